This design comes from an exercise in tuning for small area, a short achievable clock period and few clock cycles per item on the open sky130 flow, not from production work.
RTL that was checked went through simulation tests only; none was proved equivalent to the original.
Runs are listed by start time; runs that overlapped did not see each other's results, and the first one shown may already differ from the original design.
The series may have gaps, and a smaller design here may also do less where the tests do not look.
No functional check of the RTL was part of runs 2 to 9, 12, 14 to 16, 20 to 24, 41, 42, 45, 46, 49 to 52, 55 and 56.
Power and IR drop assume default switching activity.

--- design/flow/config.mk ---
export PLATFORM = sky130hd
export DESIGN_NAME = alu
export DESIGN_NICKNAME = alu
export VERILOG_FILES = /design/flow/design.v
export SDC_FILE = /design/flow/constraint.sdc
export NUM_CORES = 4
export LEC_CHECK = 0
export CAP_MARGIN = 20
export CELL_PAD_IN_SITES_DETAIL_PLACEMENT = 1
export CELL_PAD_IN_SITES_GLOBAL_PLACEMENT = 2
export CORE_MARGIN = 2
export CORE_UTILIZATION = 25
export PLACE_DENSITY = 0.5
export SLEW_MARGIN = 20
--- design/flow/run.sh ---
#!/bin/bash
# synth_recipe.tcl (not shown) runs the flow's synth.tcl, then flattens the netlist and writes it again
# the make line also repeats each setting of config.mk as NAME=value (left out here)
make -C /OpenROAD-flow-scripts/flow DESIGN_CONFIG=/design/flow/config.mk WORK_HOME=/design/flow/orfs CLKGATE_MAP_FILE= SYNTH_SCRIPT=/design/flow/synth_recipe.tcl finish
--- design/flow/constraint.sdc ---
create_clock -name core_clock -period 5.0 [get_ports {clk}]
set_input_delay 1.0000 -clock core_clock [delete_from_list [all_inputs] [get_ports {clk}]]
set_output_delay 1.0000 -clock core_clock [all_outputs]
set_load 0.01 [all_outputs]
--- design/flow/design.v ---
module alu(
        input clk,
        input rst,
        input [2:0] operation,
        input [15:0] srcA_i,
        input [15:0] srcB_i,
        input [15:0] sortNum0_i,
        input [15:0] sortNum1_i,
        input [15:0] sortNum2_i,
        input [15:0] sortNum3_i,
        input [15:0] sortNum4_i,
        input [15:0] sortNum5_i,
        input [15:0] sortNum6_i,
        input [15:0] sortNum7_i,
        input [15:0] sortNum8_i,
        output reg [15:0] data_o,
        output reg [15:0] sortNum0_o,
        output reg [15:0] sortNum1_o,
        output reg [15:0] sortNum2_o,
        output reg [15:0] sortNum3_o,
        output reg [15:0] sortNum4_o,
        output reg [15:0] sortNum5_o,
        output reg [15:0] sortNum6_o,
        output reg [15:0] sortNum7_o,
        output reg [15:0] sortNum8_o,
        output reg           done
);
localparam [2:0] OP_ADD  = 3'b000;
localparam [2:0] OP_SUB  = 3'b001;
localparam [2:0] OP_MUL  = 3'b010;
localparam [2:0] OP_DIV  = 3'b011;
localparam [2:0] OP_SORT = 3'b100;
localparam OP = 0;
localparam IDLE = 30;
localparam ADD_1 = 1;
localparam SUB_1 = 2;
localparam MUL_1 = 3;
localparam MUL_2 = 4;
localparam MUL_3 = 5;
localparam DIV_1 = 6;
localparam DIV_2 = 7;
localparam DIV_3 = 8;
localparam DIV_4 = 9;
localparam SORT_1 = 10;
localparam SORT_2 = 11;
localparam SORT_3 = 12;
localparam SORT_4 = 13;
localparam SORT_5 = 14;
localparam SORT_6 = 15;
localparam SORT_7 = 16;
localparam SORT_8 = 17;
localparam SORT_9 = 18;
localparam SORT_10 = 19;
localparam OUT = 31; 
reg signed [15:0] result;
reg OV, UN;
reg signed [32:0] P;
wire signed [15:0] P_result = P[26:11] + (P[10]&(^P[9:1]) | P[11]&P[10]&(~^P[9:1]));
wire round_bit = P[27:11] + (P[10]&(^P[9:1]) | P[11]&P[10]&(~^P[9:1]));
reg [3:0] cycle_cnt;
reg [15:0] srcA_i_tmp;
reg [15:0] divisor;
reg [31:0] remainder;
reg contrary_sign_flag;
reg [4:0]cycle_cnt2;
wire [15:0] srcA_i_n = ~srcA_i + 1;
reg [15:0] sortNum[0:15];
assign sortNum0_o = sortNum[0];
assign sortNum1_o = sortNum[1];
assign sortNum2_o = sortNum[2];
assign sortNum3_o = sortNum[3];
assign sortNum4_o = sortNum[4];
assign sortNum5_o = sortNum[5];
assign sortNum6_o = sortNum[6];
assign sortNum7_o = sortNum[7];
assign sortNum8_o = sortNum[8];
reg [4:0] cstate, nstate;
always@(posedge clk or posedge rst)begin
        if(rst)begin
                done <= 0;
                P <= 0;
                cycle_cnt <= 0; 
                cycle_cnt2 <= 0;
                cstate <= IDLE;
                divisor <= 0;
                remainder <= 0;
                result <= 0;
                OV <= 0; 
                UN <= 0;
        end
        else begin
                cstate <= nstate;
                case(cstate)
                        IDLE:begin
                        end
                        OP:begin
                                done <= 0;
                                case(operation)
                                        OP_ADD:begin
                                                result <= $signed(srcA_i) + $signed(srcB_i);
                                                OV <= ~srcA_i[15]&~srcB_i[15];
                                                UN <= srcA_i[15]&srcB_i[15];
                                        end
                                        OP_SUB:begin
                                                result <= $signed(srcA_i) - $signed(srcB_i);
                                                OV <= ~srcA_i[15]&srcB_i[15];
                                                UN <= srcA_i[15]&~srcB_i[15];
                                        end
                                        OP_MUL:begin
                                                P <= {16'b0, srcB_i[15:0], 1'b0};
                                                srcA_i_tmp <= srcA_i;
                                                OV <= ~srcA_i[15]&~srcB_i[15] | srcA_i[15]&srcB_i[15];
                                                UN <= srcA_i[15] ^ srcB_i[15];
                                        end
                                        OP_DIV:begin
                                                contrary_sign_flag <= srcA_i[15] ^ srcB_i[15];
                                                remainder <= srcA_i[15] ? {15'b0, srcA_i_n, 1'b0} : {15'b0, srcA_i, 1'b0};
                                                divisor <= srcB_i[15] ? ~srcB_i+1 : srcB_i;
                                        end
                                        OP_SORT:begin
                                                sortNum[0] <= sortNum0_i;
                                                sortNum[1] <= sortNum1_i;
                                                sortNum[2] <= sortNum2_i;
                                                sortNum[3] <= sortNum3_i;
                                                sortNum[4] <= sortNum4_i;
                                                sortNum[5] <= sortNum5_i;
                                                sortNum[6] <= sortNum6_i;
                                                sortNum[7] <= sortNum7_i;
                                                sortNum[8] <= sortNum8_i;
                                                sortNum[9] <= 16'hFFFF;
                                                sortNum[10] <= 16'hFFFF;
                                                sortNum[11] <= 16'hFFFF;
                                                sortNum[12] <= 16'hFFFF;
                                                sortNum[13] <= 16'hFFFF;
                                                sortNum[14] <= 16'hFFFF;
                                                sortNum[15] <= 16'hFFFF;
                                        end
                                endcase
                        end
                        ADD_1:begin
                                data_o <= OV&result[15] ? 16'h7FFF : UN&(~result[15]) ? 16'h8000 : result[15:0];
                        end
                        SUB_1:begin
                                data_o <= OV&result[15] ? 16'h7FFF : UN&(~result[15]) ? 16'h8000 : result[15:0];
                        end
                        MUL_1:begin
                                case(P[1:0])
                                        2'b00:begin
                                        end
                                        2'b01:begin
                                                P[32:17] <= $signed(P[32:17]) + $signed(srcA_i_tmp);
                                        end
                                        2'b10:begin
                                                P[32:17] <= $signed(P[32:17]) - $signed(srcA_i_tmp);
                                        end
                                        2'b11:begin
                                        end
                                endcase
                        end
                        MUL_2:begin
                                P <= P >>> 1;
                                cycle_cnt <= cycle_cnt + 1;
                        end
                        MUL_3:begin
                                data_o <= OV&P_result[15] ? 16'h7FFF : UN&(~P_result[15]) ? 16'h8000 : P_result;
                        end
                        DIV_1:begin
                                remainder[31:16] <= remainder[31:16] > divisor ? remainder[31:16] - divisor : remainder[31:16];
                        end
                        DIV_2:begin  
                                remainder <= {remainder[30:0], 1'b1};
                                cycle_cnt2 <= cycle_cnt2 + 1;
                        end
                        DIV_3:begin  
                                remainder <= remainder << 1;
                                cycle_cnt2 <= cycle_cnt2 + 1;
                        end
                        DIV_4:begin
                                data_o <= contrary_sign_flag ? ~remainder[15:0]+1 : remainder[15:0];
                        end
                        SORT_1:begin
                                sortNum[0] <= sortNum[0] > sortNum[1] ? sortNum[1] : sortNum[0];
                                sortNum[1] <= sortNum[0] > sortNum[1] ? sortNum[0] : sortNum[1];
                                sortNum[2] <= sortNum[2] < sortNum[3] ? sortNum[3] : sortNum[2];
                                sortNum[3] <= sortNum[2] < sortNum[3] ? sortNum[2] : sortNum[3];
                                sortNum[4] <= sortNum[4] > sortNum[5] ? sortNum[5] : sortNum[4];
                                sortNum[5] <= sortNum[4] > sortNum[5] ? sortNum[4] : sortNum[5];
                                sortNum[6] <= sortNum[6] < sortNum[7] ? sortNum[7] : sortNum[6];
                                sortNum[7] <= sortNum[6] < sortNum[7] ? sortNum[6] : sortNum[7];
                                sortNum[8] <= sortNum[8] > sortNum[9] ? sortNum[9] : sortNum[8];
                                sortNum[9] <= sortNum[8] > sortNum[9] ? sortNum[8] : sortNum[9];
                                sortNum[10] <= sortNum[10] < sortNum[11] ? sortNum[11] : sortNum[10];
                                sortNum[11] <= sortNum[10] < sortNum[11] ? sortNum[10] : sortNum[11];
                                sortNum[12] <= sortNum[12] > sortNum[13] ? sortNum[13] : sortNum[12];
                                sortNum[13] <= sortNum[12] > sortNum[13] ? sortNum[12] : sortNum[13];
                                sortNum[14] <= sortNum[14] < sortNum[15] ? sortNum[15] : sortNum[14];
                                sortNum[15] <= sortNum[14] < sortNum[15] ? sortNum[14] : sortNum[15];
                        end
                        SORT_2:begin
                                sortNum[0] <= sortNum[0] > sortNum[2] ? sortNum[2] : sortNum[0];
                                sortNum[2] <= sortNum[0] > sortNum[2] ? sortNum[0] : sortNum[2];
                                sortNum[1] <= sortNum[1] > sortNum[3] ? sortNum[3] : sortNum[1];
                                sortNum[3] <= sortNum[1] > sortNum[3] ? sortNum[1] : sortNum[3];
                                sortNum[4] <= sortNum[4] < sortNum[6] ? sortNum[6] : sortNum[4];
                                sortNum[6] <= sortNum[4] < sortNum[6] ? sortNum[4] : sortNum[6];
                                sortNum[5] <= sortNum[5] < sortNum[7] ? sortNum[7] : sortNum[5];
                                sortNum[7] <= sortNum[5] < sortNum[7] ? sortNum[5] : sortNum[7];
                                sortNum[8] <= sortNum[8] > sortNum[10] ? sortNum[10] : sortNum[8];
                                sortNum[10] <= sortNum[8] > sortNum[10] ? sortNum[8] : sortNum[10];
                                sortNum[9] <= sortNum[9] > sortNum[11] ? sortNum[11] : sortNum[9];
                                sortNum[11] <= sortNum[9] > sortNum[11] ? sortNum[9] : sortNum[11];
                                sortNum[12] <= sortNum[12] < sortNum[14] ? sortNum[14] : sortNum[12];
                                sortNum[14] <= sortNum[12] < sortNum[14] ? sortNum[12] : sortNum[14];
                                sortNum[13] <= sortNum[13] < sortNum[15] ? sortNum[15] : sortNum[13];
                                sortNum[15] <= sortNum[13] < sortNum[15] ? sortNum[13] : sortNum[15];
                        end
                        SORT_3:begin
                                sortNum[0] <= sortNum[0] > sortNum[1] ? sortNum[1] : sortNum[0]; 
                                sortNum[1] <= sortNum[0] > sortNum[1] ? sortNum[0] : sortNum[1];
                                sortNum[2] <= sortNum[2] > sortNum[3] ? sortNum[3] : sortNum[2];
                                sortNum[3] <= sortNum[2] > sortNum[3] ? sortNum[2] : sortNum[3];
                                sortNum[4] <= sortNum[4] < sortNum[5] ? sortNum[5] : sortNum[4];
                                sortNum[5] <= sortNum[4] < sortNum[5] ? sortNum[4] : sortNum[5];
                                sortNum[6] <= sortNum[6] < sortNum[7] ? sortNum[7] : sortNum[6];
                                sortNum[7] <= sortNum[6] < sortNum[7] ? sortNum[6] : sortNum[7];
                                sortNum[8] <= sortNum[8] > sortNum[9] ? sortNum[9] : sortNum[8];
                                sortNum[9] <= sortNum[8] > sortNum[9] ? sortNum[8] : sortNum[9];
                                sortNum[10] <= sortNum[10] > sortNum[11] ? sortNum[11] : sortNum[10];
                                sortNum[11] <= sortNum[10] > sortNum[11] ? sortNum[10] : sortNum[11];
                                sortNum[12] <= sortNum[12] < sortNum[13] ? sortNum[13] : sortNum[12];
                                sortNum[13] <= sortNum[12] < sortNum[13] ? sortNum[12] : sortNum[13];
                                sortNum[14] <= sortNum[14] < sortNum[15] ? sortNum[15] : sortNum[14];
                                sortNum[15] <= sortNum[14] < sortNum[15] ? sortNum[14] : sortNum[15];
                        end
                        SORT_4:begin
                                sortNum[0] <= sortNum[0] > sortNum[4] ? sortNum[4] : sortNum[0]; 
                                sortNum[4] <= sortNum[0] > sortNum[4] ? sortNum[0] : sortNum[4];
                                sortNum[1] <= sortNum[1] > sortNum[5] ? sortNum[5] : sortNum[1];
                                sortNum[5] <= sortNum[1] > sortNum[5] ? sortNum[1] : sortNum[5];
                                sortNum[2] <= sortNum[2] > sortNum[6] ? sortNum[6] : sortNum[2];
                                sortNum[6] <= sortNum[2] > sortNum[6] ? sortNum[2] : sortNum[6];
                                sortNum[3] <= sortNum[3] > sortNum[7] ? sortNum[7] : sortNum[3];
                                sortNum[7] <= sortNum[3] > sortNum[7] ? sortNum[3] : sortNum[7];
                                sortNum[8] <= sortNum[8] < sortNum[12] ? sortNum[12] : sortNum[8];
                                sortNum[12] <= sortNum[8] < sortNum[12] ? sortNum[8] : sortNum[12];
                                sortNum[9] <= sortNum[9] < sortNum[13] ? sortNum[13] : sortNum[9];
                                sortNum[13] <= sortNum[9] < sortNum[13] ? sortNum[9] : sortNum[13];
                                sortNum[10] <= sortNum[10] < sortNum[14] ? sortNum[14] : sortNum[10];
                                sortNum[14] <= sortNum[10] < sortNum[14] ? sortNum[10] : sortNum[14];
                                sortNum[11] <= sortNum[11] < sortNum[15] ? sortNum[15] : sortNum[11];
                                sortNum[15] <= sortNum[11] < sortNum[15] ? sortNum[11] : sortNum[15];
                        end
                        SORT_5:begin
                                sortNum[0] <= sortNum[0] > sortNum[2] ? sortNum[2] : sortNum[0];
                                sortNum[2] <= sortNum[0] > sortNum[2] ? sortNum[0] : sortNum[2];
                                sortNum[1] <= sortNum[1] > sortNum[3] ? sortNum[3] : sortNum[1];
                                sortNum[3] <= sortNum[1] > sortNum[3] ? sortNum[1] : sortNum[3];
                                sortNum[4] <= sortNum[4] > sortNum[6] ? sortNum[6] : sortNum[4];
                                sortNum[6] <= sortNum[4] > sortNum[6] ? sortNum[4] : sortNum[6];
                                sortNum[5] <= sortNum[5] > sortNum[7] ? sortNum[7] : sortNum[5];
                                sortNum[7] <= sortNum[5] > sortNum[7] ? sortNum[5] : sortNum[7];
                                sortNum[8] <= sortNum[8] < sortNum[10] ? sortNum[10] : sortNum[8];
                                sortNum[10] <= sortNum[8] < sortNum[10] ? sortNum[8] : sortNum[10];
                                sortNum[9] <= sortNum[9] < sortNum[11] ? sortNum[11] : sortNum[9];
                                sortNum[11] <= sortNum[9] < sortNum[11] ? sortNum[9] : sortNum[11];
                                sortNum[12] <= sortNum[12] < sortNum[14] ? sortNum[14] : sortNum[12];
                                sortNum[14] <= sortNum[12] < sortNum[14] ? sortNum[12] : sortNum[14];
                                sortNum[13] <= sortNum[13] < sortNum[15] ? sortNum[15] : sortNum[13];
                                sortNum[15] <= sortNum[13] < sortNum[15] ? sortNum[13] : sortNum[15];
                        end
                        SORT_6:begin
                                sortNum[0] <= sortNum[0] > sortNum[1] ? sortNum[1] : sortNum[0]; 
                                sortNum[1] <= sortNum[0] > sortNum[1] ? sortNum[0] : sortNum[1];
                                sortNum[2] <= sortNum[2] > sortNum[3] ? sortNum[3] : sortNum[2];
                                sortNum[3] <= sortNum[2] > sortNum[3] ? sortNum[2] : sortNum[3];
                                sortNum[4] <= sortNum[4] > sortNum[5] ? sortNum[5] : sortNum[4];
                                sortNum[5] <= sortNum[4] > sortNum[5] ? sortNum[4] : sortNum[5];
                                sortNum[6] <= sortNum[6] > sortNum[7] ? sortNum[7] : sortNum[6];
                                sortNum[7] <= sortNum[6] > sortNum[7] ? sortNum[6] : sortNum[7];
                                sortNum[8] <= sortNum[8] < sortNum[9] ? sortNum[9] : sortNum[8];
                                sortNum[9] <= sortNum[8] < sortNum[9] ? sortNum[8] : sortNum[9];
                                sortNum[10] <= sortNum[10] < sortNum[11] ? sortNum[11] : sortNum[10];
                                sortNum[11] <= sortNum[10] < sortNum[11] ? sortNum[10] : sortNum[11];
                                sortNum[12] <= sortNum[12] < sortNum[13] ? sortNum[13] : sortNum[12];
                                sortNum[13] <= sortNum[12] < sortNum[13] ? sortNum[12] : sortNum[13];
                                sortNum[14] <= sortNum[14] < sortNum[15] ? sortNum[15] : sortNum[14];
                                sortNum[15] <= sortNum[14] < sortNum[15] ? sortNum[14] : sortNum[15];
                        end
                        SORT_7:begin
                                sortNum[0] <= sortNum[0] > sortNum[8] ? sortNum[8] : sortNum[0]; 
                                sortNum[8] <= sortNum[0] > sortNum[8] ? sortNum[0] : sortNum[8];
                                sortNum[1] <= sortNum[1] > sortNum[9] ? sortNum[9] : sortNum[1];
                                sortNum[9] <= sortNum[1] > sortNum[9] ? sortNum[1] : sortNum[9];
                                sortNum[2] <= sortNum[2] > sortNum[10] ? sortNum[10] : sortNum[2];
                                sortNum[10] <= sortNum[2] > sortNum[10] ? sortNum[2] : sortNum[10];
                                sortNum[3] <= sortNum[3] > sortNum[11] ? sortNum[11] : sortNum[3];
                                sortNum[11] <= sortNum[3] > sortNum[11] ? sortNum[3] : sortNum[11];
                                sortNum[4] <= sortNum[4] > sortNum[12] ? sortNum[12] : sortNum[4];
                                sortNum[12] <= sortNum[4] > sortNum[12] ? sortNum[4] : sortNum[12];
                                sortNum[5] <= sortNum[5] > sortNum[13] ? sortNum[13] : sortNum[5];
                                sortNum[13] <= sortNum[5] > sortNum[13] ? sortNum[5] : sortNum[13];
                                sortNum[6] <= sortNum[6] > sortNum[14] ? sortNum[14] : sortNum[6];
                                sortNum[14] <= sortNum[6] > sortNum[14] ? sortNum[6] : sortNum[14];
                                sortNum[7] <= sortNum[7] > sortNum[15] ? sortNum[15] : sortNum[7];
                                sortNum[15] <= sortNum[7] > sortNum[15] ? sortNum[7] : sortNum[15];
                        end
                        SORT_8:begin
                                sortNum[0] <= sortNum[0] > sortNum[4] ? sortNum[4] : sortNum[0]; 
                                sortNum[4] <= sortNum[0] > sortNum[4] ? sortNum[0] : sortNum[4];
                                sortNum[1] <= sortNum[1] > sortNum[5] ? sortNum[5] : sortNum[1];
                                sortNum[5] <= sortNum[1] > sortNum[5] ? sortNum[1] : sortNum[5];
                                sortNum[2] <= sortNum[2] > sortNum[6] ? sortNum[6] : sortNum[2];
                                sortNum[6] <= sortNum[2] > sortNum[6] ? sortNum[2] : sortNum[6];
                                sortNum[3] <= sortNum[3] > sortNum[7] ? sortNum[7] : sortNum[3];
                                sortNum[7] <= sortNum[3] > sortNum[7] ? sortNum[3] : sortNum[7];
                                sortNum[8] <= sortNum[8] > sortNum[12] ? sortNum[12] : sortNum[8];
                                sortNum[12] <= sortNum[8] > sortNum[12] ? sortNum[8] : sortNum[12];
                                sortNum[9] <= sortNum[9] > sortNum[13] ? sortNum[13] : sortNum[9];
                                sortNum[13] <= sortNum[9] > sortNum[13] ? sortNum[9] : sortNum[13];
                                sortNum[10] <= sortNum[10] > sortNum[14] ? sortNum[14] : sortNum[10];
                                sortNum[14] <= sortNum[10] > sortNum[14] ? sortNum[10] : sortNum[14];
                                sortNum[11] <= sortNum[11] > sortNum[15] ? sortNum[15] : sortNum[11];
                                sortNum[15] <= sortNum[11] > sortNum[15] ? sortNum[11] : sortNum[15];
                        end
                        SORT_9:begin
                                sortNum[0] <= sortNum[0] > sortNum[2] ? sortNum[2] : sortNum[0];
                                sortNum[2] <= sortNum[0] > sortNum[2] ? sortNum[0] : sortNum[2];
                                sortNum[1] <= sortNum[1] > sortNum[3] ? sortNum[3] : sortNum[1];
                                sortNum[3] <= sortNum[1] > sortNum[3] ? sortNum[1] : sortNum[3];
                                sortNum[4] <= sortNum[4] > sortNum[6] ? sortNum[6] : sortNum[4];
                                sortNum[6] <= sortNum[4] > sortNum[6] ? sortNum[4] : sortNum[6];
                                sortNum[5] <= sortNum[5] > sortNum[7] ? sortNum[7] : sortNum[5];
                                sortNum[7] <= sortNum[5] > sortNum[7] ? sortNum[5] : sortNum[7];
                                sortNum[8] <= sortNum[8] > sortNum[10] ? sortNum[10] : sortNum[8];
                                sortNum[10] <= sortNum[8] > sortNum[10] ? sortNum[8] : sortNum[10];
                                sortNum[9] <= sortNum[9] > sortNum[11] ? sortNum[11] : sortNum[9];
                                sortNum[11] <= sortNum[9] > sortNum[11] ? sortNum[9] : sortNum[11];
                                sortNum[12] <= sortNum[12] > sortNum[14] ? sortNum[14] : sortNum[12];
                                sortNum[14] <= sortNum[12] > sortNum[14] ? sortNum[12] : sortNum[14];
                                sortNum[13] <= sortNum[13] > sortNum[15] ? sortNum[15] : sortNum[13];
                                sortNum[15] <= sortNum[13] > sortNum[15] ? sortNum[13] : sortNum[15];
                        end
                        SORT_10:begin
                                sortNum[0] <= sortNum[0] > sortNum[1] ? sortNum[1] : sortNum[0]; 
                                sortNum[1] <= sortNum[0] > sortNum[1] ? sortNum[0] : sortNum[1];
                                sortNum[2] <= sortNum[2] > sortNum[3] ? sortNum[3] : sortNum[2];
                                sortNum[3] <= sortNum[2] > sortNum[3] ? sortNum[2] : sortNum[3];
                                sortNum[4] <= sortNum[4] > sortNum[5] ? sortNum[5] : sortNum[4];
                                sortNum[5] <= sortNum[4] > sortNum[5] ? sortNum[4] : sortNum[5];
                                sortNum[6] <= sortNum[6] > sortNum[7] ? sortNum[7] : sortNum[6];
                                sortNum[7] <= sortNum[6] > sortNum[7] ? sortNum[6] : sortNum[7];
                                sortNum[8] <= sortNum[8] > sortNum[9] ? sortNum[9] : sortNum[8];
                                sortNum[9] <= sortNum[8] > sortNum[9] ? sortNum[8] : sortNum[9];
                                sortNum[10] <= sortNum[10] > sortNum[11] ? sortNum[11] : sortNum[10];
                                sortNum[11] <= sortNum[10] > sortNum[11] ? sortNum[10] : sortNum[11];
                                sortNum[12] <= sortNum[12] > sortNum[13] ? sortNum[13] : sortNum[12];
                                sortNum[13] <= sortNum[12] > sortNum[13] ? sortNum[12] : sortNum[13];
                                sortNum[14] <= sortNum[14] > sortNum[15] ? sortNum[15] : sortNum[14];
                                sortNum[15] <= sortNum[14] > sortNum[15] ? sortNum[14] : sortNum[15];
                        end
                        OUT:begin
                                done <= 1;
                                contrary_sign_flag <= 0;
                                P <= 0;
                                remainder <= 0;
                                cycle_cnt <= 0;
                                cycle_cnt2 <= 0;
                        end
                endcase
        end
end
always@*begin
        if(rst)begin
                nstate = OP;
        end
        else begin
                nstate = 'bx;
                case(cstate)
                        IDLE:begin
                                nstate = OP;
                        end
                        OP:begin
                                case(operation)
                                        OP_ADD:begin
                                                nstate = ADD_1;
                                        end
                                        OP_SUB:begin
                                                nstate = SUB_1;
                                        end
                                        OP_MUL:begin
                                                nstate = MUL_1;
                                        end
                                        OP_DIV:begin
                                                nstate = DIV_1;
                                        end
                                        OP_SORT:begin
                                                nstate = SORT_1;
                                        end                
                                endcase
                        end
                        ADD_1:begin
                                nstate = OUT;
                        end
                        SUB_1:begin
                                nstate = OUT;
                        end
                        MUL_1:begin
                                nstate = MUL_2;
                        end
                        MUL_2:begin
                                nstate = cycle_cnt == 15 ? MUL_3 : MUL_1;
                        end
                        MUL_3:begin
                                nstate = OUT;
                        end
                        DIV_1:begin
                                nstate = remainder[31:16] > divisor ? DIV_2 : DIV_3;
                        end
                        DIV_2:begin
                                nstate = cycle_cnt2 == 25 ? DIV_4 : DIV_1;
                        end
                        DIV_3:begin
                                nstate = cycle_cnt2 == 25 ? DIV_4 : DIV_1;
                        end
                        DIV_4:begin
                                nstate = OUT;
                        end
                        SORT_1:begin
                                nstate = SORT_2;
                        end
                        SORT_2:begin
                                nstate = SORT_3;
                        end
                        SORT_3:begin
                                nstate = SORT_4;
                        end
                        SORT_4:begin
                                nstate = SORT_5;
                        end
                        SORT_5:begin
                                nstate = SORT_6;
                        end
                        SORT_6:begin
                                nstate = SORT_7;
                        end
                        SORT_7:begin
                                nstate = SORT_8;
                        end
                        SORT_8:begin
                                nstate = SORT_9;
                        end
                        SORT_9:begin
                                nstate = SORT_10;
                        end
                        SORT_10:begin
                                nstate = OUT;
                        end
                        OUT:begin
                                nstate = OP;
                        end
                endcase
        end
end
endmodule
==> flow_summary.yaml, run 1 <==
outcome:
  status: "finished clean"
flow_run:
  maxCapViolations: 0
power_and_ir_drop:
  vdd_drop_max_mv: 0.3145
  intPower_mw: 17.10
  clockPowerShare_pct: 12.6
  seq_power_share_pct: 23.7
  swShare_pct: 53.95
  switchingPower_mw: 20.03
  combPwrFrac_pct: 63.7
  powerDensity_nw_per_um2: 806.6
  p_leak_nw: 18.85
place:
  hpwl_um: 179700
  dp.cells: 6391
  place.gp.congestion: 0.9331
  dp_slack_ns: 0.3447
  numPortBuffers: 341
clock_tree:
  cts_buffer_depth: 3
  ctsHoldBuffers: 0
  postCtsSetupBuffers: 0
  clock-root-buffer: "clkbuf_16"
  clk_latency_ns: 0.72
  clock_sinks: 403
  ctsResizeCount: 0
  tritoncts: "built"
  htree_levels: 2
  cts_buffers: 58
  clk_pin_slew_ns: 0.06
synthesis:
  yosysSeqAreaShare_pct: 31.15
  syn_area_per_cell_sq_um: 8.989
  synth_seq_cells: 403
  synth_edf_count: 289
  synth_nets: 4876
  synth_flop_cell: "edfxtp_1"
  synth_warnings: 11
  synthArstFlopShare_pct: 28.29
  ys_types: 89
  synth.cell_area_sq_um: 37040
  syn_inst: 4120
sta:
  rsz0062_at_grt: "false"
  fmax_mhz: 241.5
  hold_violations: 0
  slew_viol_final: 0
  layout_setup_ws_ns: 0.8589
  min_period_ns: 4.141
  timing.final.crit_share_pct: 82.82
  worst_pin_slew_ns: 1.247
  fin_skew_ns: 0.07457
  finalSetupTns_ns: 0
  setup_violations: 0
  relSlewSlack_pct: 15.81
final_layout:
  final_cell_mix: "572 x ha_1, 379 x nand2_1, 341 x clkdlybuf4s50_1, 335 x nor2_1, 292 x inv_1"
  fillers: 16980
  layout-drive-gt1-share_pct: 8.207
  syn_to_final_growth_pct: 24.29
  nNetsFinal: 5277
  stdcell_count: 6501
  layout_commonest_cell: "ha_1"
worst_setup_path:
  crit_slowest_cell: "dfstp_2"
  critPathCaptureType: "register"
  criticalPathCategory: "reg -> reg"
  required_ns: 5.39
  reg2reg_to: "sortNum[13][4]"
  path_cells: "inv_2 > nand2_1 > nor2_1 > a21o_1 > a21oi_1 > o311ai_0 > nor4_2 > buf_4"
  r2r_start: "cstate[4]"
  reg2reg_slack_ns: 0.86
  start_kind: "register"
  reg2reg_depth: 8
  worst-path-max-fanout: 23
  slowest_delay_ns: 0.96
  cp.arrival_ns: 4.53
min_path:
  hold_end: "divisor[1]"
  whs_path_depth: 2
  min_path_type: "reg -> reg"
  min_from: "divisor[1]"
detailed_routing:
  drt_iter0_drc: 4101
  first_pass_iters: 13
  route.detailed.drc: 0
  route.antenna.remaining_nets: 0
  vias: 38260
  wirelength_um: 229500
  viasPerCell: 5.884
  wl_per_cell_um: 35.30
global_route:
  grt_first_pass_wirelength_um: 315200
  grt-ovfl-total: 0
  grt_pass1_vias: 38710
  grt_usage_pct: 29.35
  antenna_found_initial: 8
  grt_max_degree: 139
floorplan:
  coreArea_sq_um: 147500
  die_width_um: 388.9
  rows: 141
  start_util_pct: 25.11
  die_area_sq_um: 151200
  ios: 342
  die_y_um: 388.9
worst max path at each step:
stage,start,endpoint,depth (start not counted)
after floorplan,rst,srcA_i_tmp[0],3
after global placement,srcB_i[0],result[14],15
after detailed placement,srcB_i[0],result[14],15
after CTS,P[8],data_o[0],14
after global routing,cstate[4],sortNum[13][4],8
final,cstate[4],sortNum[13][4],8
metal layers:
layer | wire (um) | vias up | global-route usage (%)
met3 | 15430 | 231 | 4.011
met5 | 13 | - | 0
met1 | 100300 | 19660 | 39.74
met2 | 106100 | 1545 | 48.26
met4 | 7643 | 2 | 8.999
li1 | - | 16820 | -
worst max-delay path, delay by kind of cell, from the launching register on:
kind                   cells  cell delay (ns)
buffers and inverters      2             0.62
AND/OR/NAND/NOR            3             0.85
AO/OA/AOI/OAI              3             1.41
flip-flops                 1             0.96
power by group through the flow:
stage / clock (mW) / sequential [mW] / combinational [mW]
3_5_place_dp: 0 / 8.73 / 23.5
5_1_grt: 4.89 / 8.83 / 25.6
6_report: 4.69 / 8.79 / 23.6
3_3_place_gp: 0 / 8.74 / 23.3
4_1_cts: 4.79 / 8.68 / 23.6
2_1_floorplan: 0 / 7.69 / 12.4
cell families after synthesis:
family | Yosys count | synth area share [%]
and+or+nand+nor | 1151 | 14.47
xor gates and xnor gates | 133 | 3.145
muxes | 12 | 0.3311
DFF | 403 | 31.15
buffers and inverters | 517 | 5.547
adders and majority gates | 576 | 19.51
AOI/OAI and AO/OA | 1328 | 25.85
per-stage QoR:
stage / hold slack [ns] / cell area [sq um] / power (mW) / util [%]
floorplan: 0.4432 / 37040 / 20.09 / -
global placement: 0.4700 / 43950 / 32.08 / 29.80
detailed placement: 0.4728 / 43950 / 32.18 / 29.80
CTS: 0.4869 / 46020 / 37.05 / 31.20
global route: 0.5281 / 46030 / 39.29 / 31.21
finish: 0.4800 / 46030 / 37.13 / 31.21
cell usage after synthesis (all sizes together) (29+ instances only):
| cell | count | area share, % |
|---|---|---|
| o221ai | 113 | 2.7 |
| a21oi | 230 | 3.1 |
| a211oi | 34 | 0.69 |
| o21ai | 203 | 2.7 |
| dfrtp | 110 | 7.4 |
| xnor2 | 66 | 1.6 |
| clkbuf | 128 | 1.3 |
| nor2 | 340 | 3.5 |
| a222oi | 144 | 3.9 |
| a31oi | 165 | 2.8 |
| xor2 | 67 | 1.6 |
| a22oi | 29 | 0.60 |
| ha | 572 | 19 |
| edfxtp | 289 | 23 |
| nand3 | 77 | 1.0 |
| nand2 | 382 | 3.9 |
| nand4 | 93 | 1.6 |
| o21a | 32 | 0.65 |
| inv | 295 | 3.0 |
| a21o | 99 | 2.0 |
| nor3 | 60 | 0.89 |
| a221o | 114 | 3.1 |
| nor2b | 65 | 1.1 |
| buf | 94 | 1.3 |
| nand2b | 30 | 0.51 |
state kept, by name (all words and copies together) (netlist names):
name / cells
cycle_cnt: 4
OV: 1
sortNum: 256
data_o: 16
result: 16
UN: 1
contrary_sign_flag: 1
cstate: 5
cycle_cnt2: 5
P: 33
srcA_i_tmp: 16
remainder: 32
divisor: 16
done: 1
layout make-up:
class                   count  area [sq um]  share of cell area (%)
well taps                1930          2415                   5.246
multi-input cells        3200         23630                   51.33
flip-flops and latches    403         11540                   25.06
diodes                      2         5.005                 0.01087
clock buffers              77          1627                   3.534
repair buffers            563          5268                   11.44
clock inverters            31         442.9                  0.9622
inverters                 295          1110                   2.411
Testbench counts, summed over its fixed seeds: cycles 34,171, items 1,600.
==> run 2: changes to the inputs <==
==> design/flow/design.v (replaced) <==
module alu(
        input clk,
        input rst,
        input [2:0] operation,
        input [15:0] srcA_i,
        input [15:0] srcB_i,
        input [15:0] sortNum0_i,
        input [15:0] sortNum1_i,
        input [15:0] sortNum2_i,
        input [15:0] sortNum3_i,
        input [15:0] sortNum4_i,
        input [15:0] sortNum5_i,
        input [15:0] sortNum6_i,
        input [15:0] sortNum7_i,
        input [15:0] sortNum8_i,
        output reg [15:0] data_o,
        output [15:0] sortNum0_o,
        output [15:0] sortNum1_o,
        output [15:0] sortNum2_o,
        output [15:0] sortNum3_o,
        output [15:0] sortNum4_o,
        output [15:0] sortNum5_o,
        output [15:0] sortNum6_o,
        output [15:0] sortNum7_o,
        output [15:0] sortNum8_o,
        output reg        done
);
localparam [2:0] OP_ADD  = 3'd0;
localparam [2:0] OP_SUB  = 3'd1;
localparam [2:0] OP_MUL  = 3'd2;
localparam [2:0] OP_DIV  = 3'd3;
localparam [2:0] OP_SORT = 3'd4;
wire [15:0] a = srcA_i;
wire [15:0] b = srcB_i;
reg  [3:0]  cnt;
reg  [15:0] H, L, D;
reg         prev;       
reg         neg;        
reg  [8:0]  cmp;        
reg  [15:0] S [0:8];
assign sortNum0_o = S[0];
assign sortNum1_o = S[1];
assign sortNum2_o = S[2];
assign sortNum3_o = S[3];
assign sortNum4_o = S[4];
assign sortNum5_o = S[5];
assign sortNum6_o = S[6];
assign sortNum7_o = S[7];
assign sortNum8_o = S[8];
wire        is_sub = operation[0];
wire [15:0] as_r   = is_sub ? a - b : a + b;
wire        as_ov  = ~a[15] & (b[15] ^ ~is_sub);
wire        as_un  =  a[15] & (b[15] ^  is_sub);
wire [15:0] as_res = (as_ov & as_r[15]) ? 16'h7fff :
                     (as_un & ~as_r[15]) ? 16'h8000 : as_r;
function [32:0] booth;
        input [15:0] h;
        input [15:0] l;
        input        p;
        input [15:0] m;
        reg   [15:0] s;
        begin
                case ({l[0], p})
                        2'b01:   s = h + m;
                        2'b10:   s = h - m;
                        default: s = h;
                endcase
                booth = {s[15], s[15:1], s[0], l[15:1], l[0]};
        end
endfunction
wire [15:0] m1_s  = b[0] ? -a : 16'd0;
wire [32:0] m_st1 = booth(H, L, prev, D);
wire [32:0] m_st2 = booth(m_st1[32:17], m_st1[16:1], m_st1[0], D);
wire [15:0] pf_h  = m_st1[32:17];
wire [15:0] pf_l  = m_st1[16:1];
wire        rnd   = (pf_l[9] & ^pf_l[8:0]) | (pf_l[10] & pf_l[9] & ~^pf_l[8:0]);
wire [15:0] mq    = {pf_h[9:0], pf_l[15:10]} + {15'd0, rnd};
wire [15:0] m_res = (~(a[15] ^ b[15]) & mq[15]) ? 16'h7fff :
                    ((a[15] ^ b[15]) & ~mq[15]) ? 16'h8000 : mq;
wire [15:0] am = a[15] ? -a : a;
wire [15:0] bm = b[15] ? -b : b;
wire        dv_g1 = am[15] & (bm == 16'd0);
wire [1:0]  dv_t1 = {am[15], am[14]};
wire        dv_g2 = {14'd0, dv_t1} > bm;
wire [1:0]  dv_t2 = dv_g2 ? dv_t1 - bm[1:0] : dv_t1;
function [32:0] dstep;
        input [15:0] top;
        input [15:0] low;
        input [15:0] d;
        reg          g;
        reg   [15:0] t;
        begin
                g = top > d;
                t = g ? top - d : top;
                dstep = {t[14:0], low[15], low[14:0], g, g};
        end
endfunction
wire [32:0] d_st1 = dstep(H, L, D);
wire [32:0] d_st2 = dstep(d_st1[32:17], d_st1[16:1], D);
wire [15:0] dq    = d_st2[16:1];
wire [15:0] d_res = neg ? -dq : dq;
reg  [15:0] sel;
always @* begin
        case (cnt)
                4'd0: sel = sortNum0_i;
                4'd1: sel = sortNum1_i;
                4'd2: sel = sortNum2_i;
                4'd3: sel = sortNum3_i;
                4'd4: sel = sortNum4_i;
                4'd5: sel = sortNum5_i;
                4'd6: sel = sortNum6_i;
                4'd7: sel = sortNum7_i;
                default: sel = sortNum8_i;
        endcase
end
wire [15:0] xin [0:8];
assign xin[0] = sortNum0_i;
assign xin[1] = sortNum1_i;
assign xin[2] = sortNum2_i;
assign xin[3] = sortNum3_i;
assign xin[4] = sortNum4_i;
assign xin[5] = sortNum5_i;
assign xin[6] = sortNum6_i;
assign xin[7] = sortNum7_i;
assign xin[8] = sortNum8_i;
reg [8:0] cmp_n;
integer j;
always @* begin
        for (j = 0; j < 9; j = j + 1)
                cmp_n[j] = (j < cnt) ? (xin[j] <= sel) : (xin[j] < sel);
end
reg [3:0] rank;
integer k;
always @* begin
        rank = 4'd0;
        for (k = 0; k < 9; k = k + 1)
                rank = rank + {3'd0, cmp[k]};
end
wire last = (operation == OP_MUL)  ? (cnt == 4'd8)  :
            (operation == OP_DIV)  ? (cnt == 4'd12) :
            (operation == OP_SORT) ? (cnt == 4'd9)  : 1'b1;
always @(posedge clk or posedge rst) begin
        if (rst) begin
                cnt  <= 4'd0;
                done <= 1'b0;
        end else begin
                cnt  <= last ? 4'd0 : cnt + 4'd1;
                done <= last;
        end
end
integer p;
always @(posedge clk) begin
        case (operation)
        OP_ADD, OP_SUB: begin
                data_o <= as_res;
        end
        OP_MUL: begin
                if (cnt == 4'd0) begin
                        H    <= {m1_s[15], m1_s[15:1]};
                        L    <= {m1_s[0], b[15:1]};
                        prev <= b[0];
                        D    <= a;
                end else begin
                        H    <= m_st2[32:17];
                        L    <= m_st2[16:1];
                        prev <= m_st2[0];
                end
                data_o <= m_res;
        end
        OP_DIV: begin
                if (cnt == 4'd0) begin
                        H   <= {13'd0, dv_t2, am[13]};
                        L   <= {am[12:0], 1'b0, dv_g1, dv_g2};
                        D   <= bm;
                        neg <= a[15] ^ b[15];
                end else begin
                        H   <= d_st2[32:17];
                        L   <= d_st2[16:1];
                end
                data_o <= d_res;
        end
        OP_SORT: begin
                D   <= sel;
                cmp <= cmp_n;
                if (cnt != 4'd0)
                        for (p = 0; p < 9; p = p + 1)
                                if (rank == p) S[p] <= D;
        end
        default: begin
                data_o <= as_res;
        end
        endcase
end
endmodule
==> run 2 against run 1 <==
The layout now fails its checks (setup timing). Wire length fell by 57%. Clock skew fell by 0.047 ns. Sequential share of layout area fell by 1.7 points. Highest routed layer is now met4.
==> flow_summary.yaml, run 2 <==
power_and_ir_drop:
  p_seq_mw: 2.26
  seq_power_share_pct: 25.5
  fin_total_pwr_mw: 8.868
  powerComb_mw: 4.49
  intPower_mw: 5.546
  p_leak_nw: 11.70
  swShare_pct: 37.45
  vdd_drop_max_mv: 0.2667
  power_clock_mw: 2.11
  clockPowerShare_pct: 23.8
  switchingPower_mw: 3.321
  powerDensity_nw_per_um2: 308.5
  maxPowerGroup: "combinational cells"
  combPwrFrac_pct: 50.7
worst_setup_path:
  worst-path-max-fanout: 5
  required_ns: 5.30
  crit_slowest_cell: "fa_2"
  crit_family: "compound AO/OA/AOI/OAI gates"
  slowest_delay_ns: 0.41
  cp_num_buf_inv: 5
  critPathCaptureType: "register"
  cp.arrival_ns: 6.63
  start_kind: "register"
  criticalPathCategory: "reg -> reg"
  crit_path_frequent_cell: "or3_4"
synthesis:
  yosysSeqAreaShare_pct: 34.73
  syn_inst: 1974
  synth_most_common_cell: "ha_1"
  synth_warnings: 2
  synth_flop_cell: "edfxtp_1"
  yosysTopAreaCellShare_pct: 34.08
  synth_nets: 2412
  synth_edf_count: 219
  syn_area_per_cell_sq_um: 9.776
  ys_types: 84
  synth_seq_cells: 224
  yosys-top-cells-area: "edfxtp_1 34%, ha_1 16%, xnor2_1 5.3%"
  synth.cell_area_sq_um: 19300
  synthArstFlopShare_pct: 2.232
  synth_area_leader_cell: "edfxtp_1"
  synth_top_cells_by_count: "246 x ha_1, 219 x edfxtp_1, 159 x nand2_1"
detailed_routing:
  viasPerCell: 5.032
  route.detailed.drc: 0
  wl_per_cell_um: 26.12
  first_pass_iters: 5
  drt_iter0_drc: 960
  vias: 19140
  wirelength_um: 99340
  route.antenna.remaining_nets: 0
sta:
  worst_pin_slew_ns: 0.9207
  whs_ns: 0.5353
  slew_viol_final: 0
  rsz0062_at_grt: "true"
  hold_violations: 0
  setup_violations: 28
  layout_setup_ws_ns: -1.328
  relSlewSlack_pct: 37.95
  min_period_ns: 6.328
  fmax_mhz: 158.0
  fin_skew_ns: 0.02733
  finalSetupTns_ns: -10.66
  timing.final.crit_share_pct: 126.6
outcome:
  status: "finished with violations"
  so_faults: "setup timing"
global_route:
  antenna_found_initial: 11
  grt_first_pass_wirelength_um: 143000
  grt_usage_pct: 24.81
  grt-ovfl-total: 0
  grt_pass1_vias: 20590
  grt_max_degree: 36
final_layout:
  finish.utilization_pct: 37.72
  syn_to_final_growth_pct: 48.94
  fillers: 8684
  layout-drive-gt1-share_pct: 23.04
  nNetsFinal: 3178
  top_register: "S"
  stdcell_count: 3803
  final_cell_mix: "459 x buf_4, 339 x clkdlybuf4s50_1, 238 x ha_1, 219 x edfxtp_1, 156 x nand2_1"
  fin_area_sq_um: 28740
  layout_commonest_cell: "buf_4"
  largest_register_ffs: 144
floorplan:
  rows: 101
  ios: 342
  die_y_um: 281.8
  die_width_um: 281.8
  coreArea_sq_um: 76200
  start_util_pct: 25.33
  die_area_sq_um: 79430
clock_tree:
  clk_pin_slew_ns: 0.07
  clk_latency_ns: 0.58
  tritoncts: "built"
  clock_sinks: 224
  htree_levels: 1
  cts_buffers: 27
  cts_buffer_depth: 3
  clock-root-buffer: "clkbuf_16"
place:
  hpwl_um: 83050
  post_dp_cell_area_sq_um: 27330
  dp_slack_ns: -1.522
  place.gp.congestion: 0.8821
  dp.cells: 3723
  numPortBuffers: 341
min_path:
  min_path_type: "reg -> reg"
flow_run:
  maxCapViolations: 0
==> run 2: cell types whose count changed in the layout (fill, tap and decap cells not counted), sizes merged, moves of 108 or more <==
cell / change
buf: +250
inv: -200
a222oi: -144
nand2: -223
ha: -326
a221o: -108
nor2: -216
a31oi: -142
a21oi: -124
o21ai: -123
==> run 2: repair_timing <==
item | in CTS | in global routing
gates resized for setup | 51 | 18
pin swaps | 12 | 8
cloned | 2 | 0
buffers inserted | 15 | 1
hold buffers | 0 | 0
setup endpoints to repair | 31 | 32
==> run 2: path summary, 6_finish.rpt <==
| kind | startpoint | to | slack (ns) | depth (start not counted) |
|---|---|---|---|---|
| worst max-delay path | H[0] | data_o[14] | -1.33 | 29 |
| worst min-delay path | cnt[0] | cnt[0] | 0.54 | 1 |
| worst max register to register | H[0] | data_o[14] | -1.33 | 29 |
| worst min register to register | cnt[0] | cnt[0] | 0.54 | 1 |
| max in group asynchronous | rst | cnt[2] | 4.11 | 2 |
| min in group asynchronous | rst | done | 0.67 | 2 |
==> run 2: area by class of cell <==
cell class | instances | area, sq um | area share, %
Antenna cell | 12 | 30.03 | 0.1045
Clock inverter | 20 | 247.7 | 0.8619
Tap cell | 1030 | 1289 | 4.484
Inverter | 95 | 356.6 | 1.241
Multi-Input combinational cell | 1579 | 12390 | 43.10
Timing Repair Buffer | 813 | 7042 | 24.50
Sequential cell | 224 | 6701 | 23.32
Clock buffer | 30 | 686.9 | 2.390
==> run 2: metal layers <==
layer | global-route usage [%] | up-vias | wire [um]
li1 | - | 9028 | -
met1 | 33.93 | 9582 | 45840
met2 | 41.65 | 430 | 47280
met3 | 2.196 | 98 | 3624
met4 | 6.942 | 0 | 2592
met5 | 0 | - | 0
==> run 2: cell families (layout without fill, tap and decap cells) <==
kind of cell / after synthesis / in the layout / share of synthesized area [%]
DFF: 224 / 224 / 34.73
xor gates and xnor gates: 152 / 152 / 6.937
other: 0 / 12 / 0
adders and majority gates: 257 / 257 / 17.09
and+or+nand+nor: 580 / 580 / 15.07
buffers and inverters: 173 / 958 / 3.443
AOI/OAI and AO/OA: 534 / 536 / 19.13
muxes: 54 / 54 / 3.598
==> run 3: changes to the inputs <==
==> design/flow/design.v (replaced) <==
module alu(
        input clk,
        input rst,
        input [2:0] operation,
        input [15:0] srcA_i,
        input [15:0] srcB_i,
        input [15:0] sortNum0_i,
        input [15:0] sortNum1_i,
        input [15:0] sortNum2_i,
        input [15:0] sortNum3_i,
        input [15:0] sortNum4_i,
        input [15:0] sortNum5_i,
        input [15:0] sortNum6_i,
        input [15:0] sortNum7_i,
        input [15:0] sortNum8_i,
        output reg [15:0] data_o,
        output [15:0] sortNum0_o,
        output [15:0] sortNum1_o,
        output [15:0] sortNum2_o,
        output [15:0] sortNum3_o,
        output [15:0] sortNum4_o,
        output [15:0] sortNum5_o,
        output [15:0] sortNum6_o,
        output [15:0] sortNum7_o,
        output [15:0] sortNum8_o,
        output reg        done
);
localparam [2:0] OP_ADD  = 3'd0;
localparam [2:0] OP_SUB  = 3'd1;
localparam [2:0] OP_MUL  = 3'd2;
localparam [2:0] OP_DIV  = 3'd3;
localparam [2:0] OP_SORT = 3'd4;
wire [15:0] a = srcA_i;
wire [15:0] b = srcB_i;
reg  [4:0]  cnt;
reg  [15:0] H, L, D;
reg         prev;       
reg         neg;        
reg  [8:0]  cmp;        
reg  [15:0] S [0:8];
assign sortNum0_o = S[0];
assign sortNum1_o = S[1];
assign sortNum2_o = S[2];
assign sortNum3_o = S[3];
assign sortNum4_o = S[4];
assign sortNum5_o = S[5];
assign sortNum6_o = S[6];
assign sortNum7_o = S[7];
assign sortNum8_o = S[8];
wire first = (cnt == 5'd0);
wire        is_sub = operation[0];
wire [15:0] as_r   = is_sub ? a - b : a + b;
wire        as_ov  = ~a[15] & (b[15] ^ ~is_sub);
wire        as_un  =  a[15] & (b[15] ^  is_sub);
wire [15:0] as_res = (as_ov & as_r[15]) ? 16'h7fff :
                     (as_un & ~as_r[15]) ? 16'h8000 : as_r;
wire [15:0] m1_s = b[0] ? -a : 16'd0;
reg  [15:0] m_s;
always @* begin
        case ({L[0], prev})
                2'b01:   m_s = H + D;
                2'b10:   m_s = H - D;
                default: m_s = H;
        endcase
end
wire        rnd   = (L[9] & ^L[8:0]) | (L[10] & L[9] & ~^L[8:0]);
wire [15:0] mq    = {H[9:0], L[15:10]} + {15'd0, rnd};
wire [15:0] m_res = (~(a[15] ^ b[15]) & mq[15]) ? 16'h7fff :
                    ((a[15] ^ b[15]) & ~mq[15]) ? 16'h8000 : mq;
wire [15:0] am = a[15] ? -a : a;
wire [15:0] bm = b[15] ? -b : b;
wire        dv_g1 = am[15] & (bm == 16'd0);
wire [1:0]  dv_t1 = {am[15], am[14]};
wire        dv_g2 = {14'd0, dv_t1} > bm;
wire [1:0]  dv_t2 = dv_g2 ? dv_t1 - bm[1:0] : dv_t1;
wire        d_g = H > D;
wire [15:0] d_t = d_g ? H - D : H;
wire [15:0] dq = {L[14:0], d_g};
reg  [15:0] orl;
integer q;
always @* begin
        orl[0] = 1'b0;
        for (q = 1; q < 16; q = q + 1)
                orl[q] = orl[q-1] | L[q-1];
end
wire [15:0] d_res = neg ? {dq[15:1] ^ (orl[14:0] | {15{d_g}}), d_g} : dq;
reg  [15:0] sel;
always @* begin
        case (cnt[3:0])
                4'd0: sel = sortNum0_i;
                4'd1: sel = sortNum1_i;
                4'd2: sel = sortNum2_i;
                4'd3: sel = sortNum3_i;
                4'd4: sel = sortNum4_i;
                4'd5: sel = sortNum5_i;
                4'd6: sel = sortNum6_i;
                4'd7: sel = sortNum7_i;
                default: sel = sortNum8_i;
        endcase
end
wire [15:0] xin [0:8];
assign xin[0] = sortNum0_i;
assign xin[1] = sortNum1_i;
assign xin[2] = sortNum2_i;
assign xin[3] = sortNum3_i;
assign xin[4] = sortNum4_i;
assign xin[5] = sortNum5_i;
assign xin[6] = sortNum6_i;
assign xin[7] = sortNum7_i;
assign xin[8] = sortNum8_i;
reg [8:0] cmp_n;
integer j;
always @* begin
        for (j = 0; j < 9; j = j + 1)
                cmp_n[j] = (j < cnt[3:0]) ? (xin[j] <= sel) : (xin[j] < sel);
end
reg [3:0] rank;
integer k;
always @* begin
        rank = 4'd0;
        for (k = 0; k < 9; k = k + 1)
                rank = rank + {3'd0, cmp[k]};
end
wire last = (operation == OP_MUL)  ? (cnt == 5'd16) :
            (operation == OP_DIV)  ? (cnt == 5'd24) :
            (operation == OP_SORT) ? (cnt == 5'd9)  : 1'b1;
always @(posedge clk or posedge rst) begin
        if (rst) begin
                cnt  <= 5'd0;
                done <= 1'b0;
        end else begin
                cnt  <= last ? 5'd0 : cnt + 5'd1;
                done <= last;
        end
end
always @(posedge clk) begin
        cmp <= cmp_n;
        neg <= a[15] ^ b[15];
        case (operation)
        OP_MUL: begin
                if (first) begin
                        H    <= {m1_s[15], m1_s[15:1]};
                        L    <= {m1_s[0], b[15:1]};
                        prev <= b[0];
                end else begin
                        H    <= {m_s[15], m_s[15:1]};
                        L    <= {m_s[0], L[15:1]};
                        prev <= L[0];
                end
                D      <= a;
                data_o <= m_res;
        end
        OP_DIV: begin
                if (first) begin
                        H <= {13'd0, dv_t2, am[13]};
                        L <= {am[12:0], 1'b0, dv_g1, dv_g2};
                end else begin
                        H <= {d_t[14:0], L[15]};
                        L <= {L[14:0], d_g};
                end
                prev   <= 1'b0;
                D      <= bm;
                data_o <= d_res;
        end
        OP_SORT: begin
                H      <= {m_s[15], m_s[15:1]};
                L      <= {m_s[0], L[15:1]};
                prev   <= L[0];
                D      <= sel;
                data_o <= as_res;
        end
        default: begin
                H      <= {m_s[15], m_s[15:1]};
                L      <= {m_s[0], L[15:1]};
                prev   <= L[0];
                D      <= a;
                data_o <= as_res;
        end
        endcase
end
integer p;
always @(posedge clk)
        if (operation == OP_SORT && !first)
                for (p = 0; p < 9; p = p + 1)
                        if (rank == p) S[p] <= D;
endmodule
==> run 3 against run 2 <==
The run now finishes clean. Highest routed layer is now met5. First-iteration DRC count decreased by 2.3%. Register-to-register slack improved by 2.0 ns. Clock power is 2% lower. Cell count shrank 18%. Via count fell by 16%. Worst setup slack better by 1.8 ns. Count of clock-buffer cells in the layout is 1 higher. Wire length decreased by 18%. Non-clock buffer count fell by 344. Sequential share of layout area is 2.6 points higher. Critical path depth decreased by 13. Fmax rose by 40%.
==> flow_summary.yaml, run 3 <==
outcome:
  status: "finished clean"
sta:
  timing.final.crit_share_pct: 90.40
  relSlewSlack_pct: 31.83
  fmax_mhz: 221.3
  slew_viol_final: 0
  hold_violations: 0
  setup_violations: 0
  rsz0062_at_grt: "false"
  worst_pin_slew_ns: 0.9942
  fin_skew_ns: 0.03868
  finalSetupTns_ns: 0
  min_period_ns: 4.520
  layout_setup_ws_ns: 0.4802
synthesis:
  yosysSeqAreaShare_pct: 35.20
  synth_flop_cell: "edfxtp_1"
  synth.cell_area_sq_um: 16980
  yosys-top-cells-area: "edfxtp_1 25%, ha_1 15%, dfxtp_1 8.8%"
  syn_area_per_cell_sq_um: 9.410
  synth_area_leader_cell: "edfxtp_1"
  yosysTopAreaCellShare_pct: 25.47
  synth_warnings: 2
  synth_edf_count: 144
  synth_seq_cells: 225
  synth_most_common_cell: "ha_1"
  syn_inst: 1804
  synthArstFlopShare_pct: 2.667
  synth_nets: 2204
  ys_types: 86
  synth_top_cells_by_count: "210 x ha_1, 144 x edfxtp_1, 117 x nand2_1"
final_layout:
  layout-drive-gt1-share_pct: 9.438
  top_register: "S"
  stdcell_count: 3100
  syn_to_final_growth_pct: 35.75
  final_cell_mix: "340 x clkdlybuf4s50_1, 210 x ha_1, 144 x edfxtp_1, 128 x buf_4, 116 x nand2_1"
  regArea_sq_um: 5976
  multiInputGateArea_sq_um: 10360
  layout_commonest_cell: "clkdlybuf4s50_1"
  fillers: 7621
  largest_register_ffs: 144
  nNetsFinal: 2604
  fin_area_sq_um: 23050
place:
  hpwl_um: 67070
  place.gp.congestion: 0.8712
  dp.cells: 3047
  post_dp_cell_area_sq_um: 22110
  dp_slack_ns: -0.4243
  numPortBuffers: 341
detailed_routing:
  viasPerCell: 5.185
  wl_per_cell_um: 26.19
  vias: 16080
  first_pass_iters: 5
  route.antenna.remaining_nets: 0
  wirelength_um: 81200
  drt_iter0_drc: 938
  route.detailed.drc: 0
clock_tree:
  clock_sinks: 225
  clk_latency_ns: 0.59
  postCtsSetupBuffers: 0
  htree_levels: 1
  tritoncts: "built"
  cts_buffers: 28
  clk_pin_slew_ns: 0.06
  clock-root-buffer: "clkbuf_16"
  ctsHoldBuffers: 0
  ctsResizeCount: 0
  cts_buffer_depth: 3
power_and_ir_drop:
  fin_total_pwr_mw: 9.133
  vdd_drop_max_mv: 0.2523
  powerDensity_nw_per_um2: 396.3
  p_leak_nw: 8.965
global_route:
  grt_max_degree: 35
  grt_pass1_vias: 16790
  grt_first_pass_wirelength_um: 118000
  grt-ovfl-total: 0
  antenna_found_initial: 2
  grt_usage_pct: 22.71
floorplan:
  start_util_pct: 25.28
  ios: 342
  die_area_sq_um: 70010
  rows: 95
  coreArea_sq_um: 67160
  die_y_um: 264.6
  die_width_um: 264.6
worst_setup_path:
  criticalPathCategory: "in -> reg"
  reg2reg_slack_ns: 0.64
  worst-path-max-fanout: 3
  crit_end: "data_o[14]"
  cp.arrival_ns: 4.99
  critPathCaptureType: "register"
  start_kind: "input pin"
  required_ns: 5.47
  reg2reg_depth: 16
  reg2reg_to: "cmp[5]"
  r2r_start: "cnt[3]"
  cp-startpoint: "srcB_i[0]"
flow_run:
  maxCapViolations: 0
min_path:
  min_path_type: "reg -> reg"
run 3: worst min path at each step:
stage          depth (start not counted)     end  slack, ns    from
2_1_floorplan                          2   L[10]       0.49   L[11]
3_3_place_gp                           2    L[1]       0.57    L[0]
3_5_place_dp                           2    L[1]       0.56    L[0]
4_1_cts                                2    L[1]       0.57    L[0]
5_1_grt                                1  cnt[0]       0.62  cnt[0]
6_report                               2    L[1]       0.57    L[0]
run 3: cell families (layout without fill, tap and decap cells):
logic type               count (synthesis)  count (layout)  synth area share [%]
AO/OA/AOI/OAI                          537             537                 21.37
AND/OR/NAND/NOR                        495             495                 15.02
flip-flops                             225             225                 35.20
adder cells (fa/ha/maj)                220             220                 16.60
buffers and inverters                  186             607                 4.201
XOR/XNOR                               105             105                 5.417
multiplexers                            36              36                 2.196
other                                    0               2                     0
run 3: stage by stage:
stage | hold WS [ns] | util [%]
after floorplan | 0.4898 | -
after global placement | 0.5664 | 32.93
after detailed placement | 0.5594 | 32.93
after CTS | 0.5682 | 34.30
after global routing | 0.6200 | 34.31
final | 0.5699 | 34.32
run 3: routing by layer:
metal	track usage [%]	up-vias	part of all wire (%)	wire (um)
li1	-	7639	-	-
met1	30.90	7983	47	38070
met2	38.73	375	47	38460
met3	2.517	76	3.8	3055
met4	4.791	2	2.0	1606
met5	0	-	0.012	10
run 3: layout make-up:
class | instances | share of cell area [%]
multi-input combinational | 1393 | 44.94
sequential | 225 | 25.93
tap | 873 | 4.740
clock inverter | 20 | 0.9067
timing repair buffer | 469 | 18.96
clock buffer | 31 | 3.089
antenna | 2 | 0.02172
inverter | 87 | 1.417
run 3: critical path, stage by stage:
cell and delay, ns:
clkdlybuf4s50_1 0.43, inv_1 0.10, ha_1 0.17, or3b_2 0.46, nor3_1 0.22, nor2_1 0.08, xnor2_1 0.14, ha_1 0.30
a211o_1 0.28, or2_1 0.23, o2111ai_2 0.22, nand4_2 0.14, and4_4 0.17, or3_4 0.37, or3b_1 0.41, a311oi_1 0.27
run 3: power breakdown:
part	switching, mW	leakage (nW)	internal [mW]
clock network	0.871	0.445	1.19
registers	0.296	2.01	2.25
logic	2.65	6.51	1.87
total	3.82	8.96	5.31
==> run 4: changes to the inputs <==
--- a/design/flow/design.v
+++ b/design/flow/design.v
@@ -110,2 +110,15 @@
 assign xin[8] = sortNum8_i;
+function gtc;
+        input [15:0] x;
+        input [15:0] y;
+        input        ci;
+        integer i;
+        reg c;
+        begin
+                c = ci;
+                for (i = 0; i < 16; i = i + 1)
+                        c = (x[i] & ~y[i]) | ((x[i] | ~y[i]) & c);
+                gtc = c;
+        end
+endfunction
 reg [8:0] cmp_n;
@@ -114,3 +127,3 @@
         for (j = 0; j < 9; j = j + 1)
-                cmp_n[j] = (j < cnt[3:0]) ? (xin[j] <= sel) : (xin[j] < sel);
+                cmp_n[j] = gtc(sel, xin[j], j < cnt[3:0]);
 end
--- a/design/flow/config.mk
+++ b/design/flow/config.mk
@@ -13,2 +13,3 @@
 export PLACE_DENSITY = 0.5
+export SETUP_SLACK_MARGIN = 2.5
 export SLEW_MARGIN = 20
==> run 4 against run 3 <==
Worst setup slack better by 0.35 ns. Clock power down 8%. Register-to-register slack improved by 0.48 ns. Via count is 3.7% higher. First-iteration DRC count fell by 3.6%. Sequential cell count unchanged. Critical path type unchanged.
==> flow_summary.yaml, run 4 <==
outcome:
  status: "finished clean"
place:
  hpwl_um: 63410
  dp.cells: 2960
  place.gp.congestion: 0.8657
  numPortBuffers: 341
  dp_slack_ns: -0.3591
sta:
  whs_ns: 0.5841
  min_period_ns: 4.169
  finalSetupTns_ns: 0
  setup_violations: 0
  slew_viol_final: 0
  hold_violations: 0
  fmax_mhz: 239.9
  rsz0062_at_grt: "true"
  worst_pin_slew_ns: 0.8379
  timing.final.crit_share_pct: 83.38
  fin_skew_ns: 0.01911
  layout_setup_ws_ns: 0.8310
  relSlewSlack_pct: 44.10
synthesis:
  yosysSeqAreaShare_pct: 37.65
  synth_warnings: 2
  syn_inst: 1742
  syn_area_per_cell_sq_um: 9.112
  yosysTopAreaCellShare_pct: 27.24
  synth_top_cells_by_count: "144 x edfxtp_1, 139 x nand2_1, 133 x a21oi_1"
  synth_seq_cells: 225
  synthArstFlopShare_pct: 2.667
  yosys-top-cells-area: "edfxtp_1 27%, dfxtp_1 9.5%, ha_1 5.1%"
  synth_nets: 1997
  synth_edf_count: 144
  synth.cell_area_sq_um: 15870
  synth_flop_cell: "edfxtp_1"
  synth_area_leader_cell: "edfxtp_1"
  synth_most_common_cell: "edfxtp_1"
  ys_types: 93
final_layout:
  syn_to_final_growth_pct: 64.13
  top_register: "S"
  layout-drive-gt1-share_pct: 30.81
  final_cell_mix: "280 x clkdlybuf4s50_1, 210 x buf_4, 144 x edfxtp_1, 117 x nand2_1, 105 x buf_6"
  layout_commonest_cell: "clkdlybuf4s50_1"
  largest_register_ffs: 144
  stdcell_count: 3211
  nNetsFinal: 2597
worst_setup_path:
  cp.arrival_ns: 4.60
  reg2reg_depth: 11
  start_kind: "input pin"
  worst-path-max-fanout: 3
  r2r_start: "cmp[0]"
  reg2reg_to: "S[7][5]"
  crit_end: "H[2]"
  critPathCaptureType: "register"
  cp-startpoint: "srcA_i[1]"
  criticalPathCategory: "in -> reg"
  reg2reg_slack_ns: 1.12
  required_ns: 5.43
detailed_routing:
  highest_layer: "met4"
  route.detailed.drc: 0
  wl_met3_um: 3372
  m1WireLength_um: 38500
  wirelength_um: 82840
  route.antenna.remaining_nets: 0
  viasPerCell: 5.191
  wl_met2_um: 39160
  vias: 16670
  drt_iter0_drc: 904
  first_pass_iters: 5
  wl_per_cell_um: 25.80
power_and_ir_drop:
  p_leak_nw: 9.995
  powerDensity_nw_per_um2: 390.7
  vdd_drop_max_mv: 0.3065
  fin_total_pwr_mw: 10.18
global_route:
  grt_pass1_vias: 17300
  grt-ovfl-total: 0
  antenna_found_initial: 3
  grt_first_pass_wirelength_um: 119200
  grt_max_degree: 29
  grt_usage_pct: 24.18
clock_tree:
  clock_sinks: 225
  clock-root-buffer: "clkbuf_16"
  clk_latency_ns: 0.58
  tritoncts: "built"
  cts_buffer_depth: 3
  clk_pin_slew_ns: 0.06
  ctsHoldBuffers: 0
  cts_buffers: 27
  htree_levels: 1
flow_run:
  maxCapViolations: 0
floorplan:
  ios: 342
  coreArea_sq_um: 62970
  rows: 92
  die_area_sq_um: 65520
  die_y_um: 256.0
  die_width_um: 256.0
  start_util_pct: 25.21
min_path:
  min_from: "D[2]"
  min_path_type: "reg -> reg"
  hold_end: "S[1][2]"
  whs_path_depth: 0
-- run 4: changes by cell type after synthesis, moves of 12 or more --
cell	before	now
a21o_1	31	10
a21oi_1	100	133
a221o_1	4	16
a221oi_1	16	39
a22oi_1	70	35
buf_2	9	25
ha_1	210	65
maj3_1	1	22
nand2_1	117	139
nand4_1	58	13
o21a_1	49	6
o21bai_1	3	19
o22ai_1	17	36
xor2_1	33	51
-- run 4: routing by layer --
layer	vias to the layer above	track usage, %
met5	-	0
met4	0	6.027
met3	83	2.535
met2	452	40.33
met1	8352	33.37
li1	7781	-
-- run 4: timing repair --
action	in CTS	in global routing
gates resized for setup	355	199
endpoints found under the setup margin	235	232
setup buffers	147	43
gates cloned	7	2
hold endpoints to repair	0	0
pin swaps	127	129
-- run 4: where the power goes --
group / internal [mW] / switching [mW]
clock network: 1.06 / 0.846
registers: 2.27 / 0.341
logic: 2.60 / 3.07
total: 5.92 / 4.26
-- run 4: worst max-delay path: stages --
cell,delay (ns)
buf_8,0.09
or3_4,0.37
or3_4,0.37
or2_4,0.25
or4_4,0.43
or3_4,0.36
or3_4,0.36
nor3_4,0.15
ha_4,0.19
fa_2,0.43
mux2_4,0.27
o211ai_1,0.18
o221ai_1,0.14
-- run 4: cell type report --
class / instances / area (sq um)
Inverter: 84 / 337.8
Clock inverter: 17 / 137.6
Multi-Input combinational cell: 1318 / 11060
Timing Repair Buffer: 686 / 6751
Antenna cell: 2 / 5.005
Fill cell: 7019 / 36910
Clock buffer: 33 / 698.2
Sequential cell: 225 / 6007
Tap cell: 846 / 1059
-- run 4: cell families (layout without fill, tap and decap cells) --
logic type      after synthesis  after routing  synth area share (%)
fa+ha+maj                   102            102                 8.072
other cells                   0              2                     0
flops                       225            225                 37.65
mux                          32             32                 2.105
xor+xnor                    122            122                 6.779
compound gates              589            590                 25.56
simple gates                472            472                 14.67
buf+inv                     200            820                 5.163
-- run 4: through the flow --
stage                     area (sq um)  util [%]
after floorplan                  16560         -
after global placement           21530     34.19
after detailed placement         21530     34.19
after CTS                        24850     39.47
after global routing             26050     41.37
final                            26050     41.37
==> run 5: changes to the inputs <==
--- a/design/flow/config.mk
+++ b/design/flow/config.mk
@@ -13,3 +13,3 @@
 export PLACE_DENSITY = 0.5
-export SETUP_SLACK_MARGIN = 2.5
+export SETUP_SLACK_MARGIN = 2.0
 export SLEW_MARGIN = 20
==> run 5 against run 4 <==
Sequential power is essentially flat. Critical endpoint is now data_o[4]. Largest power group unchanged. Sequential cell count unchanged. Cell count decreased by 0.44%.
==> flow_summary.yaml, run 5 <==
worst_setup_path:
  criticalPathCategory: "in -> reg"
  worst-path-max-fanout: 5
  start_kind: "input pin"
  critPathCaptureType: "register"
  required_ns: 5.42
  cp.arrival_ns: 4.56
sta:
  timing.final.crit_share_pct: 82.79
  layout_setup_ws_ns: 0.8605
  rsz0062_at_grt: "true"
  finalSetupTns_ns: 0
  fmax_mhz: 241.6
  whs_ns: 0.5474
  min_period_ns: 4.139
  setup_violations: 0
  hold_violations: 0
  slew_viol_final: 0
  fin_skew_ns: 0.02160
  relSlewSlack_pct: 47.94
  worst_pin_slew_ns: 0.7810
floorplan:
  coreArea_sq_um: 62970
  start_util_pct: 25.21
  die_y_um: 256.0
  die_width_um: 256.0
  rows: 92
  die_area_sq_um: 65520
  ios: 342
detailed_routing:
  first_pass_iters: 5
  wl_met3_um: 3536
  wl_per_cell_um: 26.18
  highest_layer: "met5"
  vias: 16680
  route.detailed.drc: 0
  wirelength_um: 83700
  route.antenna.remaining_nets: 0
  wl_met2_um: 38810
  viasPerCell: 5.218
  drt_iter0_drc: 930
  m1WireLength_um: 39880
final_layout:
  final_cell_mix: "305 x clkdlybuf4s50_1, 225 x buf_4, 144 x edfxtp_1, 132 x nand2_1, 101 x nor2_1"
  layout_commonest_cell: "clkdlybuf4s50_1"
  fin_area_sq_um: 25600
  stdcell_count: 3197
  top_register: "S"
  layout-drive-gt1-share_pct: 28.44
  syn_to_final_growth_pct: 61.27
  largest_register_ffs: 144
  finish.utilization_pct: 40.65
  nNetsFinal: 2582
synthesis:
  yosysSeqAreaShare_pct: 37.65
  yosys-top-cells-area: "edfxtp_1 27%, dfxtp_1 9.5%, ha_1 5.1%"
  synth_warnings: 2
  synth_flop_cell: "edfxtp_1"
  syn_inst: 1742
  synth_seq_cells: 225
  synth_most_common_cell: "edfxtp_1"
  synth.cell_area_sq_um: 15870
  synth_top_cells_by_count: "144 x edfxtp_1, 139 x nand2_1, 133 x a21oi_1"
  synthArstFlopShare_pct: 2.667
  yosysTopAreaCellShare_pct: 27.24
  syn_area_per_cell_sq_um: 9.112
  ys_types: 93
  synth_edf_count: 144
  synth_nets: 1997
  synth_area_leader_cell: "edfxtp_1"
clock_tree:
  clk_latency_ns: 0.58
  clock_sinks: 225
  htree_levels: 1
  tritoncts: "built"
  ctsHoldBuffers: 0
  clk_pin_slew_ns: 0.06
  cts_buffers: 28
  cts_buffer_depth: 3
  clock-root-buffer: "clkbuf_16"
global_route:
  grt_usage_pct: 24.64
  use_met3_pct: 2.674
  grt_max_degree: 43
  grt-ovfl-total: 0
  use_met1_pct: 34.72
  antenna_found_initial: 3
  gr-usage-met2_pct: 41.04
  grt_first_pass_wirelength_um: 121400
  grt_pass1_vias: 17140
  grt-busiest-layer: "met2"
power_and_ir_drop:
  intPower_mw: 6.013
  combPwrFrac_pct: 54.8
  p_leak_nw: 9.775
  powerDensity_nw_per_um2: 399.5
  clockPowerShare_pct: 19.8
  seq_power_share_pct: 25.4
  switchingPower_mw: 4.214
  swShare_pct: 41.20
  fin_total_pwr_mw: 10.23
  vdd_drop_max_mv: 0.3634
place:
  dp_slack_ns: -0.3739
  numPortBuffers: 341
  hpwl_um: 63630
  place.gp.congestion: 0.8828
  post_dp_cell_area_sq_um: 21490
  dp.cells: 2960
flow_run:
  maxCapViolations: 0
outcome:
  status: "finished clean"
min_path:
  min_path_type: "reg -> reg"
run 5: cell counts after synthesis:
No cell type changed its count.
run 5: critical path, cell delays in order:
cell and delay (ns):
buf_6 0.09, or3_4 0.37, or3_4 0.35, nor4b_4 0.26
buf_4 0.19, buf_6 0.11, nor2_4 0.03, xnor2_2 0.13
ha_1 0.31, or3_4 0.34, o21ai_4 0.07, a21oi_4 0.07
a31o_4 0.27, a311oi_4 0.35, nor4_2 0.07, a221oi_2 0.36
o2111ai_1 0.17
run 5: path summary, 6_finish.rpt:
kind | start | slack [ns] | to | cells past startpoint
max | srcB_i[0] | 0.86 | data_o[4] | 17
min | cnt[0] | 0.55 | cnt[0] | 1
max reg2reg | cmp[0] | 1.13 | S[0][10] | 12
min reg2reg | cnt[0] | 0.55 | cnt[0] | 1
max in group asynchronous | rst | 4.14 | cnt[3] | 2
min in group asynchronous | rst | 0.64 | cnt[4] | 2
run 5: power by group through the flow:
| stage | combinational (mW) | clock [mW] | sequential [mW] |
|---|---|---|---|
| floorplan | 2.99 | 0 | 2.50 |
| global placement | 4.42 | 0 | 2.65 |
| detailed placement | 4.46 | 0 | 2.65 |
| CTS | 5.26 | 2.08 | 2.61 |
| global route | 6.05 | 2.15 | 2.64 |
| finish | 5.61 | 2.02 | 2.60 |
run 5: what timing repair did:
item,4_1_cts,5_1_grt
setup endpoints to repair,201,191
resized for setup,290,148
pin swaps,100,110
setup buffers,138,37
cloned,8,0
run 5: cell families (layout without fill, tap and decap cells):
family	count (synthesis)	after routing	synth area share, %
xor gates and xnor gates	122	122	6.779
buffers and inverters	200	806	5.163
other	0	2	0
AOI/OAI and AO/OA	589	590	25.56
muxes	32	32	2.105
DFF	225	225	37.65
and+or+nand+nor	472	472	14.67
adders and majority gates	102	102	8.072
run 5: final cells by class:
type	count	area, sq um
Clock buffer	33	739.5
Tap cell	846	1059
Antenna cell	2	5.005
Multi-Input combinational cell	1318	10690
Timing Repair Buffer	670	6584
Inverter	84	340.3
Fill cell	7047	37370
Clock inverter	19	182.7
Sequential cell	225	6000
==> run 6: changes to the inputs <==
--- a/design/flow/design.v
+++ b/design/flow/design.v
@@ -34,6 +34,6 @@
 wire [15:0] b = srcB_i;
-reg  [4:0]  cnt;
+reg  [3:0]  cnt;
 reg  [15:0] H, L, D;
+reg  [16:0] D3;
 reg         prev;       
-reg         neg;        
 reg  [8:0]  cmp;        
@@ -49,3 +49,16 @@
 assign sortNum8_o = S[8];
-wire first = (cnt == 5'd0);
+wire first = (cnt == 4'd0);
+function gtc;
+        input [16:0] x;
+        input [16:0] y;
+        input        ci;
+        integer i;
+        reg c;
+        begin
+                c = ci;
+                for (i = 0; i < 17; i = i + 1)
+                        c = (x[i] & ~y[i]) | ((x[i] | ~y[i]) & c);
+                gtc = c;
+        end
+endfunction
 wire        is_sub = operation[0];
@@ -57,16 +70,37 @@
 wire [15:0] m1_s = b[0] ? -a : 16'd0;
-reg  [15:0] m_s;
-always @* begin
-        case ({L[0], prev})
-                2'b01:   m_s = H + D;
-                2'b10:   m_s = H - D;
-                default: m_s = H;
-        endcase
-end
-wire        rnd   = (L[9] & ^L[8:0]) | (L[10] & L[9] & ~^L[8:0]);
-wire [15:0] mq    = {H[9:0], L[15:10]} + {15'd0, rnd};
+wire        e1p = ~L[0] & prev, e1n = L[0] & ~prev;    
+wire        e2p = ~L[1] & L[0], e2n = L[1] & ~L[0];    
+wire [15:0] y1  = e1p ? D : e1n ? ~D : 16'd0;
+wire [15:0] y2  = e2p ? D : e2n ? ~D : 16'd0;
+wire        c1  = e1p ? 1'b0 : e1n;                    
+wire [15:0] ms  = H ^ y1;
+wire [15:0] mk  = H & y1;
+wire        mt0 = ms[0] & c1;
+wire        mo1 = ms[0] ^ c1;                          
+wire [15:0] ua  = {1'b0, ms[15:1]};
+wire [15:0] ub  = {1'b0, mk[14:0]};
+wire [14:0] u14 = {1'b0, ua[13:0]} + {1'b0, ub[13:0]} + {14'd0, mt0};
+wire        uc  = u14[14];                             
+wire        mf  = (ua[14] | ub[14] | uc) & ~(ua[14] & ub[14] & uc);   
+wire [15:0] cs_s = ua ^ ub ^ y2;
+wire [15:0] cs_c = (ua & ub) | (ua & y2) | (ub & y2);
+wire [15:0] s2r  = cs_s + {cs_c[14:0], mt0} + {15'd0, e2n};
+wire [15:0] s2   = {s2r[15] ^ mf, s2r[14:0]};
+wire        rnd  = (L[10] & ^L[9:1]) | (L[11] & L[10] & ~^L[9:1]);
+wire [4:0]  ql   = L[15:11] + {4'd0, rnd};
+wire        c5   = rnd & (&L[15:11]);
+wire [10:0] fa_  = H[10:0];
+wire [10:0] fb_  = y1[10:0];
+wire [10:0] fc_  = {9'd0, c1 & c5, c1 ^ c5};
+wire [10:0] qh   = (fa_ ^ fb_ ^ fc_) + {((fa_ & fb_) | (fa_ & fc_) | (fb_ & fc_)), 1'b0};
+wire [15:0] mq   = {qh, ql};
 wire [15:0] m_res = (~(a[15] ^ b[15]) & mq[15]) ? 16'h7fff :
                     ((a[15] ^ b[15]) & ~mq[15]) ? 16'h8000 : mq;
+wire [15:0] nb = b ^ {16{b[15]}};
 wire [15:0] am = a[15] ? -a : a;
-wire [15:0] bm = b[15] ? -b : b;
+wire [15:0] bm = nb + {15'd0, b[15]};
+wire [16:0] t3a = {1'b0, nb};
+wire [16:0] t3b = {nb, 1'b0};
+wire [16:0] t3c = {15'd0, b[15], b[15]};
+wire [16:0] bm3 = (t3a ^ t3b ^ t3c) + {((t3a & t3b) | (t3a & t3c) | (t3b & t3c)), 1'b0};
 wire        dv_g1 = am[15] & (bm == 16'd0);
@@ -75,6 +109,19 @@
 wire [1:0]  dv_t2 = dv_g2 ? dv_t1 - bm[1:0] : dv_t1;
-wire        d_g = H > D;
-wire [15:0] d_t = d_g ? H - D : H;
-wire [15:0] dq = {L[14:0], d_g};
-reg  [15:0] orl;
+wire [16:0] X    = {H, L[15]};
+wire        d_g1 = gtc({1'b0, H}, {1'b0, D}, 1'b0);
+wire        d_ms = H[15] & gtc({2'b0, H[14:0]}, {1'b0, D}, 1'b1);
+wire        d_ca = gtc({1'b0, X[15:0]}, {1'b0, D}, 1'b0);
+wire        d_c3 = gtc(X, D3, 1'b0);
+wire        d_ch = X[16] & ~D3[16] & gtc({1'b0, X[15:0]}, {1'b0, D3[15:0]}, 1'b0);
+wire        d_g2 = d_g1 ? (d_ms ? d_ch : d_c3) : d_ca;
+wire [14:0] r0   = X[14:0];
+wire [14:0] r1   = X[14:0] - D[14:0];
+wire [14:0] r2   = X[14:0] - {D[13:0], 1'b0};
+wire [14:0] r3   = X[14:0] - D3[14:0];
+wire [14:0] rA   = d_g1 ? r2 : r0;
+wire [14:0] rB   = d_g1 ? r3 : r1;
+wire [14:0] rr   = d_g2 ? rB : rA;
+wire        neg = a[15] ^ b[15];
+wire [15:0] dq  = {L[13:0], d_g1, d_g2};
+reg  [13:0] orl;
 integer q;
@@ -82,9 +129,10 @@
         orl[0] = 1'b0;
-        for (q = 1; q < 16; q = q + 1)
+        for (q = 1; q < 14; q = q + 1)
                 orl[q] = orl[q-1] | L[q-1];
 end
-wire [15:0] d_res = neg ? {dq[15:1] ^ (orl[14:0] | {15{d_g}}), d_g} : dq;
+wire        glo   = d_g1 | d_g2;
+wire [15:0] d_res = neg ? {L[13:0] ^ (orl | {14{glo}}), d_g1 ^ d_g2, d_g2} : dq;
 reg  [15:0] sel;
 always @* begin
-        case (cnt[3:0])
+        case (cnt)
                 4'd0: sel = sortNum0_i;
@@ -110,15 +158,2 @@
 assign xin[8] = sortNum8_i;
-function gtc;
-        input [15:0] x;
-        input [15:0] y;
-        input        ci;
-        integer i;
-        reg c;
-        begin
-                c = ci;
-                for (i = 0; i < 16; i = i + 1)
-                        c = (x[i] & ~y[i]) | ((x[i] | ~y[i]) & c);
-                gtc = c;
-        end
-endfunction
 reg [8:0] cmp_n;
@@ -127,3 +162,3 @@
         for (j = 0; j < 9; j = j + 1)
-                cmp_n[j] = gtc(sel, xin[j], j < cnt[3:0]);
+                cmp_n[j] = gtc({1'b0, sel}, {1'b0, xin[j]}, j < cnt);
 end
@@ -136,11 +171,11 @@
 end
-wire last = (operation == OP_MUL)  ? (cnt == 5'd16) :
-            (operation == OP_DIV)  ? (cnt == 5'd24) :
-            (operation == OP_SORT) ? (cnt == 5'd9)  : 1'b1;
+wire last = (operation == OP_MUL)  ? (cnt == 4'd8)  :
+            (operation == OP_DIV)  ? (cnt == 4'd12) :
+            (operation == OP_SORT) ? (cnt == 4'd9)  : 1'b1;
 always @(posedge clk or posedge rst) begin
         if (rst) begin
-                cnt  <= 5'd0;
+                cnt  <= 4'd0;
                 done <= 1'b0;
         end else begin
-                cnt  <= last ? 5'd0 : cnt + 5'd1;
+                cnt  <= last ? 4'd0 : cnt + 4'd1;
                 done <= last;
@@ -150,3 +185,3 @@
         cmp <= cmp_n;
-        neg <= a[15] ^ b[15];
+        D3  <= bm3;
         case (operation)
@@ -158,5 +193,5 @@
                 end else begin
-                        H    <= {m_s[15], m_s[15:1]};
-                        L    <= {m_s[0], L[15:1]};
-                        prev <= L[0];
+                        H    <= {s2[15], s2[15:1]};
+                        L    <= {s2[0], mo1, L[15:2]};
+                        prev <= L[1];
                 end
@@ -170,6 +205,6 @@
                 end else begin
-                        H <= {d_t[14:0], L[15]};
-                        L <= {L[14:0], d_g};
+                        H <= {rr, L[14]};
+                        L <= {L[13:0], d_g1, d_g2};
                 end
-                prev   <= 1'b0;
+                prev   <= L[1];
                 D      <= bm;
@@ -178,5 +213,5 @@
         OP_SORT: begin
-                H      <= {m_s[15], m_s[15:1]};
-                L      <= {m_s[0], L[15:1]};
-                prev   <= L[0];
+                H      <= {s2[15], s2[15:1]};
+                L      <= {s2[0], mo1, L[15:2]};
+                prev   <= L[1];
                 D      <= sel;
@@ -185,5 +220,5 @@
         default: begin
-                H      <= {m_s[15], m_s[15:1]};
-                L      <= {m_s[0], L[15:1]};
-                prev   <= L[0];
+                H      <= {s2[15], s2[15:1]};
+                L      <= {s2[0], mo1, L[15:2]};
+                prev   <= L[1];
                 D      <= a;
--- a/design/flow/config.mk
+++ b/design/flow/config.mk
@@ -13,3 +13,3 @@
 export PLACE_DENSITY = 0.5
-export SETUP_SLACK_MARGIN = 2.0
+export SETUP_SLACK_MARGIN = 0.0
 export SLEW_MARGIN = 20
==> run 6 against run 5 <==
Core utilization is 5.3 points lower. Critical path type is now reg -> reg. Sequential cell count is 15 higher. Sequential share of layout area is 0.90 points lower. Cell count is 23% higher. Design area is 8.8% higher. Synthesized cell count is 31% higher. Largest power group unchanged. Area after synthesis is 25% higher. Critical path depth is 1 lower. Count of clock-buffer cells in the layout stayed put. Global-route usage is 1.3 points lower.
==> flow_summary.yaml, run 6 <==
worst_setup_path:
  required_ns: 5.51
  cp.arrival_ns: 5.32
  criticalPathCategory: "reg -> reg"
  critPathCaptureType: "register"
  crit_path_frequent_cell: "maj3_2"
  worst-path-max-fanout: 16
  reg2reg_slack_ns: 0.19
  reg2reg_to: "cmp[1]"
  reg2reg_depth: 16
  cp_num_buf_inv: 2
  start_kind: "register"
  path_cells: "inv_1 > ha_1 > buf_4 > a22o_1 > a22oi_1 > o211ai_1 > o32ai_1 > a221oi_1 > o21ai_0 > a31o_1 > maj3_2 > maj3_2 > maj3_2 > maj3_2 > maj3_2 > a2bb2oi_2"
  slowest_delay_ns: 0.52
  r2r_start: "cnt[0]"
  crit_family: "adder cells"
  crit_slowest_cell: "ha_1"
sta:
  setup_violations: 0
  slew_viol_final: 0
  timing.final.crit_share_pct: 96.29
  worst_pin_slew_ns: 1.033
  hold_violations: 0
  fin_skew_ns: 0.04801
  min_period_ns: 4.815
  finalSetupTns_ns: 0
  whs_ns: 0.5817
  fmax_mhz: 207.7
  relSlewSlack_pct: 30.70
clock_tree:
  tritoncts: "built"
  clock-root-buffer: "clkbuf_16"
  clk_pin_slew_ns: 0.06
  htree_levels: 1
  cts_buffer_depth: 3
  clk_latency_ns: 0.61
  cts_buffers: 29
  clock_sinks: 240
place:
  numPortBuffers: 341
  post_dp_cell_area_sq_um: 26680
  place.gp.congestion: 0.8536
  hpwl_um: 81260
flow_run:
  maxCapViolations: 0
synthesis:
  synth-xor-area-share_pct: 6.873
  ys_types: 92
  synth_area_leader_cell: "edfxtp_1"
  synth_edf_count: 144
  synth_top_cells_by_count: "202 x inv_1, 187 x nand2_1, 168 x a21oi_1"
  synth_compound_area_share_pct: 24.36
  synthArstFlopShare_pct: 2.083
  synth_flop_cell: "edfxtp_1"
  yosysSeqAreaShare_pct: 31.54
  synth_warnings: 2
  synth.cell_area_sq_um: 19880
  yosys-top-cells-area: "edfxtp_1 22%, ha_1 9.5%, dfxtp_1 9.2%"
  synth_nets: 2639
  syn_area_per_cell_sq_um: 8.731
  synth_adder_area_share_pct: 15.43
  synth_top_family_by_area: "compound AO/OA/AOI/OAI gates"
  yosysTopAreaCellShare_pct: 21.75
  syn_inst: 2277
  synth_seq_cells: 240
  muxShareOfSynthArea_pct: 1.769
  synth_most_common_cell: "inv_1"
  synthSimpleGateAreaFrac_pct: 13.94
floorplan:
  ios: 342
  rows: 103
  die_y_um: 286.0
  coreArea_sq_um: 78870
  start_util_pct: 25.21
  die_width_um: 286.0
  die_area_sq_um: 81790
min_path:
  min_path_type: "reg -> reg"
  hold_end: "cnt[3]"
  whs_path_depth: 2
  min_from: "cnt[1]"
detailed_routing:
  viasPerCell: 5.072
  drt_iter0_drc: 1104
  wl_per_cell_um: 24.87
  route.antenna.remaining_nets: 0
  wirelength_um: 97900
  first_pass_iters: 6
  vias: 19970
  route.detailed.drc: 0
final_layout:
  multiInputGateArea_sq_um: 12580
  largest_register_ffs: 144
  finish.utilization_pct: 35.32
  fillers: 9230
  layout-drive-gt1-share_pct: 16.60
  syn_to_final_growth_pct: 40.13
  top_register: "S"
  regArea_sq_um: 6279
  reg_top3: "S: 144 flops, D3: 17 flops"
  layout_commonest_cell: "clkdlybuf4s50_1"
  insertedDiodeCount: 0
  nNetsFinal: 3225
  final_cell_mix: "341 x clkdlybuf4s50_1, 314 x buf_4, 201 x inv_1, 186 x nand2_1, 161 x a21oi_1"
  fin_area_sq_um: 27860
global_route:
  grt_max_degree: 39
  antenna_found_initial: 3
  grt_usage_pct: 23.36
  grt-ovfl-total: 0
  grt_first_pass_wirelength_um: 142600
  grt_pass1_vias: 21000
power_and_ir_drop:
  fin_total_pwr_mw: 14.99
  vdd_drop_max_mv: 0.2673
  p_leak_nw: 11.30
  powerDensity_nw_per_um2: 538.1
outcome:
  status: "finished clean"
-- run 6: cells by family after synthesis --
group / count (synthesis)
and+or+nand+nor: 586
xor gates and xnor gates: 156
adders and majority gates: 237
AOI/OAI and AO/OA: 715
DFF: 240
muxes: 34
buffers and inverters: 309
-- run 6: worst max-delay path by stage --
stage / from / endpoint / slack [ns] / cells past startpoint
after global placement: srcA_i[0] / H[1] / -0.33 / 17
after detailed placement: srcA_i[0] / H[1] / -0.46 / 17
after CTS: L[0] / H[14] / 0.02 / 21
after global routing: srcA_i[1] / H[1] / -0.03 / 17
after floorplan: D[8] / H[14] / 0.05 / 25
final: cnt[0] / cmp[1] / 0.19 / 16
-- run 6: routing by layer --
metal | global-route usage [%] | wire (um) | vias to the layer above
met4 | 4.908 | 1914 | 0
met5 | 0 | 0 | -
li1 | - | - | 9517
met2 | 41.26 | 48070 | 424
met1 | 30.97 | 44850 | 9932
met3 | 1.914 | 3069 | 92
-- run 6: per-stage QoR --
step                instances  setup slack (ns)
floorplan                2277           0.04686
global placement         3878           -0.3319
detailed placement       3878           -0.4561
CTS                      3932           0.02410
global route             3936          -0.03106
finish                   3936            0.1854
-- run 6: layout make-up --
cell class	instances	share of cell area, %
inverters	203	2.735
clock inverters	21	1.042
multi-input cells	1728	45.16
well taps	1050	4.716
clock buffers	33	2.695
repair buffers	661	21.11
flip-flops and latches	240	22.54
-- run 6: timing repair --
action,CTS,global route
pin swaps,0,9
gates cloned,0,0
buffers inserted,0,4
gates resized for setup,1,40
endpoints found under the setup margin,1,21
hold buffers,0,0
-- run 6: where the power goes --
group,internal [mW],leakage [nW],switching (mW)
Sequential,2.50,2.13,0.321
Clock,1.40,0.517,0.950
Combinational,4.30,8.65,5.52
Total,8.20,11.3,6.79
-- run 6: worst register-to-register path, delay by kind of cell (launching register included) --
family / cells / cell delay (ns)
compound gates: 8 / 1.67
buf+inv: 2 / 0.51
flops: 1 / 0.38
fa+ha+maj: 6 / 2.16
==> run 7: changes to the inputs <==
--- a/design/flow/config.mk
+++ b/design/flow/config.mk
@@ -13,3 +13,3 @@
 export PLACE_DENSITY = 0.5
-export SETUP_SLACK_MARGIN = 0.0
+export SETUP_SLACK_MARGIN = 1.5
 export SLEW_MARGIN = 20
==> run 7 against run 6 <==
Still clean. Highest routed layer unchanged. Count of clock-buffer cells in the layout rose by 11. Synthesized cell count unchanged. Global-route usage increased by 0.78 points. Largest cell class unchanged. Power up 15%. Register-to-register slack better by 0.34 ns. Sequential share of layout area fell by 2.0 points. Clock power is 3% lower.
==> flow_summary.yaml, run 7 <==
outcome:
  status: "finished clean"
detailed_routing:
  wl_met3_um: 3004
  wirelength_um: 101000
  highest_layer: "met4"
  m1WireLength_um: 45520
  route.antenna.remaining_nets: 0
  drt_iter0_drc: 1068
  wl_per_cell_um: 25.26
  vias: 20480
  wl_met2_um: 50220
  first_pass_iters: 6
  viasPerCell: 5.121
  route.detailed.drc: 0
clock_tree:
  clock-root-buffer: "clkbuf_16"
  clk_latency_ns: 0.62
  clk_pin_slew_ns: 0.06
  cts_buffers: 30
  htree_levels: 1
  tritoncts: "built"
  cts_buffer_depth: 3
  clock_sinks: 240
  ctsHoldBuffers: 0
floorplan:
  die_area_sq_um: 81790
  die_width_um: 286.0
  coreArea_sq_um: 78870
  die_y_um: 286.0
  ios: 342
  start_util_pct: 25.21
  rows: 103
synthesis:
  yosysSeqAreaShare_pct: 31.54
  synth_top_cells_by_count: "202 x inv_1, 187 x nand2_1, 168 x a21oi_1"
  synth_flop_cell: "edfxtp_1"
  synth_nets: 2639
  syn_area_per_cell_sq_um: 8.731
  synth_most_common_cell: "inv_1"
  synth_warnings: 2
  yosysTopAreaCellShare_pct: 21.75
  ys_types: 92
  synth_area_leader_cell: "edfxtp_1"
  synth_edf_count: 144
  yosys-top-cells-area: "edfxtp_1 22%, ha_1 9.5%, dfxtp_1 9.2%"
  synth_seq_cells: 240
  synth.cell_area_sq_um: 19880
  syn_inst: 2277
  synthArstFlopShare_pct: 2.083
worst_setup_path:
  cp.arrival_ns: 5.02
  worst-path-max-fanout: 16
  criticalPathCategory: "reg -> reg"
  required_ns: 5.54
  critPathCaptureType: "register"
  start_kind: "register"
sta:
  hold_violations: 0
  setup_violations: 0
  finalSetupTns_ns: 0
  relSlewSlack_pct: 28.90
  layout_setup_ws_ns: 0.5240
  slew_viol_final: 0
  fin_skew_ns: 0.03557
  fmax_mhz: 223.4
  timing.final.crit_share_pct: 89.52
  rsz0062_at_grt: "true"
  min_period_ns: 4.476
  worst_pin_slew_ns: 1.059
global_route:
  grt-busiest-layer: "met2"
  gr-usage-met2_pct: 42.94
  grt_first_pass_wirelength_um: 147900
  antenna_found_initial: 7
  grt_pass1_vias: 21820
  grt-ovfl-total: 0
  use_met3_pct: 2.129
  grt_usage_pct: 24.14
  use_met1_pct: 31.52
  grt_max_degree: 31
final_layout:
  fin_area_sq_um: 30800
  reg_top3: "S: 144 flops, D3: 17 flops"
  layout-drive-gt1-share_pct: 27.95
  largest_register_ffs: 144
  final_cell_mix: "318 x clkdlybuf4s50_1, 285 x buf_4, 182 x nand2_1, 180 x inv_1, 144 x edfxtp_1"
  layout_commonest_cell: "clkdlybuf4s50_1"
  syn_to_final_growth_pct: 54.92
  fillers: 8978
  top_register: "S"
  finish.utilization_pct: 39.05
  nNetsFinal: 3286
place:
  dp_slack_ns: -0.2171
  hpwl_um: 79650
  place.gp.congestion: 0.8293
  numPortBuffers: 341
  post_dp_cell_area_sq_um: 26230
power_and_ir_drop:
  fin_total_pwr_mw: 17.26
  p_leak_nw: 12.25
  powerDensity_nw_per_um2: 560.3
  vdd_drop_max_mv: 0.3265
flow_run:
  maxCapViolations: 0
min_path:
  min_path_type: "reg -> reg"
==> run 7: cell counts after synthesis <==
No cell type changed its count.
==> run 7: kinds of logic after synthesis <==
logic type,Yosys count,share of synthesized area (%)
AO/OA/AOI/OAI,715,24.36
AND/OR/NAND/NOR,586,13.94
buffers and inverters,309,6.086
flip-flops,240,31.54
adder cells (fa/ha/maj),237,15.43
XOR/XNOR,156,6.873
multiplexers,34,1.769
==> run 7: timing repair <==
item / 4_1_cts / 5_1_grt
endpoints found under the setup margin: 198 / 195
gates resized for setup: 364 / 93
buffers inserted: 160 / 27
endpoints found under the hold margin: 0 / 0
cloned: 11 / 0
pin swaps: 186 / 82
==> run 7: critical path: stages, from the launching register on <==
cell and delay [ns]:
dfxtp_4 0.36, buf_4 0.22, maj3_1 0.38, maj3_1 0.37, a21oi_1 0.20, o221ai_1 0.13
nor2_1 0.16, nor3_1 0.08, o21bai_2 0.78, clkinvlp_4 0.56, or2_2 0.56, a21oi_1 0.40
or2_4 0.19
==> run 7: worst paths after layout <==
check | startpoint | endpoint | slack (ns) | cells after the start
worst max-delay path | D[8] | data_o[0] | 0.52 | 12
worst min-delay path | cnt[0] | cnt[0] | 0.52 | 1
worst max register to register | D[8] | data_o[0] | 0.52 | 12
worst min register to register | cnt[0] | cnt[0] | 0.52 | 1
max in group asynchronous | rst | cnt[2] | 4.12 | 2
min in group asynchronous | rst | done | 0.66 | 2
==> run 7: layout make-up <==
type,instances,area [sq um],share of cell area (%)
timing repair buffer,719,6913,22.44
antenna,1,2.502,0.008125
inverter,203,813.3,2.641
clock buffer,44,853.3,2.771
sequential,240,6319,20.52
multi-input combinational,1730,14400,46.76
tap,1050,1314,4.266
clock inverter,12,183.9,0.5972
==> run 7: through the flow <==
step | cells | hold WS (ns)
2_1_floorplan | 2277 | 0.4807
3_3_place_gp | 3744 | 0.5665
3_5_place_dp | 3744 | 0.5723
4_1_cts | 3971 | 0.5003
5_1_grt | 3999 | 0.5387
6_report | 3999 | 0.5157
==> run 7: power by group <==
group          switching, mW  internal, mW
clock network          0.941          1.35
logic                   6.42          5.68
registers              0.353          2.51
total                   7.72          9.54
==> run 8: changes to the inputs <==
--- a/design/flow/design.v
+++ b/design/flow/design.v
@@ -15,3 +15,3 @@
         input [15:0] sortNum8_i,
-        output reg [15:0] data_o,
+        output [15:0] data_o,
         output [15:0] sortNum0_o,
@@ -39,3 +39,6 @@
 reg  [8:0]  cmp;        
+reg  [15:0] R;          
+reg         fmax, fmin;
 reg  [15:0] S [0:8];
+assign data_o = {(R[15] & ~fmax) | fmin, (R[14:0] | {15{fmax}}) & ~{15{fmin}}};
 assign sortNum0_o = S[0];
@@ -50,13 +53,35 @@
 wire first = (cnt == 4'd0);
-function gtc;
-        input [16:0] x;
-        input [16:0] y;
-        input        ci;
+function gt24;
+        input [23:0] x;
+        input [23:0] y;
+        reg   [23:0] g, p;
+        reg   [11:0] g1, p1;
+        reg   [5:0]  g2, p2;
+        reg   [2:0]  g3, p3;
         integer i;
-        reg c;
         begin
-                c = ci;
-                for (i = 0; i < 17; i = i + 1)
-                        c = (x[i] & ~y[i]) | ((x[i] | ~y[i]) & c);
-                gtc = c;
+                g = x & ~y;
+                p = x | ~y;
+                for (i = 0; i < 12; i = i + 1) begin
+                        g1[i] = g[2*i+1] | (p[2*i+1] & g[2*i]);
+                        p1[i] = p[2*i+1] & p[2*i];
+                end
+                for (i = 0; i < 6; i = i + 1) begin
+                        g2[i] = g1[2*i+1] | (p1[2*i+1] & g1[2*i]);
+                        p2[i] = p1[2*i+1] & p1[2*i];
+                end
+                for (i = 0; i < 3; i = i + 1) begin
+                        g3[i] = g2[2*i+1] | (p2[2*i+1] & g2[2*i]);
+                        p3[i] = p2[2*i+1] & p2[2*i];
+                end
+                gt24 = g3[2] | (p3[2] & (g3[1] | (p3[1] & g3[0])));
+        end
+endfunction
+function [15:0] lor16;
+        input [15:0] x;
+        integer i;
+        begin
+                lor16[0] = 1'b0;
+                for (i = 1; i < 16; i = i + 1)
+                        lor16[i] = lor16[i-1] | x[i-1];
         end
@@ -64,13 +89,12 @@
 wire        is_sub = operation[0];
-wire [15:0] as_r   = is_sub ? a - b : a + b;
-wire        as_ov  = ~a[15] & (b[15] ^ ~is_sub);
-wire        as_un  =  a[15] & (b[15] ^  is_sub);
-wire [15:0] as_res = (as_ov & as_r[15]) ? 16'h7fff :
-                     (as_un & ~as_r[15]) ? 16'h8000 : as_r;
-wire [15:0] m1_s = b[0] ? -a : 16'd0;
+wire [15:0] as_r   = a + (b ^ {16{is_sub}}) + {15'd0, is_sub};
+wire        as_ov  = ~a[15] & (b[15] ^ ~is_sub) & as_r[15];
+wire        as_un  =  a[15] & (b[15] ^  is_sub) & ~as_r[15];
+wire [15:0] na   = a ^ lor16(a);              
+wire [15:0] m1_h = {16{b[0]}} & {na[15], na[15:1]};
 wire        e1p = ~L[0] & prev, e1n = L[0] & ~prev;    
 wire        e2p = ~L[1] & L[0], e2n = L[1] & ~L[0];    
-wire [15:0] y1  = e1p ? D : e1n ? ~D : 16'd0;
-wire [15:0] y2  = e2p ? D : e2n ? ~D : 16'd0;
-wire        c1  = e1p ? 1'b0 : e1n;                    
+wire [15:0] y1  = (D & {16{e1p | e1n}}) ^ {16{e1n}};
+wire [15:0] y2  = (D & {16{e2p | e2n}}) ^ {16{e2n}};
+wire        c1  = e1n;
 wire [15:0] ms  = H ^ y1;
@@ -96,7 +120,6 @@
 wire [15:0] mq   = {qh, ql};
-wire [15:0] m_res = (~(a[15] ^ b[15]) & mq[15]) ? 16'h7fff :
-                    ((a[15] ^ b[15]) & ~mq[15]) ? 16'h8000 : mq;
-wire [15:0] nb = b ^ {16{b[15]}};
-wire [15:0] am = a[15] ? -a : a;
-wire [15:0] bm = nb + {15'd0, b[15]};
+wire        sgn  = a[15] ^ b[15];
+wire [15:0] am  = a ^ ({16{a[15]}} & lor16(a));      
+wire [15:0] bm  = b ^ ({16{b[15]}} & lor16(b));      
+wire [15:0] nb  = b ^ {16{b[15]}};
 wire [16:0] t3a = {1'b0, nb};
@@ -105,12 +128,17 @@
 wire [16:0] bm3 = (t3a ^ t3b ^ t3c) + {((t3a & t3b) | (t3a & t3c) | (t3b & t3c)), 1'b0};
-wire        dv_g1 = am[15] & (bm == 16'd0);
+wire        bz    = (b == 16'd0);
+wire        b1    = (b == 16'd1) | (b == 16'hffff);
+wire        dv_g1 = am[15] & bz;
 wire [1:0]  dv_t1 = {am[15], am[14]};
-wire        dv_g2 = {14'd0, dv_t1} > bm;
-wire [1:0]  dv_t2 = dv_g2 ? dv_t1 - bm[1:0] : dv_t1;
+wire        dv_g2 = ((dv_t1 != 2'd0) & bz) | (dv_t1[1] & b1);
+wire [1:0]  dv_t2 = (dv_g2 & b1) ? dv_t1 - 2'd1 : dv_t1;
 wire [16:0] X    = {H, L[15]};
-wire        d_g1 = gtc({1'b0, H}, {1'b0, D}, 1'b0);
-wire        d_ms = H[15] & gtc({2'b0, H[14:0]}, {1'b0, D}, 1'b1);
-wire        d_ca = gtc({1'b0, X[15:0]}, {1'b0, D}, 1'b0);
-wire        d_c3 = gtc(X, D3, 1'b0);
-wire        d_ch = X[16] & ~D3[16] & gtc({1'b0, X[15:0]}, {1'b0, D3[15:0]}, 1'b0);
+wire        h_gt = gt24({9'd0, H[14:0]}, {9'd0, D[14:0]});
+wire        h_eq = (H[14:0] == D[14:0]);
+wire        d_g1 = (H[15] & ~D[15]) | (~(H[15] ^ D[15]) & h_gt);           
+wire        d_ms = H[15] & ~D[15] & (h_gt | h_eq);                         
+wire        d_ca = gt24({8'd0, X[15:0]}, {8'd0, D});                       
+wire        x_gt = gt24({8'd0, X[15:0]}, {8'd0, D3[15:0]});
+wire        d_c3 = (X[16] & ~D3[16]) | (~(X[16] ^ D3[16]) & x_gt);         
+wire        d_ch = X[16] & ~D3[16] & x_gt;                                 
 wire        d_g2 = d_g1 ? (d_ms ? d_ch : d_c3) : d_ca;
@@ -123,27 +151,6 @@
 wire [14:0] rr   = d_g2 ? rB : rA;
-wire        neg = a[15] ^ b[15];
 wire [15:0] dq  = {L[13:0], d_g1, d_g2};
-reg  [13:0] orl;
-integer q;
-always @* begin
-        orl[0] = 1'b0;
-        for (q = 1; q < 14; q = q + 1)
-                orl[q] = orl[q-1] | L[q-1];
-end
-wire        glo   = d_g1 | d_g2;
-wire [15:0] d_res = neg ? {L[13:0] ^ (orl | {14{glo}}), d_g1 ^ d_g2, d_g2} : dq;
-reg  [15:0] sel;
-always @* begin
-        case (cnt)
-                4'd0: sel = sortNum0_i;
-                4'd1: sel = sortNum1_i;
-                4'd2: sel = sortNum2_i;
-                4'd3: sel = sortNum3_i;
-                4'd4: sel = sortNum4_i;
-                4'd5: sel = sortNum5_i;
-                4'd6: sel = sortNum6_i;
-                4'd7: sel = sortNum7_i;
-                default: sel = sortNum8_i;
-        endcase
-end
+wire [15:0] orl = lor16({2'b00, L[13:0]});
+wire        glo = d_g1 | d_g2;
+wire [15:0] d_res = sgn ? {L[13:0] ^ (orl[13:0] | {14{glo}}), d_g1 ^ d_g2, d_g2} : dq;
 wire [15:0] xin [0:8];
@@ -158,2 +165,9 @@
 assign xin[8] = sortNum8_i;
+reg  [15:0] sel;
+integer u;
+always @* begin
+        sel = 16'd0;
+        for (u = 0; u < 9; u = u + 1)
+                sel = sel | (xin[u] & {16{cnt == u || (u == 8 && cnt > 8)}});
+end
 reg [8:0] cmp_n;
@@ -162,3 +176,3 @@
         for (j = 0; j < 9; j = j + 1)
-                cmp_n[j] = gtc({1'b0, sel}, {1'b0, xin[j]}, j < cnt);
+                cmp_n[j] = gt24({7'd0, sel, 1'b1}, {7'd0, xin[j], ~(j < cnt)});
 end
@@ -189,4 +203,4 @@
                 if (first) begin
-                        H    <= {m1_s[15], m1_s[15:1]};
-                        L    <= {m1_s[0], b[15:1]};
+                        H    <= m1_h;
+                        L    <= {a[0] & b[0], b[15:1]};
                         prev <= b[0];
@@ -197,4 +211,6 @@
                 end
-                D      <= a;
-                data_o <= m_res;
+                D    <= a;
+                R    <= mq;
+                fmax <= ~sgn & mq[15];
+                fmin <= sgn & ~mq[15];
         end
@@ -208,19 +224,25 @@
                 end
-                prev   <= L[1];
-                D      <= bm;
-                data_o <= d_res;
+                prev <= L[1];
+                D    <= bm;
+                R    <= d_res;
+                fmax <= 1'b0;
+                fmin <= 1'b0;
         end
         OP_SORT: begin
-                H      <= {s2[15], s2[15:1]};
-                L      <= {s2[0], mo1, L[15:2]};
-                prev   <= L[1];
-                D      <= sel;
-                data_o <= as_res;
+                H    <= {s2[15], s2[15:1]};
+                L    <= {s2[0], mo1, L[15:2]};
+                prev <= L[1];
+                D    <= sel;
+                R    <= as_r;
+                fmax <= as_ov;
+                fmin <= as_un;
         end
         default: begin
-                H      <= {s2[15], s2[15:1]};
-                L      <= {s2[0], mo1, L[15:2]};
-                prev   <= L[1];
-                D      <= a;
-                data_o <= as_res;
+                H    <= {s2[15], s2[15:1]};
+                L    <= {s2[0], mo1, L[15:2]};
+                prev <= L[1];
+                D    <= a;
+                R    <= as_r;
+                fmax <= as_ov;
+                fmin <= as_un;
         end
--- a/design/flow/config.mk
+++ b/design/flow/config.mk
@@ -13,3 +13,3 @@
 export PLACE_DENSITY = 0.5
-export SETUP_SLACK_MARGIN = 1.5
+export SETUP_SLACK_MARGIN = 1.0
 export SLEW_MARGIN = 20
==> run 8 against run 7 <==
First-iteration DRC count fell by 26%. Non-clock buffer count down 134. Clock power up 3%. Worst setup slack better by 0.20 ns. Via count down 5.8%. Core utilization fell by 2.7 points. Sequential power up 8.0%. Critical endpoint is now H[12]. Highest routed layer is now met5.
==> flow_summary.yaml, run 8 <==
detailed_routing:
  wirelength_um: 98500
  route.detailed.drc: 0
  vias: 19290
  viasPerCell: 5.166
  route.antenna.remaining_nets: 0
  drt_iter0_drc: 791
  first_pass_iters: 5
  wl_per_cell_um: 26.38
clock_tree:
  ctsResizeCount: 115
  cts_buffer_depth: 3
  cts_buffers: 34
  clock_sinks: 242
  clock-root-buffer: "clkbuf_16"
  postCtsSetupBuffers: 63
  ctsHoldBuffers: 0
  tritoncts: "built"
  clk_pin_slew_ns: 0.06
  htree_levels: 2
  clk_latency_ns: 0.58
final_layout:
  seqAreaFraction_pct: 22.73
  nNonClkBuffers: 585
  multiInputGateArea_sq_um: 13380
  stdcell_count: 3734
  final_cell_mix: "327 x clkdlybuf4s50_1, 219 x buf_4, 171 x nor2_1, 161 x nand2_1, 144 x edfxtp_1"
  inv_count: 146
  fin_area_sq_um: 28050
  largestClassByArea: "multi-input combinational cells"
  top_register: "S"
  nonClkBufAreaFrac_pct: 19.12
  insertedDiodeCount: 2
  clock_buffers: 42
  layout_commonest_cell: "clkdlybuf4s50_1"
  regArea_sq_um: 6376
  multi_input_gates: 1662
  clk_share_pct: 3.769
  largest_register_ffs: 144
  syn_to_final_growth_pct: 44.29
  fillers: 8812
  nFlopsAndLatches: 242
  layout-drive-gt1-share_pct: 20.73
  reg_top3: "S: 144 flops, D3: 17 flops"
  multi_input_area_share_pct: 47.68
  nNetsFinal: 3052
floorplan:
  die_width_um: 282.9
  coreArea_sq_um: 77210
  die_area_sq_um: 80020
  start_util_pct: 25.18
  rows: 102
  ios: 342
  tap_cells: 1040
  die_y_um: 282.9
synthesis:
  synth_area_leader_cell: "edfxtp_1"
  synth_top_cells_by_count: "175 x nor2_1, 171 x ha_1, 163 x nand2_1"
  syn_inst: 2176
  synth_most_common_cell: "nor2_1"
  synth_flop_cell: "edfxtp_1"
  yosysSeqAreaShare_pct: 32.46
  synth.cell_area_sq_um: 19440
  yosysTopAreaCellShare_pct: 22.24
  synth_warnings: 2
  syn_area_per_cell_sq_um: 8.936
  synthArstFlopShare_pct: 2.066
  synth_nets: 2557
  ys_types: 93
  synth_edf_count: 144
  synth_seq_cells: 242
  yosys-top-cells-area: "edfxtp_1 22%, ha_1 11%, dfxtp_1 9.6%"
place:
  hpwl_um: 79160
  post_dp_cell_area_sq_um: 25290
  place.gp.congestion: 0.8650
  dp.cells: 3580
  numPortBuffers: 341
worst_setup_path:
  criticalPathCategory: "reg -> reg"
  cp.arrival_ns: 4.70
  required_ns: 5.42
  worst-path-max-fanout: 6
  slowest_delay_ns: 0.57
  path_cells: "inv_2 > ha_4 > nand2b_4 > xnor2_1 > ha_1 > fa_1 > ha_1 > nor2b_1 > o21ai_1 > nand2b_1 > a21o_1 > a31o_4 > a211oi_4 > o31ai_4 > xor2_2 > a32oi_1 > nor2_1 > a21oi_2 > o21ai_1"
  start_kind: "register"
  crit_slowest_cell: "fa_1"
  critPathCaptureType: "register"
sta:
  min_period_ns: 4.280
  slew_viol_final: 0
  setup_violations: 0
  relSlewSlack_pct: 32.97
  timing.final.crit_share_pct: 85.61
  fin_skew_ns: 0.03561
  rsz0062_at_grt: "true"
  worst_pin_slew_ns: 0.9987
  hold_violations: 0
  fmax_mhz: 233.6
global_route:
  use_met3_pct: 2.882
  grt_first_pass_wirelength_um: 140000
  gr-usage-met2_pct: 44.31
  antenna_found_initial: 11
  grt_max_degree: 49
  grt-ovfl-total: 0
  use_met1_pct: 28.85
  grt_usage_pct: 24.00
  grt_pass1_vias: 20200
  grt-busiest-layer: "met2"
power_and_ir_drop:
  powerDensity_nw_per_um2: 771.2
  vdd_drop_max_mv: 0.4304
  p_leak_nw: 10.90
flow_run:
  maxCapViolations: 0
outcome:
  status: "finished clean"
min_path:
  min_path_type: "reg -> reg"
==> run 8: cell count changes in the layout (fill, tap and decap cells not counted), moves of 18 or more <==
cell and delta:
buf_4 -66, inv_1 -52, buf_6 -43, xnor2_1 +35, nor2_1 +33, a22oi_1 +25, a21oi_1 -23, nand2_1 -21
ha_1 +18
==> run 8: routing by layer <==
layer	vias up	part of all wire, %
met1	9688	41
met5	-	0.11
met2	480	52
met3	147	3.7
li1	8958	-
met4	16	3.6
==> run 8: through the flow <==
stage | utilization [%] | hold slack (ns) | TNS [ns] | power [mW] | worst slack [ns]
CTS | 35.30 | 0.5740 | 0 | 20.68 | 0.5851
global placement | 32.75 | 0.6582 | -0.05863 | 16.79 | -0.03419
floorplan | - | 0.5225 | 0 | 12.10 | 0.5581
global route | 36.33 | 0.6020 | 0 | 23.35 | 0.5530
finish | 36.33 | 0.5757 | 0 | 21.64 | 0.7197
detailed placement | 32.75 | 0.6544 | -0.1645 | 16.94 | -0.07755
==> run 8: critical path, delay by kind of cell, from the launching register on <==
kind                     cells  cell delay (ns)
XOR/XNOR                     2             0.37
flip-flops                   1             0.33
AO/OA/AOI/OAI                8             1.55
buffers and inverters        1             0.04
adder cells (fa/ha/maj)      4             1.40
AND/OR/NAND/NOR              4             0.46
==> run 8: cells by family after synthesis <==
kind of cell | Yosys count | synth area share, %
adder cells (fa/ha/maj) | 250 | 16.63
multiplexers | 39 | 2.053
XOR/XNOR | 180 | 8.108
AO/OA/AOI/OAI | 644 | 22.03
buffers and inverters | 273 | 5.585
flip-flops | 242 | 32.46
AND/OR/NAND/NOR | 548 | 13.14
==> run 8: final timing paths <==
kind | start | to | slack (ns) | cells past startpoint
worst max-delay path | prev | H[12] | 0.72 | 19
worst min-delay path | L[0] | L[2] | 0.58 | 2
worst max register to register | prev | H[12] | 0.72 | 19
worst min register to register | L[0] | L[2] | 0.58 | 2
max in group asynchronous | rst | cnt[2] | 4.10 | 2
min in group asynchronous | rst | cnt[0] | 0.68 | 2
==> run 8: report_power, final <==
part	switching [mW]	internal, mW	total, mW	leakage [nW]
combinational	8.98	7.21	16.2	8.24
clock	1.01	1.35	2.36	0.516
sequential	0.429	2.66	3.09	2.15
==> run 9: changes to the inputs <==
--- a/design/flow/config.mk
+++ b/design/flow/config.mk
@@ -13,3 +13,3 @@
 export PLACE_DENSITY = 0.5
-export SETUP_SLACK_MARGIN = 1.0
+export SETUP_SLACK_MARGIN = 0.0
 export SLEW_MARGIN = 20
==> run 9 against run 8 <==
Core utilization fell by 1.6 points. Via count hardly changed. Combinational power shrank 9%. Count of clock-buffer cells in the layout up 3. Die area is the same. Sequential share of layout area increased by 0.81 points. Sequential power fell by 4%. Fmax is 10% lower. Clock power grew 12%. Register-to-register slack worse by 0.48 ns.
==> flow_summary.yaml, run 9 <==
synthesis:
  yosysTopAreaCellShare_pct: 22.24
  ys_types: 93
  synth_warnings: 2
  synth_top_cells_by_count: "175 x nor2_1, 171 x ha_1, 163 x nand2_1"
  syn_inst: 2176
  yosys-top-cells-area: "edfxtp_1 22%, ha_1 11%, dfxtp_1 9.6%"
  synth.cell_area_sq_um: 19440
  yosysSeqAreaShare_pct: 32.46
  synth_area_leader_cell: "edfxtp_1"
  synthArstFlopShare_pct: 2.066
  syn_area_per_cell_sq_um: 8.936
  synth_most_common_cell: "nor2_1"
  synth_seq_cells: 242
  synth_edf_count: 144
  synth_flop_cell: "edfxtp_1"
  synth_nets: 2557
min_path:
  hold_end: "H[1]"
  whs_path_depth: 2
  min_path_type: "reg -> reg"
  min_from: "L[15]"
global_route:
  use_met1_pct: 33.11
  grt-ovfl-total: 0
  gr-usage-met2_pct: 41.71
  grt-busiest-layer: "met2"
  grt_usage_pct: 25.03
  grt_pass1_vias: 20390
  grt_max_degree: 51
  use_met3_pct: 3.812
  antenna_found_initial: 8
  grt_first_pass_wirelength_um: 143900
detailed_routing:
  m1WireLength_um: 45800
  route.antenna.remaining_nets: 0
  drt_iter0_drc: 1132
  route.detailed.drc: 0
  first_pass_iters: 6
  wirelength_um: 101100
  viasPerCell: 5.169
  wl_per_cell_um: 27.09
  vias: 19290
  wl_met2_um: 47730
  wl_met3_um: 4503
  highest_layer: "met4"
final_layout:
  largest_register_ffs: 144
  reg_top3: "S: 144 flops, D3: 17 flops"
  regArea_sq_um: 6315
  final_cell_mix: "338 x clkdlybuf4s50_1, 233 x buf_4, 172 x nor2_1, 163 x nand2_1, 163 x ha_1"
  nNetsFinal: 3043
  multiInputGateArea_sq_um: 12250
  layout_commonest_cell: "clkdlybuf4s50_1"
  stdcell_count: 3731
  syn_to_final_growth_pct: 38.00
  fillers: 8832
  layout-drive-gt1-share_pct: 13.92
  fin_area_sq_um: 26830
  top_register: "S"
clock_tree:
  cts_buffer_depth: 3
  ctsHoldBuffers: 0
  clock-root-buffer: "clkbuf_16"
  clk_latency_ns: 0.55
  clock_sinks: 242
  cts_buffers: 35
  htree_levels: 2
  clk_pin_slew_ns: 0.06
  tritoncts: "built"
worst_setup_path:
  criticalPathCategory: "in -> reg"
  worst-path-max-fanout: 2
  crit_family: "adder cells"
  required_ns: 5.47
  critPathCaptureType: "register"
  reg2reg_slack_ns: 0.24
  reg2reg_to: "H[10]"
  slowest_delay_ns: 0.48
  crit_slowest_cell: "clkdlybuf4s50_1"
  r2r_start: "L[0]"
  cp.arrival_ns: 5.23
  start_kind: "input pin"
  cp_num_buf_inv: 3
  path_cells: "clkdlybuf4s50_1 > inv_1 > ha_2 > ha_2 > ha_2 > ha_2 > ha_2 > ha_2 > ha_2 > ha_1 > ha_1 > ha_1 > ha_1 > ha_1 > ha_2 > ha_1 > ha_1 > inv_1 > ha_1 > nor2b_1 > nor4_2 > a221oi_2 > o21ai_1"
  reg2reg_depth: 19
floorplan:
  die_y_um: 282.9
  die_width_um: 282.9
  rows: 102
  ios: 342
  die_area_sq_um: 80020
  coreArea_sq_um: 77210
  start_util_pct: 25.18
sta:
  fmax_mhz: 209.8
  whs_ns: 0.6287
  setup_violations: 0
  hold_violations: 0
  timing.final.crit_share_pct: 95.34
  relSlewSlack_pct: 29.57
  layout_setup_ws_ns: 0.2328
  fin_skew_ns: 0.02945
  worst_pin_slew_ns: 1.045
  slew_viol_final: 0
  min_period_ns: 4.767
outcome:
  status: "finished clean"
flow_run:
  maxCapViolations: 0
power_and_ir_drop:
  p_leak_nw: 10.68
  vdd_drop_max_mv: 0.4558
  fin_total_pwr_mw: 20.46
  powerDensity_nw_per_um2: 762.5
place:
  place.gp.congestion: 0.8620
  numPortBuffers: 341
  dp.cells: 3664
  post_dp_cell_area_sq_um: 25520
  dp_slack_ns: -0.5618
  hpwl_um: 82380
==> run 9: cell count changes in the layout (fill, tap and decap cells not counted), moves of 20 or more <==
cell	change
a21oi_2	-27
ha_1	+26
a21oi_1	+27
o21ai_0	+20
dfxtp_1	+20
ha_4	-29
==> run 9: how the worst max path moves through the flow <==
stage            end  depth (start not counted)  slack (ns)       from
6_report        H[2]                         23        0.23  srcA_i[1]
5_1_grt        H[13]                         21       -0.01       prev
4_1_cts        H[10]                         19        0.02       L[0]
3_5_place_dp    H[2]                         23       -0.56  srcA_i[0]
3_3_place_gp    H[2]                         23       -0.49  srcA_i[0]
2_1_floorplan   H[9]                         25        0.04       D[9]
==> run 9: where the power goes <==
group	total (mW)	internal, mW	switching (mW)
sequential	2.98	2.63	0.355
clock	2.65	1.61	1.04
combinational	14.8	6.10	8.72
==> run 9: through the flow <==
stage / util (%) / TNS, ns
2_1_floorplan: - / 0
3_3_place_gp: 33.05 / -2.410
3_5_place_dp: 33.05 / -3.084
4_1_cts: 34.62 / 0
5_1_grt: 34.74 / -0.01228
6_report: 34.75 / 0
==> run 9: cells by family (layout without fill, tap and decap cells) <==
| kind of cell | after synthesis | count (layout) | synth area share (%) |
|---|---|---|---|
| AO/OA/AOI/OAI | 644 | 644 | 22.03 |
| AND/OR/NAND/NOR | 548 | 548 | 13.14 |
| buffers and inverters | 273 | 784 | 5.585 |
| adder cells (fa/ha/maj) | 250 | 250 | 16.63 |
| flip-flops | 242 | 242 | 32.46 |
| XOR/XNOR | 180 | 180 | 8.108 |
| multiplexers | 39 | 39 | 2.053 |
| other | 0 | 4 | 0 |
==> run 9: cell type report <==
cell class,instances,area share [%]
repair buffers,576,19.36
well taps,1040,4.850
clock buffers,45,3.665
flip-flops and latches,242,23.53
clock inverters,17,0.8440
inverters,146,2.042
multi-input cells,1661,45.67
diodes,4,0.03730
==> run 9: timing repair <==
| action | CTS | global route |
|---|---|---|
| buffers inserted | 0 | 1 |
| pin swaps | 0 | 5 |
| gates cloned | 0 | 0 |
| gates resized for setup | 2 | 30 |
| setup endpoints to repair | 1 | 11 |
==> run 10: changes to the inputs <==
--- a/design/flow/design.v
+++ b/design/flow/design.v
@@ -94,4 +94,4 @@
 wire [15:0] m1_h = {16{b[0]}} & {na[15], na[15:1]};
-wire        e1p = ~L[0] & prev, e1n = L[0] & ~prev;    
-wire        e2p = ~L[1] & L[0], e2n = L[1] & ~L[0];    
+reg         e1p, e1n, e2p, e2n;                        
+wire [2:0]  bq  = first ? b[2:0] : L[3:1];             
 wire [15:0] y1  = (D & {16{e1p | e1n}}) ^ {16{e1n}};
@@ -105,4 +105,3 @@
 wire [15:0] ub  = {1'b0, mk[14:0]};
-wire [14:0] u14 = {1'b0, ua[13:0]} + {1'b0, ub[13:0]} + {14'd0, mt0};
-wire        uc  = u14[14];                             
+wire        uc  = {ua[13:0], mt0} > {~ub[13:0], 1'b0};   
 wire        mf  = (ua[14] | ub[14] | uc) & ~(ua[14] & ub[14] & uc);   
@@ -135,3 +134,3 @@
 wire [16:0] X    = {H, L[15]};
-wire        h_gt = gt24({9'd0, H[14:0]}, {9'd0, D[14:0]});
+wire        h_gt = H[14:0] > D[14:0];
 wire        h_eq = (H[14:0] == D[14:0]);
@@ -139,4 +138,4 @@
 wire        d_ms = H[15] & ~D[15] & (h_gt | h_eq);                         
-wire        d_ca = gt24({8'd0, X[15:0]}, {8'd0, D});                       
-wire        x_gt = gt24({8'd0, X[15:0]}, {8'd0, D3[15:0]});
+wire        d_ca = X[15:0] > D;
+wire        x_gt = X[15:0] > D3[15:0];
 wire        d_c3 = (X[16] & ~D3[16]) | (~(X[16] ^ D3[16]) & x_gt);         
@@ -176,3 +175,3 @@
         for (j = 0; j < 9; j = j + 1)
-                cmp_n[j] = gt24({7'd0, sel, 1'b1}, {7'd0, xin[j], ~(j < cnt)});
+                cmp_n[j] = {sel, 1'b1} > {xin[j], ~(j < cnt)};
 end
@@ -200,2 +199,6 @@
         D3  <= bm3;
+        e1p <= ~bq[1] & bq[0];
+        e1n <= bq[1] & ~bq[0];
+        e2p <= ~bq[2] & bq[1];
+        e2n <= bq[2] & ~bq[1];
         case (operation)
--- a/design/flow/config.mk
+++ b/design/flow/config.mk
@@ -13,3 +13,3 @@
 export PLACE_DENSITY = 0.5
-export SETUP_SLACK_MARGIN = 0.0
+export SETUP_SLACK_MARGIN = 1.5
 export SLEW_MARGIN = 20
==> run 10 against run 9 <==
Die area up 6.9%. Core utilization up 2.6 points. Area after synthesis up 7.0%. Clock skew up 0.0013 ns. Fmax up 12%. Non-clock buffer count up 14. Design area up 15%. Global-route usage down 1.6 points. First-iteration DRC count down 14%. Hold slack worse by 0.0074 ns. Cell count up 4.6%. Combinational power down 16%. Critical path type is now reg -> reg.
==> flow_summary.yaml, run 10 <==
worst_setup_path:
  worst-path-max-fanout: 6
  slowest_delay_ns: 0.38
  path_cells: "inv_6 > ha_4 > nor2b_4 > o31a_1 > o221a_4 > o21ai_4 > a21boi_4 > or2_4 > buf_6 > mux2_4 > ha_4 > fa_2 > nand2b_4 > a21oi_4 > o21ai_4 > o21ai_2 > a21o_1 > a21oi_2 > xnor3_1 > nor2_1 > o31ai_1"
  criticalPathCategory: "reg -> reg"
  start_kind: "register"
  cp.arrival_ns: 4.71
  crit_family: "compound AO/OA/AOI/OAI gates"
  required_ns: 5.47
  crit_slowest_cell: "dfxtp_4"
  cp_num_buf_inv: 2
  cp-startpoint: "D[1]"
  r2r_start: "D[1]"
  critPathCaptureType: "register"
synthesis:
  synth_area_leader_cell: "edfxtp_1"
  ys_types: 74
  synth_nets: 2809
  syn_area_per_cell_sq_um: 9.157
  yosysSeqAreaShare_pct: 30.62
  synth_top_cells_by_count: "327 x ha_1, 249 x inv_1, 147 x nor2_1"
  yosys-top-cells-area: "edfxtp_1 21%, ha_1 20%, dfxtp_1 9.2%"
  synth.cell_area_sq_um: 20800
  synth_warnings: 2
  synth_most_common_cell: "ha_1"
  synthArstFlopShare_pct: 2.041
  syn_inst: 2272
  synth_edf_count: 144
  synth_flop_cell: "edfxtp_1"
  yosysTopAreaCellShare_pct: 20.78
  synth_seq_cells: 245
floorplan:
  start_util_pct: 25.30
  ios: 342
  rows: 105
  die_area_sq_um: 85540
  coreArea_sq_um: 82240
  die_y_um: 292.5
  die_width_um: 292.5
power_and_ir_drop:
  switchingPower_mw: 8.140
  maxPowerGroup: "combinational cells"
  swShare_pct: 45.27
  vdd_drop_max_mv: 0.3440
  combPwrFrac_pct: 68.8
  powerDensity_nw_per_um2: 585.1
  clockPowerShare_pct: 14.6
  intPower_mw: 9.841
  fin_total_pwr_mw: 17.98
  powerComb_mw: 12.4
  power_clock_mw: 2.63
  seq_power_share_pct: 16.5
  p_seq_mw: 2.97
  p_leak_nw: 13.01
final_layout:
  layout_commonest_cell: "clkdlybuf4s50_1"
  nNetsFinal: 3339
  fillers: 9264
  stdcell_count: 3901
  largest_register_ffs: 144
  reg_top3: "S: 144 flops, D3: 17 flops"
  multiInputGateArea_sq_um: 15050
  regArea_sq_um: 6410
  top_register: "S"
  layout-drive-gt1-share_pct: 22.77
  final_cell_mix: "316 x clkdlybuf4s50_1, 264 x ha_1, 232 x inv_1, 182 x buf_4, 144 x edfxtp_1"
  syn_to_final_growth_pct: 47.71
clock_tree:
  clk_pin_slew_ns: 0.07
  clk_latency_ns: 0.58
  clock-root-buffer: "clkbuf_16"
  clock_sinks: 245
  htree_levels: 2
  tritoncts: "built"
  cts_buffers: 34
  cts_buffer_depth: 3
detailed_routing:
  wirelength_um: 102200
  route.detailed.drc: 0
  vias: 19670
  route.antenna.remaining_nets: 0
  first_pass_iters: 5
  viasPerCell: 5.043
  drt_iter0_drc: 973
  wl_per_cell_um: 26.21
global_route:
  use_met3_pct: 3.225
  grt-busiest-layer: "met2"
  grt_usage_pct: 23.44
  grt_first_pass_wirelength_um: 146300
  grt_max_degree: 52
  use_met1_pct: 30.48
  grt_pass1_vias: 20980
  antenna_found_initial: 1
  gr-usage-met2_pct: 40.54
  grt-ovfl-total: 0
place:
  hpwl_um: 81780
  place.gp.congestion: 0.8522
  dp.cells: 3695
  numPortBuffers: 341
flow_run:
  maxCapViolations: 0
sta:
  relSlewSlack_pct: 19.41
  min_period_ns: 4.240
  fmax_mhz: 235.9
  finalSetupTns_ns: 0
  timing.final.crit_share_pct: 84.79
  slew_viol_final: 0
  fin_skew_ns: 0.03074
  setup_violations: 0
  worst_pin_slew_ns: 1.201
  rsz0062_at_grt: "true"
  hold_violations: 0
outcome:
  status: "finished clean"
min_path:
  min_from: "cnt[0]"
  min_path_type: "reg -> reg"
==> run 10: cell types whose count changed after synthesis, moves of 39 or more <==
cell / delta
nand2_1: -61
inv_1: +105
o21a_1: +46
xnor2_1: -39
ha_1: +156
maj3_1: -40
==> run 10: worst paths after layout <==
path                       endpoint  slack [ns]  cells past startpoint
min in group asynchronous      done        0.65                      2
min reg2reg                  cnt[0]        0.62                      2
max in group asynchronous    cnt[2]        4.17                      2
max reg2reg                   H[15]        0.76                     21
max                           H[15]        0.76                     21
min                          cnt[0]        0.62                      2
==> run 10: final cells by class <==
class                   instances  area share [%]
inverters                     249           3.143
well taps                    1070           4.356
clock buffers                  44           3.054
diodes                          3         0.02443
repair buffers                590           18.70
multi-input cells            1682           48.98
clock inverters                18          0.8794
flip-flops and latches        245           20.86
==> run 10: per-stage QoR <==
step | worst slack (ns) | instance area [sq um] | util, % | hold WS (ns)
after floorplan | 0.8097 | 21490 | - | 0.4880
after global placement | 0.006320 | 26590 | 32.34 | 0.5729
after detailed placement | -0.01854 | 26590 | 32.34 | 0.5779
after CTS | 0.7978 | 29940 | 36.41 | 0.6254
after global routing | 0.5809 | 30730 | 37.36 | 0.6413
final | 0.7603 | 30730 | 37.37 | 0.6213
==> run 10: cells by family (layout without fill, tap and decap cells) <==
family          after synthesis  in the layout  share of synthesized area, %
compound gates              601            601                         19.27
xor+xnor                    148            148                         6.297
fa+ha+maj                   356            356                         22.46
buf+inv                     345            901                         6.297
flops                       245            245                         30.62
mux                          41             41                         2.105
other cells                   0              3                             0
simple gates                536            536                         12.95
==> run 10: timing repair <==
| action | 4_1_cts | 5_1_grt |
|---|---|---|
| setup endpoints to repair | 203 | 194 |
| cloned | 5 | 1 |
| setup buffers | 103 | 32 |
| hold buffers | 0 | 0 |
| pin swaps | 115 | 98 |
| resized for setup | 316 | 117 |
==> run 10: per-layer routing <==
layer / vias up / share of wire, %
li1: 9332 / -
met1: 9818 / 45
met2: 407 / 49
met3: 117 / 3.7
met4: 0 / 2.6
met5: - / 0
Testbench counts for the RTL of run 10, summed over its fixed seeds: cycles 10,811, items 1,600.
==> run 11: changes to the inputs <==
--- a/design/flow/config.mk
+++ b/design/flow/config.mk
@@ -13,3 +13,3 @@
 export PLACE_DENSITY = 0.5
-export SETUP_SLACK_MARGIN = 1.5
+export SETUP_SLACK_MARGIN = 1.0
 export SLEW_MARGIN = 20
==> run 11 against run 10 <==
Clock skew up 0.0027 ns. Largest power group unchanged. Still clean. Sequential share of layout area is 1.3 points higher. Count of clock-buffer cells in the layout is the same. Synthesized cell count unchanged. Die area did not move. Critical endpoint is now H[7].
==> flow_summary.yaml, run 11 <==
outcome:
  status: "finished clean"
sta:
  rsz0062_at_grt: "true"
  setup_violations: 0
  fmax_mhz: 242.8
  min_period_ns: 4.118
  worst_pin_slew_ns: 1.089
  timing.final.crit_share_pct: 82.37
  relSlewSlack_pct: 27.40
  slew_viol_final: 0
  hold_violations: 0
  fin_skew_ns: 0.03340
  finalSetupTns_ns: 0
worst_setup_path:
  required_ns: 5.44
  crit_family: "compound AO/OA/AOI/OAI gates"
  crit_path_frequent_cell: "ha_4"
  worst-path-max-fanout: 8
  cp.arrival_ns: 4.55
  cp_num_buf_inv: 2
  slowest_delay_ns: 0.36
  start_kind: "register"
  critPathCaptureType: "register"
  criticalPathCategory: "reg -> reg"
  path_cells: "inv_6 > ha_4 > nor2b_4 > o31a_1 > o221a_4 > o21ai_4 > a21boi_4 > or2_4 > mux2_4 > ha_4 > fa_2 > nand2b_4 > a21oi_4 > buf_4 > o21ai_1 > nand2b_1 > xnor2_1 > mux2i_1 > a221o_1"
  crit_slowest_cell: "dfxtp_4"
synthesis:
  synth_area_leader_cell: "edfxtp_1"
  synth-xor-area-share_pct: 6.297
  synthSimpleGateAreaFrac_pct: 12.95
  synth_compound_area_share_pct: 19.27
  synth_top_cells_by_count: "327 x ha_1, 249 x inv_1, 147 x nor2_1"
  yosysSeqAreaShare_pct: 30.62
  syn_inst: 2272
  synth_flop_cell: "edfxtp_1"
  yosysTopAreaCellShare_pct: 20.78
  synth_edf_count: 144
  syn_area_per_cell_sq_um: 9.157
  ys_types: 74
  synth_adder_area_share_pct: 22.46
  synth.cell_area_sq_um: 20800
  muxShareOfSynthArea_pct: 2.105
  synth_warnings: 2
  synth_nets: 2809
  synth_top_family_by_area: "adder cells"
  yosys-top-cells-area: "edfxtp_1 21%, ha_1 20%, dfxtp_1 9.2%"
  synth_most_common_cell: "ha_1"
  synth_seq_cells: 245
  synthArstFlopShare_pct: 2.041
floorplan:
  coreArea_sq_um: 82240
  rows: 105
  start_util_pct: 25.30
  ios: 342
  die_area_sq_um: 85540
  die_y_um: 292.5
  die_width_um: 292.5
detailed_routing:
  wl_per_cell_um: 26.28
  route.detailed.drc: 0
  drt_iter0_drc: 1093
  viasPerCell: 5.007
  vias: 19190
  first_pass_iters: 7
  wirelength_um: 100700
  route.antenna.remaining_nets: 0
power_and_ir_drop:
  switchingPower_mw: 7.694
  powerDensity_nw_per_um2: 578.3
  combPwrFrac_pct: 67.0
  swShare_pct: 46.06
  clockPowerShare_pct: 15.2
  intPower_mw: 9.009
  seq_power_share_pct: 17.8
  p_leak_nw: 12.37
  vdd_drop_max_mv: 0.2890
place:
  dp.cells: 3708
  numPortBuffers: 341
  place.gp.congestion: 0.8727
  hpwl_um: 82560
  post_dp_cell_area_sq_um: 26580
final_layout:
  largest_register_ffs: 144
  syn_to_final_growth_pct: 38.82
  nNetsFinal: 3275
  fillers: 9306
  multiInputGateArea_sq_um: 14070
  layout_commonest_cell: "clkdlybuf4s50_1"
  fin_area_sq_um: 28880
  layout-drive-gt1-share_pct: 15.89
  finish.utilization_pct: 35.12
  final_cell_mix: "334 x clkdlybuf4s50_1, 291 x ha_1, 237 x inv_1, 163 x buf_4, 144 x edfxtp_1"
  regArea_sq_um: 6406
  reg_top3: "S: 144 flops, D3: 17 flops"
  stdcell_count: 3833
  top_register: "S"
global_route:
  grt-ovfl-total: 0
  antenna_found_initial: 4
  grt_pass1_vias: 20380
  grt_usage_pct: 23.07
  grt_max_degree: 52
  grt_first_pass_wirelength_um: 144300
clock_tree:
  clk_latency_ns: 0.57
  clock_sinks: 245
  cts_buffer_depth: 3
  clk_pin_slew_ns: 0.06
  tritoncts: "built"
  clock-root-buffer: "clkbuf_16"
  htree_levels: 2
  cts_buffers: 35
flow_run:
  maxCapViolations: 0
min_path:
  min_path_type: "reg -> reg"
run 11: cell counts after synthesis:
Identical to the previous run, type by type.
run 11: power groups by stage:
stage / clock network, mW / logic (mW) / registers (mW)
final: 2.54 / 11.2 / 2.98
after global routing: 2.70 / 12.3 / 3.03
after CTS: 2.63 / 10.8 / 2.98
after detailed placement: 0 / 10.1 / 3.02
after global placement: 0 / 9.92 / 3.02
after floorplan: 0 / 6.47 / 2.89
run 11: metal layers:
metal  GRT usage [%]  wire, um  vias to the layer above  part of all wire, %
li1                -         -                     9199                    -
met1           30.57     46160                     9510                   46
met2           40.25     49070                      387                   49
met3           2.398      3276                       97                  3.3
met4           5.178      2218                        0                  2.2
met5               0         0                        -                    0
run 11: metrics by stage:
step / hold slack [ns] / setup slack [ns] / power [mW]
floorplan: 0.4880 / 0.5344 / 9.363
global placement: 0.5631 / -0.02179 / 12.94
detailed placement: 0.5813 / -0.09106 / 13.07
CTS: 0.5265 / 0.8647 / 16.38
global route: 0.5483 / 0.7172 / 18.02
finish: 0.5231 / 0.8816 / 16.70
run 11: area by class of cell:
| type | instances | area share (%) |
|---|---|---|
| Multi-Input combinational cell | 1682 | 48.72 |
| Antenna cell | 1 | 0.008664 |
| Tap cell | 1070 | 4.635 |
| Clock buffer | 44 | 3.253 |
| Inverter | 249 | 3.327 |
| Sequential cell | 245 | 22.18 |
| Clock inverter | 17 | 0.7191 |
| Timing Repair Buffer | 525 | 17.16 |
run 11: path summary, 6_finish.rpt:
check	start	to	slack (ns)	cells after the start
hold / removal	cnt[0]	cnt[0]	0.52	1
max in group asynchronous	rst	cnt[2]	4.18	2
setup reg to reg	D[1]	H[7]	0.88	19
setup / recovery	D[1]	H[7]	0.88	19
min in group asynchronous	rst	done	0.63	2
hold reg to reg	cnt[0]	cnt[0]	0.52	1
run 11: what timing repair did:
item,4_1_cts,5_1_grt
setup endpoints to repair,61,77
setup buffers,27,33
hold buffers,0,0
gates resized for setup,102,86
pin swaps,45,45
cloned,2,1
==> run 12: too many edits to list; what changed since run 11 <==
design/flow/design.v: 259 -> 533 lines; modules unchanged: 0
  alu: edited, 259 -> 533 lines, shown in part
==> module alu, changes in run 12, first 37 of 359 lines <==
@@ -81,7 +81,10 @@
         input [15:0] x;
-        integer i;
+        reg   [15:0] o;
+        integer i, l;
         begin
-                lor16[0] = 1'b0;
-                for (i = 1; i < 16; i = i + 1)
-                        lor16[i] = lor16[i-1] | x[i-1];
+                o = x;
+                for (l = 1; l < 16; l = l * 2)
+                        for (i = 15; i >= l; i = i - 1)
+                                o[i] = o[i] | o[i-l];
+                lor16 = {o[14:0], 1'b0};
         end
@@ -89,3 +92,9 @@
 wire        is_sub = operation[0];
-wire [15:0] as_r   = a + (b ^ {16{is_sub}}) + {15'd0, is_sub};
+wire        mul0;                   
+wire [15:0] m0_a, m0_b;
+wire        m0_c;
+wire [15:0] as_x   = mul0 ? m0_a : a;
+wire [15:0] as_y   = mul0 ? m0_b : b ^ {16{is_sub}};
+wire        as_ci  = mul0 ? m0_c : is_sub;
+wire [15:0] as_r   = as_x + as_y + {15'd0, as_ci};
 wire        as_ov  = ~a[15] & (b[15] ^ ~is_sub) & as_r[15];
@@ -93,5 +102,10 @@
 wire [15:0] na   = a ^ lor16(a);              
-wire [15:0] m1_h = {16{b[0]}} & {na[15], na[15:1]};
+wire        m0p  = ~b[1] & b[0], m0n = b[1] & ~b[0];
+assign mul0 = (operation == OP_MUL) & first;
+assign m0_a = {1'b0, {15{b[0]}} & na[15:1]};
+assign m0_b = (a & {16{m0p | m0n}}) ^ {16{m0n}};
+assign m0_c = m0n;
+wire [15:0] m0_s = {as_r[15] ^ (b[0] & na[15]), as_r[14:0]};
 reg         e1p, e1n, e2p, e2n;                        
-wire [2:0]  bq  = first ? b[2:0] : L[3:1];             
==> run 12 against run 11 <==
Core utilization increased by 0.37 points. Sequential cell count unchanged. Fmax is 16% lower. Critical path depth rose by 1. Critical path type unchanged. Highest routed layer unchanged. Largest power group unchanged.
==> flow_summary.yaml, run 12 <==
synthesis:
  synth_nets: 3140
  syn_inst: 2609
  yosys-top-cells-area: "edfxtp_1 19%, ha_1 18%, dfxtp_1 8.5%"
  synth_seq_cells: 245
  synth_warnings: 2
  synth_edf_count: 144
  synth_flop_cell: "edfxtp_1"
  syn_area_per_cell_sq_um: 8.688
  synth.cell_area_sq_um: 22670
  synth_area_leader_cell: "edfxtp_1"
  synthArstFlopShare_pct: 2.041
  yosysSeqAreaShare_pct: 28.11
  synth_most_common_cell: "ha_1"
  synth_top_cells_by_count: "323 x ha_1, 238 x inv_1, 197 x nand2_1"
  yosysTopAreaCellShare_pct: 19.08
  ys_types: 90
final_layout:
  multi_input_gates: 1983
  fillers: 10400
  clock_buffers: 41
  layout_commonest_cell: "clkdlybuf4s50_1"
  layout-drive-gt1-share_pct: 18.71
  nFlopsAndLatches: 245
  nNonClkBuffers: 661
  insertedDiodeCount: 2
  top_register: "S"
  nonClkBufAreaFrac_pct: 18.87
  largestClassByArea: "multi-input combinational cells"
  stdcell_count: 4369
  clk_share_pct: 3.703
  nNetsFinal: 3696
  final_cell_mix: "325 x clkdlybuf4s50_1, 305 x ha_1, 283 x buf_4, 227 x inv_1, 189 x nand2_1"
  finish.utilization_pct: 35.49
  reg_top3: "S: 144 flops, D3: 17 flops"
  multi_input_area_share_pct: 49.84
  seqAreaFraction_pct: 20.08
  inv_count: 240
  largest_register_ffs: 144
  syn_to_final_growth_pct: 40.71
  regArea_sq_um: 6405
  multiInputGateArea_sq_um: 15900
sta:
  timing.final.crit_share_pct: 98.20
  relSlewSlack_pct: 27.42
  hold_violations: 0
  slew_viol_final: 0
  setup_violations: 0
  worst_pin_slew_ns: 1.077
  min_period_ns: 4.910
  fin_skew_ns: 0.02964
  fmax_mhz: 203.7
  rsz0062_at_grt: "true"
min_path:
  min_path_type: "reg -> reg"
clock_tree:
  htree_levels: 2
  cts_buffers: 34
  clk_latency_ns: 0.58
  cts_buffer_depth: 3
  ctsHoldBuffers: 0
  tritoncts: "built"
  clk_pin_slew_ns: 0.06
  clock_sinks: 245
  clock-root-buffer: "clkbuf_16"
global_route:
  antenna_found_initial: 3
  grt-ovfl-total: 0
  grt_pass1_vias: 23480
  grt_max_degree: 42
  grt_first_pass_wirelength_um: 166800
  grt_usage_pct: 24.30
detailed_routing:
  wl_per_cell_um: 26.49
  wirelength_um: 115700
  route.antenna.remaining_nets: 0
  viasPerCell: 5.122
  vias: 22380
  drt_iter0_drc: 1229
  first_pass_iters: 7
  route.detailed.drc: 0
floorplan:
  coreArea_sq_um: 89870
  ios: 342
  die_width_um: 305.1
  rows: 110
  die_y_um: 305.1
  die_area_sq_um: 93090
  tap_cells: 1176
  start_util_pct: 25.22
worst_setup_path:
  cp_num_buf_inv: 2
  crit_slowest_cell: "or4_4"
  worst-path-max-fanout: 7
  critPathCaptureType: "register"
  path_cells: "inv_4 > ha_4 > nand2_4 > or4_4 > o31a_1 > nor2b_4 > a311oi_4 > buf_12 > nor2_4 > a21oi_4 > ha_1 > nor2b_4 > o31a_1 > o41ai_4 > o21ai_2 > o211a_1 > o21a_1 > or3_1 > a21o_1 > a31o_1"
  crit_family: "compound AO/OA/AOI/OAI gates"
  slowest_delay_ns: 0.54
  cp.arrival_ns: 5.38
  criticalPathCategory: "reg -> reg"
  required_ns: 5.47
  start_kind: "register"
power_and_ir_drop:
  vdd_drop_max_mv: 0.2635
  p_leak_nw: 13.65
  powerDensity_nw_per_um2: 526.3
place:
  hpwl_um: 95000
  numPortBuffers: 341
  dp.cells: 4259
  place.gp.congestion: 0.8725
flow_run:
  maxCapViolations: 0
outcome:
  status: "finished clean"
-- run 12: changes by cell type after synthesis, sizes merged, moves of 22 or more --
cell / change
o22ai: -23
nand2: +95
nor3: +26
xnor2: +27
clkbuf: +40
nor2: +34
nor2b: -22
mux2i: +25
-- run 12: cell families after synthesis --
kind of cell               after synthesis  share of synthesized area (%)
AOI/OAI and AO/OA                      705                          20.89
xor gates and xnor gates               167                          6.486
adders and majority gates              350                          20.21
buffers and inverters                  381                          6.469
DFF                                    245                          28.11
muxes                                   67                          3.202
and+or+nand+nor                        694                          14.63
-- run 12: layer usage --
layer	part of all wire [%]	vias to the layer above	global-route usage (%)	routed length, um
met5	0	-	0	0
met4	1.8	0	4.927	2053
met3	3.2	94	2.239	3731
met2	49	502	42.02	56440
met1	46	11180	32.82	53500
li1	-	10610	-	-
-- run 12: per-stage QoR --
| step | setup WS, ns | hold WS [ns] | power [mW] | setup TNS, ns | cell area (sq um) |
|---|---|---|---|---|---|
| 5_1_grt | -0.09771 | 0.5382 | 18.02 | -0.1670 | 31890 |
| 3_3_place_gp | -0.3697 | 0.5372 | 12.84 | -2.856 | 29420 |
| 4_1_cts | 0.09736 | 0.5552 | 16.26 | 0 | 31190 |
| 6_report | 0.09002 | 0.5229 | 16.79 | 0 | 31890 |
| 2_1_floorplan | 0.1866 | 0.4859 | 8.823 | 0 | 23140 |
| 3_5_place_dp | -0.3691 | 0.5437 | 12.98 | -3.300 | 29420 |
-- run 12: where the power goes --
group          internal, mW  total (mW)  switching [mW]
Combinational          4.91        11.3            6.41
Sequential             2.53        2.86           0.323
Clock                  1.55        2.61            1.05
Total                  9.00        16.8            7.79
-- run 12: timing repair --
item	CTS	global route
cloned	1	2
resized for setup	122	114
setup buffers	21	21
setup endpoints to repair	123	136
pin swaps	51	55
-- run 12: path summary, 6_finish.rpt --
kind / from / end / slack (ns) / depth (start not counted)
max in group asynchronous: rst / cnt[0] / 4.10 / 2
min: cnt[0] / cnt[0] / 0.52 / 1
max reg2reg: D[2] / H[14] / 0.09 / 20
max: D[2] / H[14] / 0.09 / 20
min reg2reg: cnt[0] / cnt[0] / 0.52 / 1
min in group asynchronous: rst / done / 0.67 / 2
==> run 13: changes to the inputs <==
==> design/flow/design.v: back to that of run 10 <==
--- a/design/flow/config.mk
+++ b/design/flow/config.mk
@@ -11,4 +11,5 @@
 export CORE_MARGIN = 2
-export CORE_UTILIZATION = 25
-export PLACE_DENSITY = 0.5
+export CORE_UTILIZATION = 50
+export CTS_BUF_LIST = sky130_fd_sc_hd__clkbuf_4 sky130_fd_sc_hd__clkbuf_8
+export PLACE_DENSITY = 0.7
 export SETUP_SLACK_MARGIN = 1.0
==> run 13 against run 12 <==
Synthesized cell count down 13%. The run now fails in 3_3_place_gp. Area after synthesis fell by 8.2%.
==> flow_summary.yaml, run 13 <==
synthesis:
  synth_flop_cell: "edfxtp_1"
  synth_edf_count: 144
  synth_top_family_by_area: "adder cells"
  synth_area_leader_cell: "edfxtp_1"
  yosysTopAreaCellShare_pct: 20.78
  synth_compound_area_share_pct: 19.27
  yosysSeqAreaShare_pct: 30.62
  synth_most_common_cell: "ha_1"
  synth_warnings: 2
  synth_top_cells_by_count: "327 x ha_1, 249 x inv_1, 147 x nor2_1"
  yosys-top-cells-area: "edfxtp_1 21%, ha_1 20%, dfxtp_1 9.2%"
  synthSimpleGateAreaFrac_pct: 12.95
  synth_nets: 2809
  synthArstFlopShare_pct: 2.041
  syn_inst: 2272
  syn_area_per_cell_sq_um: 9.157
  ys_types: 74
  synth_seq_cells: 245
  synth_adder_area_share_pct: 22.46
  synth-xor-area-share_pct: 6.297
  synth.cell_area_sq_um: 20800
  muxShareOfSynthArea_pct: 2.105
floorplan:
  rows: 74
  die_width_um: 208.0
  ios: 342
  start_util_pct: 50.84
  die_y_um: 208.0
outcome:
  error: "[ERROR GPL-0301] Utilization 100.838 % exceeds 100%."
  lastStage: "3_3_place_gp"
  status: "stopped before the end"
place:
  numPortBuffers: 341
==> run 13: changes by cell type after synthesis, moves of 20 or more <==
cell      change
clkbuf_1     -40
mux2i_1      -25
a22oi_1      -20
nor2b_1      +23
xnor2_1      -27
o22ai_1      +23
nand2_1      -95
nor3_1       -25
nor2_1       -34
==> run 13: cells by family after synthesis <==
kind of cell / after synthesis
muxes: 41
buffers and inverters: 345
and+or+nand+nor: 536
xor gates and xnor gates: 148
DFF: 245
AOI/OAI and AO/OA: 601
adders and majority gates: 356
Testbench counts for the RTL of run 13, summed over its fixed seeds: cycles 10,811, items 1,600.
--- run 14: outline of the changes from run 13 ---
design/flow/design.v: 259 -> 525 lines; modules unchanged: 0
  alu: edited, 259 -> 525 lines, shown in part
==> module alu, changes in run 14, first 30 of 305 lines <==
@@ -81,7 +81,10 @@
         input [15:0] x;
-        integer i;
+        reg   [15:0] o;
+        integer i, l;
         begin
-                lor16[0] = 1'b0;
-                for (i = 1; i < 16; i = i + 1)
-                        lor16[i] = lor16[i-1] | x[i-1];
+                o = x;
+                for (l = 1; l < 16; l = l * 2)
+                        for (i = 15; i >= l; i = i - 1)
+                                o[i] = o[i] | o[i-l];
+                lor16 = {o[14:0], 1'b0};
         end
@@ -127,8 +130,271 @@
 wire [16:0] bm3 = (t3a ^ t3b ^ t3c) + {((t3a & t3b) | (t3a & t3c) | (t3b & t3c)), 1'b0};
-wire        bz    = (b == 16'd0);
-wire        b1    = (b == 16'd1) | (b == 16'hffff);
-wire        dv_g1 = am[15] & bz;
-wire [1:0]  dv_t1 = {am[15], am[14]};
-wire        dv_g2 = ((dv_t1 != 2'd0) & bz) | (dv_t1[1] & b1);
-wire [1:0]  dv_t2 = (dv_g2 & b1) ? dv_t1 - 2'd1 : dv_t1;
+wire        bsm   = (b[15:4] == 12'h000) | ((b[15:4] == 12'hfff) & (b[3:0] != 4'd0));
+wire [3:0]  b4    = bm[3:0];
+function [7:0] dv4;
+        input [7:0] idx;
+        begin
+                case (idx)
+                8'd0: dv4 = 8'b00000000;
--- a/design/flow/config.mk
+++ b/design/flow/config.mk
@@ -11,5 +11,4 @@
 export CORE_MARGIN = 2
-export CORE_UTILIZATION = 50
-export CTS_BUF_LIST = sky130_fd_sc_hd__clkbuf_4 sky130_fd_sc_hd__clkbuf_8
-export PLACE_DENSITY = 0.7
+export CORE_UTILIZATION = 25
+export PLACE_DENSITY = 0.5
 export SETUP_SLACK_MARGIN = 1.0
==> run 14 against run 13 <==
The run now finishes clean. Area after synthesis rose by 6.7%. Synthesized cell count rose by 10%.
==> flow_summary.yaml, run 14 <==
power_and_ir_drop:
  p_leak_nw: 12.75
  powerDensity_nw_per_um2: 672.1
  vdd_drop_max_mv: 0.3643
  fin_total_pwr_mw: 20.34
clock_tree:
  tritoncts: "built"
  htree_levels: 2
  clock-root-buffer: "clkbuf_16"
  clk_latency_ns: 0.57
  clk_pin_slew_ns: 0.06
  cts_buffer_depth: 3
  ctsHoldBuffers: 0
  cts_buffers: 35
  clock_sinks: 245
place:
  post_dp_cell_area_sq_um: 27930
  hpwl_um: 90550
  dp.cells: 4040
  numPortBuffers: 341
  place.gp.congestion: 0.9023
  dp_slack_ns: 0.02793
final_layout:
  seqAreaFraction_pct: 21.23
  reg_top3: "S: 144 flops, D3: 17 flops"
  layout-drive-gt1-share_pct: 14.62
  final_cell_mix: "336 x clkdlybuf4s50_1, 305 x ha_1, 226 x inv_1, 184 x nor2_1, 174 x buf_4"
  top_register: "S"
  multi_input_gates: 1905
  stdcell_count: 4162
  insertedDiodeCount: 1
  fillers: 10080
  multiInputGateArea_sq_um: 15210
  layout_commonest_cell: "clkdlybuf4s50_1"
  fin_area_sq_um: 30260
  multi_input_area_share_pct: 50.27
  syn_to_final_growth_pct: 36.35
  nNonClkBuffers: 542
  clk_share_pct: 3.630
  largestClassByArea: "multi-input combinational cells"
  finish.utilization_pct: 34.29
  inv_count: 242
  nNetsFinal: 3508
  largest_register_ffs: 144
  clock_buffers: 47
  nonClkBufAreaFrac_pct: 17.01
  regArea_sq_um: 6424
  nFlopsAndLatches: 245
synthesis:
  syn_inst: 2509
  synth.cell_area_sq_um: 22190
  synth_edf_count: 144
  synth_seq_cells: 245
  synth_flop_cell: "edfxtp_1"
  synth_most_common_cell: "ha_1"
  synth_top_cells_by_count: "327 x ha_1, 239 x inv_1, 192 x nor2_1"
  synthArstFlopShare_pct: 2.041
  syn_area_per_cell_sq_um: 8.846
  synth_nets: 3046
  synth_warnings: 2
  ys_types: 83
  yosys-top-cells-area: "edfxtp_1 19%, ha_1 18%, dfxtp_1 8.7%"
  yosysTopAreaCellShare_pct: 19.48
  yosysSeqAreaShare_pct: 28.71
  synth_area_leader_cell: "edfxtp_1"
sta:
  worst_pin_slew_ns: 0.9403
  fmax_mhz: 245.7
  hold_violations: 0
  fin_skew_ns: 0.03407
  layout_setup_ws_ns: 0.9295
  rsz0062_at_grt: "true"
  min_period_ns: 4.070
  finalSetupTns_ns: 0
  timing.final.crit_share_pct: 81.41
  relSlewSlack_pct: 36.86
  whs_ns: 0.5266
  setup_violations: 0
  slew_viol_final: 0
floorplan:
  die_area_sq_um: 91170
  die_width_um: 302.0
  start_util_pct: 25.15
  ios: 342
  coreArea_sq_um: 88240
  tap_cells: 1165
  rows: 109
  die_y_um: 302.0
worst_setup_path:
  reg2reg_slack_ns: 0.93
  start_kind: "register"
  crit_slowest_cell: "fa_2"
  reg2reg_to: "H[13]"
  crit_end: "H[13]"
  r2r_start: "D[12]"
  path_cells: "inv_4 > ha_4 > a21oi_2 > o21ai_2 > or3_4 > o21a_1 > and2_4 > mux2_4 > ha_4 > inv_2 > fa_2 > a211oi_2 > nor2_2 > o41ai_2 > buf_4 > o21ai_4 > o41ai_4 > buf_4 > xnor2_2 > mux2i_1 > o211ai_1"
  cp.arrival_ns: 4.56
  reg2reg_depth: 21
  worst-path-max-fanout: 4
  slowest_delay_ns: 0.40
  cp-startpoint: "D[12]"
  criticalPathCategory: "reg -> reg"
  required_ns: 5.49
  critPathCaptureType: "register"
detailed_routing:
  wirelength_um: 111500
  wl_per_cell_um: 26.80
  route.detailed.drc: 0
  route.antenna.remaining_nets: 0
  drt_iter0_drc: 1417
  first_pass_iters: 9
  viasPerCell: 5.222
  vias: 21730
global_route:
  antenna_found_initial: 4
  grt_max_degree: 42
  grt_first_pass_wirelength_um: 160100
  grt-ovfl-total: 0
  grt_usage_pct: 23.95
  grt_pass1_vias: 22610
flow_run:
  maxCapViolations: 0
outcome:
  status: "finished clean"
min_path:
  min_path_type: "reg -> reg"
==> run 14: changes by cell type after synthesis, moves of 10 or more <==
| cell | change |
|---|---|
| a22oi_1 | +12 |
| a31oi_1 | +14 |
| clkbuf_1 | +23 |
| inv_1 | -10 |
| nand2_1 | +32 |
| nand3_1 | +29 |
| nor2_1 | +45 |
| nor2b_1 | -22 |
| nor3_1 | +27 |
| o211ai_1 | +12 |
| o21a_1 | +14 |
| o22ai_1 | -14 |
==> run 14: critical path: cells and delay by family (launching register included) <==
family	cells	cell delay, ns
flip-flops	1	0.37
adder cells (fa/ha/maj)	3	0.75
AO/OA/AOI/OAI	8	1.35
multiplexers	2	0.32
XOR/XNOR	1	0.10
buffers and inverters	4	0.45
AND/OR/NAND/NOR	3	0.63
==> run 14: power by group <==
part / total (mW) / switching, mW / internal (mW)
clock network: 2.47 / 1.04 / 1.42
logic: 14.7 / 8.44 / 6.27
registers: 3.16 / 0.437 / 2.72
==> run 14: cell families after synthesis <==
family                     share of synthesized area [%]
muxes                                              1.641
and+or+nand+nor                                    14.47
adders and majority gates                          21.05
AOI/OAI and AO/OA                                  21.65
DFF                                                28.71
xor gates and xnor gates                           6.263
buffers and inverters                              6.213
==> run 14: timing repair <==
action	CTS	global route
pin swaps	35	32
resized for setup	83	83
endpoints found under the setup margin	78	125
gates cloned	0	2
setup buffers	31	26
==> run 14: worst min-delay path by stage <==
stage	startpoint	endpoint	slack, ns	cells past startpoint
after CTS	cnt[0]	cnt[0]	0.51	1
after detailed placement	D[11]	S[2][11]	0.56	0
after global placement	D[11]	S[2][11]	0.54	0
final	cnt[0]	cnt[0]	0.53	1
after floorplan	D[11]	S[0][11]	0.49	0
after global routing	cnt[0]	cnt[0]	0.57	1
==> run 14: metal layers <==
layer / share of wire, % / wire length (um) / up-vias / GRT usage [%]
met3: 4.2 / 4645 / 113 / 2.787
met2: 48 / 53140 / 562 / 40.45
met5: 0 / 0 / - / 0
li1: - / - / 10160 / -
met4: 2.1 / 2309 / 0 / 5.080
met1: 46 / 51450 / 10890 / 32.78
==> run 15: changes to the inputs <==
==> design/flow/design.v (replaced) <==
module alu(
        input clk,
        input rst,
        input [2:0] operation,
        input [15:0] srcA_i,
        input [15:0] srcB_i,
        input [15:0] sortNum0_i,
        input [15:0] sortNum1_i,
        input [15:0] sortNum2_i,
        input [15:0] sortNum3_i,
        input [15:0] sortNum4_i,
        input [15:0] sortNum5_i,
        input [15:0] sortNum6_i,
        input [15:0] sortNum7_i,
        input [15:0] sortNum8_i,
        output [15:0] data_o,
        output [15:0] sortNum0_o,
        output [15:0] sortNum1_o,
        output [15:0] sortNum2_o,
        output [15:0] sortNum3_o,
        output [15:0] sortNum4_o,
        output [15:0] sortNum5_o,
        output [15:0] sortNum6_o,
        output [15:0] sortNum7_o,
        output [15:0] sortNum8_o,
        output reg        done
);
localparam [2:0] OP_ADD  = 3'd0;
localparam [2:0] OP_SUB  = 3'd1;
localparam [2:0] OP_MUL  = 3'd2;
localparam [2:0] OP_DIV  = 3'd3;
localparam [2:0] OP_SORT = 3'd4;
wire [15:0] a = srcA_i;
wire [15:0] b = srcB_i;
reg  [3:0]  cnt;
reg  [15:0] H, L, D;
reg  [16:0] D3;
reg         prev;       
reg  [8:0]  cmp;        
reg  [15:0] R;          
reg         fmax, fmin;
reg  [15:0] S [0:8];
assign data_o = {(R[15] & ~fmax) | fmin, (R[14:0] | {15{fmax}}) & ~{15{fmin}}};
assign sortNum0_o = S[0];
assign sortNum1_o = S[1];
assign sortNum2_o = S[2];
assign sortNum3_o = S[3];
assign sortNum4_o = S[4];
assign sortNum5_o = S[5];
assign sortNum6_o = S[6];
assign sortNum7_o = S[7];
assign sortNum8_o = S[8];
wire first = (cnt == 4'd0);
function gt24;
        input [23:0] x;
        input [23:0] y;
        reg   [23:0] g, p;
        reg   [11:0] g1, p1;
        reg   [5:0]  g2, p2;
        reg   [2:0]  g3, p3;
        integer i;
        begin
                g = x & ~y;
                p = x | ~y;
                for (i = 0; i < 12; i = i + 1) begin
                        g1[i] = g[2*i+1] | (p[2*i+1] & g[2*i]);
                        p1[i] = p[2*i+1] & p[2*i];
                end
                for (i = 0; i < 6; i = i + 1) begin
                        g2[i] = g1[2*i+1] | (p1[2*i+1] & g1[2*i]);
                        p2[i] = p1[2*i+1] & p1[2*i];
                end
                for (i = 0; i < 3; i = i + 1) begin
                        g3[i] = g2[2*i+1] | (p2[2*i+1] & g2[2*i]);
                        p3[i] = p2[2*i+1] & p2[2*i];
                end
                gt24 = g3[2] | (p3[2] & (g3[1] | (p3[1] & g3[0])));
        end
endfunction
function [15:0] lor16;
        input [15:0] x;
        reg   [15:0] o;
        integer i, l;
        begin
                o = x;
                for (l = 1; l < 16; l = l * 2)
                        for (i = 15; i >= l; i = i - 1)
                                o[i] = o[i] | o[i-l];
                lor16 = {o[14:0], 1'b0};
        end
endfunction
wire        is_sub = operation[0];
wire        mul0;                   
wire [15:0] m0_a, m0_b;
wire        m0_c;
wire [15:0] as_x   = mul0 ? m0_a : a;
wire [15:0] as_y   = mul0 ? m0_b : b ^ {16{is_sub}};
wire        as_ci  = mul0 ? m0_c : is_sub;
wire [15:0] as_r   = as_x + as_y + {15'd0, as_ci};
wire        as_ov  = ~a[15] & (b[15] ^ ~is_sub) & as_r[15];
wire        as_un  =  a[15] & (b[15] ^  is_sub) & ~as_r[15];
wire [15:0] na   = a ^ lor16(a);              
wire        m0p  = ~b[1] & b[0], m0n = b[1] & ~b[0];
assign mul0 = (operation == OP_MUL) & first;
assign m0_a = {1'b0, {15{b[0]}} & na[15:1]};
assign m0_b = (a & {16{m0p | m0n}}) ^ {16{m0n}};
assign m0_c = m0n;
wire [15:0] m0_s = {as_r[15] ^ (b[0] & na[15]), as_r[14:0]};
reg         e1p, e1n, e2p, e2n;                        
wire [2:0]  bq  = first ? b[3:1] : L[3:1];             
wire [15:0] y1  = (D & {16{e1p | e1n}}) ^ {16{e1n}};
wire [15:0] y2  = (D & {16{e2p | e2n}}) ^ {16{e2n}};
wire        c1  = e1n;
wire [15:0] ms  = H ^ y1;
wire [15:0] mk  = H & y1;
wire        mt0 = ms[0] & c1;
wire        mo1 = ms[0] ^ c1;                          
wire [15:0] ua  = {1'b0, ms[15:1]};
wire [15:0] ub  = {1'b0, mk[14:0]};
wire        uc  = {ua[13:0], mt0} > {~ub[13:0], 1'b0};   
wire        mf  = (ua[14] | ub[14] | uc) & ~(ua[14] & ub[14] & uc);   
wire [15:0] cs_s = ua ^ ub ^ y2;
wire [15:0] cs_c = (ua & ub) | (ua & y2) | (ub & y2);
wire        rnd  = (L[11] & ^L[10:2]) | (L[12] & L[11] & ~^L[10:2]);
wire [4:0]  ql   = {mo1, L[15:12]} + {4'd0, rnd};
wire        mlast = (cnt == 4'd7);
wire        c5   = mlast & rnd & mo1 & (&L[15:12]);
wire [15:0] s2r  = cs_s + {cs_c[14:0], mt0 | c5} + {15'd0, e2n};
wire [15:0] s2   = {s2r[15] ^ mf, s2r[14:0]};
wire [15:0] mq   = {s2r[10:0], ql};
wire        sgn  = a[15] ^ b[15];
wire [15:0] am  = a ^ ({16{a[15]}} & lor16(a));      
wire [15:0] bm  = b ^ ({16{b[15]}} & lor16(b));      
wire [15:0] nb  = b ^ {16{b[15]}};
wire [16:0] t3a = {1'b0, nb};
wire [16:0] t3b = {nb, 1'b0};
wire [16:0] t3c = {15'd0, b[15], b[15]};
wire [16:0] bm3 = (t3a ^ t3b ^ t3c) + {((t3a & t3b) | (t3a & t3c) | (t3b & t3c)), 1'b0};
wire        bz    = (b == 16'd0);
wire        b1    = (b == 16'd1) | (b == 16'hffff);
wire        dv_g1 = am[15] & bz;
wire [1:0]  dv_t1 = {am[15], am[14]};
wire        dv_g2 = ((dv_t1 != 2'd0) & bz) | (dv_t1[1] & b1);
wire [1:0]  dv_t2 = (dv_g2 & b1) ? dv_t1 - 2'd1 : dv_t1;
wire [16:0] X    = {H, L[15]};
wire        h_gt = H[14:0] > D[14:0];
wire        h_eq = (H[14:0] == D[14:0]);
wire        d_g1 = (H[15] & ~D[15]) | (~(H[15] ^ D[15]) & h_gt);           
wire        d_ms = H[15] & ~D[15] & (h_gt | h_eq);                         
wire        d_ca = X[15:0] > D;
wire        x_gt = X[15:0] > D3[15:0];
wire        d_c3 = (X[16] & ~D3[16]) | (~(X[16] ^ D3[16]) & x_gt);         
wire        d_ch = X[16] & ~D3[16] & x_gt;                                 
wire        d_g2 = d_g1 ? (d_ms ? d_ch : d_c3) : d_ca;
wire [14:0] r0   = X[14:0];
wire [14:0] r1   = X[14:0] - D[14:0];
wire [14:0] r2   = X[14:0] - {D[13:0], 1'b0};
wire [14:0] r3   = X[14:0] - D3[14:0];
wire [14:0] rA   = d_g1 ? r2 : r0;
wire [14:0] rB   = d_g1 ? r3 : r1;
wire [14:0] rr   = d_g2 ? rB : rA;
wire [15:0] dq  = {L[13:0], d_g1, d_g2};
wire [15:0] orl = lor16({2'b00, L[13:0]});
wire        glo = d_g1 | d_g2;
wire [15:0] d_res = sgn ? {L[13:0] ^ (orl[13:0] | {14{glo}}), d_g1 ^ d_g2, d_g2} : dq;
wire [15:0] xin [0:8];
assign xin[0] = sortNum0_i;
assign xin[1] = sortNum1_i;
assign xin[2] = sortNum2_i;
assign xin[3] = sortNum3_i;
assign xin[4] = sortNum4_i;
assign xin[5] = sortNum5_i;
assign xin[6] = sortNum6_i;
assign xin[7] = sortNum7_i;
assign xin[8] = sortNum8_i;
reg  [15:0] sel;
integer u;
always @* begin
        sel = 16'd0;
        for (u = 0; u < 9; u = u + 1)
                sel = sel | (xin[u] & {16{cnt == u || (u == 8 && cnt > 8)}});
end
reg [8:0] cmp_n;
integer j;
always @* begin
        for (j = 0; j < 9; j = j + 1)
                cmp_n[j] = {sel, 1'b1} > {xin[j], ~(j < cnt)};
end
reg [3:0] rank;
integer k;
always @* begin
        rank = 4'd0;
        for (k = 0; k < 9; k = k + 1)
                rank = rank + {3'd0, cmp[k]};
end
wire last = (operation == OP_MUL)  ? (cnt == 4'd7)  :
            (operation == OP_DIV)  ? (cnt == 4'd12) :
            (operation == OP_SORT) ? (cnt == 4'd9)  : 1'b1;
always @(posedge clk or posedge rst) begin
        if (rst) begin
                cnt  <= 4'd0;
                done <= 1'b0;
        end else begin
                cnt  <= last ? 4'd0 : cnt + 4'd1;
                done <= last;
        end
end
always @(posedge clk) begin
        cmp <= cmp_n;
        D3  <= bm3;
        e1p <= ~bq[1] & bq[0];
        e1n <= bq[1] & ~bq[0];
        e2p <= ~bq[2] & bq[1];
        e2n <= bq[2] & ~bq[1];
        case (operation)
        OP_MUL: begin
                if (first) begin
                        H    <= {m0_s[15], m0_s[15:1]};
                        L    <= {m0_s[0], a[0] & b[0], b[15:2]};
                        prev <= b[1];
                end else begin
                        H    <= {s2[15], s2[15:1]};
                        L    <= {s2[0], mo1, L[15:2]};
                        prev <= L[1];
                end
                D    <= a;
                R    <= mq;
                fmax <= ~sgn & mq[15];
                fmin <= sgn & ~mq[15];
        end
        OP_DIV: begin
                if (first) begin
                        H <= {13'd0, dv_t2, am[13]};
                        L <= {am[12:0], 1'b0, dv_g1, dv_g2};
                end else begin
                        H <= {rr, L[14]};
                        L <= {L[13:0], d_g1, d_g2};
                end
                prev <= L[1];
                D    <= bm;
                R    <= d_res;
                fmax <= 1'b0;
                fmin <= 1'b0;
        end
        OP_SORT: begin
                H    <= {s2[15], s2[15:1]};
                L    <= {s2[0], mo1, L[15:2]};
                prev <= L[1];
                D    <= sel;
                R    <= as_r;
                fmax <= as_ov;
                fmin <= as_un;
        end
        default: begin
                H    <= {s2[15], s2[15:1]};
                L    <= {s2[0], mo1, L[15:2]};
                prev <= L[1];
                D    <= a;
                R    <= as_r;
                fmax <= as_ov;
                fmin <= as_un;
        end
        endcase
end
integer p;
always @(posedge clk)
        if (operation == OP_SORT && !first)
                for (p = 0; p < 9; p = p + 1)
                        if (rank == p) S[p] <= D;
endmodule
==> run 15 against run 14 <==
Die area fell by 3.7%. Design area up 0.72%. Cell count down 1.1%. Register-to-register slack worse by 0.52 ns. First-iteration DRC count fell by 26%. Via count decreased by 5.3%. Synthesized cell count fell by 5.6%. Global-route usage rose by 0.30 points. Largest power group unchanged.
==> flow_summary.yaml, run 15 <==
sta:
  rsz0062_at_grt: "true"
  fin_skew_ns: 0.02396
  setup_violations: 0
  worst_pin_slew_ns: 1.115
  layout_setup_ws_ns: 0.4145
  relSlewSlack_pct: 25.15
  fmax_mhz: 218.1
  timing.final.crit_share_pct: 91.71
  hold_violations: 0
  min_period_ns: 4.586
  slew_viol_final: 0
power_and_ir_drop:
  vdd_drop_max_mv: 0.2661
  p_leak_nw: 13.29
  powerDensity_nw_per_um2: 527.7
  fin_total_pwr_mw: 16.08
synthesis:
  synth_edf_count: 144
  synthSimpleGateAreaFrac_pct: 13.79
  synth_flop_cell: "edfxtp_1"
  synth_most_common_cell: "ha_1"
  syn_inst: 2368
  synth_top_family_by_area: "adder cells"
  ys_types: 86
  syn_area_per_cell_sq_um: 9.024
  synth_warnings: 2
  yosys-top-cells-area: "edfxtp_1 20%, ha_1 19%, dfxtp_1 9.0%"
  muxShareOfSynthArea_pct: 2.284
  synth_nets: 2894
  synth.cell_area_sq_um: 21370
  yosysSeqAreaShare_pct: 29.82
  synthArstFlopShare_pct: 2.041
  synth_compound_area_share_pct: 20.32
  synth_seq_cells: 245
  yosysTopAreaCellShare_pct: 20.24
  synth_adder_area_share_pct: 21.15
  synth-xor-area-share_pct: 6.306
  synth_top_cells_by_count: "318 x ha_1, 233 x inv_1, 191 x nor2_1"
  synth_area_leader_cell: "edfxtp_1"
global_route:
  antenna_found_initial: 2
  grt_pass1_vias: 21970
  grt_first_pass_wirelength_um: 154800
  grt-ovfl-total: 0
  grt_usage_pct: 24.25
  grt_max_degree: 56
detailed_routing:
  first_pass_iters: 6
  viasPerCell: 5.003
  route.antenna.remaining_nets: 0
  wirelength_um: 107300
  vias: 20590
  route.detailed.drc: 0
  wl_per_cell_um: 26.08
  drt_iter0_drc: 1051
floorplan:
  rows: 107
  die_y_um: 296.4
  die_width_um: 296.4
  ios: 342
  die_area_sq_um: 87830
  coreArea_sq_um: 84880
  start_util_pct: 25.17
worst_setup_path:
  start_kind: "register"
  crit_family: "compound AO/OA/AOI/OAI gates"
  cp.arrival_ns: 5.02
  slowest_delay_ns: 0.49
  path_cells: "inv_4 > ha_4 > and4_4 > nand2_4 > or4_4 > a31oi_4 > and2_4 > nor2_2 > a21o_1 > inv_1 > ha_1 > nor2b_4 > o31a_1 > o41ai_4 > buf_4 > o2111ai_4 > a31o_2 > a21oi_2 > xor2_1 > nand2b_1 > a31o_2"
  criticalPathCategory: "reg -> reg"
  worst-path-max-fanout: 5
  crit_slowest_cell: "or4_4"
  critPathCaptureType: "register"
  crit_path_frequent_cell: "a31o_2"
  required_ns: 5.44
  cp_num_buf_inv: 3
clock_tree:
  ctsResizeCount: 109
  cts_buffers: 34
  clk_latency_ns: 0.55
  clk_pin_slew_ns: 0.06
  postCtsSetupBuffers: 28
  clock-root-buffer: "clkbuf_16"
  cts_buffer_depth: 3
  tritoncts: "built"
  clock_sinks: 245
  htree_levels: 2
  ctsHoldBuffers: 0
final_layout:
  nNetsFinal: 3470
  final_cell_mix: "323 x clkdlybuf4s50_1, 302 x ha_1, 293 x buf_4, 219 x inv_1, 175 x nor2_1"
  layout-drive-gt1-share_pct: 20.57
  reg_top3: "S: 144 flops, D3: 17 flops"
  top_register: "S"
  largest_register_ffs: 144
  multiInputGateArea_sq_um: 14730
  fillers: 9760
  regArea_sq_um: 6396
  finish.utilization_pct: 35.91
  layout_commonest_cell: "clkdlybuf4s50_1"
  syn_to_final_growth_pct: 42.63
  stdcell_count: 4116
flow_run:
  maxCapViolations: 0
place:
  place.gp.congestion: 0.8689
  dp.cells: 3997
  hpwl_um: 88570
  numPortBuffers: 341
  dp_slack_ns: -0.3050
outcome:
  status: "finished clean"
min_path:
  min_path_type: "reg -> reg"
run 15: cell types whose count changed after synthesis, moves of 9 or more:
cell / previous run / this run
a21oi_1: 140 / 149
a31oi_1: 25 / 12
a22o_1: 6 / 24
a221o_1: 25 / 15
o21ai_0: 119 / 86
nor3_1: 56 / 46
nand3_1: 83 / 63
xnor2_1: 78 / 89
o21a_1: 64 / 50
ha_1: 327 / 318
mux2_2: 19 / 30
xor2_1: 77 / 63
run 15: cell families (layout without fill, tap and decap cells):
logic type / count (synthesis) / count (layout)
adder cells (fa/ha/maj): 345 / 345
buffers and inverters: 349 / 951
AO/OA/AOI/OAI: 625 / 625
XOR/XNOR: 153 / 153
flip-flops: 245 / 245
AND/OR/NAND/NOR: 606 / 606
other: 0 / 2
multiplexers: 45 / 45
run 15: report_power, final:
part	switching (mW)	total, mW	internal, mW
logic	6.14	10.8	4.62
registers	0.338	2.86	2.53
clock network	1.05	2.46	1.41
run 15: path summary, 6_finish.rpt:
path | start | to | slack (ns) | depth (start not counted)
hold reg to reg | L[1] | e1p | 0.59 | 2
setup reg to reg | D[8] | H[14] | 0.41 | 21
min in group asynchronous | rst | done | 0.67 | 2
setup / recovery | D[8] | H[14] | 0.41 | 21
max in group asynchronous | rst | cnt[1] | 4.12 | 2
hold / removal | L[1] | e1p | 0.59 | 2
run 15: layout make-up:
| type | instances | share of cell area [%] |
|---|---|---|
| antenna | 2 | 0.01642 |
| clock buffer | 42 | 2.956 |
| clock inverter | 20 | 0.6733 |
| inverter | 233 | 3.001 |
| multi-input combinational | 1774 | 48.33 |
| sequential | 245 | 20.99 |
| tap | 1144 | 4.696 |
| timing repair buffer | 656 | 19.34 |
run 15: through the flow:
stage               cell area (sq um)  hold WS [ns]  TNS (ns)
floorplan                       21850        0.4919         0
global placement                28120        0.5724   -0.8983
detailed placement              28120        0.5888   -0.9267
CTS                             29820        0.5914         0
global route                    30470        0.6196         0
finish                          30480        0.5911         0
run 15: routing by layer:
metal / GRT usage, % / part of all wire, % / vias up
li1: - / - / 9784
met1: 31.61 / 45 / 10340
met2: 43.82 / 50 / 384
met3: 1.980 / 2.8 / 82
met4: 4.447 / 1.6 / 0
met5: 0 / 0 / -
==> run 16: changes to the inputs <==
--- a/design/flow/design.v
+++ b/design/flow/design.v
@@ -81,10 +81,7 @@
         input [15:0] x;
-        reg   [15:0] o;
-        integer i, l;
+        integer i;
         begin
-                o = x;
-                for (l = 1; l < 16; l = l * 2)
-                        for (i = 15; i >= l; i = i - 1)
-                                o[i] = o[i] | o[i-l];
-                lor16 = {o[14:0], 1'b0};
+                lor16[0] = 1'b0;
+                for (i = 1; i < 16; i = i + 1)
+                        lor16[i] = lor16[i-1] | x[i-1];
         end
@@ -92,9 +89,3 @@
 wire        is_sub = operation[0];
-wire        mul0;                   
-wire [15:0] m0_a, m0_b;
-wire        m0_c;
-wire [15:0] as_x   = mul0 ? m0_a : a;
-wire [15:0] as_y   = mul0 ? m0_b : b ^ {16{is_sub}};
-wire        as_ci  = mul0 ? m0_c : is_sub;
-wire [15:0] as_r   = as_x + as_y + {15'd0, as_ci};
+wire [15:0] as_r   = a + (b ^ {16{is_sub}}) + {15'd0, is_sub};
 wire        as_ov  = ~a[15] & (b[15] ^ ~is_sub) & as_r[15];
@@ -102,10 +93,5 @@
 wire [15:0] na   = a ^ lor16(a);              
-wire        m0p  = ~b[1] & b[0], m0n = b[1] & ~b[0];
-assign mul0 = (operation == OP_MUL) & first;
-assign m0_a = {1'b0, {15{b[0]}} & na[15:1]};
-assign m0_b = (a & {16{m0p | m0n}}) ^ {16{m0n}};
-assign m0_c = m0n;
-wire [15:0] m0_s = {as_r[15] ^ (b[0] & na[15]), as_r[14:0]};
+wire [15:0] m1_h = {16{b[0]}} & {na[15], na[15:1]};
 reg         e1p, e1n, e2p, e2n;                        
-wire [2:0]  bq  = first ? b[3:1] : L[3:1];             
+wire [2:0]  bq  = first ? b[2:0] : L[3:1];             
 wire [15:0] y1  = (D & {16{e1p | e1n}}) ^ {16{e1n}};
@@ -123,9 +109,12 @@
 wire [15:0] cs_c = (ua & ub) | (ua & y2) | (ub & y2);
-wire        rnd  = (L[11] & ^L[10:2]) | (L[12] & L[11] & ~^L[10:2]);
-wire [4:0]  ql   = {mo1, L[15:12]} + {4'd0, rnd};
-wire        mlast = (cnt == 4'd7);
-wire        c5   = mlast & rnd & mo1 & (&L[15:12]);
-wire [15:0] s2r  = cs_s + {cs_c[14:0], mt0 | c5} + {15'd0, e2n};
+wire [15:0] s2r  = cs_s + {cs_c[14:0], mt0} + {15'd0, e2n};
 wire [15:0] s2   = {s2r[15] ^ mf, s2r[14:0]};
-wire [15:0] mq   = {s2r[10:0], ql};
+wire        rnd  = (L[10] & ^L[9:1]) | (L[11] & L[10] & ~^L[9:1]);
+wire [4:0]  ql   = L[15:11] + {4'd0, rnd};
+wire        c5   = rnd & (&L[15:11]);
+wire [10:0] fa_  = H[10:0];
+wire [10:0] fb_  = y1[10:0];
+wire [10:0] fc_  = {9'd0, c1 & c5, c1 ^ c5};
+wire [10:0] qh   = (fa_ ^ fb_ ^ fc_) + {((fa_ & fb_) | (fa_ & fc_) | (fb_ & fc_)), 1'b0};
+wire [15:0] mq   = {qh, ql};
 wire        sgn  = a[15] ^ b[15];
@@ -186,3 +175,3 @@
         for (j = 0; j < 9; j = j + 1)
-                cmp_n[j] = {sel, 1'b1} > {xin[j], ~(j < cnt)};
+                cmp_n[j] = gt24({7'd0, sel, 1'b1}, {7'd0, xin[j], ~(j < cnt)});
 end
@@ -195,3 +184,3 @@
 end
-wire last = (operation == OP_MUL)  ? (cnt == 4'd7)  :
+wire last = (operation == OP_MUL)  ? (cnt == 4'd8)  :
             (operation == OP_DIV)  ? (cnt == 4'd12) :
@@ -217,5 +206,5 @@
                 if (first) begin
-                        H    <= {m0_s[15], m0_s[15:1]};
-                        L    <= {m0_s[0], a[0] & b[0], b[15:2]};
-                        prev <= b[1];
+                        H    <= m1_h;
+                        L    <= {a[0] & b[0], b[15:1]};
+                        prev <= b[0];
                 end else begin
==> run 16 against run 15 <==
Highest routed layer unchanged. Area after synthesis down 7.7%. Fmax about the same. Wire length down 6.6%. Largest power group unchanged.
==> flow_summary.yaml, run 16 <==
place:
  hpwl_um: 80630
  dp.cells: 3635
  post_dp_cell_area_sq_um: 25750
  place.gp.congestion: 0.8879
  dp_slack_ns: -0.03842
  numPortBuffers: 341
worst_setup_path:
  reg2reg_to: "H[13]"
  worst-path-max-fanout: 4
  crit_end: "H[13]"
  cp.arrival_ns: 5.03
  reg2reg_slack_ns: 0.41
  critPathCaptureType: "register"
  reg2reg_depth: 27
  cp-startpoint: "D[1]"
  r2r_start: "D[1]"
  criticalPathCategory: "reg -> reg"
  start_kind: "register"
  required_ns: 5.44
final_layout:
  stdcell_count: 3789
  finish.utilization_pct: 36.45
  nNetsFinal: 3113
  fillers: 8866
  layout_commonest_cell: "clkdlybuf4s50_1"
  largest_register_ffs: 144
  layout-drive-gt1-share_pct: 20.95
  syn_to_final_growth_pct: 43.68
  fin_area_sq_um: 28330
  reg_top3: "S: 144 flops, D3: 17 flops"
  top_register: "S"
  final_cell_mix: "328 x clkdlybuf4s50_1, 243 x buf_4, 186 x nor2_1, 157 x nand2_1, 155 x ha_1"
synthesis:
  synth_edf_count: 144
  synth_adder_area_share_pct: 17.11
  yosysSeqAreaShare_pct: 32.32
  synth_top_cells_by_count: "197 x nor2_1, 184 x ha_1, 161 x nand2_1"
  synth_top_family_by_area: "compound AO/OA/AOI/OAI gates"
  synthArstFlopShare_pct: 2.041
  muxShareOfSynthArea_pct: 2.170
  synth_nets: 2601
  syn_area_per_cell_sq_um: 8.933
  synth_most_common_cell: "nor2_1"
  yosysTopAreaCellShare_pct: 21.93
  synth_compound_area_share_pct: 23.04
  synth_seq_cells: 245
  ys_types: 98
  synth_warnings: 2
  syn_inst: 2207
  synthSimpleGateAreaFrac_pct: 13.53
  synth-xor-area-share_pct: 6.264
  synth_flop_cell: "edfxtp_1"
  synth_area_leader_cell: "edfxtp_1"
  yosys-top-cells-area: "edfxtp_1 22%, ha_1 12%, dfxtp_1 9.7%"
  synth.cell_area_sq_um: 19720
detailed_routing:
  first_pass_iters: 5
  wirelength_um: 100300
  m1WireLength_um: 44000
  route.detailed.drc: 0
  highest_layer: "met4"
  viasPerCell: 5.149
  wl_per_cell_um: 26.46
  drt_iter0_drc: 1098
  wl_met3_um: 4352
  route.antenna.remaining_nets: 0
  wl_met2_um: 49350
  vias: 19510
global_route:
  grt_max_degree: 54
  grt-ovfl-total: 0
  use_met1_pct: 30.81
  grt_first_pass_wirelength_um: 143000
  grt_usage_pct: 23.91
  grt-busiest-layer: "met2"
  use_met3_pct: 3.240
  gr-usage-met2_pct: 41.73
  antenna_found_initial: 10
  grt_pass1_vias: 20240
floorplan:
  start_util_pct: 25.37
  ios: 342
  die_area_sq_um: 81120
  die_width_um: 284.8
  die_y_um: 284.8
  rows: 102
  coreArea_sq_um: 77720
sta:
  timing.final.crit_share_pct: 91.76
  layout_setup_ws_ns: 0.4121
  rsz0062_at_grt: "true"
  slew_viol_final: 0
  hold_violations: 0
  worst_pin_slew_ns: 0.7922
  fmax_mhz: 218.0
  setup_violations: 0
  finalSetupTns_ns: 0
  relSlewSlack_pct: 46.81
  whs_ns: 0.6499
  min_period_ns: 4.588
  fin_skew_ns: 0.02329
power_and_ir_drop:
  clockPowerShare_pct: 14.6
  swShare_pct: 46.01
  vdd_drop_max_mv: 0.3200
  combPwrFrac_pct: 68.1
  seq_power_share_pct: 17.3
  powerDensity_nw_per_um2: 598.1
  switchingPower_mw: 7.794
  fin_total_pwr_mw: 16.94
  p_leak_nw: 11.15
  intPower_mw: 9.147
clock_tree:
  cts_buffers: 34
  clock-root-buffer: "clkbuf_16"
  clock_sinks: 245
  ctsHoldBuffers: 0
  cts_buffer_depth: 3
  clk_pin_slew_ns: 0.06
  tritoncts: "built"
  htree_levels: 2
  clk_latency_ns: 0.57
outcome:
  status: "finished clean"
flow_run:
  maxCapViolations: 0
min_path:
  whs_path_depth: 2
  min_path_type: "reg -> reg"
run 16: cell count changes after synthesis, moves of 22 or more:
cell     change
ha_1       -134
inv_1       -91
maj3_1      +40
nand2_1     +29
nand3_1     -27
nor3_1      -22
o21a_1      -34
o21ai_0     +53
o22ai_1     +33
run 16: power groups by stage:
stage	Clock [mW]	Sequential, mW	Combinational (mW)
3_5_place_dp	0	2.98	10.2
3_3_place_gp	0	2.98	10.1
2_1_floorplan	0	2.89	6.33
4_1_cts	2.55	2.94	11.1
6_report	2.47	2.94	11.5
5_1_grt	2.62	2.99	12.7
run 16: worst min-delay path by stage:
stage	startpoint	to	slack, ns
6_report	L[13]	L[11]	0.65
5_1_grt	D[2]	S[1][2]	0.66
4_1_cts	L[0]	L[2]	0.65
3_5_place_dp	L[0]	L[2]	0.64
3_3_place_gp	L[0]	L[2]	0.63
2_1_floorplan	D[1]	S[0][1]	0.51
run 16: worst max-delay path, stage by stage (launching register included):
cell       delay (ns)
dfxtp_4          0.36
inv_6            0.03
ha_4             0.23
nor2b_4          0.12
o21ai_2          0.14
a21boi_2         0.09
o21a_1           0.22
o21ai_2          0.19
a21boi_2         0.10
o2111ai_4        0.29
and2_4           0.20
nand2_2          0.04
nand2_1          0.06
ha_2             0.19
inv_2            0.04
fa_2             0.35
a21o_1           0.19
a21oi_2          0.18
o21ai_2          0.08
a21oi_2          0.15
o21bai_1         0.09
a21oi_2          0.18
o21ai_2          0.09
o41ai_4          0.25
xnor2_1          0.13
nor2_1           0.13
a211oi_2         0.06
a221o_1          0.28
run 16: cell type report:
cell class              instances  area, sq um  share of cell area, %
clock inverters                19        195.2                 0.6890
multi-input cells            1685        13370                  47.20
flip-flops and latches        245         6394                  22.57
well taps                    1040         1301                  4.594
repair buffers                609         5582                  19.70
diodes                          4        10.01                0.03534
inverters                     144        551.8                  1.948
clock buffers                  43        924.6                  3.264
run 16: what timing repair did:
item / in CTS / in global routing
setup buffers: 53 / 31
resized for setup: 114 / 94
setup endpoints to repair: 50 / 79
cloned: 0 / 4
pin swaps: 60 / 64
hold endpoints to repair: 0 / 0
==> run 17: changes to the inputs <==
--- a/design/flow/design.v
+++ b/design/flow/design.v
@@ -99,8 +99,6 @@
 wire        c1  = e1n;
-wire [15:0] ms  = H ^ y1;
-wire [15:0] mk  = H & y1;
-wire        mt0 = ms[0] & c1;
-wire        mo1 = ms[0] ^ c1;                          
-wire [15:0] ua  = {1'b0, ms[15:1]};
-wire [15:0] ub  = {1'b0, mk[14:0]};
+wire        mt0 = (H[0] & y1[0]) | (H[0] & c1) | (y1[0] & c1);   
+wire        mo1 = H[0] ^ y1[0] ^ c1;                   
+wire [15:0] ua  = {1'b0, H[15:1]};
+wire [15:0] ub  = {1'b0, y1[15:1]};
 wire        uc  = {ua[13:0], mt0} > {~ub[13:0], 1'b0};   
@@ -109,3 +107,4 @@
 wire [15:0] cs_c = (ua & ub) | (ua & y2) | (ub & y2);
-wire [15:0] s2r  = cs_s + {cs_c[14:0], mt0} + {15'd0, e2n};
+wire [16:0] s2t  = {cs_s, 1'b1} + {cs_c[14:0], mt0, e2n};
+wire [15:0] s2r  = s2t[16:1];
 wire [15:0] s2   = {s2r[15] ^ mf, s2r[14:0]};
@@ -147,5 +146,4 @@
 wire [14:0] r3   = X[14:0] - D3[14:0];
-wire [14:0] rA   = d_g1 ? r2 : r0;
-wire [14:0] rB   = d_g1 ? r3 : r1;
-wire [14:0] rr   = d_g2 ? rB : rA;
+wire        ds0  = ~d_g1 & ~d_g2, ds1 = ~d_g1 & d_g2, ds2 = d_g1 & ~d_g2, ds3 = d_g1 & d_g2;
+wire [14:0] rr   = ({15{ds0}} & r0) | ({15{ds1}} & r1) | ({15{ds2}} & r2) | ({15{ds3}} & r3);
 wire [15:0] dq  = {L[13:0], d_g1, d_g2};
@@ -175,3 +173,3 @@
         for (j = 0; j < 9; j = j + 1)
-                cmp_n[j] = gt24({7'd0, sel, 1'b1}, {7'd0, xin[j], ~(j < cnt)});
+                cmp_n[j] = {sel, 1'b1} > {xin[j], ~(j < cnt)};
 end
==> run 17 against run 16 <==
Cell count down 0.29%. Still clean. Area after synthesis up 5.2%. First-iteration DRC count up 13%. Register-to-register slack better by 0.65 ns. Synthesized cell count up 2.2%. Design area down 0.87%. Clock power up 6%.
==> flow_summary.yaml, run 17 <==
outcome:
  status: "finished clean"
final_layout:
  largestClassByArea: "multi-input combinational cells"
  nNetsFinal: 3200
  layout_commonest_cell: "clkdlybuf4s50_1"
  final_cell_mix: "332 x clkdlybuf4s50_1, 284 x ha_1, 244 x inv_1, 144 x edfxtp_1, 136 x nor2_1"
  multiInputGateArea_sq_um: 13630
  multi_input_area_share_pct: 48.54
  reg_top3: "S: 144 flops, D3: 17 flops"
  nonClkBufAreaFrac_pct: 16.06
  regArea_sq_um: 6390
  finish.utilization_pct: 34.20
  clk_share_pct: 4.282
  insertedDiodeCount: 2
  fillers: 9256
  layout-drive-gt1-share_pct: 12.31
  inv_count: 257
  nFlopsAndLatches: 245
  nNonClkBuffers: 477
  largest_register_ffs: 144
  fin_area_sq_um: 28080
  seqAreaFraction_pct: 22.76
  top_register: "S"
  clock_buffers: 44
  multi_input_gates: 1664
  syn_to_final_growth_pct: 35.43
sta:
  relSlewSlack_pct: 38.53
  fmax_mhz: 252.6
  hold_violations: 0
  layout_setup_ws_ns: 1.041
  fin_skew_ns: 0.04896
  setup_violations: 0
  slew_viol_final: 0
  timing.final.crit_share_pct: 79.18
  min_period_ns: 3.959
  worst_pin_slew_ns: 0.9159
  rsz0062_at_grt: "true"
worst_setup_path:
  critPathCaptureType: "register"
  crit_path_frequent_cell: "ha_4"
  required_ns: 5.43
  start_kind: "input pin"
  criticalPathCategory: "in -> reg"
  worst-path-max-fanout: 2
  crit_slowest_cell: "ha_4"
  crit_family: "adder cells"
  cp_num_buf_inv: 3
  cp.arrival_ns: 4.38
  reg2reg_slack_ns: 1.06
  slowest_delay_ns: 0.28
  path_cells: "buf_6 > buf_6 > inv_8 > ha_4 > ha_4 > ha_4 > ha_4 > ha_4 > ha_4 > ha_4 > ha_4 > ha_4 > ha_4 > ha_4 > ha_4 > ha_4 > nor2b_4 > xnor2_4 > ha_4 > o211ai_1 > a21oi_1 > nor2_1 > o211ai_1 > nand3_1"
detailed_routing:
  wl_per_cell_um: 26.55
  vias: 19150
  route.detailed.drc: 0
  first_pass_iters: 8
  viasPerCell: 5.068
  route.antenna.remaining_nets: 0
  drt_iter0_drc: 1246
  wirelength_um: 100300
synthesis:
  synth.cell_area_sq_um: 20730
  synth_seq_cells: 245
  syn_inst: 2255
  yosysTopAreaCellShare_pct: 20.85
  synth_nets: 2774
  synth_area_leader_cell: "edfxtp_1"
  synth_flop_cell: "edfxtp_1"
  synthArstFlopShare_pct: 2.041
  yosys-top-cells-area: "edfxtp_1 21%, ha_1 18%, dfxtp_1 9.3%"
  ys_types: 86
  synth_edf_count: 144
  syn_area_per_cell_sq_um: 9.195
  synth_warnings: 2
  synth_top_cells_by_count: "305 x ha_1, 255 x inv_1, 144 x edfxtp_1"
  synth_most_common_cell: "ha_1"
  yosysSeqAreaShare_pct: 30.73
floorplan:
  die_width_um: 292.0
  die_y_um: 292.0
  ios: 342
  tap_cells: 1070
  coreArea_sq_um: 82110
  die_area_sq_um: 85260
  rows: 105
  start_util_pct: 25.25
global_route:
  grt_usage_pct: 23.07
  antenna_found_initial: 7
  grt_max_degree: 51
  grt_pass1_vias: 20300
  grt_first_pass_wirelength_um: 143900
  grt-ovfl-total: 0
clock_tree:
  clk_latency_ns: 0.59
  clock_sinks: 245
  cts_buffers: 36
  clk_pin_slew_ns: 0.06
  tritoncts: "built"
  postCtsSetupBuffers: 16
  ctsResizeCount: 54
  clock-root-buffer: "clkbuf_16"
  cts_buffer_depth: 3
  htree_levels: 2
  ctsHoldBuffers: 0
place:
  post_dp_cell_area_sq_um: 26180
  hpwl_um: 81890
  numPortBuffers: 341
  place.gp.congestion: 0.8715
  dp_slack_ns: -0.09693
power_and_ir_drop:
  vdd_drop_max_mv: 0.2399
  powerDensity_nw_per_um2: 494.8
  p_leak_nw: 11.98
min_path:
  min_path_type: "reg -> reg"
flow_run:
  maxCapViolations: 0
[run 17: cell types whose count changed in the layout (fill, tap and decap cells not counted), moves of 21 or more]
cell	previous run	this run
nand3_1	35	63
a21o_1	30	54
buf_4	243	121
ha_1	155	284
inv_1	131	244
nor2b_1	16	40
nand2_1	157	86
o21a_1	16	38
nor2_1	186	136
nand4_1	19	41
a21oi_1	105	126
maj3_1	36	0
[run 17: through the flow]
stage	std cells	TNS, ns	power (mW)	hold WS, ns
2_1_floorplan	2255	0	7.962	0.4920
3_3_place_gp	3679	-0.1020	10.80	0.5608
3_5_place_dp	3679	-0.1269	10.88	0.5668
4_1_cts	3759	0	13.80	0.5925
5_1_grt	3777	0	14.98	0.6363
6_report	3778	0	13.90	0.6082
[run 17: worst paths after layout]
check                           from  endpoint  cells after the start
setup reg to reg              cmp[0]   S[8][1]                     10
min in group asynchronous        rst    cnt[1]                      2
hold / removal                 L[15]      H[1]                      2
max in group asynchronous        rst    cnt[3]                      2
hold reg to reg                L[15]      H[1]                      2
setup / recovery           srcA_i[0]      H[2]                     24
[run 17: power by group]
group / internal, mW / switching [mW] / total, mW
sequential: 2.52 / 0.478 / 3.00
clock: 1.55 / 1.07 / 2.63
combinational: 3.51 / 4.76 / 8.27
[run 17: cell families (layout without fill, tap and decap cells)]
kind of cell    Yosys count  in the layout  share of synthesized area [%]
flops                   245            245                          30.73
other cells               0              2                              0
xor+xnor                159            159                          6.716
fa+ha+maj               338            338                          21.59
compound gates          614            614                          20.07
simple gates            520            520                          12.81
buf+inv                 346            797                          6.390
mux                      33             33                          1.696
[run 17: worst register-to-register path, delay by kind of cell, from the launching register on]
family / cells / cell delay, ns
adders and majority gates: 5 / 2.47
buffers and inverters: 3 / 0.36
DFF: 1 / 0.33
and+or+nand+nor: 2 / 0.47
[run 17: metal layers]
metal	track usage (%)	up-vias	routed length, um
met5	0	-	27
met4	6.600	4	2864
met3	2.748	134	4050
met2	38.58	481	46910
met1	31.16	9430	46440
li1	-	9098	-
Testbench counts for the RTL of run 17, summed over its fixed seeds: cycles 10,811, items 1,600.
==> run 18: changes to the inputs <==
==> design/flow/flow/run.sh (new file) <==
#!/bin/bash
# The standard layout, except that the port buffers are buf_1 cells
# (buffer_ports would otherwise pick its lowest-drive buffer, a delay cell).
export BUFFER_PORTS_ARGS="-buffer_cell sky130_fd_sc_hd__buf_1"
bash standard.sh > standard.log 2>&1
==> design/flow/standard.sh (new file) <==
#!/bin/bash
# synth_recipe.tcl (not shown) runs the flow's synth.tcl, then flattens the netlist and writes it again
# the make line also repeats each setting of config.mk as NAME=value (left out here)
make -C /OpenROAD-flow-scripts/flow DESIGN_CONFIG=/design/flow/config.mk WORK_HOME=/design/flow/orfs CLKGATE_MAP_FILE= SYNTH_SCRIPT=/design/flow/synth_recipe.tcl "${@:-finish}"
removed: design/flow/run.sh
==> run 18 against run 17 <==
Largest power group unchanged. Sequential cell count is the same. Count of clock-buffer cells in the layout down 3. Critical path type unchanged. Hold slack got worse by 0.31 ns.
==> flow_summary.yaml, run 18 <==
final_layout:
  top_register: "S"
  syn_to_final_growth_pct: 23.52
  nNetsFinal: 3170
  finish.utilization_pct: 31.19
  final_cell_mix: "337 x buf_1, 288 x ha_1, 250 x inv_1, 144 x edfxtp_1, 137 x nor2_1"
  reg_top3: "S: 144 flops, D3: 17 flops"
  stdcell_count: 3749
  layout-drive-gt1-share_pct: 10.72
  largest_register_ffs: 144
  layout_commonest_cell: "buf_1"
  fin_area_sq_um: 25610
synthesis:
  synth_flop_cell: "edfxtp_1"
  yosys-top-cells-area: "edfxtp_1 21%, ha_1 18%, dfxtp_1 9.3%"
  synth-xor-area-share_pct: 6.716
  synth_compound_area_share_pct: 20.07
  synth_top_cells_by_count: "305 x ha_1, 255 x inv_1, 144 x edfxtp_1"
  yosysSeqAreaShare_pct: 30.73
  syn_area_per_cell_sq_um: 9.195
  synthSimpleGateAreaFrac_pct: 12.81
  synth_area_leader_cell: "edfxtp_1"
  synth.cell_area_sq_um: 20730
  synth_adder_area_share_pct: 21.59
  synth_seq_cells: 245
  synth_top_family_by_area: "adder cells"
  syn_inst: 2255
  synth_nets: 2774
  yosysTopAreaCellShare_pct: 20.85
  ys_types: 86
  synth_warnings: 2
  synth_edf_count: 144
  synth_most_common_cell: "ha_1"
  synthArstFlopShare_pct: 2.041
  muxShareOfSynthArea_pct: 1.696
global_route:
  grt_pass1_vias: 20150
  antenna_found_initial: 5
  grt-ovfl-total: 0
  grt_first_pass_wirelength_um: 140300
  grt_max_degree: 51
  grt_usage_pct: 22.23
place:
  post_dp_cell_area_sq_um: 23940
  dp_slack_ns: 0.2175
  numPortBuffers: 341
  place.gp.congestion: 0.8534
  dp.cells: 3663
  hpwl_um: 78470
detailed_routing:
  first_pass_iters: 5
  wl_per_cell_um: 25.73
  route.detailed.drc: 0
  vias: 19120
  route.antenna.remaining_nets: 0
  drt_iter0_drc: 1050
  viasPerCell: 5.100
  wirelength_um: 96470
worst_setup_path:
  critPathCaptureType: "register"
  crit_slowest_cell: "ha_4"
  crit_family: "adder cells"
  cp_num_buf_inv: 2
  required_ns: 5.39
  worst-path-max-fanout: 3
  worstSetupPathDepth: 23
  reg2reg_depth: 14
  start_kind: "input pin"
  cp.arrival_ns: 4.33
  path_cells: "buf_8 > inv_8 > ha_4 > ha_4 > ha_4 > ha_4 > ha_4 > ha_4 > ha_4 > ha_4 > ha_4 > ha_4 > ha_4 > ha_4 > ha_4 > nor2b_4 > xnor2_4 > ha_4 > o211ai_1 > a21oi_1 > nor2_1 > o211ai_1 > nand3_1"
  crit_path_frequent_cell: "ha_4"
  slowest_delay_ns: 0.29
  criticalPathCategory: "in -> reg"
clock_tree:
  clock_sinks: 245
  clk_latency_ns: 0.57
  cts_buffer_depth: 3
  ctsHoldBuffers: 0
  htree_levels: 2
  cts_buffers: 34
  clk_pin_slew_ns: 0.07
  tritoncts: "built"
  clock-root-buffer: "clkbuf_16"
sta:
  timing.final.crit_share_pct: 78.74
  rsz0062_at_grt: "true"
  finalSetupTns_ns: 0
  fmax_mhz: 254.0
  setup_violations: 0
  min_period_ns: 3.937
  layout_setup_ws_ns: 1.063
  fin_skew_ns: 0.05916
  worst_pin_slew_ns: 0.9362
  relSlewSlack_pct: 37.17
  whs_ns: 0.2949
  hold_violations: 0
  slew_viol_final: 0
floorplan:
  start_util_pct: 25.25
  die_y_um: 292.0
  ios: 342
  die_area_sq_um: 85260
  die_width_um: 292.0
  rows: 105
  coreArea_sq_um: 82110
flow_run:
  maxCapViolations: 0
min_path:
  min_path_type: "in -> async"
power_and_ir_drop:
  p_leak_nw: 10.85
  powerDensity_nw_per_um2: 526.5
  vdd_drop_max_mv: 0.2035
  fin_total_pwr_mw: 13.48
outcome:
  status: "finished clean"
==> run 18: worst register-to-register path, stage by stage, from the launching register on <==
cell and delay (ns):
dfrtp_2 0.43, buf_4 0.14, ha_1 0.26, and2_2 0.30, buf_4 0.24, a22oi_1 0.21
nand3_1 0.11, a221o_2 0.46, ha_1 0.33, and3_1 0.19, a221o_1 0.38, a21oi_2 0.27
o211a_1 0.20, a211oi_1 0.05, buf_4 0.17
==> run 18: worst paths after layout <==
kind | start | to | slack [ns]
max | srcA_i[0] | H[2] | 1.06
min reg2reg | cnt[0] | cnt[0] | 0.58
max in group asynchronous | rst | cnt[2] | 4.49
min in group core_clock | cnt[0] | cnt[0] | 0.58
max reg2reg | cnt[1] | cmp[7] | 1.13
min | rst | cnt[0] | 0.29
==> run 18: logic make-up after synthesis <==
group	count (synthesis)
buffers and inverters	346
adder cells (fa/ha/maj)	338
multiplexers	33
AND/OR/NAND/NOR	520
AO/OA/AOI/OAI	614
XOR/XNOR	159
flip-flops	245
==> run 18: metal layers <==
layer	GRT usage [%]	vias to the layer above	share of wire [%]
met5	0	-	0
met1	30.28	9567	47
met2	37.82	432	48
met3	1.964	99	3.1
li1	-	9021	-
met4	5.494	0	2.4
==> run 18: area by class of cell <==
| type | count | area (sq um) |
|---|---|---|
| Clock inverter | 21 | 289.0 |
| Timing Repair Buffer | 449 | 2163 |
| Sequential cell | 245 | 6384 |
| Multi-Input combinational cell | 1664 | 13540 |
| Fill cell | 9532 | 56500 |
| Clock buffer | 41 | 897.1 |
| Antenna cell | 2 | 5.005 |
| Tap cell | 1070 | 1339 |
| Inverter | 256 | 984.7 |
| Timing Repair inverter | 1 | 7.507 |
==> run 18: power by group <==
group          internal [mW]  leakage [nW]  switching [mW]
clock                   1.56         0.561            1.05
combinational           3.19          8.13            4.72
sequential              2.52          2.17           0.446
==> run 18: repair_timing <==
item	CTS	global route
resized for setup	29	57
pin swaps	5	24
gates cloned	1	0
setup endpoints to repair	78	111
buffers inserted	5	16
==> run 19: changes to the inputs <==
--- a/design/flow/config.mk
+++ b/design/flow/config.mk
@@ -13,3 +13,3 @@
 export PLACE_DENSITY = 0.5
-export SETUP_SLACK_MARGIN = 1.0
+export SETUP_SLACK_MARGIN = 1.5
 export SLEW_MARGIN = 20
==> run 19 against run 18 <==
Fmax up 1.9%. Hold slack better by 0.032 ns. Sequential cell count unchanged. Design area up 8.0%. Die area unchanged. Worst setup slack better by 0.074 ns. Clock skew down 0.026 ns. First-iteration DRC count up 9.9%. Power up 10%. Count of clock-buffer cells in the layout down 2. Critical path depth down 13. Highest routed layer unchanged.
==> flow_summary.yaml, run 19 <==
final_layout:
  largest_register_ffs: 144
  nNetsFinal: 3249
  reg_top3: "S: 144 flops, D3: 17 flops"
  top_register: "S"
  finish.utilization_pct: 33.68
  layout_commonest_cell: "buf_1"
  syn_to_final_growth_pct: 33.36
  final_cell_mix: "331 x buf_1, 254 x ha_1, 245 x inv_1, 144 x edfxtp_1, 134 x buf_4"
  insertedDiodeCount: 0
  layout-drive-gt1-share_pct: 18.37
  stdcell_count: 3824
detailed_routing:
  route.detailed.drc: 0
  route.antenna.remaining_nets: 0
  wirelength_um: 98120
  wl_per_cell_um: 25.66
  first_pass_iters: 5
  viasPerCell: 5.078
  vias: 19420
  drt_iter0_drc: 1154
global_route:
  gr-usage-met2_pct: 37.84
  use_met1_pct: 29.87
  grt_max_degree: 51
  grt_usage_pct: 22.46
  grt-ovfl-total: 0
  antenna_found_initial: 9
  grt_first_pass_wirelength_um: 140700
  grt_pass1_vias: 20470
  grt-busiest-layer: "met2"
  use_met3_pct: 2.892
clock_tree:
  tritoncts: "built"
  cts_buffers: 34
  htree_levels: 2
  clk_pin_slew_ns: 0.06
  clock_sinks: 245
  cts_buffer_depth: 3
  clk_latency_ns: 0.58
  clock-root-buffer: "clkbuf_16"
  ctsHoldBuffers: 0
synthesis:
  syn_inst: 2255
  yosysTopAreaCellShare_pct: 20.85
  synth_area_leader_cell: "edfxtp_1"
  synth.cell_area_sq_um: 20730
  syn_area_per_cell_sq_um: 9.195
  synth_nets: 2774
  synth_warnings: 2
  synth_flop_cell: "edfxtp_1"
  synth_edf_count: 144
  yosys-top-cells-area: "edfxtp_1 21%, ha_1 18%, dfxtp_1 9.3%"
  synth_most_common_cell: "ha_1"
  yosysSeqAreaShare_pct: 30.73
  ys_types: 86
  synthArstFlopShare_pct: 2.041
  synth_seq_cells: 245
  synth_top_cells_by_count: "305 x ha_1, 255 x inv_1, 144 x edfxtp_1"
sta:
  setup_violations: 0
  min_period_ns: 3.863
  timing.final.crit_share_pct: 77.25
  worst_pin_slew_ns: 0.9199
  rsz0062_at_grt: "true"
  fmax_mhz: 258.9
  slew_viol_final: 0
  relSlewSlack_pct: 38.45
  finalSetupTns_ns: 0
  layout_setup_ws_ns: 1.137
  hold_violations: 0
  fin_skew_ns: 0.03365
worst_setup_path:
  slowest_delay_ns: 0.58
  start_kind: "register"
  cp_num_buf_inv: 3
  critPathCaptureType: "register"
  cp.arrival_ns: 4.14
  worst-path-max-fanout: 5
  criticalPathCategory: "reg -> reg"
  crit_slowest_cell: "fa_2"
  crit_path_frequent_cell: "fa_1"
  crit_family: "adder cells"
  required_ns: 5.28
  path_cells: "fa_1 > inv_1 > fa_1 > fa_1 > fa_2 > fa_2 > nand4_1 > buf_6 > nor2_4 > clkbuf_16"
flow_run:
  maxCapViolations: 0
power_and_ir_drop:
  fin_total_pwr_mw: 14.87
  powerDensity_nw_per_um2: 537.8
  vdd_drop_max_mv: 0.2731
  p_leak_nw: 11.53
floorplan:
  die_y_um: 292.0
  rows: 105
  ios: 342
  die_width_um: 292.0
  coreArea_sq_um: 82110
  die_area_sq_um: 85260
  start_util_pct: 25.25
place:
  numPortBuffers: 341
  hpwl_um: 77630
  dp.cells: 3656
  place.gp.congestion: 0.8777
  dp_slack_ns: 0.2988
min_path:
  min_path_type: "in -> async"
outcome:
  status: "finished clean"
[run 19: cell counts after synthesis]
Identical to the previous run, type by type.
[run 19: worst paths after layout]
kind                       startpoint  endpoint  slack (ns)  cells past startpoint
max reg2reg                    cmp[0]   S[4][0]        1.14                     10
max                            cmp[0]   S[4][0]        1.14                     10
max in group asynchronous         rst    cnt[0]        4.46                      2
min reg2reg                    cnt[0]    cnt[0]        0.61                      2
min in group core_clock        cnt[0]    cnt[0]        0.61                      2
min                               rst      done        0.33                      2
[run 19: cells by family after synthesis]
| kind of cell | Yosys count | synth area share [%] |
|---|---|---|
| simple gates | 520 | 12.81 |
| xor+xnor | 159 | 6.716 |
| mux | 33 | 1.696 |
| fa+ha+maj | 338 | 21.59 |
| buf+inv | 346 | 6.390 |
| compound gates | 614 | 20.07 |
| flops | 245 | 30.73 |
[run 19: power by group]
part	internal [mW]	switching, mW
sequential	2.53	0.493
clock	1.73	1.07
combinational	3.92	5.12
[run 19: final cells by class]
cell class	count	area, sq um
Clock inverter	21	379.1
Inverter	256	997.2
Timing Repair Buffer	528	3142
Multi-Input combinational cell	1665	14480
Sequential cell	245	6415
Clock buffer	39	899.6
Fill cell	9440	54460
Tap cell	1070	1339
[run 19: stage by stage]
stage | cell area, sq um | hold slack (ns)
after global placement | 24040 | 0.5309
after global routing | 27650 | 0.3253
after floorplan | 21210 | 0.4920
after CTS | 26500 | 0.3083
after detailed placement | 24050 | 0.5512
final | 27650 | 0.3268
[run 19: repair_timing]
action | in CTS | in global routing
resized for setup | 181 | 141
setup buffers | 49 | 53
endpoints found under the setup margin | 191 | 187
pin swaps | 71 | 83
cloned | 2 | 4
[run 19: routing by layer]
layer / wire, um / share of wire [%]
met5: 0 / 0
met4: 2841 / 2.9
met3: 4016 / 4.1
met2: 46290 / 47
met1: 44970 / 46
==> run 20: changes to the inputs <==
--- a/design/flow/design.v
+++ b/design/flow/design.v
@@ -81,7 +81,10 @@
         input [15:0] x;
-        integer i;
+        reg   [15:0] o;
+        integer i, l;
         begin
-                lor16[0] = 1'b0;
-                for (i = 1; i < 16; i = i + 1)
-                        lor16[i] = lor16[i-1] | x[i-1];
+                o = x;
+                for (l = 1; l < 16; l = l * 2)
+                        for (i = 15; i >= l; i = i - 1)
+                                o[i] = o[i] | o[i-l];
+                lor16 = {o[14:0], 1'b0};
         end
@@ -175,8 +178,17 @@
 end
-reg [3:0] rank;
-integer k;
+reg [3:0] ga, gb, gc;       
+reg [8:0] slot;
+integer k, i1, i2;
 always @* begin
-        rank = 4'd0;
-        for (k = 0; k < 9; k = k + 1)
-                rank = rank + {3'd0, cmp[k]};
+        for (k = 0; k < 4; k = k + 1) begin
+                ga[k] = (cmp[0] + cmp[1] + cmp[2] == k);
+                gb[k] = (cmp[3] + cmp[4] + cmp[5] == k);
+                gc[k] = (cmp[6] + cmp[7] + cmp[8] == k);
+        end
+        slot = 9'd0;
+        for (i1 = 0; i1 < 4; i1 = i1 + 1)
+                for (i2 = 0; i2 < 4; i2 = i2 + 1)
+                        for (k = 0; k < 4; k = k + 1)
+                                if (i1 + i2 + k < 9)
+                                        slot[i1 + i2 + k] = slot[i1 + i2 + k] | (ga[i1] & gb[i2] & gc[k]);
 end
@@ -255,3 +267,3 @@
                 for (p = 0; p < 9; p = p + 1)
-                        if (rank == p) S[p] <= D;
+                        if (slot[p]) S[p] <= D;
 endmodule
--- a/design/flow/config.mk
+++ b/design/flow/config.mk
@@ -13,3 +13,3 @@
 export PLACE_DENSITY = 0.5
-export SETUP_SLACK_MARGIN = 1.5
+export SETUP_SLACK_MARGIN = 1.0
 export SLEW_MARGIN = 20
==> run 20 against run 19 <==
First-iteration DRC count shrank 13%. Combinational power shrank 11%. Count of clock-buffer cells in the layout rose by 4. Via count rose by 1.4%. Area after synthesis increased by 1.3%. Critical endpoint is now H[13]. Still clean. Hold slack improved by 0.026 ns. Cell count fell by 0.13%. Largest power group unchanged. Sequential power decreased by 3%.
==> flow_summary.yaml, run 20 <==
outcome:
  status: "finished clean"
place:
  hpwl_um: 82370
  post_dp_cell_area_sq_um: 23990
  numPortBuffers: 341
  place.gp.congestion: 0.8665
  dp_slack_ns: 0.5344
power_and_ir_drop:
  vdd_drop_max_mv: 0.2545
  p_leak_nw: 11.05
  combPwrFrac_pct: 59.5
  seq_power_share_pct: 21.7
  powerDensity_nw_per_um2: 531.2
  swShare_pct: 46.99
  intPower_mw: 7.185
  switchingPower_mw: 6.368
  clockPowerShare_pct: 18.8
worst_setup_path:
  start_kind: "register"
  cp-startpoint: "e1n"
  reg2reg_to: "H[13]"
  crit_path_frequent_cell: "inv_1"
  reg2reg_slack_ns: 1.11
  cp_num_buf_inv: 3
  path_cells: "nor2b_1 > buf_6 > mux2_2 > inv_1 > fa_2 > inv_1 > ha_1 > a21o_1 > a21oi_2 > nor3_1 > nor2_1 > a31oi_1 > a31oi_2 > o21ai_0 > xor2_1 > a221o_1"
  worstSetupPathDepth: 16
  criticalPathCategory: "reg -> reg"
  critPathCaptureType: "register"
  cp.arrival_ns: 4.32
  required_ns: 5.43
  reg2reg_depth: 16
  crit_family: "compound AO/OA/AOI/OAI gates"
  crit_end: "H[13]"
  worst-path-max-fanout: 15
  r2r_start: "e1n"
  slowest_delay_ns: 0.59
  crit_slowest_cell: "fa_2"
floorplan:
  die_area_sq_um: 86340
  start_util_pct: 25.17
  rows: 106
  ios: 342
  coreArea_sq_um: 83420
  die_width_um: 293.8
  die_y_um: 293.8
global_route:
  grt-ovfl-total: 0
  antenna_found_initial: 3
  grt_first_pass_wirelength_um: 144500
  grt_max_degree: 41
  grt_pass1_vias: 20800
  grt_usage_pct: 22.66
final_layout:
  layout_commonest_cell: "buf_1"
  nNetsFinal: 3213
  top_register: "S"
  fin_area_sq_um: 25510
  final_cell_mix: "337 x buf_1, 286 x ha_1, 250 x inv_1, 144 x edfxtp_1, 137 x nor2_1"
  layout-drive-gt1-share_pct: 9.748
  insertedDiodeCount: 0
  reg_top3: "S: 144 flops, D3: 17 flops"
  syn_to_final_growth_pct: 21.50
  largest_register_ffs: 144
min_path:
  min_path_type: "in -> async"
synthesis:
  synth_nets: 2826
  synth_adder_area_share_pct: 20.05
  synth_top_cells_by_count: "287 x ha_1, 252 x inv_1, 144 x edfxtp_1"
  synth_flop_cell: "edfxtp_1"
  synth_edf_count: 144
  synth_warnings: 2
  syn_inst: 2327
  synth_compound_area_share_pct: 21.09
  synth.cell_area_sq_um: 21000
  synth_most_common_cell: "ha_1"
  ys_types: 84
  synth-xor-area-share_pct: 7.132
  syn_area_per_cell_sq_um: 9.025
  yosysSeqAreaShare_pct: 30.34
  yosysTopAreaCellShare_pct: 20.59
  synthArstFlopShare_pct: 2.041
  synth_top_family_by_area: "compound AO/OA/AOI/OAI gates"
  yosys-top-cells-area: "edfxtp_1 21%, ha_1 17%, dfxtp_1 9.2%"
  synth_area_leader_cell: "edfxtp_1"
  synth_seq_cells: 245
  muxShareOfSynthArea_pct: 2.079
  synthSimpleGateAreaFrac_pct: 12.87
detailed_routing:
  wl_per_cell_um: 26.14
  first_pass_iters: 8
  wirelength_um: 99840
  drt_iter0_drc: 1008
  viasPerCell: 5.154
  route.antenna.remaining_nets: 0
  vias: 19680
  route.detailed.drc: 0
sta:
  finalSetupTns_ns: 0
  relSlewSlack_pct: 27.88
  worst_pin_slew_ns: 1.068
  fmax_mhz: 256.8
  min_period_ns: 3.894
  hold_violations: 0
  layout_setup_ws_ns: 1.106
  timing.final.crit_share_pct: 77.89
  rsz0062_at_grt: "true"
  slew_viol_final: 0
  setup_violations: 0
  fin_skew_ns: 0.02259
clock_tree:
  clock-root-buffer: "clkbuf_16"
  clk_latency_ns: 0.56
  clk_pin_slew_ns: 0.06
  htree_levels: 2
  tritoncts: "built"
  clock_sinks: 245
  cts_buffer_depth: 3
  cts_buffers: 35
flow_run:
  maxCapViolations: 0
## run 20: cell types whose count changed in the layout (fill, tap and decap cells not counted), sizes merged, moves of 11 or more
cell | previous run | this run
a21o | 54 | 68
xnor2 | 89 | 78
buf | 522 | 449
o21a | 40 | 23
a221oi | 8 | 21
ha | 305 | 287
nand2 | 87 | 116
xor2 | 70 | 93
o21ai | 123 | 134
## run 20: metal layers
layer | wire [um] | up-vias | GRT usage, % | part of all wire, %
met4 | 2001 | 2 | 4.978 | 2.0
met2 | 48810 | 437 | 39.73 | 49
met3 | 3282 | 115 | 2.137 | 3.3
li1 | - | 9296 | - | -
met5 | 13 | - | 0 | 0.013
met1 | 45730 | 9833 | 30.00 | 46
## run 20: metrics by stage
stage	power, mW	instances	hold slack (ns)	utilization, %
2_1_floorplan	8.002	2327	0.4879	-
3_3_place_gp	10.77	3737	0.6091	28.76
3_5_place_dp	10.85	3737	0.6190	28.76
4_1_cts	13.58	3804	0.3278	30.28
5_1_grt	14.59	3819	0.3460	30.58
6_report	13.55	3819	0.3524	30.58
## run 20: cells by family after synthesis
family | Yosys count
compound gates | 652
simple gates | 544
buf+inv | 356
fa+ha+maj | 318
flops | 245
xor+xnor | 171
mux | 41
## run 20: area by class of cell
type | instances | area, sq um
clock inverters | 19 | 222.7
flip-flops and latches | 245 | 6385
inverters | 253 | 953.4
fillers | 9763 | 57910
well taps | 1080 | 1351
multi-input cells | 1726 | 13530
repair buffers | 453 | 2151
clock buffers | 43 | 925.9
## run 20: worst min-delay path by stage
stage	start	end	cells after the start
floorplan	L[1]	e1n	1
global placement	L[14]	L[12]	2
detailed placement	L[14]	L[12]	2
CTS	rst	cnt[3]	2
global route	rst	cnt[2]	2
finish	rst	done	2
## run 20: power groups by stage
stage	Combinational (mW)	Clock [mW]	Sequential [mW]
detailed placement	7.85	0	3.00
global placement	7.77	0	2.99
finish	8.07	2.55	2.94
CTS	7.98	2.64	2.96
global route	8.91	2.69	2.99
floorplan	5.25	0	2.76
## run 20: timing repair
item / CTS / global route
pin swaps: 3 / 13
buffers inserted: 5 / 15
endpoints found under the setup margin: 18 / 34
hold buffers: 0 / 0
gates resized for setup: 27 / 41
## Run 21: large edit since run 20, in outline
design/flow/design.v: 269 -> 540 lines; modules unchanged: 0
  alu: edited, 269 -> 540 lines, shown in part
==> module alu, changes in run 21, first 35 of 379 lines <==
@@ -36,3 +36,3 @@
 reg  [15:0] H, L, D;
-reg  [16:0] D3;
+reg  [16:0] E;          
 reg         prev;       
@@ -92,3 +92,10 @@
 wire        is_sub = operation[0];
-wire [15:0] as_r   = a + (b ^ {16{is_sub}}) + {15'd0, is_sub};
+wire        mul0;                   
+wire [15:0] m0_a, m0_b;
+wire        m0_c;
+wire [15:0] as_x   = mul0 ? m0_a : a;
+wire [15:0] as_y   = mul0 ? m0_b : b ^ {16{is_sub}};
+wire        as_ci  = mul0 ? m0_c : is_sub;
+wire [16:0] as_t   = {as_x, 1'b1} + {as_y, as_ci};
+wire [15:0] as_r   = as_t[16:1];
 wire        as_ov  = ~a[15] & (b[15] ^ ~is_sub) & as_r[15];
@@ -96,10 +103,14 @@
 wire [15:0] na   = a ^ lor16(a);              
-wire [15:0] m1_h = {16{b[0]}} & {na[15], na[15:1]};
+wire        m0p  = ~b[1] & b[0], m0n = b[1] & ~b[0];
+assign mul0 = (operation == OP_MUL) & first;
+assign m0_a = {1'b0, {15{b[0]}} & na[15:1]};
+assign m0_b = ({16{m0p}} & a) | ({16{m0n}} & na);
+assign m0_c = 1'b0;
+wire [15:0] m0_s = {as_r[15] ^ (b[0] & na[15]), as_r[14:0]};
 reg         e1p, e1n, e2p, e2n;                        
-wire [2:0]  bq  = first ? b[2:0] : L[3:1];             
-wire [15:0] y1  = (D & {16{e1p | e1n}}) ^ {16{e1n}};
-wire [15:0] y2  = (D & {16{e2p | e2n}}) ^ {16{e2n}};
-wire        c1  = e1n;
-wire        mt0 = (H[0] & y1[0]) | (H[0] & c1) | (y1[0] & c1);   
-wire        mo1 = H[0] ^ y1[0] ^ c1;                   
+wire [2:0]  bq  = first ? b[3:1] : L[3:1];             
+wire [15:0] y1  = ({16{e1p}} & D) | ({16{e1n}} & E[15:0]);
==> run 21 against run 20 <==
Still clean. Core utilization increased by 0.67 points. Hold slack worse by 0.088 ns. Fmax is 8.6% lower. Design area is 9.7% higher. Sequential cell count is the same. Global-route usage increased by 0.85 points. Critical path depth increased by 3.
==> flow_summary.yaml, run 21 <==
floorplan:
  rows: 110
  die_y_um: 304.0
  coreArea_sq_um: 89600
  die_area_sq_um: 92400
  die_width_um: 304.0
  start_util_pct: 25.11
  ios: 342
synthesis:
  synth.cell_area_sq_um: 22500
  yosysTopAreaCellShare_pct: 19.22
  synth_flop_cell: "edfxtp_1"
  synth_warnings: 2
  syn_inst: 2621
  synth_top_cells_by_count: "287 x ha_1, 233 x inv_1, 201 x a21oi_1"
  syn_area_per_cell_sq_um: 8.583
  synth_seq_cells: 245
  synth_nets: 3113
  synth_edf_count: 144
  yosys-top-cells-area: "edfxtp_1 19%, ha_1 16%, dfxtp_1 8.5%"
  ys_types: 82
  synth_most_common_cell: "ha_1"
  synthArstFlopShare_pct: 2.041
  yosysSeqAreaShare_pct: 28.32
  synth_area_leader_cell: "edfxtp_1"
worst_setup_path:
  reg2reg_slack_ns: 0.92
  cp_num_buf_inv: 5
  criticalPathCategory: "in -> reg"
  worst-path-max-fanout: 3
  reg2reg_to: "H[13]"
  required_ns: 5.44
  r2r_start: "cnt[1]"
  reg2reg_depth: 18
  critPathCaptureType: "register"
  path_cells: "buf_8 > inv_6 > ha_4 > or3b_4 > or2_4 > or3_4 > buf_6 > xor2_2 > buf_4 > a22o_1 > ha_4 > buf_6 > and3_4 > a31oi_4 > a211o_1 > o21ai_2 > a31oi_1 > xnor2_1 > a221o_1"
  slowest_delay_ns: 0.38
  cp-startpoint: "srcA_i[0]"
  crit_family: "compound AO/OA/AOI/OAI gates"
  start_kind: "input pin"
  crit_slowest_cell: "or3b_4"
  cp.arrival_ns: 4.70
global_route:
  grt_pass1_vias: 23390
  grt_first_pass_wirelength_um: 162900
  grt_max_degree: 35
  grt_usage_pct: 23.51
  antenna_found_initial: 8
  grt-ovfl-total: 0
sta:
  setup_violations: 0
  min_period_ns: 4.262
  rsz0062_at_grt: "true"
  timing.final.crit_share_pct: 85.23
  worst_pin_slew_ns: 1.137
  relSlewSlack_pct: 23.94
  fmax_mhz: 234.6
  finalSetupTns_ns: 0
  hold_violations: 0
  slew_viol_final: 0
  fin_skew_ns: 0.06867
power_and_ir_drop:
  fin_total_pwr_mw: 18.01
  powerDensity_nw_per_um2: 643.3
  vdd_drop_max_mv: 0.3095
  p_leak_nw: 11.63
min_path:
  min_path_type: "in -> async"
final_layout:
  reg_top3: "S: 144 flops, E: 17 flops"
  finish.utilization_pct: 31.25
  final_cell_mix: "337 x buf_1, 280 x ha_1, 230 x inv_1, 195 x buf_4, 186 x a21oi_1"
  stdcell_count: 4251
  syn_to_final_growth_pct: 24.47
  layout_commonest_cell: "buf_1"
  largest_register_ffs: 144
  layout-drive-gt1-share_pct: 13.19
  top_register: "S"
  nNetsFinal: 3540
clock_tree:
  cts_buffer_depth: 3
  clock-root-buffer: "clkbuf_16"
  htree_levels: 1
  clk_latency_ns: 0.62
  ctsHoldBuffers: 0
  cts_buffers: 30
  clock_sinks: 245
  clk_pin_slew_ns: 0.07
  tritoncts: "built"
flow_run:
  maxCapViolations: 0
detailed_routing:
  route.detailed.drc: 0
  wirelength_um: 112400
  vias: 22240
  viasPerCell: 5.231
  route.antenna.remaining_nets: 0
  first_pass_iters: 7
  drt_iter0_drc: 1273
  wl_per_cell_um: 26.44
outcome:
  status: "finished clean"
place:
  dp.cells: 4169
  numPortBuffers: 341
  place.gp.congestion: 0.8775
  hpwl_um: 91710
[run 21: how the worst max path moves through the flow]
stage,endpoint,slack [ns],depth (start not counted)
floorplan,H[14],0.45,19
global placement,H[14],-0.22,20
detailed placement,H[14],-0.26,20
CTS,H[13],0.77,19
global route,H[14],0.61,20
finish,H[13],0.74,19
[run 21: report_power, final]
group	leakage (nW)	switching, mW	total [mW]	internal [mW]
registers	2.17	0.576	3.20	2.63
clock network	0.482	0.954	2.29	1.33
logic	8.98	7.48	12.5	5.04
[run 21: cells by family (layout without fill, tap and decap cells)]
family,count (synthesis),after routing,synth area share [%]
xor+xnor,181,181,7.047
simple gates,664,664,14.44
mux,34,34,1.619
buf+inv,384,834,6.480
flops,245,245,28.32
compound gates,801,801,23.95
other cells,0,4,0
fa+ha+maj,312,312,18.14
[run 21: what timing repair did]
action | in CTS | in global routing
resized for setup | 67 | 56
pin swaps | 31 | 26
setup buffers | 12 | 10
endpoints found under the hold margin | 0 | 0
endpoints found under the setup margin | 39 | 31
[run 21: metrics by stage]
stage / area (sq um) / setup slack, ns / hold WS, ns
2_1_floorplan: 22690 / 0.4479 / 0.4677
3_3_place_gp: 26270 / -0.2178 / 0.6000
3_5_place_dp: 26270 / -0.2649 / 0.5867
4_1_cts: 27660 / 0.7713 / 0.2149
5_1_grt: 28000 / 0.6084 / 0.2441
6_report: 28000 / 0.7383 / 0.2645
[run 21: layout make-up]
cell class / instances / area, sq um
Clock inverter: 21 / 254.0
Sequential cell: 245 / 6377
Tap cell: 1176 / 1471
Fill cell: 10580 / 61600
Timing Repair Buffer: 544 / 2873
Antenna cell: 4 / 10.01
Inverter: 235 / 903.4
Multi-Input combinational cell: 1992 / 15330
Clock buffer: 34 / 775.7
[run 21: routing by layer]
layer	GRT usage, %	up-vias	part of all wire [%]
met1	31.70	11160	46
met3	1.734	113	3.1
met4	5.091	0	2.1
met2	40.97	496	49
li1	-	10470	-
met5	0	-	0
==> run 22: too many edits to list; what changed since run 21 <==
design/flow/design.v: 540 -> 284 lines; modules unchanged: 0
  alu: edited, 540 -> 284 lines, shown in part
==> module alu, changes in run 22, first 43 of 348 lines <==
@@ -53,8 +53,8 @@
 wire first = (cnt == 4'd0);
-function gt24;
-        input [23:0] x;
-        input [23:0] y;
-        reg   [23:0] g, p;
-        reg   [11:0] g1, p1;
-        reg   [5:0]  g2, p2;
+function gt17;
+        input [16:0] x;
+        input [16:0] y;
+        reg   [16:0] g, p;
+        reg   [8:0]  g1, p1;
+        reg   [4:0]  g2, p2;
         reg   [2:0]  g3, p3;
@@ -64,3 +64,3 @@
                 p = x | ~y;
-                for (i = 0; i < 12; i = i + 1) begin
+                for (i = 0; i < 8; i = i + 1) begin
                         g1[i] = g[2*i+1] | (p[2*i+1] & g[2*i]);
@@ -68,3 +68,5 @@
                 end
-                for (i = 0; i < 6; i = i + 1) begin
+                g1[8] = g[16];
+                p1[8] = p[16];
+                for (i = 0; i < 4; i = i + 1) begin
                         g2[i] = g1[2*i+1] | (p1[2*i+1] & g1[2*i]);
@@ -72,3 +74,5 @@
                 end
-                for (i = 0; i < 3; i = i + 1) begin
+                g2[4] = g1[8];
+                p2[4] = p1[8];
+                for (i = 0; i < 2; i = i + 1) begin
                         g3[i] = g2[2*i+1] | (p2[2*i+1] & g2[2*i]);
@@ -76,3 +80,5 @@
                 end
-                gt24 = g3[2] | (p3[2] & (g3[1] | (p3[1] & g3[0])));
+                g3[2] = g2[4];
+                p3[2] = p2[4];
+                gt17 = g3[2] | (p3[2] & (g3[1] | (p3[1] & g3[0])));
         end
@@ -105,6 +111,7 @@
 assign mul0 = (operation == OP_MUL) & first;
==> run 22 against run 21 <==
First-iteration DRC count shrank 9.6%. Design area is 10% lower. Sequential power down 5%. Hold slack got worse by 0.0076 ns. Non-clock buffer count is 38 lower. Synthesized cell count decreased by 11%.
==> flow_summary.yaml, run 22 <==
clock_tree:
  ctsHoldBuffers: 0
  clk_pin_slew_ns: 0.06
  cts_buffer_depth: 3
  clock_sinks: 245
  tritoncts: "built"
  cts_buffers: 30
  htree_levels: 1
  clk_latency_ns: 0.61
  clock-root-buffer: "clkbuf_16"
synthesis:
  synth_warnings: 2
  synth_edf_count: 144
  synth_seq_cells: 245
  yosys-top-cells-area: "edfxtp_1 21%, dfxtp_1 9.5%, ha_1 9.1%"
  syn_area_per_cell_sq_um: 8.704
  synth_flop_cell: "edfxtp_1"
  synth_top_cells_by_count: "236 x nand2_1, 173 x nor2_1, 147 x ha_1"
  syn_inst: 2320
  synth_area_leader_cell: "edfxtp_1"
  synth.cell_area_sq_um: 20190
  ys_types: 97
  synth_nets: 2672
  yosysSeqAreaShare_pct: 31.55
  yosysTopAreaCellShare_pct: 21.41
  synthArstFlopShare_pct: 2.041
  synth_most_common_cell: "nand2_1"
sta:
  timing.final.crit_share_pct: 81.28
  finalSetupTns_ns: 0
  whs_ns: 0.2569
  relSlewSlack_pct: 17.65
  fin_skew_ns: 0.03292
  rsz0062_at_grt: "true"
  setup_violations: 0
  min_period_ns: 4.064
  worst_pin_slew_ns: 1.227
  hold_violations: 0
  fmax_mhz: 246.1
  slew_viol_final: 0
place:
  hpwl_um: 81870
  dp.cells: 3691
  numPortBuffers: 341
  place.gp.congestion: 0.8752
global_route:
  use_met1_pct: 32.32
  grt_usage_pct: 23.48
  grt-busiest-layer: "met2"
  gr-usage-met2_pct: 39.66
  grt_first_pass_wirelength_um: 143600
  grt_max_degree: 51
  grt-ovfl-total: 0
  grt_pass1_vias: 20180
  use_met3_pct: 2.204
  antenna_found_initial: 3
worst_setup_path:
  crit_slowest_cell: "or4b_4"
  crit_family: "compound AO/OA/AOI/OAI gates"
  required_ns: 5.46
  cp.arrival_ns: 4.53
  crit_path_frequent_cell: "a21o_1"
  cp_num_buf_inv: 2
  critPathCaptureType: "register"
  path_cells: "buf_2 > clkinv_8 > ha_4 > nand2_2 > xor2_1 > o21ai_2 > ha_1 > a21o_1 > a21o_1 > a41o_1 > a31oi_4 > o311ai_4 > or4b_4 > a311o_1 > xor2_2 > o2bb2ai_1 > or3_1"
  criticalPathCategory: "in -> reg"
  slowest_delay_ns: 0.54
  start_kind: "input pin"
  worst-path-max-fanout: 4
floorplan:
  die_y_um: 288.2
  ios: 342
  die_area_sq_um: 83060
  rows: 104
  coreArea_sq_um: 80290
  start_util_pct: 25.15
  die_width_um: 288.2
detailed_routing:
  route.antenna.remaining_nets: 0
  first_pass_iters: 7
  route.detailed.drc: 0
  wl_met3_um: 3375
  m1WireLength_um: 47450
  vias: 19910
  highest_layer: "met4"
  viasPerCell: 5.263
  wl_met2_um: 48390
  drt_iter0_drc: 1151
  wirelength_um: 101600
  wl_per_cell_um: 26.85
final_layout:
  fillers: 9434
  nNetsFinal: 3052
  reg_top3: "S: 144 flops, E: 17 flops"
  largest_register_ffs: 144
  layout-drive-gt1-share_pct: 13.30
  layout_commonest_cell: "buf_1"
  stdcell_count: 3783
  syn_to_final_growth_pct: 24.26
  final_cell_mix: "336 x buf_1, 230 x nand2_1, 169 x nor2_1, 154 x buf_4, 144 x edfxtp_1"
  top_register: "S"
power_and_ir_drop:
  powerDensity_nw_per_um2: 532.5
  vdd_drop_max_mv: 0.3150
  p_leak_nw: 9.645
outcome:
  status: "finished clean"
min_path:
  min_path_type: "in -> async"
flow_run:
  maxCapViolations: 0
run 22: changes by cell type after synthesis, moves of 20 or more:
cell / delta
a21oi_1: -62
clkbuf_1: -20
ha_1: -140
inv_1: -125
maj3_1: +36
nand2_1: +68
nand4_1: -20
nor3_1: -23
o22ai_1: +20
o31ai_1: +24
run 22: power breakdown:
part / internal [mW] / switching (mW)
registers: 2.50 / 0.551
logic: 3.29 / 4.94
clock network: 1.18 / 0.905
total: 6.97 / 6.39
run 22: per-stage QoR:
step                total power [mW]  util [%]  instance area, sq um  worst slack (ns)
floorplan                      8.120         -                 20450            0.2774
global placement               10.95     29.05                 23320           0.07504
detailed placement             10.98     29.05                 23320           0.02962
CTS                            13.28     30.55                 24530            0.8585
global route                   14.39     31.25                 25090            0.7726
finish                         13.36     31.25                 25090            0.9359
run 22: timing repair:
action	in CTS	in global routing
buffers inserted	7	29
hold endpoints to repair	0	0
resized for setup	51	70
endpoints found under the setup margin	27	44
gates cloned	0	1
pin swaps	15	30
run 22: area by class of cell:
| type | instances | area, sq um | share of cell area [%] |
|---|---|---|---|
| repair buffers | 506 | 2618 | 10.43 |
| inverters | 110 | 426.7 | 1.700 |
| diodes | 2 | 5.005 | 0.01995 |
| flip-flops and latches | 245 | 6377 | 25.42 |
| clock buffers | 39 | 794.5 | 3.166 |
| clock inverters | 14 | 137.6 | 0.5485 |
| multi-input cells | 1807 | 13410 | 53.43 |
| well taps | 1060 | 1326 | 5.286 |
run 22: logic make-up after synthesis:
logic type	after synthesis	synth area share, %
AO/OA/AOI/OAI	737	25.22
AND/OR/NAND/NOR	652	15.31
buffers and inverters	268	5.186
flip-flops	245	31.55
adder cells (fa/ha/maj)	210	13.43
XOR/XNOR	179	7.832
multiplexers	29	1.468
run 22: worst paths after layout:
path / startpoint / end / slack, ns / depth (start not counted)
max: srcB_i[0] / H[13] / 0.94 / 17
min: rst / done / 0.26 / 2
max reg2reg: cnt[0] / H[13] / 0.94 / 17
min reg2reg: L[6] / L[4] / 0.59 / 2
max in group asynchronous: rst / cnt[1] / 4.57 / 2
min in group core_clock: L[6] / L[4] / 0.59 / 2
==> run 23: changes to the inputs <==
--- a/design/flow/config.mk
+++ b/design/flow/config.mk
@@ -12,2 +12,3 @@
 export CORE_UTILIZATION = 25
+export CTS_BUF_LIST = sky130_fd_sc_hd__clkbuf_4 sky130_fd_sc_hd__clkbuf_8
 export PLACE_DENSITY = 0.5
==> run 23 against run 22 <==
Via count rose by 0.82%. Fmax down 1.2%. Worst setup slack got worse by 0.050 ns. Count of clock-buffer cells in the layout rose by 22. Still clean on timing, DRC and antenna. First-iteration DRC count down 0.78%. Power about the same. Wire length grew 0.30%. Sequential share of layout area fell by 0.056 points.
==> flow_summary.yaml, run 23 <==
outcome:
  status: "finished clean"
synthesis:
  synth_most_common_cell: "nand2_1"
  synth_edf_count: 144
  yosysSeqAreaShare_pct: 31.55
  synth_area_leader_cell: "edfxtp_1"
  synth_nets: 2672
  synth_seq_cells: 245
  synth_flop_cell: "edfxtp_1"
  yosys-top-cells-area: "edfxtp_1 21%, dfxtp_1 9.5%, ha_1 9.1%"
  yosysTopAreaCellShare_pct: 21.41
  synth_warnings: 2
  syn_inst: 2320
  synth_top_cells_by_count: "236 x nand2_1, 173 x nor2_1, 147 x ha_1"
  synth.cell_area_sq_um: 20190
  syn_area_per_cell_sq_um: 8.704
  synthArstFlopShare_pct: 2.041
  ys_types: 97
final_layout:
  nNetsFinal: 3064
  largest_register_ffs: 144
  final_cell_mix: "337 x buf_1, 229 x nand2_1, 169 x nor2_1, 147 x buf_4, 144 x edfxtp_1"
  syn_to_final_growth_pct: 24.58
  reg_top3: "S: 144 flops, E: 17 flops"
  stdcell_count: 3808
  top_register: "S"
  layout_commonest_cell: "buf_1"
  finish.utilization_pct: 31.33
  layout-drive-gt1-share_pct: 14.64
clock_tree:
  htree_levels: 2
  clock_sinks: 245
  clk_latency_ns: 0.68
  cts_buffer_depth: 3
  clock-root-buffer: "clkbuf_8"
  tritoncts: "built"
  cts_buffers: 46
  clk_pin_slew_ns: 0.06
floorplan:
  die_area_sq_um: 83060
  start_util_pct: 25.15
  die_width_um: 288.2
  ios: 342
  coreArea_sq_um: 80290
  rows: 104
  die_y_um: 288.2
global_route:
  grt_usage_pct: 23.69
  use_met1_pct: 32.42
  grt_max_degree: 51
  grt_pass1_vias: 20280
  grt-ovfl-total: 0
  antenna_found_initial: 6
  gr-usage-met2_pct: 39.60
  grt-busiest-layer: "met2"
  grt_first_pass_wirelength_um: 144400
  use_met3_pct: 2.773
sta:
  relSlewSlack_pct: 22.77
  finalSetupTns_ns: 0
  setup_violations: 0
  fin_skew_ns: 0.07495
  worst_pin_slew_ns: 1.151
  slew_viol_final: 0
  timing.final.crit_share_pct: 82.28
  min_period_ns: 4.114
  fmax_mhz: 243.1
  hold_violations: 0
  rsz0062_at_grt: "true"
  whs_ns: 0.1843
power_and_ir_drop:
  powerComb_mw: 8.23
  maxPowerGroup: "combinational cells"
  p_seq_mw: 3.05
  swShare_pct: 48.03
  vdd_drop_max_mv: 0.2079
  switchingPower_mw: 6.421
  seq_power_share_pct: 22.8
  powerDensity_nw_per_um2: 531.4
  p_leak_nw: 9.696
  power_clock_mw: 2.09
  combPwrFrac_pct: 61.5
  clockPowerShare_pct: 15.6
  intPower_mw: 6.947
detailed_routing:
  drt_iter0_drc: 1142
  vias: 20070
  route.antenna.remaining_nets: 0
  wirelength_um: 101900
  wl_per_cell_um: 26.75
  first_pass_iters: 8
  route.detailed.drc: 0
  viasPerCell: 5.271
place:
  hpwl_um: 81870
  place.gp.congestion: 0.8752
  dp.cells: 3691
  numPortBuffers: 341
worst_setup_path:
  critPathCaptureType: "register"
  worst-path-max-fanout: 7
  start_kind: "register"
  cp.arrival_ns: 4.61
  required_ns: 5.49
  reg2reg_slack_ns: 0.89
  criticalPathCategory: "reg -> reg"
flow_run:
  maxCapViolations: 0
min_path:
  min_path_type: "in -> async"
run 23: what timing repair did:
action                                  in CTS  in global routing
hold buffers                                 0                  0
gates cloned                                 0                  1
endpoints found under the setup margin      29                 44
setup buffers                                8                 24
gates resized for setup                     50                 94
endpoints found under the hold margin        0                  0
pin swaps                                   16                 35
run 23: routing by layer:
layer	part of all wire [%]	vias up
met5	0.036	-
met2	47	481
met1	46	10060
li1	-	9407
met4	2.4	6
met3	3.9	120
run 23: logic make-up after synthesis:
group	count (synthesis)	share of synthesized area (%)
flip-flops	245	31.55
buffers and inverters	268	5.186
AO/OA/AOI/OAI	737	25.22
XOR/XNOR	179	7.832
adder cells (fa/ha/maj)	210	13.43
AND/OR/NAND/NOR	652	15.31
multiplexers	29	1.468
run 23: final timing paths:
kind / from / cells past startpoint / to
worst max-delay path: cnt[1] / 17 / H[13]
worst min-delay path: rst / 2 / done
worst max register to register: cnt[1] / 17 / H[13]
worst min register to register: D[2] / 0 / S[4][2]
max in group asynchronous: rst / 2 / cnt[2]
min in group core_clock: D[2] / 0 / S[4][2]
run 23: worst max-delay path: stages, from the launching register on:
cell       delay [ns]
dfrtp_2          0.40
inv_2            0.08
ha_4             0.15
nor3b_4          0.29
nand2_4          0.15
nand2_2          0.09
o21ai_2          0.06
ha_1             0.31
a21o_1           0.16
a21o_1           0.15
a41o_1           0.25
a31oi_4          0.23
o311ai_4         0.11
or4b_4           0.55
a311o_1          0.31
xor2_2           0.19
o2bb2ai_1        0.14
or3_1            0.30
run 23: layout make-up:
| cell class | count | area, sq um |
|---|---|---|
| clock inverter | 20 | 202.7 |
| sequential | 245 | 6380 |
| multi-input combinational | 1807 | 13440 |
| tap | 1060 | 1326 |
| inverter | 110 | 426.7 |
| timing repair buffer | 502 | 2614 |
| clock buffer | 61 | 758.2 |
| antenna | 3 | 7.507 |
| fill | 9448 | 55130 |
run 23: per-stage QoR:
stage / cell area, sq um / worst slack, ns / power (mW)
global placement: 23320 / 0.07504 / 10.95
floorplan: 20450 / 0.2774 / 8.120
finish: 25160 / 0.8858 / 13.37
global route: 25150 / 0.7513 / 14.43
CTS: 24550 / 0.8715 / 13.26
detailed placement: 23320 / 0.02962 / 10.98
==> run 24: changes to the inputs <==
--- a/design/flow/config.mk
+++ b/design/flow/config.mk
@@ -12,5 +12,4 @@
 export CORE_UTILIZATION = 25
-export CTS_BUF_LIST = sky130_fd_sc_hd__clkbuf_4 sky130_fd_sc_hd__clkbuf_8
 export PLACE_DENSITY = 0.5
-export SETUP_SLACK_MARGIN = 1.0
+export SETUP_SLACK_MARGIN = 0.75
 export SLEW_MARGIN = 20
==> run 24 against run 23 <==
First-iteration DRC count up 1.6%. Global-route usage down 0.29 points. Hold slack better by 0.092 ns. Die area unchanged. Synthesized cell count unchanged. Via count down 0.60%.
==> flow_summary.yaml, run 24 <==
outcome:
  status: "finished clean"
worst_setup_path:
  reg2reg_depth: 17
  reg2reg_to: "H[13]"
  crit_path_frequent_cell: "nand2_1"
  r2r_start: "cnt[1]"
  criticalPathCategory: "in -> reg"
  cp_num_buf_inv: 3
  worst-path-max-fanout: 14
  crit_family: "compound AO/OA/AOI/OAI gates"
  critPathCaptureType: "register"
  reg2reg_slack_ns: 0.85
  start_kind: "input pin"
  required_ns: 5.48
  crit_slowest_cell: "or4b_4"
  path_cells: "buf_1 > inv_1 > ha_4 > buf_4 > nand2_1 > xnor2_1 > nand2_1 > o21ai_0 > ha_1 > a21o_1 > a31oi_4 > o311ai_1 > or4b_4 > a311o_1 > xor2_1 > o2bb2ai_1 > or3_1"
  cp.arrival_ns: 4.68
  slowest_delay_ns: 0.55
sta:
  timing.final.crit_share_pct: 84.13
  finalSetupTns_ns: 0
  fin_skew_ns: 0.02503
  setup_violations: 0
  layout_setup_ws_ns: 0.7934
  whs_ns: 0.2768
  hold_violations: 0
  worst_pin_slew_ns: 1.062
  slew_viol_final: 0
  fmax_mhz: 237.7
  min_period_ns: 4.207
  rsz0062_at_grt: "true"
  relSlewSlack_pct: 28.70
synthesis:
  synth.cell_area_sq_um: 20190
  synth_area_leader_cell: "edfxtp_1"
  synthArstFlopShare_pct: 2.041
  ys_types: 97
  yosysSeqAreaShare_pct: 31.55
  yosys-top-cells-area: "edfxtp_1 21%, dfxtp_1 9.5%, ha_1 9.1%"
  synth_flop_cell: "edfxtp_1"
  yosysTopAreaCellShare_pct: 21.41
  synth_seq_cells: 245
  synth_top_cells_by_count: "236 x nand2_1, 173 x nor2_1, 147 x ha_1"
  syn_area_per_cell_sq_um: 8.704
  synth_nets: 2672
  synth_warnings: 2
  synth_most_common_cell: "nand2_1"
  synth_edf_count: 144
  syn_inst: 2320
global_route:
  use_met1_pct: 32.61
  antenna_found_initial: 6
  grt-busiest-layer: "met2"
  grt_usage_pct: 23.40
  grt-ovfl-total: 0
  grt_pass1_vias: 19960
  grt_first_pass_wirelength_um: 143000
  grt_max_degree: 51
  use_met3_pct: 2.551
  gr-usage-met2_pct: 39.24
clock_tree:
  clock_sinks: 245
  cts_buffer_depth: 3
  cts_buffers: 29
  htree_levels: 1
  clock-root-buffer: "clkbuf_16"
  clk_latency_ns: 0.60
  ctsHoldBuffers: 0
  clk_pin_slew_ns: 0.06
  tritoncts: "built"
place:
  dp.cells: 3697
  hpwl_um: 81940
  dp_slack_ns: 0.04941
  numPortBuffers: 341
  place.gp.congestion: 0.8890
final_layout:
  layout_commonest_cell: "buf_1"
  nNetsFinal: 3024
  reg_top3: "S: 144 flops, E: 17 flops"
  final_cell_mix: "338 x buf_1, 232 x nand2_1, 170 x nor2_1, 144 x edfxtp_1, 140 x ha_1"
  fillers: 9441
  stdcell_count: 3757
  syn_to_final_growth_pct: 22.15
  top_register: "S"
  layout-drive-gt1-share_pct: 10.80
  largest_register_ffs: 144
power_and_ir_drop:
  vdd_drop_max_mv: 0.4007
  swShare_pct: 47.12
  p_leak_nw: 9.482
  switchingPower_mw: 6.350
  intPower_mw: 7.125
  powerDensity_nw_per_um2: 546.3
  combPwrFrac_pct: 60.7
  seq_power_share_pct: 22.4
  clockPowerShare_pct: 16.9
floorplan:
  die_y_um: 288.2
  rows: 104
  ios: 342
  die_area_sq_um: 83060
  coreArea_sq_um: 80290
  die_width_um: 288.2
  start_util_pct: 25.15
detailed_routing:
  wl_met3_um: 4077
  viasPerCell: 5.311
  vias: 19950
  highest_layer: "met4"
  m1WireLength_um: 47060
  route.detailed.drc: 0
  drt_iter0_drc: 1160
  wl_met2_um: 48140
  wl_per_cell_um: 26.89
  route.antenna.remaining_nets: 0
  wirelength_um: 101000
  first_pass_iters: 8
flow_run:
  maxCapViolations: 0
min_path:
  min_path_type: "in -> async"
run 24: cell counts after synthesis:
No cell type changed its count.
run 24: cell families (layout without fill, tap and decap cells):
kind of cell	count (synthesis)	after routing	share of synthesized area, %
xor+xnor	179	179	7.832
fa+ha+maj	210	210	13.43
mux	29	29	1.468
simple gates	652	652	15.31
flops	245	245	31.55
other cells	0	2	0
compound gates	737	737	25.22
buf+inv	268	643	5.186
run 24: power by group through the flow:
| stage | registers (mW) | logic [mW] | clock network [mW] |
|---|---|---|---|
| after floorplan | 2.79 | 5.33 | 0 |
| after global placement | 3.07 | 8.00 | 0 |
| after detailed placement | 3.07 | 8.04 | 0 |
| after CTS | 3.03 | 8.12 | 2.34 |
| after global routing | 3.07 | 9.04 | 2.41 |
| final | 3.02 | 8.18 | 2.28 |
run 24: metrics by stage:
| step | utilization (%) | instance area, sq um | power (mW) |
|---|---|---|---|
| 6_report | 30.72 | 24670 | 13.47 |
| 5_1_grt | 30.72 | 24660 | 14.52 |
| 4_1_cts | 30.45 | 24450 | 13.49 |
| 3_5_place_dp | 29.14 | 23400 | 11.11 |
| 3_3_place_gp | 29.14 | 23400 | 11.07 |
| 2_1_floorplan | - | 20430 | 8.116 |
run 24: what timing repair did:
action / in CTS / in global routing
resized for setup: 14 / 37
pin swaps: 0 / 8
endpoints found under the setup margin: 16 / 24
setup buffers: 0 / 4
run 24: how the worst max path moves through the flow:
| stage | start | to | slack, ns | cells past startpoint |
|---|---|---|---|---|
| 2_1_floorplan | srcB_i[0] | H[13] | 0.28 | 19 |
| 3_3_place_gp | srcB_i[0] | H[13] | 0.06 | 17 |
| 3_5_place_dp | srcB_i[0] | H[13] | 0.05 | 17 |
| 4_1_cts | cnt[1] | H[13] | 0.61 | 17 |
| 5_1_grt | srcB_i[1] | H[13] | 0.62 | 17 |
| 6_report | srcB_i[1] | H[13] | 0.79 | 17 |
run 24: layout make-up:
cell class              count  area [sq um]  area share (%)
clock buffers              38         779.5           3.160
multi-input cells        1807         13120           53.20
inverters                 110         426.7           1.730
well taps                1060          1326           5.377
repair buffers            479          2402           9.739
diodes                      2         5.005         0.02029
flip-flops and latches    245          6375           25.84
clock inverters            16         230.2          0.9333
==> run 25: changes to the inputs <==
--- a/design/flow/design.v
+++ b/design/flow/design.v
@@ -36,3 +36,3 @@
 reg  [15:0] H, L, D;
-reg  [16:0] E;          
+reg  [16:0] D3;
 reg         prev;       
@@ -98,10 +98,3 @@
 wire        is_sub = operation[0];
-wire        mul0;                   
-wire [15:0] m0_a, m0_b;
-wire        m0_c;
-wire [15:0] as_x   = mul0 ? m0_a : a;
-wire [15:0] as_y   = mul0 ? m0_b : b ^ {16{is_sub}};
-wire        as_ci  = mul0 ? m0_c : is_sub;
-wire [16:0] as_t   = {as_x, 1'b1} + {as_y, as_ci};
-wire [15:0] as_r   = as_t[16:1];
+wire [15:0] as_r   = a + (b ^ {16{is_sub}}) + {15'd0, is_sub};
 wire        as_ov  = ~a[15] & (b[15] ^ ~is_sub) & as_r[15];
@@ -109,15 +102,10 @@
 wire [15:0] na   = a ^ lor16(a);              
-wire        m0p  = ~b[1] & b[0], m0n = b[1] & ~b[0];
-assign mul0 = (operation == OP_MUL) & first;
-assign m0_a = {1'b0, {15{b[0]}} & ~a[15:1]};
-assign m0_b = (a & {16{m0p | m0n}}) ^ {16{m0n}};
-assign m0_c = b[0] ? ~a[0] : m0n;
-wire        m0f  = b[0] & (na[15] ^ (a == 16'd0));    
-wire [15:0] m0_s = {as_r[15] ^ m0f, as_r[14:0]};
+wire [15:0] m1_h = {16{b[0]}} & {na[15], na[15:1]};
 reg         e1p, e1n, e2p, e2n;                        
-wire [2:0]  bq  = first ? b[3:1] : L[3:1];             
-wire [15:0] y1  = ({16{e1p}} & D) | ({16{e1n}} & E[15:0]);
-wire [15:0] y2  = ({16{e2p}} & D) | ({16{e2n}} & E[15:0]);
-wire        mt0 = H[0] & y1[0];                        
-wire        mo1 = H[0] ^ y1[0];                        
+wire [2:0]  bq  = first ? b[2:0] : L[3:1];             
+wire [15:0] y1  = (D & {16{e1p | e1n}}) ^ {16{e1n}};
+wire [15:0] y2  = (D & {16{e2p | e2n}}) ^ {16{e2n}};
+wire        c1  = e1n;
+wire        mt0 = (H[0] & y1[0]) | (H[0] & c1) | (y1[0] & c1);   
+wire        mo1 = H[0] ^ y1[0] ^ c1;                   
 wire [15:0] ua  = {1'b0, H[15:1]};
@@ -128,10 +116,13 @@
 wire [15:0] cs_c = (ua & ub) | (ua & y2) | (ub & y2);
-wire        rnd  = (L[11] & ^L[10:2]) | (L[12] & L[11] & ~^L[10:2]);
-wire [4:0]  ql   = {mo1, L[15:12]} + {4'd0, rnd};
-wire        mlast = (cnt == 4'd7);
-wire        c5   = mlast & rnd & mo1 & (&L[15:12]);
-wire [16:0] s2t  = {cs_s, 1'b1} + {cs_c[14:0], mt0, c5};
+wire [16:0] s2t  = {cs_s, 1'b1} + {cs_c[14:0], mt0, e2n};
 wire [15:0] s2r  = s2t[16:1];
 wire [15:0] s2   = {s2r[15] ^ mf, s2r[14:0]};
-wire [15:0] mq   = {s2r[10:0], ql};
+wire        rnd  = (L[10] & ^L[9:1]) | (L[11] & L[10] & ~^L[9:1]);
+wire [4:0]  ql   = L[15:11] + {4'd0, rnd};
+wire        c5   = rnd & (&L[15:11]);
+wire [10:0] fa_  = H[10:0];
+wire [10:0] fb_  = y1[10:0];
+wire [10:0] fc_  = {9'd0, c1 & c5, c1 ^ c5};
+wire [10:0] qh   = (fa_ ^ fb_ ^ fc_) + {((fa_ & fb_) | (fa_ & fc_) | (fb_ & fc_)), 1'b0};
+wire [15:0] mq   = {qh, ql};
 wire        sgn  = a[15] ^ b[15];
@@ -156,5 +147,5 @@
 wire        d_ca = X[15:0] > D;
-wire        x_gt = X[15:0] > E[15:0];
-wire        d_c3 = (X[16] & ~E[16]) | (~(X[16] ^ E[16]) & x_gt);         
-wire        d_ch = X[16] & ~E[16] & x_gt;                                 
+wire        x_gt = X[15:0] > D3[15:0];
+wire        d_c3 = (X[16] & ~D3[16]) | (~(X[16] ^ D3[16]) & x_gt);         
+wire        d_ch = X[16] & ~D3[16] & x_gt;                                 
 wire        d_g2 = d_g1 ? (d_ms ? d_ch : d_c3) : d_ca;
@@ -163,3 +154,3 @@
 wire [14:0] r2   = X[14:0] - {D[13:0], 1'b0};
-wire [14:0] r3   = X[14:0] - E[14:0];
+wire [14:0] r3   = X[14:0] - D3[14:0];
 wire        ds0  = ~d_g1 & ~d_g2, ds1 = ~d_g1 & d_g2, ds2 = d_g1 & ~d_g2, ds3 = d_g1 & d_g2;
@@ -209,3 +200,3 @@
 end
-wire last = (operation == OP_MUL)  ? (cnt == 4'd7)  :
+wire last = (operation == OP_MUL)  ? (cnt == 4'd8)  :
             (operation == OP_DIV)  ? (cnt == 4'd12) :
@@ -223,3 +214,3 @@
         cmp <= cmp_n;
-        E   <= (operation == OP_MUL) ? {1'b0, na} : bm3;
+        D3  <= bm3;
         e1p <= ~bq[1] & bq[0];
@@ -231,5 +222,5 @@
                 if (first) begin
-                        H    <= {m0_s[15], m0_s[15:1]};
-                        L    <= {m0_s[0], a[0] & b[0], b[15:2]};
-                        prev <= b[1];
+                        H    <= m1_h;
+                        L    <= {a[0] & b[0], b[15:1]};
+                        prev <= b[0];
                 end else begin
--- a/design/flow/config.mk
+++ b/design/flow/config.mk
@@ -13,3 +13,3 @@
 export PLACE_DENSITY = 0.5
-export SETUP_SLACK_MARGIN = 0.75
+export SETUP_SLACK_MARGIN = 1.0
 export SLEW_MARGIN = 20
==> run 25 against run 24 <==
Die area decreased by 3.2%. Combinational power decreased by 2%. Synthesized cell count decreased by 5.8%. Design area decreased by 2.2%. Cell count decreased by 3.0%. Largest cell class unchanged. Largest power group unchanged. Highest routed layer unchanged.
==> flow_summary.yaml, run 25 <==
outcome:
  status: "finished clean"
synthesis:
  synth_nets: 2550
  syn_area_per_cell_sq_um: 8.939
  synth_seq_cells: 245
  synth_warnings: 2
  ys_types: 88
  synthArstFlopShare_pct: 2.041
  yosys-top-cells-area: "edfxtp_1 22%, dfxtp_1 9.8%, ha_1 9.8%"
  syn_inst: 2185
  synth_edf_count: 144
  yosysTopAreaCellShare_pct: 22.14
  yosysSeqAreaShare_pct: 32.62
  synth_flop_cell: "edfxtp_1"
  synth.cell_area_sq_um: 19530
  synth_most_common_cell: "nor2_1"
  synth_top_cells_by_count: "173 x nor2_1, 167 x nand2_1, 153 x ha_1"
  synth_area_leader_cell: "edfxtp_1"
clock_tree:
  cts_buffers: 31
  htree_levels: 1
  clk_pin_slew_ns: 0.06
  clock_sinks: 245
  tritoncts: "built"
  clk_latency_ns: 0.60
  clock-root-buffer: "clkbuf_16"
  cts_buffer_depth: 3
detailed_routing:
  m1WireLength_um: 43130
  drt_iter0_drc: 1152
  wl_met2_um: 45350
  wirelength_um: 95190
  first_pass_iters: 6
  wl_per_cell_um: 26.12
  vias: 18890
  route.detailed.drc: 0
  wl_met3_um: 4101
  route.antenna.remaining_nets: 0
  highest_layer: "met4"
  viasPerCell: 5.183
global_route:
  grt_usage_pct: 22.89
  grt-ovfl-total: 0
  grt_max_degree: 46
  use_met3_pct: 2.757
  grt_pass1_vias: 19390
  grt_first_pass_wirelength_um: 137100
  grt-busiest-layer: "met2"
  antenna_found_initial: 11
  use_met1_pct: 30.69
  gr-usage-met2_pct: 38.44
sta:
  rsz0062_at_grt: "true"
  hold_violations: 0
  finalSetupTns_ns: 0
  setup_violations: 0
  relSlewSlack_pct: 30.05
  fin_skew_ns: 0.01690
  timing.final.crit_share_pct: 78.83
  fmax_mhz: 253.7
  worst_pin_slew_ns: 1.046
  min_period_ns: 3.942
  slew_viol_final: 0
final_layout:
  layout_commonest_cell: "buf_1"
  fillers: 9177
  multiInputGateArea_sq_um: 12550
  largest_register_ffs: 144
  top_register: "S"
  syn_to_final_growth_pct: 23.47
  final_cell_mix: "336 x buf_1, 169 x nor2_1, 167 x nand2_1, 149 x ha_1, 144 x edfxtp_1"
  layout-drive-gt1-share_pct: 11.96
  reg_top3: "S: 144 flops, D3: 17 flops"
  nNetsFinal: 2934
  regArea_sq_um: 6389
power_and_ir_drop:
  fin_total_pwr_mw: 13.17
  powerDensity_nw_per_um2: 545.9
  vdd_drop_max_mv: 0.3603
  p_leak_nw: 9.281
flow_run:
  maxCapViolations: 0
worst_setup_path:
  crit_end: "H[2]"
  r2r_start: "cnt[0]"
  reg2reg_to: "cmp[8]"
  cp.arrival_ns: 4.44
  required_ns: 5.50
  reg2reg_slack_ns: 1.14
  worst-path-max-fanout: 4
  cp-startpoint: "srcA_i[2]"
  criticalPathCategory: "in -> reg"
  start_kind: "input pin"
  reg2reg_depth: 14
  critPathCaptureType: "register"
floorplan:
  start_util_pct: 25.26
  coreArea_sq_um: 77340
  die_width_um: 283.5
  die_area_sq_um: 80380
  die_y_um: 283.5
  rows: 102
  ios: 342
place:
  place.gp.congestion: 0.8741
  hpwl_um: 77370
  numPortBuffers: 341
min_path:
  min_path_type: "in -> async"
run 25: cell types whose count changed after synthesis, moves of 13 or more:
cell	before	now
buf_1	27	8
a22o_1	40	13
o211ai_1	30	17
xnor2_1	98	85
inv_1	108	130
o31ai_1	37	20
nand2_1	236	167
clkbuf_1	112	95
run 25: final cells by class:
type | count | area share, %
Inverter | 131 | 2.039
Clock inverter | 22 | 0.9442
Multi-Input combinational cell | 1685 | 52.03
Antenna cell | 11 | 0.1141
Timing Repair Buffer | 475 | 9.671
Clock buffer | 35 | 3.320
Sequential cell | 245 | 26.49
Tap cell | 1040 | 5.396
run 25: metrics by stage:
step	instances	hold WS [ns]	worst slack, ns	utilization (%)	instance area [sq um]
detailed placement	3557	0.5454	0.2394	29.26	22630
CTS	3614	0.2681	0.9196	30.74	23780
floorplan	2185	0.4481	0.6688	-	19630
global route	3643	0.2818	0.8389	31.18	24110
finish	3644	0.2936	1.058	31.18	24120
global placement	3557	0.5503	0.2968	29.26	22630
run 25: worst max-delay path, cell delays in order:
cell and delay, ns:
clkbuf_2 0.12, or3_4 0.39, or3_4 0.36, or2_4 0.26, or4_4 0.44, or3_4 0.36
or3_4 0.36, nor3_2 0.12, ha_2 0.22, inv_2 0.06, ha_1 0.29, inv_1 0.05
o21ai_1 0.12, a21oi_1 0.09, a21o_1 0.20
run 25: cells by family (layout without fill, tap and decap cells):
group	count (synthesis)	count (layout)	synth area share [%]
AND/OR/NAND/NOR	580	580	14.09
flip-flops	245	245	32.62
multiplexers	36	36	1.941
other	0	11	0
AO/OA/AOI/OAI	664	664	22.95
XOR/XNOR	171	171	7.668
adder cells (fa/ha/maj)	234	234	15.59
buffers and inverters	255	663	5.144
run 25: what timing repair did:
action / 4_1_cts / 5_1_grt
endpoints found under the hold margin: 0 / 0
endpoints found under the setup margin: 28 / 34
setup buffers: 0 / 19
gates resized for setup: 26 / 54
pin swaps: 0 / 16
hold buffers: 0 / 0
run 25: report_power, final:
group	internal, mW	switching (mW)
sequential	2.49	0.370
clock	1.32	1.00
combinational	3.17	4.82
total	6.98	6.19
Testbench counts for the RTL of run 25, summed over its fixed seeds: cycles 10,811, items 1,600.
==> run 26: changes to the inputs <==
--- a/design/flow/config.mk
+++ b/design/flow/config.mk
@@ -11,4 +11,4 @@
 export CORE_MARGIN = 2
-export CORE_UTILIZATION = 25
-export PLACE_DENSITY = 0.5
+export CORE_UTILIZATION = 35
+export PLACE_DENSITY = 0.6
 export SETUP_SLACK_MARGIN = 1.0
==> run 26 against run 25 <==
Still clean. Clock power is 8% lower. Critical path depth is the same. Synthesized cell count unchanged. Wire length shrank 9.6%. Combinational power is 2% lower. Register-to-register slack worse by 0.02 ns. First-iteration DRC count is 8.9% higher. Via count rose by 0.69%. Core utilization grew 11 points. Highest routed layer is now met5.
==> flow_summary.yaml, run 26 <==
final_layout:
  stdcell_count: 3322
  layout-drive-gt1-share_pct: 10.54
  regArea_sq_um: 6389
  layout_commonest_cell: "buf_1"
  final_cell_mix: "336 x buf_1, 169 x nor2_1, 167 x nand2_1, 149 x ha_1, 144 x edfxtp_1"
  nNetsFinal: 2906
  syn_to_final_growth_pct: 20.13
  finish.utilization_pct: 42.59
  multiInputGateArea_sq_um: 12540
  fillers: 6535
  fin_area_sq_um: 23460
  reg_top3: "S: 144 flops, D3: 17 flops"
  top_register: "S"
  largest_register_ffs: 144
clock_tree:
  cts_buffers: 29
  clock-root-buffer: "clkbuf_16"
  cts_buffer_depth: 3
  clk_pin_slew_ns: 0.06
  clock_sinks: 245
  clk_latency_ns: 0.59
  htree_levels: 1
  tritoncts: "built"
global_route:
  grt_first_pass_wirelength_um: 126500
  grt_pass1_vias: 19100
  grt_max_degree: 47
  grt_usage_pct: 29.40
  grt-ovfl-total: 0
  antenna_found_initial: 11
synthesis:
  synth.cell_area_sq_um: 19530
  yosysTopAreaCellShare_pct: 22.14
  synthSimpleGateAreaFrac_pct: 14.09
  muxShareOfSynthArea_pct: 1.941
  synth_edf_count: 144
  synth_warnings: 2
  synth_flop_cell: "edfxtp_1"
  synth_seq_cells: 245
  synth_compound_area_share_pct: 22.95
  synth_adder_area_share_pct: 15.59
  syn_inst: 2185
  syn_area_per_cell_sq_um: 8.939
  synth_area_leader_cell: "edfxtp_1"
  synth-xor-area-share_pct: 7.668
  yosysSeqAreaShare_pct: 32.62
  ys_types: 88
  synth_top_cells_by_count: "173 x nor2_1, 167 x nand2_1, 153 x ha_1"
  synth_top_family_by_area: "compound AO/OA/AOI/OAI gates"
  yosys-top-cells-area: "edfxtp_1 22%, dfxtp_1 9.8%, ha_1 9.8%"
  synth_nets: 2550
  synthArstFlopShare_pct: 2.041
  synth_most_common_cell: "nor2_1"
power_and_ir_drop:
  swShare_pct: 46.51
  p_leak_nw: 9.112
  clockPowerShare_pct: 16.6
  intPower_mw: 6.849
  powerDensity_nw_per_um2: 545.7
  vdd_drop_max_mv: 0.2993
  seq_power_share_pct: 22.5
  combPwrFrac_pct: 60.9
  switchingPower_mw: 5.955
place:
  numPortBuffers: 341
  place.gp.congestion: 0.9537
  post_dp_cell_area_sq_um: 22110
  hpwl_um: 69150
  dp.cells: 3245
  dp_slack_ns: 0.3946
floorplan:
  coreArea_sq_um: 55090
  die_y_um: 240.2
  die_area_sq_um: 57710
  rows: 86
  start_util_pct: 35.45
  die_width_um: 240.2
  ios: 342
worst_setup_path:
  required_ns: 5.48
  crit_end: "H[2]"
  path_cells: "clkbuf_2 > or3_4 > or3_4 > or2_4 > or4_4 > or3_4 > or3_4 > nor3_4 > ha_2 > inv_2 > ha_1 > inv_1 > o21ai_1 > a21oi_1 > a21o_1"
  crit_family: "simple AND/OR/NAND/NOR gates"
  slowest_delay_ns: 0.44
  worst-path-max-fanout: 6
  r2r_start: "cnt[0]"
  crit_path_frequent_cell: "or3_4"
  worstSetupPathDepth: 15
  cp-startpoint: "srcA_i[1]"
  cp.arrival_ns: 4.44
  criticalPathCategory: "in -> reg"
  reg2reg_slack_ns: 1.12
  critPathCaptureType: "register"
  crit_slowest_cell: "or4_4"
  reg2reg_to: "cmp[2]"
  cp_num_buf_inv: 3
  reg2reg_depth: 13
  start_kind: "input pin"
sta:
  finalSetupTns_ns: 0
  layout_setup_ws_ns: 1.043
  relSlewSlack_pct: 30.36
  fmax_mhz: 252.7
  setup_violations: 0
  slew_viol_final: 0
  timing.final.crit_share_pct: 79.15
  fin_skew_ns: 0.01205
  rsz0062_at_grt: "true"
  hold_violations: 0
  worst_pin_slew_ns: 1.045
  min_period_ns: 3.957
detailed_routing:
  first_pass_iters: 5
  route.detailed.drc: 0
  viasPerCell: 5.725
  wl_per_cell_um: 25.92
  route.antenna.remaining_nets: 0
  vias: 19020
  wirelength_um: 86090
  drt_iter0_drc: 1254
min_path:
  min_path_type: "in -> async"
flow_run:
  maxCapViolations: 0
outcome:
  status: "finished clean"
run 26: power by group through the flow:
stage	clock, mW	combinational, mW	sequential (mW)
after floorplan	0	5.09	2.76
after global routing	2.24	8.56	2.92
after global placement	0	7.38	2.93
after CTS	2.18	7.62	2.89
after detailed placement	0	7.47	2.93
final	2.13	7.80	2.88
run 26: cell type report:
class / instances / share of cell area, %
clock inverter: 15 / 0.6186
timing repair buffer: 449 / 9.119
sequential: 245 / 27.23
tap: 748 / 3.989
clock buffer: 37 / 3.354
inverter: 131 / 2.112
antenna: 12 / 0.1280
multi-input combinational: 1685 / 53.45
run 26: per-layer routing:
metal	vias to the layer above	routed length, um	global-route usage (%)
li1	8802	-	-
met1	9557	39260	40.42
met3	118	4291	3.272
met2	538	40310	49.01
met4	2	2222	7.660
met5	-	13	0
run 26: through the flow:
step	total power, mW	hold slack, ns
global route	13.72	0.2970
global placement	10.31	0.5001
CTS	12.69	0.2716
detailed placement	10.40	0.4923
floorplan	7.847	0.4481
finish	12.80	0.3000
run 26: cell families (layout without fill, tap and decap cells):
kind of cell	count (synthesis)	after routing
AOI/OAI and AO/OA	664	664
and+or+nand+nor	580	580
adders and majority gates	234	234
other	0	12
muxes	36	36
DFF	245	245
xor gates and xnor gates	171	171
buffers and inverters	255	632
run 26: how the worst min path moves through the flow:
stage / from / endpoint / cells past startpoint
after floorplan: L[0] / L[2] / 2
after global placement: L[0] / L[2] / 2
after detailed placement: L[0] / L[2] / 2
after CTS: rst / done / 2
after global routing: rst / done / 2
final: rst / done / 2
run 26: timing repair:
action	CTS	global route
endpoints found under the setup margin	21	33
pin swaps	4	13
setup buffers	4	9
hold buffers	0	0
resized for setup	21	57
==> run 27: changes to the inputs <==
--- a/design/flow/design.v
+++ b/design/flow/design.v
@@ -175,4 +175,4 @@
         sel = 16'd0;
-        for (u = 0; u < 9; u = u + 1)
-                sel = sel | (xin[u] & {16{cnt == u || (u == 8 && cnt > 8)}});
+        for (u = 0; u < 8; u = u + 1)
+                sel = sel | (xin[u] & {16{cnt[2:0] == u}});
 end
@@ -202,3 +202,3 @@
             (operation == OP_DIV)  ? (cnt == 4'd12) :
-            (operation == OP_SORT) ? (cnt == 4'd9)  : 1'b1;
+            (operation == OP_SORT) ? (cnt == 4'd8)  : 1'b1;
 always @(posedge clk or posedge rst) begin
@@ -269,7 +269,8 @@
 end
+wire [15:0] sdat = first ? sortNum8_i : D;
 integer p;
 always @(posedge clk)
-        if (operation == OP_SORT && !first)
+        if (operation == OP_SORT)
                 for (p = 0; p < 9; p = p + 1)
-                        if (slot[p]) S[p] <= D;
+                        if (first | slot[p]) S[p] <= sdat;
 endmodule
--- a/design/flow/config.mk
+++ b/design/flow/config.mk
@@ -11,4 +11,4 @@
 export CORE_MARGIN = 2
-export CORE_UTILIZATION = 35
-export PLACE_DENSITY = 0.6
+export CORE_UTILIZATION = 25
+export PLACE_DENSITY = 0.5
 export SETUP_SLACK_MARGIN = 1.0
==> run 27 against run 26 <==
Still clean. Global-route usage is 6.0 points lower. Core utilization shrank 12 points. Wire length is 14% higher. Hold slack better by 0.019 ns. Sequential share of layout area decreased by 0.81 points. Design area is 3.1% higher. Critical path type unchanged. Critical endpoint is now L[0]. Largest power group unchanged.
==> flow_summary.yaml, run 27 <==
synthesis:
  synth.cell_area_sq_um: 19810
  synth_nets: 2607
  synth_top_family_by_area: "compound AO/OA/AOI/OAI gates"
  synth-xor-area-share_pct: 7.422
  synth_edf_count: 144
  synthArstFlopShare_pct: 2.041
  syn_area_per_cell_sq_um: 8.839
  yosysTopAreaCellShare_pct: 21.83
  synth_adder_area_share_pct: 14.78
  muxShareOfSynthArea_pct: 2.495
  synth_seq_cells: 245
  syn_inst: 2241
  synth_top_cells_by_count: "176 x nand2_1, 173 x o21ai_0, 160 x nor2_1"
  yosysSeqAreaShare_pct: 32.16
  yosys-top-cells-area: "edfxtp_1 22%, ha_1 9.7%, dfxtp_1 9.7%"
  synth_warnings: 2
  synth_area_leader_cell: "edfxtp_1"
  synth_flop_cell: "edfxtp_1"
  synth_compound_area_share_pct: 24.19
  ys_types: 86
  synth_most_common_cell: "nand2_1"
  synthSimpleGateAreaFrac_pct: 13.82
sta:
  fin_skew_ns: 0.03318
  rsz0062_at_grt: "true"
  setup_violations: 0
  min_period_ns: 3.890
  relSlewSlack_pct: 26.74
  whs_ns: 0.3185
  hold_violations: 0
  fmax_mhz: 257.1
  finalSetupTns_ns: 0
  timing.final.crit_share_pct: 77.79
  slew_viol_final: 0
  worst_pin_slew_ns: 1.092
global_route:
  grt-ovfl-total: 0
  grt_usage_pct: 23.39
  antenna_found_initial: 5
  grt_pass1_vias: 20060
  grt_first_pass_wirelength_um: 141500
  grt_max_degree: 83
detailed_routing:
  first_pass_iters: 8
  wl_per_cell_um: 26.65
  vias: 19300
  drt_iter0_drc: 1249
  viasPerCell: 5.254
  route.detailed.drc: 0
  wirelength_um: 97890
  route.antenna.remaining_nets: 0
final_layout:
  regArea_sq_um: 6391
  fin_area_sq_um: 24190
  largest_register_ffs: 144
  nNetsFinal: 2966
  reg_top3: "S: 144 flops, D3: 17 flops"
  multiInputGateArea_sq_um: 12790
  syn_to_final_growth_pct: 22.14
  top_register: "S"
  stdcell_count: 3673
  fillers: 9320
  layout-drive-gt1-share_pct: 10.88
  final_cell_mix: "338 x buf_1, 176 x nand2_1, 157 x o21ai_0, 151 x nor2_1, 145 x ha_1"
  layout_commonest_cell: "buf_1"
place:
  numPortBuffers: 341
  post_dp_cell_area_sq_um: 22710
  dp.cells: 3594
  hpwl_um: 79250
  place.gp.congestion: 0.8433
clock_tree:
  clock_sinks: 245
  clk_pin_slew_ns: 0.06
  htree_levels: 2
  ctsResizeCount: 37
  clock-root-buffer: "clkbuf_16"
  cts_buffer_depth: 3
  ctsHoldBuffers: 0
  cts_buffers: 34
  postCtsSetupBuffers: 4
  clk_latency_ns: 0.57
  tritoncts: "built"
worst_setup_path:
  cp.arrival_ns: 4.36
  slowest_delay_ns: 0.41
  r2r_start: "e1n"
  crit_slowest_cell: "or3b_4"
  start_kind: "input pin"
  crit_family: "simple AND/OR/NAND/NOR gates"
  cp_num_buf_inv: 2
  path_cells: "buf_1 > inv_1 > ha_4 > or3b_4 > or3_4 > or3_4 > or3b_4 > or3_4 > nand2_2 > xor2_2 > ha_2 > nor2b_1 > o21ai_1 > o311a_1 > a221oi_1"
  worstSetupPathDepth: 15
  reg2reg_to: "H[13]"
  crit_path_frequent_cell: "or3_4"
  reg2reg_depth: 16
  criticalPathCategory: "in -> reg"
  critPathCaptureType: "register"
  required_ns: 5.47
  reg2reg_slack_ns: 1.17
  worst-path-max-fanout: 5
power_and_ir_drop:
  switchingPower_mw: 6.424
  vdd_drop_max_mv: 0.2030
  combPwrFrac_pct: 60.8
  clockPowerShare_pct: 16.9
  swShare_pct: 47.66
  p_leak_nw: 9.335
  intPower_mw: 7.055
  powerDensity_nw_per_um2: 557.1
  seq_power_share_pct: 22.3
  fin_total_pwr_mw: 13.48
floorplan:
  die_y_um: 285.5
  ios: 342
  start_util_pct: 25.16
  rows: 103
  die_area_sq_um: 81500
  coreArea_sq_um: 78740
  die_width_um: 285.5
outcome:
  status: "finished clean"
min_path:
  min_path_type: "in -> async"
flow_run:
  maxCapViolations: 0
[run 27: cell count changes in the layout (fill, tap and decap cells not counted), sizes merged, moves of 9 or more]
| cell | before | now |
|---|---|---|
| nor3 | 38 | 47 |
| nand2 | 167 | 177 |
| maj3 | 50 | 38 |
| o22ai | 27 | 40 |
| a21oi | 129 | 141 |
| o21ai | 157 | 177 |
| a2111oi | 3 | 14 |
| diode | 12 | 3 |
| nor2 | 174 | 160 |
| nand3 | 43 | 27 |
| xnor2 | 85 | 75 |
| nor2b | 15 | 28 |
[run 27: power by group through the flow]
| stage | Sequential, mW | Clock [mW] | Combinational (mW) |
|---|---|---|---|
| floorplan | 2.85 | 0 | 5.16 |
| global placement | 3.04 | 0 | 7.85 |
| detailed placement | 3.04 | 0 | 7.91 |
| CTS | 3.01 | 2.35 | 8.10 |
| global route | 3.06 | 2.42 | 9.01 |
| finish | 3.00 | 2.28 | 8.20 |
[run 27: stage by stage]
step / utilization [%] / setup WS (ns)
2_1_floorplan: - / 0.9668
3_3_place_gp: 28.85 / 0.4403
3_5_place_dp: 28.85 / 0.4037
4_1_cts: 30.35 / 0.9853
5_1_grt: 30.73 / 0.9860
6_report: 30.73 / 1.110
[run 27: layer usage]
metal / track usage [%] / vias to the layer above / wire length, um
li1: - / 9070 / -
met1: 30.77 / 9726 / 44040
met2: 41.74 / 412 / 49210
met3: 2.033 / 87 / 2996
met4: 4.660 / 2 / 1640
met5: 0 / - / 13
[run 27: final cells by class]
| type | count | share of cell area [%] |
|---|---|---|
| Tap cell | 1050 | 5.430 |
| Multi-Input combinational cell | 1731 | 52.86 |
| Sequential cell | 245 | 26.42 |
| Inverter | 139 | 2.198 |
| Clock buffer | 42 | 3.723 |
| Clock inverter | 14 | 0.5068 |
| Timing Repair Buffer | 449 | 8.838 |
| Antenna cell | 3 | 0.03103 |
[run 27: how the worst max path moves through the flow]
stage,startpoint,to,slack (ns)
2_1_floorplan,srcA_i[0],L[0],0.97
3_3_place_gp,srcA_i[0],H[15],0.44
3_5_place_dp,srcA_i[0],H[15],0.40
4_1_cts,srcA_i[0],H[15],0.99
5_1_grt,e2n,H[12],0.99
6_report,srcA_i[1],L[0],1.11
Testbench counts for the RTL of run 27, summed over its fixed seeds: cycles 10,488, items 1,600.
==> run 28: changes to the inputs <==
--- a/design/flow/config.mk
+++ b/design/flow/config.mk
@@ -13,3 +13,3 @@
 export PLACE_DENSITY = 0.5
-export SETUP_SLACK_MARGIN = 1.0
+export SETUP_SLACK_MARGIN = 1.2
 export SLEW_MARGIN = 20
==> run 28 against run 27 <==
Clock skew rose by 0.0091 ns. Hold slack improved by 0.0011 ns. Global-route usage rose by 0.24 points. Critical endpoint is now H[13].
==> flow_summary.yaml, run 28 <==
outcome:
  status: "finished clean"
floorplan:
  die_area_sq_um: 81500
  start_util_pct: 25.16
  die_width_um: 285.5
  coreArea_sq_um: 78740
  die_y_um: 285.5
  ios: 342
  rows: 103
clock_tree:
  cts_buffers: 34
  htree_levels: 2
  clock_sinks: 245
  clk_pin_slew_ns: 0.06
  ctsHoldBuffers: 0
  tritoncts: "built"
  clock-root-buffer: "clkbuf_16"
  cts_buffer_depth: 3
  clk_latency_ns: 0.56
global_route:
  grt_usage_pct: 23.63
  grt_first_pass_wirelength_um: 142700
  grt_pass1_vias: 20410
  antenna_found_initial: 4
  grt-ovfl-total: 0
  grt_max_degree: 83
sta:
  finalSetupTns_ns: 0
  worst_pin_slew_ns: 1.050
  min_period_ns: 3.814
  fin_skew_ns: 0.04224
  timing.final.crit_share_pct: 76.28
  rsz0062_at_grt: "true"
  layout_setup_ws_ns: 1.186
  slew_viol_final: 0
  setup_violations: 0
  relSlewSlack_pct: 29.24
  hold_violations: 0
  fmax_mhz: 262.2
final_layout:
  nNetsFinal: 2995
  fillers: 9239
  reg_top3: "S: 144 flops, D3: 17 flops"
  top_register: "S"
  syn_to_final_growth_pct: 25.54
  fin_area_sq_um: 24870
  final_cell_mix: "336 x buf_1, 175 x nand2_1, 156 x o21ai_0, 150 x nor2_1"
  layout-drive-gt1-share_pct: 13.45
  layout_commonest_cell: "buf_1"
  largest_register_ffs: 144
synthesis:
  syn_area_per_cell_sq_um: 8.839
  synth.cell_area_sq_um: 19810
  synth_flop_cell: "edfxtp_1"
  synth_nets: 2607
  yosys-top-cells-area: "edfxtp_1 22%, ha_1 9.7%, dfxtp_1 9.7%"
  synth_area_leader_cell: "edfxtp_1"
  ys_types: 86
  yosysSeqAreaShare_pct: 32.16
  synthArstFlopShare_pct: 2.041
  yosysTopAreaCellShare_pct: 21.83
  syn_inst: 2241
  synth_top_cells_by_count: "176 x nand2_1, 173 x o21ai_0, 160 x nor2_1"
  synth_warnings: 2
  synth_seq_cells: 245
  synth_edf_count: 144
  synth_most_common_cell: "nand2_1"
power_and_ir_drop:
  vdd_drop_max_mv: 0.2042
  p_leak_nw: 9.614
  powerDensity_nw_per_um2: 564.8
detailed_routing:
  first_pass_iters: 9
  wl_per_cell_um: 26.72
  drt_iter0_drc: 1199
  wirelength_um: 99100
  viasPerCell: 5.273
  route.antenna.remaining_nets: 0
  route.detailed.drc: 0
  vias: 19560
worst_setup_path:
  crit_family: "compound AO/OA/AOI/OAI gates"
  worst-path-max-fanout: 7
  r2r_start: "e2n"
  crit_slowest_cell: "fa_1"
  reg2reg_to: "H[13]"
  reg2reg_slack_ns: 1.19
  criticalPathCategory: "reg -> reg"
  start_kind: "register"
  slowest_delay_ns: 0.45
  critPathCaptureType: "register"
  cp_num_buf_inv: 3
  path_cells: "clkinvlp_4 > buf_4 > buf_4 > o21ai_0 > fa_1 > ha_1 > a21oi_2 > nor2b_4 > o32ai_1 > a311o_1 > a31oi_2 > nor2b_1 > o21a_1 > o41a_1 > xnor2_1 > o211ai_1"
  cp.arrival_ns: 4.24
  required_ns: 5.43
  reg2reg_depth: 16
  crit_path_frequent_cell: "buf_4"
place:
  place.gp.congestion: 0.8752
  dp_slack_ns: 0.5684
  hpwl_um: 79810
  post_dp_cell_area_sq_um: 22790
  numPortBuffers: 341
min_path:
  min_path_type: "in -> async"
flow_run:
  maxCapViolations: 0
-- run 28: cell counts after synthesis --
No cell type changed its count.
-- run 28: timing repair --
item | CTS | global route
endpoints found under the setup margin | 30 | 32
gates cloned | 0 | 0
resized for setup | 71 | 94
pin swaps | 11 | 43
buffers inserted | 8 | 33
-- run 28: worst max path at each step --
stage / startpoint / end / slack [ns] / depth (start not counted)
finish: e2n / H[13] / 1.19 / 16
global route: e1p / H[15] / 0.99 / 17
CTS: e1p / H[14] / 1.14 / 17
detailed placement: srcA_i[1] / L[0] / 0.57 / 15
global placement: srcA_i[1] / L[0] / 0.67 / 15
floorplan: srcA_i[0] / L[0] / 0.97 / 15
-- run 28: report_power, final --
| group | internal, mW | switching [mW] | leakage [nW] |
|---|---|---|---|
| combinational | 3.35 | 5.12 | 6.85 |
| clock | 1.55 | 1.01 | 0.567 |
| sequential | 2.57 | 0.449 | 2.19 |
| total | 7.47 | 6.58 | 9.61 |
-- run 28: area by class of cell --
type	instances	area (sq um)	share of cell area (%)
Timing Repair Buffer	478	2441	9.816
Inverter	139	536.8	2.158
Tap cell	1050	1314	5.283
Clock buffer	43	894.6	3.597
Multi-Input combinational cell	1731	13010	52.32
Sequential cell	245	6389	25.69
Clock inverter	19	271.5	1.092
Antenna cell	4	10.01	0.04025
-- run 28: through the flow --
stage	util, %	std cells	total power [mW]	hold slack (ns)
final	31.58	3709	14.04	0.3196
after global routing	31.58	3709	15.05	0.3251
after global placement	28.94	3601	10.97	0.5374
after floorplan	-	2241	8.018	0.4679
after CTS	30.83	3671	13.90	0.2999
after detailed placement	28.94	3601	11.03	0.5552
-- run 28: layer usage --
metal	vias up	track usage (%)	share of wire (%)
li1	9122	-	-
met1	9903	31.06	45
met2	424	41.71	50
met3	107	1.794	2.9
met4	0	6.152	2.6
met5	-	0	0
-- run 28: logic make-up after synthesis --
logic type | Yosys count | synth area share [%]
compound gates | 718 | 24.19
simple gates | 576 | 13.82
buf+inv | 265 | 5.135
flops | 245 | 32.16
fa+ha+maj | 223 | 14.78
xor+xnor | 167 | 7.422
mux | 47 | 2.495
==> run 29: changes to the inputs <==
--- a/design/flow/config.mk
+++ b/design/flow/config.mk
@@ -12,4 +12,6 @@
 export CORE_UTILIZATION = 25
+export CTS_CLUSTER_DIAMETER = 100
+export CTS_CLUSTER_SIZE = 30
 export PLACE_DENSITY = 0.5
-export SETUP_SLACK_MARGIN = 1.2
+export SETUP_SLACK_MARGIN = 1.0
 export SLEW_MARGIN = 20
==> run 29 against run 28 <==
Highest routed layer is now met5. First-iteration DRC count is 3.8% lower. Critical path depth is 1 lower. Power is 7.5% lower. Still clean on timing, DRC and antenna. Clock skew is 0.0078 ns lower. Critical endpoint is now L[0]. Sequential power hardly changed. Sequential cell count stayed put. Combinational power is 2.6% lower. Register-to-register slack worse by 0.05 ns. Non-clock buffer count is 31 lower. Hold slack worse by 0.0010 ns. Cell count is 1.7% lower.
==> flow_summary.yaml, run 29 <==
final_layout:
  seqAreaFraction_pct: 26.82
  fillers: 9314
  multi_input_gates: 1731
  reg_top3: "S: 144 flops, D3: 17 flops"
  multi_input_area_share_pct: 53.73
  nonClkBufAreaFrac_pct: 8.893
  final_cell_mix: "338 x buf_1, 176 x nand2_1, 157 x o21ai_0, 149 x nor2_1"
  clk_share_pct: 2.777
  nFlopsAndLatches: 245
  multiInputGateArea_sq_um: 12810
  syn_to_final_growth_pct: 20.31
  nNonClkBuffers: 447
  inv_count: 139
  layout-drive-gt1-share_pct: 10.41
  largestClassByArea: "multi-input combinational cells"
  clock_buffers: 19
  largest_register_ffs: 144
  layout_commonest_cell: "buf_1"
  top_register: "S"
outcome:
  status: "finished clean"
synthesis:
  synth_edf_count: 144
  synth_flop_cell: "edfxtp_1"
  synth.cell_area_sq_um: 19810
  syn_inst: 2241
  ys_types: 86
  yosys-top-cells-area: "edfxtp_1 22%, ha_1 9.7%, dfxtp_1 9.7%"
  yosysTopAreaCellShare_pct: 21.83
  syn_area_per_cell_sq_um: 8.839
  synthArstFlopShare_pct: 2.041
  yosysSeqAreaShare_pct: 32.16
  synth_seq_cells: 245
  synth_most_common_cell: "nand2_1"
  synth_top_cells_by_count: "176 x nand2_1, 173 x o21ai_0, 160 x nor2_1"
  synth_nets: 2607
place:
  dp.cells: 3594
  place.gp.congestion: 0.8433
  hpwl_um: 79250
worst_setup_path:
  start_kind: "input pin"
  criticalPathCategory: "in -> reg"
  crit_path_frequent_cell: "or3_4"
  path_cells: "buf_1 > inv_4 > ha_4 > or3b_4 > or3_4 > or3_4 > or3b_4 > or3_4 > nand2_2 > xor2_2 > ha_2 > nor2b_1 > o21ai_1 > o311a_1 > a221oi_1"
  crit_slowest_cell: "or3b_4"
  cp.arrival_ns: 4.28
  cp_num_buf_inv: 2
  critPathCaptureType: "register"
  r2r_start: "e1n"
  reg2reg_depth: 15
  reg2reg_to: "H[15]"
  worst-path-max-fanout: 5
  slowest_delay_ns: 0.41
clock_tree:
  cts_buffers: 19
  clock-root-buffer: "clkbuf_16"
  clk_pin_slew_ns: 0.09
  cts_buffer_depth: 3
  ctsHoldBuffers: 0
  clk_latency_ns: 0.57
  tritoncts: "built"
  clock_sinks: 245
power_and_ir_drop:
  clockPowerShare_pct: 13.4
  swShare_pct: 49.60
  maxPowerGroup: "combinational cells"
  intPower_mw: 6.549
  power_clock_mw: 1.74
  vdd_drop_max_mv: 0.2416
  seq_power_share_pct: 23.1
  p_leak_nw: 9.144
  combPwrFrac_pct: 63.5
  powerDensity_nw_per_um2: 545.3
  switchingPower_mw: 6.445
flow_run:
  maxCapViolations: 0
sta:
  slew_viol_final: 0
  worst_pin_slew_ns: 1.096
  min_period_ns: 3.864
  fin_skew_ns: 0.03440
  fmax_mhz: 258.8
  setup_violations: 0
  timing.final.crit_share_pct: 77.28
  hold_violations: 0
  relSlewSlack_pct: 26.47
  finalSetupTns_ns: 0
detailed_routing:
  route.detailed.drc: 0
  vias: 19120
  wirelength_um: 97760
  first_pass_iters: 6
  wl_per_cell_um: 26.81
  route.antenna.remaining_nets: 0
floorplan:
  ios: 342
  rows: 103
  start_util_pct: 25.16
  die_area_sq_um: 81500
  die_y_um: 285.5
  tap_cells: 1050
  die_width_um: 285.5
global_route:
  antenna_found_initial: 4
  grt_first_pass_wirelength_um: 140900
  use_met3_pct: 1.730
  grt_pass1_vias: 19870
  grt_max_degree: 83
  use_met1_pct: 30.87
  grt-busiest-layer: "met2"
  grt_usage_pct: 23.22
min_path:
  min_path_type: "in -> async"
## run 29: cell counts after synthesis
Identical to the previous run, type by type.
## run 29: what timing repair did
action | CTS | global route
gates resized for setup | 41 | 51
pin swaps | 1 | 8
endpoints found under the setup margin | 25 | 27
setup buffers | 4 | 14
## run 29: worst max path at each step
stage / end / from / slack [ns] / cells after the start
after floorplan: L[0] / srcA_i[0] / 0.97 / 15
after global placement: H[15] / srcA_i[0] / 0.44 / 12
after detailed placement: H[15] / srcA_i[0] / 0.40 / 12
after CTS: R[15] / L[15] / 1.02 / 15
after global routing: H[12] / e2n / 0.98 / 18
final: L[0] / srcA_i[0] / 1.14 / 15
## run 29: logic make-up (layout without fill, tap and decap cells)
kind of cell | count (synthesis) | count (layout) | share of synthesized area (%)
flops | 245 | 245 | 32.16
simple gates | 576 | 576 | 13.82
compound gates | 718 | 718 | 24.19
mux | 47 | 47 | 2.495
fa+ha+maj | 223 | 223 | 14.78
buf+inv | 265 | 617 | 5.135
other cells | 0 | 3 | 0
xor+xnor | 167 | 167 | 7.422
## run 29: per-stage QoR
stage / cell area (sq um) / hold slack, ns / total power [mW] / worst slack (ns) / util (%)
finish: 23830 / 0.3186 / 12.99 / 1.136 / 30.27
global route: 23830 / 0.3180 / 13.97 / 0.9804 / 30.27
CTS: 23550 / 0.2957 / 12.92 / 1.019 / 29.91
detailed placement: 22710 / 0.5665 / 10.95 / 0.4037 / 28.85
global placement: 22710 / 0.5377 / 10.89 / 0.4403 / 28.85
floorplan: 19860 / 0.4679 / 8.010 / 0.9668 / -
## run 29: per-layer routing
layer | vias to the layer above | share of wire, %
li1 | 9021 | -
met2 | 354 | 50
met1 | 9677 | 46
met5 | - | 0.013
met4 | 2 | 1.6
met3 | 69 | 2.6
## run 29: worst register-to-register path, stage by stage, from the launching register on
cell and delay (ns):
dfxtp_2 0.35, buf_12 0.16, mux2_2 0.30, inv_1 0.11, fa_1 0.47, fa_1 0.45, nor2b_1 0.15, o21a_1 0.16
o21ai_1 0.11, a211o_1 0.38, a21oi_4 0.19, a2111oi_4 0.08, o31ai_2 0.22, xnor2_1 0.19, a21oi_2 0.27, o211ai_1 0.14
==> run 30: changes to the inputs <==
--- a/design/flow/config.mk
+++ b/design/flow/config.mk
@@ -7,2 +7,3 @@
 export LEC_CHECK = 0
+export ABC_AREA = 1
 export CAP_MARGIN = 20
@@ -11,6 +12,4 @@
 export CORE_MARGIN = 2
-export CORE_UTILIZATION = 25
-export CTS_CLUSTER_DIAMETER = 100
-export CTS_CLUSTER_SIZE = 30
-export PLACE_DENSITY = 0.5
+export CORE_UTILIZATION = 35
+export PLACE_DENSITY = 0.6
 export SETUP_SLACK_MARGIN = 1.0
==> run 30 against run 29 <==
Sequential share of layout area is 1.1 points lower. Count of clock-buffer cells in the layout is 13 higher. Wire length is 3.5% higher. Global-route usage is 8.1 points higher. Design area is 4.1% higher. Core utilization is 11 points higher. Fmax is 0.63% higher. Clock power is 33% higher. Largest cell class unchanged. Largest power group unchanged.
==> flow_summary.yaml, run 30 <==
worst_setup_path:
  worst-path-max-fanout: 11
  start_kind: "register"
  cp.arrival_ns: 4.32
  criticalPathCategory: "reg -> reg"
  r2r_start: "e1n"
  crit_slowest_cell: "dfxtp_1"
  reg2reg_depth: 14
  critPathCaptureType: "register"
  required_ns: 5.48
  cp-startpoint: "e1n"
  reg2reg_to: "H[9]"
  slowest_delay_ns: 0.58
  reg2reg_slack_ns: 1.16
  path_cells: "clkinvlp_4 > buf_4 > o21ai_0 > inv_1 > fa_1 > ha_1 > a21oi_1 > o21a_1 > nand2_1 > a21o_1 > xnor2_1 > o22ai_1 > inv_1 > nand2_1"
synthesis:
  synth_flop_cell: "edfxtp_1"
  yosysTopAreaCellShare_pct: 20.13
  synth_seq_cells: 245
  yosysSeqAreaShare_pct: 29.65
  synth_warnings: 2
  synth_nets: 3466
  synth_top_cells_by_count: "814 x nand2_1, 417 x inv_1, 296 x nor2_1"
  syn_inst: 3100
  synth_most_common_cell: "nand2_1"
  synth_area_leader_cell: "edfxtp_1"
  ys_types: 67
  synth_edf_count: 144
  synthArstFlopShare_pct: 2.041
  yosys-top-cells-area: "edfxtp_1 20%, nand2_1 14%, ha_1 9.0%"
  syn_area_per_cell_sq_um: 6.931
  synth.cell_area_sq_um: 21490
flow_run:
  maxCapViolations: 0
final_layout:
  finish.utilization_pct: 41.02
  fin_area_sq_um: 24810
  fillers: 7888
  stdcell_count: 4234
  layout-drive-gt1-share_pct: 6.263
  top_register: "S"
  syn_to_final_growth_pct: 15.46
  reg_top3: "S: 144 flops, D3: 17 flops"
  layout_commonest_cell: "nand2_1"
  largest_register_ffs: 144
  final_cell_mix: "813 x nand2_1, 407 x inv_1, 340 x buf_1, 293 x nor2_1, 277 x nand3_1"
  nNetsFinal: 3790
detailed_routing:
  vias: 23020
  viasPerCell: 5.437
  drt_iter0_drc: 1441
  wirelength_um: 101200
  first_pass_iters: 5
  route.antenna.remaining_nets: 0
  route.detailed.drc: 0
  wl_per_cell_um: 23.89
global_route:
  grt_first_pass_wirelength_um: 149500
  grt_pass1_vias: 23440
  antenna_found_initial: 2
  grt_max_degree: 61
  grt-ovfl-total: 0
  grt_usage_pct: 31.29
sta:
  timing.final.crit_share_pct: 76.79
  worst_pin_slew_ns: 1.103
  layout_setup_ws_ns: 1.160
  relSlewSlack_pct: 25.68
  min_period_ns: 3.840
  whs_ns: 0.2753
  rsz0062_at_grt: "true"
  slew_viol_final: 0
  fmax_mhz: 260.4
  finalSetupTns_ns: 0
  fin_skew_ns: 0.03311
  setup_violations: 0
  hold_violations: 0
power_and_ir_drop:
  clockPowerShare_pct: 16.3
  powerDensity_nw_per_um2: 569.6
  fin_total_pwr_mw: 14.13
  switchingPower_mw: 7.395
  seq_power_share_pct: 21.4
  swShare_pct: 52.34
  vdd_drop_max_mv: 0.3362
  combPwrFrac_pct: 62.3
  p_leak_nw: 11.69
  intPower_mw: 6.735
clock_tree:
  cts_buffer_depth: 3
  cts_buffers: 31
  htree_levels: 1
  clk_pin_slew_ns: 0.07
  clock-root-buffer: "clkbuf_16"
  tritoncts: "built"
  clock_sinks: 245
  clk_latency_ns: 0.62
floorplan:
  die_area_sq_um: 63390
  rows: 90
  die_width_um: 251.8
  start_util_pct: 35.53
  coreArea_sq_um: 60470
  die_y_um: 251.8
  ios: 342
place:
  numPortBuffers: 341
  post_dp_cell_area_sq_um: 23580
  place.gp.congestion: 0.9370
  dp_slack_ns: 0.8445
  dp.cells: 4168
  hpwl_um: 81600
min_path:
  min_path_type: "in -> async"
outcome:
  status: "finished clean"
==> run 30: logic make-up after synthesis <==
kind of cell               count (synthesis)  synth area share (%)
buffers and inverters                    519                 9.638
adders and majority gates                185                 11.86
DFF                                      245                 29.65
AOI/OAI and AO/OA                        532                 14.38
xor gates and xnor gates                  96                 3.913
and+or+nand+nor                         1523                 30.56
==> run 30: what timing repair did <==
action                     4_1_cts  5_1_grt
pin swaps                        4        4
gates cloned                     0        1
hold buffers                     0        0
resized for setup                6       29
setup buffers                    1        2
setup endpoints to repair        2       23
==> run 30: worst max-delay path by stage <==
stage / end / slack [ns] / depth (start not counted)
after floorplan: D3[16] / 1.08 / 16
after global placement: D3[13] / 0.93 / 16
after detailed placement: D3[13] / 0.84 / 16
after CTS: R[14] / 0.99 / 26
after global routing: R[14] / 0.93 / 26
final: H[9] / 1.16 / 14
==> run 30: routing by layer <==
metal  vias up  track usage [%]  share of wire [%]
met5         -                0                  0
met1     11310            41.67                 45
met2       675            53.55                 47
met3       131            3.405                4.8
li1      10900                -                  -
met4         0            8.861                2.7
==> run 30: cell type report <==
class                      instances  area [sq um]  share of cell area [%]
antenna                            3         7.507                 0.03026
timing repair inverter             1         7.507                 0.03026
clock buffer                      32         779.5                   3.142
tap                              782         978.4                   3.944
inverter                         436          1657                   6.678
clock inverter                    26         264.0                   1.064
sequential                       245          6376                   25.70
multi-input combinational       2336         13220                   53.30
timing repair buffer             373          1516                   6.113
==> run 30: power by group through the flow <==
stage               Sequential (mW)  Combinational, mW  Clock [mW]
finish                         3.02               8.80        2.31
global placement               3.04               8.27           0
detailed placement             3.05               8.49           0
global route                   3.05               9.73        2.41
CTS                            3.01               8.58        2.34
floorplan                      2.85               5.82           0
==> run 30: worst max-delay path: cells and delay by family (launching register included) <==
| kind | cells | cell delay, ns |
|---|---|---|
| DFF | 1 | 0.58 |
| xor gates and xnor gates | 1 | 0.29 |
| and+or+nand+nor | 2 | 0.20 |
| adders and majority gates | 2 | 0.86 |
| AOI/OAI and AO/OA | 5 | 0.96 |
| buffers and inverters | 4 | 0.81 |
==> run 31: changes to the inputs <==
--- a/design/flow/config.mk
+++ b/design/flow/config.mk
@@ -7,3 +7,2 @@
 export LEC_CHECK = 0
-export ABC_AREA = 1
 export CAP_MARGIN = 20
@@ -13,2 +12,4 @@
 export CORE_UTILIZATION = 35
+export CTS_CLUSTER_DIAMETER = 80
+export CTS_CLUSTER_SIZE = 20
 export PLACE_DENSITY = 0.6
==> run 31 against run 30 <==
Still clean. Non-clock buffer count grew 71. Design area fell by 5.9%. Sequential cell count stayed put. Critical endpoint is now cmp[7]. Largest power group unchanged.
==> flow_summary.yaml, run 31 <==
outcome:
  status: "finished clean"
sta:
  finalSetupTns_ns: 0
  worst_pin_slew_ns: 1.115
  setup_violations: 0
  timing.final.crit_share_pct: 78.48
  relSlewSlack_pct: 24.91
  slew_viol_final: 0
  fmax_mhz: 254.9
  hold_violations: 0
  fin_skew_ns: 0.01396
  rsz0062_at_grt: "true"
  min_period_ns: 3.924
global_route:
  grt_max_degree: 83
  use_met1_pct: 38.54
  antenna_found_initial: 3
  gr-usage-met2_pct: 50.37
  grt-ovfl-total: 0
  grt_first_pass_wirelength_um: 129700
  grt_usage_pct: 29.10
  grt-busiest-layer: "met2"
  grt_pass1_vias: 20020
  use_met3_pct: 2.360
clock_tree:
  htree_levels: 1
  clk_latency_ns: 0.54
  clock-root-buffer: "clkbuf_16"
  postCtsSetupBuffers: 4
  cts_buffer_depth: 3
  clock_sinks: 245
  tritoncts: "built"
  ctsResizeCount: 21
  clk_pin_slew_ns: 0.08
  ctsHoldBuffers: 0
  cts_buffers: 20
detailed_routing:
  wirelength_um: 88550
  route.detailed.drc: 0
  vias: 19520
  drt_iter0_drc: 1185
  highest_layer: "met4"
  wl_per_cell_um: 26.45
  m1WireLength_um: 39320
  route.antenna.remaining_nets: 0
  wl_met3_um: 3606
  viasPerCell: 5.830
  wl_met2_um: 42750
  first_pass_iters: 6
worst_setup_path:
  reg2reg_slack_ns: 1.08
  critPathCaptureType: "register"
  start_kind: "register"
  cp.arrival_ns: 4.38
  criticalPathCategory: "reg -> reg"
  required_ns: 5.46
  r2r_start: "cnt[0]"
  reg2reg_depth: 12
  worst-path-max-fanout: 17
  reg2reg_to: "cmp[7]"
power_and_ir_drop:
  p_seq_mw: 3.01
  seq_power_share_pct: 23.9
  combPwrFrac_pct: 62.9
  intPower_mw: 6.536
  power_clock_mw: 1.66
  switchingPower_mw: 6.068
  clockPowerShare_pct: 13.2
  p_leak_nw: 9.117
  powerComb_mw: 7.93
  swShare_pct: 48.15
  maxPowerGroup: "combinational cells"
  fin_total_pwr_mw: 12.60
  vdd_drop_max_mv: 0.2221
  powerDensity_nw_per_um2: 540.1
final_layout:
  fillers: 6703
  layout-drive-gt1-share_pct: 9.614
  nNetsFinal: 2947
  reg_top3: "S: 144 flops, D3: 17 flops"
  syn_to_final_growth_pct: 17.81
  layout_commonest_cell: "buf_1"
  final_cell_mix: "337 x buf_1, 175 x nand2_1, 157 x o21ai_0, 155 x nor2_1, 146 x ha_1"
  top_register: "S"
  largest_register_ffs: 144
floorplan:
  die_width_um: 241.9
  start_util_pct: 35.27
  rows: 87
  ios: 342
  coreArea_sq_um: 56170
  die_area_sq_um: 58520
  die_y_um: 241.9
synthesis:
  synth_flop_cell: "edfxtp_1"
  synth.cell_area_sq_um: 19810
  syn_inst: 2241
  syn_area_per_cell_sq_um: 8.839
  synth_top_cells_by_count: "176 x nand2_1, 173 x o21ai_0, 160 x nor2_1"
  ys_types: 86
  yosysSeqAreaShare_pct: 32.16
  yosys-top-cells-area: "edfxtp_1 22%, ha_1 9.7%, dfxtp_1 9.7%"
  yosysTopAreaCellShare_pct: 21.83
  synth_warnings: 2
  synth_edf_count: 144
  synth_seq_cells: 245
  synth_nets: 2607
  synthArstFlopShare_pct: 2.041
  synth_area_leader_cell: "edfxtp_1"
  synth_most_common_cell: "nand2_1"
min_path:
  min_path_type: "in -> async"
place:
  place.gp.congestion: 0.9232
  numPortBuffers: 341
  hpwl_um: 71150
flow_run:
  maxCapViolations: 0
-- run 31: layout make-up --
class / count / area [sq um] / area share, %
Antenna cell: 2 / 5.005 / 0.02145
Clock buffer: 22 / 539.3 / 2.311
Clock inverter: 9 / 115.1 / 0.4933
Inverter: 139 / 528.0 / 2.263
Multi-Input combinational cell: 1731 / 12730 / 54.55
Sequential cell: 245 / 6385 / 27.36
Tap cell: 756 / 945.9 / 4.053
Timing Repair Buffer: 444 / 2088 / 8.949
-- run 31: critical path: stages, from the launching register on --
cell      delay (ns)
dfrtp_2         0.47
inv_1           0.15
ha_2            0.44
a22oi_1         0.14
a21oi_2         0.28
nor3_4          0.15
maj3_1          0.38
a222oi_1        0.39
nor3_1          0.11
maj3_1          0.39
maj3_1          0.41
maj3_1          0.37
o21ai_1         0.17
-- run 31: worst max-delay path by stage --
stage                    start     end  cells past startpoint
floorplan            srcA_i[0]    L[0]                     15
global placement     srcA_i[1]    L[0]                     15
detailed placement  srcB_i[15]  D3[15]                     16
CTS                     cnt[1]  cmp[7]                     12
global route            cnt[2]  cmp[4]                     11
finish                  cnt[0]  cmp[7]                     12
-- run 31: through the flow --
step                instance area (sq um)  util [%]  cells  setup WS, ns  hold slack (ns)
global route                        23340     41.55   3348        0.8812           0.3334
floorplan                           19860         -   2241        0.9668           0.4679
finish                              23340     41.55   3348         1.076           0.3233
detailed placement                  22250     39.60   3290        0.5466           0.5580
global placement                    22250     39.60   3290        0.6361           0.5400
CTS                                 22990     40.94   3325        0.9881           0.3070
-- run 31: logic make-up (layout without fill, tap and decap cells) --
| group | count (synthesis) | count (layout) | share of synthesized area [%] |
|---|---|---|---|
| buffers and inverters | 265 | 614 | 5.135 |
| AOI/OAI and AO/OA | 718 | 718 | 24.19 |
| xor gates and xnor gates | 167 | 167 | 7.422 |
| other | 0 | 2 | 0 |
| adders and majority gates | 223 | 223 | 14.78 |
| muxes | 47 | 47 | 2.495 |
| and+or+nand+nor | 576 | 576 | 13.82 |
| DFF | 245 | 245 | 32.16 |
==> run 32: changes to the inputs <==
--- a/design/flow/config.mk
+++ b/design/flow/config.mk
@@ -12,4 +12,2 @@
 export CORE_UTILIZATION = 35
-export CTS_CLUSTER_DIAMETER = 80
-export CTS_CLUSTER_SIZE = 20
 export PLACE_DENSITY = 0.6
@@ -17 +15,2 @@
 export SLEW_MARGIN = 20
+export TNS_END_PERCENT = 30
==> run 32 against run 31 <==
Still clean. Sequential power about the same. Sequential share of layout area down 0.39 points. Design area up 1.3%. Global-route usage up 0.21 points. Fmax up 0.84%. First-iteration DRC count up 13%. Combinational power about the same. Register-to-register slack better by 0.03 ns. Critical path type unchanged.
==> flow_summary.yaml, run 32 <==
place:
  hpwl_um: 71330
  numPortBuffers: 341
  place.gp.congestion: 0.9152
  post_dp_cell_area_sq_um: 22200
worst_setup_path:
  crit_path_frequent_cell: "maj3_1"
  cp.arrival_ns: 4.40
  slowest_delay_ns: 0.53
  crit_slowest_cell: "ha_2"
  start_kind: "register"
  criticalPathCategory: "reg -> reg"
  worst-path-max-fanout: 16
  critPathCaptureType: "register"
  required_ns: 5.51
  path_cells: "inv_2 > ha_2 > a22o_1 > a31o_2 > nor3_2 > maj3_1 > a222oi_1 > nor3_1 > maj3_1 > maj3_1 > maj3_1 > o21ai_1"
synthesis:
  yosysSeqAreaShare_pct: 32.16
  muxShareOfSynthArea_pct: 2.495
  synth_edf_count: 144
  synth_compound_area_share_pct: 24.19
  synth_warnings: 2
  syn_inst: 2241
  synth_seq_cells: 245
  synth_flop_cell: "edfxtp_1"
  yosys-top-cells-area: "edfxtp_1 22%, ha_1 9.7%, dfxtp_1 9.7%"
  synthArstFlopShare_pct: 2.041
  synth_area_leader_cell: "edfxtp_1"
  synth_adder_area_share_pct: 14.78
  ys_types: 86
  synth_nets: 2607
  synth_top_cells_by_count: "176 x nand2_1, 173 x o21ai_0, 160 x nor2_1"
  synth.cell_area_sq_um: 19810
  synth_most_common_cell: "nand2_1"
  synth_top_family_by_area: "compound AO/OA/AOI/OAI gates"
  yosysTopAreaCellShare_pct: 21.83
  synthSimpleGateAreaFrac_pct: 13.82
  synth-xor-area-share_pct: 7.422
  syn_area_per_cell_sq_um: 8.839
floorplan:
  die_y_um: 241.9
  start_util_pct: 35.27
  ios: 342
  die_area_sq_um: 58520
  rows: 87
  die_width_um: 241.9
  coreArea_sq_um: 56170
global_route:
  antenna_found_initial: 5
  grt_usage_pct: 29.30
  grt_max_degree: 83
  grt_pass1_vias: 19580
  grt_first_pass_wirelength_um: 129900
  grt-ovfl-total: 0
detailed_routing:
  first_pass_iters: 6
  route.antenna.remaining_nets: 0
  vias: 19430
  drt_iter0_drc: 1337
  wirelength_um: 89050
  viasPerCell: 5.790
  route.detailed.drc: 0
  wl_per_cell_um: 26.54
outcome:
  status: "finished clean"
sta:
  relSlewSlack_pct: 28.51
  fin_skew_ns: 0.01754
  worst_pin_slew_ns: 1.072
  timing.final.crit_share_pct: 77.83
  slew_viol_final: 0
  rsz0062_at_grt: "true"
  hold_violations: 0
  min_period_ns: 3.891
  finalSetupTns_ns: 0
  whs_ns: 0.2893
  fmax_mhz: 257.0
  setup_violations: 0
clock_tree:
  clock_sinks: 245
  clk_latency_ns: 0.59
  cts_buffers: 30
  cts_buffer_depth: 3
  ctsHoldBuffers: 0
  tritoncts: "built"
  htree_levels: 1
  clock-root-buffer: "clkbuf_16"
  clk_pin_slew_ns: 0.06
final_layout:
  nNetsFinal: 2937
  layout_commonest_cell: "buf_1"
  largest_register_ffs: 144
  fillers: 6735
  top_register: "S"
  fin_area_sq_um: 23640
  reg_top3: "S: 144 flops, D3: 17 flops"
  finish.utilization_pct: 42.09
  syn_to_final_growth_pct: 19.35
  final_cell_mix: "339 x buf_1, 175 x nand2_1, 159 x o21ai_0, 154 x nor2_1, 146 x ha_1"
  layout-drive-gt1-share_pct: 9.287
min_path:
  min_path_type: "in -> async"
flow_run:
  maxCapViolations: 0
power_and_ir_drop:
  vdd_drop_max_mv: 0.3189
  p_leak_nw: 9.237
  powerDensity_nw_per_um2: 565.4
==> run 32: cell counts after synthesis <==
No cell type changed its count.
==> run 32: final cells by class <==
cell class	count	area (sq um)	share of cell area, %
Clock inverter	22	310.3	1.312
Clock buffer	34	795.8	3.366
Multi-Input combinational cell	1731	12710	53.78
Antenna cell	4	10.01	0.04234
Inverter	139	525.5	2.223
Timing Repair Buffer	424	1964	8.309
Sequential cell	245	6376	26.97
Tap cell	756	945.9	4.001
==> run 32: critical path, delay by kind of cell (launching register included) <==
kind | cells | cell delay, ns
flops | 1 | 0.42
buf+inv | 1 | 0.28
simple gates | 2 | 0.22
compound gates | 4 | 0.83
fa+ha+maj | 5 | 2.05
==> run 32: stage by stage <==
step / setup WS, ns / total power [mW] / std cells
finish: 1.109 / 13.37 / 3355
detailed placement: 0.5479 / 10.64 / 3284
global placement: 0.6543 / 10.50 / 3284
global route: 0.9500 / 14.27 / 3355
CTS: 0.9269 / 13.16 / 3342
floorplan: 0.9154 / 8.008 / 2241
==> run 32: path summary, 6_finish.rpt <==
check / endpoint / start / cells past startpoint / slack, ns
setup / recovery: cmp[7] / cnt[2] / 12 / 1.11
hold / removal: cnt[1] / rst / 2 / 0.29
setup reg to reg: cmp[7] / cnt[2] / 12 / 1.11
hold reg to reg: cnt[0] / cnt[0] / 1 / 0.51
max in group asynchronous: cnt[2] / rst / 2 / 4.51
min in group core_clock: cnt[0] / cnt[0] / 1 / 0.51
==> run 32: per-layer routing <==
layer | track usage, % | part of all wire, % | wire length (um) | up-vias
met5 | 0 | 0.015 | 13 | -
met4 | 8.261 | 2.8 | 2505 | 2
met3 | 3.501 | 4.9 | 4342 | 108
met2 | 49.16 | 47 | 42220 | 636
met1 | 39.72 | 45 | 39970 | 9675
li1 | - | - | - | 9006
==> run 32: report_power, final <==
part	internal (mW)	switching [mW]	total, mW
clock network	1.47	0.964	2.43
logic	3.11	4.81	7.92
registers	2.56	0.458	3.02
total	7.14	6.23	13.4
==> run 32: what timing repair did <==
action | 4_1_cts | 5_1_grt
resized for setup | 13 | 44
endpoints found under the setup margin | 12 | 35
pin swaps | 0 | 3
setup buffers | 2 | 8
==> run 33: changes to the inputs <==
--- a/design/flow/config.mk
+++ b/design/flow/config.mk
@@ -15,2 +15 @@
 export SLEW_MARGIN = 20
-export TNS_END_PERCENT = 30
==> run 33 against run 32 <==
Sequential cell count unchanged. First-iteration DRC count increased by 1.2%. Clock power decreased by 11%. Largest cell class unchanged. Core utilization about the same. Still clean on timing, DRC and antenna.
==> flow_summary.yaml, run 33 <==
worst_setup_path:
  worst-path-max-fanout: 9
  cp.arrival_ns: 4.35
  required_ns: 5.50
  reg2reg_slack_ns: 1.15
  cp-startpoint: "cnt[0]"
  reg2reg_depth: 13
  start_kind: "register"
  criticalPathCategory: "reg -> reg"
  reg2reg_to: "cmp[7]"
  critPathCaptureType: "register"
  crit_end: "cmp[7]"
  r2r_start: "cnt[0]"
floorplan:
  start_util_pct: 35.27
  die_width_um: 241.9
  die_y_um: 241.9
  coreArea_sq_um: 56170
  die_area_sq_um: 58520
  rows: 87
  ios: 342
detailed_routing:
  route.detailed.drc: 0
  first_pass_iters: 8
  wl_per_cell_um: 26.41
  viasPerCell: 5.834
  route.antenna.remaining_nets: 0
  wirelength_um: 88770
  drt_iter0_drc: 1353
  vias: 19610
clock_tree:
  clock-root-buffer: "clkbuf_16"
  clk_pin_slew_ns: 0.07
  cts_buffer_depth: 3
  ctsHoldBuffers: 0
  htree_levels: 1
  clk_latency_ns: 0.59
  tritoncts: "built"
  cts_buffers: 29
  clock_sinks: 245
power_and_ir_drop:
  p_seq_mw: 3.01
  p_leak_nw: 9.252
  maxPowerGroup: "combinational cells"
  clockPowerShare_pct: 16.5
  powerComb_mw: 7.94
  swShare_pct: 46.93
  powerDensity_nw_per_um2: 555.4
  vdd_drop_max_mv: 0.2422
  switchingPower_mw: 6.160
  power_clock_mw: 2.17
  seq_power_share_pct: 23.0
  intPower_mw: 6.965
  fin_total_pwr_mw: 13.12
  combPwrFrac_pct: 60.5
global_route:
  grt-ovfl-total: 0
  grt_first_pass_wirelength_um: 130000
  grt_usage_pct: 29.16
  grt_pass1_vias: 20090
  antenna_found_initial: 3
  grt_max_degree: 83
sta:
  finalSetupTns_ns: 0
  fmax_mhz: 259.6
  worst_pin_slew_ns: 1.107
  rsz0062_at_grt: "false"
  hold_violations: 0
  fin_skew_ns: 0.02891
  setup_violations: 0
  min_period_ns: 3.853
  timing.final.crit_share_pct: 77.05
  relSlewSlack_pct: 25.44
  slew_viol_final: 0
synthesis:
  synth_most_common_cell: "nand2_1"
  syn_inst: 2241
  yosysSeqAreaShare_pct: 32.16
  muxShareOfSynthArea_pct: 2.495
  synth_area_leader_cell: "edfxtp_1"
  synthArstFlopShare_pct: 2.041
  synth-xor-area-share_pct: 7.422
  yosysTopAreaCellShare_pct: 21.83
  synth_compound_area_share_pct: 24.19
  synth_warnings: 2
  synthSimpleGateAreaFrac_pct: 13.82
  synth_nets: 2607
  synth.cell_area_sq_um: 19810
  synth_seq_cells: 245
  synth_top_family_by_area: "compound AO/OA/AOI/OAI gates"
  syn_area_per_cell_sq_um: 8.839
  ys_types: 86
  synth_top_cells_by_count: "176 x nand2_1, 173 x o21ai_0, 160 x nor2_1"
  synth_adder_area_share_pct: 14.78
  synth_edf_count: 144
  yosys-top-cells-area: "edfxtp_1 22%, ha_1 9.7%, dfxtp_1 9.7%"
  synth_flop_cell: "edfxtp_1"
place:
  hpwl_um: 71150
  place.gp.congestion: 0.9232
  numPortBuffers: 341
final_layout:
  nNetsFinal: 2948
  syn_to_final_growth_pct: 19.29
  layout_commonest_cell: "buf_1"
  regArea_sq_um: 6384
  largest_register_ffs: 144
  fillers: 6656
  final_cell_mix: "337 x buf_1, 175 x nand2_1, 158 x o21ai_0, 155 x nor2_1, 146 x ha_1"
  layout-drive-gt1-share_pct: 9.988
  reg_top3: "S: 144 flops, D3: 17 flops"
  multiInputGateArea_sq_um: 12770
  top_register: "S"
min_path:
  min_path_type: "in -> async"
flow_run:
  maxCapViolations: 0
outcome:
  status: "finished clean"
==> run 33: cell counts after synthesis <==
No cell type changed its count.
==> run 33: cell type report <==
class                      instances  share of cell area [%]
sequential                       245                   27.01
antenna                            2                 0.02118
multi-input combinational       1731                   54.03
clock inverter                    16                  0.7254
clock buffer                      36                   3.352
inverter                         139                   2.234
timing repair buffer             436                   8.615
tap                              756                   4.003
==> run 33: what timing repair did <==
item | CTS | global route
pin swaps | 1 | 11
setup endpoints to repair | 16 | 34
gates cloned | 0 | 1
setup buffers | 3 | 12
gates resized for setup | 23 | 54
==> run 33: metal layers <==
layer | track usage (%) | part of all wire (%) | vias up
li1 | - | - | 9046
met1 | 38.65 | 45 | 9851
met2 | 50.43 | 48 | 574
met3 | 2.238 | 3.7 | 137
met4 | 9.314 | 3.4 | 0
met5 | 0 | 0 | -
==> run 33: worst max-delay path, stage by stage, from the launching register on <==
cell	delay (ns)
dfrtp_1	0.48
inv_2	0.15
ha_4	0.20
buf_4	0.21
a22oi_1	0.12
a21oi_2	0.27
nor3_4	0.15
maj3_1	0.38
a222oi_1	0.35
nor3_1	0.11
maj3_1	0.39
maj3_1	0.41
maj3_1	0.37
o21ai_1	0.17
==> run 33: stage by stage <==
step	setup slack, ns	util, %	hold WS, ns	cell area [sq um]	cells
finish	1.147	42.07	0.2727	23630	3361
global route	0.9490	42.07	0.2824	23630	3361
CTS	0.9734	41.50	0.2618	23310	3345
detailed placement	0.5466	39.60	0.5580	22250	3290
global placement	0.6361	39.60	0.5400	22250	3290
floorplan	0.9668	-	0.4679	19860	2241
==> run 33: how the worst min path moves through the flow <==
| stage | from | end | slack (ns) | cells after the start |
|---|---|---|---|---|
| 3_3_place_gp | cnt[0] | cnt[0] | 0.54 | 1 |
| 2_1_floorplan | L[3] | e2p | 0.47 | 1 |
| 4_1_cts | rst | cnt[1] | 0.26 | 2 |
| 6_report | rst | done | 0.27 | 2 |
| 3_5_place_dp | cnt[0] | cnt[0] | 0.56 | 1 |
| 5_1_grt | rst | done | 0.28 | 2 |
==> run 34: changes to the inputs <==
--- a/design/flow/design.v
+++ b/design/flow/design.v
@@ -36,3 +36,3 @@
 reg  [15:0] H, L, D;
-reg  [16:0] D3;
+reg  [16:0] E;          
 reg         prev;       
@@ -102,10 +102,19 @@
 wire [15:0] na   = a ^ lor16(a);              
-wire [15:0] m1_h = {16{b[0]}} & {na[15], na[15:1]};
+wire [15:0] m0_h2 = {a[15] & ~(a[14:0] == 15'd0), a[15:1]};    
+reg  [15:0] m0_h;                             
+reg         m0_o1, m0_o2;                     
+always @* begin
+        case (b[1:0])
+                2'b00: begin m0_h = 16'd0; m0_o1 = 1'b0; m0_o2 = 1'b0; end
+                2'b01: begin m0_h = {m0_h2[15], m0_h2[15:1]}; m0_o1 = a[0]; m0_o2 = m0_h2[0]; end
+                2'b10: begin m0_h = {na[15], na[15:1]}; m0_o1 = 1'b0; m0_o2 = a[0]; end
+                default: begin m0_h = {na[15], na[15], na[15:2]}; m0_o1 = a[0]; m0_o2 = na[1]; end
+        endcase
+end
 reg         e1p, e1n, e2p, e2n;                        
-wire [2:0]  bq  = first ? b[2:0] : L[3:1];             
-wire [15:0] y1  = (D & {16{e1p | e1n}}) ^ {16{e1n}};
-wire [15:0] y2  = (D & {16{e2p | e2n}}) ^ {16{e2n}};
-wire        c1  = e1n;
-wire        mt0 = (H[0] & y1[0]) | (H[0] & c1) | (y1[0] & c1);   
-wire        mo1 = H[0] ^ y1[0] ^ c1;                   
+wire [2:0]  bq  = first ? b[3:1] : L[3:1];             
+wire [15:0] y1  = ({16{e1p}} & D) | ({16{e1n}} & E[15:0]);
+wire [15:0] y2  = ({16{e2p}} & D) | ({16{e2n}} & E[15:0]);
+wire        mt0 = H[0] & y1[0];                        
+wire        mo1 = H[0] ^ y1[0];                        
 wire [15:0] ua  = {1'b0, H[15:1]};
@@ -116,13 +125,10 @@
 wire [15:0] cs_c = (ua & ub) | (ua & y2) | (ub & y2);
-wire [16:0] s2t  = {cs_s, 1'b1} + {cs_c[14:0], mt0, e2n};
+wire        rnd  = (L[11] & ^L[10:2]) | (L[12] & L[11] & ~^L[10:2]);
+wire [4:0]  ql   = {mo1, L[15:12]} + {4'd0, rnd};
+wire        mlast = (cnt == 4'd7);
+wire        c5   = mlast & rnd & mo1 & (&L[15:12]);
+wire [16:0] s2t  = {cs_s, 1'b1} + {cs_c[14:0], mt0, c5};
 wire [15:0] s2r  = s2t[16:1];
 wire [15:0] s2   = {s2r[15] ^ mf, s2r[14:0]};
-wire        rnd  = (L[10] & ^L[9:1]) | (L[11] & L[10] & ~^L[9:1]);
-wire [4:0]  ql   = L[15:11] + {4'd0, rnd};
-wire        c5   = rnd & (&L[15:11]);
-wire [10:0] fa_  = H[10:0];
-wire [10:0] fb_  = y1[10:0];
-wire [10:0] fc_  = {9'd0, c1 & c5, c1 ^ c5};
-wire [10:0] qh   = (fa_ ^ fb_ ^ fc_) + {((fa_ & fb_) | (fa_ & fc_) | (fb_ & fc_)), 1'b0};
-wire [15:0] mq   = {qh, ql};
+wire [15:0] mq   = {s2r[10:0], ql};
 wire        sgn  = a[15] ^ b[15];
@@ -147,5 +153,5 @@
 wire        d_ca = X[15:0] > D;
-wire        x_gt = X[15:0] > D3[15:0];
-wire        d_c3 = (X[16] & ~D3[16]) | (~(X[16] ^ D3[16]) & x_gt);         
-wire        d_ch = X[16] & ~D3[16] & x_gt;                                 
+wire        x_gt = X[15:0] > E[15:0];
+wire        d_c3 = (X[16] & ~E[16]) | (~(X[16] ^ E[16]) & x_gt);         
+wire        d_ch = X[16] & ~E[16] & x_gt;                                 
 wire        d_g2 = d_g1 ? (d_ms ? d_ch : d_c3) : d_ca;
@@ -154,3 +160,3 @@
 wire [14:0] r2   = X[14:0] - {D[13:0], 1'b0};
-wire [14:0] r3   = X[14:0] - D3[14:0];
+wire [14:0] r3   = X[14:0] - E[14:0];
 wire        ds0  = ~d_g1 & ~d_g2, ds1 = ~d_g1 & d_g2, ds2 = d_g1 & ~d_g2, ds3 = d_g1 & d_g2;
@@ -200,3 +206,3 @@
 end
-wire last = (operation == OP_MUL)  ? (cnt == 4'd8)  :
+wire last = (operation == OP_MUL)  ? (cnt == 4'd7)  :
             (operation == OP_DIV)  ? (cnt == 4'd12) :
@@ -214,3 +220,3 @@
         cmp <= cmp_n;
-        D3  <= bm3;
+        E   <= (operation == OP_MUL) ? {1'b0, na} : bm3;
         e1p <= ~bq[1] & bq[0];
@@ -222,5 +228,5 @@
                 if (first) begin
-                        H    <= m1_h;
-                        L    <= {a[0] & b[0], b[15:1]};
-                        prev <= b[0];
+                        H    <= m0_h;
+                        L    <= {m0_o2, m0_o1, b[15:2]};
+                        prev <= b[1];
                 end else begin
==> run 34 against run 33 <==
Worst setup slack got worse by 0.067 ns. Sequential power about the same. Still clean. Highest routed layer unchanged. Count of clock-buffer cells in the layout decreased by 2. Cell count decreased by 0.24%. Critical path type unchanged. Sequential share of layout area increased by 0.18 points. Area after synthesis decreased by 1.5%. Via count increased by 0.30%.
==> flow_summary.yaml, run 34 <==
synthesis:
  synth_seq_cells: 245
  yosysSeqAreaShare_pct: 32.64
  synth.cell_area_sq_um: 19520
  synth_area_leader_cell: "edfxtp_1"
  synth_top_cells_by_count: "199 x nand2_1, 191 x nor2_1, 166 x a21oi_1"
  yosys-top-cells-area: "edfxtp_1 22%, dfxtp_1 9.8%, ha_1 9.6%"
  syn_area_per_cell_sq_um: 8.694
  yosysTopAreaCellShare_pct: 22.15
  synth_nets: 2600
  ys_types: 85
  synth_flop_cell: "edfxtp_1"
  synth_edf_count: 144
  synth_most_common_cell: "nand2_1"
  synthArstFlopShare_pct: 2.041
  synth_warnings: 2
  syn_inst: 2245
power_and_ir_drop:
  vdd_drop_max_mv: 0.2914
  swShare_pct: 46.94
  p_leak_nw: 9.118
  intPower_mw: 7.094
  combPwrFrac_pct: 60.7
  powerDensity_nw_per_um2: 570.5
  fin_total_pwr_mw: 13.37
  clockPowerShare_pct: 16.7
  seq_power_share_pct: 22.6
  switchingPower_mw: 6.275
detailed_routing:
  route.detailed.drc: 0
  wl_met2_um: 43400
  wl_per_cell_um: 26.95
  route.antenna.remaining_nets: 0
  first_pass_iters: 10
  m1WireLength_um: 38630
  vias: 19670
  wirelength_um: 90360
  wl_met3_um: 5318
  highest_layer: "met4"
  viasPerCell: 5.865
  drt_iter0_drc: 1501
sta:
  finalSetupTns_ns: 0
  setup_violations: 0
  rsz0062_at_grt: "true"
  layout_setup_ws_ns: 1.081
  worst_pin_slew_ns: 1.088
  fin_skew_ns: 0.02375
  whs_ns: 0.2992
  min_period_ns: 3.920
  fmax_mhz: 255.1
  timing.final.crit_share_pct: 78.39
  hold_violations: 0
  slew_viol_final: 0
  relSlewSlack_pct: 26.73
worst_setup_path:
  reg2reg_slack_ns: 1.08
  critPathCaptureType: "register"
  criticalPathCategory: "reg -> reg"
  crit_end: "H[6]"
  reg2reg_to: "H[6]"
  reg2reg_depth: 16
  required_ns: 5.46
  start_kind: "register"
  cp-startpoint: "e1n"
  worst-path-max-fanout: 14
  cp.arrival_ns: 4.38
  r2r_start: "e1n"
final_layout:
  fin_area_sq_um: 23440
  largest_register_ffs: 144
  multiInputGateArea_sq_um: 12450
  layout-drive-gt1-share_pct: 10.27
  layout_commonest_cell: "buf_1"
  final_cell_mix: "337 x buf_1, 199 x nand2_1, 186 x nor2_1, 154 x a21oi_1"
  reg_top3: "S: 144 flops, E: 17 flops"
  fillers: 6611
  regArea_sq_um: 6374
  top_register: "S"
  syn_to_final_growth_pct: 20.06
  stdcell_count: 3353
  nNetsFinal: 2934
  finish.utilization_pct: 42.54
global_route:
  use_met1_pct: 39.33
  grt_first_pass_wirelength_um: 132000
  grt_usage_pct: 30.56
  antenna_found_initial: 3
  grt_pass1_vias: 20090
  grt-ovfl-total: 0
  use_met3_pct: 3.938
  grt_max_degree: 83
  grt-busiest-layer: "met2"
  gr-usage-met2_pct: 53.28
place:
  dp_slack_ns: 0.4568
  hpwl_um: 72850
  post_dp_cell_area_sq_um: 22070
  place.gp.congestion: 0.9516
  numPortBuffers: 341
  dp.cells: 3281
clock_tree:
  tritoncts: "built"
  htree_levels: 1
  cts_buffer_depth: 3
  cts_buffers: 28
  clk_latency_ns: 0.60
  clk_pin_slew_ns: 0.07
  clock-root-buffer: "clkbuf_16"
  clock_sinks: 245
floorplan:
  die_area_sq_um: 57670
  coreArea_sq_um: 55090
  start_util_pct: 35.43
  die_width_um: 240.2
  die_y_um: 240.2
  rows: 86
  ios: 342
flow_run:
  maxCapViolations: 0
min_path:
  min_path_type: "in -> async"
outcome:
  status: "finished clean"
==> run 34: area by class of cell <==
| class | instances | area share (%) |
|---|---|---|
| Antenna cell | 4 | 0.04271 |
| Sequential cell | 245 | 27.20 |
| Clock buffer | 34 | 3.262 |
| Clock inverter | 18 | 0.9877 |
| Inverter | 116 | 1.911 |
| Multi-Input combinational cell | 1729 | 53.13 |
| Timing Repair Buffer | 459 | 9.477 |
| Tap cell | 748 | 3.994 |
==> run 34: what timing repair did <==
item	4_1_cts	5_1_grt
pin swaps	2	8
hold buffers	0	0
setup buffers	2	11
endpoints found under the setup margin	18	42
cloned	0	1
gates resized for setup	18	44
==> run 34: critical path: stages, from the launching register on <==
cell and delay [ns]:
dfxtp_1 0.34, buf_4 0.20, a22o_1 0.25, fa_1 0.60, ha_4 0.24, nor2b_2 0.16
o21ai_1 0.17, a21boi_1 0.11, o21ai_2 0.20, nand2_1 0.12, a21o_1 0.22, a21oi_2 0.15
xor2_1 0.22, buf_4 0.15, o22a_1 0.12, o22ai_1 0.13, or3_1 0.40
==> run 34: cell families after synthesis <==
kind of cell / after synthesis / share of synthesized area (%)
XOR/XNOR: 161 / 7.321
flip-flops: 245 / 32.64
adder cells (fa/ha/maj): 210 / 13.96
AND/OR/NAND/NOR: 588 / 13.71
buffers and inverters: 272 / 5.429
multiplexers: 14 / 0.7308
AO/OA/AOI/OAI: 755 / 26.21
==> run 34: how the worst min path moves through the flow <==
stage	startpoint	end	slack (ns)	cells past startpoint
floorplan	L[3]	e2p	0.47	1
global placement	cnt[0]	cnt[0]	0.54	1
detailed placement	cnt[0]	cnt[0]	0.56	1
CTS	rst	done	0.27	2
global route	rst	cnt[0]	0.30	2
finish	rst	cnt[0]	0.30	2
==> run 34: power by group through the flow <==
stage          sequential, mW  combinational (mW)  clock (mW)
5_1_grt                  3.07                8.87        2.34
2_1_floorplan            2.86                5.13           0
4_1_cts                  3.02                7.80        2.27
3_5_place_dp             3.06                7.67           0
6_report                 3.02                8.12        2.23
3_3_place_gp             3.05                7.56           0
Testbench counts for the RTL of run 34, summed over its fixed seeds: cycles 10,165, items 1,600.
==> run 35: changes to the inputs <==
--- a/design/flow/config.mk
+++ b/design/flow/config.mk
@@ -13,3 +13,3 @@
 export PLACE_DENSITY = 0.6
-export SETUP_SLACK_MARGIN = 1.0
+export SETUP_SLACK_MARGIN = 0.9
 export SLEW_MARGIN = 20
==> run 35 against run 34 <==
Still clean on timing, DRC and antenna. Count of clock-buffer cells in the layout rose by 1. Clock power barely moved. Non-clock buffer count fell by 8. Core utilization fell by 0.33 points. Cell count fell by 0.30%. Power fell by 1.5%. Wire length rose by 0.58%. Sequential share of layout area rose by 0.22 points. Critical endpoint unchanged. Largest power group unchanged.
==> flow_summary.yaml, run 35 <==
outcome:
  status: "finished clean"
clock_tree:
  htree_levels: 1
  clock-root-buffer: "clkbuf_16"
  clk_latency_ns: 0.59
  clk_pin_slew_ns: 0.06
  cts_buffers: 29
  ctsResizeCount: 11
  tritoncts: "built"
  postCtsSetupBuffers: 2
  clock_sinks: 245
  ctsHoldBuffers: 0
  cts_buffer_depth: 3
worst_setup_path:
  crit_family: "compound AO/OA/AOI/OAI gates"
  criticalPathCategory: "reg -> reg"
  cp_num_buf_inv: 2
  crit_slowest_cell: "fa_1"
  cp.arrival_ns: 4.46
  slowest_delay_ns: 0.57
  path_cells: "buf_4 > a22o_1 > fa_1 > ha_4 > nor2b_1 > o21ai_1 > a21boi_0 > o21ai_1 > nand2_1 > a21o_1 > a21oi_1 > xor2_1 > buf_4 > o22a_1 > o22ai_1 > or3_1"
  start_kind: "register"
  required_ns: 5.45
  critPathCaptureType: "register"
  worst-path-max-fanout: 15
synthesis:
  synth.cell_area_sq_um: 19520
  syn_inst: 2245
  yosysSeqAreaShare_pct: 32.64
  synth_nets: 2600
  synth_flop_cell: "edfxtp_1"
  ys_types: 85
  synthArstFlopShare_pct: 2.041
  syn_area_per_cell_sq_um: 8.694
  synth_top_cells_by_count: "199 x nand2_1, 191 x nor2_1, 166 x a21oi_1"
  yosysTopAreaCellShare_pct: 22.15
  synth_seq_cells: 245
  yosys-top-cells-area: "edfxtp_1 22%, dfxtp_1 9.8%, ha_1 9.6%"
  synth_most_common_cell: "nand2_1"
  synth_edf_count: 144
  synth_area_leader_cell: "edfxtp_1"
  synth_warnings: 2
global_route:
  grt_pass1_vias: 19730
  antenna_found_initial: 3
  grt-ovfl-total: 0
  grt_first_pass_wirelength_um: 132500
  grt_max_degree: 47
  grt_usage_pct: 30.76
sta:
  relSlewSlack_pct: 27.87
  finalSetupTns_ns: 0
  slew_viol_final: 0
  layout_setup_ws_ns: 0.9940
  hold_violations: 0
  fmax_mhz: 249.6
  worst_pin_slew_ns: 1.080
  whs_ns: 0.2956
  rsz0062_at_grt: "true"
  setup_violations: 0
  min_period_ns: 4.006
  fin_skew_ns: 0.02356
  timing.final.crit_share_pct: 80.12
place:
  numPortBuffers: 341
  hpwl_um: 73510
  place.gp.congestion: 0.9689
  dp_slack_ns: 0.4441
detailed_routing:
  wl_per_cell_um: 27.19
  first_pass_iters: 7
  drt_iter0_drc: 1392
  highest_layer: "met5"
  vias: 19660
  viasPerCell: 5.881
  wl_met3_um: 5712
  wirelength_um: 90880
  route.antenna.remaining_nets: 0
  route.detailed.drc: 0
  m1WireLength_um: 38620
  wl_met2_um: 43830
power_and_ir_drop:
  clockPowerShare_pct: 17.1
  power_clock_mw: 2.25
  p_leak_nw: 9.047
  fin_total_pwr_mw: 13.17
  seq_power_share_pct: 22.9
  maxPowerGroup: "combinational cells"
  intPower_mw: 6.972
  switchingPower_mw: 6.198
  powerComb_mw: 7.90
  vdd_drop_max_mv: 0.3065
  p_seq_mw: 3.02
  powerDensity_nw_per_um2: 566.4
  combPwrFrac_pct: 60.0
  swShare_pct: 47.06
floorplan:
  die_area_sq_um: 57670
  coreArea_sq_um: 55090
  start_util_pct: 35.43
  rows: 86
  ios: 342
  die_y_um: 240.2
  die_width_um: 240.2
final_layout:
  nNetsFinal: 2926
  largest_register_ffs: 144
  top_register: "S"
  final_cell_mix: "338 x buf_1, 199 x nand2_1, 189 x nor2_1, 159 x a21oi_1"
  reg_top3: "S: 144 flops, E: 17 flops"
  syn_to_final_growth_pct: 19.13
  fillers: 6562
  layout_commonest_cell: "buf_1"
  layout-drive-gt1-share_pct: 9.382
  finish.utilization_pct: 42.21
min_path:
  min_path_type: "in -> async"
flow_run:
  maxCapViolations: 0
[run 35: path summary, 6_finish.rpt]
path | depth (start not counted) | slack (ns) | startpoint | endpoint
worst max-delay path | 16 | 0.99 | e2p | H[6]
worst min register to register | 1 | 0.54 | cnt[0] | cnt[0]
max in group asynchronous | 2 | 4.50 | rst | cnt[0]
min in group core_clock | 1 | 0.54 | cnt[0] | cnt[0]
worst max register to register | 16 | 0.99 | e2p | H[6]
worst min-delay path | 2 | 0.30 | rst | cnt[3]
[run 35: per-layer routing]
| layer | global-route usage, % | up-vias |
|---|---|---|
| li1 | - | 9033 |
| met1 | 39.52 | 9779 |
| met2 | 53.88 | 732 |
| met3 | 3.949 | 114 |
| met4 | 8.790 | 2 |
| met5 | 0 | - |
[run 35: kinds of logic (layout without fill, tap and decap cells)]
group                      after synthesis  after routing  synth area share, %
xor gates and xnor gates               161            161                7.321
adders and majority gates              210            210                13.96
AOI/OAI and AO/OA                      755            755                26.21
other                                    0              5                    0
and+or+nand+nor                        588            588                13.71
DFF                                    245            245                32.64
muxes                                   14             14               0.7308
buffers and inverters                  272            617                5.429
[run 35: area by class of cell]
type | count | area, sq um | area share (%)
inverters | 116 | 440.4 | 1.894
well taps | 748 | 935.9 | 4.025
flip-flops and latches | 245 | 6375 | 27.42
repair buffers | 451 | 2137 | 9.191
clock buffers | 35 | 793.3 | 3.412
multi-input cells | 1728 | 12350 | 53.13
clock inverters | 15 | 205.2 | 0.8825
diodes | 5 | 12.51 | 0.05381
[run 35: metrics by stage]
step | cells | area (sq um)
final | 3343 | 23250
after global routing | 3339 | 23240
after CTS | 3331 | 23070
after detailed placement | 3279 | 22020
after global placement | 3279 | 22020
after floorplan | 2245 | 19640
[run 35: worst reg2reg max path: stages, from the launching register on]
cell and delay (ns):
dfxtp_1 0.32, buf_4 0.20, a22o_1 0.25, fa_1 0.57, ha_4 0.23, nor2b_1 0.13, o21ai_1 0.21, a21boi_0 0.15
o21ai_1 0.27, nand2_1 0.12, a21o_1 0.22, a21oi_1 0.17, xor2_1 0.21, buf_4 0.19, o22a_1 0.14, o22ai_1 0.12
or3_1 0.39
==> run 36: changes to the inputs <==
--- a/design/flow/config.mk
+++ b/design/flow/config.mk
@@ -13,3 +13,3 @@
 export PLACE_DENSITY = 0.6
-export SETUP_SLACK_MARGIN = 0.9
+export SETUP_SLACK_MARGIN = 1.1
 export SLEW_MARGIN = 20
==> run 36 against run 35 <==
Power grew 0.87%. Core utilization grew 0.27 points. Register-to-register slack gained 0.15 ns. Hold slack lost 0.0040 ns. Sequential cell count is the same. Clock skew shrank 0.00075 ns. Sequential power is essentially flat. Synthesized cell count is the same. Combinational power grew 2.8%. Area after synthesis is the same. Critical path type unchanged. Largest power group unchanged. Highest routed layer is now met4.
==> flow_summary.yaml, run 36 <==
final_layout:
  layout-drive-gt1-share_pct: 10.60
  top_register: "S"
  finish.utilization_pct: 42.47
  layout_commonest_cell: "buf_1"
  regArea_sq_um: 6374
  reg_top3: "S: 144 flops, E: 17 flops"
  nNetsFinal: 2928
  final_cell_mix: "337 x buf_1, 199 x nand2_1, 186 x nor2_1, 151 x a21oi_1, 144 x edfxtp_1"
  fillers: 6606
  syn_to_final_growth_pct: 19.88
  multiInputGateArea_sq_um: 12510
  largest_register_ffs: 144
floorplan:
  die_y_um: 240.2
  die_width_um: 240.2
  ios: 342
  die_area_sq_um: 57670
  start_util_pct: 35.43
  coreArea_sq_um: 55090
  rows: 86
clock_tree:
  clk_latency_ns: 0.59
  cts_buffer_depth: 3
  cts_buffers: 28
  clk_pin_slew_ns: 0.06
  ctsHoldBuffers: 0
  htree_levels: 1
  clock-root-buffer: "clkbuf_16"
  ctsResizeCount: 33
  clock_sinks: 245
  tritoncts: "built"
  postCtsSetupBuffers: 4
synthesis:
  synth_area_leader_cell: "edfxtp_1"
  yosys-top-cells-area: "edfxtp_1 22%, dfxtp_1 9.8%, ha_1 9.6%"
  synth_nets: 2600
  yosysSeqAreaShare_pct: 32.64
  synthArstFlopShare_pct: 2.041
  synth_edf_count: 144
  synth.cell_area_sq_um: 19520
  synth_warnings: 2
  synth_most_common_cell: "nand2_1"
  syn_area_per_cell_sq_um: 8.694
  ys_types: 85
  synth_top_cells_by_count: "199 x nand2_1, 191 x nor2_1, 166 x a21oi_1"
  synth_flop_cell: "edfxtp_1"
  synth_seq_cells: 245
  syn_inst: 2245
  yosysTopAreaCellShare_pct: 22.15
global_route:
  grt-ovfl-total: 0
  grt_usage_pct: 30.43
  grt_first_pass_wirelength_um: 131400
  grt_max_degree: 83
  grt-busiest-layer: "met2"
  gr-usage-met2_pct: 52.87
  use_met3_pct: 3.697
  use_met1_pct: 39.08
  antenna_found_initial: 0
  grt_pass1_vias: 19900
worst_setup_path:
  r2r_start: "cnt[0]"
  crit_end: "cmp[0]"
  worst-path-max-fanout: 18
  critPathCaptureType: "register"
  reg2reg_depth: 14
  reg2reg_slack_ns: 1.14
  start_kind: "register"
  cp.arrival_ns: 4.31
  reg2reg_to: "cmp[0]"
  required_ns: 5.45
  criticalPathCategory: "reg -> reg"
  cp-startpoint: "cnt[0]"
detailed_routing:
  vias: 19690
  first_pass_iters: 7
  m1WireLength_um: 38410
  wl_met3_um: 5453
  wirelength_um: 90760
  drt_iter0_drc: 1493
  route.detailed.drc: 0
  route.antenna.remaining_nets: 0
  viasPerCell: 5.888
  highest_layer: "met4"
  wl_per_cell_um: 27.14
  wl_met2_um: 43820
sta:
  timing.final.crit_share_pct: 77.16
  relSlewSlack_pct: 31.29
  min_period_ns: 3.858
  finalSetupTns_ns: 0
  fmax_mhz: 259.2
  fin_skew_ns: 0.02281
  setup_violations: 0
  hold_violations: 0
  worst_pin_slew_ns: 1.020
  whs_ns: 0.2916
  rsz0062_at_grt: "true"
  layout_setup_ws_ns: 1.142
  slew_viol_final: 0
outcome:
  status: "finished clean"
place:
  numPortBuffers: 341
  dp_slack_ns: 0.3238
  place.gp.congestion: 0.9347
  hpwl_um: 72100
power_and_ir_drop:
  vdd_drop_max_mv: 0.3038
  p_leak_nw: 9.098
  powerDensity_nw_per_um2: 567.7
flow_run:
  maxCapViolations: 0
min_path:
  min_path_type: "in -> async"
==> run 36: cell counts after synthesis <==
No cell type changed its count.
==> run 36: critical path, cell delays in order (launching register included) <==
cell       delay [ns]
dfrtp_2          0.42
inv_2            0.07
ha_2             0.27
buf_4            0.24
a222oi_1         0.49
nand2_1          0.11
a222oi_1         0.51
bufbuf_16        0.36
nand2_1          0.07
a31oi_1          0.15
maj3_1           0.19
a21oi_1          0.06
a2111oi_2        0.48
o211a_1          0.24
a211oi_2         0.05
==> run 36: worst min-delay path by stage <==
stage	depth (start not counted)	endpoint	slack [ns]	start
floorplan	1	e2p	0.47	L[3]
global placement	2	L[2]	0.55	L[0]
detailed placement	2	L[2]	0.55	L[0]
CTS	2	done	0.28	rst
global route	2	done	0.30	rst
finish	2	done	0.29	rst
==> run 36: stage by stage <==
| stage | area (sq um) | std cells | total power [mW] |
|---|---|---|---|
| after floorplan | 19730 | 2245 | 8.000 |
| after global placement | 22010 | 3276 | 10.56 |
| after detailed placement | 22010 | 3276 | 10.68 |
| after CTS | 23140 | 3333 | 13.11 |
| after global routing | 23400 | 3343 | 14.16 |
| final | 23400 | 3344 | 13.28 |
==> run 36: final cells by class <==
class,instances,share of cell area (%)
multi-input cells,1729,53.44
flip-flops and latches,245,27.24
repair buffers,453,9.336
well taps,748,4.000
clock buffers,34,3.181
inverters,116,1.882
clock inverters,18,0.9090
diodes,1,0.01069
==> run 36: report_power, final <==
| group | total [mW] | switching [mW] | internal, mW | leakage (nW) |
|---|---|---|---|---|
| Combinational | 8.12 | 4.92 | 3.20 | 6.44 |
| Sequential | 3.01 | 0.445 | 2.56 | 2.19 |
| Clock | 2.16 | 0.925 | 1.23 | 0.463 |
| Total | 13.3 | 6.29 | 6.99 | 9.10 |
==> run 36: cells by family after synthesis <==
family / Yosys count / synth area share [%]
AOI/OAI and AO/OA: 755 / 26.21
xor gates and xnor gates: 161 / 7.321
muxes: 14 / 0.7308
DFF: 245 / 32.64
adders and majority gates: 210 / 13.96
buffers and inverters: 272 / 5.429
and+or+nand+nor: 588 / 13.71
==> run 37: changes to the inputs <==
--- a/design/flow/config.mk
+++ b/design/flow/config.mk
@@ -11,5 +11,5 @@
 export CORE_MARGIN = 2
-export CORE_UTILIZATION = 35
-export PLACE_DENSITY = 0.6
-export SETUP_SLACK_MARGIN = 1.1
+export CORE_UTILIZATION = 40
+export PLACE_DENSITY = 0.7
+export SETUP_SLACK_MARGIN = 1.0
 export SLEW_MARGIN = 20
==> run 37 against run 36 <==
Register-to-register slack got worse by 0.05 ns. Clock skew increased by 0.0047 ns. Sequential cell count unchanged. Sequential share of layout area grew 0.27 points. Critical path depth is the same. Cell count down 4.0%. Design area fell by 0.99%. Die area shrank 12%. Fmax shrank 1.4%.
==> flow_summary.yaml, run 37 <==
min_path:
  min_path_type: "in -> async"
global_route:
  grt_pass1_vias: 20100
  antenna_found_initial: 8
  gr-usage-met2_pct: 57.64
  use_met3_pct: 5.098
  grt-busiest-layer: "met2"
  grt_max_degree: 47
  grt-ovfl-total: 0
  grt_usage_pct: 34.10
  use_met1_pct: 43.52
  grt_first_pass_wirelength_um: 130100
floorplan:
  start_util_pct: 40.71
  die_area_sq_um: 50580
  ios: 342
  coreArea_sq_um: 47950
  rows: 80
  die_width_um: 224.9
  die_y_um: 224.9
power_and_ir_drop:
  vdd_drop_max_mv: 0.2412
  p_seq_mw: 3.01
  combPwrFrac_pct: 59.3
  maxPowerGroup: "combinational cells"
  switchingPower_mw: 6.250
  powerComb_mw: 7.92
  intPower_mw: 7.094
  power_clock_mw: 2.42
  seq_power_share_pct: 22.6
  powerDensity_nw_per_um2: 576.0
  clockPowerShare_pct: 18.1
  p_leak_nw: 9.074
  swShare_pct: 46.84
place:
  place.gp.congestion: 0.9690
  numPortBuffers: 341
  hpwl_um: 70260
  dp.cells: 3142
sta:
  rsz0062_at_grt: "true"
  relSlewSlack_pct: 27.51
  min_period_ns: 3.911
  fin_skew_ns: 0.02755
  worst_pin_slew_ns: 1.076
  timing.final.crit_share_pct: 78.22
  slew_viol_final: 0
  fmax_mhz: 255.7
  setup_violations: 0
  hold_violations: 0
  finalSetupTns_ns: 0
clock_tree:
  clk_pin_slew_ns: 0.07
  htree_levels: 1
  cts_buffers: 29
  ctsHoldBuffers: 0
  clk_latency_ns: 0.60
  cts_buffer_depth: 3
  clock_sinks: 245
  tritoncts: "built"
  clock-root-buffer: "clkbuf_16"
detailed_routing:
  drt_iter0_drc: 1971
  route.detailed.drc: 0
  vias: 20030
  wirelength_um: 88470
  first_pass_iters: 6
  viasPerCell: 6.240
  wl_per_cell_um: 27.56
  route.antenna.remaining_nets: 0
final_layout:
  syn_to_final_growth_pct: 18.69
  layout-drive-gt1-share_pct: 9.737
  stdcell_count: 3210
  multiInputGateArea_sq_um: 12400
  final_cell_mix: "337 x buf_1, 199 x nand2_1, 189 x nor2_1, 156 x a21oi_1"
  layout_commonest_cell: "buf_1"
  largest_register_ffs: 144
  regArea_sq_um: 6374
  reg_top3: "S: 144 flops, E: 17 flops"
  fillers: 5700
  nNetsFinal: 2920
  top_register: "S"
flow_run:
  maxCapViolations: 0
worst_setup_path:
  reg2reg_depth: 14
  start_kind: "register"
  r2r_start: "e1n"
  worstSetupPathDepth: 14
  path_cells: "buf_4 > a22o_1 > fa_1 > ha_1 > o21ai_1 > a21boi_1 > o21ai_2 > nand2_1 > a21o_1 > a21oi_1 > xor2_1 > buf_4 > o22ai_1 > or3_1"
  reg2reg_to: "H[6]"
  cp.arrival_ns: 4.38
  critPathCaptureType: "register"
  required_ns: 5.47
  cp_num_buf_inv: 2
  slowest_delay_ns: 0.48
  crit_path_frequent_cell: "buf_4"
  worst-path-max-fanout: 13
  cp-startpoint: "e1n"
  reg2reg_slack_ns: 1.09
  criticalPathCategory: "reg -> reg"
  crit_family: "compound AO/OA/AOI/OAI gates"
  crit_end: "H[6]"
  crit_slowest_cell: "dfxtp_1"
synthesis:
  yosysSeqAreaShare_pct: 32.64
  syn_inst: 2245
  synth.cell_area_sq_um: 19520
  syn_area_per_cell_sq_um: 8.694
  ys_types: 85
  synth_flop_cell: "edfxtp_1"
  yosys-top-cells-area: "edfxtp_1 22%, dfxtp_1 9.8%, ha_1 9.6%"
  synthArstFlopShare_pct: 2.041
  synth_area_leader_cell: "edfxtp_1"
  synth_warnings: 2
  synth_seq_cells: 245
  synth_most_common_cell: "nand2_1"
  synth_nets: 2600
  synth_edf_count: 144
  yosysTopAreaCellShare_pct: 22.15
  synth_top_cells_by_count: "199 x nand2_1, 191 x nor2_1, 166 x a21oi_1"
outcome:
  status: "finished clean"
## run 37: cell counts after synthesis
Identical to the previous run, type by type.
## run 37: layout make-up
cell class              count  area share, %
multi-input cells        1728          53.53
flip-flops and latches    245          27.51
repair buffers            445          8.998
well taps                 615          3.321
clock buffers              29          3.132
inverters                 116          1.912
clock inverters            25          1.518
diodes                      7        0.07561
## run 37: worst reg2reg max path, cell delays in order (launching register included)
cell      delay, ns
dfxtp_1        0.48
buf_4          0.27
a22o_1         0.22
fa_1           0.44
ha_1           0.36
o21ai_1        0.15
a21boi_1       0.11
o21ai_2        0.22
nand2_1        0.13
a21o_1         0.22
a21oi_1        0.20
xor2_1         0.26
buf_4          0.20
o22ai_1        0.12
or3_1          0.40
## run 37: what timing repair did
| item | in CTS | in global routing |
|---|---|---|
| setup endpoints to repair | 20 | 38 |
| buffers inserted | 0 | 6 |
| pin swaps | 0 | 5 |
| gates resized for setup | 12 | 35 |
## run 37: routing by layer
layer	up-vias	share of wire, %
met4	6	4.2
met3	184	7.2
li1	9003	-
met5	-	0.040
met2	886	47
met1	9952	41
## run 37: cell families after synthesis
| kind of cell | count (synthesis) | share of synthesized area (%) |
|---|---|---|
| AND/OR/NAND/NOR | 588 | 13.71 |
| XOR/XNOR | 161 | 7.321 |
| flip-flops | 245 | 32.64 |
| multiplexers | 14 | 0.7308 |
| AO/OA/AOI/OAI | 755 | 26.21 |
| buffers and inverters | 272 | 5.429 |
| adder cells (fa/ha/maj) | 210 | 13.96 |
## run 37: per-stage QoR
stage	setup WS (ns)	utilization (%)	total power, mW	hold slack, ns	instance area [sq um]
finish	1.089	48.32	13.34	0.2839	23170
global route	0.9546	48.29	14.17	0.2923	23150
CTS	1.013	47.86	13.13	0.2766	22950
detailed placement	0.4003	45.52	10.62	0.5446	21830
global placement	0.5099	45.52	10.44	0.5162	21830
floorplan	0.8386	-	7.993	0.4694	19700
## run 37: worst min-delay path by stage
stage               depth (start not counted)  endpoint    from
floorplan                                   1       e2p    L[3]
global placement                            1    cnt[0]  cnt[0]
detailed placement                          2      L[2]    L[0]
CTS                                         2    cnt[1]     rst
global route                                2      done     rst
finish                                      2    cnt[2]     rst
==> run 38: changes to the inputs <==
--- a/design/flow/config.mk
+++ b/design/flow/config.mk
@@ -11,5 +11,6 @@
 export CORE_MARGIN = 2
-export CORE_UTILIZATION = 40
-export PLACE_DENSITY = 0.7
-export SETUP_SLACK_MARGIN = 1.0
+export CORE_UTILIZATION = 35
+export GPL_ROUTABILITY_DRIVEN = 0
+export PLACE_DENSITY = 0.6
+export SETUP_SLACK_MARGIN = 1.1
 export SLEW_MARGIN = 20
==> run 38 against run 37 <==
Largest power group unchanged. Register-to-register slack better by 0.12 ns. Combinational power up 2%. Power down 0.75%. First-iteration DRC count decreased by 21%. Critical path type is now in -> reg. Clock skew decreased by 0.013 ns. Critical path depth up 3.
==> flow_summary.yaml, run 38 <==
outcome:
  status: "finished clean"
synthesis:
  synth_nets: 2600
  synthSimpleGateAreaFrac_pct: 13.71
  yosysSeqAreaShare_pct: 32.64
  synth_area_leader_cell: "edfxtp_1"
  synth_most_common_cell: "nand2_1"
  muxShareOfSynthArea_pct: 0.7308
  synth_warnings: 2
  synth_flop_cell: "edfxtp_1"
  synth_top_family_by_area: "compound AO/OA/AOI/OAI gates"
  synth.cell_area_sq_um: 19520
  ys_types: 85
  syn_inst: 2245
  synth_adder_area_share_pct: 13.96
  synth_seq_cells: 245
  synth_compound_area_share_pct: 26.21
  syn_area_per_cell_sq_um: 8.694
  synthArstFlopShare_pct: 2.041
  yosysTopAreaCellShare_pct: 22.15
  synth_edf_count: 144
  yosys-top-cells-area: "edfxtp_1 22%, dfxtp_1 9.8%, ha_1 9.6%"
  synth_top_cells_by_count: "199 x nand2_1, 191 x nor2_1, 166 x a21oi_1"
  synth-xor-area-share_pct: 7.321
floorplan:
  die_width_um: 240.2
  die_area_sq_um: 57670
  coreArea_sq_um: 55090
  start_util_pct: 35.43
  die_y_um: 240.2
  ios: 342
  rows: 86
worst_setup_path:
  start_kind: "input pin"
  crit_family: "simple AND/OR/NAND/NOR gates"
  worst-path-max-fanout: 8
  cp_num_buf_inv: 3
  crit_slowest_cell: "or4_4"
  criticalPathCategory: "in -> reg"
  required_ns: 5.47
  path_cells: "buf_2 > inv_4 > ha_4 > inv_2 > or3_4 > or3_4 > or4_4 > or3_4 > nand2_4 > xor2_4 > ha_4 > nor2_1 > nor2_1 > nor2_1 > xor2_1 > o31ai_1 > a221o_1"
  critPathCaptureType: "register"
  slowest_delay_ns: 0.48
  cp.arrival_ns: 4.27
power_and_ir_drop:
  fin_total_pwr_mw: 13.24
  clockPowerShare_pct: 16.4
  vdd_drop_max_mv: 0.2427
  powerDensity_nw_per_um2: 567.4
  seq_power_share_pct: 22.9
  switchingPower_mw: 6.246
  combPwrFrac_pct: 60.7
  swShare_pct: 47.16
  intPower_mw: 6.998
  p_leak_nw: 9.068
flow_run:
  maxCapViolations: 0
sta:
  finalSetupTns_ns: 0
  timing.final.crit_share_pct: 76.01
  worst_pin_slew_ns: 1.149
  hold_violations: 0
  min_period_ns: 3.801
  setup_violations: 0
  fin_skew_ns: 0.01498
  relSlewSlack_pct: 23.37
  slew_viol_final: 0
  rsz0062_at_grt: "true"
  fmax_mhz: 263.1
detailed_routing:
  route.detailed.drc: 0
  highest_layer: "met5"
  first_pass_iters: 6
  drt_iter0_drc: 1555
  wl_met3_um: 5659
  wl_per_cell_um: 27.03
  m1WireLength_um: 38400
  wl_met2_um: 43160
  viasPerCell: 5.903
  wirelength_um: 90300
  route.antenna.remaining_nets: 0
  vias: 19720
clock_tree:
  tritoncts: "built"
  ctsHoldBuffers: 0
  clock_sinks: 245
  htree_levels: 1
  clock-root-buffer: "clkbuf_16"
  clk_pin_slew_ns: 0.07
  cts_buffers: 28
  cts_buffer_depth: 3
  clk_latency_ns: 0.59
min_path:
  min_path_type: "in -> async"
global_route:
  grt-ovfl-total: 0
  use_met3_pct: 4.064
  use_met1_pct: 39.40
  grt-busiest-layer: "met2"
  gr-usage-met2_pct: 52.41
  antenna_found_initial: 4
  grt_first_pass_wirelength_um: 130600
  grt_usage_pct: 30.45
  grt_max_degree: 83
  grt_pass1_vias: 19760
final_layout:
  layout-drive-gt1-share_pct: 10.23
  finish.utilization_pct: 42.36
  layout_commonest_cell: "buf_1"
  largest_register_ffs: 144
  top_register: "S"
  reg_top3: "S: 144 flops, E: 17 flops"
  nNetsFinal: 2924
  syn_to_final_growth_pct: 19.58
  final_cell_mix: "336 x buf_1, 199 x nand2_1, 186 x nor2_1, 155 x a21oi_1"
place:
  hpwl_um: 72410
  numPortBuffers: 341
==> run 38: power by group through the flow <==
stage          clock (mW)  combinational (mW)  sequential, mW
2_1_floorplan           0                5.14            2.86
3_3_place_gp            0                7.50            3.06
3_5_place_dp            0                7.62            3.07
4_1_cts              2.22                7.80            3.03
5_1_grt              2.29                8.80            3.08
6_report             2.18                8.04            3.03
==> run 38: area by class of cell <==
cell class,instances,area [sq um]
diodes,2,5.005
inverters,116,440.4
clock buffers,38,758.2
fillers,6568,31750
well taps,748,935.9
repair buffers,450,2147
flip-flops and latches,245,6379
multi-input cells,1728,12470
clock inverters,14,209.0
==> run 38: worst register-to-register path, cell delays in order (launching register included) <==
cell and delay (ns):
dfxtp_1 0.30, buf_4 0.23, a22oi_1 0.13, fa_1 0.56, inv_1 0.07, ha_1 0.27
a41o_1 0.16, a21oi_1 0.07, buf_4 0.15, o21ai_0 0.41, o311a_1 0.27, nor2_1 0.08
xnor2_2 0.44, mux2i_1 0.15, o41ai_1 0.37
==> run 38: metrics by stage <==
stage / area [sq um] / setup WS, ns / hold WS (ns) / cells
after floorplan: 19730 / 0.8419 / 0.4694 / 2245
after global placement: 21980 / 0.4831 / 0.5253 / 3271
after detailed placement: 21980 / 0.4666 / 0.5558 / 3271
after CTS: 23010 / 1.051 / 0.2852 / 3324
after global routing: 23330 / 1.054 / 0.3103 / 3339
final: 23340 / 1.199 / 0.2945 / 3341
==> run 38: timing repair <==
| action | 4_1_cts | 5_1_grt |
|---|---|---|
| pin swaps | 2 | 9 |
| gates resized for setup | 21 | 52 |
| endpoints found under the setup margin | 26 | 41 |
| buffers inserted | 1 | 14 |
| cloned | 0 | 1 |
==> run 38: worst paths after layout <==
| path | start | end | slack, ns | depth (start not counted) |
|---|---|---|---|---|
| worst max register to register | e2n | fmax | 1.21 | 14 |
| worst min register to register | cnt[0] | cnt[0] | 0.54 | 1 |
| worst min-delay path | rst | cnt[3] | 0.29 | 2 |
| max in group asynchronous | rst | cnt[1] | 4.48 | 2 |
| min in group core_clock | cnt[0] | cnt[0] | 0.54 | 1 |
| worst max-delay path | srcA_i[1] | H[1] | 1.20 | 17 |
==> run 39: changes to the inputs <==
--- a/design/flow/config.mk
+++ b/design/flow/config.mk
@@ -13,4 +13,5 @@
 export GPL_ROUTABILITY_DRIVEN = 0
+export GPL_TIMING_DRIVEN = 0
 export PLACE_DENSITY = 0.6
-export SETUP_SLACK_MARGIN = 1.1
+export SETUP_SLACK_MARGIN = 1.0
 export SLEW_MARGIN = 20
==> run 39 against run 38 <==
Still clean. Fmax fell by 6.1%. Synthesized cell count did not move. Wire length rose by 6.1%. Critical path depth rose by 3. Design area rose by 4.2%. Register-to-register slack got worse by 0.12 ns. Die area did not move. Sequential power fell by 2%. Area after synthesis did not move. Critical endpoint unchanged. Largest cell class unchanged. Highest routed layer unchanged.
==> flow_summary.yaml, run 39 <==
final_layout:
  fin_area_sq_um: 24320
  layout-drive-gt1-share_pct: 12.79
  largest_register_ffs: 144
  reg_top3: "S: 144 flops, E: 17 flops"
  top_register: "S"
  multiInputGateArea_sq_um: 12700
  fillers: 6588
  nNetsFinal: 3031
  layout_commonest_cell: "buf_1"
  stdcell_count: 3446
  syn_to_final_growth_pct: 24.61
  insertedDiodeCount: 0
  final_cell_mix: "330 x buf_1, 199 x nand2_1, 183 x nor2_1, 151 x a21oi_1"
  regArea_sq_um: 6375
worst_setup_path:
  crit_slowest_cell: "or4_4"
  cp_num_buf_inv: 6
  crit_family: "simple AND/OR/NAND/NOR gates"
  worstSetupPathDepth: 20
  cp.arrival_ns: 4.59
  worst-path-max-fanout: 4
  crit_end: "H[1]"
  cp-startpoint: "srcA_i[0]"
  criticalPathCategory: "in -> reg"
  reg2reg_to: "R[14]"
  reg2reg_slack_ns: 1.09
  slowest_delay_ns: 0.41
  r2r_start: "e1p"
  start_kind: "input pin"
  reg2reg_depth: 17
  required_ns: 5.55
  path_cells: "buf_12 > clkinv_8 > ha_4 > inv_4 > or3_4 > buf_6 > or3_4 > buf_6 > or4_4 > buf_6 > or3_4 > nand2_4 > xor2_4 > ha_4 > nor2_2 > nor2_1 > nor2_1 > xor2_1 > o31ai_2 > a221o_1"
  critPathCaptureType: "register"
power_and_ir_drop:
  intPower_mw: 7.172
  combPwrFrac_pct: 62.6
  swShare_pct: 47.85
  clockPowerShare_pct: 15.7
  seq_power_share_pct: 21.6
  powerDensity_nw_per_um2: 565.4
  p_leak_nw: 9.482
  vdd_drop_max_mv: 0.3221
  switchingPower_mw: 6.579
synthesis:
  synth_flop_cell: "edfxtp_1"
  yosys-top-cells-area: "edfxtp_1 22%, dfxtp_1 9.8%, ha_1 9.6%"
  synth_edf_count: 144
  synth_nets: 2600
  syn_inst: 2245
  synth_seq_cells: 245
  yosysSeqAreaShare_pct: 32.64
  syn_area_per_cell_sq_um: 8.694
  yosysTopAreaCellShare_pct: 22.15
  synth_warnings: 2
  synth_area_leader_cell: "edfxtp_1"
  synth_top_cells_by_count: "199 x nand2_1, 191 x nor2_1, 166 x a21oi_1"
  ys_types: 85
  synth_most_common_cell: "nand2_1"
  synth.cell_area_sq_um: 19520
  synthArstFlopShare_pct: 2.041
place:
  numPortBuffers: 330
  post_dp_cell_area_sq_um: 22030
  hpwl_um: 77050
  dp.cells: 3327
sta:
  min_period_ns: 4.046
  hold_violations: 0
  fin_skew_ns: 0.02434
  relSlewSlack_pct: 23.18
  worst_pin_slew_ns: 1.152
  timing.final.crit_share_pct: 80.91
  fmax_mhz: 247.2
  slew_viol_final: 0
  finalSetupTns_ns: 0
  setup_violations: 0
  rsz0062_at_grt: "true"
clock_tree:
  clk_latency_ns: 0.60
  clock-root-buffer: "clkbuf_16"
  clock_sinks: 245
  cts_buffer_depth: 3
  cts_buffers: 28
  clk_pin_slew_ns: 0.07
  tritoncts: "built"
  htree_levels: 1
detailed_routing:
  route.detailed.drc: 0
  route.antenna.remaining_nets: 0
  drt_iter0_drc: 1718
  wl_per_cell_um: 27.80
  wirelength_um: 95800
  viasPerCell: 5.999
  vias: 20670
  first_pass_iters: 8
global_route:
  gr-usage-met2_pct: 55.39
  grt_pass1_vias: 20830
  use_met1_pct: 41.23
  grt-busiest-layer: "met2"
  grt_usage_pct: 32.27
  antenna_found_initial: 2
  grt_max_degree: 17
  use_met3_pct: 3.858
  grt_first_pass_wirelength_um: 138600
  grt-ovfl-total: 0
floorplan:
  ios: 342
  start_util_pct: 35.43
  rows: 86
  coreArea_sq_um: 55090
  die_width_um: 240.2
  die_y_um: 240.2
  die_area_sq_um: 57670
flow_run:
  maxCapViolations: 0
min_path:
  min_path_type: "in -> async"
outcome:
  status: "finished clean"
## run 39: metal layers
layer | wire (um) | vias up
li1 | - | 9247
met4 | 4431 | 4
met2 | 44940 | 942
met3 | 6575 | 214
met1 | 39830 | 10270
met5 | 27 | -
## run 39: power groups by stage
| stage | Combinational, mW | Clock [mW] | Sequential [mW] |
|---|---|---|---|
| final | 8.61 | 2.16 | 2.98 |
| after detailed placement | 7.63 | 0 | 3.01 |
| after global routing | 9.32 | 2.25 | 3.03 |
| after floorplan | 5.13 | 0 | 2.86 |
| after global placement | 7.44 | 0 | 3.01 |
| after CTS | 8.25 | 2.19 | 2.97 |
## run 39: worst register-to-register path, delay by kind of cell (launching register included)
| family | cells | cell delay [ns] |
|---|---|---|
| compound gates | 8 | 1.17 |
| mux | 1 | 0.27 |
| fa+ha+maj | 2 | 0.86 |
| xor+xnor | 1 | 0.36 |
| simple gates | 2 | 0.24 |
| buf+inv | 3 | 0.49 |
| flops | 1 | 0.35 |
## run 39: final cells by class
cell class,count,share of cell area [%]
repair buffers,401,7.809
well taps,748,3.848
inverters,116,1.939
flip-flops and latches,245,26.21
plain buffers,156,4.033
multi-input cells,1728,52.24
clock buffers,32,2.984
clock inverters,20,0.9414
## run 39: cells by family after synthesis
kind of cell               count (synthesis)  share of synthesized area, %
DFF                                      245                         32.64
and+or+nand+nor                          588                         13.71
adders and majority gates                210                         13.96
xor gates and xnor gates                 161                         7.321
buffers and inverters                    272                         5.429
muxes                                     14                        0.7308
AOI/OAI and AO/OA                        755                         26.21
## run 39: what timing repair did
action	CTS	global route
buffers inserted	30	37
pin swaps	28	41
resized for setup	160	113
gates cloned	0	0
endpoints found under the hold margin	0	0
hold buffers	0	0
setup endpoints to repair	159	72
## run 39: stage by stage
stage / utilization, % / total power, mW / setup WS [ns] / hold WS [ns]
global placement: 39.71 / 10.45 / -0.3337 / 0.5418
detailed placement: 39.99 / 10.64 / -0.3442 / 0.5406
CTS: 43.14 / 13.41 / 0.9782 / 0.2610
finish: 44.15 / 13.75 / 0.9543 / 0.2836
global route: 44.15 / 14.59 / 0.8358 / 0.3026
floorplan: - / 7.993 / 0.8386 / 0.4694
==> run 40: changes to the inputs <==
--- a/design/flow/config.mk
+++ b/design/flow/config.mk
@@ -13,3 +13,2 @@
 export GPL_ROUTABILITY_DRIVEN = 0
-export GPL_TIMING_DRIVEN = 0
 export PLACE_DENSITY = 0.6
==> run 40 against run 39 <==
Non-clock buffer count decreased by 118. Core utilization decreased by 2.1 points. Sequential power increased by 2%. Sequential cell count unchanged. Register-to-register slack improved by 0.09 ns. Synthesized cell count unchanged. Area after synthesis unchanged. Power decreased by 4.9%. Hold slack improved by 0.0057 ns.
==> flow_summary.yaml, run 40 <==
sta:
  rsz0062_at_grt: "true"
  slew_viol_final: 0
  finalSetupTns_ns: 0
  relSlewSlack_pct: 28.31
  timing.final.crit_share_pct: 76.39
  whs_ns: 0.2892
  fin_skew_ns: 0.01515
  setup_violations: 0
  worst_pin_slew_ns: 1.064
  hold_violations: 0
  fmax_mhz: 261.8
  min_period_ns: 3.820
worst_setup_path:
  critPathCaptureType: "register"
  cp-startpoint: "cnt[0]"
  crit_end: "cmp[3]"
  cp_num_buf_inv: 2
  criticalPathCategory: "reg -> reg"
  reg2reg_slack_ns: 1.18
  worst-path-max-fanout: 16
  worstSetupPathDepth: 14
  reg2reg_to: "cmp[3]"
  reg2reg_depth: 14
  slowest_delay_ns: 0.46
  r2r_start: "cnt[0]"
  crit_path_frequent_cell: "maj3_2"
  crit_family: "adder cells"
  start_kind: "register"
  crit_slowest_cell: "dfrtp_2"
  cp.arrival_ns: 4.34
  required_ns: 5.52
  path_cells: "inv_2 > ha_4 > buf_12 > a22oi_1 > a31oi_2 > nor2_4 > maj3_2 > maj3_2 > maj3_2 > maj3_2 > maj3_2 > a211oi_1 > o2111ai_1 > a21oi_1"
power_and_ir_drop:
  powerDensity_nw_per_um2: 563.8
  p_leak_nw: 8.988
  vdd_drop_max_mv: 0.2964
clock_tree:
  tritoncts: "built"
  ctsHoldBuffers: 0
  htree_levels: 1
  cts_buffer_depth: 3
  clock_sinks: 245
  cts_buffers: 29
  clk_pin_slew_ns: 0.06
  clk_latency_ns: 0.60
  clock-root-buffer: "clkbuf_16"
synthesis:
  yosys-top-cells-area: "edfxtp_1 22%, dfxtp_1 9.8%, ha_1 9.6%"
  syn_area_per_cell_sq_um: 8.694
  syn_inst: 2245
  synthArstFlopShare_pct: 2.041
  synth_top_family_by_area: "compound AO/OA/AOI/OAI gates"
  synth-xor-area-share_pct: 7.321
  muxShareOfSynthArea_pct: 0.7308
  synth_warnings: 2
  synth_top_cells_by_count: "199 x nand2_1, 191 x nor2_1, 166 x a21oi_1"
  ys_types: 85
  synth_compound_area_share_pct: 26.21
  synth_edf_count: 144
  yosysTopAreaCellShare_pct: 22.15
  synthSimpleGateAreaFrac_pct: 13.71
  synth_area_leader_cell: "edfxtp_1"
  synth_flop_cell: "edfxtp_1"
  yosysSeqAreaShare_pct: 32.64
  synth_most_common_cell: "nand2_1"
  synth_seq_cells: 245
  synth_adder_area_share_pct: 13.96
  synth.cell_area_sq_um: 19520
  synth_nets: 2600
flow_run:
  maxCapViolations: 0
detailed_routing:
  viasPerCell: 5.855
  wl_per_cell_um: 26.97
  vias: 19500
  first_pass_iters: 6
  wirelength_um: 89800
  route.antenna.remaining_nets: 0
  drt_iter0_drc: 1519
  route.detailed.drc: 0
final_layout:
  top_register: "S"
  nNetsFinal: 2914
  finish.utilization_pct: 42.09
  stdcell_count: 3330
  layout_commonest_cell: "buf_1"
  syn_to_final_growth_pct: 18.79
  layout-drive-gt1-share_pct: 9.605
  fillers: 6654
  reg_top3: "S: 144 flops, E: 17 flops"
  insertedDiodeCount: 0
  final_cell_mix: "337 x buf_1, 198 x nand2_1, 187 x nor2_1, 155 x a21oi_1"
  largest_register_ffs: 144
  fin_area_sq_um: 23190
global_route:
  grt_max_degree: 83
  grt-ovfl-total: 0
  grt_pass1_vias: 19750
  antenna_found_initial: 0
  grt_usage_pct: 30.45
  grt_first_pass_wirelength_um: 131300
floorplan:
  ios: 342
  start_util_pct: 35.43
  rows: 86
  die_area_sq_um: 57670
  die_y_um: 240.2
  coreArea_sq_um: 55090
  die_width_um: 240.2
place:
  dp.cells: 3267
  hpwl_um: 71870
  numPortBuffers: 341
  post_dp_cell_area_sq_um: 21960
outcome:
  status: "finished clean"
min_path:
  min_path_type: "in -> async"
-- run 40: cell counts after synthesis --
Identical to the previous run, type by type.
-- run 40: area by class of cell --
type	instances	area, sq um	share of cell area, %
inverters	116	440.4	1.899
well taps	748	935.9	4.036
flip-flops and latches	245	6380	27.51
multi-input cells	1728	12430	53.63
repair buffers	439	2082	8.979
clock buffers	42	804.5	3.470
clock inverters	12	110.1	0.4749
-- run 40: through the flow --
| stage | setup WS (ns) | power (mW) |
|---|---|---|
| after floorplan | 0.8386 | 7.993 |
| after global placement | 0.4543 | 10.57 |
| after detailed placement | 0.3793 | 10.70 |
| after CTS | 0.9822 | 12.96 |
| after global routing | 0.9859 | 13.98 |
| final | 1.180 | 13.07 |
-- run 40: kinds of logic after synthesis --
family                   Yosys count
AO/OA/AOI/OAI                    755
AND/OR/NAND/NOR                  588
buffers and inverters            272
flip-flops                       245
adder cells (fa/ha/maj)          210
XOR/XNOR                         161
multiplexers                      14
-- run 40: timing repair --
action	CTS	global route
endpoints found under the hold margin	0	0
buffers inserted	4	4
pin swaps	1	7
gates cloned	0	1
setup endpoints to repair	21	33
resized for setup	18	46
-- run 40: how the worst min path moves through the flow --
stage	to	start	cells past startpoint
detailed placement	cnt[0]	cnt[0]	1
finish	cnt[3]	rst	2
global route	cnt[0]	rst	2
CTS	cnt[3]	rst	2
global placement	cnt[0]	cnt[0]	1
floorplan	e2p	L[3]	1
-- run 40: where the power goes --
group          switching, mW  internal [mW]
Sequential             0.460           2.57
Clock                  0.896           1.17
Combinational           4.85           3.12
-- run 40: layer usage --
layer / wire [um] / part of all wire [%] / GRT usage, %
met1: 39450 / 44 / 40.04
met2: 43020 / 48 / 52.56
met5: 0 / 0 / 0
met4: 2312 / 2.6 / 8.131
met3: 5015 / 5.6 / 3.812
==> run 41: changes to the inputs <==
--- a/design/flow/design.v
+++ b/design/flow/design.v
@@ -143,6 +143,7 @@
 wire        b1    = (b == 16'd1) | (b == 16'hffff);
-wire        dv_g1 = am[15] & bz;
-wire [1:0]  dv_t1 = {am[15], am[14]};
-wire        dv_g2 = ((dv_t1 != 2'd0) & bz) | (dv_t1[1] & b1);
-wire [1:0]  dv_t2 = (dv_g2 & b1) ? dv_t1 - 2'd1 : dv_t1;
+wire        am15  = a[15] & (a[14:0] == 15'd0);                       
+wire        am14  = a[14] ^ (a[15] & (a[13:0] != 14'd0));
+wire        dv_g1 = am15 & bz;
+wire        dv_g2 = ((am15 | am14) & bz) | (am15 & b1);
+wire [1:0]  dv_t2 = (am15 & b1) ? 2'b01 : {am15, am14};
 wire [16:0] X    = {H, L[15]};
@@ -177,2 +178,3 @@
 assign xin[8] = sortNum8_i;
+reg  [7:0]  sidx;
 reg  [15:0] sel;
@@ -182,3 +184,3 @@
         for (u = 0; u < 8; u = u + 1)
-                sel = sel | (xin[u] & {16{cnt[2:0] == u}});
+                sel = sel | (xin[u] & {16{sidx[u]}});
 end
@@ -212,2 +214,3 @@
                 cnt  <= 4'd0;
+                sidx <= 8'd1;
                 done <= 1'b0;
@@ -215,2 +218,3 @@
                 cnt  <= last ? 4'd0 : cnt + 4'd1;
+                sidx <= last ? 8'd1 : {sidx[6:0], sidx[7]};
                 done <= last;
==> run 41 against run 40 <==
Register-to-register slack lost 0.18 ns. Critical endpoint unchanged. Still clean on timing, DRC and antenna. Sequential cell count grew 8. Global-route usage shrank 0.67 points. Count of clock-buffer cells in the layout shrank 5. Cell count shrank 0.54%.
==> flow_summary.yaml, run 41 <==
outcome:
  status: "finished clean"
synthesis:
  synth.cell_area_sq_um: 19440
  synth_seq_cells: 253
  synth_flop_cell: "edfxtp_1"
  yosysSeqAreaShare_pct: 33.80
  syn_inst: 2224
  synth_warnings: 2
  synth_most_common_cell: "nand2_1"
  ys_types: 75
  synth_edf_count: 144
  synth_top_cells_by_count: "194 x nand2_1, 171 x o21ai_0, 160 x nor2_1"
  yosys-top-cells-area: "edfxtp_1 22%, dfxtp_1 9.9%, ha_1 9.3%"
  synthArstFlopShare_pct: 5.138
  synth_area_leader_cell: "edfxtp_1"
  synth_nets: 2573
  yosysTopAreaCellShare_pct: 22.24
  syn_area_per_cell_sq_um: 8.743
clock_tree:
  clock-root-buffer: "clkbuf_16"
  ctsResizeCount: 41
  clk_pin_slew_ns: 0.06
  htree_levels: 1
  ctsHoldBuffers: 0
  cts_buffer_depth: 3
  tritoncts: "built"
  cts_buffers: 31
  clock_sinks: 253
  postCtsSetupBuffers: 17
  clk_latency_ns: 0.61
sta:
  relSlewSlack_pct: 23.39
  slew_viol_final: 0
  whs_ns: 0.4470
  min_period_ns: 4.024
  setup_violations: 0
  layout_setup_ws_ns: 0.9758
  finalSetupTns_ns: 0
  fmax_mhz: 248.5
  hold_violations: 0
  fin_skew_ns: 0.03771
  worst_pin_slew_ns: 1.137
  rsz0062_at_grt: "true"
  timing.final.crit_share_pct: 80.48
detailed_routing:
  vias: 19130
  first_pass_iters: 5
  route.antenna.remaining_nets: 0
  viasPerCell: 5.776
  route.detailed.drc: 0
  drt_iter0_drc: 1288
  wirelength_um: 87340
  wl_per_cell_um: 26.37
floorplan:
  start_util_pct: 35.36
  rows: 86
  ios: 342
  die_width_um: 239.7
  die_y_um: 239.7
  coreArea_sq_um: 54990
  die_area_sq_um: 57450
worst_setup_path:
  required_ns: 5.56
  path_cells: "buf_1 > a22oi_2 > and4_4 > maj3_2 > maj3_2 > maj3_2 > maj3_2 > maj3_2 > maj3_2 > maj3_2 > o311a_1 > maj3_2 > a21boi_2 > maj3_2"
  crit_family: "adder cells"
  start_kind: "input pin"
  crit_path_frequent_cell: "maj3_2"
  criticalPathCategory: "in -> reg"
  worst-path-max-fanout: 5
  crit_slowest_cell: "maj3_2"
  cp_num_buf_inv: 1
  slowest_delay_ns: 0.33
  cp.arrival_ns: 4.58
  critPathCaptureType: "register"
final_layout:
  final_cell_mix: "338 x buf_1, 192 x nand2_1, 155 x nor2_1, 144 x edfxtp_1, 144 x o21ai_0"
  top_register: "S"
  syn_to_final_growth_pct: 20.03
  fin_area_sq_um: 23340
  nNetsFinal: 2889
  layout_commonest_cell: "buf_1"
  layout-drive-gt1-share_pct: 10.82
  finish.utilization_pct: 42.44
  stdcell_count: 3312
  largest_register_ffs: 144
  reg_top3: "S: 144 flops, E: 17 flops"
place:
  dp.cells: 3224
  post_dp_cell_area_sq_um: 21680
  dp_slack_ns: 0.2576
  numPortBuffers: 341
  hpwl_um: 69460
power_and_ir_drop:
  powerDensity_nw_per_um2: 562.3
  vdd_drop_max_mv: 0.3170
  p_leak_nw: 8.924
  fin_total_pwr_mw: 13.12
global_route:
  grt-ovfl-total: 0
  gr-usage-met2_pct: 50.43
  antenna_found_initial: 4
  use_met3_pct: 3.423
  grt-busiest-layer: "met2"
  grt_usage_pct: 29.78
  grt_pass1_vias: 19440
  use_met1_pct: 40.26
  grt_max_degree: 47
  grt_first_pass_wirelength_um: 128300
flow_run:
  maxCapViolations: 0
min_path:
  min_path_type: "in -> async"
==> run 41: cell types whose count changed in the layout (fill, tap and decap cells not counted), sizes merged, moves of 8 or more <==
cell	before	now
maj3	36	48
and4	3	17
a211oi	20	12
a222oi	44	5
nand3	39	31
nand2b	10	18
a22oi	31	91
nor2	191	160
o211ai	16	34
o21ai	155	172
a21oi	166	150
==> run 41: kinds of logic (layout without fill, tap and decap cells) <==
group                      count (synthesis)  count (layout)  share of synthesized area [%]
AOI/OAI and AO/OA                        751             751                          25.47
xor gates and xnor gates                 153             153                          6.892
adders and majority gates                216             216                          14.28
buffers and inverters                    274             610                          5.399
DFF                                      253             253                          33.80
muxes                                      9               9                         0.4826
other                                      0               4                              0
and+or+nand+nor                          568             568                          13.67
==> run 41: report_power, final <==
| part | switching (mW) | internal (mW) | total (mW) |
|---|---|---|---|
| sequential | 0.492 | 2.62 | 3.11 |
| combinational | 4.66 | 3.11 | 7.77 |
| clock | 0.980 | 1.26 | 2.24 |
==> run 41: worst paths after layout <==
check | end | slack, ns | cells past startpoint | start
worst max register to register | cmp[3] | 1.00 | 13 | sidx[0]
min in group core_clock | cnt[0] | 0.50 | 1 | cnt[0]
worst min register to register | cnt[0] | 0.50 | 1 | cnt[0]
max in group asynchronous | cnt[1] | 4.07 | 2 | rst
worst max-delay path | cmp[3] | 0.98 | 14 | sortNum0_i[0]
worst min-delay path | sidx[4] | 0.45 | 2 | rst
==> run 41: layout make-up <==
cell class / count / area [sq um]
Antenna cell: 4 / 10.01
Clock inverter: 16 / 173.9
Timing Repair Buffer: 443 / 2078
Inverter: 114 / 430.4
Sequential cell: 253 / 6599
Multi-Input combinational cell: 1697 / 12300
Tap cell: 748 / 935.9
Fill cell: 6472 / 31650
Clock buffer: 37 / 808.3
==> run 41: per-layer routing <==
| metal | up-vias | wire length, um |
|---|---|---|
| met3 | 98 | 3853 |
| li1 | 8847 | - |
| met2 | 540 | 41600 |
| met1 | 9644 | 39780 |
| met5 | - | 12 |
| met4 | 2 | 2098 |
==> run 42: changes to the inputs <==
--- a/design/flow/design.v
+++ b/design/flow/design.v
@@ -113,6 +113,6 @@
 end
-reg         e1p, e1n, e2p, e2n;                        
+reg  [15:0] y1, y2;                                    
 wire [2:0]  bq  = first ? b[3:1] : L[3:1];             
-wire [15:0] y1  = ({16{e1p}} & D) | ({16{e1n}} & E[15:0]);
-wire [15:0] y2  = ({16{e2p}} & D) | ({16{e2n}} & E[15:0]);
+wire        n1p = ~bq[1] & bq[0], n1n = bq[1] & ~bq[0];
+wire        n2p = ~bq[2] & bq[1], n2n = bq[2] & ~bq[1];
 wire        mt0 = H[0] & y1[0];                        
@@ -224,7 +224,5 @@
         cmp <= cmp_n;
-        E   <= (operation == OP_MUL) ? {1'b0, na} : bm3;
-        e1p <= ~bq[1] & bq[0];
-        e1n <= bq[1] & ~bq[0];
-        e2p <= ~bq[2] & bq[1];
-        e2n <= bq[2] & ~bq[1];
+        E   <= bm3;
+        y1  <= ({16{n1p}} & a) | ({16{n1n}} & na);
+        y2  <= ({16{n2p}} & a) | ({16{n2n}} & na);
         case (operation)
@@ -240,3 +238,3 @@
                 end
-                D    <= a;
+                D    <= bm;
                 R    <= mq;
@@ -272,3 +270,3 @@
                 prev <= L[1];
-                D    <= a;
+                D    <= bm;
                 R    <= as_r;
==> run 42 against run 41 <==
Still clean on timing, DRC and antenna. Sequential share of layout area rose by 1.8 points. Sequential cell count up 28. Wire length is essentially flat. Non-clock buffer count down 23. Synthesized cell count increased by 2.7%. Clock skew is 0.011 ns lower. Count of clock-buffer cells in the layout increased by 8. Critical endpoint is now cmp[4]. Largest cell class unchanged. Highest routed layer unchanged.
==> flow_summary.yaml, run 42 <==
power_and_ir_drop:
  seq_power_share_pct: 25.0
  powerDensity_nw_per_um2: 562.5
  clockPowerShare_pct: 20.0
  combPwrFrac_pct: 55.0
  intPower_mw: 7.256
  switchingPower_mw: 6.108
  vdd_drop_max_mv: 0.3958
  p_leak_nw: 9.175
  swShare_pct: 45.70
clock_tree:
  cts_buffer_depth: 3
  clk_pin_slew_ns: 0.07
  ctsHoldBuffers: 0
  clock-root-buffer: "clkbuf_16"
  clk_latency_ns: 0.57
  tritoncts: "built"
  clock_sinks: 281
  cts_buffers: 35
  htree_levels: 2
global_route:
  grt_first_pass_wirelength_um: 129300
  use_met3_pct: 3.446
  use_met1_pct: 36.72
  grt_usage_pct: 28.73
  grt-busiest-layer: "met2"
  grt_max_degree: 74
  antenna_found_initial: 4
  grt_pass1_vias: 19650
  grt-ovfl-total: 0
  gr-usage-met2_pct: 50.31
outcome:
  status: "finished clean"
place:
  dp_slack_ns: 0.5258
  hpwl_um: 69110
  numPortBuffers: 341
worst_setup_path:
  worst-path-max-fanout: 17
  crit_family: "compound AO/OA/AOI/OAI gates"
  cp_num_buf_inv: 1
  path_cells: "a22oi_1 > and4_1 > a222oi_1 > nand4_1 > a221oi_1 > or3_1 > o211ai_1 > maj3_2 > maj3_2 > maj3_2 > inv_1"
  required_ns: 5.50
  start_kind: "register"
  crit_path_frequent_cell: "maj3_2"
  crit_slowest_cell: "dfstp_4"
  critPathCaptureType: "register"
  cp.arrival_ns: 4.32
  slowest_delay_ns: 0.77
  criticalPathCategory: "reg -> reg"
sta:
  setup_violations: 0
  finalSetupTns_ns: 0
  hold_violations: 0
  relSlewSlack_pct: 24.75
  rsz0062_at_grt: "false"
  layout_setup_ws_ns: 1.177
  min_period_ns: 3.823
  fmax_mhz: 261.6
  fin_skew_ns: 0.02623
  slew_viol_final: 0
  worst_pin_slew_ns: 1.129
  timing.final.crit_share_pct: 76.46
synthesis:
  yosysSeqAreaShare_pct: 35.30
  synth_edf_count: 144
  synth_area_leader_cell: "edfxtp_1"
  syn_area_per_cell_sq_um: 8.844
  yosys-top-cells-area: "edfxtp_1 21%, dfxtp_1 12%, ha_1 8.8%"
  synth_nets: 2632
  synth_seq_cells: 281
  ys_types: 76
  synth_most_common_cell: "a21oi_1"
  synth_flop_cell: "edfxtp_1"
  synth_warnings: 2
  yosysTopAreaCellShare_pct: 21.40
  syn_inst: 2285
  synth.cell_area_sq_um: 20210
  synth_top_cells_by_count: "225 x a21oi_1, 181 x nand2_1, 177 x nor2_1"
  synthArstFlopShare_pct: 4.626
final_layout:
  layout_commonest_cell: "buf_1"
  top_register: "S"
  reg_top3: "S: 144 flops, E: 17 flops"
  final_cell_mix: "338 x buf_1, 216 x a21oi_1, 181 x nand2_1, 175 x nor2_1, 144 x edfxtp_1"
  layout-drive-gt1-share_pct: 8.671
  nNetsFinal: 2938
  syn_to_final_growth_pct: 17.55
  largest_register_ffs: 144
detailed_routing:
  highest_layer: "met5"
  m1WireLength_um: 37550
  wl_met3_um: 4426
  first_pass_iters: 7
  vias: 19390
  wl_met2_um: 42590
  wl_per_cell_um: 25.81
  viasPerCell: 5.724
  route.detailed.drc: 0
  route.antenna.remaining_nets: 0
  drt_iter0_drc: 1078
  wirelength_um: 87400
min_path:
  min_path_type: "in -> async"
floorplan:
  rows: 88
  die_width_um: 244.3
  ios: 342
  coreArea_sq_um: 57370
  die_area_sq_um: 59680
  start_util_pct: 35.23
  die_y_um: 244.3
flow_run:
  maxCapViolations: 0
## run 42: cell count changes in the layout (fill, tap and decap cells not counted), moves of 14 or more
cell / change
xnor2_1: +15
a21o_1: +14
maj3_1: -15
buf_4: -18
dfxtp_1: +36
a22oi_1: -14
a21oi_1: +83
nor2_1: +20
o211ai_1: -14
a22o_1: -23
o21ai_0: -15
## run 42: path summary, 6_finish.rpt
path	slack, ns	startpoint	to	cells after the start
min in group core_clock	0.55	cnt[0]	cnt[0]	1
max in group asynchronous	4.21	rst	sidx[7]	2
hold reg to reg	0.55	cnt[0]	cnt[0]	1
setup reg to reg	1.18	sidx[0]	cmp[4]	11
hold / removal	0.43	rst	sidx[1]	2
setup / recovery	1.18	sidx[0]	cmp[4]	11
## run 42: power by group through the flow
stage / combinational, mW / sequential, mW / clock [mW]
finish: 7.36 / 3.34 / 2.67
global placement: 7.11 / 3.38 / 0
detailed placement: 7.20 / 3.39 / 0
global route: 8.05 / 3.40 / 2.80
CTS: 7.27 / 3.34 / 2.72
floorplan: 4.82 / 3.17 / 0
## run 42: through the flow
stage               cells  total power, mW  hold slack [ns]  cell area, sq um  utilization, %
finish               3387            13.36           0.4264             23760           41.41
global route         3386            14.25           0.4630             23750           41.41
CTS                  3380            13.33           0.4284             23630           41.19
global placement     3315            10.49           0.5416             22420           39.08
detailed placement   3316            10.59           0.5542             22420           39.09
floorplan            2285            7.992           0.4921             20240               -
## run 42: logic make-up (layout without fill, tap and decap cells)
kind of cell	Yosys count	count (layout)	synth area share (%)
fa+ha+maj	206	206	13.28
xor+xnor	162	162	7.021
flops	281	281	35.30
mux	14	14	0.7058
buf+inv	264	597	5.405
other cells	0	4	0
compound gates	775	775	24.67
simple gates	583	583	13.63
## run 42: layout make-up
cell class,count,area [sq um]
antenna,4,10.01
clock buffer,45,947.2
clock inverter,19,242.7
fill,6846,33610
inverter,113,424.2
multi-input combinational,1740,12140
sequential,281,7152
tap,765,957.2
timing repair buffer,420,1881
## run 42: what timing repair did
action,in CTS,in global routing
setup buffers,0,3
cloned,0,0
gates resized for setup,9,32
pin swaps,0,2
endpoints found under the setup margin,4,28
==> run 43: changes to the inputs <==
--- a/design/flow/design.v
+++ b/design/flow/design.v
@@ -113,6 +113,6 @@
 end
-reg  [15:0] y1, y2;                                    
+reg         e1p, e1n, e2p, e2n;                        
 wire [2:0]  bq  = first ? b[3:1] : L[3:1];             
-wire        n1p = ~bq[1] & bq[0], n1n = bq[1] & ~bq[0];
-wire        n2p = ~bq[2] & bq[1], n2n = bq[2] & ~bq[1];
+wire [15:0] y1  = ({16{e1p}} & D) | ({16{e1n}} & E[15:0]);
+wire [15:0] y2  = ({16{e2p}} & D) | ({16{e2n}} & E[15:0]);
 wire        mt0 = H[0] & y1[0];                        
@@ -143,7 +143,6 @@
 wire        b1    = (b == 16'd1) | (b == 16'hffff);
-wire        am15  = a[15] & (a[14:0] == 15'd0);                       
-wire        am14  = a[14] ^ (a[15] & (a[13:0] != 14'd0));
-wire        dv_g1 = am15 & bz;
-wire        dv_g2 = ((am15 | am14) & bz) | (am15 & b1);
-wire [1:0]  dv_t2 = (am15 & b1) ? 2'b01 : {am15, am14};
+wire        dv_g1 = am[15] & bz;
+wire [1:0]  dv_t1 = {am[15], am[14]};
+wire        dv_g2 = ((dv_t1 != 2'd0) & bz) | (dv_t1[1] & b1);
+wire [1:0]  dv_t2 = (dv_g2 & b1) ? dv_t1 - 2'd1 : dv_t1;
 wire [16:0] X    = {H, L[15]};
@@ -178,3 +177,2 @@
 assign xin[8] = sortNum8_i;
-reg  [7:0]  sidx;
 reg  [15:0] sel;
@@ -184,3 +182,3 @@
         for (u = 0; u < 8; u = u + 1)
-                sel = sel | (xin[u] & {16{sidx[u]}});
+                sel = sel | (xin[u] & {16{cnt[2:0] == u}});
 end
@@ -214,3 +212,2 @@
                 cnt  <= 4'd0;
-                sidx <= 8'd1;
                 done <= 1'b0;
@@ -218,3 +215,2 @@
                 cnt  <= last ? 4'd0 : cnt + 4'd1;
-                sidx <= last ? 8'd1 : {sidx[6:0], sidx[7]};
                 done <= last;
@@ -224,5 +220,7 @@
         cmp <= cmp_n;
-        E   <= bm3;
-        y1  <= ({16{n1p}} & a) | ({16{n1n}} & na);
-        y2  <= ({16{n2p}} & a) | ({16{n2n}} & na);
+        E   <= (operation == OP_MUL) ? {1'b0, na} : bm3;
+        e1p <= ~bq[1] & bq[0];
+        e1n <= bq[1] & ~bq[0];
+        e2p <= ~bq[2] & bq[1];
+        e2n <= bq[2] & ~bq[1];
         case (operation)
@@ -238,3 +236,3 @@
                 end
-                D    <= bm;
+                D    <= a;
                 R    <= mq;
@@ -270,3 +268,3 @@
                 prev <= L[1];
-                D    <= bm;
+                D    <= a;
                 R    <= as_r;
--- a/design/flow/config.mk
+++ b/design/flow/config.mk
@@ -13,3 +13,3 @@
 export GPL_ROUTABILITY_DRIVEN = 0
-export PLACE_DENSITY = 0.6
+export PLACE_DENSITY = 0.65
 export SETUP_SLACK_MARGIN = 1.0
==> run 43 against run 42 <==
Non-clock buffer count up 19. Hold slack worse by 0.14 ns. Register-to-register slack barely moved. Via count is 0.58% higher. Cell count is 1.7% lower. Still clean on timing, DRC and antenna. Sequential share of layout area decreased by 2.6 points. Power decreased by 2.2%. Area after synthesis is 3.4% lower. Sequential cell count is 36 lower. Critical path depth is 3 higher. Worst setup slack improved by 0.0036 ns. Global-route usage increased by 1.7 points. Critical endpoint is now cmp[3].
==> flow_summary.yaml, run 43 <==
synthesis:
  syn_inst: 2245
  synth_top_family_by_area: "compound AO/OA/AOI/OAI gates"
  ys_types: 85
  synth_nets: 2600
  syn_area_per_cell_sq_um: 8.694
  yosys-top-cells-area: "edfxtp_1 22%, dfxtp_1 9.8%, ha_1 9.6%"
  synth_warnings: 2
  synth-xor-area-share_pct: 7.321
  synth_top_cells_by_count: "199 x nand2_1, 191 x nor2_1, 166 x a21oi_1"
  synth_area_leader_cell: "edfxtp_1"
  muxShareOfSynthArea_pct: 0.7308
  synth_edf_count: 144
  synth_seq_cells: 245
  synth_most_common_cell: "nand2_1"
  synthSimpleGateAreaFrac_pct: 13.71
  synthArstFlopShare_pct: 2.041
  yosysTopAreaCellShare_pct: 22.15
  synth_flop_cell: "edfxtp_1"
  synth_compound_area_share_pct: 26.21
  synth.cell_area_sq_um: 19520
  synth_adder_area_share_pct: 13.96
  yosysSeqAreaShare_pct: 32.64
power_and_ir_drop:
  seq_power_share_pct: 23.2
  swShare_pct: 47.49
  fin_total_pwr_mw: 13.07
  switchingPower_mw: 6.209
  intPower_mw: 6.865
  clockPowerShare_pct: 15.8
  powerDensity_nw_per_um2: 563.8
  vdd_drop_max_mv: 0.2964
  combPwrFrac_pct: 61.0
  p_leak_nw: 8.988
final_layout:
  stdcell_count: 3330
  reg_top3: "S: 144 flops, E: 17 flops"
  top_register: "S"
  fin_area_sq_um: 23190
  layout-drive-gt1-share_pct: 9.605
  regArea_sq_um: 6380
  multiInputGateArea_sq_um: 12430
  insertedDiodeCount: 0
  finish.utilization_pct: 42.09
  fillers: 6654
  largest_register_ffs: 144
  syn_to_final_growth_pct: 18.79
  layout_commonest_cell: "buf_1"
  final_cell_mix: "337 x buf_1, 198 x nand2_1, 187 x nor2_1, 155 x a21oi_1"
  nNetsFinal: 2914
worst_setup_path:
  crit_path_frequent_cell: "maj3_2"
  path_cells: "inv_2 > ha_4 > buf_12 > a22oi_1 > a31oi_2 > nor2_4 > maj3_2 > maj3_2 > maj3_2 > maj3_2 > maj3_2 > a211oi_1 > o2111ai_1 > a21oi_1"
  criticalPathCategory: "reg -> reg"
  reg2reg_to: "cmp[3]"
  r2r_start: "cnt[0]"
  required_ns: 5.52
  reg2reg_slack_ns: 1.18
  critPathCaptureType: "register"
  cp.arrival_ns: 4.34
  start_kind: "register"
  slowest_delay_ns: 0.46
  crit_slowest_cell: "dfrtp_2"
  worst-path-max-fanout: 16
  reg2reg_depth: 14
clock_tree:
  clock-root-buffer: "clkbuf_16"
  cts_buffer_depth: 3
  ctsHoldBuffers: 0
  tritoncts: "built"
  clk_latency_ns: 0.60
  htree_levels: 1
  cts_buffers: 29
  clk_pin_slew_ns: 0.06
  clock_sinks: 245
sta:
  min_period_ns: 3.820
  setup_violations: 0
  fin_skew_ns: 0.01515
  rsz0062_at_grt: "true"
  hold_violations: 0
  relSlewSlack_pct: 28.31
  fmax_mhz: 261.8
  worst_pin_slew_ns: 1.064
  slew_viol_final: 0
  finalSetupTns_ns: 0
  timing.final.crit_share_pct: 76.39
  whs_ns: 0.2892
  layout_setup_ws_ns: 1.180
floorplan:
  rows: 86
  die_area_sq_um: 57670
  start_util_pct: 35.43
  die_width_um: 240.2
  die_y_um: 240.2
  coreArea_sq_um: 55090
  ios: 342
place:
  hpwl_um: 71870
  dp.cells: 3267
  post_dp_cell_area_sq_um: 21960
  dp_slack_ns: 0.3793
  numPortBuffers: 341
detailed_routing:
  route.detailed.drc: 0
  vias: 19500
  wl_per_cell_um: 26.97
  drt_iter0_drc: 1519
  wirelength_um: 89800
  route.antenna.remaining_nets: 0
  viasPerCell: 5.855
  first_pass_iters: 6
global_route:
  antenna_found_initial: 0
  grt-ovfl-total: 0
  grt_max_degree: 83
  grt_first_pass_wirelength_um: 131300
  grt_pass1_vias: 19750
  grt_usage_pct: 30.45
min_path:
  min_path_type: "in -> async"
outcome:
  status: "finished clean"
flow_run:
  maxCapViolations: 0
run 43: changes by cell type after synthesis, sizes merged, moves of 20 or more:
cell / delta
dfxtp: -28
clkbuf: +23
a22oi: -44
nand2: +20
a222oi: +37
a22o: +20
a21oi: -59
run 43: worst max path at each step:
stage	startpoint	end	depth (start not counted)
finish	cnt[0]	cmp[3]	14
global route	cnt[0]	cmp[0]	14
CTS	cnt[1]	cmp[2]	15
detailed placement	srcA_i[0]	H[1]	16
global placement	srcA_i[1]	H[1]	16
floorplan	srcA_i[2]	H[1]	18
run 43: power groups by stage:
stage	combinational (mW)	sequential (mW)	clock (mW)
5_1_grt	8.71	3.08	2.20
6_report	7.98	3.03	2.07
4_1_cts	7.81	3.02	2.12
2_1_floorplan	5.13	2.86	0
3_3_place_gp	7.51	3.06	0
3_5_place_dp	7.64	3.06	0
run 43: cells by family after synthesis:
family,Yosys count
xor gates and xnor gates,161
and+or+nand+nor,588
buffers and inverters,272
muxes,14
DFF,245
AOI/OAI and AO/OA,755
adders and majority gates,210
run 43: repair_timing:
item,4_1_cts,5_1_grt
setup endpoints to repair,21,33
cloned,0,1
gates resized for setup,18,46
endpoints found under the hold margin,0,0
buffers inserted,4,4
pin swaps,1,7
run 43: worst max-delay path, delay by kind of cell (launching register included):
family / cells / cell delay, ns
fa+ha+maj: 6 / 1.80
flops: 1 / 0.46
compound gates: 5 / 1.04
simple gates: 1 / 0.13
buf+inv: 2 / 0.31
run 43: area by class of cell:
class	count	area share [%]
clock inverter	12	0.4749
inverter	116	1.899
timing repair buffer	439	8.979
multi-input combinational	1728	53.63
sequential	245	27.51
clock buffer	42	3.470
tap	748	4.036
run 43: metal layers:
layer | share of wire [%] | vias to the layer above | track usage (%) | wire [um]
met2 | 48 | 640 | 52.56 | 43020
met4 | 2.6 | 0 | 8.131 | 2312
met1 | 44 | 9752 | 40.04 | 39450
li1 | - | 9011 | - | -
met3 | 5.6 | 95 | 3.812 | 5015
met5 | 0 | - | 0 | 0
Testbench counts for the RTL of run 43, summed over its fixed seeds: cycles 10,165, items 1,600.
==> run 44: changes to the inputs <==
--- a/design/flow/config.mk
+++ b/design/flow/config.mk
@@ -7,3 +7,3 @@
 export LEC_CHECK = 0
-export CAP_MARGIN = 20
+export CAP_MARGIN = 10
 export CELL_PAD_IN_SITES_DETAIL_PLACEMENT = 1
@@ -13,4 +13,4 @@
 export GPL_ROUTABILITY_DRIVEN = 0
-export PLACE_DENSITY = 0.65
+export PLACE_DENSITY = 0.6
 export SETUP_SLACK_MARGIN = 1.0
-export SLEW_MARGIN = 20
+export SLEW_MARGIN = 10
==> run 44 against run 43 <==
Still clean on timing, DRC and antenna. Design area is 0.15% higher. Via count increased by 0.10%. Cell count decreased by 0.15%. Core utilization rose by 0.061 points. Register-to-register slack worse by 0.05 ns. Clock power is 2% higher. Non-clock buffer count shrank 2. Sequential cell count is the same. Synthesized cell count stayed put. Power up 0.68%. First-iteration DRC count up 0.79%. Fmax fell by 1.2%. Critical endpoint is now cmp[5]. Highest routed layer unchanged.
==> flow_summary.yaml, run 44 <==
global_route:
  grt_first_pass_wirelength_um: 131500
  grt-ovfl-total: 0
  antenna_found_initial: 0
  grt_max_degree: 83
  grt_pass1_vias: 19820
  grt_usage_pct: 30.48
worst_setup_path:
  cp_num_buf_inv: 2
  start_kind: "register"
  reg2reg_to: "cmp[5]"
  crit_slowest_cell: "dfrtp_2"
  path_cells: "inv_2 > ha_4 > buf_12 > a22oi_1 > a31oi_2 > nor2_4 > maj3_1 > a21oi_1 > o21ai_0 > maj3_1 > maj3_1 > maj3_1 > o21ai_0 > a22o_1"
  r2r_start: "cnt[0]"
  criticalPathCategory: "reg -> reg"
  reg2reg_slack_ns: 1.13
  crit_path_frequent_cell: "maj3_1"
  critPathCaptureType: "register"
  crit_family: "adder cells"
  reg2reg_depth: 14
  required_ns: 5.51
  slowest_delay_ns: 0.46
  worst-path-max-fanout: 16
  cp.arrival_ns: 4.37
final_layout:
  insertedDiodeCount: 0
  reg_top3: "S: 144 flops, E: 17 flops"
  layout-drive-gt1-share_pct: 9.585
  nNetsFinal: 2911
  top_register: "S"
  final_cell_mix: "337 x buf_1, 199 x nand2_1, 188 x nor2_1, 156 x a21oi_1"
  syn_to_final_growth_pct: 18.97
  fin_area_sq_um: 23220
  largest_register_ffs: 144
  layout_commonest_cell: "buf_1"
clock_tree:
  clk_latency_ns: 0.59
  tritoncts: "built"
  clk_pin_slew_ns: 0.07
  cts_buffer_depth: 3
  htree_levels: 1
  cts_buffers: 28
  clock_sinks: 245
  clock-root-buffer: "clkbuf_16"
synthesis:
  synth_compound_area_share_pct: 26.21
  syn_inst: 2245
  synth_top_cells_by_count: "199 x nand2_1, 191 x nor2_1, 166 x a21oi_1"
  yosysTopAreaCellShare_pct: 22.15
  ys_types: 85
  synth_edf_count: 144
  synth.cell_area_sq_um: 19520
  synth_nets: 2600
  yosys-top-cells-area: "edfxtp_1 22%, dfxtp_1 9.8%, ha_1 9.6%"
  muxShareOfSynthArea_pct: 0.7308
  synth_adder_area_share_pct: 13.96
  synth_seq_cells: 245
  synth_warnings: 2
  synthArstFlopShare_pct: 2.041
  synth_area_leader_cell: "edfxtp_1"
  synthSimpleGateAreaFrac_pct: 13.71
  synth_top_family_by_area: "compound AO/OA/AOI/OAI gates"
  synth_flop_cell: "edfxtp_1"
  synth-xor-area-share_pct: 7.321
  yosysSeqAreaShare_pct: 32.64
  synth_most_common_cell: "nand2_1"
  syn_area_per_cell_sq_um: 8.694
sta:
  fin_skew_ns: 0.01822
  layout_setup_ws_ns: 1.134
  setup_violations: 0
  relSlewSlack_pct: 21.57
  worst_pin_slew_ns: 1.176
  finalSetupTns_ns: 0
  min_period_ns: 3.866
  rsz0062_at_grt: "true"
  timing.final.crit_share_pct: 77.33
  fmax_mhz: 258.6
  slew_viol_final: 0
  hold_violations: 0
floorplan:
  ios: 342
  die_width_um: 240.2
  coreArea_sq_um: 55090
  die_area_sq_um: 57670
  rows: 86
  die_y_um: 240.2
  start_util_pct: 35.43
detailed_routing:
  route.detailed.drc: 0
  route.antenna.remaining_nets: 0
  wirelength_um: 89840
  m1WireLength_um: 38750
  wl_met2_um: 42370
  drt_iter0_drc: 1531
  viasPerCell: 5.870
  wl_met3_um: 5799
  wl_per_cell_um: 27.02
  vias: 19520
  first_pass_iters: 6
  highest_layer: "met4"
power_and_ir_drop:
  vdd_drop_max_mv: 0.3035
  p_leak_nw: 9.004
  powerDensity_nw_per_um2: 566.8
  fin_total_pwr_mw: 13.16
place:
  post_dp_cell_area_sq_um: 21950
  dp_slack_ns: 0.4005
  numPortBuffers: 341
  hpwl_um: 71780
outcome:
  status: "finished clean"
flow_run:
  maxCapViolations: 0
min_path:
  min_path_type: "in -> async"
==> run 44: cell counts after synthesis <==
No cell type changed its count.
==> run 44: worst max-delay path by stage <==
stage | startpoint | to | slack (ns) | depth (start not counted)
4_1_cts | e2p | H[6] | 0.93 | 15
6_report | cnt[0] | cmp[5] | 1.13 | 14
2_1_floorplan | srcA_i[2] | H[1] | 0.84 | 18
3_3_place_gp | srcA_i[1] | H[1] | 0.45 | 16
5_1_grt | D[1] | R[3] | 0.98 | 16
3_5_place_dp | srcA_i[1] | H[1] | 0.40 | 16
==> run 44: what timing repair did <==
action,in CTS,in global routing
endpoints found under the hold margin,0,0
setup endpoints to repair,23,36
resized for setup,18,49
cloned,0,1
setup buffers,3,4
pin swaps,1,5
hold buffers,0,0
==> run 44: cells by family (layout without fill, tap and decap cells) <==
kind of cell,count (synthesis),in the layout
buffers and inverters,272,604
adder cells (fa/ha/maj),210,210
AO/OA/AOI/OAI,755,755
flip-flops,245,245
XOR/XNOR,161,161
AND/OR/NAND/NOR,588,588
multiplexers,14,14
==> run 44: through the flow <==
stage / hold WS, ns / cells / util, %
detailed placement: 0.5451 / 3266 / 39.84
global placement: 0.5254 / 3266 / 39.84
global route: 0.3079 / 3325 / 42.15
CTS: 0.2883 / 3320 / 41.70
floorplan: 0.4694 / 2245 / -
finish: 0.2931 / 3325 / 42.15
==> run 44: area by class of cell <==
type                            instances  area, sq um
Clock buffer                           33        719.4
Sequential cell                       245         6379
Inverter                              116        440.4
Multi-Input combinational cell       1728        12470
Clock inverter                         18        207.7
Tap cell                              748        935.9
Fill cell                            6604        31870
Timing Repair Buffer                  437         2067
==> run 44: routing by layer <==
layer  track usage, %  vias up
met2            52.08      656
li1                 -     8996
met4            9.204        0
met3            4.179      119
met1            39.84     9747
met5                0        -
==> run 44: report_power, final <==
part           leakage (nW)  switching [mW]  total [mW]  internal [mW]
clock network         0.450           0.913        2.11           1.19
logic                  6.36            4.90        8.02           3.13
registers              2.19           0.466        3.03           2.57
total                  9.00            6.27        13.2           6.89
==> run 45: changes to the inputs <==
--- a/design/flow/design.v
+++ b/design/flow/design.v
@@ -143,6 +143,7 @@
 wire        b1    = (b == 16'd1) | (b == 16'hffff);
-wire        dv_g1 = am[15] & bz;
-wire [1:0]  dv_t1 = {am[15], am[14]};
-wire        dv_g2 = ((dv_t1 != 2'd0) & bz) | (dv_t1[1] & b1);
-wire [1:0]  dv_t2 = (dv_g2 & b1) ? dv_t1 - 2'd1 : dv_t1;
+wire        am15  = a[15] & (a[14:0] == 15'd0);                       
+wire        am14  = a[14] ^ (a[15] & (a[13:0] != 14'd0));
+wire        dv_g1 = am15 & bz;
+wire        dv_g2 = ((am15 | am14) & bz) | (am15 & b1);
+wire [1:0]  dv_t2 = (am15 & b1) ? 2'b01 : {am15, am14};
 wire [16:0] X    = {H, L[15]};
@@ -177,2 +178,3 @@
 assign xin[8] = sortNum8_i;
+reg  [7:0]  sidx;
 reg  [15:0] sel;
@@ -182,3 +184,3 @@
         for (u = 0; u < 8; u = u + 1)
-                sel = sel | (xin[u] & {16{cnt[2:0] == u}});
+                sel = sel | (xin[u] & {16{sidx[u]}});
 end
@@ -212,2 +214,3 @@
                 cnt  <= 4'd0;
+                sidx <= 8'd1;
                 done <= 1'b0;
@@ -215,2 +218,3 @@
                 cnt  <= last ? 4'd0 : cnt + 4'd1;
+                sidx <= last ? 8'd1 : {sidx[6:0], sidx[7]};
                 done <= last;
--- a/design/flow/config.mk
+++ b/design/flow/config.mk
@@ -7,3 +7,3 @@
 export LEC_CHECK = 0
-export CAP_MARGIN = 10
+export CAP_MARGIN = 20
 export CELL_PAD_IN_SITES_DETAIL_PLACEMENT = 1
@@ -14,3 +14,3 @@
 export PLACE_DENSITY = 0.6
-export SETUP_SLACK_MARGIN = 1.0
-export SLEW_MARGIN = 10
+export SETUP_SLACK_MARGIN = 1.2
+export SLEW_MARGIN = 20
==> run 45 against run 44 <==
Clock power up 8%. Core utilization up 0.67 points. Count of clock-buffer cells in the layout down 1. Sequential cell count up 8. Non-clock buffer count up 10. Combinational power down 0.7%. Worst setup slack worse by 0.17 ns. Critical path depth down 1. Hold slack better by 0.17 ns. Critical endpoint is now cmp[3]. Power up 1.4%. Global-route usage down 0.58 points. Largest power group unchanged. Synthesized cell count down 0.94%.
==> flow_summary.yaml, run 45 <==
sta:
  slew_viol_final: 0
  relSlewSlack_pct: 25.30
  whs_ns: 0.4624
  min_period_ns: 4.033
  finalSetupTns_ns: 0
  rsz0062_at_grt: "true"
  timing.final.crit_share_pct: 80.66
  layout_setup_ws_ns: 0.9670
  fin_skew_ns: 0.02092
  worst_pin_slew_ns: 1.118
  hold_violations: 0
  fmax_mhz: 248.0
  setup_violations: 0
final_layout:
  stdcell_count: 3321
  syn_to_final_growth_pct: 21.09
  finish.utilization_pct: 42.82
  final_cell_mix: "337 x buf_1, 191 x nand2_1, 155 x nor2_1, 144 x edfxtp_1, 140 x ha_1"
  largest_register_ffs: 144
  fillers: 6480
  nNetsFinal: 2891
  layout-drive-gt1-share_pct: 12.40
  layout_commonest_cell: "buf_1"
  top_register: "S"
  fin_area_sq_um: 23550
  reg_top3: "S: 144 flops, E: 17 flops"
detailed_routing:
  first_pass_iters: 7
  wl_per_cell_um: 26.51
  wirelength_um: 88040
  viasPerCell: 5.852
  drt_iter0_drc: 1521
  vias: 19440
  route.antenna.remaining_nets: 0
  route.detailed.drc: 0
global_route:
  antenna_found_initial: 8
  grt_max_degree: 78
  grt_pass1_vias: 19510
  grt_first_pass_wirelength_um: 129100
  grt_usage_pct: 29.90
  grt-ovfl-total: 0
clock_tree:
  htree_levels: 1
  tritoncts: "built"
  clk_latency_ns: 0.60
  cts_buffer_depth: 3
  clock-root-buffer: "clkbuf_16"
  clk_pin_slew_ns: 0.07
  cts_buffers: 29
  clock_sinks: 253
power_and_ir_drop:
  clockPowerShare_pct: 17.0
  intPower_mw: 7.118
  combPwrFrac_pct: 59.6
  fin_total_pwr_mw: 13.34
  powerDensity_nw_per_um2: 566.7
  swShare_pct: 46.65
  p_leak_nw: 8.987
  vdd_drop_max_mv: 0.2822
  seq_power_share_pct: 23.3
  switchingPower_mw: 6.224
synthesis:
  syn_area_per_cell_sq_um: 8.743
  synth_nets: 2573
  synth_top_family_by_area: "compound AO/OA/AOI/OAI gates"
  synth.cell_area_sq_um: 19440
  yosysSeqAreaShare_pct: 33.80
  synth_most_common_cell: "nand2_1"
  synth_seq_cells: 253
  synthArstFlopShare_pct: 5.138
  synth_top_cells_by_count: "194 x nand2_1, 171 x o21ai_0, 160 x nor2_1"
  ys_types: 75
  synth-xor-area-share_pct: 6.892
  synth_area_leader_cell: "edfxtp_1"
  yosys-top-cells-area: "edfxtp_1 22%, dfxtp_1 9.9%, ha_1 9.3%"
  synth_adder_area_share_pct: 14.28
  muxShareOfSynthArea_pct: 0.4826
  synth_warnings: 2
  synth_edf_count: 144
  synthSimpleGateAreaFrac_pct: 13.67
  yosysTopAreaCellShare_pct: 22.24
  syn_inst: 2224
  synth_compound_area_share_pct: 25.47
  synth_flop_cell: "edfxtp_1"
worst_setup_path:
  cp.arrival_ns: 4.56
  reg2reg_slack_ns: 0.97
  required_ns: 5.53
  criticalPathCategory: "reg -> reg"
  start_kind: "register"
  reg2reg_to: "cmp[3]"
  worst-path-max-fanout: 3
  critPathCaptureType: "register"
  reg2reg_depth: 13
  r2r_start: "sidx[0]"
place:
  post_dp_cell_area_sq_um: 21720
  dp.cells: 3225
  dp_slack_ns: 0.3035
  numPortBuffers: 341
  hpwl_um: 69220
floorplan:
  start_util_pct: 35.36
  die_width_um: 239.7
  ios: 342
  rows: 86
  die_y_um: 239.7
  die_area_sq_um: 57450
  coreArea_sq_um: 54990
min_path:
  min_path_type: "in -> async"
outcome:
  status: "finished clean"
flow_run:
  maxCapViolations: 0
## run 45: worst max path at each step
stage             startpoint  endpoint  slack, ns  cells after the start
2_1_floorplan  sortNum6_i[0]    cmp[3]       0.72                     13
3_3_place_gp   sortNum0_i[0]    cmp[3]       0.34                     14
3_5_place_dp   sortNum0_i[0]    cmp[3]       0.30                     14
4_1_cts              sidx[0]    cmp[3]       0.97                     13
5_1_grt                  e1p      fmax       0.88                     16
6_report             sidx[0]    cmp[3]       0.97                     13
## run 45: cell type report
cell class / instances / area [sq um] / share of cell area [%]
Multi-Input combinational cell: 1697 / 12450 / 52.89
Clock buffer: 32 / 737.0 / 3.130
Antenna cell: 8 / 20.02 / 0.08502
Sequential cell: 253 / 6593 / 28.00
Clock inverter: 22 / 257.7 / 1.095
Timing Repair Buffer: 447 / 2122 / 9.013
Tap cell: 748 / 935.9 / 3.975
Inverter: 114 / 427.9 / 1.817
## run 45: critical path: stages (launching register included)
cell,delay (ns)
dfstp_2,0.56
a22oi_2,0.08
and4_4,0.20
maj3_2,0.31
maj3_2,0.31
maj3_2,0.31
maj3_2,0.31
maj3_2,0.31
maj3_2,0.31
maj3_2,0.30
o311a_1,0.32
maj3_2,0.33
a21boi_2,0.14
maj3_2,0.18
## run 45: layer usage
| metal | track usage (%) | vias to the layer above | routed length [um] | part of all wire (%) |
|---|---|---|---|---|
| met5 | 0 | - | 28 | 0.032 |
| met4 | 7.140 | 4 | 2033 | 2.3 |
| met2 | 50.36 | 622 | 41700 | 47 |
| met3 | 2.985 | 117 | 4449 | 5.1 |
| li1 | - | 8866 | - | - |
| met1 | 41.07 | 9826 | 39820 | 45 |
## run 45: power by group through the flow
stage	clock network, mW	logic [mW]	registers (mW)
after floorplan	0	4.87	2.92
after global placement	0	6.97	3.15
after detailed placement	0	7.09	3.15
after CTS	2.32	7.38	3.11
after global routing	2.39	8.69	3.15
final	2.27	7.96	3.11
## run 45: repair_timing
action                     4_1_cts  5_1_grt
setup buffers                   23       11
setup endpoints to repair       43       40
pin swaps                       27       48
resized for setup               65       84
hold buffers                     0        0
==> run 46: changes to the inputs <==
--- a/design/flow/design.v
+++ b/design/flow/design.v
@@ -113,6 +113,6 @@
 end
-reg         e1p, e1n, e2p, e2n;                        
+reg  [15:0] y1, y2;                                    
 wire [2:0]  bq  = first ? b[3:1] : L[3:1];             
-wire [15:0] y1  = ({16{e1p}} & D) | ({16{e1n}} & E[15:0]);
-wire [15:0] y2  = ({16{e2p}} & D) | ({16{e2n}} & E[15:0]);
+wire        n1p = ~bq[1] & bq[0], n1n = bq[1] & ~bq[0];
+wire        n2p = ~bq[2] & bq[1], n2n = bq[2] & ~bq[1];
 wire        mt0 = H[0] & y1[0];                        
@@ -224,7 +224,5 @@
         cmp <= cmp_n;
-        E   <= (operation == OP_MUL) ? {1'b0, na} : bm3;
-        e1p <= ~bq[1] & bq[0];
-        e1n <= bq[1] & ~bq[0];
-        e2p <= ~bq[2] & bq[1];
-        e2n <= bq[2] & ~bq[1];
+        E   <= bm3;
+        y1  <= ({16{n1p}} & a) | ({16{n1n}} & na);
+        y2  <= ({16{n2p}} & a) | ({16{n2n}} & na);
         case (operation)
@@ -240,3 +238,3 @@
                 end
-                D    <= a;
+                D    <= bm;
                 R    <= mq;
@@ -272,3 +270,3 @@
                 prev <= L[1];
-                D    <= a;
+                D    <= bm;
                 R    <= as_r;
==> run 46 against run 45 <==
Power up 3.4%. Hold slack worse by 0.028 ns. Via count down 0.30%. Critical endpoint is now fmax. Design area up 1.6%.
==> flow_summary.yaml, run 46 <==
global_route:
  grt-ovfl-total: 0
  grt_max_degree: 41
  grt_pass1_vias: 19870
  grt_usage_pct: 29.12
  antenna_found_initial: 3
  grt_first_pass_wirelength_um: 131500
floorplan:
  ios: 342
  start_util_pct: 35.23
  die_y_um: 244.3
  rows: 88
  die_width_um: 244.3
  die_area_sq_um: 59680
  coreArea_sq_um: 57370
power_and_ir_drop:
  fin_total_pwr_mw: 13.79
  clockPowerShare_pct: 20.0
  powerDensity_nw_per_um2: 576.3
  vdd_drop_max_mv: 0.3823
  seq_power_share_pct: 24.3
  p_leak_nw: 9.231
  intPower_mw: 7.490
  swShare_pct: 45.69
  combPwrFrac_pct: 55.7
  switchingPower_mw: 6.300
sta:
  finalSetupTns_ns: 0
  setup_violations: 0
  slew_viol_final: 0
  timing.final.crit_share_pct: 75.06
  fin_skew_ns: 0.02133
  whs_ns: 0.4340
  worst_pin_slew_ns: 1.085
  min_period_ns: 3.753
  layout_setup_ws_ns: 1.247
  hold_violations: 0
  relSlewSlack_pct: 26.87
  rsz0062_at_grt: "true"
  fmax_mhz: 266.5
worst_setup_path:
  path_cells: "fa_1 > ha_1 > inv_1 > o41ai_2 > a21oi_2 > o21ai_2 > o41a_1 > a21oi_1 > o21ai_1 > xor2_1 > buf_4 > nand2_1 > a2111oi_2 > a21o_1"
  cp-startpoint: "H[1]"
  critPathCaptureType: "register"
  reg2reg_slack_ns: 1.25
  cp.arrival_ns: 4.25
  slowest_delay_ns: 0.53
  worst-path-max-fanout: 7
  criticalPathCategory: "reg -> reg"
  start_kind: "register"
  crit_slowest_cell: "fa_1"
  required_ns: 5.50
  r2r_start: "H[1]"
place:
  dp.cells: 3308
  post_dp_cell_area_sq_um: 22390
  hpwl_um: 69200
  dp_slack_ns: 0.4813
  numPortBuffers: 341
detailed_routing:
  wl_per_cell_um: 26.20
  vias: 19380
  wirelength_um: 88700
  viasPerCell: 5.723
  route.antenna.remaining_nets: 0
  drt_iter0_drc: 1227
  route.detailed.drc: 0
  first_pass_iters: 5
synthesis:
  synth_flop_cell: "edfxtp_1"
  yosysSeqAreaShare_pct: 35.30
  synthSimpleGateAreaFrac_pct: 13.63
  synth_top_family_by_area: "compound AO/OA/AOI/OAI gates"
  synth_area_leader_cell: "edfxtp_1"
  synth_edf_count: 144
  yosysTopAreaCellShare_pct: 21.40
  synth_warnings: 2
  syn_inst: 2285
  synth_nets: 2632
  synth_top_cells_by_count: "225 x a21oi_1, 181 x nand2_1, 177 x nor2_1"
  synth_compound_area_share_pct: 24.67
  synth_adder_area_share_pct: 13.28
  synth_most_common_cell: "a21oi_1"
  synth_seq_cells: 281
  ys_types: 76
  yosys-top-cells-area: "edfxtp_1 21%, dfxtp_1 12%, ha_1 8.8%"
  synthArstFlopShare_pct: 4.626
  muxShareOfSynthArea_pct: 0.7058
  syn_area_per_cell_sq_um: 8.844
  synth.cell_area_sq_um: 20210
  synth-xor-area-share_pct: 7.021
final_layout:
  regArea_sq_um: 7161
  fillers: 6814
  multiInputGateArea_sq_um: 12260
  fin_area_sq_um: 23930
  final_cell_mix: "338 x buf_1, 213 x a21oi_1, 181 x nand2_1, 175 x nor2_1, 144 x edfxtp_1"
  stdcell_count: 3386
  nNetsFinal: 2937
  largest_register_ffs: 144
  top_register: "S"
  reg_top3: "S: 144 flops, E: 17 flops"
  syn_to_final_growth_pct: 18.39
  layout-drive-gt1-share_pct: 9.438
  finish.utilization_pct: 41.71
  layout_commonest_cell: "buf_1"
clock_tree:
  cts_buffer_depth: 3
  clk_pin_slew_ns: 0.06
  tritoncts: "built"
  clock_sinks: 281
  htree_levels: 2
  cts_buffers: 35
  ctsHoldBuffers: 0
  clk_latency_ns: 0.56
  clock-root-buffer: "clkbuf_16"
min_path:
  min_path_type: "in -> async"
outcome:
  status: "finished clean"
flow_run:
  maxCapViolations: 0
## run 46: cell count changes in the layout (fill, tap and decap cells not counted), moves of 12 or more
cell,change
a21oi_1,+86
nand4_1,+12
xnor2_1,+14
dfxtp_1,+30
o211ai_1,-14
nor2_1,+20
a22o_1,-22
a22oi_1,-14
buf_4,-21
a21o_1,+15
o21ai_0,-13
## run 46: cell families (layout without fill, tap and decap cells)
kind of cell	after synthesis	after routing
AO/OA/AOI/OAI	775	775
XOR/XNOR	162	162
adder cells (fa/ha/maj)	206	206
buffers and inverters	264	596
flip-flops	281	281
multiplexers	14	14
other	0	4
AND/OR/NAND/NOR	583	583
## run 46: path summary, 6_finish.rpt
path / endpoint / depth (start not counted)
setup / recovery: fmax / 14
max in group asynchronous: sidx[7] / 2
min in group core_clock: cnt[0] / 1
setup reg to reg: fmax / 14
hold / removal: done / 2
hold reg to reg: cnt[0] / 1
## run 46: area by class of cell
cell class                 instances  share of cell area [%]
multi-input combinational       1740                   51.24
sequential                       281                   29.93
timing repair buffer             419                   7.839
tap                              765                   4.000
clock buffer                      41                   3.838
inverter                         113                   1.773
clock inverter                    23                   1.344
antenna                            4                 0.04183
## run 46: repair_timing
item,in CTS,in global routing
pin swaps,7,4
setup endpoints to repair,33,45
gates resized for setup,28,37
buffers inserted,7,3
## run 46: power groups by stage
stage	clock network [mW]	registers, mW	logic [mW]
global route	2.90	3.40	8.39
global placement	0	3.39	7.17
floorplan	0	3.17	4.84
detailed placement	0	3.39	7.25
CTS	2.81	3.35	7.53
finish	2.76	3.35	7.68
## run 46: critical path, delay by kind of cell (launching register included)
kind | cells | cell delay (ns)
XOR/XNOR | 1 | 0.24
adder cells (fa/ha/maj) | 2 | 0.83
flip-flops | 1 | 0.39
AO/OA/AOI/OAI | 8 | 1.85
buffers and inverters | 2 | 0.28
AND/OR/NAND/NOR | 1 | 0.08
## run 46: layer usage
metal  part of all wire (%)  up-vias  GRT usage, %
met1                     43     9690         37.06
met3                    4.7      116         3.237
met2                     49      520         51.42
li1                       -     9051             -
met5                      0        -             0
met4                    3.4        0         9.290
==> run 47: changes to the inputs <==
--- a/design/flow/design.v
+++ b/design/flow/design.v
@@ -113,6 +113,6 @@
 end
-reg  [15:0] y1, y2;                                    
+reg         e1p, e1n, e2p, e2n;                        
 wire [2:0]  bq  = first ? b[3:1] : L[3:1];             
-wire        n1p = ~bq[1] & bq[0], n1n = bq[1] & ~bq[0];
-wire        n2p = ~bq[2] & bq[1], n2n = bq[2] & ~bq[1];
+wire [15:0] y1  = ({16{e1p}} & D) | ({16{e1n}} & E[15:0]);
+wire [15:0] y2  = ({16{e2p}} & D) | ({16{e2n}} & E[15:0]);
 wire        mt0 = H[0] & y1[0];                        
@@ -143,7 +143,6 @@
 wire        b1    = (b == 16'd1) | (b == 16'hffff);
-wire        am15  = a[15] & (a[14:0] == 15'd0);                       
-wire        am14  = a[14] ^ (a[15] & (a[13:0] != 14'd0));
-wire        dv_g1 = am15 & bz;
-wire        dv_g2 = ((am15 | am14) & bz) | (am15 & b1);
-wire [1:0]  dv_t2 = (am15 & b1) ? 2'b01 : {am15, am14};
+wire        dv_g1 = am[15] & bz;
+wire [1:0]  dv_t1 = {am[15], am[14]};
+wire        dv_g2 = ((dv_t1 != 2'd0) & bz) | (dv_t1[1] & b1);
+wire [1:0]  dv_t2 = (dv_g2 & b1) ? dv_t1 - 2'd1 : dv_t1;
 wire [16:0] X    = {H, L[15]};
@@ -178,3 +177,2 @@
 assign xin[8] = sortNum8_i;
-reg  [7:0]  sidx;
 reg  [15:0] sel;
@@ -184,3 +182,3 @@
         for (u = 0; u < 8; u = u + 1)
-                sel = sel | (xin[u] & {16{sidx[u]}});
+                sel = sel | (xin[u] & {16{cnt[2:0] == u}});
 end
@@ -214,3 +212,2 @@
                 cnt  <= 4'd0;
-                sidx <= 8'd1;
                 done <= 1'b0;
@@ -218,3 +215,2 @@
                 cnt  <= last ? 4'd0 : cnt + 4'd1;
-                sidx <= last ? 8'd1 : {sidx[6:0], sidx[7]};
                 done <= last;
@@ -224,5 +220,7 @@
         cmp <= cmp_n;
-        E   <= bm3;
-        y1  <= ({16{n1p}} & a) | ({16{n1n}} & na);
-        y2  <= ({16{n2p}} & a) | ({16{n2n}} & na);
+        E   <= (operation == OP_MUL) ? {1'b0, na} : bm3;
+        e1p <= ~bq[1] & bq[0];
+        e1n <= bq[1] & ~bq[0];
+        e2p <= ~bq[2] & bq[1];
+        e2n <= bq[2] & ~bq[1];
         case (operation)
@@ -238,3 +236,3 @@
                 end
-                D    <= bm;
+                D    <= a;
                 R    <= mq;
@@ -270,3 +268,3 @@
                 prev <= L[1];
-                D    <= bm;
+                D    <= a;
                 R    <= as_r;
--- a/design/flow/config.mk
+++ b/design/flow/config.mk
@@ -8,4 +8,4 @@
 export CAP_MARGIN = 20
-export CELL_PAD_IN_SITES_DETAIL_PLACEMENT = 1
-export CELL_PAD_IN_SITES_GLOBAL_PLACEMENT = 2
+export CELL_PAD_IN_SITES_DETAIL_PLACEMENT = 0
+export CELL_PAD_IN_SITES_GLOBAL_PLACEMENT = 1
 export CORE_MARGIN = 2
@@ -14,3 +14,3 @@
 export PLACE_DENSITY = 0.6
-export SETUP_SLACK_MARGIN = 1.2
+export SETUP_SLACK_MARGIN = 1.0
 export SLEW_MARGIN = 20
==> run 47 against run 46 <==
Hold slack worse by 0.13 ns. Critical endpoint is now cmp[2]. Cell count down 1.9%. Combinational power about the same. Largest cell class unchanged. Critical path depth unchanged. Still clean.
==> flow_summary.yaml, run 47 <==
global_route:
  grt_first_pass_wirelength_um: 118800
  grt_pass1_vias: 18750
  grt_max_degree: 83
  grt_usage_pct: 27.26
  antenna_found_initial: 4
  grt-ovfl-total: 0
sta:
  finalSetupTns_ns: 0
  fmax_mhz: 257.5
  relSlewSlack_pct: 28.43
  layout_setup_ws_ns: 1.117
  timing.final.crit_share_pct: 77.67
  hold_violations: 0
  worst_pin_slew_ns: 1.062
  min_period_ns: 3.883
  rsz0062_at_grt: "true"
  slew_viol_final: 0
  fin_skew_ns: 0.02047
  setup_violations: 0
detailed_routing:
  route.antenna.remaining_nets: 0
  drt_iter0_drc: 2018
  route.detailed.drc: 0
  vias: 19390
  wl_per_cell_um: 24.33
  viasPerCell: 5.837
  wirelength_um: 80840
  first_pass_iters: 9
final_layout:
  reg_top3: "S: 144 flops, E: 17 flops"
  regArea_sq_um: 6374
  stdcell_count: 3322
  fillers: 5758
  syn_to_final_growth_pct: 18.19
  finish.utilization_pct: 41.87
  final_cell_mix: "337 x buf_1, 199 x nand2_1, 187 x nor2_1, 157 x a21oi_1, 144 x edfxtp_1"
  multiInputGateArea_sq_um: 12390
  layout-drive-gt1-share_pct: 9.105
  top_register: "S"
  layout_commonest_cell: "buf_1"
  largest_register_ffs: 144
  nNetsFinal: 2904
synthesis:
  synth_nets: 2600
  yosysSeqAreaShare_pct: 32.64
  yosys-top-cells-area: "edfxtp_1 22%, dfxtp_1 9.8%, ha_1 9.6%"
  synth_area_leader_cell: "edfxtp_1"
  synth_most_common_cell: "nand2_1"
  syn_inst: 2245
  syn_area_per_cell_sq_um: 8.694
  synth_seq_cells: 245
  synth_top_cells_by_count: "199 x nand2_1, 191 x nor2_1, 166 x a21oi_1"
  synth.cell_area_sq_um: 19520
  yosysTopAreaCellShare_pct: 22.15
  synth_edf_count: 144
  synthArstFlopShare_pct: 2.041
  synth_warnings: 2
  ys_types: 85
  synth_flop_cell: "edfxtp_1"
worst_setup_path:
  start_kind: "register"
  cp_num_buf_inv: 2
  reg2reg_slack_ns: 1.12
  worst-path-max-fanout: 30
  reg2reg_depth: 14
  required_ns: 5.48
  r2r_start: "cnt[1]"
  critPathCaptureType: "register"
  path_cells: "inv_1 > ha_2 > buf_8 > a22oi_1 > a32oi_1 > nor2_2 > nand2_1 > a21boi_0 > maj3_1 > o31ai_1 > o2111ai_1 > a32o_1 > a222oi_1 > or3_1"
  cp.arrival_ns: 4.37
  crit_slowest_cell: "dfrtp_2"
  criticalPathCategory: "reg -> reg"
  slowest_delay_ns: 0.46
  reg2reg_to: "cmp[2]"
  crit_family: "compound AO/OA/AOI/OAI gates"
  cp-startpoint: "cnt[1]"
flow_run:
  maxCapViolations: 0
outcome:
  status: "finished clean"
floorplan:
  coreArea_sq_um: 55090
  ios: 342
  die_width_um: 240.2
  rows: 86
  die_area_sq_um: 57670
  start_util_pct: 35.43
  die_y_um: 240.2
min_path:
  min_path_type: "in -> async"
place:
  dp_slack_ns: 0.3760
  hpwl_um: 64340
  dp.cells: 3262
  numPortBuffers: 341
power_and_ir_drop:
  p_leak_nw: 8.956
  vdd_drop_max_mv: 0.3072
  powerDensity_nw_per_um2: 553.5
clock_tree:
  clock_sinks: 245
  clk_pin_slew_ns: 0.06
  clk_latency_ns: 0.58
  clock-root-buffer: "clkbuf_16"
  htree_levels: 1
  ctsHoldBuffers: 0
  cts_buffer_depth: 3
  tritoncts: "built"
  cts_buffers: 27
-- run 47: cell type report --
type                            count  share of cell area, %
Clock buffer                       35                  3.276
Tap cell                          748                  4.057
Clock inverter                     15                 0.6834
Inverter                          116                  1.909
Antenna cell                        4                0.04339
Sequential cell                   245                  27.63
Multi-Input combinational cell   1728                  53.69
Timing Repair Buffer              431                  8.716
-- run 47: logic make-up (layout without fill, tap and decap cells) --
| kind of cell | after synthesis | after routing | synth area share [%] |
|---|---|---|---|
| AO/OA/AOI/OAI | 755 | 755 | 26.21 |
| flip-flops | 245 | 245 | 32.64 |
| XOR/XNOR | 161 | 161 | 7.321 |
| buffers and inverters | 272 | 597 | 5.429 |
| AND/OR/NAND/NOR | 588 | 588 | 13.71 |
| other | 0 | 4 | 0 |
| multiplexers | 14 | 14 | 0.7308 |
| adder cells (fa/ha/maj) | 210 | 210 | 13.96 |
-- run 47: metrics by stage --
stage / hold slack (ns) / total power [mW] / cell area, sq um
global placement: 0.5418 / 10.37 / 21900
CTS: 0.2818 / 12.58 / 22860
finish: 0.3015 / 12.77 / 23070
detailed placement: 0.5361 / 10.41 / 21900
global route: 0.2974 / 13.67 / 23060
floorplan: 0.4694 / 7.993 / 19700
-- run 47: metal layers --
metal | vias up | GRT usage, % | wire length [um]
li1 | 9005 | - | -
met1 | 9341 | 37.25 | 35300
met2 | 898 | 44.07 | 36100
met3 | 147 | 3.789 | 6480
met4 | 0 | 9.392 | 2954
met5 | - | 0 | 0
-- run 47: worst max path at each step --
stage                   to  cells past startpoint
global placement      H[1]                     16
finish              cmp[2]                     14
global route          R[7]                     15
floorplan             H[1]                     18
detailed placement    H[1]                     16
CTS                 cmp[2]                     14
-- run 47: report_power, final --
part,total [mW],switching (mW),internal (mW)
combinational,7.69,4.66,3.03
sequential,3.02,0.454,2.56
clock,2.06,0.880,1.18
-- run 47: repair_timing --
| item | in CTS | in global routing |
|---|---|---|
| pin swaps | 1 | 3 |
| resized for setup | 15 | 43 |
| setup buffers | 0 | 4 |
| setup endpoints to repair | 14 | 37 |
| cloned | 0 | 1 |
Testbench counts for the RTL of run 47, summed over its fixed seeds: cycles 10,165, items 1,600.
==> run 48: changes to the inputs <==
--- a/design/flow/config.mk
+++ b/design/flow/config.mk
@@ -8,8 +8,8 @@
 export CAP_MARGIN = 20
-export CELL_PAD_IN_SITES_DETAIL_PLACEMENT = 0
-export CELL_PAD_IN_SITES_GLOBAL_PLACEMENT = 1
+export CELL_PAD_IN_SITES_DETAIL_PLACEMENT = 1
+export CELL_PAD_IN_SITES_GLOBAL_PLACEMENT = 2
 export CORE_MARGIN = 2
-export CORE_UTILIZATION = 35
+export CORE_UTILIZATION = 30
 export GPL_ROUTABILITY_DRIVEN = 0
-export PLACE_DENSITY = 0.6
+export PLACE_DENSITY = 0.55
 export SETUP_SLACK_MARGIN = 1.0
==> run 48 against run 47 <==
Sequential share of layout area decreased by 0.48 points. Combinational power increased by 3.5%. Critical endpoint is now H[1]. Cell count increased by 3.8%.
==> flow_summary.yaml, run 48 <==
outcome:
  status: "finished clean"
detailed_routing:
  first_pass_iters: 6
  wl_per_cell_um: 26.94
  viasPerCell: 5.639
  vias: 19450
  route.antenna.remaining_nets: 0
  drt_iter0_drc: 1525
  route.detailed.drc: 0
  wirelength_um: 92910
power_and_ir_drop:
  combPwrFrac_pct: 59.9
  seq_power_share_pct: 22.7
  p_leak_nw: 9.087
  powerDensity_nw_per_um2: 566.1
  vdd_drop_max_mv: 0.2524
  clockPowerShare_pct: 17.4
  fin_total_pwr_mw: 13.29
  swShare_pct: 47.03
  intPower_mw: 7.041
  switchingPower_mw: 6.252
synthesis:
  syn_inst: 2245
  synth.cell_area_sq_um: 19520
  synth_compound_area_share_pct: 26.21
  synth_adder_area_share_pct: 13.96
  muxShareOfSynthArea_pct: 0.7308
  synth_most_common_cell: "nand2_1"
  synth_area_leader_cell: "edfxtp_1"
  synth_nets: 2600
  synth-xor-area-share_pct: 7.321
  syn_area_per_cell_sq_um: 8.694
  synthArstFlopShare_pct: 2.041
  synth_warnings: 2
  synth_seq_cells: 245
  synthSimpleGateAreaFrac_pct: 13.71
  synth_top_family_by_area: "compound AO/OA/AOI/OAI gates"
  yosysSeqAreaShare_pct: 32.64
  synth_edf_count: 144
  yosys-top-cells-area: "edfxtp_1 22%, dfxtp_1 9.8%, ha_1 9.6%"
  synth_flop_cell: "edfxtp_1"
  ys_types: 85
  synth_top_cells_by_count: "199 x nand2_1, 191 x nor2_1, 166 x a21oi_1"
  yosysTopAreaCellShare_pct: 22.15
sta:
  finalSetupTns_ns: 0
  relSlewSlack_pct: 30.00
  layout_setup_ws_ns: 1.149
  worst_pin_slew_ns: 1.039
  fin_skew_ns: 0.01151
  slew_viol_final: 0
  timing.final.crit_share_pct: 77.03
  min_period_ns: 3.851
  rsz0062_at_grt: "false"
  whs_ns: 0.2930
  hold_violations: 0
  fmax_mhz: 259.7
  setup_violations: 0
min_path:
  min_path_type: "in -> async"
clock_tree:
  ctsHoldBuffers: 0
  clock-root-buffer: "clkbuf_16"
  clk_latency_ns: 0.60
  clock_sinks: 245
  clk_pin_slew_ns: 0.06
  cts_buffers: 30
  tritoncts: "built"
  cts_buffer_depth: 3
  htree_levels: 1
final_layout:
  fin_area_sq_um: 23480
  regArea_sq_um: 6375
  multiInputGateArea_sq_um: 12390
  finish.utilization_pct: 36.49
  syn_to_final_growth_pct: 20.30
  layout_commonest_cell: "buf_1"
  reg_top3: "S: 144 flops, E: 17 flops"
  final_cell_mix: "338 x buf_1, 199 x nand2_1, 187 x nor2_1, 155 x a21oi_1"
  top_register: "S"
  stdcell_count: 3449
  layout-drive-gt1-share_pct: 10.03
  largest_register_ffs: 144
  nNetsFinal: 2925
  fillers: 7626
place:
  dp_slack_ns: 0.3793
  post_dp_cell_area_sq_um: 22170
  numPortBuffers: 341
  hpwl_um: 75270
  dp.cells: 3383
worst_setup_path:
  criticalPathCategory: "in -> reg"
  crit_family: "simple AND/OR/NAND/NOR gates"
  path_cells: "clkbuf_2 > inv_4 > ha_4 > inv_2 > or3_4 > or3_4 > or4_4 > or3_4 > nand2_4 > xor2_4 > ha_4 > nor2_1 > nor2_1 > nor2_1 > xor2_1 > o31ai_1 > a221o_1"
  cp.arrival_ns: 4.33
  start_kind: "input pin"
  critPathCaptureType: "register"
  reg2reg_to: "H[6]"
  required_ns: 5.48
  reg2reg_slack_ns: 1.16
  worst-path-max-fanout: 8
  slowest_delay_ns: 0.47
  r2r_start: "e1p"
  cp_num_buf_inv: 3
  reg2reg_depth: 15
  crit_slowest_cell: "or4_4"
global_route:
  grt-ovfl-total: 0
  grt_usage_pct: 26.85
  grt_first_pass_wirelength_um: 134200
  antenna_found_initial: 6
  grt_max_degree: 47
  grt_pass1_vias: 19880
floorplan:
  ios: 342
  die_y_um: 259.1
  rows: 93
  die_width_um: 259.1
  die_area_sq_um: 67120
  start_util_pct: 30.33
  coreArea_sq_um: 64350
flow_run:
  maxCapViolations: 0
-- run 48: layout make-up --
type                            count  share of cell area, %
Tap cell                          855                  4.556
Clock inverter                     18                 0.9858
Sequential cell                   245                  27.15
Multi-Input combinational cell   1728                  52.78
Timing Repair Buffer              449                  9.154
Inverter                          116                  1.876
Clock buffer                       36                  3.474
Antenna cell                        2                0.02131
-- run 48: cells by family (layout without fill, tap and decap cells) --
group / Yosys count / after routing
simple gates: 588 / 588
other cells: 0 / 2
buf+inv: 272 / 619
mux: 14 / 14
flops: 245 / 245
xor+xnor: 161 / 161
compound gates: 755 / 755
fa+ha+maj: 210 / 210
-- run 48: power by group through the flow --
| stage | Combinational, mW | Sequential (mW) | Clock, mW |
|---|---|---|---|
| final | 7.96 | 3.02 | 2.31 |
| after floorplan | 5.13 | 2.86 | 0 |
| after global routing | 8.72 | 3.08 | 2.43 |
| after CTS | 7.81 | 3.02 | 2.35 |
| after detailed placement | 7.70 | 3.06 | 0 |
| after global placement | 7.64 | 3.06 | 0 |
-- run 48: worst max-delay path by stage --
stage                          from  endpoint  slack [ns]  cells past startpoint
final                     srcA_i[0]      H[1]        1.15                     17
after global routing         cnt[1]    cmp[3]        1.02                     14
after CTS                     L[15]      R[3]         1.0                     17
after detailed placement  srcA_i[0]      H[1]        0.38                     16
after global placement    srcA_i[0]      H[1]        0.50                     16
after floorplan           srcA_i[2]      H[1]        0.84                     18
-- run 48: repair_timing --
| item | 4_1_cts | 5_1_grt |
|---|---|---|
| pin swaps | 2 | 7 |
| resized for setup | 12 | 47 |
| buffers inserted | 2 | 7 |
| setup endpoints to repair | 18 | 40 |
| cloned | 0 | 0 |
-- run 48: per-layer routing --
layer | routed length [um] | vias to the layer above | share of wire (%) | track usage, %
met3 | 4515 | 116 | 4.9 | 3.173
met5 | 26 | - | 0.028 | 0
li1 | - | 9022 | - | -
met2 | 44200 | 556 | 48 | 46.45
met1 | 40890 | 9752 | 44 | 34.67
met4 | 3270 | 4 | 3.5 | 8.799
## Run 49: large edit since run 48, in outline
design/flow/design.v: 282 -> 315 lines; modules unchanged: 0
  alu: edited, 282 -> 203 lines, shown in part
  alu_mul2: new, 24 lines, not shown
  alu_div2: new, 41 lines, not shown
  alu_sortcmp: new, 47 lines, not shown
==> module alu, changes in run 49, first 29 of 115 lines <==
@@ -53,34 +53,2 @@
 wire first = (cnt == 4'd0);
-function gt17;
-        input [16:0] x;
-        input [16:0] y;
-        reg   [16:0] g, p;
-        reg   [8:0]  g1, p1;
-        reg   [4:0]  g2, p2;
-        reg   [2:0]  g3, p3;
-        integer i;
-        begin
-                g = x & ~y;
-                p = x | ~y;
-                for (i = 0; i < 8; i = i + 1) begin
-                        g1[i] = g[2*i+1] | (p[2*i+1] & g[2*i]);
-                        p1[i] = p[2*i+1] & p[2*i];
-                end
-                g1[8] = g[16];
-                p1[8] = p[16];
-                for (i = 0; i < 4; i = i + 1) begin
-                        g2[i] = g1[2*i+1] | (p1[2*i+1] & g1[2*i]);
-                        p2[i] = p1[2*i+1] & p1[2*i];
-                end
-                g2[4] = g1[8];
-                p2[4] = p1[8];
-                for (i = 0; i < 2; i = i + 1) begin
-                        g3[i] = g2[2*i+1] | (p2[2*i+1] & g2[2*i]);
-                        p3[i] = p2[2*i+1] & p2[2*i];
-                end
--- a/design/flow/config.mk
+++ b/design/flow/config.mk
@@ -11,6 +11,7 @@
 export CORE_MARGIN = 2
-export CORE_UTILIZATION = 30
+export CORE_UTILIZATION = 35
 export GPL_ROUTABILITY_DRIVEN = 0
-export PLACE_DENSITY = 0.55
+export PLACE_DENSITY = 0.6
 export SETUP_SLACK_MARGIN = 1.0
 export SLEW_MARGIN = 20
+export SYNTH_HIERARCHICAL = 1
==> run 49 against run 48 <==
Design area is 3.7% higher. Largest cell class unchanged. Sequential share of layout area is 0.93 points lower. Global-route usage is 2.5 points higher. Synthesized cell count is 5.5% higher. Largest power group unchanged. Register-to-register slack worse by 0.02 ns. Power is 5.7% higher. First-iteration DRC count is 3.7% lower. Non-clock buffer count is 14 lower. Sequential power is 3% higher. Still clean. Wire length is 1.5% higher. Worst setup slack worse by 0.0068 ns.
==> flow_summary.yaml, run 49 <==
final_layout:
  stdcell_count: 3468
  layout-drive-gt1-share_pct: 9.989
  largest_register_ffs: 144
  final_cell_mix: "339 x buf_1, 207 x nand2_1, 165 x nor2_1, 149 x o21ai_0, 145 x a21oi_1"
  nNetsFinal: 3015
  fin_area_sq_um: 24340
  finish.utilization_pct: 41.17
  layout_commonest_cell: "buf_1"
  top_register: "S"
  syn_to_final_growth_pct: 16.09
  reg_top3: "S: 144 flops, E: 17 flops"
clock_tree:
  clock-root-buffer: "clkbuf_16"
  clk_latency_ns: 0.61
  clk_pin_slew_ns: 0.07
  ctsHoldBuffers: 0
  tritoncts: "built"
  cts_buffer_depth: 3
  htree_levels: 1
  cts_buffers: 30
  clock_sinks: 245
sta:
  fmax_mhz: 259.2
  whs_ns: 0.2603
  setup_violations: 0
  layout_setup_ws_ns: 1.142
  hold_violations: 0
  timing.final.crit_share_pct: 77.16
  slew_viol_final: 0
  fin_skew_ns: 0.02155
  finalSetupTns_ns: 0
  relSlewSlack_pct: 35.85
  rsz0062_at_grt: "false"
  min_period_ns: 3.858
  worst_pin_slew_ns: 0.9522
worst_setup_path:
  criticalPathCategory: "reg -> reg"
  required_ns: 5.47
  cp.arrival_ns: 4.33
  worst-path-max-fanout: 7
  slowest_delay_ns: 0.59
  path_cells: "buf_4 > nor2b_1 > a2bb2o_4 > or2_1 > maj3_2 > maj3_1 > maj3_2 > maj3_1 > o221ai_1 > a31oi_1 > o211ai_1 > maj3_1"
  critPathCaptureType: "register"
  start_kind: "register"
  crit_slowest_cell: "nor2b_1"
  crit_path_frequent_cell: "maj3_1"
detailed_routing:
  route.antenna.remaining_nets: 0
  vias: 20540
  drt_iter0_drc: 1468
  wl_per_cell_um: 27.20
  viasPerCell: 5.924
  route.detailed.drc: 0
  wirelength_um: 94340
  first_pass_iters: 5
synthesis:
  synth_nets: 2715
  synth_top_family_by_area: "compound AO/OA/AOI/OAI gates"
  syn_inst: 2369
  synth_flop_cell: "edfxtp_1"
  synthArstFlopShare_pct: 2.041
  synth_area_leader_cell: "edfxtp_1"
  synth.cell_area_sq_um: 20970
  yosysSeqAreaShare_pct: 30.38
  muxShareOfSynthArea_pct: 4.857
  synthSimpleGateAreaFrac_pct: 14.35
  synth_edf_count: 144
  synth-xor-area-share_pct: 6.928
  yosys-top-cells-area: "edfxtp_1 21%, dfxtp_1 9.2%, ha_1 8.4%"
  synth_most_common_cell: "nand2_1"
  yosysTopAreaCellShare_pct: 20.62
  synth_warnings: 10
  syn_area_per_cell_sq_um: 8.851
  synth_adder_area_share_pct: 12.69
  synth_compound_area_share_pct: 24.62
  synth_seq_cells: 245
  ys_types: 113
  synth_top_cells_by_count: "208 x nand2_1, 171 x nor2_1, 153 x a21oi_1"
place:
  post_dp_cell_area_sq_um: 23120
  numPortBuffers: 341
  dp_slack_ns: 0.5431
  dp.cells: 3398
  hpwl_um: 74900
floorplan:
  die_area_sq_um: 61880
  rows: 89
  coreArea_sq_um: 59130
  die_y_um: 248.8
  die_width_um: 248.8
  start_util_pct: 35.46
  ios: 342
global_route:
  grt-ovfl-total: 0
  grt_max_degree: 53
  grt_first_pass_wirelength_um: 137600
  grt_pass1_vias: 20660
  grt_usage_pct: 29.30
  antenna_found_initial: 1
flow_run:
  maxCapViolations: 0
outcome:
  status: "finished clean"
power_and_ir_drop:
  vdd_drop_max_mv: 0.3788
  fin_total_pwr_mw: 14.06
  powerDensity_nw_per_um2: 577.4
  p_leak_nw: 9.379
min_path:
  min_path_type: "in -> async"
==> run 49: cell families (layout without fill, tap and decap cells) <==
| group | count (synthesis) | count (layout) |
|---|---|---|
| compound gates | 753 | 753 |
| simple gates | 622 | 622 |
| buf+inv | 299 | 623 |
| flops | 245 | 245 |
| fa+ha+maj | 205 | 205 |
| xor+xnor | 165 | 165 |
| mux | 80 | 80 |
| other cells | 0 | 2 |
==> run 49: power by group <==
part | internal [mW] | leakage (nW) | switching [mW]
sequential | 2.58 | 2.19 | 0.526
combinational | 3.39 | 6.67 | 5.23
clock | 1.38 | 0.522 | 0.953
total | 7.34 | 9.38 | 6.71
==> run 49: timing repair <==
action                     in CTS  in global routing
resized for setup               6                  5
setup buffers                   0                 12
pin swaps                       0                  2
setup endpoints to repair      16                 20
==> run 49: area by class of cell <==
class | instances | area [sq um]
clock inverters | 16 | 201.4
multi-input cells | 1825 | 13410
diodes | 2 | 5.005
flip-flops and latches | 245 | 6384
clock buffers | 40 | 868.3
well taps | 773 | 967.2
repair buffers | 435 | 2008
inverters | 132 | 499.2
fillers | 6987 | 34790
==> run 49: per-module statistics from Yosys, one instance, submodules excluded <==
module	flops+latches	cells
alu	245	1197
alu_sortcmp	0	486
alu_mul2	0	246
alu_div2	0	440
==> run 49: critical path: cells and delay by family, from the launching register on <==
kind,cells,cell delay [ns]
fa+ha+maj,5,1.25
compound gates,4,0.86
flops,1,0.52
buf+inv,1,0.20
simple gates,2,0.88
==> run 49: path summary, 6_finish.rpt <==
path / slack [ns] / to / cells past startpoint / start
max: 1.14 / cmp[1] / 12 / cnt[1]
min: 0.26 / done / 2 / rst
max reg2reg: 1.14 / cmp[1] / 12 / cnt[1]
min reg2reg: 0.60 / L[2] / 2 / L[0]
max in group asynchronous: 4.55 / cnt[0] / 2 / rst
min in group core_clock: 0.60 / L[2] / 2 / L[0]
==> run 49: routing by layer <==
layer  routed length, um  up-vias  global-route usage (%)
li1                    -     9428                       -
met1               41740    10400                   38.99
met2               44970      578                   49.75
met3                4311      139                   2.978
met4                3315        0                   9.680
met5                   0        -                       0
==> run 50: changes to the inputs <==
--- a/design/flow/config.mk
+++ b/design/flow/config.mk
@@ -16,2 +16 @@
 export SLEW_MARGIN = 20
-export SYNTH_HIERARCHICAL = 1
==> run 50 against run 49 <==
Still clean. Via count fell by 4.7%. Count of clock-buffer cells in the layout shrank 6. Combinational power rose by 4.2%. Sequential cell count did not move. Critical path type unchanged. Critical endpoint is now cmp[2]. Highest routed layer is now met5.
==> flow_summary.yaml, run 50 <==
outcome:
  status: "finished clean"
floorplan:
  die_y_um: 240.0
  die_width_um: 240.0
  start_util_pct: 35.39
  coreArea_sq_um: 55090
  ios: 342
  rows: 86
  die_area_sq_um: 57610
final_layout:
  syn_to_final_growth_pct: 19.12
  stdcell_count: 3330
  reg_top3: "S: 144 flops, E: 17 flops"
  nNetsFinal: 2915
  largest_register_ffs: 144
  layout-drive-gt1-share_pct: 9.193
  top_register: "S"
  finish.utilization_pct: 42.16
  final_cell_mix: "339 x buf_1, 183 x nand2_1, 183 x a21oi_1, 162 x nor2_1, 154 x o21ai_0"
  fin_area_sq_um: 23230
  layout_commonest_cell: "buf_1"
sta:
  hold_violations: 0
  slew_viol_final: 0
  min_period_ns: 3.924
  finalSetupTns_ns: 0
  worst_pin_slew_ns: 1.063
  fmax_mhz: 254.9
  rsz0062_at_grt: "false"
  timing.final.crit_share_pct: 78.47
  setup_violations: 0
  layout_setup_ws_ns: 1.076
  fin_skew_ns: 0.01391
  whs_ns: 0.2824
  relSlewSlack_pct: 28.39
global_route:
  grt-ovfl-total: 0
  grt_first_pass_wirelength_um: 131100
  antenna_found_initial: 6
  grt_max_degree: 41
  grt_usage_pct: 30.47
  grt_pass1_vias: 19790
worst_setup_path:
  path_cells: "inv_1 > ha_4 > a222oi_1 > mux2_2 > and2_1 > maj3_1 > maj3_2 > o21ai_0 > a21oi_1 > maj3_2 > maj3_2 > maj3_2 > o21ai_1"
  start_kind: "register"
  crit_path_frequent_cell: "maj3_2"
  critPathCaptureType: "register"
  criticalPathCategory: "reg -> reg"
  crit_family: "adder cells"
  crit_slowest_cell: "dfrtp_2"
  cp.arrival_ns: 4.40
  slowest_delay_ns: 0.46
  required_ns: 5.48
  cp_num_buf_inv: 1
  reg2reg_slack_ns: 1.08
  worst-path-max-fanout: 13
power_and_ir_drop:
  powerDensity_nw_per_um2: 616.0
  vdd_drop_max_mv: 0.3078
  p_leak_nw: 9.067
  fin_total_pwr_mw: 14.31
synthesis:
  synth_edf_count: 144
  yosys-top-cells-area: "edfxtp_1 22%, dfxtp_1 9.9%, ha_1 9.6%"
  synth_top_cells_by_count: "194 x a21oi_1, 184 x nand2_1, 174 x o21ai_0"
  syn_area_per_cell_sq_um: 8.713
  synth_most_common_cell: "a21oi_1"
  syn_inst: 2238
  synth_flop_cell: "edfxtp_1"
  ys_types: 79
  yosysTopAreaCellShare_pct: 22.18
  synthArstFlopShare_pct: 2.041
  synth_nets: 2593
  synth_seq_cells: 245
  synth_area_leader_cell: "edfxtp_1"
  synth_warnings: 4
  synth.cell_area_sq_um: 19500
  yosysSeqAreaShare_pct: 32.67
place:
  dp.cells: 3262
  hpwl_um: 72490
  post_dp_cell_area_sq_um: 21950
  numPortBuffers: 341
  dp_slack_ns: 0.4933
detailed_routing:
  vias: 19570
  wirelength_um: 90620
  drt_iter0_drc: 1324
  route.antenna.remaining_nets: 0
  first_pass_iters: 8
  viasPerCell: 5.878
  wl_per_cell_um: 27.21
  route.detailed.drc: 0
clock_tree:
  clk_pin_slew_ns: 0.06
  clock-root-buffer: "clkbuf_16"
  clock_sinks: 245
  htree_levels: 1
  cts_buffers: 30
  clk_latency_ns: 0.59
  tritoncts: "built"
  cts_buffer_depth: 3
flow_run:
  maxCapViolations: 0
min_path:
  min_path_type: "in -> async"
-- run 50: cell count changes after synthesis, sizes merged, moves of 14 or more --
cell / before / now
mux2i: 47 / 20
clkbuf: 94 / 118
inv: 129 / 115
a21o: 31 / 51
a222oi: 10 / 34
a22oi: 58 / 36
mux4: 15 / 0
o21ai: 155 / 180
nand2: 208 / 184
buf: 73 / 35
a21oi: 156 / 196
-- run 50: timing repair --
| item | CTS | global route |
|---|---|---|
| pin swaps | 0 | 5 |
| hold buffers | 0 | 0 |
| cloned | 0 | 0 |
| gates resized for setup | 15 | 23 |
| setup buffers | 0 | 14 |
| setup endpoints to repair | 17 | 26 |
-- run 50: layout make-up --
| class | count | area (sq um) |
|---|---|---|
| Fill cell | 6626 | 31870 |
| Multi-Input combinational cell | 1724 | 12400 |
| Sequential cell | 245 | 6374 |
| Timing Repair Buffer | 443 | 2069 |
| Tap cell | 748 | 935.9 |
| Clock buffer | 34 | 765.7 |
| Inverter | 116 | 460.4 |
| Clock inverter | 16 | 210.2 |
| Antenna cell | 4 | 10.01 |
-- run 50: routing by layer --
layer / track usage, % / wire length [um] / share of wire [%]
met5: 0 / 46 / 0.051
met4: 8.978 / 2825 / 3.1
met3: 4.076 / 5586 / 6.2
met2: 51.73 / 42870 / 47
met1: 40.29 / 39280 / 43
-- run 50: worst paths after layout --
kind,from,end,depth (start not counted)
max,cnt[0],cmp[2],13
min,rst,cnt[3],2
max reg2reg,cnt[0],cmp[2],13
min reg2reg,cnt[0],cnt[0],1
max in group asynchronous,rst,cnt[1],2
min in group core_clock,cnt[0],cnt[0],1
-- run 50: logic make-up (layout without fill, tap and decap cells) --
family	count (synthesis)	count (layout)	share of synthesized area (%)
AOI/OAI and AO/OA	787	787	26.69
and+or+nand+nor	533	533	12.31
buffers and inverters	269	609	5.332
DFF	245	245	32.67
adders and majority gates	216	216	14.31
xor gates and xnor gates	163	163	7.360
muxes	25	25	1.315
other	0	4	0
-- run 50: report_power, final --
group / internal [mW] / switching, mW / leakage [nW]
Sequential: 2.64 / 0.495 / 2.19
Combinational: 3.43 / 5.55 / 6.41
Clock: 1.30 / 0.892 / 0.461
Total: 7.37 / 6.94 / 9.07
--- run 51: outline of the changes from run 50 ---
design/flow/design.v: 315 -> 280 lines; modules unchanged: 0
  alu: edited, 203 -> 280 lines, shown in part
  removed: alu_mul2, alu_div2, alu_sortcmp
==> module alu, changes in run 51, first 41 of 139 lines <==
@@ -53,2 +53,34 @@
 wire first = (cnt == 4'd0);
+function gt17;
+        input [16:0] x;
+        input [16:0] y;
+        reg   [16:0] g, p;
+        reg   [8:0]  g1, p1;
+        reg   [4:0]  g2, p2;
+        reg   [2:0]  g3, p3;
+        integer i;
+        begin
+                g = x & ~y;
+                p = x | ~y;
+                for (i = 0; i < 8; i = i + 1) begin
+                        g1[i] = g[2*i+1] | (p[2*i+1] & g[2*i]);
+                        p1[i] = p[2*i+1] & p[2*i];
+                end
+                g1[8] = g[16];
+                p1[8] = p[16];
+                for (i = 0; i < 4; i = i + 1) begin
+                        g2[i] = g1[2*i+1] | (p1[2*i+1] & g1[2*i]);
+                        p2[i] = p1[2*i+1] & p1[2*i];
+                end
+                g2[4] = g1[8];
+                p2[4] = p1[8];
+                for (i = 0; i < 2; i = i + 1) begin
+                        g3[i] = g2[2*i+1] | (p2[2*i+1] & g2[2*i]);
+                        p3[i] = p2[2*i+1] & p2[2*i];
+                end
+                g3[2] = g2[4];
+                p3[2] = p2[4];
+                gt17 = g3[2] | (p3[2] & (g3[1] | (p3[1] & g3[0])));
+        end
+endfunction
 function [15:0] lor16;
@@ -81,9 +113,22 @@
 end
-reg         e1p, e1n, e2p, e2n;                        
+reg  [15:0] y1, y2;                                    
 wire [2:0]  bq  = first ? b[3:1] : L[3:1];             
+wire        n1p = ~bq[1] & bq[0], n1n = bq[1] & ~bq[0];
==> run 51 against run 50 <==
Worst setup slack got worse by 0.14 ns. Largest cell class unchanged. Design area grew 5.1%. Still clean on timing, DRC and antenna. Clock skew is 0.014 ns higher. Combinational power is 12% lower. Via count rose by 3.2%. Power down 3.7%.
==> flow_summary.yaml, run 51 <==
worst_setup_path:
  cp-startpoint: "srcA_i[1]"
  critPathCaptureType: "register"
  cp_num_buf_inv: 2
  required_ns: 5.43
  crit_path_frequent_cell: "or3_4"
  crit_slowest_cell: "or3_4"
  worst-path-max-fanout: 2
  start_kind: "input pin"
  slowest_delay_ns: 0.38
  criticalPathCategory: "in -> reg"
  r2r_start: "cnt[1]"
  cp.arrival_ns: 4.49
  crit_family: "simple AND/OR/NAND/NOR gates"
  path_cells: "buf_4 > or3_4 > or3_4 > or3_4 > or3_4 > or3_4 > nor3_4 > ha_4 > inv_2 > ha_4 > nor3_4 > o21ai_2 > xnor2_2 > a21oi_2 > nor2b_2 > a221o_1"
synthesis:
  ys_types: 83
  yosysTopAreaCellShare_pct: 21.24
  yosys-top-cells-area: "edfxtp_1 21%, dfxtp_1 12%, ha_1 9.2%"
  synth_warnings: 2
  synth_edf_count: 144
  synthArstFlopShare_pct: 1.832
  synth_seq_cells: 273
  synth_top_cells_by_count: "240 x a21oi_1, 211 x nand2_1, 177 x o21ai_0"
  synth.cell_area_sq_um: 20360
  synth_area_leader_cell: "edfxtp_1"
  synth_flop_cell: "edfxtp_1"
  syn_area_per_cell_sq_um: 8.692
  synth_most_common_cell: "a21oi_1"
  synth_nets: 2696
  syn_inst: 2342
  yosysSeqAreaShare_pct: 34.05
final_layout:
  clk_share_pct: 4.866
  final_cell_mix: "338 x buf_1, 228 x a21oi_1, 209 x nand2_1, 158 x o21ai_0, 151 x nor2_1"
  syn_to_final_growth_pct: 19.88
  regArea_sq_um: 6939
  nNonClkBuffers: 450
  insertedDiodeCount: 1
  top_register: "S"
  layout_commonest_cell: "buf_1"
  nFlopsAndLatches: 273
  layout-drive-gt1-share_pct: 9.874
  fillers: 6876
  clock_buffers: 40
  inv_count: 124
  multi_input_area_share_pct: 51.98
  largest_register_ffs: 144
  reg_top3: "S: 144 flops, E: 17 flops"
  multi_input_gates: 1795
  largestClassByArea: "multi-input combinational cells"
  nonClkBufAreaFrac_pct: 8.875
  multiInputGateArea_sq_um: 12690
  nNetsFinal: 3032
  finish.utilization_pct: 42.38
  seqAreaFraction_pct: 28.44
clock_tree:
  clk_latency_ns: 0.57
  clock-root-buffer: "clkbuf_16"
  clock_sinks: 273
  htree_levels: 2
  ctsHoldBuffers: 0
  cts_buffers: 34
  tritoncts: "built"
  cts_buffer_depth: 3
  clk_pin_slew_ns: 0.06
power_and_ir_drop:
  p_leak_nw: 9.502
  fin_total_pwr_mw: 13.78
  intPower_mw: 7.377
  switchingPower_mw: 6.400
  clockPowerShare_pct: 18.9
  powerDensity_nw_per_um2: 564.6
  vdd_drop_max_mv: 0.2996
  swShare_pct: 46.45
  seq_power_share_pct: 24.0
  combPwrFrac_pct: 57.1
sta:
  rsz0062_at_grt: "true"
  whs_ns: 0.3149
  hold_violations: 0
  fin_skew_ns: 0.02834
  relSlewSlack_pct: 30.25
  setup_violations: 0
  worst_pin_slew_ns: 1.035
  finalSetupTns_ns: 0
  layout_setup_ws_ns: 0.9342
  timing.final.crit_share_pct: 81.32
  min_period_ns: 4.066
  slew_viol_final: 0
  fmax_mhz: 246.0
detailed_routing:
  vias: 20200
  route.antenna.remaining_nets: 0
  first_pass_iters: 6
  wirelength_um: 89110
  viasPerCell: 5.822
  route.detailed.drc: 0
  drt_iter0_drc: 1482
  wl_per_cell_um: 25.68
global_route:
  grt-ovfl-total: 0
  antenna_found_initial: 3
  grt_max_degree: 79
  grt_pass1_vias: 20530
  grt_first_pass_wirelength_um: 132100
  grt_usage_pct: 28.95
place:
  hpwl_um: 70780
  numPortBuffers: 341
  dp_slack_ns: 0.1158
floorplan:
  die_y_um: 245.2
  rows: 88
  die_width_um: 245.2
  die_area_sq_um: 60100
  coreArea_sq_um: 57590
  ios: 342
  start_util_pct: 35.35
  tap_cells: 765
min_path:
  min_path_type: "in -> async"
outcome:
  status: "finished clean"
flow_run:
  maxCapViolations: 0
[run 51: path summary, 6_finish.rpt]
kind / endpoint / slack, ns / depth (start not counted)
worst max register to register: cmp[7] / 1.10 / 14
worst min-delay path: done / 0.31 / 2
max in group asynchronous: cnt[1] / 4.49 / 2
worst max-delay path: H[1] / 0.93 / 16
min in group core_clock: cnt[0] / 0.53 / 1
worst min register to register: cnt[0] / 0.53 / 1
[run 51: logic make-up after synthesis]
logic type | share of synthesized area, %
mux | 1.432
flops | 34.05
buf+inv | 5.249
compound gates | 25.93
simple gates | 13.25
xor+xnor | 6.798
fa+ha+maj | 13.28
[run 51: power groups by stage]
stage / Combinational (mW) / Clock (mW) / Sequential, mW
after CTS: 7.68 / 2.65 / 3.30
after floorplan: 5.08 / 0 / 3.13
after detailed placement: 7.57 / 0 / 3.35
after global routing: 8.59 / 2.73 / 3.36
after global placement: 7.39 / 0 / 3.34
final: 7.87 / 2.60 / 3.31
[run 51: worst register-to-register path: cells and delay by family (launching register included)]
family | cells | cell delay, ns
AND/OR/NAND/NOR | 3 | 0.63
adder cells (fa/ha/maj) | 5 | 1.41
flip-flops | 1 | 0.45
buffers and inverters | 1 | 0.28
AO/OA/AOI/OAI | 5 | 1.07
[run 51: repair_timing]
item | CTS | global route
gates resized for setup | 23 | 42
cloned | 1 | 0
setup endpoints to repair | 26 | 39
pin swaps | 7 | 15
buffers inserted | 6 | 6
[run 51: layer usage]
layer  global-route usage [%]  vias to the layer above  routed length [um]
met5                        0                        -                  17
met4                    8.501                        2                2864
met3                    3.521                      137                4562
met2                    51.61                      629               43780
met1                    36.44                    10090               37880
li1                         -                     9349                   -
[run 51: metrics by stage]
stage	instance area, sq um	cells
after global placement	22820	3394
after global routing	24400	3470
after floorplan	20420	2342
after detailed placement	22820	3394
final	24400	3470
after CTS	24180	3463
==> run 52: changes to the inputs <==
--- a/design/flow/design.v
+++ b/design/flow/design.v
@@ -143,6 +143,7 @@
 wire        b1    = (b == 16'd1) | (b == 16'hffff);
-wire        dv_g1 = am[15] & bz;
-wire [1:0]  dv_t1 = {am[15], am[14]};
-wire        dv_g2 = ((dv_t1 != 2'd0) & bz) | (dv_t1[1] & b1);
-wire [1:0]  dv_t2 = (dv_g2 & b1) ? dv_t1 - 2'd1 : dv_t1;
+wire        am15  = a[15] & (a[14:0] == 15'd0);                       
+wire        am14  = a[14] ^ (a[15] & (a[13:0] != 14'd0));
+wire        dv_g1 = am15 & bz;
+wire        dv_g2 = ((am15 | am14) & bz) | (am15 & b1);
+wire [1:0]  dv_t2 = (am15 & b1) ? 2'b01 : {am15, am14};
 wire [16:0] X    = {H, L[15]};
@@ -177,2 +178,3 @@
 assign xin[8] = sortNum8_i;
+reg  [7:0]  sidx;
 reg  [15:0] sel;
@@ -182,3 +184,3 @@
         for (u = 0; u < 8; u = u + 1)
-                sel = sel | (xin[u] & {16{cnt[2:0] == u}});
+                sel = sel | (xin[u] & {16{sidx[u]}});
 end
@@ -212,2 +214,3 @@
                 cnt  <= 4'd0;
+                sidx <= 8'd1;
                 done <= 1'b0;
@@ -215,2 +218,3 @@
                 cnt  <= last ? 4'd0 : cnt + 4'd1;
+                sidx <= last ? 8'd1 : {sidx[6:0], sidx[7]};
                 done <= last;
--- a/design/flow/config.mk
+++ b/design/flow/config.mk
@@ -14,3 +14,3 @@
 export PLACE_DENSITY = 0.6
-export SETUP_SLACK_MARGIN = 1.0
+export SETUP_SLACK_MARGIN = 1.1
 export SLEW_MARGIN = 20
==> run 52 against run 51 <==
Core utilization decreased by 0.78 points. Combinational power decreased by 6.4%. Wire length decreased by 1.5%. Clock skew decreased by 0.0051 ns. Sequential cell count increased by 8. Sequential share of layout area increased by 1.5 points. Hold slack improved by 0.14 ns. Cell count decreased by 2.1%. First-iteration DRC count decreased by 27%. Worst setup slack improved by 0.30 ns. Largest cell class unchanged.
==> flow_summary.yaml, run 52 <==
floorplan:
  start_util_pct: 35.23
  coreArea_sq_um: 57370
  die_area_sq_um: 59680
  die_width_um: 244.3
  rows: 88
  die_y_um: 244.3
  ios: 342
final_layout:
  layout-drive-gt1-share_pct: 9.417
  reg_top3: "S: 144 flops, E: 17 flops"
  nNetsFinal: 2943
  largest_register_ffs: 144
  layout_commonest_cell: "buf_1"
  top_register: "S"
  syn_to_final_growth_pct: 18.07
  multiInputGateArea_sq_um: 12200
  fillers: 6827
  regArea_sq_um: 7152
  final_cell_mix: "337 x buf_1, 214 x a21oi_1, 181 x nand2_1, 174 x nor2_1, 144 x edfxtp_1"
worst_setup_path:
  worst-path-max-fanout: 7
  critPathCaptureType: "register"
  criticalPathCategory: "reg -> reg"
  required_ns: 5.49
  start_kind: "register"
  cp.arrival_ns: 4.26
detailed_routing:
  wl_per_cell_um: 25.84
  first_pass_iters: 5
  drt_iter0_drc: 1075
  viasPerCell: 5.711
  route.antenna.remaining_nets: 0
  route.detailed.drc: 0
  wirelength_um: 87770
  vias: 19390
clock_tree:
  clock_sinks: 281
  htree_levels: 2
  tritoncts: "built"
  clock-root-buffer: "clkbuf_16"
  cts_buffer_depth: 3
  clk_pin_slew_ns: 0.06
  clk_latency_ns: 0.56
  cts_buffers: 36
synthesis:
  synth_compound_area_share_pct: 24.67
  synth_area_leader_cell: "edfxtp_1"
  synth_adder_area_share_pct: 13.28
  yosysTopAreaCellShare_pct: 21.40
  synth_top_family_by_area: "compound AO/OA/AOI/OAI gates"
  synth_most_common_cell: "a21oi_1"
  yosysSeqAreaShare_pct: 35.30
  syn_inst: 2285
  synthArstFlopShare_pct: 4.626
  yosys-top-cells-area: "edfxtp_1 21%, dfxtp_1 12%, ha_1 8.8%"
  syn_area_per_cell_sq_um: 8.844
  ys_types: 76
  synth.cell_area_sq_um: 20210
  synth_edf_count: 144
  synth_top_cells_by_count: "225 x a21oi_1, 181 x nand2_1, 177 x nor2_1"
  synth-xor-area-share_pct: 7.021
  synth_seq_cells: 281
  synth_warnings: 2
  muxShareOfSynthArea_pct: 0.7058
  synth_nets: 2632
  synthSimpleGateAreaFrac_pct: 13.63
  synth_flop_cell: "edfxtp_1"
power_and_ir_drop:
  swShare_pct: 45.41
  vdd_drop_max_mv: 0.3766
  power_clock_mw: 2.62
  powerComb_mw: 7.37
  clockPowerShare_pct: 19.6
  powerDensity_nw_per_um2: 558.6
  fin_total_pwr_mw: 13.33
  maxPowerGroup: "combinational cells"
  intPower_mw: 7.276
  seq_power_share_pct: 25.1
  combPwrFrac_pct: 55.3
  switchingPower_mw: 6.053
  p_seq_mw: 3.34
  p_leak_nw: 9.204
sta:
  rsz0062_at_grt: "false"
  timing.final.crit_share_pct: 75.41
  min_period_ns: 3.771
  fin_skew_ns: 0.02322
  hold_violations: 0
  worst_pin_slew_ns: 1.066
  setup_violations: 0
  relSlewSlack_pct: 28.20
  slew_viol_final: 0
  finalSetupTns_ns: 0
  fmax_mhz: 265.2
min_path:
  min_path_type: "in -> async"
place:
  hpwl_um: 68870
  numPortBuffers: 341
global_route:
  antenna_found_initial: 8
  grt_pass1_vias: 19750
  grt_max_degree: 74
  grt_first_pass_wirelength_um: 129500
  grt-ovfl-total: 0
  grt_usage_pct: 28.82
outcome:
  status: "finished clean"
flow_run:
  maxCapViolations: 0
run 52: metal layers:
layer,part of all wire (%),track usage [%]
met4,4.4,12.12
met3,5.3,4.456
met5,0.031,0
met2,48,49.50
met1,42,35.91
run 52: cell type report:
type	instances	area share, %
Multi-Input combinational cell	1740	51.14
Clock buffer	47	4.242
Timing Repair Buffer	424	8.028
Clock inverter	18	0.7289
Tap cell	765	4.011
Antenna cell	8	0.08390
Inverter	113	1.793
Sequential cell	281	29.97
run 52: timing repair:
action                                  in CTS  in global routing
buffers inserted                             1                  3
hold buffers                                 0                  0
endpoints found under the setup margin      16                 30
pin swaps                                    1                  7
resized for setup                           19                 39
run 52: worst paths after layout:
check | startpoint | to | depth (start not counted) | slack [ns]
min reg2reg | cnt[0] | cnt[0] | 1 | 0.56
max reg2reg | H[1] | fmax | 14 | 1.23
max | H[1] | fmax | 14 | 1.23
min in group core_clock | cnt[0] | cnt[0] | 1 | 0.56
min | rst | done | 2 | 0.45
max in group asynchronous | rst | sidx[2] | 2 | 4.15
run 52: cells by family after synthesis:
group	count (synthesis)
flops	281
mux	14
buf+inv	264
fa+ha+maj	206
simple gates	583
compound gates	775
xor+xnor	162
run 52: metrics by stage:
| step | hold slack (ns) | worst slack (ns) | instance area, sq um | util (%) | std cells |
|---|---|---|---|---|---|
| 6_report | 0.4530 | 1.229 | 23860 | 41.60 | 3396 |
| 3_3_place_gp | 0.5498 | 0.6725 | 22450 | 39.13 | 3318 |
| 4_1_cts | 0.4472 | 1.077 | 23690 | 41.30 | 3384 |
| 2_1_floorplan | 0.4921 | 1.116 | 20250 | - | 2285 |
| 3_5_place_dp | 0.5570 | 0.5501 | 22450 | 39.13 | 3318 |
| 5_1_grt | 0.4914 | 1.072 | 23860 | 41.59 | 3394 |
run 52: worst max-delay path, cell delays in order (launching register included):
cell and delay, ns:
dfxtp_2 0.47, fa_1 0.48, ha_1 0.31, inv_1 0.05, o41ai_2 0.41, a21oi_2 0.17
o21ai_2 0.26, o41a_1 0.23, a21oi_1 0.12, o21ai_1 0.20, xor2_1 0.17, buf_4 0.23
nand2_1 0.08, a2111oi_1 0.41, a21o_1 0.12
==> run 53: changes to the inputs <==
--- a/design/flow/design.v
+++ b/design/flow/design.v
@@ -113,6 +113,6 @@
 end
-reg  [15:0] y1, y2;                                    
+reg         e1p, e1n, e2p, e2n;                        
 wire [2:0]  bq  = first ? b[3:1] : L[3:1];             
-wire        n1p = ~bq[1] & bq[0], n1n = bq[1] & ~bq[0];
-wire        n2p = ~bq[2] & bq[1], n2n = bq[2] & ~bq[1];
+wire [15:0] y1  = ({16{e1p}} & D) | ({16{e1n}} & E[15:0]);
+wire [15:0] y2  = ({16{e2p}} & D) | ({16{e2n}} & E[15:0]);
 wire        mt0 = H[0] & y1[0];                        
@@ -143,7 +143,6 @@
 wire        b1    = (b == 16'd1) | (b == 16'hffff);
-wire        am15  = a[15] & (a[14:0] == 15'd0);                       
-wire        am14  = a[14] ^ (a[15] & (a[13:0] != 14'd0));
-wire        dv_g1 = am15 & bz;
-wire        dv_g2 = ((am15 | am14) & bz) | (am15 & b1);
-wire [1:0]  dv_t2 = (am15 & b1) ? 2'b01 : {am15, am14};
+wire        dv_g1 = am[15] & bz;
+wire [1:0]  dv_t1 = {am[15], am[14]};
+wire        dv_g2 = ((dv_t1 != 2'd0) & bz) | (dv_t1[1] & b1);
+wire [1:0]  dv_t2 = (dv_g2 & b1) ? dv_t1 - 2'd1 : dv_t1;
 wire [16:0] X    = {H, L[15]};
@@ -178,3 +177,2 @@
 assign xin[8] = sortNum8_i;
-reg  [7:0]  sidx;
 reg  [15:0] sel;
@@ -184,3 +182,3 @@
         for (u = 0; u < 8; u = u + 1)
-                sel = sel | (xin[u] & {16{sidx[u]}});
+                sel = sel | (xin[u] & {16{cnt[2:0] == u}});
 end
@@ -214,3 +212,2 @@
                 cnt  <= 4'd0;
-                sidx <= 8'd1;
                 done <= 1'b0;
@@ -218,3 +215,2 @@
                 cnt  <= last ? 4'd0 : cnt + 4'd1;
-                sidx <= last ? 8'd1 : {sidx[6:0], sidx[7]};
                 done <= last;
@@ -224,5 +220,7 @@
         cmp <= cmp_n;
-        E   <= bm3;
-        y1  <= ({16{n1p}} & a) | ({16{n1n}} & na);
-        y2  <= ({16{n2p}} & a) | ({16{n2n}} & na);
+        E   <= (operation == OP_MUL) ? {1'b0, na} : bm3;
+        e1p <= ~bq[1] & bq[0];
+        e1n <= bq[1] & ~bq[0];
+        e2p <= ~bq[2] & bq[1];
+        e2n <= bq[2] & ~bq[1];
         case (operation)
@@ -238,3 +236,3 @@
                 end
-                D    <= bm;
+                D    <= a;
                 R    <= mq;
@@ -270,3 +268,3 @@
                 prev <= L[1];
-                D    <= bm;
+                D    <= a;
                 R    <= as_r;
--- a/design/flow/config.mk
+++ b/design/flow/config.mk
@@ -12,5 +12,7 @@
 export CORE_UTILIZATION = 35
+export CTS_CLUSTER_DIAMETER = 90
+export CTS_CLUSTER_SIZE = 25
 export GPL_ROUTABILITY_DRIVEN = 0
 export PLACE_DENSITY = 0.6
-export SETUP_SLACK_MARGIN = 1.1
+export SETUP_SLACK_MARGIN = 1.0
 export SLEW_MARGIN = 20
==> run 53 against run 52 <==
Critical path type is now in -> reg. Sequential share of layout area down 2.2 points. Design area decreased by 3.9%. Sequential power shrank 9.6%. Via count grew 0.21%. Register-to-register slack worse by 0.099 ns. First-iteration DRC count grew 41%. Power decreased by 5.5%. Global-route usage grew 1.5 points. Clock skew grew 0.0011 ns. Highest routed layer is now met4. Combinational power grew 8.1%. Sequential cell count down 36.
==> flow_summary.yaml, run 53 <==
power_and_ir_drop:
  vdd_drop_max_mv: 0.2284
  seq_power_share_pct: 24.0
  combPwrFrac_pct: 63.2
  p_leak_nw: 8.863
  switchingPower_mw: 6.159
  powerComb_mw: 7.97
  clockPowerShare_pct: 12.8
  maxPowerGroup: "combinational cells"
  power_clock_mw: 1.61
  swShare_pct: 48.89
  p_seq_mw: 3.02
  powerDensity_nw_per_um2: 549.5
  intPower_mw: 6.439
clock_tree:
  clk_latency_ns: 0.53
  cts_buffer_depth: 3
  clock_sinks: 245
  htree_levels: 1
  cts_buffers: 19
  clock-root-buffer: "clkbuf_16"
  tritoncts: "built"
  clk_pin_slew_ns: 0.09
detailed_routing:
  route.antenna.remaining_nets: 0
  wirelength_um: 89580
  vias: 19430
  route.detailed.drc: 0
  first_pass_iters: 7
  wl_per_cell_um: 27.06
  viasPerCell: 5.871
  drt_iter0_drc: 1516
sta:
  rsz0062_at_grt: "true"
  hold_violations: 0
  min_period_ns: 3.896
  setup_violations: 0
  fmax_mhz: 256.7
  relSlewSlack_pct: 29.43
  fin_skew_ns: 0.02430
  slew_viol_final: 0
  worst_pin_slew_ns: 1.047
  timing.final.crit_share_pct: 77.91
  finalSetupTns_ns: 0
  whs_ns: 0.3388
  layout_setup_ws_ns: 1.104
synthesis:
  synthArstFlopShare_pct: 2.041
  synth_seq_cells: 245
  synth.cell_area_sq_um: 19520
  synth_area_leader_cell: "edfxtp_1"
  synth_most_common_cell: "nand2_1"
  synth_warnings: 2
  yosysSeqAreaShare_pct: 32.64
  synth_top_cells_by_count: "199 x nand2_1, 191 x nor2_1, 166 x a21oi_1"
  yosys-top-cells-area: "edfxtp_1 22%, dfxtp_1 9.8%, ha_1 9.6%"
  syn_inst: 2245
  synth_nets: 2600
  synth_flop_cell: "edfxtp_1"
  ys_types: 85
  synth_edf_count: 144
  yosysTopAreaCellShare_pct: 22.15
  syn_area_per_cell_sq_um: 8.694
worst_setup_path:
  start_kind: "input pin"
  worst-path-max-fanout: 8
  reg2reg_slack_ns: 1.13
  cp.arrival_ns: 4.36
  criticalPathCategory: "in -> reg"
  required_ns: 5.46
  critPathCaptureType: "register"
place:
  numPortBuffers: 341
  dp_slack_ns: 0.3793
  hpwl_um: 71870
  post_dp_cell_area_sq_um: 21960
  dp.cells: 3267
global_route:
  grt-ovfl-total: 0
  grt_pass1_vias: 19620
  grt_max_degree: 83
  grt_usage_pct: 30.30
  grt_first_pass_wirelength_um: 130700
  antenna_found_initial: 0
final_layout:
  layout-drive-gt1-share_pct: 9.297
  layout_commonest_cell: "buf_1"
  nNetsFinal: 2906
  syn_to_final_growth_pct: 17.46
  fin_area_sq_um: 22930
  stdcell_count: 3310
  final_cell_mix: "337 x buf_1, 198 x nand2_1, 187 x nor2_1, 155 x a21oi_1"
  top_register: "S"
  largest_register_ffs: 144
  reg_top3: "S: 144 flops, E: 17 flops"
outcome:
  status: "finished clean"
flow_run:
  maxCapViolations: 0
floorplan:
  start_util_pct: 35.43
  die_y_um: 240.2
  rows: 86
  ios: 342
  die_area_sq_um: 57670
  die_width_um: 240.2
  coreArea_sq_um: 55090
min_path:
  min_path_type: "in -> async"
## run 53: changes by cell type after synthesis, moves of 14 or more
cell and change:
a22oi_1 -44, nand2_1 +18, dfxtp_1 -28, a21oi_1 -59, maj3_2 -15, nor3_1 -16, nand3_1 +18, and4_1 -16
nor2_1 +14, a22o_1 +20, clkbuf_1 +22, a222oi_1 +37
## run 53: final timing paths
check / startpoint / end / cells after the start
max: srcA_i[1] / H[13] / 13
min: rst / done / 2
max reg2reg: cnt[1] / cmp[5] / 15
min reg2reg: cnt[0] / cnt[0] / 1
max in group asynchronous: rst / cnt[2] / 2
min in group core_clock: cnt[0] / cnt[0] / 1
## run 53: layout make-up
class / count / area, sq um
Inverter: 116 / 440.4
Clock buffer: 20 / 500.5
Antenna cell: 2 / 5.005
Multi-Input combinational cell: 1728 / 12440
Clock inverter: 10 / 117.6
Tap cell: 748 / 935.9
Sequential cell: 245 / 6379
Timing Repair Buffer: 441 / 2110
Fill cell: 6636 / 32170
## run 53: cells by family after synthesis
family	after synthesis	share of synthesized area (%)
xor gates and xnor gates	161	7.321
DFF	245	32.64
muxes	14	0.7308
buffers and inverters	272	5.429
adders and majority gates	210	13.96
and+or+nand+nor	588	13.71
AOI/OAI and AO/OA	755	26.21
## run 53: timing repair
action | 4_1_cts | 5_1_grt
gates cloned | 0 | 1
buffers inserted | 5 | 5
hold buffers | 0 | 0
endpoints found under the setup margin | 26 | 36
gates resized for setup | 20 | 45
pin swaps | 1 | 7
## run 53: metrics by stage
step	util, %	power [mW]
5_1_grt	41.61	13.48
4_1_cts	41.19	12.48
3_5_place_dp	39.85	10.70
6_report	41.62	12.60
2_1_floorplan	-	7.993
3_3_place_gp	39.84	10.57
## run 53: worst max-delay path: stages
cell      delay, ns
clkbuf_2       0.19
inv_4          0.10
ha_4           0.15
inv_2          0.04
or3_4          0.36
or3_1          0.34
or4_4          0.48
or3_4          0.38
xor2_1         0.43
a221oi_1       0.14
a211oi_1       0.45
a211oi_1       0.11
o21ai_1        0.17
## run 53: per-layer routing
metal	up-vias	global-route usage (%)	wire length [um]
met4	0	7.397	2254
met3	96	3.318	5039
met1	9720	40.26	39240
met5	-	0	0
li1	8986	-	-
met2	632	52.44	43040
Testbench counts for the RTL of run 53, summed over its fixed seeds: cycles 10,165, items 1,600.
==> run 54: changes to the inputs <==
--- a/design/flow/config.mk
+++ b/design/flow/config.mk
@@ -12,4 +12,4 @@
 export CORE_UTILIZATION = 35
-export CTS_CLUSTER_DIAMETER = 90
-export CTS_CLUSTER_SIZE = 25
+export CTS_CLUSTER_DIAMETER = 100
+export CTS_CLUSTER_SIZE = 30
 export GPL_ROUTABILITY_DRIVEN = 0
==> run 54 against run 53 <==
Still clean on timing, DRC and antenna. Global-route usage barely moved. Via count rose by 0.20%. Area after synthesis did not move. Clock skew rose by 0.010 ns. Sequential cell count did not move. Worst setup slack improved by 0.056 ns. Cell count fell by 0.30%. Hold slack improved by 0.0033 ns. Combinational power barely moved. Synthesized cell count did not move. Core utilization fell by 0.20 points. First-iteration DRC count fell by 0.40%. Critical endpoint is now H[1].
==> flow_summary.yaml, run 54 <==
final_layout:
  regArea_sq_um: 6379
  largestClassByArea: "multi-input combinational cells"
  seqAreaFraction_pct: 27.96
  reg_top3: "S: 144 flops, E: 17 flops"
  stdcell_count: 3300
  nNetsFinal: 2900
  clock_buffers: 17
  syn_to_final_growth_pct: 16.88
  fillers: 6640
  layout-drive-gt1-share_pct: 9.052
  multiInputGateArea_sq_um: 12440
  top_register: "S"
  inv_count: 116
  final_cell_mix: "337 x buf_1, 198 x nand2_1, 187 x nor2_1, 155 x a21oi_1, 144 x edfxtp_1"
  nNonClkBuffers: 438
  clk_share_pct: 2.380
  multi_input_area_share_pct: 54.54
  nFlopsAndLatches: 245
  nonClkBufAreaFrac_pct: 9.093
  largest_register_ffs: 144
  insertedDiodeCount: 0
  multi_input_gates: 1728
  layout_commonest_cell: "buf_1"
detailed_routing:
  drt_iter0_drc: 1510
  first_pass_iters: 7
  route.antenna.remaining_nets: 0
  vias: 19470
  wl_per_cell_um: 27.10
  m1WireLength_um: 39550
  highest_layer: "met5"
  wl_met3_um: 4707
  route.detailed.drc: 0
  viasPerCell: 5.901
  wl_met2_um: 42980
  wirelength_um: 89440
floorplan:
  rows: 86
  coreArea_sq_um: 55090
  die_y_um: 240.2
  tap_cells: 748
  start_util_pct: 35.43
  die_area_sq_um: 57670
  die_width_um: 240.2
  ios: 342
clock_tree:
  clock_sinks: 245
  postCtsSetupBuffers: 4
  clk_pin_slew_ns: 0.10
  cts_buffers: 16
  htree_levels: 1
  tritoncts: "built"
  ctsHoldBuffers: 0
  clock-root-buffer: "clkbuf_16"
  clk_latency_ns: 0.53
  ctsResizeCount: 19
  cts_buffer_depth: 3
sta:
  slew_viol_final: 0
  rsz0062_at_grt: "true"
  fmax_mhz: 260.4
  timing.final.crit_share_pct: 76.80
  min_period_ns: 3.840
  finalSetupTns_ns: 0
  worst_pin_slew_ns: 1.074
  hold_violations: 0
  setup_violations: 0
  fin_skew_ns: 0.03429
  relSlewSlack_pct: 27.67
worst_setup_path:
  critPathCaptureType: "register"
  criticalPathCategory: "in -> reg"
  cp.arrival_ns: 4.25
  start_kind: "input pin"
  worst-path-max-fanout: 8
  required_ns: 5.41
power_and_ir_drop:
  powerComb_mw: 7.96
  swShare_pct: 49.23
  seq_power_share_pct: 24.2
  switchingPower_mw: 6.151
  p_leak_nw: 8.812
  vdd_drop_max_mv: 0.2275
  p_seq_mw: 3.02
  maxPowerGroup: "combinational cells"
  power_clock_mw: 1.52
  combPwrFrac_pct: 63.7
  clockPowerShare_pct: 12.1
  powerDensity_nw_per_um2: 547.6
  intPower_mw: 6.342
synthesis:
  synth_nets: 2600
  synth_warnings: 2
  yosysTopAreaCellShare_pct: 22.15
  synth_flop_cell: "edfxtp_1"
  synth.cell_area_sq_um: 19520
  synth_edf_count: 144
  synth_top_cells_by_count: "199 x nand2_1, 191 x nor2_1, 166 x a21oi_1"
  syn_area_per_cell_sq_um: 8.694
  synth_seq_cells: 245
  syn_inst: 2245
  synthArstFlopShare_pct: 2.041
  synth_area_leader_cell: "edfxtp_1"
  synth_most_common_cell: "nand2_1"
  yosys-top-cells-area: "edfxtp_1 22%, dfxtp_1 9.8%, ha_1 9.6%"
  ys_types: 85
  yosysSeqAreaShare_pct: 32.64
outcome:
  status: "finished clean"
place:
  hpwl_um: 71870
  dp.cells: 3267
  numPortBuffers: 341
global_route:
  grt_max_degree: 83
  grt_usage_pct: 30.31
  grt_first_pass_wirelength_um: 130700
  antenna_found_initial: 1
  grt-ovfl-total: 0
  grt_pass1_vias: 19620
flow_run:
  maxCapViolations: 0
min_path:
  min_path_type: "in -> async"
## run 54: changes by cell type in the layout (fill, tap and decap cells not counted)
| cell | change |
|---|---|
| ha_1 | -1 |
| inv_12 | +4 |
| clkinv_8 | -2 |
| buf_12 | -1 |
| o21ai_0 | +1 |
| clkinvlp_4 | -2 |
| ha_2 | +1 |
| inv_6 | -2 |
| diode_2 | -2 |
| clkbuf_16 | -3 |
| buf_4 | -2 |
| o21ai_1 | -1 |
## run 54: critical path: stages
cell,delay (ns)
clkbuf_2,0.18
or3_4,0.42
or3_4,0.40
nor3_4,0.27
nand2b_4,0.10
or3_4,0.37
nor3_2,0.20
ha_2,0.27
inv_2,0.07
ha_4,0.16
nor2_1,0.10
nor2_1,0.05
nor2_1,0.12
xor2_1,0.17
o31ai_1,0.08
a221o_1,0.28
## run 54: final timing paths
path,startpoint,to,slack [ns],cells after the start
max,srcA_i[0],H[1],1.16,16
min,rst,done,0.34,2
max reg2reg,e2n,H[7],1.17,15
min reg2reg,cnt[0],cnt[0],0.55,1
max in group asynchronous,rst,cnt[2],4.44,2
min in group core_clock,cnt[0],cnt[0],0.55,1
## run 54: per-layer routing
layer,track usage [%],vias up
li1,-,8964
met1,40.08,9769
met2,52.62,648
met3,3.421,90
met4,7.397,2
met5,0,-
## run 54: cells by family (layout without fill, tap and decap cells)
group | after synthesis | after routing | share of synthesized area [%]
and+or+nand+nor | 588 | 588 | 13.71
buffers and inverters | 272 | 579 | 5.429
xor gates and xnor gates | 161 | 161 | 7.321
DFF | 245 | 245 | 32.64
muxes | 14 | 14 | 0.7308
AOI/OAI and AO/OA | 755 | 755 | 26.21
adders and majority gates | 210 | 210 | 13.96
## run 54: through the flow
stage / hold WS [ns] / worst slack (ns) / total power [mW] / area (sq um) / utilization, %
finish: 0.3421 / 1.160 / 12.49 / 22810 / 41.41
global route: 0.3593 / 0.9905 / 13.37 / 22810 / 41.41
CTS: 0.3459 / 0.9706 / 12.37 / 22610 / 41.05
detailed placement: 0.5451 / 0.3793 / 10.70 / 21960 / 39.85
global placement: 0.5254 / 0.4543 / 10.57 / 21950 / 39.84
floorplan: 0.4694 / 0.8386 / 7.993 / 19700 / -
==> run 55: changes to the inputs <==
--- a/design/flow/design.v
+++ b/design/flow/design.v
@@ -35,3 +35,3 @@
 reg  [3:0]  cnt;
-reg  [15:0] H, L, D;
+reg  [15:0] Hm, Hd, L, D;    
 reg  [16:0] E;          
@@ -117,5 +117,5 @@
 wire [15:0] y2  = ({16{e2p}} & D) | ({16{e2n}} & E[15:0]);
-wire        mt0 = H[0] & y1[0];                        
-wire        mo1 = H[0] ^ y1[0];                        
-wire [15:0] ua  = {1'b0, H[15:1]};
+wire        mt0 = Hm[0] & y1[0];                        
+wire        mo1 = Hm[0] ^ y1[0];                        
+wire [15:0] ua  = {1'b0, Hm[15:1]};
 wire [15:0] ub  = {1'b0, y1[15:1]};
@@ -147,7 +147,7 @@
 wire [1:0]  dv_t2 = (dv_g2 & b1) ? dv_t1 - 2'd1 : dv_t1;
-wire [16:0] X    = {H, L[15]};
-wire        h_gt = H[14:0] > D[14:0];
-wire        h_eq = (H[14:0] == D[14:0]);
-wire        d_g1 = (H[15] & ~D[15]) | (~(H[15] ^ D[15]) & h_gt);           
-wire        d_ms = H[15] & ~D[15] & (h_gt | h_eq);                         
+wire [16:0] X    = {Hd, L[15]};
+wire        h_gt = Hd[14:0] > D[14:0];
+wire        h_eq = (Hd[14:0] == D[14:0]);
+wire        d_g1 = (Hd[15] & ~D[15]) | (~(Hd[15] ^ D[15]) & h_gt);           
+wire        d_ms = Hd[15] & ~D[15] & (h_gt | h_eq);                         
 wire        d_ca = X[15:0] > D;
@@ -219,2 +219,4 @@
 always @(posedge clk) begin
+        Hm  <= first ? m0_h : {s2[15], s2[15:1]};
+        Hd  <= first ? {13'd0, dv_t2, am[13]} : {rr, L[14]};
         cmp <= cmp_n;
@@ -228,3 +230,2 @@
                 if (first) begin
-                        H    <= m0_h;
                         L    <= {m0_o2, m0_o1, b[15:2]};
@@ -232,3 +233,2 @@
                 end else begin
-                        H    <= {s2[15], s2[15:1]};
                         L    <= {s2[0], mo1, L[15:2]};
@@ -243,6 +243,4 @@
                 if (first) begin
-                        H <= {13'd0, dv_t2, am[13]};
                         L <= {am[12:0], 1'b0, dv_g1, dv_g2};
                 end else begin
-                        H <= {rr, L[14]};
                         L <= {L[13:0], d_g1, d_g2};
@@ -256,3 +254,2 @@
         OP_SORT: begin
-                H    <= {s2[15], s2[15:1]};
                 L    <= {s2[0], mo1, L[15:2]};
@@ -265,3 +262,2 @@
         default: begin
-                H    <= {s2[15], s2[15:1]};
                 L    <= {s2[0], mo1, L[15:2]};
--- a/design/flow/config.mk
+++ b/design/flow/config.mk
@@ -12,7 +12,5 @@
 export CORE_UTILIZATION = 35
-export CTS_CLUSTER_DIAMETER = 100
-export CTS_CLUSTER_SIZE = 30
 export GPL_ROUTABILITY_DRIVEN = 0
 export PLACE_DENSITY = 0.6
-export SETUP_SLACK_MARGIN = 1.0
+export SETUP_SLACK_MARGIN = 1.2
 export SLEW_MARGIN = 20
==> run 55 against run 54 <==
Still clean on timing, DRC and antenna. Register-to-register slack worse by 0.08 ns. Non-clock buffer count is 101 higher. Count of clock-buffer cells in the layout is 24 higher. Hold slack got worse by 0.065 ns. Clock power grew 56%. Global-route usage decreased by 0.093 points. Power decreased by 11%. Worst setup slack lost 0.071 ns. Largest cell class unchanged.
==> flow_summary.yaml, run 55 <==
synthesis:
  synth_edf_count: 144
  ys_types: 76
  synthSimpleGateAreaFrac_pct: 13.61
  synth_top_family_by_area: "compound AO/OA/AOI/OAI gates"
  synth_most_common_cell: "nand2_1"
  syn_area_per_cell_sq_um: 8.765
  synth_warnings: 2
  yosys-top-cells-area: "edfxtp_1 22%, dfxtp_1 11%, ha_1 9.6%"
  synth_top_cells_by_count: "199 x nand2_1, 183 x nor2_1, 157 x a21oi_1"
  synth_seq_cells: 260
  synth.cell_area_sq_um: 19510
  yosysTopAreaCellShare_pct: 22.16
  synth-xor-area-share_pct: 7.048
  synthArstFlopShare_pct: 1.923
  yosysSeqAreaShare_pct: 34.19
  synth_nets: 2580
  synth_compound_area_share_pct: 25.59
  synth_adder_area_share_pct: 13.51
  muxShareOfSynthArea_pct: 0.6926
  synth_area_leader_cell: "edfxtp_1"
  synth_flop_cell: "edfxtp_1"
  syn_inst: 2226
clock_tree:
  cts_buffer_depth: 3
  cts_buffers: 31
  tritoncts: "built"
  clock_sinks: 260
  clk_pin_slew_ns: 0.06
  clock-root-buffer: "clkbuf_16"
  clk_latency_ns: 0.61
  htree_levels: 1
  ctsHoldBuffers: 0
sta:
  min_period_ns: 3.911
  finalSetupTns_ns: 0
  slew_viol_final: 0
  hold_violations: 0
  fmax_mhz: 255.7
  whs_ns: 0.2773
  timing.final.crit_share_pct: 78.22
  worst_pin_slew_ns: 1.115
  fin_skew_ns: 0.02344
  relSlewSlack_pct: 25.70
  setup_violations: 0
  rsz0062_at_grt: "true"
min_path:
  min_path_type: "in -> async"
final_layout:
  inv_count: 120
  clock_buffers: 41
  multi_input_gates: 1696
  layout-drive-gt1-share_pct: 15.34
  fin_area_sq_um: 24820
  fillers: 6549
  nFlopsAndLatches: 260
  reg_top3: "S: 144 flops, E: 17 flops"
  layout_commonest_cell: "buf_1"
  multiInputGateArea_sq_um: 12630
  seqAreaFraction_pct: 26.96
  nNonClkBuffers: 539
  finish.utilization_pct: 45.04
  top_register: "S"
  regArea_sq_um: 6690
  insertedDiodeCount: 9
  syn_to_final_growth_pct: 27.18
  final_cell_mix: "335 x buf_1, 195 x nand2_1, 175 x nor2_1, 166 x buf_4, 144 x edfxtp_1"
  clk_share_pct: 4.306
  stdcell_count: 3430
  nonClkBufAreaFrac_pct: 12.15
  nNetsFinal: 3002
  largest_register_ffs: 144
  largestClassByArea: "multi-input combinational cells"
  multi_input_area_share_pct: 50.89
detailed_routing:
  wl_per_cell_um: 26.37
  drt_iter0_drc: 1525
  wirelength_um: 90470
  first_pass_iters: 8
  route.antenna.remaining_nets: 0
  viasPerCell: 5.787
  vias: 19850
  route.detailed.drc: 0
floorplan:
  die_y_um: 240.1
  rows: 86
  ios: 342
  die_area_sq_um: 57650
  start_util_pct: 35.42
  coreArea_sq_um: 55090
  die_width_um: 240.1
  tap_cells: 748
worst_setup_path:
  worst-path-max-fanout: 3
  criticalPathCategory: "reg -> reg"
  start_kind: "register"
  slowest_delay_ns: 0.41
  critPathCaptureType: "register"
  required_ns: 5.48
  cp_num_buf_inv: 4
  crit_family: "compound AO/OA/AOI/OAI gates"
  path_cells: "buf_6 > ha_4 > ha_4 > buf_12 > a22oi_2 > o211ai_1 > nor2_2 > buf_4 > buf_4 > o221ai_2 > a31oi_4 > maj3_2 > a21oi_2 > or3_4 > a32oi_2 > a311oi_2 > o311a_1 > maj3_2"
  cp.arrival_ns: 4.39
  crit_slowest_cell: "dfrtp_2"
power_and_ir_drop:
  combPwrFrac_pct: 51.6
  intPower_mw: 6.344
  vdd_drop_max_mv: 0.5102
  clockPowerShare_pct: 21.3
  powerDensity_nw_per_um2: 448.1
  p_leak_nw: 9.821
  seq_power_share_pct: 27.0
  switchingPower_mw: 4.775
  swShare_pct: 42.95
global_route:
  grt-ovfl-total: 0
  grt_usage_pct: 30.21
  antenna_found_initial: 11
  grt_pass1_vias: 20120
  grt_max_degree: 68
  grt_first_pass_wirelength_um: 131100
place:
  dp.cells: 3259
  numPortBuffers: 341
  hpwl_um: 70430
  post_dp_cell_area_sq_um: 21940
flow_run:
  maxCapViolations: 0
outcome:
  status: "finished clean"
[run 55: changes by cell type after synthesis, sizes merged, moves of 13 or more]
cell,delta
nand3,-13
nor3,+30
buf,+14
xor2,+13
clkbuf,-20
dfxtp,+15
xnor2,-17
[run 55: power groups by stage]
stage	clock, mW	sequential (mW)	combinational [mW]
2_1_floorplan	0	2.91	3.21
3_3_place_gp	0	3.04	4.86
3_5_place_dp	0	3.04	4.94
4_1_cts	2.41	3.00	5.33
5_1_grt	2.49	3.04	6.23
6_report	2.37	3.00	5.74
[run 55: worst reg2reg max path, stage by stage (launching register included)]
cell	delay, ns
dfrtp_2	0.41
buf_6	0.13
ha_4	0.17
ha_4	0.17
buf_12	0.13
a22oi_2	0.21
o211ai_1	0.20
nor2_2	0.17
buf_4	0.13
buf_4	0.10
o221ai_2	0.11
a31oi_4	0.22
maj3_2	0.26
a21oi_2	0.05
or3_4	0.37
a32oi_2	0.19
a311oi_2	0.09
o311a_1	0.38
maj3_2	0.32
[run 55: through the flow]
step	power [mW]	setup WS (ns)
CTS	10.74	1.087
detailed placement	7.981	0.2516
floorplan	6.116	0.3600
finish	11.12	1.089
global route	11.76	0.9152
global placement	7.903	0.3718
[run 55: worst paths after layout]
path	slack [ns]	to	depth (start not counted)	from
setup reg to reg	1.09	cmp[3]	18	cnt[0]
min in group core_clock	0.58	e1p	2	L[1]
max in group asynchronous	4.53	cnt[1]	2	rst
hold / removal	0.28	cnt[0]	2	rst
setup / recovery	1.09	cmp[3]	18	cnt[0]
hold reg to reg	0.58	e1p	2	L[1]
[run 55: timing repair]
action / CTS / global route
setup endpoints to repair: 46 / 42
setup buffers: 59 / 40
cloned: 3 / 2
pin swaps: 48 / 98
gates resized for setup: 114 / 116
[run 55: routing by layer]
metal  GRT usage (%)  vias up  share of wire [%]
li1                -     9140                  -
met1           38.75     9862                 42
met4           10.31        8                3.5
met5               0        -              0.061
met2           52.09      685                 48
met3           4.041      156                6.4
==> run 56: changes to the inputs <==
--- a/design/flow/config.mk
+++ b/design/flow/config.mk
@@ -14,3 +14,3 @@
 export PLACE_DENSITY = 0.6
-export SETUP_SLACK_MARGIN = 1.2
+export SETUP_SLACK_MARGIN = 1.0
 export SLEW_MARGIN = 20
==> run 56 against run 55 <==
Still clean. First-iteration DRC count down 9.0%. Power down 5.2%. Sequential share of layout area up 1.1 points. Fmax down 1.9%. Hold slack better by 0.0014 ns. Critical path type unchanged. Critical endpoint unchanged. Largest cell class unchanged.
==> flow_summary.yaml, run 56 <==
outcome:
  status: "finished clean"
floorplan:
  die_y_um: 240.1
  coreArea_sq_um: 55090
  start_util_pct: 35.42
  die_area_sq_um: 57650
  rows: 86
  ios: 342
  die_width_um: 240.1
worst_setup_path:
  crit_slowest_cell: "dfrtp_2"
  criticalPathCategory: "reg -> reg"
  crit_family: "compound AO/OA/AOI/OAI gates"
  worstSetupPathDepth: 15
  cp-startpoint: "cnt[0]"
  r2r_start: "cnt[0]"
  path_cells: "ha_4 > ha_2 > buf_12 > a22oi_2 > nand2_2 > o41ai_2 > o221ai_2 > a31oi_4 > maj3_2 > a21oi_1 > or3_1 > a32oi_2 > a311oi_2 > o311a_1 > maj3_1"
  required_ns: 5.45
  reg2reg_depth: 15
  critPathCaptureType: "register"
  worst-path-max-fanout: 17
  reg2reg_to: "cmp[3]"
  start_kind: "register"
  crit_end: "cmp[3]"
  slowest_delay_ns: 0.45
  cp_num_buf_inv: 1
  reg2reg_slack_ns: 1.01
  cp.arrival_ns: 4.44
clock_tree:
  clk_latency_ns: 0.58
  htree_levels: 1
  clk_pin_slew_ns: 0.06
  tritoncts: "built"
  cts_buffers: 30
  clock_sinks: 260
  clock-root-buffer: "clkbuf_16"
  cts_buffer_depth: 3
place:
  dp.cells: 3256
  numPortBuffers: 341
  hpwl_um: 70460
  dp_slack_ns: 0.3015
  post_dp_cell_area_sq_um: 21920
synthesis:
  synth_flop_cell: "edfxtp_1"
  yosysSeqAreaShare_pct: 34.19
  syn_area_per_cell_sq_um: 8.765
  synth_seq_cells: 260
  synth_edf_count: 144
  synthArstFlopShare_pct: 1.923
  yosysTopAreaCellShare_pct: 22.16
  syn_inst: 2226
  synth_area_leader_cell: "edfxtp_1"
  synth_nets: 2580
  synth_top_cells_by_count: "199 x nand2_1, 183 x nor2_1, 157 x a21oi_1"
  yosys-top-cells-area: "edfxtp_1 22%, dfxtp_1 11%, ha_1 9.6%"
  ys_types: 76
  synth.cell_area_sq_um: 19510
  synth_most_common_cell: "nand2_1"
  synth_warnings: 2
power_and_ir_drop:
  clockPowerShare_pct: 21.8
  p_leak_nw: 9.348
  intPower_mw: 6.030
  seq_power_share_pct: 28.4
  switchingPower_mw: 4.509
  vdd_drop_max_mv: 0.6130
  fin_total_pwr_mw: 10.54
  powerDensity_nw_per_um2: 443.7
  swShare_pct: 42.79
  combPwrFrac_pct: 49.9
final_layout:
  nNetsFinal: 2932
  stdcell_count: 3361
  reg_top3: "S: 144 flops, E: 17 flops"
  layout_commonest_cell: "buf_1"
  fin_area_sq_um: 23750
  syn_to_final_growth_pct: 21.74
  final_cell_mix: "335 x buf_1, 197 x nand2_1, 178 x nor2_1, 144 x edfxtp_1, 143 x a21oi_1"
  top_register: "S"
  layout-drive-gt1-share_pct: 10.77
  finish.utilization_pct: 43.11
  fillers: 6548
  largest_register_ffs: 144
global_route:
  grt_pass1_vias: 19490
  grt-ovfl-total: 0
  grt_first_pass_wirelength_um: 127500
  antenna_found_initial: 9
  grt_usage_pct: 29.36
  grt_max_degree: 57
detailed_routing:
  route.antenna.remaining_nets: 0
  wl_per_cell_um: 26.13
  route.detailed.drc: 0
  viasPerCell: 5.819
  drt_iter0_drc: 1387
  vias: 19560
  first_pass_iters: 6
  wirelength_um: 87820
sta:
  fmax_mhz: 250.9
  rsz0062_at_grt: "true"
  fin_skew_ns: 0.01607
  hold_violations: 0
  slew_viol_final: 0
  whs_ns: 0.2786
  min_period_ns: 3.986
  finalSetupTns_ns: 0
  layout_setup_ws_ns: 1.014
  relSlewSlack_pct: 31.79
  worst_pin_slew_ns: 1.012
  setup_violations: 0
  timing.final.crit_share_pct: 79.72
min_path:
  min_path_type: "in -> async"
flow_run:
  maxCapViolations: 0
run 56: cell counts after synthesis:
No cell type changed its count.
run 56: logic make-up after synthesis:
family	Yosys count	share of synthesized area (%)
DFF	260	34.19
muxes	13	0.6926
and+or+nand+nor	587	13.61
adders and majority gates	202	13.51
xor gates and xnor gates	157	7.048
AOI/OAI and AO/OA	737	25.59
buffers and inverters	270	5.355
run 56: what timing repair did:
action | in CTS | in global routing
buffers inserted | 3 | 32
pin swaps | 10 | 32
hold endpoints to repair | 0 | 0
gates resized for setup | 39 | 83
hold buffers | 0 | 0
endpoints found under the setup margin | 34 | 38
cloned | 0 | 1
run 56: area by class of cell:
| cell class | count | area [sq um] | area share [%] |
|---|---|---|---|
| inverters | 120 | 450.4 | 1.896 |
| repair buffers | 470 | 2338 | 9.845 |
| flip-flops and latches | 260 | 6675 | 28.10 |
| clock inverters | 12 | 175.2 | 0.7375 |
| multi-input cells | 1696 | 12280 | 51.69 |
| well taps | 748 | 935.9 | 3.940 |
| clock buffers | 43 | 869.6 | 3.661 |
| diodes | 12 | 30.03 | 0.1264 |
run 56: how the worst min path moves through the flow:
stage	from	endpoint	slack, ns	cells after the start
floorplan	L[1]	e1p	0.50	2
global placement	cnt[0]	cnt[0]	0.54	1
detailed placement	L[4]	L[2]	0.57	2
CTS	rst	done	0.26	2
global route	rst	done	0.29	2
finish	rst	done	0.28	2
run 56: power by group through the flow:
stage	Combinational, mW	Sequential, mW	Clock [mW]
2_1_floorplan	3.20	2.91	0
3_3_place_gp	4.85	3.02	0
3_5_place_dp	4.94	3.03	0
4_1_cts	5.09	2.99	2.34
5_1_grt	5.74	3.03	2.40
6_report	5.26	2.99	2.30
run 56: per-layer routing:
metal / part of all wire, % / vias up / GRT usage (%) / wire [um]
met4: 3.1 / 4 / 8.940 / 2720
met2: 48 / 658 / 50.18 / 41720
li1: - / 9008 / - / -
met1: 43 / 9761 / 38.55 / 38030
met3: 6.1 / 128 / 3.720 / 5317
met5: 0.031 / - / 0 / 27

-- static timing again, ports no longer ideal --
How much do the figures lean on ideal ports? The routed layouts below were timed once more, with nothing changed but the port constraints. Step 1, drivers: a clkbuf_16 drives clk and a buf_2 each remaining input, both assumed. Step 2 also shifts input and output timing later by t, the mid clock arrival at the registers, as if the neighbouring blocks saw the same clock. Three values: ideal ports, drivers, drivers and shift; two values: the first two.
run | t, ns | setup slack, ns | hold slack, ns | worst setup path at the end | cell pins on the clock port's net
run 1 | 0.764 | 0.859 / 0.859 / 0.378 | 0.480 / 0.480 / 0.480 | input to register | 1
run 2 | 0.629 | -1.328 / -1.328 / -1.328 | 0.535 / 0.535 / 0.535 | register to register | 1
run 3 | 0.633 | 0.480 / 0.519 / -0.114 | 0.570 / 0.570 / 0.570 | input to register | 1
run 4 | 0.625 | 0.831 / 0.853 / 0.228 | 0.584 / 0.584 / 0.584 | input to register | 1
run 5 | 0.630 | 0.861 / 0.884 / 0.254 | 0.547 / 0.547 / 0.547 | input to register | 1
run 6 | 0.660 | 0.185 / 0.185 / -0.399 | 0.582 / 0.552 / 0.582 | input to register | 1
run 7 | 0.665 | 0.524 / 0.524 / 0.095 | 0.516 / 0.516 / 0.516 | input to register | 1
run 8 | 0.623 | 0.720 / 0.720 / 0.421 | 0.576 / 0.576 / 0.576 | input to register | 1
run 9 | 0.615 | 0.233 / 0.236 / -0.341 | 0.629 / 0.629 / 0.629 | input to register | 1
run 10 | 0.631 | 0.760 / 0.760 / 0.477 | 0.621 / 0.596 / 0.621 | input to register | 1
run 11 | 0.627 | 0.882 / 0.882 / 0.387 | 0.523 / 0.523 / 0.523 | input to register | 1
run 12 | 0.628 | 0.090 / 0.090 / 0.090 | 0.523 / 0.523 / 0.523 | register to register | 1
run 14 | 0.625 | 0.930 / 0.930 / 0.505 | 0.527 / 0.527 / 0.527 | input to register | 1
run 15 | 0.611 | 0.414 / 0.414 / 0.228 | 0.591 / 0.591 / 0.591 | input to register | 1
run 16 | 0.622 | 0.412 / 0.412 / 0.368 | 0.650 / 0.650 / 0.650 | input to register | 1
run 17 | 0.631 | 1.041 / 1.060 / 0.433 | 0.608 / 0.600 / 0.608 | input to register | 1
run 18 | 0.607 | 1.063 / 1.075 / 0.468 | 0.295 / 0.250 / 0.576 | input to register | 1
run 19 | 0.623 | 1.137 / 1.137 / 0.544 | 0.327 / 0.289 / 0.614 | input to register | 1
run 20 | 0.620 | 1.106 / 1.106 / 0.548 | 0.352 / 0.335 / 0.595 | input to register | 1
run 21 | 0.647 | 0.738 / 0.751 / 0.104 | 0.264 / 0.220 / 0.614 | input to register | 1
run 22 | 0.653 | 0.936 / 0.921 / 0.267 | 0.257 / 0.219 / 0.594 | input to register | 1
run 23 | 0.695 | 0.886 / 0.879 / 0.184 | 0.184 / 0.151 / 0.572 | input to register | 1
run 24 | 0.648 | 0.793 / 0.816 / 0.168 | 0.277 / 0.245 / 0.524 | input to register | 1
run 25 | 0.661 | 1.058 / 1.082 / 0.421 | 0.294 / 0.249 / 0.547 | input to register | 1
run 26 | 0.645 | 1.043 / 1.075 / 0.430 | 0.300 / 0.259 / 0.511 | input to register | 1
run 27 | 0.619 | 1.110 / 1.135 / 0.516 | 0.319 / 0.273 / 0.555 | input to register | 1
run 28 | 0.607 | 1.186 / 1.186 / 0.608 | 0.320 / 0.273 / 0.549 | input to register | 1
run 29 | 0.619 | 1.136 / 1.140 / 0.540 | 0.319 / 0.273 / 0.559 | input to register | 1
run 30 | 0.663 | 1.160 / 1.160 / 0.824 | 0.275 / 0.233 / 0.562 | input to register | 1
run 31 | 0.596 | 1.076 / 1.076 / 0.621 | 0.323 / 0.276 / 0.548 | input to register | 1
run 32 | 0.647 | 1.109 / 1.109 / 0.522 | 0.289 / 0.248 / 0.509 | input to register | 1
run 33 | 0.639 | 1.147 / 1.147 / 0.614 | 0.273 / 0.228 / 0.613 | input to register | 1
run 34 | 0.647 | 1.081 / 1.081 / 0.580 | 0.299 / 0.258 / 0.577 | input to register | 1
run 35 | 0.638 | 0.994 / 0.994 / 0.522 | 0.296 / 0.255 / 0.537 | input to register | 1
run 36 | 0.639 | 1.142 / 1.142 / 0.640 | 0.292 / 0.253 / 0.557 | input to register | 1
run 37 | 0.637 | 1.089 / 1.089 / 0.558 | 0.284 / 0.251 / 0.534 | input to register | 1
run 38 | 0.641 | 1.199 / 1.208 / 0.601 | 0.295 / 0.253 / 0.536 | input to register | 1
run 39 | 0.649 | 0.954 / 0.972 / 0.323 | 0.284 / 0.239 / 0.486 | input to register | 1
run 40 | 0.649 | 1.180 / 1.180 / 0.583 | 0.289 / 0.247 / 0.544 | input to register | 1
run 41 | 0.657 | 0.976 / 1.002 / 0.356 | 0.447 / 0.406 / 0.497 | input to register | 1
run 42 | 0.616 | 1.177 / 1.177 / 0.639 | 0.426 / 0.388 / 0.549 | input to register | 1
run 43 | 0.649 | 1.180 / 1.180 / 0.583 | 0.289 / 0.247 / 0.544 | input to register | 1
run 44 | 0.643 | 1.134 / 1.134 / 0.590 | 0.293 / 0.255 / 0.545 | input to register | 1
run 45 | 0.651 | 0.967 / 0.967 / 0.341 | 0.462 / 0.420 / 0.516 | input to register | 1
run 46 | 0.613 | 1.247 / 1.247 / 0.743 | 0.434 / 0.393 / 0.559 | input to register | 1
run 47 | 0.629 | 1.117 / 1.117 / 0.555 | 0.302 / 0.262 / 0.555 | input to register | 1
run 48 | 0.652 | 1.149 / 1.163 / 0.536 | 0.293 / 0.251 / 0.520 | input to register | 1
run 49 | 0.655 | 1.142 / 1.142 / 0.585 | 0.260 / 0.226 / 0.595 | input to register | 1
run 50 | 0.638 | 1.076 / 1.076 / 0.586 | 0.282 / 0.245 / 0.552 | input to register | 1
run 51 | 0.617 | 0.934 / 0.976 / 0.359 | 0.315 / 0.278 / 0.528 | input to register | 1
run 52 | 0.613 | 1.229 / 1.229 / 0.765 | 0.453 / 0.407 / 0.563 | input to register | 1
run 53 | 0.585 | 1.104 / 1.129 / 0.550 | 0.339 / 0.298 / 0.548 | input to register | 1
run 54 | 0.584 | 1.160 / 1.169 / 0.618 | 0.342 / 0.299 / 0.550 | input to register | 1
run 55 | 0.655 | 1.089 / 1.089 / 0.441 | 0.277 / 0.246 / 0.582 | input to register | 1
run 56 | 0.633 | 1.014 / 1.014 / 0.415 | 0.279 / 0.242 / 0.532 | input to register | 1
With both steps, setup timing fails in run 3, run 6 and run 9, where it was met with ideal ports. The setup slack of run 23, which loses most, moves by -0.007 ns with the drivers and by -0.702 ns with both steps.
